This design comes from an exercise in tuning for small area, a short achievable clock period and few clock cycles per item on the open sky130 flow, not from production work.
In this exercise RTL edits were held to simulation tests only and were not proved equivalent to the original.
Runs are listed by start time; runs that overlapped did not see each other's results, and the first one shown may already differ from the original design.
The series may have gaps, and a smaller design here may also do less where the tests do not look.

--- flow/design.v ---
`timescale 1ns / 1ps
module carry_sel_adder #(parameter ADDER_W = 124)
                      (input wire clk,
                       input wire [ADDER_W-1:0] A,
                       input wire [ADDER_W-1:0] B,
                       input wire cin,
                       output wire [ADDER_W-1:0] S,
                       output wire cout);
    reg [ADDER_W-1:0] S0, S1;
    reg C0, C1;
    always @(posedge clk)
    begin
        {C0, S0} <= A + B;
        {C1, S1} <= A + B + {{(ADDER_W-1){1'b0}}, 1'b1};
    end
    assign cout = (cin == 1'b1) ? C1 : C0;
    assign S    = (cin == 1'b1) ? S1 : S0;
endmodule
module mpadder #(parameter N = 512, parameter ADDER_W = 124, parameter ADDER_NUM = 4)
       (
        input  wire          clk,
        input  wire          resetn,
        input  wire          start,
        input  wire          subtract,
        input  wire [N+2:0]  in_a,
        input  wire [N+2:0]  in_b,
        output wire [N+3:0]  result,
        output wire          done
        );
        localparam LOW_W = ADDER_W * ADDER_NUM;
        wire cin;
        assign cin = subtract;
        wire [N+2:0] in_b_xor;
        wire [ADDER_NUM+1:0] carries;
        assign in_b_xor = in_b ^ {(N+3){subtract}};
        carry_sel_adder #(ADDER_W) adder_0(clk, in_a[ADDER_W-1:0], in_b_xor[ADDER_W-1:0], cin, result[ADDER_W-1:0], carries[0]);
        for (genvar i = 1; i < ADDER_NUM; i = i + 1) begin : g_adder
            carry_sel_adder #(ADDER_W) adder_i(clk, in_a[ADDER_W*i + ADDER_W-1 : ADDER_W*i], in_b_xor[ADDER_W*i + ADDER_W-1 : ADDER_W*i], carries[i-1], result[ADDER_W*i + ADDER_W-1 : ADDER_W*i], carries[i]);
        end
        assign {carries[ADDER_NUM], result[N+2:LOW_W]} = in_a[N+2:LOW_W] + in_b_xor[N+2:LOW_W] + {{(N+2-LOW_W){1'b0}}, carries[ADDER_NUM-1]};
        assign result[N+3]  = carries[ADDER_NUM] ^ subtract;
        reg regDone;
        always @(posedge clk)
        begin
            if (~resetn)
                regDone <= 1'b0;
            else
                regDone <= start;
        end
        assign done = regDone;
    endmodule
`timescale 1ns / 1ps
module montgomery #(parameter N = 512, parameter LOGN = 9) (
    input clk,
    input resetn,
    input start,
    input wire [N-1:0] in_a,
    input wire [N-1:0] in_b,
    input wire [N-1:0] in_m,
    output wire [N+3:0] result,
    output wire done);
    reg [LOGN:0] shift_counter;
    wire ai;
    wire c0;
    wire adder_b_done;
    wire [N+3:0] muxOutAdder_B;
    wire adder_b_done_mux;
    wire adder_m_done;
    reg adder_m_done_reg;
    assign c0 = (start) ? 1'b0 : muxOutAdder_B[0];
    wire mux1;
    assign mux1 = (c0) ? adder_m_done : adder_b_done_mux;
    always @(posedge clk)
    begin
        if (~resetn)
            adder_m_done_reg <= 1'b0;
        else if (shift_counter[LOGN] == 1'b0)
            adder_m_done_reg <= mux1;
        else
            adder_m_done_reg <= 1'b0;
    end
    reg [N-1:0] in_a_reg;
    always @(posedge clk)
    begin
        if (~resetn || start)
        begin
            shift_counter <= 0;
            in_a_reg      <= in_a;
        end
        else if (mux1 && shift_counter[LOGN] == 1'b0)
        begin
            in_a_reg      <= in_a_reg >> 1;
            shift_counter <= shift_counter + 1;
        end
    end
    reg stage;
    always @(posedge clk) begin
        if (~resetn || start)
            stage <= 1'b0;
        else if (shift_counter[LOGN] == 1'b1)
            stage <= 1'b1;
    end
    reg [N+3:0] regC_Q;
    wire start_b_;
    assign start_b_ = start || adder_m_done_reg;
    wire start_b;
    assign start_b = ai && start_b_;
    assign ai = (start) ? in_a[0] : in_a_reg[0];
    wire [N+3:0] adder_b_result;
    mpadder #(.N(N)) adder_B (
    .clk      (clk),
    .resetn   (resetn),
    .start    (start_b),
    .subtract (1'b0),
    .in_a     (regC_Q),
    .in_b     ({3'b0, in_b}),
    .result   (adder_b_result),
    .done     (adder_b_done));
    assign muxOutAdder_B = (in_a_reg[0] == 1) ? adder_b_result : regC_Q;
    assign adder_b_done_mux = (ai == 1) ? adder_b_done : start_b_;
    reg start_m_sub;
    always @(posedge clk) begin
        if (~resetn || start)
            start_m_sub <= 1'b0;
        else if (shift_counter[LOGN] == 1'b1)
            start_m_sub <= adder_m_done;
    end
    reg regLoopDone;
    reg start_m_sub_d;
    always @(posedge clk) begin
        if (~resetn || start)
            start_m_sub_d <= 1'b0;
        else if (shift_counter[LOGN] == 1'b1)
            start_m_sub_d <= start_m_sub || regLoopDone;
    end
    reg [N+3:0] regC_sub;
    wire [N+3:0] adder_m_input;
    assign adder_m_input = (stage) ? regC_sub : muxOutAdder_B;
    wire [N+3:0] adder_m_result;
    wire start_m;
    assign start_m = (shift_counter[LOGN]) ? start_m_sub_d : (adder_b_done_mux && c0);
    mpadder #(.N(N)) adder_M (
    .clk      (clk),
    .resetn   (resetn),
    .start    (start_m),
    .subtract (stage),
    .in_a     (adder_m_input),
    .in_b     ({3'b0, in_m}),
    .result   (adder_m_result),
    .done     (adder_m_done));
    wire [N+3:0] muxOutAdder_M;
    assign muxOutAdder_M = (c0 == 1) ? adder_m_result : muxOutAdder_B;
    always @(posedge clk)
    begin
        if (~resetn || start)
            regC_Q <= {(N+4){1'b0}};
        else if (mux1 && shift_counter[LOGN] == 1'b0)
            regC_Q <= (muxOutAdder_M >> (~shift_counter[LOGN]));
    end
    always @(posedge clk) begin
        if (~resetn || start) begin
            regLoopDone <= 1'b0;
        end else if(shift_counter[LOGN] == 1'b1) begin
            regLoopDone <= adder_m_done_reg;
        end
    end
    reg subDone;
    always @(posedge clk) begin
        if (~resetn || start)
            regC_sub <= {(N+4){1'b0}};
        else if (regLoopDone)
            regC_sub <= regC_Q;
        else if (stage == 1'b1 && start_m_sub == 1'b1 && subDone == 1'b0)
            regC_sub <= adder_m_result;
    end
    always @(posedge clk) begin
        if (~resetn || start)
            subDone      <= 1'b0;
        else if (adder_m_result[N+3] == 1'b1 && adder_m_done)
            subDone      <= 1'b1;
    end
    assign result = regC_sub[N-1:0];
    assign done = subDone;
endmodule
module montgomery_exp #(parameter N = 512, parameter LOGN = 9) (
    input clk,
    input resetn,
    input start,
    input encryp_mode,
    input [N-1:0] msg,
    input [N-1:0] exp,
    input [N-1:0] n,
    input [N-1:0] rmodn,
    input [N-1:0] r2modn,
    output [N-1:0] result,
    output done);
    wire [N-1:0] m0_in_a;
    wire [N-1:0] m0_in_b;
    wire [N-1:0] m0_res;
    wire [N-1:0] m1_in_a;
    wire [N-1:0] m1_in_b;
    wire [N-1:0] m1_res;
    wire m0_resetn;
    wire m1_resetn;
    wire m0_start;
    wire m1_start;
    wire m0_done;
    wire m1_done;
    wire m0m1_done;
    assign m0m1_done = m0_done && m1_done;
    reg regStart;
    always @(posedge clk) begin
        if (~resetn)
            regStart <= 1'b0;
        else if (m0_done || start)
            regStart <= start;
    end
    wire inLoop;
    assign inLoop = ~(regStart || start);
    reg [LOGN:0] shift_counter;
    always @(posedge clk) begin
        if (~resetn || start)
            shift_counter <= 0;
        else if (encryp_mode == 0 && inLoop && m0m1_done && shift_counter[4] == 1'b0)
            shift_counter <= shift_counter + 1;
        else if (encryp_mode != 0 && inLoop && m0m1_done && shift_counter[LOGN] == 1'b0)
            shift_counter <= shift_counter + 1;
    end
    wire outLoop;
    assign outLoop = inLoop && ((encryp_mode == 0) ? shift_counter[4] : shift_counter[LOGN]);
    reg [N-1:0] e_reg;
    always @(posedge clk) begin
        if (~resetn || start)
        begin
            if(encryp_mode == 0)
                e_reg <= exp << (N-16);
            else
                e_reg <= exp;
        end
        else if (inLoop && m0m1_done)
            e_reg <= e_reg << 1;
    end
    wire e_i;
    assign e_i = e_reg[N-1];
    reg start_d;
    always @(posedge clk) begin
        if (~resetn)
            start_d <= 1'b0;
        else
            start_d <= start;
    end
    reg m0_start_reg;
    always @(posedge clk) begin
        if (~resetn)
            m0_start_reg <= 1'b0;
        else if (start)
            m0_start_reg <= start;
        else if(~inLoop)
            m0_start_reg <= m0_done;
        else
            m0_start_reg <= m0m1_done;
    end
    assign m0_start = m0_start_reg && ((encryp_mode == 0) ? ~shift_counter[4] : ~shift_counter[LOGN]);
    assign m1_start = (outLoop) ? m0_start_reg : (m0_start && inLoop);
    wire [N-1:0] muxA_out;
    assign muxA_out = (e_i) ? m0_res : m1_res;
    reg muxX_sel;
    always @(posedge clk) begin
        if (~resetn || start)
            muxX_sel <= 1'b1;
        else if (inLoop)
            muxX_sel <= ~e_i;
    end
    wire [N-1:0] muxX_out;
    assign muxX_out = (muxX_sel) ? m0_res : m1_res;
    wire [N-1:0] muxRegA_D;
    assign muxRegA_D = (start) ? rmodn : muxA_out;
    reg [N-1:0] regA_Q;
    always @(posedge clk) begin
        if (~resetn)
            regA_Q <= {N{1'b0}};
        else if (start || m0m1_done)
            regA_Q <= muxRegA_D;
    end
    reg [N-1:0] regX_Q;
    always @(posedge clk) begin
        if (~resetn || start)
            regX_Q <= {N{1'b0}};
        else if (m0m1_done || (m0_done && regStart))
            regX_Q <= muxX_out;
    end
    assign m0_in_a = (~inLoop) ? msg : regA_Q;
    assign m0_in_b = (~inLoop) ? r2modn : regX_Q;
    montgomery #(.N(N), .LOGN(LOGN)) multi_0 (
    .clk      (clk),
    .resetn   (m0_resetn),
    .start    (m0_start),
    .in_a     (m0_in_a),
    .in_b     (m0_in_b),
    .in_m     (n),
    .result   (m0_res),
    .done     (m0_done));
    assign m1_in_a = (outLoop) ? regA_Q : ((e_i) ? regX_Q : regA_Q);
    assign m1_in_b = (outLoop) ? {{(N-1){1'b0}}, 1'b1} : m1_in_a;
    montgomery #(.N(N), .LOGN(LOGN)) multi_1 (
    .clk      (clk),
    .resetn   (m1_resetn),
    .start    (m1_start),
    .in_a     (m1_in_a),
    .in_b     (m1_in_b),
    .in_m     (n),
    .result   (m1_res),
    .done     (m1_done));
    reg regDone;
    always @(posedge clk) begin
        if (~resetn || start)
            regDone <= 1'b0;
        else if (m1_done && outLoop)
            regDone <= 1'b1;
        else
            regDone <= 1'b0;
    end
    assign result = m1_res;
    assign done = regDone;
    assign m0_resetn = (~inLoop) ? ((~m0_done) && resetn) : ((~m0m1_done) && resetn);
    assign m1_resetn = m0_resetn;
endmodule
`timescale 1ns / 1ps
module rsa_wrapper #(parameter N = 512, parameter LOGN = 9)
(
    input           clk,
    input           resetn,
    input  [  31:0] arm_to_fpga_cmd,
    input           arm_to_fpga_cmd_valid,
    output          fpga_to_arm_done,
    input           fpga_to_arm_done_read,
    input           arm_to_fpga_data_valid,
    output          arm_to_fpga_data_ready,
    input  [N-1:0] arm_to_fpga_data,
    output          fpga_to_arm_data_valid,
    input           fpga_to_arm_data_ready,
    output [N-1:0] fpga_to_arm_data);
    localparam STATE_BITS           = 3;    
    localparam STATE_WAIT_FOR_CMD   = 3'h0;  
    localparam STATE_READ_DATA      = 3'h1;
    localparam STATE_COMPUTE        = 3'h2;
    localparam STATE_ENCRYPT        = 3'h3;
    localparam STATE_DECRYPT        = 3'h4;
    localparam STATE_WRITE_DATA     = 3'h5;
    localparam STATE_ASSERT_DONE    = 3'h6;
    localparam STATE_WAIT_FOR_RESULT= 3'h7;
    reg [STATE_BITS-1:0] r_state;
    reg [STATE_BITS-1:0] next_state;
    localparam CMD_READ             = 32'h0;
    localparam CMD_ENCRYPT          = 32'h1;    
    localparam CMD_WRITE            = 32'h2;
    localparam CMD_DECRYPT          = 32'h3;
    wire calc_done;
    always @(*)
    begin
        if (resetn==1'b0)
        begin
            next_state <= STATE_WAIT_FOR_CMD;
        end
        else
        begin
            case (r_state)
                STATE_WAIT_FOR_CMD:
                    begin
                        if (arm_to_fpga_cmd_valid) begin
                            case (arm_to_fpga_cmd)
                                CMD_READ:
                                begin
                                    next_state <= STATE_READ_DATA;
                                end
                                CMD_ENCRYPT:
                                begin                      
                                    next_state <= STATE_ENCRYPT;
                                end
                                CMD_DECRYPT:
                                begin
                                    next_state <= STATE_DECRYPT;
                                end
                                CMD_WRITE:
                                begin
                                    next_state <= STATE_WRITE_DATA;
                                end
                                default:
                                    next_state <= r_state;
                            endcase
                        end else begin
                            next_state <= r_state;
                        end
                    end
                STATE_READ_DATA:
                    next_state <= (arm_to_fpga_data_valid) ? STATE_ASSERT_DONE : r_state;
                STATE_ENCRYPT:
                    next_state <= STATE_COMPUTE;
                STATE_DECRYPT:
                    next_state <= STATE_COMPUTE;
                STATE_COMPUTE:
                    next_state <= STATE_WAIT_FOR_RESULT;
                STATE_WAIT_FOR_RESULT:
                    next_state <= (calc_done) ? STATE_ASSERT_DONE : STATE_WAIT_FOR_RESULT;
                STATE_WRITE_DATA:
                begin
                    next_state <= (fpga_to_arm_data_ready) ? STATE_ASSERT_DONE : r_state;
                end
                STATE_ASSERT_DONE:
                begin
                    next_state <= (fpga_to_arm_done_read) ? STATE_WAIT_FOR_CMD : r_state;
                end
                default:
                    next_state <= STATE_WAIT_FOR_CMD;
            endcase
        end
    end
    always @(posedge(clk))
        if (resetn==1'b0)
            r_state <= STATE_WAIT_FOR_CMD;
        else
            r_state <= next_state;   
    reg [N-1:0] core_data;
    reg start;
    reg encrpyt_mode;
    reg exp_resetn;
    wire [N-1:0] result;
    reg  [N-1:0]   msg;
    reg  [N-1:0]   exp;
    reg  [N-1:0]   n;
    reg  [N-1:0]   rmodn;
    reg  [N-1:0]   r2modn;
    montgomery_exp #(.N(N), .LOGN(LOGN)) mont_exp(
        .clk(clk),
        .resetn(exp_resetn),
        .start(start),
        .encryp_mode(encrpyt_mode),
        .msg(msg),
        .exp(exp),
        .n(n),
        .rmodn(rmodn),
        .r2modn(r2modn),
        .result(result),
        .done(calc_done)
    );
    reg[2:0] param_cnt;
    always @(posedge(clk))
        if (resetn==1'b0)
        begin
            core_data <= {N{1'b0}};
            param_cnt <= 0;
            exp_resetn <= 1'b0;
        end
        else
        begin
            case (r_state)
                STATE_READ_DATA: begin
                    exp_resetn <= 1'b0;
                    if (arm_to_fpga_data_valid)
                    begin
                        case (param_cnt)
                            3'b000:
                            begin
                                msg <= arm_to_fpga_data;
                                param_cnt <= 3'b001;
                            end
                            3'b001:
                            begin
                                exp <= arm_to_fpga_data;
                                param_cnt <= 3'b010;
                            end
                            3'b010:
                            begin
                                n <= arm_to_fpga_data;
                                param_cnt <= 3'b011;
                            end
                            3'b011:
                            begin
                                rmodn <= arm_to_fpga_data;
                                param_cnt <= 3'b100;
                            end
                            3'b100:
                            begin
                                r2modn <= arm_to_fpga_data;
                                param_cnt <= 3'b000;
                            end
                            default: param_cnt <= 3'b000;
                        endcase
                    end
                    else
                    begin
                        msg <= msg;
                        exp <= exp;
                        n <= n;
                        rmodn <= rmodn;
                        r2modn <= r2modn;
                    end
                end
                STATE_ENCRYPT: begin
                    exp_resetn <= 1'b0;
                    encrpyt_mode <= 1'b0;
                end
                STATE_DECRYPT: begin
                    exp_resetn <= 1'b0;
                    encrpyt_mode <= 1'b1;
                end
                STATE_COMPUTE:
                begin
                    start <= 1'b1;
                    exp_resetn <= 1'b1;
                end
                default: begin
                    msg <= msg;
                    exp <= exp;
                    n <= n;
                    rmodn <= rmodn;
                    r2modn <= r2modn;
                    start <= 1'b0;
                end
            endcase
        end
    assign fpga_to_arm_data       = result;
    reg r_fpga_to_arm_data_valid;
    reg r_arm_to_fpga_data_ready;
    always @(posedge(clk)) begin
        r_fpga_to_arm_data_valid <= (r_state==STATE_WRITE_DATA);
        r_arm_to_fpga_data_ready <= (r_state==STATE_READ_DATA);
    end
    assign fpga_to_arm_data_valid = r_fpga_to_arm_data_valid;
    assign arm_to_fpga_data_ready = r_arm_to_fpga_data_ready;
    reg r_fpga_to_arm_done;
    always @(posedge(clk))
    begin
        r_fpga_to_arm_done <= (r_state==STATE_ASSERT_DONE);
    end
    assign fpga_to_arm_done = r_fpga_to_arm_done;
endmodule
--- flow/run.sh ---
#!/bin/bash
# synth_recipe.tcl (not shown) runs the flow's synth.tcl, then flattens the netlist and writes it again
# the make line also repeats each setting of config.mk as NAME=value (left out here)
make -C /OpenROAD-flow-scripts/flow DESIGN_CONFIG=/design/flow/config.mk WORK_HOME=/design/flow/orfs CLKGATE_MAP_FILE= SYNTH_SCRIPT=/design/flow/synth_recipe.tcl finish
--- flow/config.mk ---
export PLATFORM = sky130hd
export DESIGN_NAME = rsa_wrapper
export DESIGN_NICKNAME = rsa_wrapper
export VERILOG_FILES = /design/flow/design.v
export SDC_FILE = /design/flow/constraint.sdc
export NUM_CORES = 8
export LEC_CHECK = 0
export CAP_MARGIN = 30
export CORE_MARGIN = 2
export CORE_UTILIZATION = 35
export SETUP_SLACK_MARGIN = 0.3
export SLEW_MARGIN = 50
--- flow/constraint.sdc ---
create_clock -name core_clock -period 9.0 [get_ports {clk}]
set_input_delay 1.8000 -clock core_clock [delete_from_list [all_inputs] [get_ports {clk}]]
set_output_delay 1.8000 -clock core_clock [all_outputs]
set_load 0.01 [all_outputs]
==> results of run 1 <==
==> repair_timing <==
action / CTS / global route
gates resized for setup: 8 / 71
gates cloned: 0 / 2
buffers inserted: 6 / 17
endpoints found under the setup margin: 22 / 113
pin swaps: 2 / 11
==> final cells by class <==
class,instances,area share [%]
clock inverter,490,0.7161
tap,22701,4.121
sequential,10992,37.88
timing repair buffer,3427,4.798
multi-input combinational,52355,46.19
inverter,1255,0.6875
antenna,217,0.07878
clock buffer,1866,5.530
==> cell usage after synthesis (all sizes together) (75+ instances only) <==
cell type / count / share of area [%]
nand2: 13327 / 8.3
ha: 2061 / 4.3
nand3: 2223 / 1.9
xnor2: 2264 / 3.3
mux2: 549 / 1.0
and4: 177 / 0.26
nand4: 646 / 0.67
or3: 246 / 0.26
inv: 1255 / 0.78
o21a: 412 / 0.51
nand2b: 317 / 0.33
nor4: 294 / 0.34
edfxtp: 4098 / 20
o21bai: 430 / 0.54
and2: 947 / 0.99
buf: 999 / 0.95
nor3: 875 / 0.74
nor2: 5667 / 3.5
mux2i: 3639 / 6.1
a311oi: 104 / 0.16
nor2b: 310 / 0.32
o2111ai: 128 / 0.19
a21o: 1474 / 1.8
o211ai: 357 / 0.45
and3: 520 / 0.54
clkbuf: 3581 / 2.2
nor3b: 113 / 0.14
a221oi: 75 / 0.11
xor2: 2017 / 2.9
o21ai: 3836 / 3.2
a21oi: 4985 / 4.1
o31ai: 164 / 0.21
a211oi: 1110 / 1.4
or4: 104 / 0.13
dfxtp: 6894 / 23
a21boi: 114 / 0.14
a211o: 110 / 0.16
a2111oi: 134 / 0.22
or2: 190 / 0.20
a31oi: 1312 / 1.4
==> worst min-delay path, stage by stage, from the launching register on <==
cell      delay [ns]
edfxtp_1        0.32
nand2_1         0.04
nand2_1         0.05
==> stage by stage <==
| stage | TNS, ns | worst slack, ns | std cells | hold slack (ns) | utilization (%) |
|---|---|---|---|---|---|
| 2_1_floorplan | - | -9.461 | 69182 | 0.4161 | - |
| 3_3_place_gp | -2.214 | -0.2110 | 90611 | 0.4278 | 37.44 |
| 3_5_place_dp | 0 | 0.1060 | 90660 | 0.4312 | 37.53 |
| 4_1_cts | 0 | 0.3181 | 93022 | 0.4371 | 40.05 |
| 5_1_grt | 0 | 0.1797 | 93223 | 0.4515 | 40.19 |
| 6_report | 0 | 0.2740 | 93303 | 0.4392 | 40.20 |
==> metal layers <==
layer	share of wire, %	vias to the layer above
li1	-	243809
met1	44	251769
met2	42	20245
met3	8.3	3649
met4	5.3	96
met5	0.039	-
==> kinds of logic (layout without fill, tap and decap cells) <==
family	Yosys count	count (layout)	synth area share [%]
AND/OR/NAND/NOR	26249	26249	19.06
AO/OA/AOI/OAI	15551	15551	15.88
flip-flops	10992	10992	43.41
buffers and inverters	5835	7038	3.968
XOR/XNOR	4281	4281	6.235
multiplexers	4189	4189	7.088
adder cells (fa/ha/maj)	2085	2085	4.367
other	0	217	0
==> cell usage in the layout (no fill, tap or decap), types with 246 or more instances in the layout <==
master	count
a211oi_1	1079
a21o_1	1474
a21oi_1	4961
a31oi_1	1308
and2_1	929
and3_1	519
buf_12	287
buf_4	1930
clkbuf_1	302
clkbuf_16	1376
clkdlybuf4s50_1	989
dfxtp_1	6880
edfxtp_1	4098
ha_1	2060
inv_1	1251
mux2_2	549
mux2i_1	3621
nand2_1	13319
nand2b_1	313
nand3_1	2215
nand4_1	644
nor2_1	5648
nor2b_1	307
nor3_1	840
o211ai_1	352
o21a_1	409
o21ai_0	3760
o21bai_1	428
or3_1	246
xnor2_1	2258
xor2_1	2016
==> how the worst max path moves through the flow <==
stage | start | endpoint | cells past startpoint
5_1_grt | mont_exp.multi_0.adder_B.adder_0.C0 | mont_exp.multi_0.adder_M.g_adder[3].adder_i.S1[121] | 30
3_5_place_dp | encrpyt_mode | mont_exp.multi_1.adder_B.adder_0.C0 | 28
6_report | encrpyt_mode | mont_exp.multi_1.adder_B.adder_0.C0 | 29
3_3_place_gp | mont_exp.multi_0.adder_B.adder_0.C0 | mont_exp.multi_0.adder_M.g_adder[1].adder_i.S1[122] | 25
2_1_floorplan | arm_to_fpga_data_valid | r2modn[0] | 2
4_1_cts | mont_exp.multi_1.adder_B.adder_0.C0 | mont_exp.multi_1.adder_M.g_adder[3].adder_i.S1[118] | 32
==> results.txt, run 1 <==
* Layout cells sized above 1 at 8.057%
* Number of global-route vias before repair at between 400k and 500k
* Wirelength, routed at roughly 2,500,000 microns
* Worst R2R Path Depth at 29
* Mapped Nets at between 70,000 and 80,000
* Post-synth EDFFs at 4,098
* Slew HR at 37.07%
* Critical path class: reg2reg
* Post-synth ARST share at 0%
* Core footprint at 1,715,000 sq um
* Dpl hpwl at about 1,900,000 microns
* RSZ-0062 raised after global routing: true
* Die ar. at between 1,500,000 and 2,000,000 sq um
* Routed Antenna Nets at 0
* Setup Skew at ~0.13 ns
* Worst Hold Depth at 2
* #FFs+latches synth at between 10,000 and 15,000
* TritonCTS clock tree: built
* Worst Hold Launch: mont_exp.e_reg[111]
* Flop2flop setup slack at 0.27 ns
* Total CTS buffers at ~1,300
* Buf+Inv Stages, Crit Path at 10
* Outcome: finished clean
* Period minus WS final at approximately 8.7 ns
* Port bufs at roughly 1,100
* Largest net degree at the start of global routing at 167
* Syn Inst Count at slightly below 70,000
* Critical Path AT at slightly below 10 ns
* Sequential share of the synthesized area at a little over two fifths
* Initial antenna violation count at about 320
* Busiest grt layer: met2
* Final period utilization at 96.96%
* R2R Path Start: encrpyt_mode
* Nets at 72,000
* P&R area growth vs syn at 14.60%
* Top Registers: mont_exp.multi_0.regC_Q (516), mont_exp.multi_1.regC_Q (516)
* Top delay family on crit path: buffers and inverters
* Via count at a little over 500k
* Met2 usage at between 40% and 50%
* Starting density of the core at a little over a third
* FMAX at about 110 MHz
* Wire length per cell at roughly 26 microns
* IO Pins at ~1,100
* Least-Margin Pin Slew at 0.9440 ns
* CP max stage delay at around 0.55 ns
* Vias per inst at ~5.6
* Number of remaining DRC errors at 0
* Gr ovfl total at 0
* CP Launch Type: flip-flop
* First-pass GRT wire length at 3,491,000 microns
* Met1 Use GR at roughly 38%
* Layout fillers at roughly 170k
* H-tree levels at 7
* Root buffer cell: clkbuf_16
* Post-route cell area at 689,300 sq um
* Total Routing Usage GR at approximately 27%
* Mean post-synth cell area at approximately 8.7 sq um
* CP Max Fanout at 32
* Yosys warns at 9
* Row Count at between 400 and 500
* Register area at about 260,000 sq um
* Detailed Route Iter0 Violations at around 56,000
* # setup viols final at 0
* GP Congestion at between 1 and 1.5
* Clk Latency, worst-skew pair at between 1 and 1.5 ns
* Drt pass-1 iters at 10
* Met3 Use GR at about 5.4%
* Hold Path Class: reg2reg
* CP Capture Type: flip-flop
* Most Frequent Cell on Critical Path: buf_4
* Crit-path slowest cell: buf_4
* Multi-input gate area at roughly 320,000 sq um
* Hold EP: mont_exp.e_reg[112]
* Final Slew Violations at 0
* Reg clk slew, reported paths at around 0.060 ns
* Y dimension of the die at between 1000 and 1500 microns
* Chip Width at around 1300 microns
* Worst R2R End: mont_exp.multi_1.adder_B.adder_0.C0
* Main flop type after synthesis: dfxtp_1
* Area after DPL at between 600,000 and 700,000 sq um
* Synth cell types at roughly 130
* CP Data Required Time at around 10 ns
* MaxCap Viol Count at 0
* Bufs on Longest Clock Path at 6
* Clock Sinks at ~11,000
* Area of the mapped netlist at approximately 600,000 sq um
* Hold Buf Count CTS at 0
* Final Hold Vio Count at 0
Testbench counts, summed over its fixed seeds: cycles 2,281,739, ops 12.
Power of run 1 is not shown: the default activity estimate is doubtful for this run.
==> run 2: changes to the inputs <==
==> flow/design.v (replaced) <==
`timescale 1ns / 1ps
module mont_stage #(parameter W = 515) (
    input  wire [W-1:0] s_in,
    input  wire [W-1:0] c_in,
    input  wire         cl_in,
    input  wire [W:0]   pa,
    input  wire         neg,
    input  wire [W:0]   pq,
    output wire [W-1:0] s_out,
    output wire [W-1:0] c_out,
    output wire         cl_out);
    wire [W:0]   sx  = {1'b0, s_in};
    wire [W:0]   cx  = {1'b0, c_in};
    wire [W:0]   s1  = sx ^ cx ^ pa;
    wire [W:0]   c1  = (sx & cx) | (sx & pa) | (cx & pa);
    wire [W+1:0] c1s = {c1, neg};
    wire [W+1:0] s1x = {1'b0, s1};
    wire [W+1:0] pqx = {1'b0, pq};
    wire [W+1:0] s2  = s1x ^ c1s ^ pqx;
    wire [W+1:0] c2  = (s1x & c1s) | (s1x & pqx) | (c1s & pqx);
    assign s_out  = s2[W+1:2];
    assign c_out  = c2[W:1];
    assign cl_out = s2[0] | s2[1] | c2[0] | cl_in;
endmodule
`timescale 1ns / 1ps
module rsa_core (
    input  wire         clk,
    input  wire         rst,
    input  wire         start,
    input  wire         enc,
    input  wire [511:0] msg,
    input  wire [511:0] expo,
    input  wire [511:0] nmod,
    input  wire [511:0] r2,
    output reg          finish,
    output wire [511:0] result);
    localparam W  = 515;    
    localparam CW = 130;    
    localparam ST_IDLE  = 4'd0;
    localparam ST_LDA   = 4'd1;
    localparam ST_LDX   = 4'd2;
    localparam ST_PRIM1 = 4'd3;
    localparam ST_PRIM2 = 4'd4;
    localparam ST_ITER  = 4'd5;
    localparam ST_CNV   = 4'd6;
    localparam ST_WAIT  = 4'd7;
    localparam ST_ONE   = 4'd8;
    localparam ST_CORR  = 4'd9;
    localparam ST_DONE  = 4'd10;
    localparam OP_C1  = 3'd0;   
    localparam OP_C2  = 3'd1;   
    localparam OP_SQ  = 3'd2;   
    localparam OP_MU  = 3'd3;   
    localparam OP_FIN = 3'd4;   
    reg [3:0] st;
    reg [2:0] op;
    reg [1:0] k;
    reg [7:0] it;
    reg [7:0] fi;
    reg       first;
    reg [519:0] A;
    reg [519:0] X;
    reg [W-1:0] S;
    reg [W-1:0] C;
    reg         cl;
    reg         cy;
    assign result = A[511:0];
    reg [8:0] eidx, eidx1, eidx2;
    reg [7:0] e8;
    reg       ebit;
    reg       ev1, ev2, siss, scanning, found;
    reg [8:0] top;
    reg [8:0] cur;
    integer j;
    always @(posedge clk) begin
        for (j = 0; j < 8; j = j + 1)
            e8[j] <= expo[64*j + eidx[5:0]];
        eidx1 <= eidx;
        ebit  <= e8[eidx1[8:6]];
        eidx2 <= eidx1;
    end
    wire [515:0] Abits = {A[513], A[513], A[513:0]};
    wire [515:0] Xbits = {X[513], X[513], X[513:0]};
    wire         src_a   = (op == OP_SQ);
    wire         src_one = (op == OP_FIN);
    wire         fi_ok   = (fi <= 8'd128);
    wire [3:0]   ga = Abits[4*fi +: 4];
    wire [3:0]   gx = Xbits[4*fi +: 4];
    wire         gsign = src_a ? A[513] : X[513];
    wire [3:0]   gfetch = !fi_ok ? {4{gsign & ~src_one}} :
                          src_one ? ((fi == 8'd0) ? 4'b0001 : 4'b0000) :
                          src_a ? ga : gx;
    reg [3:0] gn;     
    reg       gnp;    
    reg d0s1, d0s2, d0n, d1s1, d1s2, d1n;
    reg q0s1, q0s2, q0n;
    wire n0s1 = gn[0] ^ gnp;
    wire n0s2 = (gn[1] & ~gn[0] & ~gnp) | (~gn[1] & gn[0] & gnp);
    wire n0n  = gn[1] & ~(gn[0] & gnp);
    wire n1s1 = gn[2] ^ gn[1];
    wire n1s2 = (gn[3] & ~gn[2] & ~gn[1]) | (~gn[3] & gn[2] & gn[1]);
    wire n1n  = gn[3] & ~(gn[2] & gn[1]);
    wire [515:0] B  = {A[513], A[513], A[513:0]};
    wire [513:0] Mx = {2'b00, nmod};
    wire [515:0] pa0r = (({516{d0s1}} & B) | ({516{d0s2}} & {B[514:0], 1'b0})) ^ {516{d0n}};
    wire [515:0] pa0  = {~pa0r[515], pa0r[514:0]};
    wire [515:0] pa1r = (({516{d1s1}} & B) | ({516{d1s2}} & {B[514:0], 1'b0})) ^ {516{d1n}};
    wire [515:0] pa1  = {~pa1r[515], pa1r[514:0]};
    wire [513:0] pq0l = ({514{q0s1}} & (Mx ^ {{513{q0n}}, 1'b0})) | ({514{q0s2}} & {Mx[512:0], 1'b0});
    wire [515:0] pq0  = first ? {~q0n, q0n, pq0l} : {1'b0, ~q0n, pq0l};
    wire [W-1:0] s1o, c1o;
    wire         cl1o;
    mont_stage #(.W(W)) stage0 (
        .s_in(S), .c_in(C), .cl_in(cl),
        .pa(pa0), .neg(d0n), .pq(pq0),
        .s_out(s1o), .c_out(c1o), .cl_out(cl1o));
    wire [1:0] L1 = s1o[1:0] + c1o[1:0] + pa1[1:0] + {1'b0, cl1o} + {1'b0, d1n};
    wire q1s1 = L1[0];
    wire q1s2 = L1[1] & ~L1[0];
    wire q1n  = L1[0] & (L1[1] == nmod[1]);
    wire [513:0] pq1l = ({514{q1s1}} & (Mx ^ {{513{q1n}}, 1'b0})) | ({514{q1s2}} & {Mx[512:0], 1'b0});
    wire [515:0] pq1  = {1'b0, ~q1n, pq1l};
    wire [W-1:0] s2o, c2o;
    wire         cl2o;
    mont_stage #(.W(W)) stage1 (
        .s_in(s1o), .c_in(c1o), .cl_in(cl1o),
        .pa(pa1), .neg(d1n), .pq(pq1),
        .s_out(s2o), .c_out(c2o), .cl_out(cl2o));
    wire [1:0] pa0n = (({2{n0s1}} & B[1:0]) | ({2{n0s2}} & {B[0], 1'b0})) ^ {2{n0n}};
    wire       iter = (st == ST_ITER);
    wire [1:0] Ln = (iter ? (s2o[1:0] + c2o[1:0] + {1'b0, cl2o}) : 2'b00) + pa0n + {1'b0, n0n};
    wire qns1 = Ln[0];
    wire qns2 = Ln[1] & ~Ln[0];
    wire qnn  = Ln[0] & (Ln[1] == nmod[1]);
    wire [519:0] r2e = {8'b0, r2};
    wire [519:0] mse = {8'b0, msg};
    wire [519:0] nme = {8'b0, nmod};
    wire [CW-1:0] op1 = (st == ST_CNV)  ? S[CW-1:0] :
                        (st == ST_CORR) ? A[CW-1:0] : {CW{1'b0}};
    wire [CW-1:0] op2 = (st == ST_CNV)  ? C[CW-1:0] :
                        (st == ST_LDA)  ? r2e[CW*k +: CW] :
                        (st == ST_LDX)  ? mse[CW*k +: CW] :
                        (st == ST_CORR) ? nme[CW*k +: CW] : {CW{1'b0}};
    wire          cin = (k == 2'd0) ? ((st == ST_CNV) ? cl : (st == ST_ONE)) : cy;
    wire [CW:0]   sum = {1'b0, op1} + {1'b0, op2} + {{CW{1'b0}}, cin};
    wire cnv_a = (op != OP_C1);
    wire cnv_x = (op == OP_C1) || (op == OP_C2);
    wire a_we = (st == ST_LDA) || (st == ST_ONE) || (st == ST_CORR) || ((st == ST_CNV) && cnv_a);
    wire x_we = (st == ST_LDX) || ((st == ST_CNV) && cnv_x);
    always @(posedge clk) begin
        if (a_we) A <= {sum[CW-1:0], A[519:CW]};
        if (x_we) X <= {sum[CW-1:0], X[519:CW]};
        cy <= sum[CW];
        if (iter) begin
            S  <= s2o;
            C  <= c2o;
            cl <= cl2o;
        end else begin
            S  <= {{CW{1'b0}}, S[W-1:CW]};
            C  <= {{CW{1'b0}}, C[W-1:CW]};
            cl <= 1'b0;
        end
    end
    always @(posedge clk) begin
        if (st == ST_PRIM1) begin
            gn  <= gfetch;
            gnp <= 1'b0;
            fi  <= fi + 8'd1;
        end else if (st == ST_PRIM2 || iter) begin
            d0s1 <= n0s1; d0s2 <= n0s2; d0n <= n0n;
            d1s1 <= n1s1; d1s2 <= n1s2; d1n <= n1n;
            q0s1 <= qns1; q0s2 <= qns2; q0n <= qnn;
            gnp <= gn[3];
            gn  <= gfetch;
            fi  <= fi + 8'd1;
        end else begin
            fi  <= 8'd0;
        end
        first <= (st == ST_PRIM2);
    end
    wire [7:0] it_last = (op == OP_C2) ? 8'd253 : 8'd128;
    wire       zsign   = sum[513 - 3*CW];    
    always @(posedge clk) begin
        finish <= 1'b0;
        if (rst) begin
            st       <= ST_IDLE;
            scanning <= 1'b0;
            siss     <= 1'b0;
            ev1      <= 1'b0;
            ev2      <= 1'b0;
        end else begin
            ev1 <= siss;
            ev2 <= ev1;
            if (siss) begin
                eidx <= eidx - 9'd1;
                if (eidx == 9'd0) siss <= 1'b0;
            end
            if (scanning && ev2) begin
                if (ebit) begin
                    scanning <= 1'b0;
                    siss     <= 1'b0;
                    ev1      <= 1'b0;
                    ev2      <= 1'b0;
                    found    <= 1'b1;
                    top      <= eidx2;
                end else if (eidx2 == 9'd0) begin
                    scanning <= 1'b0;
                    found    <= 1'b0;
                end
            end
            case (st)
            ST_IDLE: begin
                if (start) begin
                    st       <= ST_LDA;
                    k        <= 2'd0;
                    scanning <= 1'b1;
                    siss     <= 1'b1;
                    ev1      <= 1'b0;
                    ev2      <= 1'b0;
                    found    <= 1'b0;
                    eidx     <= enc ? 9'd15 : 9'd511;
                end
            end
            ST_LDA: begin
                k <= k + 2'd1;
                if (k == 2'd3) st <= ST_LDX;
            end
            ST_LDX: begin
                k <= k + 2'd1;
                if (k == 2'd3) begin
                    st <= ST_PRIM1;
                    op <= OP_C1;
                end
            end
            ST_PRIM1: st <= ST_PRIM2;
            ST_PRIM2: begin
                st <= ST_ITER;
                it <= 8'd0;
            end
            ST_ITER: begin
                it <= it + 8'd1;
                if (it == it_last) begin
                    st <= ST_CNV;
                    k  <= 2'd0;
                end
            end
            ST_CNV: begin
                k <= k + 2'd1;
                if (k == 2'd3) begin
                    case (op)
                    OP_C1: begin
                        op <= OP_C2;
                        st <= ST_PRIM1;
                    end
                    OP_C2: st <= ST_WAIT;
                    OP_SQ: begin
                        if (ebit) begin
                            op <= OP_MU;
                            st <= ST_PRIM1;
                        end else if (cur == 9'd0) begin
                            op <= OP_FIN;
                            st <= ST_PRIM1;
                        end else begin
                            cur  <= cur - 9'd1;
                            eidx <= cur - 9'd1;
                            op   <= OP_SQ;
                            st   <= ST_PRIM1;
                        end
                    end
                    OP_MU: begin
                        if (cur == 9'd0) begin
                            op <= OP_FIN;
                        end else begin
                            cur  <= cur - 9'd1;
                            eidx <= cur - 9'd1;
                            op   <= OP_SQ;
                        end
                        st <= ST_PRIM1;
                    end
                    default: begin   
                        if (zsign) begin
                            st <= ST_CORR;
                        end else begin
                            st     <= ST_IDLE;
                            finish <= 1'b1;
                        end
                    end
                    endcase
                end
            end
            ST_WAIT: begin
                if (!scanning) begin
                    if (!found) begin
                        st <= ST_ONE;
                        k  <= 2'd0;
                    end else if (top == 9'd0) begin
                        op <= OP_FIN;
                        st <= ST_PRIM1;
                    end else begin
                        cur  <= top - 9'd1;
                        eidx <= top - 9'd1;
                        op   <= OP_SQ;
                        st   <= ST_PRIM1;
                    end
                end
            end
            ST_ONE, ST_CORR: begin
                k <= k + 2'd1;
                if (k == 2'd3) begin
                    st     <= ST_IDLE;
                    finish <= 1'b1;
                end
            end
            default: st <= ST_IDLE;
            endcase
        end
    end
endmodule
`timescale 1ns / 1ps
module rsa_wrapper #(parameter N = 512, parameter LOGN = 9)
(
    input           clk,
    input           resetn,
    input  [  31:0] arm_to_fpga_cmd,
    input           arm_to_fpga_cmd_valid,
    output          fpga_to_arm_done,
    input           fpga_to_arm_done_read,
    input           arm_to_fpga_data_valid,
    output          arm_to_fpga_data_ready,
    input  [N-1:0] arm_to_fpga_data,
    output          fpga_to_arm_data_valid,
    input           fpga_to_arm_data_ready,
    output [N-1:0] fpga_to_arm_data);
    reg st_idle, st_rd, st_wr, st_comp, st_done;
    reg [2:0] slot;
    wire cmd_go   = st_idle & arm_to_fpga_cmd_valid;
    wire start    = cmd_go & arm_to_fpga_cmd[0];
    wire core_fin;
    always @(posedge clk) begin
        if (resetn == 1'b0) begin
            st_idle <= 1'b1;
            st_rd   <= 1'b0;
            st_wr   <= 1'b0;
            st_comp <= 1'b0;
            st_done <= 1'b0;
            slot    <= 3'd0;
        end else begin
            if (cmd_go) begin
                st_idle <= 1'b0;
                case (arm_to_fpga_cmd[1:0])
                    2'd0:    st_rd   <= 1'b1;
                    2'd2:    st_wr   <= 1'b1;
                    default: st_comp <= 1'b1;
                endcase
            end
            if (st_rd & arm_to_fpga_data_valid) begin
                st_rd   <= 1'b0;
                st_done <= 1'b1;
                slot    <= (slot == 3'd4) ? 3'd0 : slot + 3'd1;
            end
            if (st_wr & fpga_to_arm_data_ready) begin
                st_wr   <= 1'b0;
                st_done <= 1'b1;
            end
            if (st_comp & core_fin) begin
                st_comp <= 1'b0;
                st_done <= 1'b1;
            end
            if (st_done & fpga_to_arm_done_read) begin
                st_done <= 1'b0;
                st_idle <= 1'b1;
            end
        end
    end
    reg [N-1:0] msg, expo, nmod, r2;
    always @(posedge clk) begin
        if (st_rd && slot == 3'd0) msg  <= arm_to_fpga_data;
        if (st_rd && slot == 3'd1) expo <= arm_to_fpga_data;
        if (st_rd && slot == 3'd2) nmod <= arm_to_fpga_data;
        if (st_rd && slot == 3'd4) r2   <= arm_to_fpga_data;
    end
    rsa_core core (
        .clk    (clk),
        .rst    (~resetn),
        .start  (start),
        .enc    (~arm_to_fpga_cmd[1]),
        .msg    (msg),
        .expo   (expo),
        .nmod   (nmod),
        .r2     (r2),
        .finish (core_fin),
        .result (fpga_to_arm_data));
    assign fpga_to_arm_done       = st_done;
    assign arm_to_fpga_data_ready = st_rd;
    assign fpga_to_arm_data_valid = st_wr;
endmodule
==> run 2 against run 1 <==
Against the previous run: still clean; non-clock buffer count fell by 1955; clock-buffer cell count fell by 1325; design area fell by 58%; fmax rose by 16%; hold slack got worse by 0.12 ns; critical path type unchanged.
==> results.txt, run 2 <==
* Least-Margin Pin Slew at 0.8066 ns (-0.1373 ns)
* Mean post-synth cell area at 12.05 sq um (+39%)
* Crit-path slowest cell: edfxtp_1
* Gr ovfl total at 0 (unchanged)
* Post-CTS Setup Inserts at 0 (-6)
* Count leader, synth: nand2_1
* Top cells by area, synth: edfxtp_1, fa_1, dfxtp_1, mux4_2, xnor2_1
* Final Slew Violations at 0 (unchanged)
* Via count at 171,251 (-67%)
* FMAX at 132.7 MHz (+16%)
* Syn Inst Count at 20,977 (-70%)
* CP Max Fanout at 30 (-6.3%)
* Clock Sinks at 4,227 (-62%)
* Buf+Inv Stages, Crit Path at 2 (-8)
* Top delay family on crit path: compound AO/OA/AOI/OAI gates
* Critical Path AT at 8.38 ns (-1.50 ns)
* Synth top area share at 37.32% (+14 points)
* Critical path, cell by cell: buf_12, buf_4, mux4_2, o21ai_0, o21ai_0, ha_1, a21o_1, a21oi_1, o21bai_1, a211oi_1, o21ai_0, a21oi_1, a21oi_1, o211ai_1, a31oi_1, o21a_1, nor2_1, xnor2_1
* Detailed Route Iter0 Violations at 20,116 (-64%)
* Post-Place Cells at 30,201 (-67%)
* Post-synth EDFFs at 3,142 (-23%)
* Drt pass-1 iters at 9 (-1)
* Number of remaining DRC errors at 0 (unchanged)
* CP max stage delay at 0.71 ns (+0.16 ns)
* H-tree levels at 5 (-2)
* Top Registers: core.A (520), core.X (520), core.C (515)
* MaxCap Viol Count at 0 (unchanged)
* Reg clk slew, reported paths at 0.07 ns (about the same)
* Initial antenna violation count at 73 (-77%)
* First-pass GRT wire length at 1,340,000 microns (-62%)
* Y dimension of the die at 853.9 microns (-35%)
* Setup Skew at 0.09185 ns (-0.03333 ns)
* IO Pins at 1,065 (unchanged)
* Sequential share of the synthesized area at 45.91% (+2.5 points)
* CP Capture Type: flip-flop
* Synth cell types at 91 (-32%)
* Post-synth ARST share at 0% (unchanged)
* Routed Antenna Nets at 0 (unchanged)
* # setup viols final at 0 (unchanged)
* Layout cells sized above 1 at 9.367% (+1.3 points)
* Most common library cells after synthesis: nand2_1, edfxtp_1, inv_1
* RSZ-0062 raised after global routing: false
* Hold Buf Count CTS at 0 (unchanged)
* Wire length per cell at 30.93 microns (+17%)
* Area of the mapped netlist at 252,800 sq um (-58%)
* Yosys top cell by area: edfxtp_1
* Bufs on Longest Clock Path at 4 (-2)
* Chip Width at 853.9 microns (-35%)
* #FFs+latches synth at 4,227 (-62%)
* Total CTS buffers at 470 (-65%)
* Most common library cell in the layout ignoring fill and taps: nand2_1
* Period minus WS final at 7.538 ns (-1.188 ns)
* P&R area growth vs syn at 14.01%
* Yosys warns at 2 (-7)
* Vias per inst at 5.502 (-1.2%)
* Final non-filler cell total at 31,125 (-67%)
* Core footprint at 721,000 sq um (-58%)
* Row Count at 312 (-35%)
* Fin util at 39.98% (-0.22 points)
* Dpl hpwl at 721,500 microns (-63%)
* Setup TNS at 0 ns (unchanged)
* Final Hold Vio Count at 0 (unchanged)
* Largest net degree at the start of global routing at 133 (-20%)
* Hold Path Class: reg2reg
* Clk Latency, worst-skew pair at 1.15 ns (-0.23 ns)
* Layout fillers at 67,975 (-60%)
* Final setup margin at 1.462 ns (+1.188 ns)
* CP Launch Type: flip-flop
* Outcome: finished clean
* CP Data Required Time at 9.85 ns (-0.31 ns)
* TritonCTS clock tree: built
* Number of global-route vias before repair at 171,401 (-64%)
* Starting density of the core at 35.07% (about the same)
* Placement Setup Slack at 1.761 ns (+1.655 ns)
* Final period utilization at 83.75% (-13 points)
* Slew HR at 45.66% (+8.6 points)
* Commonest non-fill, non-tap cells in the layout: nand2_1, edfxtp_1, inv_1
* Mapped Nets at 23,737 (-67%)
* GP Congestion at 0.9720 (-3.8%)
* Root buffer cell: clkbuf_16
* Wirelength, routed at 962,800 microns (-61%)
* Die ar. at 729,200 sq um (-58%)
* Critical path class: reg2reg
* Port bufs at 1,034 (-2.8%)
* Nets at 23,873 (-67%)
* Main flop type after synthesis: edfxtp_1
* Total Routing Usage GR at 25.71% (-1.5 points)
* Resized Gates After CTS at 0 (-8)
run 2: cell type report:
cell class	count	area (sq um)	area share [%]
tap	9577	11980	4.157
inverter	2127	8016	2.781
antenna	26	65.06	0.02257
clock buffer	541	12200	4.231
timing repair buffer	1472	15840	5.495
clock inverter	340	3796	1.317
multi-input combinational	12815	120300	41.72
sequential	4227	116100	40.27
run 2: kinds of logic (layout without fill, tap and decap cells):
group,after synthesis,in the layout,synth area share [%]
muxes,858,858,6.853
adders and majority gates,2211,2211,17.06
DFF,4227,4227,45.91
xor gates and xnor gates,2213,2213,7.666
and+or+nand+nor,4182,4182,6.766
buffers and inverters,3935,4480,6.664
AOI/OAI and AO/OA,3351,3351,9.082
other,0,26,0
run 2: worst paths after layout:
kind / cells past startpoint / endpoint / slack, ns / from
setup reg to reg: 18 / core.X[517] / 1.46 / core.k[0]
hold reg to reg: 0 / core.eidx2[1] / 0.32 / core.eidx1[1]
setup / recovery: 18 / core.X[517] / 1.46 / core.k[0]
hold / removal: 0 / core.eidx2[1] / 0.32 / core.eidx1[1]
run 2: metal layers:
metal  wire length (microns)  part of all wire, %  vias up  GRT usage (%)
met5                     422                0.044        -              0
met4                   50350                  5.2       48          11.32
met3                  102800                   11     1458          7.065
met2                  426500                   44     8796          39.15
met1                  382700                   40    89208          34.43
li1                        -                    -    71741              -
run 2: metrics by stage:
stage	hold slack [ns]	cell area [sq um]
2_1_floorplan	0.3096	252900
3_3_place_gp	0.3119	270200
3_5_place_dp	0.3121	271700
4_1_cts	0.3194	287700
5_1_grt	0.3172	288200
6_report	0.3198	288300
Testbench counts for the RTL of run 2, summed over its fixed seeds: cycles 443,592, ops 12.
Power of run 2 is not shown: the default activity estimate is doubtful for this run.
==> run 3: changes to the inputs <==
--- a/flow/config.mk
+++ b/flow/config.mk
@@ -5,8 +5,9 @@
 export SDC_FILE = /design/flow/constraint.sdc
 export NUM_CORES = 8
 export LEC_CHECK = 0
+export ABC_CLOCK_PERIOD_IN_PS = 3500
 export CAP_MARGIN = 30
 export CORE_MARGIN = 2
 export CORE_UTILIZATION = 35
-export SETUP_SLACK_MARGIN = 0.3
+export SETUP_SLACK_MARGIN = 5
 export SLEW_MARGIN = 50
==> run 3 against run 2 <==
Against the previous run: routed wire length rose by 14%; non-clock buffer count rose by 1303; clock skew rose by 0.044 ns; sequential share of layout area fell by 4.2 points; clock-buffer cell count rose by 9; largest cell class unchanged; critical path type unchanged; design area rose by 12%; synthesized area did not move; final cell count rose by 4.3%.
==> results.txt, run 3 <==
* Outcome: finished clean
* P&R area growth vs syn at 27.31%
* CP max stage delay at 0.53 ns (-0.18 ns)
* Starting density of the core at 35.07% (unchanged)
* Hold Buf Count CTS at 0 (unchanged)
* Worst R2R End: core.q0n
* Crit-path slowest cell: fa_1
* Slew HR at 41.78% (-3.9 points)
* Root buffer cell: clkbuf_16
* Total CTS buffers at 473 (+0.64%)
* Mapped Nets at 23,737 (unchanged)
* Nets at 25,186 (+5.5%)
* Dpl hpwl at 710,800 microns (-1.5%)
* Multi-input gate area at 135,500 sq um (+13%)
* CP Max Fanout at 5 (-83%)
* Least-Margin Pin Slew at 0.8734 ns (+0.06672 ns)
* Vias per inst at 5.700 (+3.6%)
* Setup Skew at 0.1355 ns (+0.04368 ns)
* Setup crit end: core.q0n
* Hold Path Class: reg2reg
* Final period utilization at 72.49% (-11 points)
* CP Data Required Time at 9.91 ns (+0.06 ns)
* Most common library cells after synthesis: nand2_1, edfxtp_1, inv_1
* Gr ovfl total at 0 (unchanged)
* Commonest non-fill, non-tap cells in the layout: edfxtp_1, nand2_1, inv_1
* TritonCTS clock tree: built
* Port bufs at 1,034 (unchanged)
* Placement Setup Slack at 1.675 ns (-0.08641 ns)
* Worst Hold Depth at 0 (unchanged)
* Drt pass-1 iters at 6 (-3)
* Wirelength, routed at 1,099,000 microns (+14%)
* Sequential share of the synthesized area at 45.91% (unchanged)
* Setup TNS at 0 ns (unchanged)
* Mean post-synth cell area at 12.05 sq um (unchanged)
* Flop2flop setup slack at 2.48 ns (+1.01 ns)
* Main flop type after synthesis: edfxtp_1
* #FFs+latches synth at 4,227 (unchanged)
* CP Launch Type: flip-flop
* Post-synth ARST share at 0% (unchanged)
* Register area at 116,100 sq um (about the same)
* First-pass GRT wire length at 1,476,000 microns (+10%)
* Via count at 185,024 (+8.0%)
* MaxCap Viol Count at 0 (unchanged)
* Number of global-route vias before repair at 182,523 (+6.5%)
* Synth top area share at 37.32% (unchanged)
* Clock Sinks at 4,227 (unchanged)
* Total Routing Usage GR at 28.82% (+3.1 points)
* Final Hold Vio Count at 0 (unchanged)
* Largest net degree at the start of global routing at 165 (+24%)
* Final setup margin at 2.476 ns (+1.014 ns)
* Chip Width at 853.9 microns (unchanged)
* Layout fillers at 64,097 (-5.7%)
* Top cells by area, synth: edfxtp_1, fa_1, dfxtp_1, mux4_2, xnor2_1
* Bufs on Longest Clock Path at 4 (unchanged)
* Final Slew Violations at 0 (unchanged)
* RSZ-0062 raised after global routing: true
* Row Count at 312 (unchanged)
* Area of the mapped netlist at 252,800 sq um (unchanged)
* Count leader, synth: nand2_1
* Synth cell types at 91 (unchanged)
* Y dimension of the die at 853.9 microns (unchanged)
* Top Registers: core.A (520), core.X (520), core.C (515)
* Die ar. at 729,200 sq um (unchanged)
* Period minus WS final at 6.524 ns (-1.014 ns)
* H-tree levels at 5 (unchanged)
* Reg clk slew, reported paths at 0.07 ns (about the same)
* Critical Path AT at 7.44 ns (-0.94 ns)
* IO Pins at 1,065 (unchanged)
* Routed Antenna Nets at 0 (unchanged)
* # setup viols final at 0 (unchanged)
* Wire length per cell at 33.86 microns (+9.4%)
* Crit. Startpoint: core.d0s2
* Most Frequent Cell on Critical Path: fa_1
* Core footprint at 721,000 sq um (unchanged)
* CP Capture Type: flip-flop
* Critical path class: reg2reg
* R2R Path Start: core.d0s2
* GP Congestion at 0.9619 (-1.0%)
* Initial antenna violation count at 118 (+62%)
* Clk Latency, worst-skew pair at 1.18 ns (+0.03 ns)
* Syn Inst Count at 20,977 (unchanged)
* Most common library cell in the layout ignoring fill and taps: edfxtp_1
* Layout cells sized above 1 at 25.67% (+16 points)
* FMAX at 153.3 MHz (+16%)
* Post-synth EDFFs at 3,142 (unchanged)
* Number of remaining DRC errors at 0 (unchanged)
* Yosys top cell by area: edfxtp_1
* WHS at 0.3274 ns (+0.007621 ns)
* Detailed Route Iter0 Violations at 23,541 (+17%)
* Worst R2R Path Depth at 25 (+7)
* Yosys warns at 2 (unchanged)
## run 3: cell counts after synthesis
No cell type changed its count.
## run 3: how the worst min path moves through the flow
stage / start / to / slack, ns
final: core.eidx1[1] / core.eidx2[1] / 0.33
after global routing: core.eidx1[2] / core.eidx2[2] / 0.33
after CTS: core.eidx1[1] / core.eidx2[1] / 0.33
after detailed placement: core.eidx1[1] / core.eidx2[1] / 0.31
after global placement: core.eidx1[3] / core.eidx2[3] / 0.31
after floorplan: core.eidx1[0] / core.eidx2[0] / 0.31
## run 3: final cells by class
type	instances	share of cell area, %
Clock buffer	550	3.815
Timing Repair Buffer	2775	10.47
Timing Repair inverter	7	0.04587
Multi-Input combinational cell	12815	42.09
Inverter	2127	2.497
Antenna cell	40	0.03110
Sequential cell	4227	36.07
Tap cell	9577	3.723
Clock inverter	340	1.260
## run 3: cell families after synthesis
family,Yosys count,share of synthesized area [%]
and+or+nand+nor,4182,6.766
xor gates and xnor gates,2213,7.666
DFF,4227,45.91
AOI/OAI and AO/OA,3351,9.082
adders and majority gates,2211,17.06
muxes,858,6.853
buffers and inverters,3935,6.664
## run 3: critical path: cells and delay by family (launching register included)
kind / cells / cell delay, ns
compound gates: 5 / 0.85
xor+xnor: 8 / 1.40
fa+ha+maj: 6 / 2.87
buf+inv: 3 / 0.13
flops: 1 / 0.48
simple gates: 3 / 0.60
## run 3: stage by stage
stage	utilization, %	cells	area [sq um]
final	44.64	32458	321900
after global routing	44.63	32422	321800
after CTS	43.17	32122	311300
after detailed placement	37.67	30202	271600
after global placement	37.49	30148	270300
after floorplan	-	20977	252900
## run 3: layer usage
| metal | share of wire (%) | GRT usage, % | up-vias |
|---|---|---|---|
| met5 | 0.049 | 0 | - |
| met2 | 43 | 42.64 | 11831 |
| met4 | 7.3 | 16.41 | 72 |
| li1 | - | - | 74711 |
| met1 | 37 | 37.30 | 95956 |
| met3 | 13 | 9.227 | 2454 |
## run 3: what timing repair did
item	CTS	global route
gates cloned	161	43
buffers inserted	869	238
gates resized for setup	3777	1468
pin swaps	792	1070
setup endpoints to repair	1924	1352
Power of run 3 is not shown: the default activity estimate is doubtful for this run.
==> run 4: changes to the inputs <==
==> flow/design.v (replaced) <==
`timescale 1ns / 1ps
module csel_add #(parameter W = 130) (
    input  wire [W-1:0] a,
    input  wire [W-1:0] b,
    input  wire         cin,
    output wire [W-1:0] s,
    output wire         cout);
    localparam L = W / 2;
    localparam H = W - L;
    wire [L:0] lo  = {1'b0, a[L-1:0]} + {1'b0, b[L-1:0]} + {{L{1'b0}}, cin};
    wire [H:0] hi0 = {1'b0, a[W-1:L]} + {1'b0, b[W-1:L]};
    wire [H:0] hi1 = {1'b0, a[W-1:L]} + {1'b0, b[W-1:L]} + {{H{1'b0}}, 1'b1};
    wire [H:0] hi  = lo[L] ? hi1 : hi0;
    assign s    = {hi[H-1:0], lo[L-1:0]};
    assign cout = hi[H];
endmodule
`timescale 1ns / 1ps
module rsa_core (
    input  wire         clk,
    input  wire         rst,
    input  wire         start,
    input  wire         enc,
    input  wire [1:0]   ph,       
    input  wire [129:0] msg_t,    
    input  wire [129:0] exp_t,    
    input  wire [129:0] r2_t,     
    input  wire [511:0] nmod,
    output reg          finish,
    output wire [511:0] result);
    localparam W  = 515;    
    localparam CW = 130;    
    localparam ST_IDLE  = 4'd0;
    localparam ST_LDA   = 4'd1;
    localparam ST_LDX   = 4'd2;
    localparam ST_PRIM1 = 4'd3;
    localparam ST_PRIM2 = 4'd4;
    localparam ST_ITER  = 4'd5;
    localparam ST_CNV   = 4'd6;
    localparam ST_WAIT  = 4'd7;
    localparam ST_ONE   = 4'd8;
    localparam ST_CORR  = 4'd9;
    localparam ST_ALN   = 4'd10;
    localparam OP_C1  = 3'd0;   
    localparam OP_C2  = 3'd1;   
    localparam OP_SQ  = 3'd2;   
    localparam OP_MU  = 3'd3;   
    localparam OP_FIN = 3'd4;   
    reg [3:0] st;
    reg [2:0] op;
    reg [1:0] k;
    reg [7:0] it;
    reg [7:0] fi;
    reg       first;
    reg [519:0] A;
    reg [519:0] X;
    reg [W-1:0] S;
    reg [W-1:0] C;
    reg         cl;
    reg         cy;
    assign result = A[511:0];
    wire iter = (st == ST_ITER);
    reg [1:0] ecc;
    reg [7:0] eco;
    reg       ebit, ebv, scanning, found;
    wire      eb_now = exp_t[eco];
    wire      ehere  = (ph == ecc);
    wire      ezero  = (ecc == 2'd0) && (eco == 8'd0);
    wire [1:0] ecc_m = (eco == 8'd0) ? ecc - 2'd1 : ecc;
    wire [7:0] eco_m = (eco == 8'd0) ? 8'd129 : eco - 8'd1;
    wire [515:0] Abits = {A[513], A[513], A[513:0]};
    wire [515:0] Xbits = {X[513], X[513], X[513:0]};
    wire         src_a   = (op == OP_SQ);
    wire         src_one = (op == OP_FIN);
    wire         fi_ok   = (fi <= 8'd128);
    wire [3:0]   ga = Abits[4*fi +: 4];
    wire [3:0]   gx = Xbits[4*fi +: 4];
    wire         gsign = src_a ? A[513] : X[513];
    wire [3:0]   gfetch = !fi_ok ? {4{gsign & ~src_one}} :
                          src_one ? ((fi == 8'd0) ? 4'b0001 : 4'b0000) :
                          src_a ? ga : gx;
    reg [3:0] gn;     
    reg       gnp;    
    wire n0s1 = gn[0] ^ gnp;
    wire n0s2 = (gn[1] & ~gn[0] & ~gnp) | (~gn[1] & gn[0] & gnp);
    wire n0n  = gn[1] & ~(gn[0] & gnp);
    wire n1s1 = gn[2] ^ gn[1];
    wire n1s2 = (gn[3] & ~gn[2] & ~gn[1]) | (~gn[3] & gn[2] & gn[1]);
    wire n1n  = gn[3] & ~(gn[2] & gn[1]);
    reg a0s1, a0s2, a0n, a1s1, a1s2, a1n;
    reg q0p1, q0m1, q0p2, q1p1, q1m1, q1p2;    
    wire [515:0] B  = {A[513], A[513], A[513:0]};
    wire [513:0] Mx = {2'b00, nmod};
    wire [513:0] Mn = ~Mx;
    wire [515:0] pa0r = (({516{a0s1}} & B) | ({516{a0s2}} & {B[514:0], 1'b0})) ^ {516{a0n}};
    wire [515:0] pa0  = {~pa0r[515], pa0r[514:0]};
    wire [515:0] pa1r = (({516{a1s1}} & B) | ({516{a1s2}} & {B[514:0], 1'b0})) ^ {516{a1n}};
    wire [515:0] pa1  = {~pa1r[515], pa1r[514:0]};
    wire [513:0] pq0l = ({514{q0p1}} & Mx) | ({514{q0m1}} & {Mn[513:1], 1'b1}) | ({514{q0p2}} & {Mx[512:0], 1'b0});
    wire [515:0] pq0  = first ? {~q0m1, q0m1, pq0l} : {1'b0, ~q0m1, pq0l};
    wire [513:0] pq1l = ({514{q1p1}} & Mx) | ({514{q1m1}} & {Mn[513:1], 1'b1}) | ({514{q1p2}} & {Mx[512:0], 1'b0});
    wire [515:0] pq1  = {1'b0, ~q1m1, pq1l};
    wire [515:0] xs  = {1'b0, S};
    wire [515:0] xc  = {1'b0, C};
    wire [515:0] sa  = xs ^ xc ^ pa0;
    wire [515:0] ca  = (xs & xc) | (xs & pa0) | (xc & pa0);
    wire [517:0] pq0x = {2'b00, pq0};
    wire [517:0] pa1x = {pa1, a1n, 1'b0};
    wire [517:0] pq1x = {pq1, a1n, 1'b0};
    wire [517:0] sb  = pq0x ^ pa1x ^ pq1x;
    wire [517:0] cb  = (pq0x & pa1x) | (pq0x & pq1x) | (pa1x & pq1x);
    wire [517:0] sax = {2'b00, sa};
    wire [517:0] cax = {1'b0, ca, cl};
    wire [517:0] sc  = sax ^ cax ^ sb;
    wire [517:0] cc  = (sax & cax) | (sax & sb) | (cax & sb);
    wire [518:0] scx = {1'b0, sc};
    wire [518:0] ccx = {cc, 1'b0};
    wire [518:0] cbx = {cb, a0n};
    wire [518:0] sd  = scx ^ ccx ^ cbx;
    wire [518:0] cd  = (scx & ccx) | (scx & cbx) | (ccx & cbx);
    wire [W-1:0] s_nx  = sd[518:4];
    wire [W-1:0] c_nx  = cd[517:3];
    wire         cl_nx = (|sd[3:0]) | (|cd[2:0]);
    reg  [7:0] pa_r;     
    wire [7:0] m8   = nmod[7:0];
    wire [7:0] q0m8 = ({8{q0p1}} & m8) | ({8{q0m1}} & {~m8[7:1], 1'b1}) | ({8{q0p2}} & {m8[6:0], 1'b0});
    wire [5:0] q1m6 = ({6{q1p1}} & m8[5:0]) | ({6{q1m1}} & {~m8[5:1], 1'b1}) | ({6{q1p2}} & {m8[4:0], 1'b0});
    wire [7:0] T    = S[7:0] + C[7:0] + {7'd0, cl} + pa_r + q0m8 + {q1m6, 2'b00};
    wire [3:0] Z4   = iter ? T[7:4] : 4'd0;
    wire [7:0] pn0  = (({8{n0s1}} & B[7:0]) | ({8{n0s2}} & {B[6:0], 1'b0})) ^ {8{n0n}};
    wire [7:0] pn1  = (({8{n1s1}} & B[7:0]) | ({8{n1s2}} & {B[6:0], 1'b0})) ^ {8{n1n}};
    wire [7:0] pa_n = pn0 + {7'd0, n0n} + {pn1[5:0], 2'b00} + {5'd0, n1n, 2'b00};
    wire [3:0] K0   = pn0[3:0] + {3'd0, n0n};
    wire [1:0] L0   = Z4[1:0] + K0[1:0];
    wire       nq0p1 = L0[0] & (L0[1] != nmod[1]);
    wire       nq0m1 = L0[0] & (L0[1] == nmod[1]);
    wire       nq0p2 = (L0 == 2'd2);
    wire [3:0] q0m4 = ({4{nq0p1}} & m8[3:0]) | ({4{nq0m1}} & {~m8[3:1], 1'b1}) | ({4{nq0p2}} & {m8[2:0], 1'b0});
    wire [3:0] Wv   = Z4 + K0 + q0m4;
    wire [1:0] L1   = Wv[3:2] + pn1[1:0] + {1'b0, n1n};
    wire       nq1p1 = L1[0] & (L1[1] != nmod[1]);
    wire       nq1m1 = L1[0] & (L1[1] == nmod[1]);
    wire       nq1p2 = (L1 == 2'd2);
    reg  sel_cnv, sel_lda, sel_ldx, sel_corr;
    wire [519:0]  nme = {8'b0, nmod};
    wire [CW-1:0] nch = nme[CW*k +: CW];
    wire [CW-1:0] op1 = ({CW{sel_cnv}} & S[CW-1:0]) | ({CW{sel_corr}} & A[CW-1:0]);
    wire [CW-1:0] op2 = ({CW{sel_cnv}} & C[CW-1:0]) | ({CW{sel_lda}} & r2_t) |
                        ({CW{sel_ldx}} & msg_t) | ({CW{sel_corr}} & nch);
    wire          cin = (k == 2'd0) ? ((st == ST_CNV) ? cl : (st == ST_ONE)) : cy;
    wire [CW-1:0] sum;
    wire          cout;
    csel_add #(.W(CW)) cadd (.a(op1), .b(op2), .cin(cin), .s(sum), .cout(cout));
    wire cnv_a = (op != OP_C1);
    wire cnv_x = (op == OP_C1) || (op == OP_C2);
    wire a_we = (st == ST_LDA) || (st == ST_ONE) || (st == ST_CORR) || ((st == ST_CNV) && cnv_a);
    wire x_we = (st == ST_LDX) || ((st == ST_CNV) && cnv_x);
    always @(posedge clk) begin
        if (a_we) A <= {sum, A[519:CW]};
        if (x_we) X <= {sum, X[519:CW]};
        cy <= cout;
        if (iter) begin
            S  <= s_nx;
            C  <= c_nx;
            cl <= cl_nx;
        end else begin
            S  <= {{CW{1'b0}}, S[W-1:CW]};
            C  <= {{CW{1'b0}}, C[W-1:CW]};
            cl <= 1'b0;
        end
    end
    always @(posedge clk) begin
        if (st == ST_PRIM1) begin
            gn  <= gfetch;
            gnp <= 1'b0;
            fi  <= fi + 8'd1;
        end else if (st == ST_PRIM2 || iter) begin
            a0s1 <= n0s1; a0s2 <= n0s2; a0n <= n0n;
            a1s1 <= n1s1; a1s2 <= n1s2; a1n <= n1n;
            q0p1 <= nq0p1; q0m1 <= nq0m1; q0p2 <= nq0p2;
            q1p1 <= nq1p1; q1m1 <= nq1m1; q1p2 <= nq1p2;
            pa_r <= pa_n;
            gnp  <= gn[3];
            gn   <= gfetch;
            fi   <= fi + 8'd1;
        end else begin
            fi   <= 8'd0;
        end
        first <= (st == ST_PRIM2);
    end
    wire [7:0] it_last = (op == OP_C2) ? 8'd253 : 8'd128;
    wire       zsign   = sum[513 - 3*CW];    
    reg [3:0] st_n;
    reg [1:0] k_n;
    always @(*) begin
        st_n = st;
        k_n  = k;
        case (st)
        ST_IDLE:  if (start) st_n = ST_ALN;
        ST_ALN:   if (ph == 2'd3) begin st_n = ST_LDA; k_n = 2'd0; end
        ST_LDA:   begin k_n = k + 2'd1; if (k == 2'd3) st_n = ST_LDX; end
        ST_LDX:   begin k_n = k + 2'd1; if (k == 2'd3) st_n = ST_PRIM1; end
        ST_PRIM1: st_n = ST_PRIM2;
        ST_PRIM2: st_n = ST_ITER;
        ST_ITER:  if (it == it_last) begin st_n = ST_CNV; k_n = 2'd0; end
        ST_CNV: begin
            k_n = k + 2'd1;
            if (k == 2'd3) begin
                if (op == OP_C2)        st_n = ST_WAIT;
                else if (op == OP_FIN)  st_n = zsign ? ST_CORR : ST_IDLE;
                else                    st_n = ST_PRIM1;
            end
        end
        ST_WAIT: if (!scanning) begin
            if (!found) begin st_n = ST_ONE; k_n = 2'd0; end
            else st_n = ST_PRIM1;
        end
        ST_ONE, ST_CORR: begin k_n = k + 2'd1; if (k == 2'd3) st_n = ST_IDLE; end
        default: st_n = ST_IDLE;
        endcase
        if (rst) st_n = ST_IDLE;
    end
    always @(posedge clk) begin
        st <= st_n;
        k  <= k_n;
        sel_cnv  <= (st_n == ST_CNV);
        sel_lda  <= (st_n == ST_LDA);
        sel_ldx  <= (st_n == ST_LDX);
        sel_corr <= (st_n == ST_CORR);
    end
    always @(posedge clk) begin
        finish <= 1'b0;
        if (rst) begin
            scanning <= 1'b0;
        end else begin
            if (scanning && ehere) begin
                if (eb_now) begin
                    scanning <= 1'b0;
                    found    <= 1'b1;
                end else if (ezero) begin
                    scanning <= 1'b0;
                    found    <= 1'b0;
                end else begin
                    ecc <= ecc_m;
                    eco <= eco_m;
                end
            end
            if (!scanning && !ebv && ehere) begin
                ebit <= eb_now;
                ebv  <= 1'b1;
            end
            case (st)
            ST_IDLE: begin
                if (start) begin
                    scanning <= 1'b1;
                    found    <= 1'b0;
                    ebv      <= 1'b1;
                    ecc      <= enc ? 2'd0 : 2'd3;
                    eco      <= enc ? 8'd15 : 8'd121;
                end
            end
            ST_LDX: if (k == 2'd3) op <= OP_C1;
            ST_PRIM2: it <= 8'd0;
            ST_ITER: it <= it + 8'd1;
            ST_CNV: begin
                if (k == 2'd3) begin
                    case (op)
                    OP_C1: op <= OP_C2;
                    OP_C2: ;
                    OP_SQ, OP_MU: begin
                        if (op == OP_SQ && ebit) begin
                            op <= OP_MU;
                        end else if (ezero) begin
                            op <= OP_FIN;
                        end else begin
                            ecc <= ecc_m;
                            eco <= eco_m;
                            ebv <= 1'b0;
                            op  <= OP_SQ;
                        end
                    end
                    default: if (!zsign) finish <= 1'b1;   
                    endcase
                end
            end
            ST_WAIT: begin
                if (!scanning && found) begin
                    if (ezero) begin
                        op <= OP_FIN;
                    end else begin
                        ecc <= ecc_m;
                        eco <= eco_m;
                        ebv <= 1'b0;
                        op  <= OP_SQ;
                    end
                end
            end
            ST_ONE, ST_CORR: if (k == 2'd3) finish <= 1'b1;
            default: ;
            endcase
        end
    end
endmodule
`timescale 1ns / 1ps
module rsa_wrapper #(parameter N = 512, parameter LOGN = 9)
(
    input           clk,
    input           resetn,
    input  [  31:0] arm_to_fpga_cmd,
    input           arm_to_fpga_cmd_valid,
    output          fpga_to_arm_done,
    input           fpga_to_arm_done_read,
    input           arm_to_fpga_data_valid,
    output          arm_to_fpga_data_ready,
    input  [N-1:0] arm_to_fpga_data,
    output          fpga_to_arm_data_valid,
    input           fpga_to_arm_data_ready,
    output [N-1:0] fpga_to_arm_data);
    reg st_idle, st_rd, st_wr, st_comp, st_done;
    reg [2:0] slot;
    wire cmd_go   = st_idle & arm_to_fpga_cmd_valid;
    wire start    = cmd_go & arm_to_fpga_cmd[0];
    wire core_fin;
    always @(posedge clk) begin
        if (resetn == 1'b0) begin
            st_idle <= 1'b1;
            st_rd   <= 1'b0;
            st_wr   <= 1'b0;
            st_comp <= 1'b0;
            st_done <= 1'b0;
            slot    <= 3'd0;
        end else begin
            if (cmd_go) begin
                st_idle <= 1'b0;
                case (arm_to_fpga_cmd[1:0])
                    2'd0:    st_rd   <= 1'b1;
                    2'd2:    st_wr   <= 1'b1;
                    default: st_comp <= 1'b1;
                endcase
            end
            if (rd_ready & arm_to_fpga_data_valid) begin
                st_rd   <= 1'b0;
                st_done <= 1'b1;
                slot    <= (slot == 3'd4) ? 3'd0 : slot + 3'd1;
            end
            if (st_wr & fpga_to_arm_data_ready) begin
                st_wr   <= 1'b0;
                st_done <= 1'b1;
            end
            if (st_comp & core_fin) begin
                st_comp <= 1'b0;
                st_done <= 1'b1;
            end
            if (st_done & fpga_to_arm_done_read) begin
                st_done <= 1'b0;
                st_idle <= 1'b1;
            end
        end
    end
    reg  [1:0]   ph;
    reg  [1:0]   lc;
    reg  [519:0] msg_r, exp_r, r2_r;
    reg  [N-1:0] nmod;
    wire [519:0] din_e  = {8'b0, arm_to_fpga_data};
    wire [129:0] dchunk = din_e[130*ph +: 130];
    wire         ring_slot = (slot != 3'd2) && (slot != 3'd3);
    wire         rd_ready  = st_rd & (~ring_slot | (lc == 2'd3));
    always @(posedge clk) begin
        if (resetn == 1'b0) ph <= 2'd0;
        else                ph <= ph + 2'd1;
        if (st_rd && arm_to_fpga_data_valid) lc <= lc + 2'd1;
        else if (!st_rd)                     lc <= 2'd0;
        msg_r <= {(st_rd && slot == 3'd0) ? dchunk : msg_r[129:0], msg_r[519:130]};
        exp_r <= {(st_rd && slot == 3'd1) ? dchunk : exp_r[129:0], exp_r[519:130]};
        r2_r  <= {(st_rd && slot == 3'd4) ? dchunk : r2_r[129:0],  r2_r[519:130]};
        if (st_rd && slot == 3'd2) nmod <= arm_to_fpga_data;
    end
    rsa_core core (
        .clk    (clk),
        .rst    (~resetn),
        .start  (start),
        .enc    (~arm_to_fpga_cmd[1]),
        .ph     (ph),
        .msg_t  (msg_r[129:0]),
        .exp_t  (exp_r[129:0]),
        .r2_t   (r2_r[129:0]),
        .nmod   (nmod),
        .finish (core_fin),
        .result (fpga_to_arm_data));
    assign fpga_to_arm_done       = st_done;
    assign arm_to_fpga_data_ready = rd_ready;
    assign fpga_to_arm_data_valid = st_wr;
endmodule
--- a/flow/config.mk
+++ b/flow/config.mk
@@ -5,7 +5,6 @@
 export SDC_FILE = /design/flow/constraint.sdc
 export NUM_CORES = 8
 export LEC_CHECK = 0
-export ABC_CLOCK_PERIOD_IN_PS = 3500
 export CAP_MARGIN = 30
 export CORE_MARGIN = 2
 export CORE_UTILIZATION = 35
==> run 4 against run 3 <==
Against the previous run: still clean on timing, DRC and antenna; critical path depth rose by 7; clock-buffer cell count rose by 94; register-to-register slack got worse by 0.67 ns; via count fell by 2.3%; utilization fell by 0.74 points; final cell count fell by 2.9%; fmax fell by 9.3%; worst setup slack got worse by 0.67 ns; non-clock buffer count fell by 205; synthesized cell count fell by 0.68%; die area fell by 7.0%; largest cell class unchanged.
==> results.txt, run 4 <==
* Outcome: finished clean
* Clk Latency, worst-skew pair at 1.13 ns (-0.05 ns)
* Worst R2R Path Depth at 32 (+28%)
* Worst R2R End: core.q1p1
* Setup crit end: core.q1p1
* Reg clk slew, reported paths at 0.07 ns (about the same)
* Most common library cells after synthesis: nand2_1, inv_1, dfxtp_1
* P&R area growth vs syn at 25.21%
* WL met1 at 374,900 microns (-7.3%)
* Mapped Nets at 23,642 (-0.40%)
* RSZ-0062 raised after global routing: true
* Crit. Startpoint: core.q0m1
* Clock Sinks at 4,225 (-0.047%)
* Layout fillers at 61,298 (-4.4%)
* Wire length per cell at 33.27 microns (-1.7%)
* Layout cells sized above 1 at 21.73% (-3.9 points)
* Routed wl met2 at 443,000 microns (-6.1%)
* Yosys warns at 2 (unchanged)
* Synth top area share at 22.31% (-15 points)
* Hold Path Class: reg2reg
* Core footprint at 670,700 sq um (-7.0%)
* First-pass GRT wire length at 1,406,000 microns (-4.7%)
* Yosys top cell by area: dfxtp_1
* Least-Margin Pin Slew at 0.8962 ns (+0.02278 ns)
* Number of global-route vias before repair at 176,341 (-3.4%)
* Flop2flop setup slack at 1.81 ns (-0.67 ns)
* Period minus WS final at 7.194 ns (+0.6703 ns)
* Post-synth ARST share at 0% (unchanged)
* Die ar. at 678,500 sq um (-7.0%)
* Gr ovfl total at 0 (unchanged)
* Critical Path AT at 8.09 ns (+0.65 ns)
* Y dimension of the die at 823.7 microns (-3.5%)
* Bufs on Longest Clock Path at 4 (unchanged)
* MaxCap Viol Count at 0 (unchanged)
* Drt pass-1 iters at 9 (+3)
* CP Launch Type: flip-flop
* Mean post-synth cell area at 11.29 sq um (-6.3%)
* # setup viols final at 0 (unchanged)
* Critical path depth at 32 (+28%)
* FMAX at 139.0 MHz (-9.3%)
* Port bufs at 1,034 (unchanged)
* Top cells by area, synth: dfxtp_1, edfxtp_1, fa_1, mux4_2, nand2_1
* Post-synth EDFFs at 1,604 (-49%)
* CP Data Required Time at 9.89 ns (-0.02 ns)
* #FFs+latches synth at 4,225 (-0.047%)
* Top delay family on crit path: adder cells
* Final setup margin at 1.806 ns (-0.6703 ns)
* Crit-path slowest cell: fa_1
* Register area at 100,700 sq um (-13%)
* GP Congestion at 0.9592 (-0.28%)
* H-tree levels at 5 (unchanged)
* Main flop type after synthesis: dfxtp_1
* Via count at 180,767 (-2.3%)
* Initial antenna violation count at 104 (-12%)
* R2R Path Start: core.q0m1
* Setup Skew at 0.1416 ns (+0.006092 ns)
* Starting density of the core at 35.06% (about the same)
* Area of the mapped netlist at 235,200 sq um (-7.0%)
* Critical path class: reg2reg
* Wirelength, routed at 1,049,000 microns (-4.6%)
* Placement Setup Slack at 1.140 ns (-0.5341 ns)
* Number of remaining DRC errors at 0 (unchanged)
* Detailed Route Iter0 Violations at 23,776 (+1.0%)
* Vias per inst at 5.735 (+0.60%)
* Final Hold Vio Count at 0 (unchanged)
* Nets at 24,924 (-1.0%)
* IO Pins at 1,065 (unchanged)
* CP max stage delay at 0.51 ns (-0.02 ns)
* Total CTS buffers at 459 (-3.0%)
* Commonest non-fill, non-tap cells in the layout: nand2_1, inv_1, dfxtp_1
* Total Routing Usage GR at 29.18% (+0.36 points)
* Count leader, synth: nand2_1
* Root buffer cell: clkbuf_16
* Most Frequent Cell on Critical Path: xnor2_1
* Slew HR at 39.83% (-1.9 points)
* Syn Inst Count at 20,834 (-0.68%)
* Largest net degree at the start of global routing at 135 (-18%)
* Row Count at 301 (-3.5%)
* Multi-input gate area at 125,900 sq um (-7.1%)
* Final Slew Violations at 0 (unchanged)
* DR top layer: met5
* CP Capture Type: flip-flop
* Routed Antenna Nets at 0 (unchanged)
* TritonCTS clock tree: built
* CP Max Fanout at 5 (unchanged)
* Synth cell types at 105 (+15%)
* WL met3 at 139,700 microns (-1.2%)
* Dpl hpwl at 675,200 microns (-5.0%)
* Sequential share of the synthesized area at 42.79% (-3.1 points)
* Hold Buf Count CTS at 0 (unchanged)
* Buf+Inv Stages, Crit Path at 5 (+2)
* Final period utilization at 79.94% (+7.4 points)
* Chip Width at 823.7 microns (-3.5%)
* Most common library cell in the layout ignoring fill and taps: nand2_1
==> run 4: cell count changes after synthesis, sizes merged, moves of 756 or more <==
cell,before,now
a221oi,48,1013
a22oi,1800,1044
dfxtp,1085,2621
nor2,198,1183
xnor2,1630,664
edfxtp,3142,1604
==> run 4: area by class of cell <==
cell class                      count  area share (%)
Clock inverter                    227          0.8545
Multi-Input combinational cell  12187           42.76
Timing Repair Buffer             2570           10.25
Antenna cell                       58         0.04929
Inverter                         2670           3.426
Sequential cell                  4225           34.19
Timing Repair inverter              3        0.008923
Tap cell                         8938           3.798
Clock buffer                      644           4.658
==> run 4: how the worst min path moves through the flow <==
stage                     startpoint  cells after the start          to  slack [ns]
after floorplan           exp_r[130]                      0    exp_r[0]        0.31
after global placement    exp_r[420]                      0  exp_r[290]        0.31
after detailed placement   r2_r[236]                      0   r2_r[106]        0.31
after CTS                 exp_r[219]                      0   exp_r[89]        0.26
after global routing      exp_r[219]                      0   exp_r[89]        0.28
final                     exp_r[219]                      0   exp_r[89]        0.27
==> run 4: worst reg2reg max path: cells and delay by family (launching register included) <==
kind | cells | cell delay (ns)
buffers and inverters | 5 | 0.57
AOI/OAI and AO/OA | 6 | 1.21
DFF | 1 | 0.39
adders and majority gates | 7 | 2.68
xor gates and xnor gates | 11 | 1.80
and+or+nand+nor | 3 | 0.32
==> run 4: metrics by stage <==
| stage | util (%) | std cells | setup TNS [ns] | hold slack, ns | cell area (sq um) |
|---|---|---|---|---|---|
| 6_report | 43.90 | 31522 | 0 | 0.2661 | 294500 |
| 5_1_grt | 43.89 | 31487 | 0 | 0.2801 | 294400 |
| 2_1_floorplan | - | 20834 | -67.09 | 0.3096 | 235200 |
| 3_5_place_dp | 37.62 | 29375 | 0 | 0.3121 | 252400 |
| 4_1_cts | 42.58 | 31169 | 0 | 0.2625 | 285600 |
| 3_3_place_gp | 37.44 | 29329 | 0 | 0.3095 | 251100 |
==> run 4: kinds of logic after synthesis <==
group                      share of synthesized area [%]
buffers and inverters                              7.899
AOI/OAI and AO/OA                                  9.977
adders and majority gates                          18.66
and+or+nand+nor                                    8.115
xor gates and xnor gates                           4.734
muxes                                              7.823
DFF                                                42.79
==> run 4: routing by layer <==
metal	GRT usage (%)	up-vias
met1	36.47	91665
met5	0	-
li1	-	72977
met4	18.74	68
met3	9.683	2985
met2	43.32	13072
==> run 4: timing repair <==
action | 4_1_cts | 5_1_grt
gates resized for setup | 2050 | 996
pin swaps | 241 | 672
endpoints found under the setup margin | 1568 | 972
buffers inserted | 803 | 226
gates cloned | 120 | 60
Testbench counts for the RTL of run 4, summed over its fixed seeds: cycles 443,729, ops 12.
Power of run 4 is not shown: the default activity estimate is doubtful for this run.
==> run 5: changes to the inputs <==
==> flow/design.v (replaced) <==
`timescale 1ns / 1ps
`timescale 1ns / 1ps
module rsa_core (
    input  wire         clk,
    input  wire         rst,
    input  wire         start,
    input  wire         enc,
    input  wire [2:0]   ph,       
    input  wire [64:0]  exp_t,    
    input  wire [64:0]  msg_t1,   
    input  wire [64:0]  r2_t1,    
    input  wire [511:0] nmod,
    output reg          finish,
    output wire [511:0] result);
    localparam W  = 515;    
    localparam CW = 65;     
    localparam ST_IDLE  = 4'd0;
    localparam ST_LDA   = 4'd1;
    localparam ST_LDX   = 4'd2;
    localparam ST_PRIM1 = 4'd3;
    localparam ST_PRIM2 = 4'd4;
    localparam ST_ITER  = 4'd5;
    localparam ST_CNV   = 4'd6;
    localparam ST_WAIT  = 4'd7;
    localparam ST_ONE   = 4'd8;
    localparam ST_CORR  = 4'd9;
    localparam ST_ALN   = 4'd10;
    localparam ST_PRIM0 = 4'd11;
    localparam ST_WAIT2 = 4'd12;
    localparam OP_C1  = 3'd0;   
    localparam OP_C2  = 3'd1;   
    localparam OP_SQ  = 3'd2;   
    localparam OP_MU  = 3'd3;   
    localparam OP_FIN = 3'd4;   
    reg [3:0] st;
    reg [2:0] op;      
    reg [2:0] nop;     
    reg [2:0] k;
    reg [7:0] it;
    reg [7:0] fi;
    reg       first;
    reg [519:0] A;
    reg [519:0] X;
    reg [W-1:0] S;
    reg [W-1:0] C;
    reg         cl;
    reg         cy;
    reg [11:0]  lo12;  
    reg [7:0]   blo;   
    assign result = A[511:0];
    wire iter  = (st == ST_ITER);
    wire cnv   = (st == ST_CNV);
    wire chain = cnv && (op == OP_C1 || op == OP_SQ || op == OP_MU);
    wire prim0 = (st == ST_PRIM0) || (chain && k == 3'd5);
    wire prim1 = (st == ST_PRIM1) || (chain && k == 3'd6);
    wire prim2 = (st == ST_PRIM2) || (chain && k == 3'd7);
    wire cnv_a = (op != OP_C1);
    wire cnv_x = (op == OP_C1) || (op == OP_C2);
    reg [2:0] ecc;
    reg [6:0] eco;
    reg       ebit, ebv, scanning, found;
    wire      eb_now = exp_t[eco];
    wire      ehere  = (ph == ecc);
    wire      ezero  = (ecc == 3'd0) && (eco == 7'd0);
    wire [2:0] ecc_m = (eco == 7'd0) ? ecc - 3'd1 : ecc;
    wire [6:0] eco_m = (eco == 7'd0) ? 7'd64 : eco - 7'd1;
    reg          src_a, src_one, byp;
    wire [515:0] Abits = {A[513], A[513], A[513:0]};
    wire [515:0] Xbits = {X[513], X[513], X[513:0]};
    wire         fi_ok   = (fi <= 8'd128);
    wire [3:0]   ga = Abits[4*fi +: 4];
    wire [3:0]   gx = Xbits[4*fi +: 4];
    wire [3:0]   glo = (fi[1:0] == 2'd0) ? lo12[3:0] : (fi[1:0] == 2'd1) ? lo12[7:4] : lo12[11:8];
    reg  [3:0]   gfa, gfx, gfl;
    reg          fok_d, f0_d, flo_d;
    wire         gsign = src_a ? A[513] : X[513];
    wire [3:0]   gsel = !fok_d ? {4{gsign & ~src_one}} :
                        src_one ? {3'b000, f0_d} :
                        (byp && flo_d) ? gfl :
                        src_a ? gfa : gfx;
    reg       gn3;    
    wire       gp   = prim1 ? 1'b0 : gn3;
    wire       e0s1 = gsel[0] ^ gp;
    wire       e0s2 = (gsel[1] & ~gsel[0] & ~gp) | (~gsel[1] & gsel[0] & gp);
    wire       e0n  = gsel[1] & ~(gsel[0] & gp);
    wire       e1s1 = gsel[2] ^ gsel[1];
    wire       e1s2 = (gsel[3] & ~gsel[2] & ~gsel[1]) | (~gsel[3] & gsel[2] & gsel[1]);
    wire       e1n  = gsel[3] & ~(gsel[2] & gsel[1]);
    wire [7:0] ep0  = (({8{e0s1}} & blo) | ({8{e0s2}} & {blo[6:0], 1'b0})) ^ {8{e0n}};
    wire [7:0] ep1  = (({8{e1s1}} & blo) | ({8{e1s2}} & {blo[6:0], 1'b0})) ^ {8{e1n}};
    reg n0s1, n0s2, n0n, n1s1, n1s2, n1n;
    reg [3:0] K0;       
    reg [1:0] K1;       
    reg [7:0] pa_r;     
    reg a0s1, a0s2, a0n, a1s1, a1s2, a1n;
    reg q0p1, q0m1, q0p2, q1p1, q1m1, q1p2;    
    wire [515:0] B  = {A[513], A[513], A[513:0]};
    wire [513:0] Mx = {2'b00, nmod};
    wire [513:0] Mn = ~Mx;
    wire [515:0] pa0r = (({516{a0s1}} & B) | ({516{a0s2}} & {B[514:0], 1'b0})) ^ {516{a0n}};
    wire [515:0] pa0  = {~pa0r[515], pa0r[514:0]};
    wire [515:0] pa1r = (({516{a1s1}} & B) | ({516{a1s2}} & {B[514:0], 1'b0})) ^ {516{a1n}};
    wire [515:0] pa1  = {~pa1r[515], pa1r[514:0]};
    wire [513:0] pq0l = ({514{q0p1}} & Mx) | ({514{q0m1}} & {Mn[513:1], 1'b1}) | ({514{q0p2}} & {Mx[512:0], 1'b0});
    wire [515:0] pq0  = first ? {~q0m1, q0m1, pq0l} : {1'b0, ~q0m1, pq0l};
    wire [513:0] pq1l = ({514{q1p1}} & Mx) | ({514{q1m1}} & {Mn[513:1], 1'b1}) | ({514{q1p2}} & {Mx[512:0], 1'b0});
    wire [515:0] pq1  = {1'b0, ~q1m1, pq1l};
    wire [515:0] xs  = {1'b0, S};
    wire [515:0] xc  = {1'b0, C};
    wire [515:0] sa  = xs ^ xc ^ pa0;
    wire [515:0] ca  = (xs & xc) | (xs & pa0) | (xc & pa0);
    wire [517:0] pq0x = {2'b00, pq0};
    wire [517:0] pa1x = {pa1, a1n, 1'b0};
    wire [517:0] pq1x = {pq1, a1n, 1'b0};
    wire [517:0] sb  = pq0x ^ pa1x ^ pq1x;
    wire [517:0] cb  = (pq0x & pa1x) | (pq0x & pq1x) | (pa1x & pq1x);
    wire [517:0] sax = {2'b00, sa};
    wire [517:0] cax = {1'b0, ca, cl};
    wire [517:0] sc  = sax ^ cax ^ sb;
    wire [517:0] cc  = (sax & cax) | (sax & sb) | (cax & sb);
    wire [518:0] scx = {1'b0, sc};
    wire [518:0] ccx = {cc, 1'b0};
    wire [518:0] cbx = {cb, a0n};
    wire [518:0] sd  = scx ^ ccx ^ cbx;
    wire [518:0] cd  = (scx & ccx) | (scx & cbx) | (ccx & cbx);
    wire [W-1:0] s_nx  = sd[518:4];
    wire [W-1:0] c_nx  = cd[517:3];
    wire         cl_nx = (|sd[3:0]) | (|cd[2:0]);
    reg  [7:0] p1_r;
    wire [7:0] m8   = nmod[7:0];
    wire [7:0] q1m8 = {({6{q1p1}} & m8[5:0]) | ({6{q1m1}} & {~m8[5:1], 1'b1}) | ({6{q1p2}} & {m8[4:0], 1'b0}), 2'b00};
    wire [7:0] x1 = S[7:0] ^ C[7:0] ^ p1_r;
    wire [7:0] y1 = {(S[6:0] & C[6:0]) | (S[6:0] & p1_r[6:0]) | (C[6:0] & p1_r[6:0]), cl};
    wire [7:0] x2 = x1 ^ y1 ^ q1m8;
    wire [7:0] y2 = {(x1[6:0] & y1[6:0]) | (x1[6:0] & q1m8[6:0]) | (y1[6:0] & q1m8[6:0]), 1'b0};
    wire [7:0] g  = x2 & y2;
    wire [7:0] p  = x2 ^ y2;
    wire       g10 = g[1] | (p[1] & g[0]);
    wire       g32 = g[3] | (p[3] & g[2]);
    wire       p32 = p[3] & p[2];
    wire       c4  = g32 | (p32 & g10);
    wire       c5  = g[4] | (p[4] & c4);
    wire       g54 = g[5] | (p[5] & g[4]);
    wire       p54 = p[5] & p[4];
    wire       c6  = g54 | (p54 & c4);
    wire       c7  = g[6] | (p[6] & c6);
    wire [3:0] Zt  = {p[7] ^ c7, p[6] ^ c6, p[5] ^ c5, p[4] ^ c4};
    wire [3:0] Z4  = {4{iter}} & Zt;
    wire [3:0] mp1  = m8[3:0];
    wire [3:0] mm1  = {~m8[3:1], 1'b1};
    wire [3:0] mp2  = {m8[2:0], 1'b0};
    wire [7:0] M8m1 = {~m8[7:1], 1'b1};
    wire [7:0] M8p2 = {m8[6:0], 1'b0};
    wire [2:0] q1tab [0:15];
    wire [2:0] q0tab [0:3];
    wire [7:0] p1tab [0:3];
    genvar z;
    generate
        for (z = 0; z < 16; z = z + 1) begin : g_qt
            wire [3:0] e   = z + K0;
            wire       t0p1 = e[0] & (e[1] ^ nmod[1]);
            wire       t0m1 = e[0] & ~(e[1] ^ nmod[1]);
            wire       t0p2 = e[1] & ~e[0];
            wire [3:0] qm  = ({4{t0p1}} & mp1) | ({4{t0m1}} & mm1) | ({4{t0p2}} & mp2);
            wire [3:0] w   = e + qm;
            wire [1:0] l   = w[3:2] + K1;
            assign q1tab[z] = {l[0] & (l[1] ^ nmod[1]), l[0] & ~(l[1] ^ nmod[1]), l[1] & ~l[0]};
            if (z < 4) begin : g_q0
                assign q0tab[z] = {t0p1, t0m1, t0p2};
                assign p1tab[z] = pa_r + (({8{t0p1}} & m8) | ({8{t0m1}} & M8m1) | ({8{t0p2}} & M8p2));
            end
        end
    endgenerate
    wire [2:0] q0n = q0tab[Z4[1:0]];
    wire [2:0] q1n = q1tab[Z4];
    wire [7:0] p1n = ({8{Z4[1:0] == 2'd0}} & p1tab[0]) | ({8{Z4[1:0] == 2'd1}} & p1tab[1]) |
                     ({8{Z4[1:0] == 2'd2}} & p1tab[2]) | ({8{Z4[1:0] == 2'd3}} & p1tab[3]);
    wire [CW:0] sum = {1'b0, S[CW-1:0]} + {1'b0, C[CW-1:0]} + {{CW{1'b0}}, cy};
    reg  ld_r2, ld_msg, ld_a;
    reg  [7:0] nsel;     
    wire [519:0]  nme = {8'b0, nmod};
    reg  [CW-1:0] nch;
    integer j;
    always @(*) begin
        nch = {CW{1'b0}};
        for (j = 0; j < 8; j = j + 1)
            nch = nch | ({CW{nsel[j]}} & nme[CW*j +: CW]);
    end
    wire [CW-1:0] s_ld = ({CW{ld_a}} & A[2*CW-1:CW]);
    wire [CW-1:0] c_ld = ({CW{ld_r2}} & r2_t1) | ({CW{ld_msg}} & msg_t1) | nch;
    reg  zneg;           
    wire a_we = (st == ST_LDA) || (st == ST_ONE) || ((st == ST_CORR) && zneg) || (cnv && cnv_a);
    wire x_we = (st == ST_LDX) || (cnv && cnv_x);
    always @(posedge clk) begin
        if (a_we) A <= {sum[CW-1:0], A[519:CW]};
        if (x_we) X <= {sum[CW-1:0], X[519:CW]};
        if (iter && it == it_last)                     cy <= cl_nx;
        else if (st == ST_WAIT && !scanning && !found) cy <= 1'b1;
        else                                           cy <= sum[CW];
        if (cnv && k == 3'd0) lo12 <= sum[11:0];
        if (cnv && k == 3'd7) zneg <= sum[513 - 7*CW];
        if (cnv && k == 3'd0 && cnv_a) blo <= sum[7:0];
        else if (!(cnv && cnv_a))      blo <= A[7:0];
        if (iter) begin
            S  <= s_nx;
            C  <= c_nx;
            cl <= cl_nx;
        end else begin
            S  <= {{CW{1'b0}}, S[W-1:2*CW], S[2*CW-1:CW] | s_ld};
            C  <= {{CW{1'b0}}, C[W-1:2*CW], C[2*CW-1:CW] | c_ld};
            cl <= 1'b0;
        end
    end
    always @(posedge clk) begin
        a0s1 <= n0s1; a0s2 <= n0s2; a0n <= n0n;
        a1s1 <= n1s1; a1s2 <= n1s2; a1n <= n1n;
        {q0p1, q0m1, q0p2} <= q0n;
        {q1p1, q1m1, q1p2} <= q1n;
        p1_r <= p1n;
        gfa  <= ga;
        gfx  <= gx;
        gfl  <= glo;
        fok_d <= fi_ok;
        f0_d  <= (fi == 8'd0);
        flo_d <= (fi < 8'd3);
        gn3  <= gsel[3];
        n0s1 <= e0s1; n0s2 <= e0s2; n0n <= e0n;
        n1s1 <= e1s1; n1s2 <= e1s2; n1n <= e1n;
        K0   <= ep0[3:0] + {3'd0, e0n};
        K1   <= ep1[1:0] + {1'b0, e1n};
        pa_r <= ep0 + {7'd0, e0n} + {ep1[5:0], 2'b00} + {5'd0, e1n, 2'b00};
        fi   <= (prim0 || prim1 || prim2 || iter) ? fi + 8'd1 : 8'd0;
        src_a   <= (cnv ? nop : op) == OP_SQ;
        src_one <= (cnv ? nop : op) == OP_FIN;
        byp     <= cnv && (((cnv ? nop : op) == OP_SQ) ? cnv_a : cnv_x);
        first <= prim2;
    end
    wire [7:0] it_last = (op == OP_C2) ? 8'd253 : 8'd128;
    reg [3:0] st_n;
    reg [2:0] k_n;
    always @(*) begin
        st_n = st;
        k_n  = k;
        case (st)
        ST_IDLE:  if (start) st_n = ST_ALN;
        ST_ALN:   if (ph == 3'd7) begin st_n = ST_LDA; k_n = 3'd0; end
        ST_LDA:   begin k_n = k + 3'd1; if (k == 3'd7) st_n = ST_LDX; end
        ST_LDX:   begin k_n = k + 3'd1; if (k == 3'd7) st_n = ST_PRIM0; end
        ST_PRIM0: st_n = ST_PRIM1;
        ST_PRIM1: st_n = ST_PRIM2;
        ST_PRIM2: st_n = ST_ITER;
        ST_ITER:  if (it == it_last) begin st_n = ST_CNV; k_n = 3'd0; end
        ST_CNV: begin
            k_n = k + 3'd1;
            if (k == 3'd7) begin
                if (op == OP_C2)        st_n = ST_WAIT;
                else if (op == OP_FIN)  st_n = ST_CORR;
                else                    st_n = ST_ITER;
            end
        end
        ST_WAIT: if (!scanning) begin
            if (!found) begin st_n = ST_ONE; k_n = 3'd0; end
            else st_n = ST_WAIT2;
        end
        ST_WAIT2: st_n = ST_PRIM0;
        ST_ONE, ST_CORR: begin k_n = k + 3'd1; if (k == 3'd7) st_n = ST_IDLE; end
        default: st_n = ST_IDLE;
        endcase
        if (rst) st_n = ST_IDLE;
    end
    always @(posedge clk) begin
        st <= st_n;
        k  <= k_n;
        ld_r2  <= ((st == ST_IDLE) && start && (ph == 3'd6)) ||
                  ((st == ST_ALN) && (ph == 3'd6)) ||
                  ((st == ST_ALN) && (ph == 3'd7)) ||
                  ((st == ST_LDA) && (k <= 3'd5));
        ld_msg <= ((st == ST_LDA) && (k == 3'd6)) || ((st == ST_LDA) && (k == 3'd7)) ||
                  ((st == ST_LDX) && (k <= 3'd5));
        ld_a   <= (cnv && (op == OP_FIN) && (k >= 3'd6)) || ((st == ST_CORR) && (k <= 3'd5));
        nsel   <= ((cnv && (op == OP_FIN) && (k == 3'd6)) ? 8'b00000001 : 8'b0) |
                  ((cnv && (op == OP_FIN) && (k == 3'd7)) ? 8'b00000010 : 8'b0) |
                  (((st == ST_CORR) && (k <= 3'd5)) ? (8'b00000100 << k) : 8'b0);
    end
    always @(posedge clk) begin
        finish <= 1'b0;
        if (rst) begin
            scanning <= 1'b0;
        end else begin
            if (scanning && ehere) begin
                if (eb_now) begin
                    scanning <= 1'b0;
                    found    <= 1'b1;
                end else if (ezero) begin
                    scanning <= 1'b0;
                    found    <= 1'b0;
                end else begin
                    ecc <= ecc_m;
                    eco <= eco_m;
                end
            end
            if (!scanning && !ebv && ehere) begin
                ebit <= eb_now;
                ebv  <= 1'b1;
            end
            case (st)
            ST_IDLE: begin
                if (start) begin
                    scanning <= 1'b1;
                    found    <= 1'b0;
                    ebv      <= 1'b1;
                    ecc      <= enc ? 3'd0 : 3'd7;
                    eco      <= enc ? 7'd15 : 7'd56;
                end
            end
            ST_LDX: if (k == 3'd6) op <= OP_C1;
            ST_PRIM2: it <= 8'd0;
            ST_ITER: begin
                it <= it + 8'd1;
                if (it == it_last) begin
                    case (op)
                    OP_C1: nop <= OP_C2;
                    OP_SQ, OP_MU: begin
                        if (op == OP_SQ && ebit) begin
                            nop <= OP_MU;
                        end else if (ezero) begin
                            nop <= OP_FIN;
                        end else begin
                            ecc <= ecc_m;
                            eco <= eco_m;
                            ebv <= 1'b0;
                            nop <= OP_SQ;
                        end
                    end
                    default: nop <= op;
                    endcase
                end
            end
            ST_CNV: begin
                if (k == 3'd7) begin
                    it <= 8'd0;
                    if (op != OP_FIN && op != OP_C2) begin
                        op <= nop;
                    end
                end
            end
            ST_WAIT: begin
                if (!scanning && found) begin
                    if (ezero) begin
                        op <= OP_FIN;
                    end else begin
                        ecc <= ecc_m;
                        eco <= eco_m;
                        ebv <= 1'b0;
                        op  <= OP_SQ;
                    end
                end
            end
            ST_ONE, ST_CORR: if (k == 3'd7) finish <= 1'b1;
            default: ;
            endcase
        end
    end
endmodule
`timescale 1ns / 1ps
module rsa_wrapper #(parameter N = 512, parameter LOGN = 9)
(
    input           clk,
    input           resetn,
    input  [  31:0] arm_to_fpga_cmd,
    input           arm_to_fpga_cmd_valid,
    output          fpga_to_arm_done,
    input           fpga_to_arm_done_read,
    input           arm_to_fpga_data_valid,
    output          arm_to_fpga_data_ready,
    input  [N-1:0] arm_to_fpga_data,
    output          fpga_to_arm_data_valid,
    input           fpga_to_arm_data_ready,
    output [N-1:0] fpga_to_arm_data);
    reg st_idle, st_rd, st_wr, st_comp, st_done;
    reg [2:0] slot;
    wire cmd_go   = st_idle & arm_to_fpga_cmd_valid;
    wire start    = cmd_go & arm_to_fpga_cmd[0];
    wire core_fin;
    always @(posedge clk) begin
        if (resetn == 1'b0) begin
            st_idle <= 1'b1;
            st_rd   <= 1'b0;
            st_wr   <= 1'b0;
            st_comp <= 1'b0;
            st_done <= 1'b0;
            slot    <= 3'd0;
        end else begin
            if (cmd_go) begin
                st_idle <= 1'b0;
                case (arm_to_fpga_cmd[1:0])
                    2'd0:    st_rd   <= 1'b1;
                    2'd2:    st_wr   <= 1'b1;
                    default: st_comp <= 1'b1;
                endcase
            end
            if (rd_ready & arm_to_fpga_data_valid) begin
                st_rd   <= 1'b0;
                st_done <= 1'b1;
                slot    <= (slot == 3'd4) ? 3'd0 : slot + 3'd1;
            end
            if (st_wr & fpga_to_arm_data_ready) begin
                st_wr   <= 1'b0;
                st_done <= 1'b1;
            end
            if (st_comp & core_fin) begin
                st_comp <= 1'b0;
                st_done <= 1'b1;
            end
            if (st_done & fpga_to_arm_done_read) begin
                st_done <= 1'b0;
                st_idle <= 1'b1;
            end
        end
    end
    reg  [2:0]   ph;
    reg  [2:0]   lc;
    reg  [519:0] msg_r, exp_r, r2_r;
    reg  [N-1:0] nmod;
    wire [519:0] din_e  = {8'b0, arm_to_fpga_data};
    wire [64:0]  dchunk = din_e[65*ph +: 65];
    wire         ring_slot = (slot != 3'd2) && (slot != 3'd3);
    wire         rd_ready  = st_rd & (~ring_slot | (lc == 3'd7));
    always @(posedge clk) begin
        if (resetn == 1'b0) ph <= 3'd0;
        else                ph <= ph + 3'd1;
        if (st_rd && arm_to_fpga_data_valid) lc <= lc + 3'd1;
        else if (!st_rd)                     lc <= 3'd0;
        msg_r <= {(st_rd && slot == 3'd0) ? dchunk : msg_r[64:0], msg_r[519:65]};
        exp_r <= {(st_rd && slot == 3'd1) ? dchunk : exp_r[64:0], exp_r[519:65]};
        r2_r  <= {(st_rd && slot == 3'd4) ? dchunk : r2_r[64:0],  r2_r[519:65]};
        if (st_rd && slot == 3'd2) nmod <= arm_to_fpga_data;
    end
    rsa_core core (
        .clk    (clk),
        .rst    (~resetn),
        .start  (start),
        .enc    (~arm_to_fpga_cmd[1]),
        .ph     (ph),
        .exp_t  (exp_r[64:0]),
        .msg_t1 (msg_r[129:65]),
        .r2_t1  (r2_r[129:65]),
        .nmod   (nmod),
        .finish (core_fin),
        .result (fpga_to_arm_data));
    assign fpga_to_arm_done       = st_done;
    assign arm_to_fpga_data_ready = rd_ready;
    assign fpga_to_arm_data_valid = st_wr;
endmodule
==> run 5 against run 4 <==
Against the previous run: still clean; synthesized cell count is 1.8% lower; hold slack worse by 0.035 ns; die area is 2.5% lower; first-iteration DRC count is 17% higher; worst setup slack improved by 2.8 ns; largest cell class unchanged.
==> results.txt, run 5 <==
* Syn Inst Count at 20,449 (-1.8%)
* Commonest non-fill, non-tap cells in the layout: nand2_1, inv_1, dfxtp_1
* Setup crit end: core.q1p2
* Total CTS buffers at 463 (+0.87%)
* MaxCap Viol Count at 0 (unchanged)
* Main flop type after synthesis: dfxtp_1
* Final Hold Vio Count at 0 (unchanged)
* H-tree levels at 5 (unchanged)
* Root buffer cell: clkbuf_16
* Final period utilization at 48.59% (-31 points)
* Layout fillers at 61,525 (+0.37%)
* Flop2flop setup slack at 4.63 ns (+2.82 ns)
* Nets at 24,278 (-2.6%)
* Die ar. at 661,800 sq um (-2.5%)
* Mean post-synth cell area at 11.22 sq um (-0.64%)
* TritonCTS clock tree: built
* Chip Width at 813.5 microns (-1.2%)
* Setup Skew at 0.1310 ns (-0.01065 ns)
* CP Capture Type: flip-flop
* Via count at 177,932 (-1.6%)
* Hold Path Class: reg2reg
* RSZ-0062 raised after global routing: true
* Number of global-route vias before repair at 171,279 (-2.9%)
* Detailed Route Iter0 Violations at 27,743 (+17%)
* Count leader, synth: nand2_1
* Final Slew Violations at 0 (unchanged)
* Gr ovfl total at 0 (unchanged)
* Drt pass-1 iters at 10 (+1)
* #FFs+latches synth at 4,291 (+1.6%)
* CP Max Fanout at 5 (unchanged)
* Wire length per cell at 37.41 microns (+12%)
* CP Launch Type: flip-flop
* Core footprint at 653,700 sq um (-2.5%)
* Critical path class: reg2reg
* Least-Margin Pin Slew at 0.8566 ns (-0.03958 ns)
* Clock Sinks at 4,291 (+1.6%)
* FMAX at 228.7 MHz (+65%)
* Synth cell types at 102 (-2.9%)
* Mapped Nets at 23,251 (-1.7%)
* Initial antenna violation count at 274 (+160%)
* Most common library cells after synthesis: nand2_1, dfxtp_1, inv_1
* P&R area growth vs syn at 19.95%
* First-pass GRT wire length at 1,523,000 microns (+8.3%)
* IO Pins at 1,065 (unchanged)
* Yosys warns at 2 (unchanged)
* Y dimension of the die at 813.5 microns (-1.2%)
* Fin util at 42.09% (-1.8 points)
* Post-route cell area at 275,100 sq um (-6.6%)
* Outcome: finished clean
* Yosys top cell by area: dfxtp_1
* R2R Path Start: core.C[2]
* Layout cells sized above 1 at 13.27% (-8.5 points)
* Total Routing Usage GR at 33.73% (+4.6 points)
* # setup viols final at 0 (unchanged)
* Area after DPL at 250,800 sq um (-0.60%)
* Port bufs at 1,034 (unchanged)
* Top cells by area, synth: dfxtp_1, edfxtp_1, fa_1, mux4_2, nand2_1
* Reg clk slew, reported paths at 0.06 ns (about the same)
* Setup TNS at 0 ns (unchanged)
* Synth top area share at 23.44% (+1.1 points)
* Starting density of the core at 35.09% (about the same)
* Largest net degree at the start of global routing at 152 (+13%)
* Wirelength, routed at 1,150,000 microns (+9.7%)
* Area of the mapped netlist at 229,300 sq um (-2.5%)
* Row Count at 297 (-1.3%)
* GP Congestion at 0.9896 (+3.2%)
* Clk Latency, worst-skew pair at 1.17 ns (+0.04 ns)
* Bufs on Longest Clock Path at 4 (unchanged)
* CP Data Required Time at 9.97 ns (+0.08 ns)
* Post-synth ARST share at 0% (unchanged)
* Crit. Startpoint: core.C[2]
* Post-synth EDFFs at 1,606 (+0.12%)
* Sequential share of the synthesized area at 44.46% (+1.7 points)
* Routed Antenna Nets at 0 (unchanged)
* Most common library cell in the layout ignoring fill and taps: nand2_1
* Number of remaining DRC errors at 0 (unchanged)
* Dpl hpwl at 843,200 microns (+25%)
* Slew HR at 42.90% (+3.1 points)
* Period minus WS final at 4.373 ns (-2.821 ns)
* Worst R2R End: core.q1p2
* Critical Path AT at 5.35 ns (-2.74 ns)
* Vias per inst at 5.786 (+0.89%)
* Worst R2R Path Depth at 19 (-41%)
[run 5: layer usage]
layer / track usage, % / up-vias / share of wire (%)
li1: - / 70840 / -
met1: 39.83 / 89257 / 34
met2: 46.82 / 14456 / 40
met3: 11.80 / 3273 / 13
met4: 33.50 / 106 / 12
met5: 0.2535 / - / 0.092
[run 5: what timing repair did]
action | CTS | global route
gates resized for setup | 745 | 138
hold buffers | 0 | 0
setup endpoints to repair | 1463 | 330
gates cloned | 18 | 8
pin swaps | 53 | 52
hold endpoints to repair | 0 | 0
setup buffers | 524 | 42
[run 5: area by class of cell]
class	instances	area, sq um	area share, %
clock buffer	625	13390	4.868
sequential	4291	102100	37.12
clock inverter	251	2918	1.061
tap	8671	10850	3.944
inverter	2660	10040	3.649
multi-input combinational	11757	110800	40.27
antenna	196	490.5	0.1783
timing repair inverter	3	26.28	0.009551
timing repair buffer	2300	24480	8.899
[run 5: critical path: stages, from the launching register on]
cell,delay [ns]
dfxtp_4,0.35
fa_1,0.56
inv_1,0.06
fa_1,0.49
inv_2,0.05
ha_4,0.25
a41o_1,0.21
a21oi_2,0.08
o21bai_1,0.18
a21oi_2,0.09
fa_2,0.34
xnor3_2,0.28
xor2_4,0.17
buf_12,0.17
buf_4,0.14
buf_8,0.12
xor2_1,0.16
nor4_2,0.31
nor3_1,0.08
a31oi_1,0.15
[run 5: metrics by stage]
| stage | setup WS [ns] | hold slack [ns] | cells |
|---|---|---|---|
| final | 4.627 | 0.2315 | 30754 |
| after global routing | 4.459 | 0.2497 | 30623 |
| after CTS | 4.629 | 0.2323 | 30489 |
| after detailed placement | 3.737 | 0.3118 | 29071 |
| after global placement | 3.262 | 0.3091 | 28732 |
| after floorplan | 4.058 | 0.3096 | 20449 |
[run 5: logic make-up (layout without fill, tap and decap cells)]
logic type,count (synthesis),in the layout,share of synthesized area (%)
adder cells (fa/ha/maj),2252,2252,19.09
XOR/XNOR,1232,1232,4.745
multiplexers,576,576,5.132
AND/OR/NAND/NOR,4394,4394,7.670
flip-flops,4291,4291,44.46
buffers and inverters,4401,5839,8.072
other,0,196,0
AO/OA/AOI/OAI,3303,3303,10.83
[run 5: worst min path at each step]
stage                     end  slack, ns  startpoint  depth (start not counted)
finish              exp_r[60]       0.23  exp_r[125]                          0
global placement     core.a1n       0.31    core.n1n                          0
global route        exp_r[60]       0.25  exp_r[125]                          0
CTS                 exp_r[60]       0.23  exp_r[125]                          0
detailed placement   core.a0n       0.31    core.n0n                          0
floorplan            core.a0n       0.31    core.n0n                          0
Testbench counts for the RTL of run 5, summed over its fixed seeds: cycles 450,699, ops 12.
Power of run 5 is not shown: the default activity estimate is doubtful for this run.
==> run 6: changes to the inputs <==
--- a/flow/design.v
+++ b/flow/design.v
@@ -14,6 +14,7 @@
     output wire [511:0] result);
     localparam W  = 515;    
     localparam CW = 65;     
+    localparam NG = 86;     
     localparam ST_IDLE  = 4'd0;
     localparam ST_LDA   = 4'd1;
     localparam ST_LDX   = 4'd2;
@@ -27,17 +28,19 @@
     localparam ST_ALN   = 4'd10;
     localparam ST_PRIM0 = 4'd11;
     localparam ST_WAIT2 = 4'd12;
+    localparam ST_PRIM3 = 4'd13;
     localparam OP_C1  = 3'd0;   
     localparam OP_C2  = 3'd1;   
-    localparam OP_SQ  = 3'd2;   
-    localparam OP_MU  = 3'd3;   
-    localparam OP_FIN = 3'd4;   
+    localparam OP_C3  = 3'd2;   
+    localparam OP_SQ  = 3'd3;   
+    localparam OP_MU  = 3'd4;   
+    localparam OP_FIN = 3'd5;   
     reg [3:0] st;
     reg [2:0] op;      
     reg [2:0] nop;     
     reg [2:0] k;
     reg [7:0] it;
-    reg [7:0] fi;
+    reg [6:0] fi;
     reg       first;
     reg [519:0] A;
     reg [519:0] X;
@@ -45,17 +48,18 @@
     reg [W-1:0] C;
     reg         cl;
     reg         cy;
-    reg [11:0]  lo12;  
-    reg [7:0]   blo;   
+    reg [23:0]  lo24;  
+    reg [11:0]  blo;   
     assign result = A[511:0];
     wire iter  = (st == ST_ITER);
     wire cnv   = (st == ST_CNV);
-    wire chain = cnv && (op == OP_C1 || op == OP_SQ || op == OP_MU);
-    wire prim0 = (st == ST_PRIM0) || (chain && k == 3'd5);
-    wire prim1 = (st == ST_PRIM1) || (chain && k == 3'd6);
-    wire prim2 = (st == ST_PRIM2) || (chain && k == 3'd7);
-    wire cnv_a = (op != OP_C1);
-    wire cnv_x = (op == OP_C1) || (op == OP_C2);
+    wire chain = cnv && (op == OP_C1 || op == OP_C2 || op == OP_SQ || op == OP_MU);
+    wire prim0 = (st == ST_PRIM0) || (chain && k == 3'd4);
+    wire prim1 = (st == ST_PRIM1) || (chain && k == 3'd5);
+    wire prim2 = (st == ST_PRIM2) || (chain && k == 3'd6);
+    wire prim3 = (st == ST_PRIM3) || (chain && k == 3'd7);
+    wire cnv_a = (op == OP_C3) || (op == OP_SQ) || (op == OP_MU) || (op == OP_FIN);
+    wire cnv_x = (op == OP_C1) || (op == OP_C2) || (op == OP_C3);
     reg [2:0] ecc;
     reg [6:0] eco;
     reg       ebit, ebv, scanning, found;
@@ -67,140 +71,203 @@
     reg          src_a, src_one, byp;
     wire [515:0] Abits = {A[513], A[513], A[513:0]};
     wire [515:0] Xbits = {X[513], X[513], X[513:0]};
-    wire         fi_ok   = (fi <= 8'd128);
-    wire [3:0]   ga = Abits[4*fi +: 4];
-    wire [3:0]   gx = Xbits[4*fi +: 4];
-    wire [3:0]   glo = (fi[1:0] == 2'd0) ? lo12[3:0] : (fi[1:0] == 2'd1) ? lo12[7:4] : lo12[11:8];
-    reg  [3:0]   gfa, gfx, gfl;
+    wire         fi_ok = (fi < NG);
+    wire [5:0]   ga  = Abits[6*fi +: 6];
+    wire [5:0]   gx  = Xbits[6*fi +: 6];
+    wire [5:0]   glo = lo24[6*fi[1:0] +: 6];
+    reg  [5:0]   gfa, gfx, gfl;
     reg          fok_d, f0_d, flo_d;
     wire         gsign = src_a ? A[513] : X[513];
-    wire [3:0]   gsel = !fok_d ? {4{gsign & ~src_one}} :
-                        src_one ? {3'b000, f0_d} :
+    wire [5:0]   gsel = !fok_d ? {6{gsign & ~src_one}} :
+                        src_one ? {5'b00000, f0_d} :
                         (byp && flo_d) ? gfl :
                         src_a ? gfa : gfx;
-    reg       gn3;    
-    wire       gp   = prim1 ? 1'b0 : gn3;
-    wire       e0s1 = gsel[0] ^ gp;
-    wire       e0s2 = (gsel[1] & ~gsel[0] & ~gp) | (~gsel[1] & gsel[0] & gp);
-    wire       e0n  = gsel[1] & ~(gsel[0] & gp);
-    wire       e1s1 = gsel[2] ^ gsel[1];
-    wire       e1s2 = (gsel[3] & ~gsel[2] & ~gsel[1]) | (~gsel[3] & gsel[2] & gsel[1]);
-    wire       e1n  = gsel[3] & ~(gsel[2] & gsel[1]);
-    wire [7:0] ep0  = (({8{e0s1}} & blo) | ({8{e0s2}} & {blo[6:0], 1'b0})) ^ {8{e0n}};
-    wire [7:0] ep1  = (({8{e1s1}} & blo) | ({8{e1s2}} & {blo[6:0], 1'b0})) ^ {8{e1n}};
-    reg n0s1, n0s2, n0n, n1s1, n1s2, n1n;
-    reg [3:0] K0;       
-    reg [1:0] K1;       
-    reg [7:0] pa_r;     
-    reg a0s1, a0s2, a0n, a1s1, a1s2, a1n;
-    reg q0p1, q0m1, q0p2, q1p1, q1m1, q1p2;    
+    reg          gn5;   
+    wire       gp   = prim1 ? 1'b0 : gn5;
+    wire [2:0] eb1  = {gsel[5], gsel[3], gsel[1]};
+    wire [2:0] eb0  = {gsel[4], gsel[2], gsel[0]};
+    wire [2:0] ebm  = {gsel[3], gsel[1], gp};
+    wire [2:0] es1  = eb0 ^ ebm;
+    wire [2:0] es2  = (eb1 & ~eb0 & ~ebm) | (~eb1 & eb0 & ebm);
+    wire [2:0] en   = eb1 & ~(eb0 & ebm);
+    wire [11:0] ep0 = (({12{es1[0]}} & blo) | ({12{es2[0]}} & {blo[10:0], 1'b0})) ^ {12{en[0]}};
+    wire [11:0] ep1 = (({12{es1[1]}} & blo) | ({12{es2[1]}} & {blo[10:0], 1'b0})) ^ {12{en[1]}};
+    wire [11:0] ep2 = (({12{es1[2]}} & blo) | ({12{es2[2]}} & {blo[10:0], 1'b0})) ^ {12{en[2]}};
+    wire [5:0]  eK0 = ep0[5:0] + {5'd0, en[0]};
+    wire [3:0]  eK1 = ep1[3:0] + {3'd0, en[1]};
+    wire [1:0]  eK2 = ep2[1:0] + {1'b0, en[2]};
+    wire [11:0] ePa = ep0 + {11'd0, en[0]} + {ep1[9:0], 2'b00} + {9'd0, en[1], 2'b00} +
+                      {ep2[7:0], 4'b0000} + {7'd0, en[2], 4'b0000};
+    reg [2:0]  ns1, ns2, nn;
+    reg [5:0]  K0;       
+    reg [3:0]  K1;       
+    reg [1:0]  K2;       
+    reg [11:0] pa_r;     
+    reg [2:0] as1, as2, an;           
+    reg [2:0] qp1, qm1, qp2;          
     wire [515:0] B  = {A[513], A[513], A[513:0]};
     wire [513:0] Mx = {2'b00, nmod};
     wire [513:0] Mn = ~Mx;
-    wire [515:0] pa0r = (({516{a0s1}} & B) | ({516{a0s2}} & {B[514:0], 1'b0})) ^ {516{a0n}};
-    wire [515:0] pa0  = {~pa0r[515], pa0r[514:0]};
-    wire [515:0] pa1r = (({516{a1s1}} & B) | ({516{a1s2}} & {B[514:0], 1'b0})) ^ {516{a1n}};
-    wire [515:0] pa1  = {~pa1r[515], pa1r[514:0]};
-    wire [513:0] pq0l = ({514{q0p1}} & Mx) | ({514{q0m1}} & {Mn[513:1], 1'b1}) | ({514{q0p2}} & {Mx[512:0], 1'b0});
-    wire [515:0] pq0  = first ? {~q0m1, q0m1, pq0l} : {1'b0, ~q0m1, pq0l};
-    wire [513:0] pq1l = ({514{q1p1}} & Mx) | ({514{q1m1}} & {Mn[513:1], 1'b1}) | ({514{q1p2}} & {Mx[512:0], 1'b0});
-    wire [515:0] pq1  = {1'b0, ~q1m1, pq1l};
-    wire [515:0] xs  = {1'b0, S};
-    wire [515:0] xc  = {1'b0, C};
-    wire [515:0] sa  = xs ^ xc ^ pa0;
-    wire [515:0] ca  = (xs & xc) | (xs & pa0) | (xc & pa0);
-    wire [517:0] pq0x = {2'b00, pq0};
-    wire [517:0] pa1x = {pa1, a1n, 1'b0};
-    wire [517:0] pq1x = {pq1, a1n, 1'b0};
-    wire [517:0] sb  = pq0x ^ pa1x ^ pq1x;
-    wire [517:0] cb  = (pq0x & pa1x) | (pq0x & pq1x) | (pa1x & pq1x);
-    wire [517:0] sax = {2'b00, sa};
-    wire [517:0] cax = {1'b0, ca, cl};
-    wire [517:0] sc  = sax ^ cax ^ sb;
-    wire [517:0] cc  = (sax & cax) | (sax & sb) | (cax & sb);
-    wire [518:0] scx = {1'b0, sc};
-    wire [518:0] ccx = {cc, 1'b0};
-    wire [518:0] cbx = {cb, a0n};
-    wire [518:0] sd  = scx ^ ccx ^ cbx;
-    wire [518:0] cd  = (scx & ccx) | (scx & cbx) | (ccx & cbx);
-    wire [W-1:0] s_nx  = sd[518:4];
-    wire [W-1:0] c_nx  = cd[517:3];
-    wire         cl_nx = (|sd[3:0]) | (|cd[2:0]);
-    reg  [7:0] p1_r;
-    wire [7:0] m8   = nmod[7:0];
-    wire [7:0] q1m8 = {({6{q1p1}} & m8[5:0]) | ({6{q1m1}} & {~m8[5:1], 1'b1}) | ({6{q1p2}} & {m8[4:0], 1'b0}), 2'b00};
-    wire [7:0] x1 = S[7:0] ^ C[7:0] ^ p1_r;
-    wire [7:0] y1 = {(S[6:0] & C[6:0]) | (S[6:0] & p1_r[6:0]) | (C[6:0] & p1_r[6:0]), cl};
-    wire [7:0] x2 = x1 ^ y1 ^ q1m8;
-    wire [7:0] y2 = {(x1[6:0] & y1[6:0]) | (x1[6:0] & q1m8[6:0]) | (y1[6:0] & q1m8[6:0]), 1'b0};
-    wire [7:0] g  = x2 & y2;
-    wire [7:0] p  = x2 ^ y2;
-    wire       g10 = g[1] | (p[1] & g[0]);
-    wire       g32 = g[3] | (p[3] & g[2]);
-    wire       p32 = p[3] & p[2];
-    wire       c4  = g32 | (p32 & g10);
-    wire       c5  = g[4] | (p[4] & c4);
-    wire       g54 = g[5] | (p[5] & g[4]);
-    wire       p54 = p[5] & p[4];
-    wire       c6  = g54 | (p54 & c4);
-    wire       c7  = g[6] | (p[6] & c6);
-    wire [3:0] Zt  = {p[7] ^ c7, p[6] ^ c6, p[5] ^ c5, p[4] ^ c4};
-    wire [3:0] Z4  = {4{iter}} & Zt;
-    wire [3:0] mp1  = m8[3:0];
-    wire [3:0] mm1  = {~m8[3:1], 1'b1};
-    wire [3:0] mp2  = {m8[2:0], 1'b0};
-    wire [7:0] M8m1 = {~m8[7:1], 1'b1};
-    wire [7:0] M8p2 = {m8[6:0], 1'b0};
-    wire [2:0] q1tab [0:15];
-    wire [2:0] q0tab [0:3];
-    wire [7:0] p1tab [0:3];
+    wire [515:0] pa [0:2];
+    wire [515:0] pq [0:2];
+    genvar j;
+    generate
+        for (j = 0; j < 3; j = j + 1) begin : g_pp
+            wire [515:0] par = (({516{as1[j]}} & B) | ({516{as2[j]}} & {B[514:0], 1'b0})) ^ {516{an[j]}};
+            assign pa[j] = {~par[515], par[514:0]};
+            wire [513:0] pql = ({514{qp1[j]}} & Mx) | ({514{qm1[j]}} & {Mn[513:1], 1'b1}) |
+                               ({514{qp2[j]}} & {Mx[512:0], 1'b0});
+            if (j == 0) begin : g_first
+                assign pq[j] = first ? {~qm1[j], qm1[j], pql} : {1'b0, ~qm1[j], pql};
+            end else begin : g_rest
+                assign pq[j] = {1'b0, ~qm1[j], pql};
+            end
+        end
+    endgenerate
+    localparam UW = 521;
+    wire [UW-1:0] vS   = {6'd0, S};
+    wire [UW-1:0] vC   = {6'd0, C};
+    wire [UW-1:0] vPA0 = {5'd0, pa[0]};
+    wire [UW-1:0] vPQ0 = {5'd0, pq[0]};
+    wire [UW-1:0] vPA1 = {3'd0, pa[1], an[1], 1'b0};
+    wire [UW-1:0] vPQ1 = {3'd0, pq[1], an[1], 1'b0};
+    wire [UW-1:0] vPA2 = {1'b0, pa[2], an[2], 3'b000};
+    wire [UW-1:0] vPQ2 = {1'b0, pq[2], an[2], 3'b000};
+    wire [UW-1:0] s1 = vS ^ vC ^ vPA0;
+    wire [UW-1:0] c1 = {(vS[UW-2:0] & vC[UW-2:0]) | (vS[UW-2:0] & vPA0[UW-2:0]) | (vC[UW-2:0] & vPA0[UW-2:0]), cl};
+    wire [UW-1:0] s2 = vPQ0 ^ vPA1 ^ vPQ1;
+    wire [UW-1:0] c2 = {(vPQ0[UW-2:0] & vPA1[UW-2:0]) | (vPQ0[UW-2:0] & vPQ1[UW-2:0]) | (vPA1[UW-2:0] & vPQ1[UW-2:0]), an[0]};
+    wire [UW-1:0] s3 = s1 ^ c1 ^ s2;
+    wire [UW-1:0] c3 = {(s1[UW-2:0] & c1[UW-2:0]) | (s1[UW-2:0] & s2[UW-2:0]) | (c1[UW-2:0] & s2[UW-2:0]), 1'b0};
+    wire [UW-1:0] s4 = c2 ^ vPA2 ^ vPQ2;
+    wire [UW-1:0] c4 = {(c2[UW-2:0] & vPA2[UW-2:0]) | (c2[UW-2:0] & vPQ2[UW-2:0]) | (vPA2[UW-2:0] & vPQ2[UW-2:0]), 1'b0};
+    wire [UW-1:0] s5 = s3 ^ c3 ^ s4;
+    wire [UW-1:0] c5 = {(s3[UW-2:0] & c3[UW-2:0]) | (s3[UW-2:0] & s4[UW-2:0]) | (c3[UW-2:0] & s4[UW-2:0]), 1'b0};
+    wire [UW-1:0] s6 = s5 ^ c5 ^ c4;
+    wire [UW-1:0] c6 = {(s5[UW-2:0] & c5[UW-2:0]) | (s5[UW-2:0] & c4[UW-2:0]) | (c5[UW-2:0] & c4[UW-2:0]), 1'b0};
+    wire [W-1:0] s_nx  = s6[520:6];
+    wire [W-1:0] c_nx  = c6[520:6];
+    wire         cl_nx = (|s6[5:0]) | (|c6[5:0]);
+    reg  [11:0] p1_r;
+    reg  [11:0] m12;
+    wire [11:0] q1m  = {({10{qp1[1]}} & m12[9:0]) | ({10{qm1[1]}} & {~m12[9:1], 1'b1}) | ({10{qp2[1]}} & {m12[8:0], 1'b0}), 2'b00};
+    wire [11:0] q2m  = {({8{qp1[2]}} & m12[7:0]) | ({8{qm1[2]}} & {~m12[7:1], 1'b1}) | ({8{qp2[2]}} & {m12[6:0], 1'b0}), 4'b0000};
+    wire [11:0] x1 = S[11:0] ^ C[11:0] ^ p1_r;
+    wire [11:0] y1 = {(S[10:0] & C[10:0]) | (S[10:0] & p1_r[10:0]) | (C[10:0] & p1_r[10:0]), cl};
+    wire [11:0] x2 = x1 ^ y1 ^ q1m;
+    wire [11:0] y2 = {(x1[10:0] & y1[10:0]) | (x1[10:0] & q1m[10:0]) | (y1[10:0] & q1m[10:0]), 1'b0};
+    wire [11:0] x3 = x2 ^ y2 ^ q2m;
+    wire [11:0] y3 = {(x2[10:0] & y2[10:0]) | (x2[10:0] & q2m[10:0]) | (y2[10:0] & q2m[10:0]), 1'b0};
+    wire [11:0] g = x3 & y3;
+    wire [11:0] p = x3 ^ y3;
+    wire       G10 = g[1] | (p[1] & g[0]);
+    wire       G32 = g[3] | (p[3] & g[2]);   wire P32 = p[3] & p[2];
+    wire       G54 = g[5] | (p[5] & g[4]);   wire P54 = p[5] & p[4];
+    wire       G30 = G32 | (P32 & G10);
+    wire       c6_ = G54 | (P54 & G30);       
+    wire       c7_ = g[6] | (p[6] & c6_);
+    wire       G76 = g[7] | (p[7] & g[6]);   wire P76 = p[7] & p[6];
+    wire       c8_ = G76 | (P76 & c6_);
+    wire       c9_ = g[8] | (p[8] & c8_);
+    wire       G98 = g[9] | (p[9] & g[8]);   wire P98 = p[9] & p[8];
+    wire       G96 = G98 | (P98 & G76);      wire P96 = P98 & P76;
+    wire       c10_ = G96 | (P96 & c6_);
+    wire       c11_ = g[10] | (p[10] & c10_);
+    wire [5:0] Zt  = {p[11] ^ c11_, p[10] ^ c10_, p[9] ^ c9_, p[8] ^ c8_, p[7] ^ c7_, p[6] ^ c6_};
+    wire [5:0] Z   = {6{iter}} & Zt;
+    wire [5:0]  m6   = m12[5:0];
+    wire [5:0]  mm6  = {~m12[5:1], 1'b1};
+    wire [5:0]  mp6  = {m12[4:0], 1'b0};
+    wire [11:0] Mm12 = {~m12[11:1], 1'b1};
+    wire [11:0] Mp12 = {m12[10:0], 1'b0};
+    wire [11:0] sq0n;            
+    wire [47:0] sq1n;            
+    wire [31:0] shn;             
+    reg  [11:0] sq0;
+    reg  [47:0] sq1;
+    reg  [31:0] sh;
+    wire [5:0]  n6   = nmod[5:0];
+    wire [5:0]  nm6  = {~nmod[5:1], 1'b1};
+    wire [5:0]  np6  = {nmod[4:0], 1'b0};
     genvar z;
     generate
+        for (z = 0; z < 16; z = z + 1) begin : g_st
+            wire [1:0] f0   = z;
+            wire       t0p1 = f0[0] & (f0[1] ^ nmod[1]);
+            wire       t0m1 = f0[0] & ~(f0[1] ^ nmod[1]);
+            wire       t0p2 = f0[1] & ~f0[0];
+            wire [5:0] q0v  = ({6{t0p1}} & n6) | ({6{t0m1}} & nm6) | ({6{t0p2}} & np6);
+            wire [5:0] e1   = z + q0v;
+            wire [1:0] l1   = e1[3:2];
+            wire       t1p1 = l1[0] & (l1[1] ^ nmod[1]);
+            wire       t1m1 = l1[0] & ~(l1[1] ^ nmod[1]);
+            wire       t1p2 = l1[1] & ~l1[0];
+            wire [3:0] q1v  = ({4{t1p1}} & n6[3:0]) | ({4{t1m1}} & nm6[3:0]) | ({4{t1p2}} & np6[3:0]);
+            wire [3:0] e2   = e1[5:2] + q1v;
+            assign sq1n[3*z +: 3] = {t1p1, t1m1, t1p2};
+            assign shn[2*z +: 2]  = e2[3:2];
+            if (z < 4) begin : g_q0
+                assign sq0n[3*z +: 3] = {t0p1, t0m1, t0p2};
+            end
+        end
+    endgenerate
+    wire [5:0]  KK  = K0 + {K1, 2'b00};
+    wire [95:0] sq1d = {sq1, sq1};
+    wire [63:0] shd  = {sh, sh};
+    wire [23:0] sq0d = {sq0, sq0};
+    wire [47:0] q1tn = sq1d[3*KK[3:0] +: 48];
+    wire [31:0] hr   = shd[2*KK[3:0] +: 32];
+    wire [11:0] q0tn = sq0d[3*KK[1:0] +: 12];
+    wire [31:0] w2tn;
+    wire [47:0] p1tn;
+    generate
         for (z = 0; z < 16; z = z + 1) begin : g_qt
-            wire [3:0] e   = z + K0;
-            wire       t0p1 = e[0] & (e[1] ^ nmod[1]);
-            wire       t0m1 = e[0] & ~(e[1] ^ nmod[1]);
-            wire       t0p2 = e[1] & ~e[0];
-            wire [3:0] qm  = ({4{t0p1}} & mp1) | ({4{t0m1}} & mm1) | ({4{t0p2}} & mp2);
-            wire [3:0] w   = e + qm;
-            wire [1:0] l   = w[3:2] + K1;
-            assign q1tab[z] = {l[0] & (l[1] ^ nmod[1]), l[0] & ~(l[1] ^ nmod[1]), l[1] & ~l[0]};
+            wire wrap = (z + KK[3:0]) > 15;
+            assign w2tn[2*z +: 2] = KK[5:4] + {1'b0, wrap} + hr[2*z +: 2] + K2;
             if (z < 4) begin : g_q0
-                assign q0tab[z] = {t0p1, t0m1, t0p2};
-                assign p1tab[z] = pa_r + (({8{t0p1}} & m8) | ({8{t0m1}} & M8m1) | ({8{t0p2}} & M8p2));
+                wire [2:0] q0z = q0tn[3*z +: 3];
+                assign p1tn[12*z +: 12] = pa_r + (({12{q0z[2]}} & m12) | ({12{q0z[1]}} & Mm12) | ({12{q0z[0]}} & Mp12));
             end
         end
     endgenerate
-    wire [2:0] q0n = q0tab[Z4[1:0]];
-    wire [2:0] q1n = q1tab[Z4];
-    wire [7:0] p1n = ({8{Z4[1:0] == 2'd0}} & p1tab[0]) | ({8{Z4[1:0] == 2'd1}} & p1tab[1]) |
-                     ({8{Z4[1:0] == 2'd2}} & p1tab[2]) | ({8{Z4[1:0] == 2'd3}} & p1tab[3]);
+    reg [2:0]  ds1, ds2, dn;     
+    reg [11:0] q0t;
+    reg [47:0] q1t;
+    reg [31:0] w2t;
+    reg [47:0] p1t;
+    wire [2:0]  q0n = q0t[3*Z[1:0] +: 3];
+    wire [2:0]  q1n = q1t[3*Z[3:0] +: 3];
+    wire [1:0]  l2  = Z[5:4] + w2t[2*Z[3:0] +: 2];
+    wire [2:0]  q2n = {l2[0] & (l2[1] ^ m12[1]), l2[0] & ~(l2[1] ^ m12[1]), l2[1] & ~l2[0]};
+    wire [11:0] p1n = ({12{Z[1:0] == 2'd0}} & p1t[11:0])  | ({12{Z[1:0] == 2'd1}} & p1t[23:12]) |
+                      ({12{Z[1:0] == 2'd2}} & p1t[35:24]) | ({12{Z[1:0] == 2'd3}} & p1t[47:36]);
     wire [CW:0] sum = {1'b0, S[CW-1:0]} + {1'b0, C[CW-1:0]} + {{CW{1'b0}}, cy};
     reg  ld_r2, ld_msg, ld_a;
     reg  [7:0] nsel;     
     wire [519:0]  nme = {8'b0, nmod};
     reg  [CW-1:0] nch;
-    integer j;
+    integer i;
     always @(*) begin
         nch = {CW{1'b0}};
-        for (j = 0; j < 8; j = j + 1)
-            nch = nch | ({CW{nsel[j]}} & nme[CW*j +: CW]);
+        for (i = 0; i < 8; i = i + 1)
+            nch = nch | ({CW{nsel[i]}} & nme[CW*i +: CW]);
     end
     wire [CW-1:0] s_ld = ({CW{ld_a}} & A[2*CW-1:CW]);
     wire [CW-1:0] c_ld = ({CW{ld_r2}} & r2_t1) | ({CW{ld_msg}} & msg_t1) | nch;
     reg  zneg;           
     wire a_we = (st == ST_LDA) || (st == ST_ONE) || ((st == ST_CORR) && zneg) || (cnv && cnv_a);
     wire x_we = (st == ST_LDX) || (cnv && cnv_x);
+    wire [7:0] it_last = (op == OP_C3) ? 8'd253 : (NG - 1);
     always @(posedge clk) begin
         if (a_we) A <= {sum[CW-1:0], A[519:CW]};
         if (x_we) X <= {sum[CW-1:0], X[519:CW]};
         if (iter && it == it_last)                     cy <= cl_nx;
         else if (st == ST_WAIT && !scanning && !found) cy <= 1'b1;
         else                                           cy <= sum[CW];
-        if (cnv && k == 3'd0) lo12 <= sum[11:0];
+        if (cnv && k == 3'd0) lo24 <= sum[23:0];
         if (cnv && k == 3'd7) zneg <= sum[513 - 7*CW];
-        if (cnv && k == 3'd0 && cnv_a) blo <= sum[7:0];
-        else if (!(cnv && cnv_a))      blo <= A[7:0];
+        if (cnv && k == 3'd0 && cnv_a) blo <= sum[11:0];
+        else if (!(cnv && cnv_a))      blo <= A[11:0];
         if (iter) begin
             S  <= s_nx;
             C  <= c_nx;
@@ -212,30 +279,40 @@
         end
     end
     always @(posedge clk) begin
-        a0s1 <= n0s1; a0s2 <= n0s2; a0n <= n0n;
-        a1s1 <= n1s1; a1s2 <= n1s2; a1n <= n1n;
-        {q0p1, q0m1, q0p2} <= q0n;
-        {q1p1, q1m1, q1p2} <= q1n;
+        as1 <= ds1; as2 <= ds2; an <= dn;
+        if (st == ST_ALN) begin
+            m12 <= nmod[11:0];
+            sq0 <= sq0n;
+            sq1 <= sq1n;
+            sh  <= shn;
+        end
+        ds1 <= ns1; ds2 <= ns2; dn <= nn;
+        q0t <= q0tn;
+        q1t <= q1tn;
+        w2t <= w2tn;
+        p1t <= p1tn;
+        {qp1[0], qm1[0], qp2[0]} <= q0n;
+        {qp1[1], qm1[1], qp2[1]} <= q1n;
+        {qp1[2], qm1[2], qp2[2]} <= q2n;
         p1_r <= p1n;
         gfa  <= ga;
         gfx  <= gx;
         gfl  <= glo;
         fok_d <= fi_ok;
-        f0_d  <= (fi == 8'd0);
-        flo_d <= (fi < 8'd3);
-        gn3  <= gsel[3];
-        n0s1 <= e0s1; n0s2 <= e0s2; n0n <= e0n;
-        n1s1 <= e1s1; n1s2 <= e1s2; n1n <= e1n;
-        K0   <= ep0[3:0] + {3'd0, e0n};
-        K1   <= ep1[1:0] + {1'b0, e1n};
-        pa_r <= ep0 + {7'd0, e0n} + {ep1[5:0], 2'b00} + {5'd0, e1n, 2'b00};
-        fi   <= (prim0 || prim1 || prim2 || iter) ? fi + 8'd1 : 8'd0;
+        f0_d  <= (fi == 7'd0);
+        flo_d <= (fi < 7'd4);
+        gn5  <= gsel[5];
+        ns1  <= es1; ns2 <= es2; nn <= en;
+        K0   <= eK0;
+        K1   <= eK1;
+        K2   <= eK2;
+        pa_r <= ePa;
+        fi   <= (prim0 || prim1 || prim2 || prim3 || iter) ? (fi_ok ? fi + 7'd1 : fi) : 7'd0;
+        first <= prim3;
         src_a   <= (cnv ? nop : op) == OP_SQ;
         src_one <= (cnv ? nop : op) == OP_FIN;
         byp     <= cnv && (((cnv ? nop : op) == OP_SQ) ? cnv_a : cnv_x);
-        first <= prim2;
     end
-    wire [7:0] it_last = (op == OP_C2) ? 8'd253 : 8'd128;
     reg [3:0] st_n;
     reg [2:0] k_n;
     always @(*) begin
@@ -248,12 +325,13 @@
         ST_LDX:   begin k_n = k + 3'd1; if (k == 3'd7) st_n = ST_PRIM0; end
         ST_PRIM0: st_n = ST_PRIM1;
         ST_PRIM1: st_n = ST_PRIM2;
-        ST_PRIM2: st_n = ST_ITER;
+        ST_PRIM2: st_n = ST_PRIM3;
+        ST_PRIM3: st_n = ST_ITER;
         ST_ITER:  if (it == it_last) begin st_n = ST_CNV; k_n = 3'd0; end
         ST_CNV: begin
             k_n = k + 3'd1;
             if (k == 3'd7) begin
-                if (op == OP_C2)        st_n = ST_WAIT;
+                if (op == OP_C3)        st_n = ST_WAIT;
                 else if (op == OP_FIN)  st_n = ST_CORR;
                 else                    st_n = ST_ITER;
             end
@@ -314,12 +392,13 @@
                 end
             end
             ST_LDX: if (k == 3'd6) op <= OP_C1;
-            ST_PRIM2: it <= 8'd0;
+            ST_PRIM3: it <= 8'd0;
             ST_ITER: begin
                 it <= it + 8'd1;
                 if (it == it_last) begin
                     case (op)
                     OP_C1: nop <= OP_C2;
+                    OP_C2: nop <= OP_C3;
                     OP_SQ, OP_MU: begin
                         if (op == OP_SQ && ebit) begin
                             nop <= OP_MU;
@@ -339,7 +418,7 @@
             ST_CNV: begin
                 if (k == 3'd7) begin
                     it <= 8'd0;
-                    if (op != OP_FIN && op != OP_C2) begin
+                    if (op != OP_FIN && op != OP_C3) begin
                         op <= nop;
                     end
                 end
--- a/flow/config.mk
+++ b/flow/config.mk
@@ -8,5 +8,5 @@
 export CAP_MARGIN = 30
 export CORE_MARGIN = 2
 export CORE_UTILIZATION = 35
-export SETUP_SLACK_MARGIN = 5
+export SETUP_SLACK_MARGIN = 4.6
 export SLEW_MARGIN = 50
==> run 6 against run 5 <==
Against the previous run: fmax shrank 17%; utilization shrank 0.30 points; still clean; sequential share of layout area shrank 5.9 points; synthesized cell count grew 39%; clock skew shrank 0.011 ns; worst setup slack lost 0.88 ns; global-route usage grew 2.2 points; register-to-register slack lost 0.88 ns; critical endpoint is now core.qp1[2]; final cell count grew 32%; first-iteration DRC count grew 38%.
==> results.txt, run 6 <==
* Setup Skew at 0.1200 ns (-0.01095 ns)
* First-pass GRT wire length at 2,060,000 microns (+35%)
* Clock Sinks at 4,563 (+6.3%)
* Total Routing Usage GR at 35.91% (+2.2 points)
* Sequential share of the synthesized area at 37.16% (-7.3 points)
* Yosys top cell by area: fa_1
* GP Congestion at 1.015 (+2.5%)
* Final Slew Violations at 0 (unchanged)
* Number of global-route vias before repair at 229,280 (+34%)
* Mapped Nets at 32,428 (+39%)
* Chip Width at 916.8 microns (+13%)
* Top cells by area, synth: fa_1, dfxtp_1, edfxtp_1, nand2_1, inv_1
* Setup TNS at 0 ns (unchanged)
* CP Max Fanout at 5 (unchanged)
* Synth cell types at 85 (-17%)
* Reg clk slew, reported paths at 0.07 ns (about the same)
* Area after DPL at 318,300 sq um (+27%)
* Gr ovfl total at 0 (unchanged)
* Port bufs at 1,034 (unchanged)
* Crit. Startpoint: core.S[3]
* R2R Path Start: core.S[3]
* IO Pins at 1,065 (unchanged)
* Final Hold Vio Count at 0 (unchanged)
* Wire length per cell at 38.48 microns (+2.9%)
* Setup crit end: core.qp1[2]
* Least-Margin Pin Slew at 0.8794 ns (+0.02286 ns)
* Slew HR at 41.37% (-1.5 points)
* Post-synth EDFFs at 1,701 (+5.9%)
* Total CTS buffers at 538 (+16%)
* P&R area growth vs syn at 19.09%
* Die ar. at 840,500 sq um (+27%)
* CP Capture Type: flip-flop
* Area of the mapped netlist at 291,600 sq um (+27%)
* Most common library cells after synthesis: nand2_1, inv_1, fa_1
* Starting density of the core at 35.08% (about the same)
* Fin util at 41.78% (-0.30 points)
* Synth top area share at 21.61% (-1.8 points)
* Detailed Route Iter0 Violations at 38,223 (+38%)
* Placement Setup Slack at 2.956 ns (-0.7807 ns)
* Via count at 240,227 (+35%)
* Final setup margin at 3.744 ns (-0.8831 ns)
* Root buffer cell: clkbuf_16
* Final period utilization at 58.40% (+9.8 points)
* Nets at 32,928 (+36%)
* CP Launch Type: flip-flop
* Clk Latency, worst-skew pair at 1.24 ns (+0.07 ns)
* Hold Path Class: reg2reg
* RSZ-0062 raised after global routing: true
* Y dimension of the die at 916.8 microns (+13%)
* Main flop type after synthesis: dfxtp_1
* Drt pass-1 iters at 8 (-2)
* Layout cells sized above 1 at 12.10% (-1.2 points)
* Routed Antenna Nets at 0 (unchanged)
* Critical Path AT at 6.41 ns (+1.06 ns)
* Critical path class: reg2reg
* Count leader, synth: nand2_1
* Outcome: finished clean
* CP Data Required Time at 10.15 ns (+0.18 ns)
* Core footprint at 831,200 sq um (+27%)
* Vias per inst at 5.897 (+1.9%)
* TritonCTS clock tree: built
* Period minus WS final at 5.256 ns (+0.8831 ns)
* Number of remaining DRC errors at 0 (unchanged)
* Bufs on Longest Clock Path at 4 (unchanged)
* Wirelength, routed at 1,567,000 microns (+36%)
* Post-route cell area at 347,300 sq um (+26%)
* Flop2flop setup slack at 3.74 ns (-0.88 ns)
* Mean post-synth cell area at 10.24 sq um (-8.7%)
* Most common library cell in the layout ignoring fill and taps: nand2_1
* Worst R2R End: core.qp1[2]
* Post-synth ARST share at 0% (unchanged)
* Yosys warns at 2 (unchanged)
* H-tree levels at 6 (+1)
* Largest net degree at the start of global routing at 141 (-7.2%)
* Worst R2R Path Depth at 24 (+5)
* Worst Hold Depth at 0 (unchanged)
* MaxCap Viol Count at 0 (unchanged)
* Row Count at 335 (+13%)
* #FFs+latches synth at 4,563 (+6.3%)
* Commonest non-fill, non-tap cells in the layout: nand2_1, inv_1, fa_1
* Initial antenna violation count at 213 (-22%)
* Syn Inst Count at 28,475 (+39%)
* FMAX at 190.3 MHz (-17%)
* # setup viols final at 0 (unchanged)
* Dpl hpwl at 1,125,000 microns (+33%)
## run 6: cell count changes in the layout (fill, tap and decap cells not counted), sizes merged, moves of 587 or more
cell    previous run  this run
inv             2711      3841
o211ai            25      1055
fa              2078      3148
xnor2            649      1254
nand2           2743      4952
a22oi           1188      1775
## run 6: worst min-delay path by stage
stage                from          to  slack, ns
2_1_floorplan  core.dn[0]  core.an[0]       0.31
6_report       msg_r[379]  msg_r[314]       0.26
3_3_place_gp   exp_r[290]  exp_r[225]       0.31
4_1_cts        msg_r[379]  msg_r[314]       0.25
5_1_grt        msg_r[379]  msg_r[314]       0.24
3_5_place_dp   core.dn[0]  core.an[0]       0.31
## run 6: per-stage QoR
stage	hold WS, ns	std cells
4_1_cts	0.2483	40382
3_5_place_dp	0.3118	39035
2_1_floorplan	0.3096	28475
6_report	0.2586	40736
3_3_place_gp	0.3096	38504
5_1_grt	0.2369	40600
## run 6: timing repair
action	4_1_cts	5_1_grt
setup endpoints to repair	1337	652
resized for setup	511	161
hold buffers	0	0
pin swaps	87	57
buffers inserted	274	78
gates cloned	87	42
## run 6: per-layer routing
| layer | routed length (microns) | share of wire, % | GRT usage, % | vias up |
|---|---|---|---|---|
| li1 | - | - | - | 94572 |
| met1 | 527000 | 34 | 42.03 | 119639 |
| met2 | 621600 | 40 | 49.44 | 20891 |
| met3 | 219900 | 14 | 13.93 | 5047 |
| met4 | 198200 | 13 | 35.22 | 78 |
| met5 | 663 | 0.042 | 0.05089 | - |
## run 6: critical path: stages (launching register included)
cell	delay [ns]
dfxtp_4	0.38
inv_2	0.04
fa_1	0.52
inv_2	0.04
fa_1	0.45
ha_1	0.31
ha_1	0.29
and3_1	0.15
a31o_2	0.20
a21o_1	0.17
a21oi_2	0.17
fa_2	0.57
inv_4	0.14
o21ai_4	0.09
buf_6	0.17
a22oi_2	0.13
nand2_1	0.10
o211ai_1	0.16
o21ai_1	0.10
buf_4	0.18
ha_4	0.18
xnor2_4	0.13
xnor2_2	0.16
xnor2_1	0.22
and2_1	0.15
## run 6: area by class of cell
cell class,count,area [sq um]
well taps,11121,13910
clock buffers,742,15550
clock inverters,244,3013
fillers,79008,483900
repair inverters,3,26.28
inverters,3808,14370
diodes,194,485.5
flip-flops and latches,4563,108600
multi-input cells,17296,159000
repair buffers,2765,32360
## run 6: cells by family (layout without fill, tap and decap cells)
group	count (synthesis)	after routing	share of synthesized area, %
buf+inv	6616	7562	9.186
simple gates	6365	6365	8.590
compound gates	4918	4918	12.19
flops	4563	4563	37.16
fa+ha+maj	3404	3404	22.71
xor+xnor	1853	1853	5.565
mux	756	756	4.594
other cells	0	194	0
Testbench counts for the RTL of run 6, summed over its fixed seeds: cycles 311,686, ops 12.
Power of run 6 is left out: the tool's default activity adds up to more than one toggle a clock period on the data nets, which glitch-free logic cannot reach.
==> run 7: changes to the inputs <==
==> flow/design.v (replaced) <==
`timescale 1ns / 1ps
`timescale 1ns / 1ps
module rsa_core (
    input  wire         clk,
    input  wire         rst,
    input  wire         start,
    input  wire         enc,
    input  wire [2:0]   ph,       
    input  wire [64:0]  exp_t,    
    input  wire [64:0]  msg_t1,   
    input  wire [64:0]  r2_t1,    
    input  wire [511:0] nmod,
    output reg          finish,
    output wire [511:0] result);
    localparam W  = 515;    
    localparam CW = 65;     
    localparam ST_IDLE  = 4'd0;
    localparam ST_LDA   = 4'd1;
    localparam ST_LDX   = 4'd2;
    localparam ST_PRIM1 = 4'd3;
    localparam ST_PRIM2 = 4'd4;
    localparam ST_ITER  = 4'd5;
    localparam ST_CNV   = 4'd6;
    localparam ST_WAIT  = 4'd7;
    localparam ST_ONE   = 4'd8;
    localparam ST_CORR  = 4'd9;
    localparam ST_ALN   = 4'd10;
    localparam ST_PRIM0 = 4'd11;
    localparam ST_WAIT2 = 4'd12;
    localparam OP_C1  = 3'd0;   
    localparam OP_C2  = 3'd1;   
    localparam OP_SQ  = 3'd2;   
    localparam OP_MU  = 3'd3;   
    localparam OP_FIN = 3'd4;   
    reg [3:0] st;
    reg [2:0] op;      
    reg [2:0] nop;     
    reg [2:0] k;
    reg [7:0] it;
    reg [7:0] fi;
    reg       first;
    reg [519:0] A;
    reg [519:0] X;
    reg [W-1:0] S;
    reg [W-1:0] C;
    reg         cl;
    reg         cy;
    reg [11:0]  lo12;  
    reg [7:0]   blo;   
    assign result = A[511:0];
    wire iter  = (st == ST_ITER);
    wire cnv   = (st == ST_CNV);
    wire chain = cnv && (op == OP_C1 || op == OP_SQ || op == OP_MU);
    wire prim0 = (st == ST_PRIM0) || (chain && k == 3'd5);
    wire prim1 = (st == ST_PRIM1) || (chain && k == 3'd6);
    wire prim2 = (st == ST_PRIM2) || (chain && k == 3'd7);
    wire cnv_a = (op != OP_C1);
    wire cnv_x = (op == OP_C1) || (op == OP_C2);
    reg [2:0] ecc;
    reg [6:0] eco;
    reg       ebit, ebv, scanning, found;
    reg       eb_now, eh_r, pchg;
    wire      ehere = eh_r && !pchg;
    always @(posedge clk) begin
        eb_now <= exp_t[eco];
        eh_r   <= (ph == ecc);
    end
    wire      ezero  = (ecc == 3'd0) && (eco == 7'd0);
    wire [2:0] ecc_m = (eco == 7'd0) ? ecc - 3'd1 : ecc;
    wire [6:0] eco_m = (eco == 7'd0) ? 7'd64 : eco - 7'd1;
    reg          src_a, src_one, byp;
    wire [515:0] Abits = {A[513], A[513], A[513:0]};
    wire [515:0] Xbits = {X[513], X[513], X[513:0]};
    wire         fi_ok   = (fi <= 8'd128);
    wire [3:0]   ga = Abits[4*fi +: 4];
    wire [3:0]   gx = Xbits[4*fi +: 4];
    wire [3:0]   glo = (fi[1:0] == 2'd0) ? lo12[3:0] : (fi[1:0] == 2'd1) ? lo12[7:4] : lo12[11:8];
    reg  [3:0]   gfa, gfx, gfl;
    reg          fok_d, f0_d, flo_d;
    wire         gsign = src_a ? A[513] : X[513];
    wire [3:0]   gsel = !fok_d ? {4{gsign & ~src_one}} :
                        src_one ? {3'b000, f0_d} :
                        (byp && flo_d) ? gfl :
                        src_a ? gfa : gfx;
    reg       gn3;    
    wire       gp   = prim1 ? 1'b0 : gn3;
    wire       e0s1 = gsel[0] ^ gp;
    wire       e0s2 = (gsel[1] & ~gsel[0] & ~gp) | (~gsel[1] & gsel[0] & gp);
    wire       e0n  = gsel[1] & ~(gsel[0] & gp);
    wire       e1s1 = gsel[2] ^ gsel[1];
    wire       e1s2 = (gsel[3] & ~gsel[2] & ~gsel[1]) | (~gsel[3] & gsel[2] & gsel[1]);
    wire       e1n  = gsel[3] & ~(gsel[2] & gsel[1]);
    wire [7:0] ep0  = (({8{e0s1}} & blo) | ({8{e0s2}} & {blo[6:0], 1'b0})) ^ {8{e0n}};
    wire [7:0] ep1  = (({8{e1s1}} & blo) | ({8{e1s2}} & {blo[6:0], 1'b0})) ^ {8{e1n}};
    reg n0s1, n0s2, n0n, n1s1, n1s2, n1n;
    reg [3:0] K0;       
    reg [1:0] K1;       
    reg [7:0] pa_r;     
    reg a0s1, a0s2, a0n, a1s1, a1s2, a1n;
    reg q0p1, q0m1, q0p2, q1p1, q1m1, q1p2;    
    wire [515:0] B  = {A[513], A[513], A[513:0]};
    wire [513:0] Mx = {2'b00, nmod};
    wire [513:0] Mn = ~Mx;
    wire [515:0] pa0r = (({516{a0s1}} & B) | ({516{a0s2}} & {B[514:0], 1'b0})) ^ {516{a0n}};
    wire [515:0] pa0  = {~pa0r[515], pa0r[514:0]};
    wire [515:0] pa1r = (({516{a1s1}} & B) | ({516{a1s2}} & {B[514:0], 1'b0})) ^ {516{a1n}};
    wire [515:0] pa1  = {~pa1r[515], pa1r[514:0]};
    wire [513:0] pq0l = ({514{q0p1}} & Mx) | ({514{q0m1}} & {Mn[513:1], 1'b1}) | ({514{q0p2}} & {Mx[512:0], 1'b0});
    wire [515:0] pq0  = first ? {~q0m1, q0m1, pq0l} : {1'b0, ~q0m1, pq0l};
    wire [513:0] pq1l = ({514{q1p1}} & Mx) | ({514{q1m1}} & {Mn[513:1], 1'b1}) | ({514{q1p2}} & {Mx[512:0], 1'b0});
    wire [515:0] pq1  = {1'b0, ~q1m1, pq1l};
    wire [515:0] xs  = {1'b0, S};
    wire [515:0] xc  = {1'b0, C};
    wire [515:0] sa  = xs ^ xc ^ pa0;
    wire [515:0] ca  = (xs & xc) | (xs & pa0) | (xc & pa0);
    wire [517:0] pq0x = {2'b00, pq0};
    wire [517:0] pa1x = {pa1, a1n, 1'b0};
    wire [517:0] pq1x = {pq1, a1n, 1'b0};
    wire [517:0] sb  = pq0x ^ pa1x ^ pq1x;
    wire [517:0] cb  = (pq0x & pa1x) | (pq0x & pq1x) | (pa1x & pq1x);
    wire [517:0] sax = {2'b00, sa};
    wire [517:0] cax = {1'b0, ca, cl};
    wire [517:0] sc  = sax ^ cax ^ sb;
    wire [517:0] cc  = (sax & cax) | (sax & sb) | (cax & sb);
    wire [518:0] scx = {1'b0, sc};
    wire [518:0] ccx = {cc, 1'b0};
    wire [518:0] cbx = {cb, a0n};
    wire [518:0] sd  = scx ^ ccx ^ cbx;
    wire [518:0] cd  = (scx & ccx) | (scx & cbx) | (ccx & cbx);
    wire [W-1:0] s_nx  = sd[518:4];
    wire [W-1:0] c_nx  = cd[517:3];
    wire         cl_nx = (|sd[3:0]) | (|cd[2:0]);
    reg  [7:0] p1_r;
    wire [7:0] m8   = nmod[7:0];
    wire [7:0] q1m8 = {({6{q1p1}} & m8[5:0]) | ({6{q1m1}} & {~m8[5:1], 1'b1}) | ({6{q1p2}} & {m8[4:0], 1'b0}), 2'b00};
    wire [7:0] x1 = S[7:0] ^ C[7:0] ^ p1_r;
    wire [7:0] y1 = {(S[6:0] & C[6:0]) | (S[6:0] & p1_r[6:0]) | (C[6:0] & p1_r[6:0]), cl};
    wire [7:0] x2 = x1 ^ y1 ^ q1m8;
    wire [7:0] y2 = {(x1[6:0] & y1[6:0]) | (x1[6:0] & q1m8[6:0]) | (y1[6:0] & q1m8[6:0]), 1'b0};
    wire [3:0] g  = x2[3:0] & y2[3:0];
    wire [3:0] p  = x2[3:0] ^ y2[3:0];
    wire       g10 = g[1] | (p[1] & g[0]);
    wire       g32 = g[3] | (p[3] & g[2]);
    wire       p32 = p[3] & p[2];
    wire       c4  = g32 | (p32 & g10);
    wire [3:0] H0  = x2[7:4] + y2[7:4];
    wire [3:0] H1  = H0 + 4'd1;
    wire [3:0] mp1  = m8[3:0];
    wire [3:0] mm1  = {~m8[3:1], 1'b1};
    wire [3:0] mp2  = {m8[2:0], 1'b0};
    wire [7:0] M8m1 = {~m8[7:1], 1'b1};
    wire [7:0] M8p2 = {m8[6:0], 1'b0};
    wire [2:0] q1tab [0:15];
    wire [2:0] q0tab [0:3];
    wire [7:0] p1tab [0:3];
    genvar z;
    generate
        for (z = 0; z < 16; z = z + 1) begin : g_qt
            wire [3:0] e   = z + K0;
            wire       t0p1 = e[0] & (e[1] ^ nmod[1]);
            wire       t0m1 = e[0] & ~(e[1] ^ nmod[1]);
            wire       t0p2 = e[1] & ~e[0];
            wire [3:0] qm  = ({4{t0p1}} & mp1) | ({4{t0m1}} & mm1) | ({4{t0p2}} & mp2);
            wire [3:0] w   = e + qm;
            wire [1:0] l   = w[3:2] + K1;
            assign q1tab[z] = {l[0] & (l[1] ^ nmod[1]), l[0] & ~(l[1] ^ nmod[1]), l[1] & ~l[0]};
            if (z < 4) begin : g_q0
                assign q0tab[z] = {t0p1, t0m1, t0p2};
                assign p1tab[z] = pa_r + (({8{t0p1}} & m8) | ({8{t0m1}} & M8m1) | ({8{t0p2}} & M8p2));
            end
        end
    endgenerate
    wire [2:0] q0n = !iter ? q0tab[0] : c4 ? q0tab[H1[1:0]] : q0tab[H0[1:0]];
    wire [2:0] q1n = !iter ? q1tab[0] : c4 ? q1tab[H1] : q1tab[H0];
    wire [1:0] Z2  = {2{iter}} & (c4 ? H1[1:0] : H0[1:0]);
    wire [7:0] p1n = ({8{Z2 == 2'd0}} & p1tab[0]) | ({8{Z2 == 2'd1}} & p1tab[1]) |
                     ({8{Z2 == 2'd2}} & p1tab[2]) | ({8{Z2 == 2'd3}} & p1tab[3]);
    wire [CW:0] sum = {1'b0, S[CW-1:0]} + {1'b0, C[CW-1:0]} + {{CW{1'b0}}, cy};
    reg  ld_r2, ld_msg, ld_a;
    reg  [7:0] nsel;     
    wire [519:0]  nme = {8'b0, nmod};
    reg  [CW-1:0] nch;
    integer j;
    always @(*) begin
        nch = {CW{1'b0}};
        for (j = 0; j < 8; j = j + 1)
            nch = nch | ({CW{nsel[j]}} & nme[CW*j +: CW]);
    end
    wire [CW-1:0] s_ld = ({CW{ld_a}} & A[2*CW-1:CW]);
    wire [CW-1:0] c_ld = ({CW{ld_r2}} & r2_t1) | ({CW{ld_msg}} & msg_t1) | nch;
    reg  zneg;           
    wire a_we = (st == ST_LDA) || (st == ST_ONE) || ((st == ST_CORR) && zneg) || (cnv && cnv_a);
    wire x_we = (st == ST_LDX) || (cnv && cnv_x);
    always @(posedge clk) begin
        if (a_we) A <= {sum[CW-1:0], A[519:CW]};
        if (x_we) X <= {sum[CW-1:0], X[519:CW]};
        if (iter && it == it_last)                     cy <= cl_nx;
        else if (st == ST_WAIT && !scanning && !found) cy <= 1'b1;
        else                                           cy <= sum[CW];
        if (cnv && k == 3'd0) lo12 <= sum[11:0];
        if (cnv && k == 3'd7) zneg <= sum[513 - 7*CW];
        if (cnv && k == 3'd0 && cnv_a) blo <= sum[7:0];
        else if (!(cnv && cnv_a))      blo <= A[7:0];
        if (iter) begin
            S  <= s_nx;
            C  <= c_nx;
            cl <= cl_nx;
        end else begin
            S  <= {{CW{1'b0}}, S[W-1:2*CW], S[2*CW-1:CW] | s_ld};
            C  <= {{CW{1'b0}}, C[W-1:2*CW], C[2*CW-1:CW] | c_ld};
            cl <= 1'b0;
        end
    end
    always @(posedge clk) begin
        a0s1 <= n0s1; a0s2 <= n0s2; a0n <= n0n;
        a1s1 <= n1s1; a1s2 <= n1s2; a1n <= n1n;
        {q0p1, q0m1, q0p2} <= q0n;
        {q1p1, q1m1, q1p2} <= q1n;
        p1_r <= p1n;
        gfa  <= ga;
        gfx  <= gx;
        gfl  <= glo;
        fok_d <= fi_ok;
        f0_d  <= (fi == 8'd0);
        flo_d <= (fi < 8'd3);
        gn3  <= gsel[3];
        n0s1 <= e0s1; n0s2 <= e0s2; n0n <= e0n;
        n1s1 <= e1s1; n1s2 <= e1s2; n1n <= e1n;
        K0   <= ep0[3:0] + {3'd0, e0n};
        K1   <= ep1[1:0] + {1'b0, e1n};
        pa_r <= ep0 + {7'd0, e0n} + {ep1[5:0], 2'b00} + {5'd0, e1n, 2'b00};
        fi   <= (prim0 || prim1 || prim2 || iter) ? fi + 8'd1 : 8'd0;
        src_a   <= (cnv ? nop : op) == OP_SQ;
        src_one <= (cnv ? nop : op) == OP_FIN;
        byp     <= cnv && (((cnv ? nop : op) == OP_SQ) ? cnv_a : cnv_x);
        first <= prim2;
    end
    wire [7:0] it_last = (op == OP_C2) ? 8'd253 : 8'd128;
    reg [3:0] st_n;
    reg [2:0] k_n;
    always @(*) begin
        st_n = st;
        k_n  = k;
        case (st)
        ST_IDLE:  if (start) st_n = ST_ALN;
        ST_ALN:   if (ph == 3'd7) begin st_n = ST_LDA; k_n = 3'd0; end
        ST_LDA:   begin k_n = k + 3'd1; if (k == 3'd7) st_n = ST_LDX; end
        ST_LDX:   begin k_n = k + 3'd1; if (k == 3'd7) st_n = ST_PRIM0; end
        ST_PRIM0: st_n = ST_PRIM1;
        ST_PRIM1: st_n = ST_PRIM2;
        ST_PRIM2: st_n = ST_ITER;
        ST_ITER:  if (it == it_last) begin st_n = ST_CNV; k_n = 3'd0; end
        ST_CNV: begin
            k_n = k + 3'd1;
            if (k == 3'd7) begin
                if (op == OP_C2)        st_n = ST_WAIT;
                else if (op == OP_FIN)  st_n = ST_CORR;
                else                    st_n = ST_ITER;
            end
        end
        ST_WAIT: if (!scanning) begin
            if (!found) begin st_n = ST_ONE; k_n = 3'd0; end
            else st_n = ST_WAIT2;
        end
        ST_WAIT2: st_n = ST_PRIM0;
        ST_ONE, ST_CORR: begin k_n = k + 3'd1; if (k == 3'd7) st_n = ST_IDLE; end
        default: st_n = ST_IDLE;
        endcase
        if (rst) st_n = ST_IDLE;
    end
    always @(posedge clk) begin
        st <= st_n;
        k  <= k_n;
        ld_r2  <= ((st == ST_IDLE) && start && (ph == 3'd6)) ||
                  ((st == ST_ALN) && (ph == 3'd6)) ||
                  ((st == ST_ALN) && (ph == 3'd7)) ||
                  ((st == ST_LDA) && (k <= 3'd5));
        ld_msg <= ((st == ST_LDA) && (k == 3'd6)) || ((st == ST_LDA) && (k == 3'd7)) ||
                  ((st == ST_LDX) && (k <= 3'd5));
        ld_a   <= (cnv && (op == OP_FIN) && (k >= 3'd6)) || ((st == ST_CORR) && (k <= 3'd5));
        nsel   <= ((cnv && (op == OP_FIN) && (k == 3'd6)) ? 8'b00000001 : 8'b0) |
                  ((cnv && (op == OP_FIN) && (k == 3'd7)) ? 8'b00000010 : 8'b0) |
                  (((st == ST_CORR) && (k <= 3'd5)) ? (8'b00000100 << k) : 8'b0);
    end
    always @(posedge clk) begin
        finish <= 1'b0;
        pchg   <= 1'b0;
        if (rst) begin
            scanning <= 1'b0;
        end else begin
            if (scanning && ehere) begin
                if (eb_now) begin
                    scanning <= 1'b0;
                    found    <= 1'b1;
                end else if (ezero) begin
                    scanning <= 1'b0;
                    found    <= 1'b0;
                end else begin
                    ecc <= ecc_m;
                    eco <= eco_m;
                    pchg <= 1'b1;
                end
            end
            if (!scanning && !ebv && ehere) begin
                ebit <= eb_now;
                ebv  <= 1'b1;
            end
            case (st)
            ST_IDLE: begin
                if (start) begin
                    scanning <= 1'b1;
                    found    <= 1'b0;
                    ebv      <= 1'b1;
                    ecc      <= enc ? 3'd0 : 3'd7;
                    pchg     <= 1'b1;
                    eco      <= enc ? 7'd15 : 7'd56;
                end
            end
            ST_LDX: if (k == 3'd6) op <= OP_C1;
            ST_PRIM2: it <= 8'd0;
            ST_ITER: begin
                it <= it + 8'd1;
                if (it == it_last) begin
                    case (op)
                    OP_C1: nop <= OP_C2;
                    OP_SQ, OP_MU: begin
                        if (op == OP_SQ && ebit) begin
                            nop <= OP_MU;
                        end else if (ezero) begin
                            nop <= OP_FIN;
                        end else begin
                            ecc <= ecc_m;
                            eco <= eco_m;
                            pchg <= 1'b1;
                            ebv <= 1'b0;
                            nop <= OP_SQ;
                        end
                    end
                    default: nop <= op;
                    endcase
                end
            end
            ST_CNV: begin
                if (k == 3'd7) begin
                    it <= 8'd0;
                    if (op != OP_FIN && op != OP_C2) begin
                        op <= nop;
                    end
                end
            end
            ST_WAIT: begin
                if (!scanning && found) begin
                    if (ezero) begin
                        op <= OP_FIN;
                    end else begin
                        ecc <= ecc_m;
                        eco <= eco_m;
                        pchg <= 1'b1;
                        ebv <= 1'b0;
                        op  <= OP_SQ;
                    end
                end
            end
            ST_ONE, ST_CORR: if (k == 3'd7) finish <= 1'b1;
            default: ;
            endcase
        end
    end
endmodule
`timescale 1ns / 1ps
module rsa_wrapper #(parameter N = 512, parameter LOGN = 9)
(
    input           clk,
    input           resetn,
    input  [  31:0] arm_to_fpga_cmd,
    input           arm_to_fpga_cmd_valid,
    output          fpga_to_arm_done,
    input           fpga_to_arm_done_read,
    input           arm_to_fpga_data_valid,
    output          arm_to_fpga_data_ready,
    input  [N-1:0] arm_to_fpga_data,
    output          fpga_to_arm_data_valid,
    input           fpga_to_arm_data_ready,
    output [N-1:0] fpga_to_arm_data);
    reg st_idle, st_rd, st_wr, st_comp, st_done;
    reg [2:0] slot;
    wire cmd_go   = st_idle & arm_to_fpga_cmd_valid;
    wire start    = cmd_go & arm_to_fpga_cmd[0];
    wire core_fin;
    always @(posedge clk) begin
        if (resetn == 1'b0) begin
            st_idle <= 1'b1;
            st_rd   <= 1'b0;
            st_wr   <= 1'b0;
            st_comp <= 1'b0;
            st_done <= 1'b0;
            slot    <= 3'd0;
        end else begin
            if (cmd_go) begin
                st_idle <= 1'b0;
                case (arm_to_fpga_cmd[1:0])
                    2'd0:    st_rd   <= 1'b1;
                    2'd2:    st_wr   <= 1'b1;
                    default: st_comp <= 1'b1;
                endcase
            end
            if (rd_ready & arm_to_fpga_data_valid) begin
                st_rd   <= 1'b0;
                st_done <= 1'b1;
                slot    <= (slot == 3'd4) ? 3'd0 : slot + 3'd1;
            end
            if (st_wr & fpga_to_arm_data_ready) begin
                st_wr   <= 1'b0;
                st_done <= 1'b1;
            end
            if (st_comp & core_fin) begin
                st_comp <= 1'b0;
                st_done <= 1'b1;
            end
            if (st_done & fpga_to_arm_done_read) begin
                st_done <= 1'b0;
                st_idle <= 1'b1;
            end
        end
    end
    reg  [2:0]   ph;
    reg  [2:0]   lc;
    reg  [519:0] msg_r, exp_r, r2_r;
    reg  [N-1:0] nmod;
    wire [519:0] din_e  = {8'b0, arm_to_fpga_data};
    wire [64:0]  dchunk = din_e[65*ph +: 65];
    wire         ring_slot = (slot != 3'd2) && (slot != 3'd3);
    wire         rd_ready  = st_rd & (~ring_slot | (lc == 3'd7));
    always @(posedge clk) begin
        if (resetn == 1'b0) ph <= 3'd0;
        else                ph <= ph + 3'd1;
        if (st_rd && arm_to_fpga_data_valid) lc <= lc + 3'd1;
        else if (!st_rd)                     lc <= 3'd0;
        msg_r <= {(st_rd && slot == 3'd0) ? dchunk : msg_r[64:0], msg_r[519:65]};
        exp_r <= {(st_rd && slot == 3'd1) ? dchunk : exp_r[64:0], exp_r[519:65]};
        r2_r  <= {(st_rd && slot == 3'd4) ? dchunk : r2_r[64:0],  r2_r[519:65]};
        if (st_rd && slot == 3'd2) nmod <= arm_to_fpga_data;
    end
    rsa_core core (
        .clk    (clk),
        .rst    (~resetn),
        .start  (start),
        .enc    (~arm_to_fpga_cmd[1]),
        .ph     (ph),
        .exp_t  (exp_r[64:0]),
        .msg_t1 (msg_r[129:65]),
        .r2_t1  (r2_r[129:65]),
        .nmod   (nmod),
        .finish (core_fin),
        .result (fpga_to_arm_data));
    assign fpga_to_arm_done       = st_done;
    assign arm_to_fpga_data_ready = rd_ready;
    assign fpga_to_arm_data_valid = st_wr;
endmodule
--- a/flow/config.mk
+++ b/flow/config.mk
@@ -8,5 +8,5 @@
 export CAP_MARGIN = 30
 export CORE_MARGIN = 2
 export CORE_UTILIZATION = 35
-export SETUP_SLACK_MARGIN = 4.6
+export SETUP_SLACK_MARGIN = 5
 export SLEW_MARGIN = 50
==> run 7 against run 6 <==
Against the previous run: now fails the layout checks on antenna rules; routed wire length is 22% lower; clock skew increased by 0.046 ns; design area is 20% lower; fmax rose by 27%; via count shrank 23%; final cell count is 24% lower; register-to-register slack better by 1.1 ns; clock-buffer cell count shrank 132; first-iteration DRC count decreased by 19%; synthesized cell count decreased by 28%; die area is 21% lower; global-route usage is 0.33 points lower.
==> results.txt, run 7 <==
* Commonest non-fill, non-tap cells in the layout: nand2_1, inv_1, dfxtp_1
* Top delay family on crit path: multiplexers
* P&R area growth vs syn at 20.54%
* Number of global-route vias before repair at 175,104 (-24%)
* Largest family of logic cells by synthesized area: adder cells
* Wirelength, routed at 1,218,000 microns (-22%)
* Yosys top cell by area: dfxtp_1
* Period minus WS final at 4.146 ns (-1.111 ns)
* Worst R2R Path Depth at 6 (-75%)
* Synth top area share at 23.43% (+1.8 points)
* Violated checks: antenna rules
* Dpl hpwl at 890,900 microns (-21%)
* Largest net degree at the start of global routing at 141 (unchanged)
* Syn Inst Count at 20,479 (-28%)
* Critical path class: reg2reg
* Crit-path slowest cell: mux4_2
* Top cells by area, synth: dfxtp_1, edfxtp_1, fa_1, mux4_2, nand2_1
* Critical Path AT at 5.15 ns (-1.26 ns)
* Die ar. at 662,600 sq um (-21%)
* WHS at 0.2617 ns (+0.003073 ns)
* Post-synth ARST share at 0% (unchanged)
* Clk Latency, worst-skew pair at 1.17 ns (-0.07 ns)
* Core footprint at 654,000 sq um (-21%)
* Adder-cell share of the synthesized area at 19.09% (-3.6 points)
* Buf+Inv Stages, Crit Path at 1 (-4)
* Hold Path Class: reg2reg
* Via count at 185,376 (-23%)
* Worst R2R End: core.gfa[1]
* Least-Margin Pin Slew at 0.9722 ns (+0.09276 ns)
* Layout cells sized above 1 at 13.60% (+1.5 points)
* First-pass GRT wire length at 1,590,000 microns (-23%)
* Hold EP: exp_r[104]
* #FFs+latches synth at 4,294 (-5.9%)
* Most common library cells after synthesis: nand2_1, dfxtp_1, inv_1
* Total Routing Usage GR at 35.58% (-0.33 points)
* Post-synth EDFFs at 1,606 (-5.6%)
* IO Pins at 1,065 (unchanged)
* Routed Antenna Nets at 1 (+1)
* Initial antenna violation count at 325 (+53%)
* TritonCTS clock tree: built
* Area of the mapped netlist at 229,700 sq um (-21%)
* Mean post-synth cell area at 11.21 sq um (+9.5%)
* Drt pass-1 iters at 17 (+9)
* Bufs on Longest Clock Path at 4 (unchanged)
* RSZ-0062 raised after global routing: true
* Port bufs at 1,034 (unchanged)
* Wire length per cell at 39.27 microns (+2.1%)
* Post-Synth Simple-Gate Area at 7.640% (-0.95 points)
* FMAX at 241.2 MHz (+27%)
* Reg clk slew, reported paths at 0.06 ns (about the same)
* Outcome: finished with violations
* H-tree levels at 5 (-1)
* Root buffer cell: clkbuf_16
* Vias per inst at 5.978 (+1.4%)
* GP Congestion at 1.041 (+2.6%)
* Critical path, cell by cell: buf_12, mux4_2, mux4_2, mux4_2, mux2i_1, o21ai_0
* Final Slew Violations at 0 (unchanged)
* Worst Hold Depth at 0 (unchanged)
* Slew HR at 34.98% (-6.4 points)
* Nets at 24,409 (-26%)
* Synth Area in XOR/XNOR at 4.785% (-0.78 points)
* # setup viols final at 0 (unchanged)
* Flop2flop setup slack at 4.85 ns (+1.11 ns)
* Compound-Gate Fraction of Synth Area at 10.88% (-1.3 points)
* CP Max Fanout at 68 (+63)
* Yosys warns at 2 (unchanged)
* Gr ovfl total at 0 (unchanged)
* Mapped Nets at 23,287 (-28%)
* MaxCap Viol Count at 0 (unchanged)
* Most common library cell in the layout ignoring fill and taps: nand2_1
* Number of remaining DRC errors at 0 (unchanged)
* Final Hold Vio Count at 0 (unchanged)
* Setup Skew at 0.1656 ns (+0.04554 ns)
* Clock Sinks at 4,294 (-5.9%)
* Synth cell types at 94 (+11%)
* Worst Hold Launch: exp_r[169]
* Sequential share of the synthesized area at 44.43% (+7.3 points)
* Total CTS buffers at 463 (-14%)
* Main flop type after synthesis: dfxtp_1
* Most Frequent Cell on Critical Path: mux4_2
* CP Launch Type: flip-flop
* Final period utilization at 46.06% (-12 points)
* Multiplexer area fraction after synthesis at 5.152% (+0.56 points)
* CP Capture Type: flip-flop
* Final setup margin at 4.854 ns (+1.111 ns)
* Y dimension of the die at 814.0 microns (-11%)
* Chip Width at 814.0 microns (-11%)
* Count leader, synth: nand2_1
* Starting density of the core at 35.11% (about the same)
* Placement Setup Slack at 3.526 ns (+0.5698 ns)
* Setup TNS at 0 ns (unchanged)
* Detailed Route Iter0 Violations at 30,885 (-19%)
* R2R Path Start: core.fi[1]
* CP max stage delay at 0.74 ns (+0.17 ns)
* Row Count at 297 (-11%)
* CP Data Required Time at 10.00 ns (-0.15 ns)
-- run 7: changes by cell type after synthesis, moves of 156 or more --
cell and delta:
dfxtp_1 -174, fa_1 -1071, nand2_1 -2196, inv_1 -1129, buf_1 -455, a21oi_1 -156, a221oi_1 +489, o211ai_1 -1025
a22oi_1 -568, xnor2_1 -616, clkbuf_1 -641, nor2_1 +283
-- run 7: layer usage --
| layer | up-vias | track usage, % | wire (microns) |
|---|---|---|---|
| li1 | 71286 | - | - |
| met1 | 92847 | 41.13 | 401800 |
| met2 | 16607 | 48.60 | 482200 |
| met3 | 4510 | 15.69 | 187100 |
| met4 | 126 | 33.82 | 145700 |
| met5 | - | 0.7244 | 1094 |
-- run 7: how the worst max path moves through the flow --
stage,from,depth (start not counted),end,slack [ns]
floorplan,core.st[1],3,core.X[0],4.07
global placement,core.q1m1,16,core.q1m1,3.36
detailed placement,core.K0[0],21,core.q1p1,3.53
CTS,lc[0],5,arm_to_fpga_data_ready,4.86
global route,core.C[4],15,core.q1m1,4.78
finish,core.fi[1],6,core.gfa[1],4.85
-- run 7: cell type report --
cell class / count / area (sq um)
Inverter: 2669 / 10080
Tap cell: 8671 / 10850
Sequential cell: 4294 / 102200
Multi-Input combinational cell: 11797 / 111200
Timing Repair inverter: 4 / 35.03
Clock inverter: 262 / 2959
Antenna cell: 330 / 825.8
Clock buffer: 610 / 13120
Fill cell: 61569 / 377200
Timing Repair Buffer: 2372 / 25530
-- run 7: repair_timing --
action                                  4_1_cts  5_1_grt
pin swaps                                    53       45
cloned                                       29       13
hold buffers                                  0        0
gates resized for setup                     851      131
setup buffers                               536       31
endpoints found under the setup margin     1480      447
-- run 7: metrics by stage --
step	std cells	util, %	instance area (sq um)
final	31009	42.32	276800
after global routing	30744	42.22	276200
after CTS	30595	41.93	274200
after detailed placement	29158	38.37	251000
after global placement	28834	37.64	246200
after floorplan	20479	-	229700
-- run 7: cell families after synthesis --
family,count (synthesis)
muxes,583
buffers and inverters,4388
and+or+nand+nor,4387
adders and majority gates,2258
xor gates and xnor gates,1236
AOI/OAI and AO/OA,3333
DFF,4294
Testbench counts for the RTL of run 7, summed over its fixed seeds: cycles 450,699, ops 12.
Power of run 7 is not shown: the default activity estimate is doubtful for this run.
==> run 8: changes to the inputs <==
--- a/flow/config.mk
+++ b/flow/config.mk
@@ -7,6 +7,6 @@
 export LEC_CHECK = 0
 export CAP_MARGIN = 30
 export CORE_MARGIN = 2
-export CORE_UTILIZATION = 35
+export CORE_UTILIZATION = 40
 export SETUP_SLACK_MARGIN = 5
 export SLEW_MARGIN = 50
==> run 8 against run 7 <==
Against the previous run: the run now finishes clean; worst setup slack worse by 0.013 ns; first-iteration DRC count hardly changed; synthesized area stayed put; critical path depth is 10 higher; global-route usage is 4.3 points higher; die area is 12% lower; via count is 0.17% higher; hold slack better by 0.0041 ns; highest routed layer unchanged.
==> results.txt, run 8 <==
* Hold Path Class: reg2reg
* Worst R2R Path Depth at 16 (+10)
* Dpl hpwl at 871,000 microns (-2.2%)
* Layout cells sized above 1 at 13.84% (+0.25 points)
* Mean post-synth cell area at 11.21 sq um (unchanged)
* Vias per inst at 6.214 (+3.9%)
* Yosys warns at 2 (unchanged)
* Starting density of the core at 40.11% (+5.0 points)
* Final Hold Vio Count at 0 (unchanged)
* Critical Path AT at 5.16 ns (about the same)
* Row Count at 278 (-6.4%)
* Nets at 24,469 (+0.25%)
* Least-Margin Pin Slew at 0.8798 ns (-0.09237 ns)
* Largest net degree at the start of global routing at 139 (-1.4%)
* Y dimension of the die at 761.7 microns (-6.4%)
* IO Pins at 1,065 (unchanged)
* FMAX at 240.5 MHz (-0.31%)
* Final Slew Violations at 0 (unchanged)
* Initial antenna violation count at 298 (-8.3%)
* Number of global-route vias before repair at 175,348 (+0.14%)
* Reg clk slew, reported paths at 0.06 ns (about the same)
* CP max stage delay at 0.72 ns (-0.02 ns)
* Hold Buf Count CTS at 0 (unchanged)
* Drt pass-1 iters at 10 (-7)
* Top cells by area, synth: dfxtp_1, edfxtp_1, fa_1, mux4_2, nand2_1
* Worst Hold Launch: r2_r[240]
* TritonCTS clock tree: built
* Clock Sinks at 4,294 (unchanged)
* Main flop type after synthesis: dfxtp_1
* Most common library cell in the layout ignoring fill and taps: nand2_1
* Wirelength, routed at 1,194,000 microns (-2.0%)
* Total Routing Usage GR at 39.92% (+4.3 points)
* Setup TNS at 0 ns (unchanged)
* Chip Width at 761.7 microns (-6.4%)
* Bufs on Longest Clock Path at 4 (unchanged)
* Critical path, cell by cell: a21bo_2, a31o_4, nor2b_4, mux2_4, a22oi_2, xnor2_1, ha_1, ha_4, a21o_1, a21oi_2, o21bai_1, a21oi_2, xnor2_2, xnor2_2, xnor2_1, xnor2_1
* Mapped Nets at 23,287 (unchanged)
* Outcome: finished clean
* Synth cell types at 94 (unchanged)
* Core footprint at 572,500 sq um (-12%)
* MaxCap Viol Count at 0 (unchanged)
* Root buffer cell: clkbuf_16
* Count leader, synth: nand2_1
* Post-route cell area at 275,700 sq um (-0.40%)
* Clk Latency, worst-skew pair at 1.15 ns (-0.02 ns)
* Worst R2R End: core.pa_r[7]
* Area of the mapped netlist at 229,700 sq um (unchanged)
* Gr ovfl total at 0 (unchanged)
* Die ar. at 580,200 sq um (-12%)
* Port bufs at 1,034 (unchanged)
* Detailed Route Iter0 Violations at 30,891 (+0.019%)
* Post-synth ARST share at 0% (unchanged)
* Period minus WS final at 4.159 ns (+0.01301 ns)
* R2R Path Start: core.gn3
* Hold EP: r2_r[175]
* Via count at 185,690 (+0.17%)
* Most Frequent Cell on Critical Path: xnor2_1
* Final period utilization at 46.21% (+0.14 points)
* CP Launch Type: flip-flop
* Syn Inst Count at 20,479 (unchanged)
* P&R area growth vs syn at 20.06%
* Sequential share of the synthesized area at 44.43% (unchanged)
* Routed Antenna Nets at 0 (-1)
* Post-synth EDFFs at 1,606 (unchanged)
* Slew HR at 41.35% (+6.4 points)
* RSZ-0062 raised after global routing: true
* Most common library cells after synthesis: nand2_1, dfxtp_1, inv_1
* # setup viols final at 0 (unchanged)
* Yosys top cell by area: dfxtp_1
* Crit-path slowest cell: dfxtp_2
* CP Max Fanout at 12 (-82%)
* GP Congestion at 1.066 (+2.4%)
* #FFs+latches synth at 4,294 (unchanged)
* Synth top area share at 23.43% (unchanged)
* Flop2flop setup slack at 4.84 ns (about the same)
* H-tree levels at 5 (unchanged)
* Total CTS buffers at 462 (-0.22%)
* Area after DPL at 249,900 sq um (-0.43%)
* CP Data Required Time at 10.00 ns (about the same)
* Number of remaining DRC errors at 0 (unchanged)
* Setup Skew at 0.1068 ns (-0.05875 ns)
* Commonest non-fill, non-tap cells in the layout: nand2_1, inv_1, dfxtp_1
* Worst Hold Depth at 0 (unchanged)
* Fin util at 48.16% (+5.8 points)
* Critical path class: reg2reg
* First-pass GRT wire length at 1,568,000 microns (-1.4%)
* CP Capture Type: flip-flop
* Wire length per cell at 39.95 microns (+1.7%)
run 8: layout make-up:
type	count	area (sq um)
Clock buffer	631	13520
Sequential cell	4294	102200
Antenna cell	257	643.1
Tap cell	7560	9459
Clock inverter	238	2733
Inverter	2669	10070
Fill cell	51803	296800
Timing Repair inverter	4	35.03
Multi-Input combinational cell	11797	111200
Timing Repair Buffer	2433	25900
run 8: worst max-delay path by stage:
stage                     startpoint           end  slack [ns]  cells past startpoint
after floorplan           core.st[1]     core.X[0]        4.07                      3
after global placement     core.q1m1   core.S[167]        3.43                     13
after detailed placement   core.q1m1     core.q1m1        3.80                     17
after CTS                 core.K0[1]     core.q1m1        4.85                     16
after global routing      core.st[3]  core.pa_r[7]        4.79                     18
final                       core.gn3  core.pa_r[7]        4.84                     16
run 8: cell families (layout without fill, tap and decap cells):
logic type               Yosys count  count (layout)  share of synthesized area (%)
AO/OA/AOI/OAI                   3333            3333                          10.88
XOR/XNOR                        1236            1236                          4.785
adder cells (fa/ha/maj)         2258            2258                          19.09
buffers and inverters           4388            5975                          8.022
flip-flops                      4294            4294                          44.43
multiplexers                     583             583                          5.152
other                              0             257                              0
AND/OR/NAND/NOR                 4387            4387                          7.640
run 8: worst max-delay path, delay by kind of cell (launching register included):
kind                       cells  cell delay (ns)
AOI/OAI and AO/OA              7             1.48
adders and majority gates      2             0.58
DFF                            1             0.72
muxes                          1             0.32
and+or+nand+nor                1             0.18
xor gates and xnor gates       5             0.71
run 8: layer usage:
metal  vias up  GRT usage [%]  wire length, microns
met5         -              0                  1916
met4       160          33.84                130900
met3      4280          19.69                200300
met2     16924          53.82                466000
met1     93077          47.18                394700
li1      71249              -                     -
run 8: what timing repair did:
| item | in CTS | in global routing |
|---|---|---|
| hold endpoints to repair | 0 | 0 |
| cloned | 25 | 9 |
| pin swaps | 57 | 90 |
| setup buffers | 543 | 67 |
| setup endpoints to repair | 1520 | 381 |
| resized for setup | 725 | 210 |
run 8: metrics by stage:
stage / instances / hold slack [ns] / setup slack [ns]
after floorplan: 20479 / 0.3096 / 4.065
after global placement: 27734 / 0.3095 / 3.429
after detailed placement: 28073 / 0.3118 / 3.803
after CTS: 29510 / 0.2733 / 4.853
after global routing: 29676 / 0.2865 / 4.793
final: 29883 / 0.2658 / 4.841
Power of run 8 is not shown: the default activity estimate is doubtful for this run.
==> run 9: changes to the inputs <==
==> flow/design.v (replaced) <==
`timescale 1ns / 1ps
module csel_add #(parameter W = 130) (
    input  wire [W-1:0] a,
    input  wire [W-1:0] b,
    input  wire         cin,
    output wire [W-1:0] s,
    output wire         cout);
    localparam L = W / 2;
    localparam H = W - L;
    wire [L:0] lo  = {1'b0, a[L-1:0]} + {1'b0, b[L-1:0]} + {{L{1'b0}}, cin};
    wire [H:0] hi0 = {1'b0, a[W-1:L]} + {1'b0, b[W-1:L]};
    wire [H:0] hi1 = {1'b0, a[W-1:L]} + {1'b0, b[W-1:L]} + {{H{1'b0}}, 1'b1};
    wire [H:0] hi  = lo[L] ? hi1 : hi0;
    assign s    = {hi[H-1:0], lo[L-1:0]};
    assign cout = hi[H];
endmodule
`timescale 1ns / 1ps
module rsa_core (
    input  wire         clk,
    input  wire         rst,
    input  wire         start,
    input  wire         enc,
    input  wire [1:0]   ph,       
    input  wire [129:0] exp_t,    
    input  wire [129:0] msg_t1,   
    input  wire [129:0] r2_t1,    
    input  wire [511:0] nmod,
    output reg          finish,
    output wire [511:0] result);
    localparam W  = 515;    
    localparam CW = 130;    
    localparam NG = 86;     
    localparam ST_IDLE  = 4'd0;
    localparam ST_LDA   = 4'd1;
    localparam ST_LDX   = 4'd2;
    localparam ST_PRIM1 = 4'd3;
    localparam ST_PRIM2 = 4'd4;
    localparam ST_ITER  = 4'd5;
    localparam ST_CNV   = 4'd6;
    localparam ST_WAIT  = 4'd7;
    localparam ST_ONE   = 4'd8;
    localparam ST_CORR  = 4'd9;
    localparam ST_ALN   = 4'd10;
    localparam ST_PRIM0 = 4'd11;
    localparam ST_WAIT2 = 4'd12;
    localparam ST_PRIM3 = 4'd13;
    localparam OP_C1  = 3'd0;   
    localparam OP_C2  = 3'd1;   
    localparam OP_C3  = 3'd2;   
    localparam OP_SQ  = 3'd3;   
    localparam OP_MU  = 3'd4;   
    localparam OP_FIN = 3'd5;   
    localparam OP_P3  = 3'd6;   
    localparam OP_M3  = 3'd7;   
    reg [3:0] st;
    reg [2:0] op;      
    reg [2:0] nop;     
    reg       wf, nwf;     
    reg       pre, npre;   
    reg [1:0] k;
    reg [7:0] it;
    reg [6:0] fi;
    reg       first;
    reg [519:0] A;
    reg [519:0] X;
    reg [519:0] X3;
    reg [W-1:0] S;
    reg [W-1:0] C;
    reg         cl;
    reg         cy;
    reg [23:0]  lo24;  
    reg [11:0]  blo;   
    assign result = A[511:0];
    wire iter  = (st == ST_ITER);
    wire cnv   = (st == ST_CNV);
    wire chain = cnv && (op == OP_C1 || op == OP_C2 || op == OP_SQ || op == OP_MU ||
                         op == OP_P3 || op == OP_M3);
    wire prim0 = (st == ST_PRIM0) || (chain && k == 2'd0);
    wire prim1 = (st == ST_PRIM1) || (chain && k == 2'd1);
    wire prim2 = (st == ST_PRIM2) || (chain && k == 2'd2);
    wire prim3 = (st == ST_PRIM3) || (chain && k == 2'd3);
    wire cnv_a = (op == OP_C3) || (op == OP_SQ) || (op == OP_MU) || (op == OP_FIN) || (op == OP_M3);
    wire cnv_3 = (op == OP_P3);
    wire cnv_x = (op == OP_C1) || (op == OP_C2) || (op == OP_C3);
    reg [1:0] ecc;
    reg [7:0] eco;
    reg       ebit, ebv, scanning, found;
    reg       eb_now, eh_r, pchg;
    wire      ehere = eh_r && !pchg;
    always @(posedge clk) begin
        eb_now <= exp_t[eco];
        eh_r   <= (ph == ecc);
    end
    wire      ezero  = (ecc == 2'd0) && (eco == 8'd0);
    wire [1:0] ecc_m = (eco == 8'd0) ? ecc - 2'd1 : ecc;
    wire [7:0] eco_m = (eco == 8'd0) ? 8'd129 : eco - 8'd1;
    reg       ebit1, ebv1, eb1_now, eh1_r;
    wire      ehere1 = eh1_r && !pchg;
    always @(posedge clk) begin
        eb1_now <= exp_t[eco_m];
        eh1_r   <= (ph == ecc_m);
    end
    reg          src_a, src_one, src_3, byp;
    wire [515:0] Abits = {A[513], A[513], A[513:0]};
    wire [515:0] Xbits = {X[513], X[513], X[513:0]};
    wire         fi_ok = (fi < NG);
    wire [5:0]   ga  = Abits[6*fi +: 6];
    wire [5:0]   gx  = Xbits[6*fi +: 6];
    wire [5:0]   glo = (fi[1:0] == 2'd0) ? sum[5:0] : lo24[6*fi[1:0] +: 6];
    wire [515:0] X3bits = {X3[513], X3[513], X3[513:0]};
    wire [5:0]   g3  = X3bits[6*fi +: 6];
    wire         gsign = src_a ? A[513] : src_3 ? X3[513] : X[513];
    wire [5:0]   gfetch = !fi_ok ? {6{gsign & ~src_one}} :
                          src_one ? {5'b00000, fi == 7'd0} :
                          (byp && fi < 7'd4) ? glo :
                          src_a ? ga : src_3 ? g3 : gx;
    reg  [5:0]   gsel;   
    reg          gn5;   
    wire       gp   = prim1 ? 1'b0 : gn5;
    wire [2:0] eb1  = {gsel[5], gsel[3], gsel[1]};
    wire [2:0] eb0  = {gsel[4], gsel[2], gsel[0]};
    wire [2:0] ebm  = {gsel[3], gsel[1], gp};
    wire [2:0] es1  = eb0 ^ ebm;
    wire [2:0] es2  = (eb1 & ~eb0 & ~ebm) | (~eb1 & eb0 & ebm);
    wire [2:0] en   = eb1 & ~(eb0 & ebm);
    wire [11:0] ep0 = (({12{es1[0]}} & blo) | ({12{es2[0]}} & {blo[10:0], 1'b0})) ^ {12{en[0]}};
    wire [11:0] ep1 = (({12{es1[1]}} & blo) | ({12{es2[1]}} & {blo[10:0], 1'b0})) ^ {12{en[1]}};
    wire [11:0] ep2 = (({12{es1[2]}} & blo) | ({12{es2[2]}} & {blo[10:0], 1'b0})) ^ {12{en[2]}};
    wire [5:0]  eK0 = ep0[5:0] + {5'd0, en[0]};
    wire [3:0]  eK1 = ep1[3:0] + {3'd0, en[1]};
    wire [1:0]  eK2 = ep2[1:0] + {1'b0, en[2]};
    wire [11:0] ePa = ep0 + {11'd0, en[0]} + {ep1[9:0], 2'b00} + {9'd0, en[1], 2'b00} +
                      {ep2[7:0], 4'b0000} + {7'd0, en[2], 4'b0000};
    reg [2:0]  ns1, ns2, nn;
    reg [5:0]  K0;       
    reg [3:0]  K1;       
    reg [1:0]  K2;       
    reg [11:0] pa_r;     
    reg [2:0] as1, as2, an;           
    reg [2:0] qp1, qm1, qp2;          
    wire [515:0] B  = {A[513], A[513], A[513:0]};
    wire [513:0] Mx = {2'b00, nmod};
    wire [513:0] Mn = ~Mx;
    wire [515:0] pa [0:2];
    wire [515:0] pq [0:2];
    genvar j;
    generate
        for (j = 0; j < 3; j = j + 1) begin : g_pp
            wire [515:0] par = (({516{as1[j]}} & B) | ({516{as2[j]}} & {B[514:0], 1'b0})) ^ {516{an[j]}};
            assign pa[j] = {~par[515], par[514:0]};
            wire [513:0] pql = ({514{qp1[j]}} & Mx) | ({514{qm1[j]}} & {Mn[513:1], 1'b1}) |
                               ({514{qp2[j]}} & {Mx[512:0], 1'b0});
            if (j == 0) begin : g_first
                assign pq[j] = first ? {~qm1[j], qm1[j], pql} : {1'b0, ~qm1[j], pql};
            end else begin : g_rest
                assign pq[j] = {1'b0, ~qm1[j], pql};
            end
        end
    endgenerate
    localparam UW = 521;
    wire [UW-1:0] vS   = {6'd0, S};
    wire [UW-1:0] vC   = {6'd0, C};
    wire [UW-1:0] vPA0 = {5'd0, pa[0]};
    wire [UW-1:0] vPQ0 = {5'd0, pq[0]};
    wire [UW-1:0] vPA1 = {3'd0, pa[1], an[1], 1'b0};
    wire [UW-1:0] vPQ1 = {3'd0, pq[1], an[1], 1'b0};
    wire [UW-1:0] vPA2 = {1'b0, pa[2], an[2], 3'b000};
    wire [UW-1:0] vPQ2 = {1'b0, pq[2], an[2], 3'b000};
    wire [UW-1:0] s1 = vS ^ vC ^ vPA0;
    wire [UW-1:0] c1 = {(vS[UW-2:0] & vC[UW-2:0]) | (vS[UW-2:0] & vPA0[UW-2:0]) | (vC[UW-2:0] & vPA0[UW-2:0]), cl};
    wire [UW-1:0] s2 = vPQ0 ^ vPA1 ^ vPQ1;
    wire [UW-1:0] c2 = {(vPQ0[UW-2:0] & vPA1[UW-2:0]) | (vPQ0[UW-2:0] & vPQ1[UW-2:0]) | (vPA1[UW-2:0] & vPQ1[UW-2:0]), an[0]};
    wire [UW-1:0] s3 = s1 ^ c1 ^ s2;
    wire [UW-1:0] c3 = {(s1[UW-2:0] & c1[UW-2:0]) | (s1[UW-2:0] & s2[UW-2:0]) | (c1[UW-2:0] & s2[UW-2:0]), 1'b0};
    wire [UW-1:0] s4 = c2 ^ vPA2 ^ vPQ2;
    wire [UW-1:0] c4 = {(c2[UW-2:0] & vPA2[UW-2:0]) | (c2[UW-2:0] & vPQ2[UW-2:0]) | (vPA2[UW-2:0] & vPQ2[UW-2:0]), 1'b0};
    wire [UW-1:0] s5 = s3 ^ c3 ^ s4;
    wire [UW-1:0] c5 = {(s3[UW-2:0] & c3[UW-2:0]) | (s3[UW-2:0] & s4[UW-2:0]) | (c3[UW-2:0] & s4[UW-2:0]), 1'b0};
    wire [UW-1:0] s6 = s5 ^ c5 ^ c4;
    wire [UW-1:0] c6 = {(s5[UW-2:0] & c5[UW-2:0]) | (s5[UW-2:0] & c4[UW-2:0]) | (c5[UW-2:0] & c4[UW-2:0]), 1'b0};
    wire [W-1:0] s_nx  = s6[520:6];
    wire [W-1:0] c_nx  = c6[520:6];
    wire         cl_nx = (|s6[5:0]) | (|c6[5:0]);
    reg  [11:0] p1_r;
    reg  [11:0] m12;
    wire [11:0] q1m  = {({10{qp1[1]}} & m12[9:0]) | ({10{qm1[1]}} & {~m12[9:1], 1'b1}) | ({10{qp2[1]}} & {m12[8:0], 1'b0}), 2'b00};
    wire [11:0] q2m  = {({8{qp1[2]}} & m12[7:0]) | ({8{qm1[2]}} & {~m12[7:1], 1'b1}) | ({8{qp2[2]}} & {m12[6:0], 1'b0}), 4'b0000};
    wire [11:0] x1 = S[11:0] ^ C[11:0] ^ p1_r;
    wire [11:0] y1 = {(S[10:0] & C[10:0]) | (S[10:0] & p1_r[10:0]) | (C[10:0] & p1_r[10:0]), cl};
    wire [11:0] x2 = x1 ^ y1 ^ q1m;
    wire [11:0] y2 = {(x1[10:0] & y1[10:0]) | (x1[10:0] & q1m[10:0]) | (y1[10:0] & q1m[10:0]), 1'b0};
    wire [11:0] x3 = x2 ^ y2 ^ q2m;
    wire [11:0] y3 = {(x2[10:0] & y2[10:0]) | (x2[10:0] & q2m[10:0]) | (y2[10:0] & q2m[10:0]), 1'b0};
    wire [5:0] g  = x3[5:0] & y3[5:0];
    wire [5:0] p  = x3[5:0] ^ y3[5:0];
    wire       G10 = g[1] | (p[1] & g[0]);
    wire       G32 = g[3] | (p[3] & g[2]);   wire P32 = p[3] & p[2];
    wire       G54 = g[5] | (p[5] & g[4]);   wire P54 = p[5] & p[4];
    wire       G30 = G32 | (P32 & G10);
    wire       tc6 = G54 | (P54 & G30);       
    wire [5:0] H0  = x3[11:6] + y3[11:6];
    wire [5:0]  m6   = m12[5:0];
    wire [5:0]  mm6  = {~m12[5:1], 1'b1};
    wire [5:0]  mp6  = {m12[4:0], 1'b0};
    wire [11:0] Mm12 = {~m12[11:1], 1'b1};
    wire [11:0] Mp12 = {m12[10:0], 1'b0};
    wire [11:0] sq0n;            
    wire [47:0] sq1n;            
    wire [31:0] shn;             
    reg  [11:0] sq0;
    reg  [47:0] sq1;
    reg  [31:0] sh;
    wire [5:0]  n6   = nmod[5:0];
    wire [5:0]  nm6  = {~nmod[5:1], 1'b1};
    wire [5:0]  np6  = {nmod[4:0], 1'b0};
    genvar z;
    generate
        for (z = 0; z < 16; z = z + 1) begin : g_st
            wire [1:0] f0   = z;
            wire       t0p1 = f0[0] & (f0[1] ^ nmod[1]);
            wire       t0m1 = f0[0] & ~(f0[1] ^ nmod[1]);
            wire       t0p2 = f0[1] & ~f0[0];
            wire [5:0] q0v  = ({6{t0p1}} & n6) | ({6{t0m1}} & nm6) | ({6{t0p2}} & np6);
            wire [5:0] e1   = z + q0v;
            wire [1:0] l1   = e1[3:2];
            wire       t1p1 = l1[0] & (l1[1] ^ nmod[1]);
            wire       t1m1 = l1[0] & ~(l1[1] ^ nmod[1]);
            wire       t1p2 = l1[1] & ~l1[0];
            wire [3:0] q1v  = ({4{t1p1}} & n6[3:0]) | ({4{t1m1}} & nm6[3:0]) | ({4{t1p2}} & np6[3:0]);
            wire [3:0] e2   = e1[5:2] + q1v;
            assign sq1n[3*z +: 3] = {t1p1, t1m1, t1p2};
            assign shn[2*z +: 2]  = e2[3:2];
            if (z < 4) begin : g_q0
                assign sq0n[3*z +: 3] = {t0p1, t0m1, t0p2};
            end
        end
    endgenerate
    wire [5:0]  KK  = K0 + {K1, 2'b00};
    wire [95:0] sq1d = {sq1, sq1};
    wire [63:0] shd  = {sh, sh};
    wire [23:0] sq0d = {sq0, sq0};
    wire [47:0] q1tn = sq1d[3*KK[3:0] +: 48];
    wire [31:0] hr   = shd[2*KK[3:0] +: 32];
    wire [11:0] q0tn = sq0d[3*KK[1:0] +: 12];
    wire [31:0] w2tn;
    wire [63:0] w2on;            
    wire [63:0] w2pn;            
    wire [47:0] p1tn;
    generate
        for (z = 0; z < 16; z = z + 1) begin : g_qt
            wire wrap = (z + KK[3:0]) > 15;
            assign w2tn[2*z +: 2] = KK[5:4] + {1'b0, wrap} + hr[2*z +: 2] + K2;
            assign w2on[4*z +: 4] = 4'b0001 << w2tn[2*z +: 2];
            if (z < 4) begin : g_q0
                wire [2:0] q0z = q0tn[3*z +: 3];
                assign p1tn[12*z +: 12] = pa_r + (({12{q0z[2]}} & m12) | ({12{q0z[1]}} & Mm12) | ({12{q0z[0]}} & Mp12));
            end
        end
    endgenerate
    reg [2:0]  ds1, ds2, dn;     
    reg [11:0] q0t;
    reg [47:0] q1t;
    reg [63:0] w2o;              
    reg [63:0] w2p;              
    reg [47:0] p1t;
    assign w2pn = {w2on[2:0], w2on[3], w2on[63:4]};
    wire [47:0] q1t1 = {q1t[2:0], q1t[47:3]};
    wire [11:0] q0t1 = {q0t[2:0], q0t[11:3]};
    wire [47:0] p1t1 = {p1t[11:0], p1t[47:12]};
    wire [3:0]  oa  = w2o[4*H0[3:0] +: 4];
    wire [3:0]  ob  = w2p[4*H0[3:0] +: 4];
    wire [7:0]  oad = {oa, oa};
    wire [7:0]  obd = {ob, ob};
    wire [3:0]  ra  = oad[4 - H0[5:4] +: 4];
    wire [3:0]  rb  = obd[4 - H0[5:4] +: 4];
    wire [3:0]  lo2 = !iter ? w2o[3:0] : tc6 ? rb : ra;
    wire [2:0]  q2n = {m12[1] ? lo2[1] : lo2[3], m12[1] ? lo2[3] : lo2[1], lo2[2]};
    wire [2:0]  q0n = !iter ? q0t[2:0] : tc6 ? q0t1[3*H0[1:0] +: 3] : q0t[3*H0[1:0] +: 3];
    wire [2:0]  q1n = !iter ? q1t[2:0] : tc6 ? q1t1[3*H0[3:0] +: 3] : q1t[3*H0[3:0] +: 3];
    wire [1:0]  Z2  = H0[1:0];
    wire [11:0] p1a = ({12{Z2 == 2'd0}} & p1t[11:0])  | ({12{Z2 == 2'd1}} & p1t[23:12]) |
                      ({12{Z2 == 2'd2}} & p1t[35:24]) | ({12{Z2 == 2'd3}} & p1t[47:36]);
    wire [11:0] p1b = ({12{Z2 == 2'd0}} & p1t1[11:0])  | ({12{Z2 == 2'd1}} & p1t1[23:12]) |
                      ({12{Z2 == 2'd2}} & p1t1[35:24]) | ({12{Z2 == 2'd3}} & p1t1[47:36]);
    wire [11:0] p1n = !iter ? p1t[11:0] : tc6 ? p1b : p1a;
    wire [CW-1:0] sum;
    wire          sum_co;
    csel_add #(.W(CW)) cadd (.a(S[CW-1:0]), .b(C[CW-1:0]), .cin(cy), .s(sum), .cout(sum_co));
    reg  ld_r2, ld_msg, ld_a;
    reg  [3:0] nsel;     
    wire [519:0]  nme = {8'b0, nmod};
    reg  [CW-1:0] nch;
    integer i;
    always @(*) begin
        nch = {CW{1'b0}};
        for (i = 0; i < 4; i = i + 1)
            nch = nch | ({CW{nsel[i]}} & nme[CW*i +: CW]);
    end
    wire [CW-1:0] s_ld = ({CW{ld_a}} & A[2*CW-1:CW]);
    wire [CW-1:0] c_ld = ({CW{ld_r2}} & r2_t1) | ({CW{ld_msg}} & msg_t1) | nch;
    reg  zneg;           
    wire a_we = (st == ST_LDA) || (st == ST_ONE) || ((st == ST_CORR) && zneg) || (cnv && cnv_a);
    wire x_we = (st == ST_LDX) || (cnv && cnv_x);
    wire [7:0] it_last = (op == OP_C3) ? 8'd253 : (NG - 1);
    always @(posedge clk) begin
        if (a_we) A <= {sum[CW-1:0], A[519:CW]};
        if (x_we) X <= {sum[CW-1:0], X[519:CW]};
        if (cnv && cnv_3) X3 <= {sum[CW-1:0], X3[519:CW]};
        if (iter && it == it_last)                     cy <= cl_nx;
        else if (st == ST_WAIT && !scanning && !found) cy <= 1'b1;
        else                                           cy <= sum_co;
        if (cnv && k == 2'd0) lo24 <= sum[23:0];
        if (cnv && k == 2'd3) zneg <= sum[513 - 3*CW];
        if (cnv && k == 2'd0 && cnv_a) blo <= sum[11:0];
        else if (!(cnv && cnv_a))      blo <= A[11:0];
        if (iter) begin
            S  <= s_nx;
            C  <= c_nx;
            cl <= cl_nx;
        end else begin
            S  <= {{CW{1'b0}}, S[W-1:2*CW], S[2*CW-1:CW] | s_ld};
            C  <= {{CW{1'b0}}, C[W-1:2*CW], C[2*CW-1:CW] | c_ld};
            cl <= 1'b0;
        end
    end
    always @(posedge clk) begin
        as1 <= ds1; as2 <= ds2; an <= dn;
        if (st == ST_ALN) begin
            m12 <= nmod[11:0];
            sq0 <= sq0n;
            sq1 <= sq1n;
            sh  <= shn;
        end
        ds1 <= ns1; ds2 <= ns2; dn <= nn;
        q0t <= q0tn;
        q1t <= q1tn;
        w2o <= w2on;
        w2p <= w2pn;
        p1t <= p1tn;
        {qp1[0], qm1[0], qp2[0]} <= q0n;
        {qp1[1], qm1[1], qp2[1]} <= q1n;
        {qp1[2], qm1[2], qp2[2]} <= q2n;
        p1_r <= p1n;
        gsel <= gfetch;
        gn5  <= gsel[5];
        ns1  <= es1; ns2 <= es2; nn <= en;
        K0   <= eK0;
        K1   <= eK1;
        K2   <= eK2;
        pa_r <= ePa;
        fi   <= ((prim0 || prim1 || prim2 || prim3 || iter) && !(iter && it == it_last)) ? (fi_ok ? fi + 7'd1 : fi) : 7'd0;
        first <= prim3;
        src_a   <= (cnv || (iter && it == it_last) ? nop : op) == OP_SQ;
        src_one <= (cnv || (iter && it == it_last) ? nop : op) == OP_FIN;
        src_3   <= (cnv || (iter && it == it_last) ? nop : op) == OP_M3;
        byp     <= (cnv || (iter && it == it_last)) &&
                   ((nop == OP_SQ) ? cnv_a : (nop == OP_M3) ? cnv_3 : cnv_x);
    end
    reg [3:0] st_n;
    reg [1:0] k_n;
    always @(*) begin
        st_n = st;
        k_n  = k;
        case (st)
        ST_IDLE:  if (start) st_n = ST_ALN;
        ST_ALN:   if (ph == 2'd3) begin st_n = ST_LDA; k_n = 2'd0; end
        ST_LDA:   begin k_n = k + 2'd1; if (k == 2'd3) st_n = ST_LDX; end
        ST_LDX:   begin k_n = k + 2'd1; if (k == 2'd3) st_n = ST_PRIM0; end
        ST_PRIM0: st_n = ST_PRIM1;
        ST_PRIM1: st_n = ST_PRIM2;
        ST_PRIM2: st_n = ST_PRIM3;
        ST_PRIM3: st_n = ST_ITER;
        ST_ITER:  if (it == it_last) begin st_n = ST_CNV; k_n = 2'd0; end
        ST_CNV: begin
            k_n = k + 2'd1;
            if (k == 2'd3) begin
                if (op == OP_C3)        st_n = ST_WAIT;
                else if (op == OP_FIN)  st_n = ST_CORR;
                else                    st_n = ST_ITER;
            end
        end
        ST_WAIT: if (!scanning) begin
            if (!found) begin st_n = ST_ONE; k_n = 2'd0; end
            else st_n = ST_WAIT2;
        end
        ST_WAIT2: st_n = ST_PRIM0;
        ST_ONE, ST_CORR: begin k_n = k + 2'd1; if (k == 2'd3) st_n = ST_IDLE; end
        default: st_n = ST_IDLE;
        endcase
        if (rst) st_n = ST_IDLE;
    end
    always @(posedge clk) begin
        st <= st_n;
        k  <= k_n;
        ld_r2  <= ((st == ST_IDLE) && start && (ph == 2'd2)) ||
                  ((st == ST_ALN) && (ph == 2'd2)) ||
                  ((st == ST_ALN) && (ph == 2'd3)) ||
                  ((st == ST_LDA) && (k <= 2'd1));
        ld_msg <= ((st == ST_LDA) && (k == 2'd2)) || ((st == ST_LDA) && (k == 2'd3)) ||
                  ((st == ST_LDX) && (k <= 2'd1));
        ld_a   <= (cnv && (op == OP_FIN) && (k >= 2'd2)) || ((st == ST_CORR) && (k <= 2'd1));
        nsel   <= ((cnv && (op == OP_FIN) && (k == 2'd2)) ? 4'b0001 : 4'b0) |
                  ((cnv && (op == OP_FIN) && (k == 2'd3)) ? 4'b0010 : 4'b0) |
                  (((st == ST_CORR) && (k <= 2'd1)) ? (4'b0100 << k) : 4'b0);
    end
    always @(posedge clk) begin
        finish <= 1'b0;
        pchg   <= 1'b0;
        if (rst) begin
            scanning <= 1'b0;
        end else begin
            if (scanning && ehere) begin
                if (eb_now) begin
                    scanning <= 1'b0;
                    found    <= 1'b1;
                end else if (ezero) begin
                    scanning <= 1'b0;
                    found    <= 1'b0;
                end else begin
                    ecc <= ecc_m;
                    eco <= eco_m; pchg <= 1'b1;
                end
            end
            if (!scanning && !ebv && ehere) begin
                ebit <= eb_now;
                ebv  <= 1'b1;
            end
            if (!scanning && !ebv1 && ehere1) begin
                ebit1 <= eb1_now;
                ebv1  <= 1'b1;
            end
            case (st)
            ST_IDLE: begin
                if (start) begin
                    scanning <= 1'b1;
                    found    <= 1'b0;
                    ebv      <= 1'b1;
                    ebv1     <= 1'b1;
                    ecc      <= enc ? 2'd0 : 2'd3;
                    pchg     <= 1'b1;
                    eco      <= enc ? 8'd15 : 8'd121;
                end
            end
            ST_LDX: if (k == 2'd2) op <= OP_C1;
            ST_PRIM3: it <= 8'd0;
            ST_ITER: begin
                it <= it + 8'd1;
                if (it == it_last - 8'd1) begin
                    case (op)
                    OP_C1: nop <= OP_C2;
                    OP_C2: nop <= OP_C3;
                    OP_SQ, OP_P3, OP_MU, OP_M3: begin
                        nwf  <= 1'b0;
                        npre <= 1'b0;
                        if (op == OP_SQ && pre) begin
                            nop <= OP_P3;
                        end else if (op == OP_SQ && wf) begin
                            nop <= OP_M3;
                        end else if ((op == OP_SQ || op == OP_P3) && ebit) begin
                            if (!ezero && ebit1) begin
                                ecc <= ecc_m;
                                eco <= eco_m; pchg <= 1'b1;
                                ebv <= 1'b0; ebv1 <= 1'b0;
                                nop <= OP_SQ;
                                nwf <= 1'b1;
                            end else begin
                                nop <= OP_MU;
                            end
                        end else if (ezero) begin
                            nop <= OP_FIN;
                        end else begin
                            ecc <= ecc_m;
                            eco <= eco_m; pchg <= 1'b1;
                            ebv <= 1'b0; ebv1 <= 1'b0;
                            nop <= OP_SQ;
                        end
                    end
                    default: nop <= op;
                    endcase
                end
            end
            ST_CNV: begin
                if (k == 2'd3) begin
                    it <= 8'd0;
                    if (op != OP_FIN && op != OP_C3) begin
                        op  <= nop;
                        wf  <= nwf;
                        pre <= npre;
                    end
                end
            end
            ST_WAIT: begin
                if (!scanning && found) begin
                    if (ezero) begin
                        op <= OP_FIN;
                    end else begin
                        ecc <= ecc_m;
                        eco <= eco_m; pchg <= 1'b1;
                        ebv <= 1'b0; ebv1 <= 1'b0;
                        op  <= OP_SQ;
                        pre <= 1'b1;
                        wf  <= 1'b0;
                    end
                end
            end
            ST_ONE, ST_CORR: if (k == 2'd3) finish <= 1'b1;
            default: ;
            endcase
        end
    end
endmodule
`timescale 1ns / 1ps
module rsa_wrapper #(parameter N = 512, parameter LOGN = 9)
(
    input           clk,
    input           resetn,
    input  [  31:0] arm_to_fpga_cmd,
    input           arm_to_fpga_cmd_valid,
    output          fpga_to_arm_done,
    input           fpga_to_arm_done_read,
    input           arm_to_fpga_data_valid,
    output          arm_to_fpga_data_ready,
    input  [N-1:0] arm_to_fpga_data,
    output          fpga_to_arm_data_valid,
    input           fpga_to_arm_data_ready,
    output [N-1:0] fpga_to_arm_data);
    reg st_idle, st_rd, st_wr, st_comp, st_done;
    reg [2:0] slot;
    wire cmd_go   = st_idle & arm_to_fpga_cmd_valid;
    wire start    = cmd_go & arm_to_fpga_cmd[0];
    wire core_fin;
    always @(posedge clk) begin
        if (resetn == 1'b0) begin
            st_idle <= 1'b1;
            st_rd   <= 1'b0;
            st_wr   <= 1'b0;
            st_comp <= 1'b0;
            st_done <= 1'b0;
            slot    <= 3'd0;
        end else begin
            if (cmd_go) begin
                st_idle <= 1'b0;
                case (arm_to_fpga_cmd[1:0])
                    2'd0:    st_rd   <= 1'b1;
                    2'd2:    st_wr   <= 1'b1;
                    default: st_comp <= 1'b1;
                endcase
            end
            if (rd_ready & arm_to_fpga_data_valid) begin
                st_rd   <= 1'b0;
                st_done <= 1'b1;
                slot    <= (slot == 3'd4) ? 3'd0 : slot + 3'd1;
            end
            if (st_wr & fpga_to_arm_data_ready) begin
                st_wr   <= 1'b0;
                st_done <= 1'b1;
            end
            if (st_comp & core_fin) begin
                st_comp <= 1'b0;
                st_done <= 1'b1;
            end
            if (st_done & fpga_to_arm_done_read) begin
                st_done <= 1'b0;
                st_idle <= 1'b1;
            end
        end
    end
    reg  [1:0]   ph;
    reg  [1:0]   lc;
    reg  [519:0] msg_r, exp_r, r2_r;
    reg  [N-1:0] nmod;
    wire [519:0] din_e  = {8'b0, arm_to_fpga_data};
    wire [129:0] dchunk = din_e[130*ph +: 130];
    wire         ring_slot = (slot != 3'd2) && (slot != 3'd3);
    reg          rd_ready;    
    wire         st_rd_n   = (cmd_go & (arm_to_fpga_cmd[1:0] == 2'd0)) |
                             (st_rd & ~(rd_ready & arm_to_fpga_data_valid));
    wire [1:0]   lc_n      = !st_rd ? 2'd0 : arm_to_fpga_data_valid ? lc + 2'd1 : lc;
    always @(posedge clk) begin
        if (resetn == 1'b0) ph <= 2'd0;
        else                ph <= ph + 2'd1;
 rd_ready <= resetn & st_rd_n & (~ring_slot | (lc_n == 2'd3));
        if (st_rd && arm_to_fpga_data_valid) lc <= lc + 2'd1;
        else if (!st_rd)                     lc <= 2'd0;
        msg_r <= {(st_rd && slot == 3'd0) ? dchunk : msg_r[129:0], msg_r[519:130]};
        exp_r <= {(st_rd && slot == 3'd1) ? dchunk : exp_r[129:0], exp_r[519:130]};
        r2_r  <= {(st_rd && slot == 3'd4) ? dchunk : r2_r[129:0],  r2_r[519:130]};
        if (st_rd && slot == 3'd2) nmod <= arm_to_fpga_data;
    end
    rsa_core core (
        .clk    (clk),
        .rst    (~resetn),
        .start  (start),
        .enc    (~arm_to_fpga_cmd[1]),
        .ph     (ph),
        .exp_t  (exp_r[129:0]),
        .msg_t1 (msg_r[259:130]),
        .r2_t1  (r2_r[259:130]),
        .nmod   (nmod),
        .finish (core_fin),
        .result (fpga_to_arm_data));
    assign fpga_to_arm_done       = st_done;
    assign arm_to_fpga_data_ready = rd_ready;
    assign fpga_to_arm_data_valid = st_wr;
endmodule
--- a/flow/config.mk
+++ b/flow/config.mk
@@ -8,5 +8,5 @@
 export CAP_MARGIN = 30
 export CORE_MARGIN = 2
 export CORE_UTILIZATION = 40
-export SETUP_SLACK_MARGIN = 5
+export SETUP_SLACK_MARGIN = 4.7
 export SLEW_MARGIN = 50
==> run 9 against run 8 <==
Against the previous run: design area is 37% higher; global-route usage is 6.6 points lower; still clean; via count is 37% higher.
==> results.txt, run 9 <==
* Core footprint at 811,300 sq um (+42%)
* Final non-filler cell total at 42,333 (+42%)
* FMAX at 190.9 MHz (-21%)
* Final Hold Vio Count at 0 (unchanged)
* Clk Latency, worst-skew pair at 1.17 ns (+0.02 ns)
* Initial antenna violation count at 250 (-16%)
* Period minus WS final at 5.238 ns (+1.079 ns)
* Yosys top cell by area: edfxtp_1
* Multiplexer area fraction after synthesis at 6.902% (+1.7 points)
* Critical path class: reg2reg
* Number of global-route vias before repair at 250,291 (+43%)
* CP Max Fanout at 6 (-6)
* Critical Path AT at 6.31 ns (+1.15 ns)
* Dpl hpwl at 1,002,000 microns (+15%)
* Root buffer cell: clkbuf_16
* Wire length per cell at 33.65 microns (-16%)
* Area after DPL at 343,900 sq um (+38%)
* Layout cells sized above 1 at 13.70% (-0.14 points)
* Post-synth ARST share at 0% (unchanged)
* MaxCap Viol Count at 0 (unchanged)
* Vias per inst at 5.991 (-3.6%)
* Setup Skew at 0.09803 ns (-0.008777 ns)
* Wirelength, routed at 1,424,000 microns (+19%)
* Chip Width at 905.7 microns (+19%)
* Largest net degree at the start of global routing at 127 (-8.6%)
* Post-route cell area at 378,100 sq um (+37%)
* Synth cell types at 100 (+6.4%)
* GP Congestion at 0.9577 (-10%)
* Compound-Gate Fraction of Synth Area at 12.16% (+1.3 points)
* Bufs on Longest Clock Path at 4 (unchanged)
* Post-Synth Simple-Gate Area at 8.234% (+0.59 points)
* Largest family of logic cells by synthesized area: adder cells
* Least-Margin Pin Slew at 1.015 ns (+0.1351 ns)
* Total CTS buffers at 587 (+27%)
* Die ar. at 820,200 sq um (+41%)
* First-pass GRT wire length at 1,957,000 microns (+25%)
* TritonCTS clock tree: built
* Y dimension of the die at 905.7 microns (+19%)
* Drt pass-1 iters at 9 (-1)
* Syn Inst Count at 30,842 (+51%)
* Yosys warns at 2 (unchanged)
* Most common library cells after synthesis: nand2_1, inv_1, fa_1
* RSZ-0062 raised after global routing: true
* Port bufs at 1,034 (unchanged)
* Starting density of the core at 40.08% (about the same)
* Row Count at 331 (+19%)
* Post-synth EDFFs at 2,224 (+38%)
* Most common library cell in the layout ignoring fill and taps: nand2_1
* Gr ovfl total at 0 (unchanged)
* Sequential share of the synthesized area at 38.27% (-6.2 points)
* Final period utilization at 58.19% (+12 points)
* Detailed Route Iter0 Violations at 35,811 (+16%)
* Mean post-synth cell area at 10.54 sq um (-6.0%)
* Reg clk slew, reported paths at 0.07 ns (about the same)
* Synth Area in XOR/XNOR at 5.287% (+0.50 points)
* Slew HR at 32.34% (-9.0 points)
* CP Data Required Time at 10.07 ns (+0.07 ns)
* Final Slew Violations at 0 (unchanged)
* Number of remaining DRC errors at 0 (unchanged)
* Area of the mapped netlist at 325,200 sq um (+42%)
* Total Routing Usage GR at 33.34% (-6.6 points)
* Main flop type after synthesis: dfxtp_1
* Outcome: finished clean
* CP Capture Type: flip-flop
* Hold Buf Count CTS at 0 (unchanged)
* Adder-cell share of the synthesized area at 20.58% (+1.5 points)
* Clock Sinks at 5,105 (+19%)
* IO Pins at 1,065 (unchanged)
* Nets at 34,921 (+43%)
* Commonest non-fill, non-tap cells in the layout: nand2_1, inv_1, fa_1
* Count leader, synth: nand2_1
* P&R area growth vs syn at 16.27%
* # setup viols final at 0 (unchanged)
* Synth top area share at 20.54% (-2.9 points)
* Routed Antenna Nets at 0 (unchanged)
* CP Launch Type: flip-flop
* Post-Place Cells at 40,317 (+44%)
* Top cells by area, synth: edfxtp_1, fa_1, dfxtp_1, nand2_1, mux4_2
* #FFs+latches synth at 5,105 (+19%)
* Mapped Nets at 34,852 (+50%)
* Hold Path Class: reg2reg
* H-tree levels at 6 (+1)
* Via count at 253,601 (+37%)
==> run 9: changes by cell type after synthesis, moves of 239 or more <==
cell	previous run	this run
a21oi_1	284	818
a221oi_1	1032	537
a22oi_1	1207	1708
buf_1	156	604
clkbuf_1	1029	1797
edfxtp_1	1606	2224
fa_1	2077	3147
inv_1	2666	3809
mux2_2	12	426
mux2i_1	92	331
nand2_1	2755	4355
o211ai_1	30	1091
xnor2_1	638	1326
==> run 9: per-layer routing <==
layer | vias up | global-route usage, % | part of all wire, %
li1 | 103535 | - | -
met1 | 127308 | 42.56 | 36
met2 | 18316 | 48.89 | 42
met3 | 4380 | 9.339 | 12
met4 | 62 | 23.56 | 9.0
met5 | - | 0 | 0.038
==> run 9: worst paths after layout <==
path                            slack [ns]  cells past startpoint          end      start
worst max-delay path                  3.76                     21  core.qm1[2]  core.S[6]
worst min-delay path                  0.29                      0    r2_r[206]  r2_r[336]
worst max register to register        3.76                     21  core.qm1[2]  core.S[6]
worst min register to register        0.29                      0    r2_r[206]  r2_r[336]
==> run 9: cells by family (layout without fill, tap and decap cells) <==
group / count (synthesis) / in the layout
buffers and inverters: 6863 / 7424
flip-flops: 5105 / 5105
AND/OR/NAND/NOR: 6525 / 6526
AO/OA/AOI/OAI: 5532 / 5533
adder cells (fa/ha/maj): 3460 / 3460
XOR/XNOR: 1963 / 1964
multiplexers: 1394 / 1395
other: 0 / 104
==> run 9: worst max-delay path, cell delays in order, from the launching register on <==
cell and delay (ns):
dfxtp_4 0.38, inv_1 0.05, fa_1 0.48, inv_1 0.05, fa_1 0.48, inv_1 0.05, fa_1 0.50, inv_2 0.05
ha_4 0.15, fa_4 0.92, buf_6 0.18, buf_12 0.12, mux4_2 0.17, mux2i_1 0.07, mux4_2 0.53, o21a_1 0.22
a21oi_2 0.15, mux2i_1 0.09, nor2_1 0.12, a21oi_2 0.06, buf_6 0.16, mux2i_1 0.16
==> run 9: layout make-up <==
| cell class | instances | area (sq um) |
|---|---|---|
| Timing Repair Buffer | 2513 | 27700 |
| Antenna cell | 104 | 260.3 |
| Clock buffer | 790 | 16620 |
| Sequential cell | 5105 | 124600 |
| Multi-Input combinational cell | 18878 | 177300 |
| Tap cell | 10822 | 13540 |
| Inverter | 3820 | 14420 |
| Timing Repair inverter | 6 | 52.55 |
| Clock inverter | 295 | 3526 |
| Fill cell | 73741 | 433200 |
==> run 9: repair_timing <==
| item | 4_1_cts | 5_1_grt |
|---|---|---|
| cloned | 55 | 37 |
| resized for setup | 918 | 398 |
| endpoints found under the setup margin | 1720 | 649 |
| pin swaps | 143 | 245 |
| buffers inserted | 564 | 148 |
==> run 9: through the flow <==
step	hold slack [ns]	setup slack, ns	setup TNS (ns)	util (%)
finish	0.2913	3.762	0	46.60
global route	0.3037	3.641	0	46.59
global placement	0.3088	2.494	0	41.94
CTS	0.2912	3.847	0	46.04
detailed placement	0.3118	2.693	0	42.39
floorplan	0.3096	-0.6535	-339.81	-
Testbench counts for the RTL of run 9, summed over its fixed seeds: cycles 266,826, ops 12.
Power of run 9 is not shown: default switching activity piles up to over one toggle a cycle in this logic, so the estimate is an artifact.
==> run 10: changes to the inputs <==
==> flow/design.v (replaced) <==
`timescale 1ns / 1ps
`timescale 1ns / 1ps
module rsa_core (
    input  wire         clk,
    input  wire         rst,
    input  wire         start,
    input  wire         enc,
    input  wire [2:0]   ph,       
    input  wire [64:0]  exp_t,    
    input  wire [64:0]  msg_t1,   
    input  wire [64:0]  r2_t1,    
    input  wire [511:0] nmod,
    output reg          finish,
    output wire [511:0] result);
    localparam W  = 515;    
    localparam CW = 65;     
    localparam ST_IDLE  = 4'd0;
    localparam ST_LDA   = 4'd1;
    localparam ST_LDX   = 4'd2;
    localparam ST_PRIM1 = 4'd3;
    localparam ST_PRIM2 = 4'd4;
    localparam ST_ITER  = 4'd5;
    localparam ST_CNV   = 4'd6;
    localparam ST_WAIT  = 4'd7;
    localparam ST_ONE   = 4'd8;
    localparam ST_CORR  = 4'd9;
    localparam ST_ALN   = 4'd10;
    localparam ST_PRIM0 = 4'd11;
    localparam ST_WAIT2 = 4'd12;
    localparam OP_C1  = 3'd0;   
    localparam OP_C2  = 3'd1;   
    localparam OP_SQ  = 3'd2;   
    localparam OP_MU  = 3'd3;   
    localparam OP_FIN = 3'd4;   
    localparam OP_P3  = 3'd5;   
    localparam OP_M3  = 3'd6;   
    reg [3:0] st;
    reg [2:0] op;      
    reg [2:0] nop;     
    reg       wf, nwf;     
    reg       pre, npre;   
    reg [2:0] k;
    reg [7:0] it;
    reg [7:0] fi;
    reg       first;
    reg [519:0] A;
    reg [519:0] X;
    reg [519:0] X3;
    reg [W-1:0] S;
    reg [W-1:0] C;
    reg         cl;
    reg         cy;
    reg [11:0]  lo12;  
    reg [7:0]   blo;   
    assign result = A[511:0];
    wire iter  = (st == ST_ITER);
    wire cnv   = (st == ST_CNV);
    wire chain = cnv && (op == OP_C1 || op == OP_SQ || op == OP_MU || op == OP_P3 || op == OP_M3);
    wire prim0 = (st == ST_PRIM0) || (chain && k == 3'd5);
    wire prim1 = (st == ST_PRIM1) || (chain && k == 3'd6);
    wire prim2 = (st == ST_PRIM2) || (chain && k == 3'd7);
    wire cnv_a = (op != OP_C1) && (op != OP_P3);
    wire cnv_3 = (op == OP_P3);
    wire cnv_x = (op == OP_C1) || (op == OP_C2);
    reg [2:0] ecc;
    reg [6:0] eco;
    reg       ebit, ebv, scanning, found;
    reg       eb_now, eh_r, pchg;
    wire      ehere = eh_r && !pchg;
    always @(posedge clk) begin
        eb_now <= exp_t[eco];
        eh_r   <= (ph == ecc);
    end
    wire      ezero  = (ecc == 3'd0) && (eco == 7'd0);
    wire [2:0] ecc_m = (eco == 7'd0) ? ecc - 3'd1 : ecc;
    wire [6:0] eco_m = (eco == 7'd0) ? 7'd64 : eco - 7'd1;
    reg       ebit1, ebv1, eb1_now, eh1_r;
    wire      ehere1 = eh1_r && !pchg;
    always @(posedge clk) begin
        eb1_now <= exp_t[eco_m];
        eh1_r   <= (ph == ecc_m);
    end
    reg          src_a, src_one, src_3, byp;
    wire [515:0] Abits = {A[513], A[513], A[513:0]};
    wire [515:0] Xbits = {X[513], X[513], X[513:0]};
    wire         fi_ok   = (fi <= 8'd128);
    wire [3:0]   ga = Abits[4*fi +: 4];
    wire [3:0]   gx = Xbits[4*fi +: 4];
    wire [3:0]   glo = (fi[1:0] == 2'd0) ? lo12[3:0] : (fi[1:0] == 2'd1) ? lo12[7:4] : lo12[11:8];
    wire [515:0] X3bits = {X3[513], X3[513], X3[513:0]};
    wire [3:0]   g3 = X3bits[4*fi +: 4];
    reg  [3:0]   gfa, gfx, gfl, gf3;
    reg          fok_d, f0_d, flo_d;
    wire         gsign = src_a ? A[513] : src_3 ? X3[513] : X[513];
    wire [3:0]   gsel = !fok_d ? {4{gsign & ~src_one}} :
                        src_one ? {3'b000, f0_d} :
                        (byp && flo_d) ? gfl :
                        src_a ? gfa : src_3 ? gf3 : gfx;
    reg       gn3;    
    wire       gp   = prim1 ? 1'b0 : gn3;
    wire       e0s1 = gsel[0] ^ gp;
    wire       e0s2 = (gsel[1] & ~gsel[0] & ~gp) | (~gsel[1] & gsel[0] & gp);
    wire       e0n  = gsel[1] & ~(gsel[0] & gp);
    wire       e1s1 = gsel[2] ^ gsel[1];
    wire       e1s2 = (gsel[3] & ~gsel[2] & ~gsel[1]) | (~gsel[3] & gsel[2] & gsel[1]);
    wire       e1n  = gsel[3] & ~(gsel[2] & gsel[1]);
    wire [7:0] ep0  = (({8{e0s1}} & blo) | ({8{e0s2}} & {blo[6:0], 1'b0})) ^ {8{e0n}};
    wire [7:0] ep1  = (({8{e1s1}} & blo) | ({8{e1s2}} & {blo[6:0], 1'b0})) ^ {8{e1n}};
    reg n0s1, n0s2, n0n, n1s1, n1s2, n1n;
    reg [3:0] K0;       
    reg [1:0] K1;       
    reg [7:0] pa_r;     
    reg a0s1, a0s2, a0n, a1s1, a1s2, a1n;
    reg q0p1, q0m1, q0p2, q1p1, q1m1, q1p2;    
    wire [515:0] B  = {A[513], A[513], A[513:0]};
    wire [513:0] Mx = {2'b00, nmod};
    wire [513:0] Mn = ~Mx;
    wire [515:0] pa0r = (({516{a0s1}} & B) | ({516{a0s2}} & {B[514:0], 1'b0})) ^ {516{a0n}};
    wire [515:0] pa0  = {~pa0r[515], pa0r[514:0]};
    wire [515:0] pa1r = (({516{a1s1}} & B) | ({516{a1s2}} & {B[514:0], 1'b0})) ^ {516{a1n}};
    wire [515:0] pa1  = {~pa1r[515], pa1r[514:0]};
    wire [513:0] pq0l = ({514{q0p1}} & Mx) | ({514{q0m1}} & {Mn[513:1], 1'b1}) | ({514{q0p2}} & {Mx[512:0], 1'b0});
    wire [515:0] pq0  = first ? {~q0m1, q0m1, pq0l} : {1'b0, ~q0m1, pq0l};
    wire [513:0] pq1l = ({514{q1p1}} & Mx) | ({514{q1m1}} & {Mn[513:1], 1'b1}) | ({514{q1p2}} & {Mx[512:0], 1'b0});
    wire [515:0] pq1  = {1'b0, ~q1m1, pq1l};
    wire [515:0] xs  = {1'b0, S};
    wire [515:0] xc  = {1'b0, C};
    wire [515:0] sa  = xs ^ xc ^ pa0;
    wire [515:0] ca  = (xs & xc) | (xs & pa0) | (xc & pa0);
    wire [517:0] pq0x = {2'b00, pq0};
    wire [517:0] pa1x = {pa1, a1n, 1'b0};
    wire [517:0] pq1x = {pq1, a1n, 1'b0};
    wire [517:0] sb  = pq0x ^ pa1x ^ pq1x;
    wire [517:0] cb  = (pq0x & pa1x) | (pq0x & pq1x) | (pa1x & pq1x);
    wire [517:0] sax = {2'b00, sa};
    wire [517:0] cax = {1'b0, ca, cl};
    wire [517:0] sc  = sax ^ cax ^ sb;
    wire [517:0] cc  = (sax & cax) | (sax & sb) | (cax & sb);
    wire [518:0] scx = {1'b0, sc};
    wire [518:0] ccx = {cc, 1'b0};
    wire [518:0] cbx = {cb, a0n};
    wire [518:0] sd  = scx ^ ccx ^ cbx;
    wire [518:0] cd  = (scx & ccx) | (scx & cbx) | (ccx & cbx);
    wire [W-1:0] s_nx  = sd[518:4];
    wire [W-1:0] c_nx  = cd[517:3];
    wire         cl_nx = (|sd[3:0]) | (|cd[2:0]);
    reg  [7:0] p1_r;
    wire [7:0] m8   = nmod[7:0];
    wire [7:0] q1m8 = {({6{q1p1}} & m8[5:0]) | ({6{q1m1}} & {~m8[5:1], 1'b1}) | ({6{q1p2}} & {m8[4:0], 1'b0}), 2'b00};
    wire [7:0] x1 = S[7:0] ^ C[7:0] ^ p1_r;
    wire [7:0] y1 = {(S[6:0] & C[6:0]) | (S[6:0] & p1_r[6:0]) | (C[6:0] & p1_r[6:0]), cl};
    wire [7:0] x2 = x1 ^ y1 ^ q1m8;
    wire [7:0] y2 = {(x1[6:0] & y1[6:0]) | (x1[6:0] & q1m8[6:0]) | (y1[6:0] & q1m8[6:0]), 1'b0};
    wire [3:0] g  = x2[3:0] & y2[3:0];
    wire [3:0] p  = x2[3:0] ^ y2[3:0];
    wire       g10 = g[1] | (p[1] & g[0]);
    wire       g32 = g[3] | (p[3] & g[2]);
    wire       p32 = p[3] & p[2];
    wire       c4  = g32 | (p32 & g10);
    wire [3:0] H0  = x2[7:4] + y2[7:4];
    wire [3:0] H1  = H0 + 4'd1;
    wire [3:0] mp1  = m8[3:0];
    wire [3:0] mm1  = {~m8[3:1], 1'b1};
    wire [3:0] mp2  = {m8[2:0], 1'b0};
    wire [7:0] M8m1 = {~m8[7:1], 1'b1};
    wire [7:0] M8p2 = {m8[6:0], 1'b0};
    wire [2:0] q1tab [0:15];
    wire [2:0] q0tab [0:3];
    wire [7:0] p1tab [0:3];
    genvar z;
    generate
        for (z = 0; z < 16; z = z + 1) begin : g_qt
            wire [3:0] e   = z + K0;
            wire       t0p1 = e[0] & (e[1] ^ nmod[1]);
            wire       t0m1 = e[0] & ~(e[1] ^ nmod[1]);
            wire       t0p2 = e[1] & ~e[0];
            wire [3:0] qm  = ({4{t0p1}} & mp1) | ({4{t0m1}} & mm1) | ({4{t0p2}} & mp2);
            wire [3:0] w   = e + qm;
            wire [1:0] l   = w[3:2] + K1;
            assign q1tab[z] = {l[0] & (l[1] ^ nmod[1]), l[0] & ~(l[1] ^ nmod[1]), l[1] & ~l[0]};
            if (z < 4) begin : g_q0
                assign q0tab[z] = {t0p1, t0m1, t0p2};
                assign p1tab[z] = pa_r + (({8{t0p1}} & m8) | ({8{t0m1}} & M8m1) | ({8{t0p2}} & M8p2));
            end
        end
    endgenerate
    wire [2:0] q0n = !iter ? q0tab[0] : c4 ? q0tab[H1[1:0]] : q0tab[H0[1:0]];
    wire [2:0] q1n = !iter ? q1tab[0] : c4 ? q1tab[H1] : q1tab[H0];
    wire [1:0] Z2  = {2{iter}} & (c4 ? H1[1:0] : H0[1:0]);
    wire [7:0] p1n = ({8{Z2 == 2'd0}} & p1tab[0]) | ({8{Z2 == 2'd1}} & p1tab[1]) |
                     ({8{Z2 == 2'd2}} & p1tab[2]) | ({8{Z2 == 2'd3}} & p1tab[3]);
    wire [CW:0] sum = {1'b0, S[CW-1:0]} + {1'b0, C[CW-1:0]} + {{CW{1'b0}}, cy};
    reg  ld_r2, ld_msg, ld_a;
    reg  [7:0] nsel;     
    wire [519:0]  nme = {8'b0, nmod};
    reg  [CW-1:0] nch;
    integer j;
    always @(*) begin
        nch = {CW{1'b0}};
        for (j = 0; j < 8; j = j + 1)
            nch = nch | ({CW{nsel[j]}} & nme[CW*j +: CW]);
    end
    wire [CW-1:0] s_ld = ({CW{ld_a}} & A[2*CW-1:CW]);
    wire [CW-1:0] c_ld = ({CW{ld_r2}} & r2_t1) | ({CW{ld_msg}} & msg_t1) | nch;
    reg  zneg;           
    wire a_we = (st == ST_LDA) || (st == ST_ONE) || ((st == ST_CORR) && zneg) || (cnv && cnv_a);
    wire x_we = (st == ST_LDX) || (cnv && cnv_x);
    always @(posedge clk) begin
        if (a_we) A <= {sum[CW-1:0], A[519:CW]};
        if (x_we) X <= {sum[CW-1:0], X[519:CW]};
        if (cnv && cnv_3) X3 <= {sum[CW-1:0], X3[519:CW]};
        if (iter && it == it_last)                     cy <= cl_nx;
        else if (st == ST_WAIT && !scanning && !found) cy <= 1'b1;
        else                                           cy <= sum[CW];
        if (cnv && k == 3'd0) lo12 <= sum[11:0];
        if (cnv && k == 3'd7) zneg <= sum[513 - 7*CW];
        if (cnv && k == 3'd0 && cnv_a) blo <= sum[7:0];
        else if (!(cnv && cnv_a))      blo <= A[7:0];
        if (iter) begin
            S  <= s_nx;
            C  <= c_nx;
            cl <= cl_nx;
        end else begin
            S  <= {{CW{1'b0}}, S[W-1:2*CW], S[2*CW-1:CW] | s_ld};
            C  <= {{CW{1'b0}}, C[W-1:2*CW], C[2*CW-1:CW] | c_ld};
            cl <= 1'b0;
        end
    end
    always @(posedge clk) begin
        a0s1 <= n0s1; a0s2 <= n0s2; a0n <= n0n;
        a1s1 <= n1s1; a1s2 <= n1s2; a1n <= n1n;
        {q0p1, q0m1, q0p2} <= q0n;
        {q1p1, q1m1, q1p2} <= q1n;
        p1_r <= p1n;
        gfa  <= ga;
        gfx  <= gx;
        gf3  <= g3;
        gfl  <= glo;
        fok_d <= fi_ok;
        f0_d  <= (fi == 8'd0);
        flo_d <= (fi < 8'd3);
        gn3  <= gsel[3];
        n0s1 <= e0s1; n0s2 <= e0s2; n0n <= e0n;
        n1s1 <= e1s1; n1s2 <= e1s2; n1n <= e1n;
        K0   <= ep0[3:0] + {3'd0, e0n};
        K1   <= ep1[1:0] + {1'b0, e1n};
        pa_r <= ep0 + {7'd0, e0n} + {ep1[5:0], 2'b00} + {5'd0, e1n, 2'b00};
        fi   <= (prim0 || prim1 || prim2 || iter) ? fi + 8'd1 : 8'd0;
        src_a   <= (cnv ? nop : op) == OP_SQ;
        src_one <= (cnv ? nop : op) == OP_FIN;
        src_3   <= (cnv ? nop : op) == OP_M3;
        byp     <= cnv && (((cnv ? nop : op) == OP_SQ) ? cnv_a : ((cnv ? nop : op) == OP_M3) ? cnv_3 : cnv_x);
        first <= prim2;
    end
    wire [7:0] it_last = (op == OP_C2) ? 8'd253 : 8'd128;
    reg [3:0] st_n;
    reg [2:0] k_n;
    always @(*) begin
        st_n = st;
        k_n  = k;
        case (st)
        ST_IDLE:  if (start) st_n = ST_ALN;
        ST_ALN:   if (ph == 3'd7) begin st_n = ST_LDA; k_n = 3'd0; end
        ST_LDA:   begin k_n = k + 3'd1; if (k == 3'd7) st_n = ST_LDX; end
        ST_LDX:   begin k_n = k + 3'd1; if (k == 3'd7) st_n = ST_PRIM0; end
        ST_PRIM0: st_n = ST_PRIM1;
        ST_PRIM1: st_n = ST_PRIM2;
        ST_PRIM2: st_n = ST_ITER;
        ST_ITER:  if (it == it_last) begin st_n = ST_CNV; k_n = 3'd0; end
        ST_CNV: begin
            k_n = k + 3'd1;
            if (k == 3'd7) begin
                if (op == OP_C2)        st_n = ST_WAIT;
                else if (op == OP_FIN)  st_n = ST_CORR;
                else                    st_n = ST_ITER;
            end
        end
        ST_WAIT: if (!scanning) begin
            if (!found) begin st_n = ST_ONE; k_n = 3'd0; end
            else st_n = ST_WAIT2;
        end
        ST_WAIT2: st_n = ST_PRIM0;
        ST_ONE, ST_CORR: begin k_n = k + 3'd1; if (k == 3'd7) st_n = ST_IDLE; end
        default: st_n = ST_IDLE;
        endcase
        if (rst) st_n = ST_IDLE;
    end
    always @(posedge clk) begin
        st <= st_n;
        k  <= k_n;
        ld_r2  <= ((st == ST_IDLE) && start && (ph == 3'd6)) ||
                  ((st == ST_ALN) && (ph == 3'd6)) ||
                  ((st == ST_ALN) && (ph == 3'd7)) ||
                  ((st == ST_LDA) && (k <= 3'd5));
        ld_msg <= ((st == ST_LDA) && (k == 3'd6)) || ((st == ST_LDA) && (k == 3'd7)) ||
                  ((st == ST_LDX) && (k <= 3'd5));
        ld_a   <= (cnv && (op == OP_FIN) && (k >= 3'd6)) || ((st == ST_CORR) && (k <= 3'd5));
        nsel   <= ((cnv && (op == OP_FIN) && (k == 3'd6)) ? 8'b00000001 : 8'b0) |
                  ((cnv && (op == OP_FIN) && (k == 3'd7)) ? 8'b00000010 : 8'b0) |
                  (((st == ST_CORR) && (k <= 3'd5)) ? (8'b00000100 << k) : 8'b0);
    end
    always @(posedge clk) begin
        finish <= 1'b0;
        pchg   <= 1'b0;
        if (rst) begin
            scanning <= 1'b0;
        end else begin
            if (scanning && ehere) begin
                if (eb_now) begin
                    scanning <= 1'b0;
                    found    <= 1'b1;
                end else if (ezero) begin
                    scanning <= 1'b0;
                    found    <= 1'b0;
                end else begin
                    ecc <= ecc_m;
                    eco <= eco_m;
                    pchg <= 1'b1;
                end
            end
            if (!scanning && !ebv && ehere) begin
                ebit <= eb_now;
                ebv  <= 1'b1;
            end
            if (!scanning && !ebv1 && ehere1) begin
                ebit1 <= eb1_now;
                ebv1  <= 1'b1;
            end
            case (st)
            ST_IDLE: begin
                if (start) begin
                    scanning <= 1'b1;
                    found    <= 1'b0;
                    ebv      <= 1'b1;
                    ebv1     <= 1'b1;
                    ecc      <= enc ? 3'd0 : 3'd7;
                    pchg     <= 1'b1;
                    eco      <= enc ? 7'd15 : 7'd56;
                end
            end
            ST_LDX: if (k == 3'd6) op <= OP_C1;
            ST_PRIM2: it <= 8'd0;
            ST_ITER: begin
                it <= it + 8'd1;
                if (it == it_last) begin
                    case (op)
                    OP_C1: nop <= OP_C2;
                    OP_SQ, OP_P3, OP_MU, OP_M3: begin
                        nwf  <= 1'b0;
                        npre <= 1'b0;
                        if (op == OP_SQ && pre) begin
                            nop <= OP_P3;
                        end else if (op == OP_SQ && wf) begin
                            nop <= OP_M3;
                        end else if ((op == OP_SQ || op == OP_P3) && ebit) begin
                            if (!ezero && ebit1) begin
                                ecc <= ecc_m;
                                eco <= eco_m;
                                pchg <= 1'b1;
                                ebv <= 1'b0; ebv1 <= 1'b0;
                                nop <= OP_SQ;
                                nwf <= 1'b1;
                            end else begin
                                nop <= OP_MU;
                            end
                        end else if (ezero) begin
                            nop <= OP_FIN;
                        end else begin
                            ecc <= ecc_m;
                            eco <= eco_m;
                            pchg <= 1'b1;
                            ebv <= 1'b0; ebv1 <= 1'b0;
                            nop <= OP_SQ;
                        end
                    end
                    default: nop <= op;
                    endcase
                end
            end
            ST_CNV: begin
                if (k == 3'd7) begin
                    it <= 8'd0;
                    if (op != OP_FIN && op != OP_C2) begin
                        op  <= nop;
                        wf  <= nwf;
                        pre <= npre;
                    end
                end
            end
            ST_WAIT: begin
                if (!scanning && found) begin
                    if (ezero) begin
                        op <= OP_FIN;
                    end else begin
                        ecc <= ecc_m;
                        eco <= eco_m;
                        pchg <= 1'b1;
                        ebv <= 1'b0; ebv1 <= 1'b0;
                        op  <= OP_SQ;
                        pre <= 1'b1;
                        wf  <= 1'b0;
                    end
                end
            end
            ST_ONE, ST_CORR: if (k == 3'd7) finish <= 1'b1;
            default: ;
            endcase
        end
    end
endmodule
`timescale 1ns / 1ps
module rsa_wrapper #(parameter N = 512, parameter LOGN = 9)
(
    input           clk,
    input           resetn,
    input  [  31:0] arm_to_fpga_cmd,
    input           arm_to_fpga_cmd_valid,
    output          fpga_to_arm_done,
    input           fpga_to_arm_done_read,
    input           arm_to_fpga_data_valid,
    output          arm_to_fpga_data_ready,
    input  [N-1:0] arm_to_fpga_data,
    output          fpga_to_arm_data_valid,
    input           fpga_to_arm_data_ready,
    output [N-1:0] fpga_to_arm_data);
    reg st_idle, st_rd, st_wr, st_comp, st_done;
    reg [2:0] slot;
    wire cmd_go   = st_idle & arm_to_fpga_cmd_valid;
    wire start    = cmd_go & arm_to_fpga_cmd[0];
    wire core_fin;
    always @(posedge clk) begin
        if (resetn == 1'b0) begin
            st_idle <= 1'b1;
            st_rd   <= 1'b0;
            st_wr   <= 1'b0;
            st_comp <= 1'b0;
            st_done <= 1'b0;
            slot    <= 3'd0;
        end else begin
            if (cmd_go) begin
                st_idle <= 1'b0;
                case (arm_to_fpga_cmd[1:0])
                    2'd0:    st_rd   <= 1'b1;
                    2'd2:    st_wr   <= 1'b1;
                    default: st_comp <= 1'b1;
                endcase
            end
            if (rd_ready & arm_to_fpga_data_valid) begin
                st_rd   <= 1'b0;
                st_done <= 1'b1;
                slot    <= (slot == 3'd4) ? 3'd0 : slot + 3'd1;
            end
            if (st_wr & fpga_to_arm_data_ready) begin
                st_wr   <= 1'b0;
                st_done <= 1'b1;
            end
            if (st_comp & core_fin) begin
                st_comp <= 1'b0;
                st_done <= 1'b1;
            end
            if (st_done & fpga_to_arm_done_read) begin
                st_done <= 1'b0;
                st_idle <= 1'b1;
            end
        end
    end
    reg  [2:0]   ph;
    reg  [2:0]   lc;
    reg  [519:0] msg_r, exp_r, r2_r;
    reg  [N-1:0] nmod;
    wire [519:0] din_e  = {8'b0, arm_to_fpga_data};
    wire [64:0]  dchunk = din_e[65*ph +: 65];
    wire         ring_slot = (slot != 3'd2) && (slot != 3'd3);
    reg          rd_ready;    
    wire         st_rd_n   = (cmd_go & (arm_to_fpga_cmd[1:0] == 2'd0)) |
                             (st_rd & ~(rd_ready & arm_to_fpga_data_valid));
    wire [2:0]   lc_n      = !st_rd ? 3'd0 : arm_to_fpga_data_valid ? lc + 3'd1 : lc;
    always @(posedge clk) begin
        if (resetn == 1'b0) ph <= 3'd0;
        else                ph <= ph + 3'd1;
 rd_ready <= resetn & st_rd_n & (~ring_slot | (lc_n == 3'd7));
        if (st_rd && arm_to_fpga_data_valid) lc <= lc + 3'd1;
        else if (!st_rd)                     lc <= 3'd0;
        msg_r <= {(st_rd && slot == 3'd0) ? dchunk : msg_r[64:0], msg_r[519:65]};
        exp_r <= {(st_rd && slot == 3'd1) ? dchunk : exp_r[64:0], exp_r[519:65]};
        r2_r  <= {(st_rd && slot == 3'd4) ? dchunk : r2_r[64:0],  r2_r[519:65]};
        if (st_rd && slot == 3'd2) nmod <= arm_to_fpga_data;
    end
    rsa_core core (
        .clk    (clk),
        .rst    (~resetn),
        .start  (start),
        .enc    (~arm_to_fpga_cmd[1]),
        .ph     (ph),
        .exp_t  (exp_r[64:0]),
        .msg_t1 (msg_r[129:65]),
        .r2_t1  (r2_r[129:65]),
        .nmod   (nmod),
        .finish (core_fin),
        .result (fpga_to_arm_data));
    assign fpga_to_arm_done       = st_done;
    assign arm_to_fpga_data_ready = rd_ready;
    assign fpga_to_arm_data_valid = st_wr;
endmodule
--- a/flow/config.mk
+++ b/flow/config.mk
@@ -8,5 +8,5 @@
 export CAP_MARGIN = 30
 export CORE_MARGIN = 2
 export CORE_UTILIZATION = 40
-export SETUP_SLACK_MARGIN = 4.7
+export SETUP_SLACK_MARGIN = 5
 export SLEW_MARGIN = 50
==> run 10 against run 9 <==
Against the previous run: sequential share of layout area increased by 6.4 points; routed wire length is 13% lower; critical path type unchanged; first-iteration DRC count decreased by 17%; still clean on timing, DRC and antenna; non-clock buffer count down 172; global-route usage increased by 4.6 points; worst setup slack better by 1.1 ns; clock-buffer cell count down 84; fmax is 28% higher; utilization grew 1.4 points; die area decreased by 23%.
==> results.txt, run 10 <==
* MaxCap Viol Count at 0 (unchanged)
* Most common library cells after synthesis: nand2_1, dfxtp_1, inv_1
* Final setup margin at 4.900 ns (+1.137 ns)
* Main flop type after synthesis: dfxtp_1
* Starting density of the core at 40.16% (+0.075 points)
* Vias per inst at 6.068 (+1.3%)
* First-pass GRT wire length at 1,633,000 microns (-17%)
* Number of global-route vias before repair at 182,831 (-27%)
* CP Capture Type: flip-flop
* Crit-path slowest cell: dfxtp_1
* Mean post-synth cell area at 11.70 sq um (+11%)
* Initial antenna violation count at 275 (+10%)
* Drt pass-1 iters at 12 (+3)
* Die ar. at 632,900 sq um (-23%)
* Root buffer cell: clkbuf_16
* Dpl hpwl at 885,700 microns (-12%)
* Wire length per cell at 39.25 microns (+17%)
* Synth top area share at 25.53% (+5.0 points)
* Final Slew Violations at 0 (unchanged)
* Row Count at 290 (-12%)
* GP Congestion at 1.069 (+12%)
* Wirelength, routed at 1,238,000 microns (-13%)
* Most common library cell in the layout ignoring fill and taps: nand2_1
* FMAX at 243.9 MHz (+28%)
* H-tree levels at 6 (unchanged)
* Yosys top cell by area: edfxtp_1
* Post-synth ARST share at 0% (unchanged)
* RSZ-0062 raised after global routing: true
* Bufs on Longest Clock Path at 4 (unchanged)
* Critical path class: reg2reg
* TritonCTS clock tree: built
* Clock Sinks at 4,827 (-5.4%)
* Layout fillers at 56,050 (-24%)
* Largest net degree at the start of global routing at 121 (-4.7%)
* Port bufs at 1,034 (unchanged)
* Reg clk slew, reported paths at 0.06 ns (about the same)
* Least-Margin Pin Slew at 0.8843 ns (-0.1307 ns)
* # setup viols final at 0 (unchanged)
* CP max stage delay at 0.45 ns (-0.47 ns)
* Final period utilization at 45.56% (-13 points)
* Total Routing Usage GR at 37.91% (+4.6 points)
* Buf+Inv Stages, Crit Path at 2 (-5)
* Final Hold Vio Count at 0 (unchanged)
* IO Pins at 1,065 (unchanged)
* Hold Path Class: reg2reg
* Via count at 191,478 (-24%)
* Slew HR at 41.05% (+8.7 points)
* Multi-input gate area at 116,800 sq um (-34%)
* Hold Buf Count CTS at 0 (unchanged)
* Register area at 118,100 sq um (-5.2%)
* Most Frequent Cell on Critical Path: o21ai_2
* WHS at 0.2841 ns (-0.007150 ns)
* Outcome: finished clean
* Sequential share of the synthesized area at 47.07% (+8.8 points)
* Layout cells sized above 1 at 14.47% (+0.77 points)
* Routed Antenna Nets at 0 (unchanged)
* CP Max Fanout at 5 (-1)
* Yosys warns at 2 (unchanged)
* Critical path, cell by cell: ha_1, a211oi_1, nand3_4, a32o_2, buf_12, nor2_2, o21ai_2, a31oi_4, o21ai_2, o41ai_2, xnor2_2, buf_6
* Placement Setup Slack at 3.541 ns (+0.8475 ns)
* Commonest non-fill, non-tap cells in the layout: nand2_1, inv_1, dfxtp_1
* Y dimension of the die at 795.6 microns (-12%)
* Area of the mapped netlist at 250,600 sq um (-23%)
* CP Data Required Time at 9.89 ns (-0.18 ns)
* P&R area growth vs syn at 19.58%
* Flop2flop setup slack at 4.90 ns (+1.14 ns)
* Mapped Nets at 24,225 (-30%)
* Count leader, synth: nand2_1
* Nets at 25,329 (-27%)
* Clk Latency, worst-skew pair at 1.14 ns (-0.03 ns)
* Total CTS buffers at 543 (-7.5%)
* Gr ovfl total at 0 (unchanged)
* #FFs+latches synth at 4,827 (-5.4%)
* CP Launch Type: flip-flop
* Setup Skew at 0.08447 ns (-0.01356 ns)
* Number of remaining DRC errors at 0 (unchanged)
* Detailed Route Iter0 Violations at 29,725 (-17%)
* Synth cell types at 88 (-12%)
* Syn Inst Count at 21,417 (-31%)
* Core footprint at 624,100 sq um (-23%)
* Critical Path AT at 4.99 ns (-1.32 ns)
* Post-synth EDFFs at 2,131 (-4.2%)
* Period minus WS final at 4.100 ns (-1.137 ns)
* Top delay family on crit path: compound AO/OA/AOI/OAI gates
* Chip Width at 795.6 microns (-12%)
* Top cells by area, synth: edfxtp_1, dfxtp_1, fa_1, mux4_2, nand2_1
run 10: repair_timing:
action / 4_1_cts / 5_1_grt
pin swaps: 64 / 74
gates cloned: 27 / 14
setup endpoints to repair: 1618 / 373
resized for setup: 808 / 201
buffers inserted: 518 / 66
run 10: worst paths after layout:
| path | from | end | cells past startpoint |
|---|---|---|---|
| hold / removal | msg_r[189] | msg_r[124] | 0 |
| hold reg to reg | msg_r[189] | msg_r[124] | 0 |
| setup reg to reg | core.C[6] | core.X[506] | 12 |
| setup / recovery | core.C[6] | core.X[506] | 12 |
run 10: layer usage:
metal / share of wire (%) / wire, microns / track usage, % / up-vias
met5: 0.070 / 869 / 0.01512 / -
met4: 10 / 127600 / 31.71 / 124
met3: 15 / 180900 / 15.28 / 3569
met2: 40 / 499000 / 51.98 / 15891
met1: 35 / 430000 / 46.51 / 96588
li1: - / - / - / 75306
run 10: cells by family (layout without fill, tap and decap cells):
family / after synthesis / count (layout) / synth area share, %
adder cells (fa/ha/maj): 2258 / 2258 / 17.49
AO/OA/AOI/OAI: 3395 / 3395 / 10.11
other: 0 / 257 / 0
XOR/XNOR: 1246 / 1246 / 4.429
multiplexers: 756 / 756 / 6.266
AND/OR/NAND/NOR: 4477 / 4477 / 7.185
buffers and inverters: 4458 / 6015 / 7.451
flip-flops: 4827 / 4827 / 47.07
run 10: per-stage QoR:
| stage | std cells | TNS [ns] | utilization [%] | area, sq um |
|---|---|---|---|---|
| after floorplan | 21417 | -4521.61 | - | 250700 |
| after global placement | 29358 | 0 | 42.78 | 267000 |
| after detailed placement | 29639 | 0 | 43.52 | 271600 |
| after CTS | 31182 | 0 | 47.53 | 296600 |
| after global routing | 31375 | 0 | 47.95 | 299300 |
| final | 31553 | 0 | 48.02 | 299700 |
run 10: area by class of cell:
class / instances / area share [%]
Sequential cell: 4827 / 39.41
Multi-Input combinational cell: 12132 / 38.97
Timing Repair Buffer: 2341 / 8.364
Clock buffer: 706 / 5.035
Tap cell: 8322 / 3.474
Inverter: 2672 / 3.365
Clock inverter: 292 / 1.156
Antenna cell: 257 / 0.2146
Timing Repair inverter: 4 / 0.01169
Testbench counts for the RTL of run 10, summed over its fixed seeds: cycles 402,877, ops 12.
Power of run 10 is not shown: the default activity estimate is doubtful for this run.
==> run 11: changes to the inputs <==
--- a/flow/config.mk
+++ b/flow/config.mk
@@ -8,5 +8,7 @@
 export CAP_MARGIN = 30
 export CORE_MARGIN = 2
 export CORE_UTILIZATION = 40
+export CTS_CLUSTER_DIAMETER = 150
+export CTS_CLUSTER_SIZE = 20
 export SETUP_SLACK_MARGIN = 5
 export SLEW_MARGIN = 50
==> run 11 against run 10 <==
Against the previous run: the layout now fails its checks (antenna rules); hold slack improved by 0.0099 ns; final cell count decreased by 1.6%; worst setup slack improved by 0.0048 ns; flip-flop and latch count unchanged; design area decreased by 3.4%; synthesized cell count unchanged; first-iteration DRC count decreased by 0.62%; utilization decreased by 1.6 points; non-clock buffer count increased by 2; clock skew decreased by 0.011 ns; sequential share of layout area increased by 1.4 points; critical path type unchanged.
==> results.txt, run 11 <==
* Crit-path slowest cell: mux4_2
* Port bufs at 1,034 (unchanged)
* CP Data Required Time at 9.83 ns (-0.06 ns)
* Wirelength, routed at 1,229,000 microns (-0.78%)
* Register area at 118,100 sq um (about the same)
* Number of remaining DRC errors at 0 (unchanged)
* Y dimension of the die at 795.6 microns (unchanged)
* Gr ovfl total at 0 (unchanged)
* Total CTS buffers at 281 (-48%)
* Count leader, synth: nand2_1
* IO Pins at 1,065 (unchanged)
* Dpl hpwl at 885,700 microns (unchanged)
* Nets at 25,069 (-1.0%)
* Adder-cell share of the synthesized area at 17.49% (unchanged)
* #FFs+latches synth at 4,827 (unchanged)
* GP Congestion at 1.069 (unchanged)
* Multi-input gate area at 116,800 sq um (about the same)
* Critical path class: reg2reg
* Detailed Route Iter0 Violations at 29,541 (-0.62%)
* Most common library cells after synthesis: nand2_1, dfxtp_1, inv_1
* Setup TNS at 0 ns (unchanged)
* Reg clk slew, reported paths at 0.11 ns (+0.05 ns)
* Yosys warns at 2 (unchanged)
* Hold Path Class: reg2reg
* Hold Buf Count CTS at 0 (unchanged)
* Core footprint at 624,100 sq um (unchanged)
* Bufs on Longest Clock Path at 4 (unchanged)
* Number of global-route vias before repair at 179,698 (-1.7%)
* Mean post-synth cell area at 11.70 sq um (unchanged)
* Synth Area in XOR/XNOR at 4.429% (unchanged)
* Synth cell types at 88 (unchanged)
* Slew HR at 42.76% (+1.7 points)
* Routed Antenna Nets at 1 (+1)
* CP Max Fanout at 36 (+31)
* Top cells by area, synth: edfxtp_1, dfxtp_1, fa_1, mux4_2, nand2_1
* Final Slew Violations at 0 (unchanged)
* Period minus WS final at 4.096 ns (-0.004790 ns)
* Initial antenna violation count at 276 (+0.36%)
* CP max stage delay at 0.81 ns (+0.36 ns)
* CP Capture Type: flip-flop
* Sequential share of the synthesized area at 47.07% (unchanged)
* Least-Margin Pin Slew at 0.8586 ns (-0.02562 ns)
* TritonCTS clock tree: built
* Mapped Nets at 24,225 (unchanged)
* Syn Inst Count at 21,417 (unchanged)
* Critical path, cell by cell: buf_12, buf_16, mux4_2, mux4_2, mux4_2, mux2i_1, o21ai_0
* Drt pass-1 iters at 10 (-2)
* P&R area growth vs syn at 15.53%
* First-pass GRT wire length at 1,618,000 microns (-0.97%)
* Largest net degree at the start of global routing at 121 (unchanged)
* Most Frequent Cell on Critical Path: mux4_2
* Clock Sinks at 4,827 (unchanged)
* Final period utilization at 45.51% (-0.053 points)
* Root buffer cell: clkbuf_16
* Layout fillers at 57,039 (+1.8%)
* Vias per inst at 6.077 (+0.14%)
* Largest family of logic cells by synthesized area: adder cells
* Starting density of the core at 40.16% (unchanged)
* Wire length per cell at 39.55 microns (+0.78%)
* # setup viols final at 0 (unchanged)
* Final Hold Vio Count at 0 (unchanged)
* Critical Path AT at 4.93 ns (-0.06 ns)
* Multiplexer area fraction after synthesis at 6.266% (unchanged)
* Layout cells sized above 1 at 12.37% (-2.1 points)
* Post-synth ARST share at 0% (unchanged)
* FMAX at 244.2 MHz (+0.12%)
* RSZ-0062 raised after global routing: true
* Commonest non-fill, non-tap cells in the layout: nand2_1, inv_1, dfxtp_1
* Yosys top cell by area: edfxtp_1
* Violated checks: antenna rules
* H-tree levels at 5 (-1)
* Most common library cell in the layout ignoring fill and taps: nand2_1
* Post-Synth Simple-Gate Area at 7.185% (unchanged)
* Row Count at 290 (unchanged)
* Setup Skew at 0.07318 ns (-0.01129 ns)
* Chip Width at 795.6 microns (unchanged)
* CP Launch Type: flip-flop
* Outcome: finished with violations
* Die ar. at 632,900 sq um (unchanged)
* Area of the mapped netlist at 250,600 sq um (unchanged)
* Total Routing Usage GR at 37.61% (-0.30 points)
* Synth top area share at 25.53% (unchanged)
* Via count at 188,762 (-1.4%)
* Main flop type after synthesis: dfxtp_1
* Clk Latency, worst-skew pair at 1.06 ns (-0.08 ns)
* Compound-Gate Fraction of Synth Area at 10.11% (unchanged)
* MaxCap Viol Count at 0 (unchanged)
* Post-synth EDFFs at 2,131 (unchanged)
-- run 11: kinds of logic (layout without fill, tap and decap cells) --
logic type | count (synthesis) | in the layout
muxes | 756 | 756
adders and majority gates | 2258 | 2258
xor gates and xnor gates | 1246 | 1246
and+or+nand+nor | 4477 | 4477
buffers and inverters | 4458 | 5497
DFF | 4827 | 4827
AOI/OAI and AO/OA | 3395 | 3395
other | 0 | 285
-- run 11: per-layer routing --
metal  wire length (microns)  share of wire, %  track usage (%)
met1                  427900                35            46.33
met2                  497800                41            52.08
met3                  177800                14            14.69
met4                  124400                10            30.63
met5                     860             0.070                0
-- run 11: path summary, 6_finish.rpt --
| path | from | end | slack (ns) | cells past startpoint |
|---|---|---|---|---|
| worst max register to register | core.fi[0] | core.gfa[2] | 4.90 | 7 |
| worst min-delay path | exp_r[151] | exp_r[86] | 0.29 | 0 |
| worst max-delay path | core.fi[0] | core.gfa[2] | 4.90 | 7 |
| worst min register to register | exp_r[151] | exp_r[86] | 0.29 | 0 |
-- run 11: per-stage QoR --
stage	utilization [%]	std cells	cell area (sq um)	setup slack, ns	hold WS, ns
2_1_floorplan	-	21417	250700	-4.588	0.3096
3_3_place_gp	42.78	29358	267000	2.964	0.3095
3_5_place_dp	43.52	29639	271600	3.541	0.3118
4_1_cts	45.86	30660	286200	4.878	0.2876
5_1_grt	46.33	30900	289100	4.762	0.3081
6_report	46.39	31063	289500	4.904	0.2940
-- run 11: repair_timing --
item                                     CTS  global route
resized for setup                        675           221
pin swaps                                 69           102
endpoints found under the setup margin  1601           423
gates cloned                              27            15
setup buffers                            516            72
endpoints found under the hold margin      0             0
-- run 11: layout make-up --
cell class | instances | share of cell area, %
inverters | 2672 | 3.487
clock buffers | 452 | 2.680
diodes | 285 | 0.2463
multi-input cells | 12132 | 40.34
well taps | 8322 | 3.596
clock inverters | 26 | 0.1340
flip-flops and latches | 4827 | 40.80
repair inverters | 4 | 0.01210
repair buffers | 2343 | 8.705
-- run 11: critical path, delay by kind of cell, from the launching register on --
family	cells	cell delay (ns)
flip-flops	1	0.64
multiplexers	4	2.21
buffers and inverters	2	0.65
AO/OA/AOI/OAI	1	0.21
Power of run 11 is not shown: the default activity estimate is doubtful for this run.
==> run 12: changes to the inputs <==
--- a/flow/config.mk
+++ b/flow/config.mk
@@ -7,7 +7,7 @@
 export LEC_CHECK = 0
 export CAP_MARGIN = 30
 export CORE_MARGIN = 2
-export CORE_UTILIZATION = 40
+export CORE_UTILIZATION = 45
 export CTS_CLUSTER_DIAMETER = 150
 export CTS_CLUSTER_SIZE = 20
 export SETUP_SLACK_MARGIN = 5
==> run 12 against run 11 <==
Against the previous run: now clean on timing, DRC and antenna; fmax shrank 1.0%; non-clock buffer count is 65 lower; final cell count decreased by 3.0%.
==> results.txt, run 12 <==
* Final Slew Violations at 0 (unchanged)
* Hold Buf Count CTS at 0 (unchanged)
* Mean post-synth cell area at 11.70 sq um (unchanged)
* Detailed Route Iter0 Violations at 31,628 (+7.1%)
* Compound-Gate Fraction of Synth Area at 10.11% (unchanged)
* Outcome: finished clean
* Drt pass-1 iters at 10 (unchanged)
* Synth Area in XOR/XNOR at 4.429% (unchanged)
* Bufs on Longest Clock Path at 4 (unchanged)
* Number of remaining DRC errors at 0 (unchanged)
* Vias per inst at 6.300 (+3.7%)
* Area of the mapped netlist at 250,600 sq um (unchanged)
* Chip Width at 750.3 microns (-5.7%)
* Total Routing Usage GR at 41.69% (+4.1 points)
* Largest family of logic cells by synthesized area: adder cells
* TritonCTS clock tree: built
* Syn Inst Count at 21,417 (unchanged)
* Wirelength, routed at 1,203,000 microns (-2.1%)
* Flop2flop setup slack at 4.86 ns (-0.04 ns)
* Final Hold Vio Count at 0 (unchanged)
* Nets at 25,002 (-0.27%)
* First-pass GRT wire length at 1,590,000 microns (-1.7%)
* Dpl hpwl at 870,600 microns (-1.7%)
* RSZ-0062 raised after global routing: true
* Period minus WS final at 4.138 ns (+0.04253 ns)
* CP Launch Type: flip-flop
* Root buffer cell: clkbuf_16
* Number of global-route vias before repair at 178,984 (-0.40%)
* Commonest non-fill, non-tap cells in the layout: nand2_1, inv_1, dfxtp_1
* Die ar. at 562,900 sq um (-11%)
* Routed Antenna Nets at 0 (-1)
* Core footprint at 555,700 sq um (-11%)
* Starting density of the core at 45.10% (+4.9 points)
* Critical Path AT at 4.90 ns (-0.03 ns)
* H-tree levels at 5 (unchanged)
* Least-Margin Pin Slew at 0.8741 ns (+0.01542 ns)
* Setup Skew at 0.1116 ns (+0.03842 ns)
* #FFs+latches synth at 4,827 (unchanged)
* Layout cells sized above 1 at 11.83% (-0.54 points)
* Initial antenna violation count at 290 (+5.1%)
* GP Congestion at 1.098 (+2.7%)
* Port bufs at 1,034 (unchanged)
* Most common library cell in the layout ignoring fill and taps: nand2_1
* MaxCap Viol Count at 0 (unchanged)
* Hold Path Class: reg2reg
* # setup viols final at 0 (unchanged)
* IO Pins at 1,065 (unchanged)
* P&R area growth vs syn at 14.80%
* Worst Hold Depth at 0 (unchanged)
* Total CTS buffers at 280 (-0.36%)
* Multiplexer area fraction after synthesis at 6.266% (unchanged)
* Sequential share of the synthesized area at 47.07% (unchanged)
* Row Count at 274 (-5.5%)
* Clock Sinks at 4,827 (unchanged)
* Reg clk slew, reported paths at 0.10 ns (about the same)
* Wire length per cell at 39.89 microns (+0.86%)
* Final period utilization at 45.98% (+0.47 points)
* CP Max Fanout at 3 (-92%)
* Mapped Nets at 24,225 (unchanged)
* Top cells by area, synth: edfxtp_1, dfxtp_1, fa_1, mux4_2, nand2_1
* Yosys warns at 2 (unchanged)
* Layout fillers at 48,718 (-15%)
* Via count at 189,906 (+0.61%)
* Critical path class: reg2reg
* WHS at 0.2582 ns (-0.03584 ns)
* Post-synth EDFFs at 2,131 (unchanged)
* Main flop type after synthesis: dfxtp_1
* Adder-cell share of the synthesized area at 17.49% (unchanged)
* Largest net degree at the start of global routing at 133 (+9.9%)
* Count leader, synth: nand2_1
* Slew HR at 41.73% (-1.0 points)
* Most common library cells after synthesis: nand2_1, dfxtp_1, inv_1
* Synth cell types at 88 (unchanged)
* Gr ovfl total at 0 (unchanged)
* Post-Synth Simple-Gate Area at 7.185% (unchanged)
* Clk Latency, worst-skew pair at 1.12 ns (+0.06 ns)
* CP Capture Type: flip-flop
* FMAX at 241.7 MHz (-1.0%)
* Yosys top cell by area: edfxtp_1
* Worst R2R Path Depth at 13 (+6)
* Post-synth ARST share at 0% (unchanged)
* Y dimension of the die at 750.3 microns (-5.7%)
* CP Data Required Time at 9.76 ns (-0.07 ns)
* Synth top area share at 25.53% (unchanged)
## run 12: cell counts after synthesis
No cell type changed its count.
## run 12: repair_timing
item                        CTS  global route
setup endpoints to repair  1545           458
buffers inserted            529            65
resized for setup           623           171
pin swaps                    59            82
cloned                       25            14
## run 12: area by class of cell
class / instances / area, sq um / area share [%]
Sequential cell: 4827 / 118100 / 41.05
Multi-Input combinational cell: 12132 / 116500 / 40.50
Timing Repair Buffer: 2278 / 24730 / 8.596
Inverter: 2672 / 10080 / 3.502
Tap cell: 7452 / 9324 / 3.241
Clock buffer: 447 / 7697 / 2.675
Antenna cell: 304 / 760.7 / 0.2644
Clock inverter: 29 / 464.2 / 0.1613
Timing Repair inverter: 3 / 26.28 / 0.009132
## run 12: worst max-delay path: stages (launching register included)
cell       delay (ns)
dfxtp_1          0.35
inv_2            0.05
fa_2             0.41
buf_4            0.14
nor2b_1          0.14
o2111ai_1        0.24
nand3_4          0.31
a31oi_1          0.24
o21ai_1          0.57
nand4_1          0.17
and2_1           0.20
o21ai_0          0.25
a21oi_1          0.17
xnor2_2          0.58
## run 12: worst paths after layout
kind	startpoint	to
max	core.cy	core.X3[480]
max reg2reg	core.cy	core.X3[480]
min	r2_r[359]	r2_r[294]
min reg2reg	r2_r[359]	r2_r[294]
## run 12: kinds of logic (layout without fill, tap and decap cells)
group / after synthesis / after routing
AO/OA/AOI/OAI: 3395 / 3395
buffers and inverters: 4458 / 5429
AND/OR/NAND/NOR: 4477 / 4477
adder cells (fa/ha/maj): 2258 / 2258
other: 0 / 304
XOR/XNOR: 1246 / 1246
multiplexers: 756 / 756
flip-flops: 4827 / 4827
## run 12: routing by layer
layer | vias up | share of wire, % | global-route usage [%]
met1 | 95919 | 35 | 52.54
met2 | 16043 | 40 | 55.88
met3 | 3438 | 15 | 17.64
met5 | - | 0.082 | 0.4843
met4 | 150 | 9.8 | 32.90
li1 | 74356 | - | -
## run 12: through the flow
stage	cell area (sq um)	setup TNS [ns]	utilization, %	setup slack, ns	std cells
after floorplan	250700	-4521.61	-	-4.588	21417
after global placement	265700	0	47.81	3.180	28472
after detailed placement	270100	0	48.60	3.220	28714
after CTS	285000	0	51.28	4.706	29744
after global routing	287200	0	51.68	4.749	29936
final	287700	0	51.77	4.862	30144
Power of run 12 is not shown: the default activity estimate is doubtful for this run.
==> run 13: changes to the inputs <==
--- a/flow/config.mk
+++ b/flow/config.mk
@@ -7,8 +7,9 @@
 export LEC_CHECK = 0
 export CAP_MARGIN = 30
 export CORE_MARGIN = 2
-export CORE_UTILIZATION = 45
+export CORE_UTILIZATION = 40
 export CTS_CLUSTER_DIAMETER = 150
 export CTS_CLUSTER_SIZE = 20
+export PLACE_DENSITY = 0.65
 export SETUP_SLACK_MARGIN = 5
 export SLEW_MARGIN = 50
==> run 13 against run 12 <==
Against the previous run: still clean on timing, DRC and antenna; clock skew decreased by 0.020 ns; final cell count increased by 3.2%; utilization decreased by 5.3 points; hold slack improved by 0.031 ns; critical endpoint is now core.q1m1; highest routed layer unchanged.
==> results.txt, run 13 <==
* Top cells by area, synth: edfxtp_1, dfxtp_1, fa_1, mux4_2, nand2_1
* Slew HR at 37.01% (-4.7 points)
* Synth cell types at 88 (unchanged)
* Post-synth EDFFs at 2,131 (unchanged)
* Outcome: finished clean
* Critical path, cell by cell: inv_16, nor2_4, a221oi_4, fa_1, inv_1, ha_2, fa_2, ha_4, xnor2_4, buf_4, nand2_1, o22ai_1, a32o_1, a211o_1, a31oi_1, a211oi_1, a2111o_1
* Clk Latency, worst-skew pair at 1.09 ns (-0.03 ns)
* IO Pins at 1,065 (unchanged)
* Most common library cell in the layout ignoring fill and taps: nand2_1
* Detailed Route Iter0 Violations at 30,697 (-2.9%)
* Mapped Nets at 24,225 (unchanged)
* Synth top area share at 25.53% (unchanged)
* CP Capture Type: flip-flop
* RSZ-0062 raised after global routing: true
* First-pass GRT wire length at 1,615,000 microns (+1.6%)
* Period minus WS final at 4.143 ns (+0.004990 ns)
* CP Data Required Time at 9.98 ns (+0.22 ns)
* # setup viols final at 0 (unchanged)
* Bufs on Longest Clock Path at 4 (unchanged)
* Routed Antenna Nets at 0 (unchanged)
* Die ar. at 632,900 sq um (+12%)
* WHS at 0.2889 ns (+0.03074 ns)
* Setup Skew at 0.09163 ns (-0.01998 ns)
* Final Slew Violations at 0 (unchanged)
* Number of global-route vias before repair at 180,976 (+1.1%)
* Sequential share of the synthesized area at 47.07% (unchanged)
* Chip Width at 795.6 microns (+6.0%)
* Hold Path Class: reg2reg
* GP Congestion at 1.035 (-5.7%)
* Count leader, synth: nand2_1
* Setup TNS at 0 ns (unchanged)
* CP Max Fanout at 16 (+13)
* Yosys top cell by area: edfxtp_1
* Top delay family on crit path: compound AO/OA/AOI/OAI gates
* Yosys warns at 2 (unchanged)
* Dpl hpwl at 871,400 microns (about the same)
* CP Launch Type: flip-flop
* Via count at 191,996 (+1.1%)
* Fin util at 46.51% (-5.3 points)
* Reg clk slew, reported paths at 0.10 ns (about the same)
* Post-synth ARST share at 0% (unchanged)
* Final Hold Vio Count at 0 (unchanged)
* Largest net degree at the start of global routing at 124 (-6.8%)
* Hold Buf Count CTS at 0 (unchanged)
* TritonCTS clock tree: built
* Critical Path AT at 5.12 ns (+0.22 ns)
* Drt pass-1 iters at 8 (-2)
* Wirelength, routed at 1,230,000 microns (+2.3%)
* Least-Margin Pin Slew at 0.9449 ns (+0.07079 ns)
* Number of remaining DRC errors at 0 (unchanged)
* Syn Inst Count at 21,417 (unchanged)
* Most common library cells after synthesis: nand2_1, dfxtp_1, inv_1
* FMAX at 241.4 MHz (-0.12%)
* Wire length per cell at 39.54 microns (-0.89%)
* Buf+Inv Stages, Crit Path at 3 (+1)
* Y dimension of the die at 795.6 microns (+6.0%)
* Total Routing Usage GR at 37.39% (-4.3 points)
* Port bufs at 1,034 (unchanged)
* Starting density of the core at 40.16% (-4.9 points)
* Core footprint at 624,100 sq um (+12%)
* Mean post-synth cell area at 11.70 sq um (unchanged)
* Vias per inst at 6.171 (-2.0%)
* Total CTS buffers at 284 (+1.4%)
* Final period utilization at 46.03% (+0.055 points)
* Clock Sinks at 4,827 (unchanged)
* MaxCap Viol Count at 0 (unchanged)
* Flop2flop setup slack at 4.86 ns (about the same)
* Gr ovfl total at 0 (unchanged)
* Initial antenna violation count at 276 (-4.8%)
* H-tree levels at 5 (unchanged)
* Nets at 25,095 (+0.37%)
* Commonest non-fill, non-tap cells in the layout: nand2_1, inv_1, dfxtp_1
* Row Count at 290 (+5.8%)
* P&R area growth vs syn at 15.82%
* Layout cells sized above 1 at 12.30% (+0.46 points)
* Root buffer cell: clkbuf_16
* Main flop type after synthesis: dfxtp_1
* CP max stage delay at 0.50 ns (-0.08 ns)
* #FFs+latches synth at 4,827 (unchanged)
* Area of the mapped netlist at 250,600 sq um (unchanged)
* Critical path class: reg2reg
* Crit-path slowest cell: fa_2
-- run 13: cell families after synthesis --
logic type      synth area share, %
xor+xnor                      4.429
compound gates                10.11
fa+ha+maj                     17.49
mux                           6.266
buf+inv                       7.451
simple gates                  7.185
flops                         47.07
-- run 13: path summary, 6_finish.rpt --
check | startpoint | endpoint | depth (start not counted)
setup / recovery | core.q1m1 | core.q1m1 | 17
hold / removal | exp_r[492] | exp_r[427] | 0
setup reg to reg | core.q1m1 | core.q1m1 | 17
hold reg to reg | exp_r[492] | exp_r[427] | 0
-- run 13: metal layers --
layer / part of all wire, % / global-route usage (%) / vias to the layer above
li1: - / - / 74580
met1: 33 / 44.61 / 96580
met2: 40 / 51.71 / 16686
met3: 15 / 16.01 / 4006
met4: 11 / 31.85 / 144
met5: 0.081 / 0.3781 / -
-- run 13: layout make-up --
class                   count  area (sq um)
repair buffers           2365         25910
repair inverters            4         35.03
diodes                    296         740.7
fillers                 56743        333800
inverters                2672         10100
flip-flops and latches   4827        118100
clock buffers             461          7898
well taps                8322         10410
multi-input cells       12133        116500
clock inverters            33         534.3
-- run 13: timing repair --
item	in CTS	in global routing
setup buffers	558	27
resized for setup	728	173
cloned	33	28
pin swaps	62	59
endpoints found under the setup margin	1623	509
-- run 13: metrics by stage --
stage / worst slack, ns / area (sq um) / instances
2_1_floorplan: -4.588 / 250700 / 21417
3_3_place_gp: 3.050 / 267000 / 29376
3_5_place_dp: 3.278 / 271700 / 29646
4_1_cts: 4.906 / 287400 / 30731
5_1_grt: 4.779 / 289900 / 30955
6_report: 4.857 / 290300 / 31113
-- run 13: worst reg2reg max path: cells and delay by family (launching register included) --
family,cells,cell delay [ns]
compound gates,7,1.39
buf+inv,3,0.50
fa+ha+maj,4,1.38
simple gates,2,0.15
flops,1,0.43
xor+xnor,1,0.17
Power of run 13 is not shown: the default activity estimate is doubtful for this run.
==> run 14: changes to the inputs <==
--- a/flow/config.mk
+++ b/flow/config.mk
@@ -7,9 +7,8 @@
 export LEC_CHECK = 0
 export CAP_MARGIN = 30
 export CORE_MARGIN = 2
-export CORE_UTILIZATION = 40
+export CORE_UTILIZATION = 50
 export CTS_CLUSTER_DIAMETER = 150
 export CTS_CLUSTER_SIZE = 20
-export PLACE_DENSITY = 0.65
 export SETUP_SLACK_MARGIN = 5
 export SLEW_MARGIN = 50
==> run 14 against run 13 <==
Against the previous run: hold slack got worse by 0.057 ns; fmax rose by 1.3%; sequential share of layout area rose by 0.37 points; global-route usage rose by 9.0 points; synthesized area did not move; flip-flop and latch count did not move; via count fell by 1.0%; design area fell by 0.91%; clock-buffer cell count fell by 22; highest routed layer unchanged.
==> results.txt, run 14 <==
* Outcome: finished clean
* Met1 Use GR at 58.27% (+14 points)
* Post-synth ARST share at 0% (unchanged)
* Commonest non-fill, non-tap cells in the layout: nand2_1, inv_1, dfxtp_1
* RSZ-0062 raised after global routing: true
* CP max stage delay at 0.52 ns (+0.02 ns)
* Routed Antenna Nets at 0 (unchanged)
* #FFs+latches synth at 4,827 (unchanged)
* Setup Skew at 0.1134 ns (+0.02173 ns)
* Crit. Startpoint: core.q1p1
* FMAX at 244.6 MHz (+1.3%)
* Port bufs at 1,034 (unchanged)
* Number of remaining DRC errors at 0 (unchanged)
* Final period utilization at 45.42% (-0.61 points)
* Yosys warns at 2 (unchanged)
* Bufs on Longest Clock Path at 4 (unchanged)
* Slew HR at 41.81% (+4.8 points)
* Final non-filler cell total at 29,490 (-5.2%)
* Reg clk slew, reported paths at 0.10 ns (about the same)
* Area of the mapped netlist at 250,600 sq um (unchanged)
* Area after DPL at 269,500 sq um (-0.83%)
* GP Congestion at 1.110 (+7.2%)
* Total CTS buffers at 280 (-1.4%)
* Top cells by area, synth: edfxtp_1, dfxtp_1, fa_1, mux4_2, nand2_1
* H-tree levels at 5 (unchanged)
* Total Routing Usage GR at 46.42% (+9.0 points)
* Gr ovfl total at 0 (unchanged)
* Layout cells sized above 1 at 12.22% (-0.080 points)
* Most common library cells after synthesis: nand2_1, dfxtp_1, inv_1
* Flop2flop setup slack at 4.91 ns (+0.05 ns)
* Starting density of the core at 50.09% (+9.9 points)
* Hold Buf Count CTS at 0 (unchanged)
* Busiest grt layer: met2
* Worst R2R Path Depth at 14 (-3)
* Placement Setup Slack at 3.600 ns (+0.3222 ns)
* Least-Margin Pin Slew at 0.8728 ns (-0.07208 ns)
* Final setup margin at 4.912 ns (+0.05488 ns)
* Vias per inst at 6.444 (+4.4%)
* Via count at 190,044 (-1.0%)
* Critical Path AT at 5.00 ns (-0.12 ns)
* Synth top area share at 25.53% (unchanged)
* Worst R2R End: core.q1m1
* Mapped Nets at 24,225 (unchanged)
* Clock Sinks at 4,827 (unchanged)
* Chip Width at 712.0 microns (-11%)
* IO Pins at 1,065 (unchanged)
* Fin util at 57.49% (+11 points)
* Detailed Route Iter0 Violations at 30,085 (-2.0%)
* First-pass GRT wire length at 1,593,000 microns (-1.3%)
* Top delay family on crit path: compound AO/OA/AOI/OAI gates
* Most common library cell in the layout ignoring fill and taps: nand2_1
* Met3 Use GR at 17.87% (+1.9 points)
* Final Hold Vio Count at 0 (unchanged)
* Post-route cell area at 287,600 sq um (-0.91%)
* Hold Path Class: reg2reg
* Crit-path slowest cell: fa_2
* CP Max Fanout at 12 (-4)
* Largest net degree at the start of global routing at 147 (+19%)
* Clk Latency, worst-skew pair at 1.05 ns (-0.04 ns)
* Root buffer cell: clkbuf_16
* Initial antenna violation count at 309 (+12%)
* Synth cell types at 88 (unchanged)
* Main flop type after synthesis: dfxtp_1
* Sequential share of the synthesized area at 47.07% (unchanged)
* Critical path depth at 14 (-3)
* Number of global-route vias before repair at 179,380 (-0.88%)
* Setup crit end: core.q1m1
* Row Count at 260 (-10%)
* Nets at 25,097 (+0.0080%)
* Syn Inst Count at 21,417 (unchanged)
* Drt pass-1 iters at 10 (+2)
* Critical path class: reg2reg
* Post-synth EDFFs at 2,131 (unchanged)
* Wirelength, routed at 1,205,000 microns (-2.0%)
* Dpl hpwl at 877,700 microns (+0.72%)
* CP Launch Type: flip-flop
* CP Data Required Time at 9.91 ns (-0.07 ns)
* MaxCap Viol Count at 0 (unchanged)
* Yosys top cell by area: edfxtp_1
* Post-Place Cells at 27,989 (-5.6%)
* Critical path, cell by cell: buf_12, a221oi_4, fa_1, inv_1, ha_2, fa_2, ha_4, xnor2_4, nor3b_1, a31o_2, a211o_1, a31oi_1, a211oi_1, a2111o_1
* Wire length per cell at 40.87 microns (+3.4%)
* Period minus WS final at 4.088 ns (-0.05488 ns)
* Mean post-synth cell area at 11.70 sq um (unchanged)
* R2R Path Start: core.q1p1
* Count leader, synth: nand2_1
* Core footprint at 500,300 sq um (-20%)
* Die ar. at 506,900 sq um (-20%)
* TritonCTS clock tree: built
* P&R area growth vs syn at 14.76%
* Buf+Inv Stages, Crit Path at 2 (-1)
* Final Slew Violations at 0 (unchanged)
* CP Capture Type: flip-flop
* Met2 usage at 63.07% (+11 points)
* # setup viols final at 0 (unchanged)
* Y dimension of the die at 712.0 microns (-11%)
==> run 14: cell counts after synthesis <==
Identical to the previous run, type by type.
==> run 14: worst min path at each step <==
stage,start,end,slack [ns],depth (start not counted)
final,exp_r[90],exp_r[25],0.23,0
after floorplan,core.n0n,core.a0n,0.31,0
after global routing,exp_r[90],exp_r[25],0.24,0
after CTS,r2_r[422],r2_r[357],0.23,0
after detailed placement,core.n1s2,core.a1s2,0.31,0
after global placement,msg_r[360],msg_r[295],0.31,0
==> run 14: cell families after synthesis <==
kind of cell | after synthesis | share of synthesized area (%)
DFF | 4827 | 47.07
buffers and inverters | 4458 | 7.451
xor gates and xnor gates | 1246 | 4.429
adders and majority gates | 2258 | 17.49
and+or+nand+nor | 4477 | 7.185
AOI/OAI and AO/OA | 3395 | 10.11
muxes | 756 | 6.266
==> run 14: per-layer routing <==
layer / vias up / wire length, microns
met4: 154 / 125200
met2: 15747 / 483500
li1: 74586 / -
met5: - / 1305
met3: 3493 / 174900
met1: 96064 / 420200
==> run 14: area by class of cell <==
cell class	instances	area, sq um
Antenna cell	338	845.8
Clock buffer	439	7646
Clock inverter	25	573.1
Fill cell	42210	212700
Inverter	2672	10090
Multi-Input combinational cell	12132	116600
Sequential cell	4827	118100
Tap cell	6681	8359
Timing Repair Buffer	2372	25370
Timing Repair inverter	4	35.03
==> run 14: timing repair <==
item	CTS	global route
resized for setup	516	174
gates cloned	17	16
setup endpoints to repair	1560	580
pin swaps	66	70
setup buffers	578	49
==> run 14: metrics by stage <==
stage	hold WS, ns	setup TNS (ns)
after floorplan	0.3096	-4521.61
after global routing	0.2412	0
after CTS	0.2319	0
after global placement	0.3097	0
final	0.2323	0
after detailed placement	0.3118	0
Power of run 14 is not shown: the default activity estimate is doubtful for this run.
==> run 15: changes to the inputs <==
--- a/flow/design.v
+++ b/flow/design.v
@@ -89,13 +89,12 @@
     wire [3:0]   glo = (fi[1:0] == 2'd0) ? lo12[3:0] : (fi[1:0] == 2'd1) ? lo12[7:4] : lo12[11:8];
     wire [515:0] X3bits = {X3[513], X3[513], X3[513:0]};
     wire [3:0]   g3 = X3bits[4*fi +: 4];
-    reg  [3:0]   gfa, gfx, gfl, gf3;
-    reg          fok_d, f0_d, flo_d;
+    reg  [3:0]   gsel;   
     wire         gsign = src_a ? A[513] : src_3 ? X3[513] : X[513];
-    wire [3:0]   gsel = !fok_d ? {4{gsign & ~src_one}} :
-                        src_one ? {3'b000, f0_d} :
-                        (byp && flo_d) ? gfl :
-                        src_a ? gfa : src_3 ? gf3 : gfx;
+    wire [3:0]   gfetch = !fi_ok ? {4{gsign & ~src_one}} :
+                          src_one ? {3'b000, fi == 8'd0} :
+                          (byp && fi < 8'd3) ? glo :
+                          src_a ? ga : src_3 ? g3 : gx;
     reg       gn3;    
     wire       gp   = prim1 ? 1'b0 : gn3;
     wire       e0s1 = gsel[0] ^ gp;
@@ -157,8 +156,11 @@
     wire       g32 = g[3] | (p[3] & g[2]);
     wire       p32 = p[3] & p[2];
     wire       c4  = g32 | (p32 & g10);
-    wire [3:0] H0  = x2[7:4] + y2[7:4];
-    wire [3:0] H1  = H0 + 4'd1;
+    wire [3:0] hg  = x2[7:4] & y2[7:4];
+    wire [3:0] hp  = x2[7:4] ^ y2[7:4];
+    wire       hc2 = hg[1] | (hp[1] & hg[0]);
+    wire       hc3 = hg[2] | (hp[2] & hg[1]) | (hp[2] & hp[1] & hg[0]);
+    wire [3:0] H0  = hp ^ {hc3, hc2, hg[0], 1'b0};
     wire [3:0] mp1  = m8[3:0];
     wire [3:0] mm1  = {~m8[3:1], 1'b1};
     wire [3:0] mp2  = {m8[2:0], 1'b0};
@@ -184,11 +186,26 @@
             end
         end
     endgenerate
-    wire [2:0] q0n = !iter ? q0tab[0] : c4 ? q0tab[H1[1:0]] : q0tab[H0[1:0]];
-    wire [2:0] q1n = !iter ? q1tab[0] : c4 ? q1tab[H1] : q1tab[H0];
-    wire [1:0] Z2  = {2{iter}} & (c4 ? H1[1:0] : H0[1:0]);
-    wire [7:0] p1n = ({8{Z2 == 2'd0}} & p1tab[0]) | ({8{Z2 == 2'd1}} & p1tab[1]) |
+    wire [2:0] q0tab1 [0:3];
+    wire [2:0] q1tab1 [0:15];
+    wire [7:0] p1tab1 [0:3];
+    generate
+        for (z = 0; z < 16; z = z + 1) begin : g_rot
+            assign q1tab1[z] = q1tab[(z + 1) % 16];
+            if (z < 4) begin : g_rot4
+                assign q0tab1[z] = q0tab[(z + 1) % 4];
+                assign p1tab1[z] = p1tab[(z + 1) % 4];
+            end
+        end
+    endgenerate
+    wire [2:0] q0n = !iter ? q0tab[0] : c4 ? q0tab1[H0[1:0]] : q0tab[H0[1:0]];
+    wire [2:0] q1n = !iter ? q1tab[0] : c4 ? q1tab1[H0] : q1tab[H0];
+    wire [1:0] Z2  = H0[1:0];
+    wire [7:0] p1a = ({8{Z2 == 2'd0}} & p1tab[0]) | ({8{Z2 == 2'd1}} & p1tab[1]) |
                      ({8{Z2 == 2'd2}} & p1tab[2]) | ({8{Z2 == 2'd3}} & p1tab[3]);
+    wire [7:0] p1b = ({8{Z2 == 2'd0}} & p1tab1[0]) | ({8{Z2 == 2'd1}} & p1tab1[1]) |
+                     ({8{Z2 == 2'd2}} & p1tab1[2]) | ({8{Z2 == 2'd3}} & p1tab1[3]);
+    wire [7:0] p1n = !iter ? p1tab[0] : c4 ? p1b : p1a;
     wire [CW:0] sum = {1'b0, S[CW-1:0]} + {1'b0, C[CW-1:0]} + {{CW{1'b0}}, cy};
     reg  ld_r2, ld_msg, ld_a;
     reg  [7:0] nsel;     
@@ -232,13 +249,7 @@
         {q0p1, q0m1, q0p2} <= q0n;
         {q1p1, q1m1, q1p2} <= q1n;
         p1_r <= p1n;
-        gfa  <= ga;
-        gfx  <= gx;
-        gf3  <= g3;
-        gfl  <= glo;
-        fok_d <= fi_ok;
-        f0_d  <= (fi == 8'd0);
-        flo_d <= (fi < 8'd3);
+        gsel <= gfetch;
         gn3  <= gsel[3];
         n0s1 <= e0s1; n0s2 <= e0s2; n0n <= e0n;
         n1s1 <= e1s1; n1s2 <= e1s2; n1n <= e1n;
--- a/flow/config.mk
+++ b/flow/config.mk
@@ -7,7 +7,7 @@
 export LEC_CHECK = 0
 export CAP_MARGIN = 30
 export CORE_MARGIN = 2
-export CORE_UTILIZATION = 50
+export CORE_UTILIZATION = 45
 export CTS_CLUSTER_DIAMETER = 150
 export CTS_CLUSTER_SIZE = 20
 export SETUP_SLACK_MARGIN = 5
==> run 15 against run 14 <==
Against the previous run: still clean on timing, DRC and antenna; worst setup slack worse by 0.099 ns; synthesized cell count grew 3.7%; via count rose by 2.5%; clock skew decreased by 0.017 ns; routed wire length decreased by 0.30%; critical endpoint is now core.zneg.
==> results.txt, run 15 <==
* Outcome: finished clean
* FMAX at 238.8 MHz (-2.4%)
* TritonCTS clock tree: built
* Multi-input gate area at 117,300 sq um (+0.63%)
* Root buffer cell: clkbuf_16
* Die ar. at 565,900 sq um (+12%)
* Worst R2R Path Depth at 19 (+5)
* Clk Latency, worst-skew pair at 1.10 ns (+0.05 ns)
* Yosys top cell by area: edfxtp_1
* Synth top area share at 25.40% (-0.13 points)
* #FFs+latches synth at 4,812 (-0.31%)
* H-tree levels at 5 (unchanged)
* Final Slew Violations at 0 (unchanged)
* Most common library cell in the layout ignoring fill and taps: nand2_1
* Core footprint at 557,100 sq um (+11%)
* Critical path class: reg2reg
* # setup viols final at 0 (unchanged)
* Dpl hpwl at 877,400 microns (about the same)
* Bufs on Longest Clock Path at 4 (unchanged)
* Post-synth ARST share at 0% (unchanged)
* Wire length per cell at 39.08 microns (-4.4%)
* Period minus WS final at 4.187 ns (+0.09895 ns)
* Routed Antenna Nets at 0 (unchanged)
* Fin util at 51.60% (-5.9 points)
* Gr ovfl total at 0 (unchanged)
* Largest family of logic cells by synthesized area: adder cells
* Final period utilization at 46.52% (+1.1 points)
* Layout fillers at 49,346 (+17%)
* Synth cell types at 97 (+10%)
* Compound-Gate Fraction of Synth Area at 10.96% (+0.85 points)
* Flop2flop setup slack at 4.81 ns (-0.10 ns)
* CP Data Required Time at 9.78 ns (-0.13 ns)
* Setup TNS at 0 ns (unchanged)
* First-pass GRT wire length at 1,596,000 microns (+0.17%)
* GP Congestion at 0.9931 (-10%)
* Syn Inst Count at 22,207 (+3.7%)
* Largest net degree at the start of global routing at 143 (-2.7%)
* Worst Hold Launch: r2_r[219]
* Mapped Nets at 25,008 (+3.2%)
* CP Capture Type: flip-flop
* Number of remaining DRC errors at 0 (unchanged)
* Post-synth EDFFs at 2,131 (unchanged)
* Drt pass-1 iters at 10 (unchanged)
* Synth Area in XOR/XNOR at 4.401% (-0.027 points)
* Number of global-route vias before repair at 183,904 (+2.5%)
* MaxCap Viol Count at 0 (unchanged)
* Hold Path Class: reg2reg
* Critical Path AT at 4.97 ns (-0.03 ns)
* Multiplexer area fraction after synthesis at 5.308% (-0.96 points)
* Reg clk slew, reported paths at 0.11 ns (about the same)
* R2R Path Start: core.cy
* IO Pins at 1,065 (unchanged)
* Port bufs at 1,034 (unchanged)
* Initial antenna violation count at 238 (-23%)
* Worst Hold Depth at 0 (unchanged)
* Register area at 117,800 sq um (-0.25%)
* Commonest non-fill, non-tap cells in the layout: nand2_1, inv_1, dfxtp_1
* RSZ-0062 raised after global routing: true
* P&R area growth vs syn at 14.10%
* Clock Sinks at 4,812 (-0.31%)
* Mean post-synth cell area at 11.35 sq um (-3.0%)
* Setup Skew at 0.09638 ns (-0.01698 ns)
* Placement Setup Slack at 3.248 ns (-0.3515 ns)
* Post-Synth Simple-Gate Area at 7.667% (+0.48 points)
* Count leader, synth: nand2_1
* Nets at 25,732 (+2.5%)
* Main flop type after synthesis: dfxtp_1
* Slew HR at 37.41% (-4.4 points)
* Vias per inst at 6.335 (-1.7%)
* CP Max Fanout at 5 (-7)
* Final non-filler cell total at 30,747 (+4.3%)
* Detailed Route Iter0 Violations at 32,780 (+9.0%)
* Total CTS buffers at 278 (-0.71%)
* Worst R2R End: core.zneg
* Row Count at 274 (+5.4%)
* Via count at 194,767 (+2.5%)
* Top cells by area, synth: edfxtp_1, dfxtp_1, fa_1, nand2_1, mux4_2
* Adder-cell share of the synthesized area at 17.37% (-0.13 points)
* Starting density of the core at 45.23% (-4.9 points)
* Y dimension of the die at 752.3 microns (+5.7%)
* Post-Place Cells at 29,472 (+5.3%)
* Final Hold Vio Count at 0 (unchanged)
* Most common library cells after synthesis: nand2_1, dfxtp_1, inv_1
* Chip Width at 752.3 microns (+5.7%)
* Sequential share of the synthesized area at 46.70% (-0.37 points)
* Least-Margin Pin Slew at 0.9389 ns (+0.06613 ns)
* CP Launch Type: flip-flop
* Area of the mapped netlist at 251,900 sq um (+0.53%)
* Hold EP: r2_r[154]
* Final setup margin at 4.813 ns (-0.09895 ns)
* Layout cells sized above 1 at 11.09% (-1.1 points)
* Wirelength, routed at 1,202,000 microns (-0.30%)
* Yosys warns at 2 (unchanged)
* Total Routing Usage GR at 41.06% (-5.4 points)
run 15: logic make-up after synthesis:
group	Yosys count
simple gates	4813
flops	4812
buf+inv	4529
compound gates	3777
fa+ha+maj	2251
xor+xnor	1246
mux	779
run 15: stage by stage:
step | instance area [sq um] | hold slack [ns]
after floorplan | 252000 | 0.3096
after global placement | 266700 | 0.3096
after detailed placement | 270300 | 0.3118
after CTS | 285600 | 0.2767
after global routing | 287200 | 0.2819
final | 287500 | 0.2822
run 15: layout make-up:
type,instances,area share (%)
inverter,2669,3.507
antenna,149,0.1297
clock buffer,467,2.681
timing repair inverter,5,0.01523
timing repair buffer,2299,8.424
sequential,4812,40.98
clock inverter,28,0.2102
tap,7452,3.243
multi-input combinational,12866,40.81
run 15: worst max path at each step:
stage | depth (start not counted) | endpoint | from
after floorplan | 3 | core.X3[0] | core.op[1]
after global placement | 17 | core.q1m1 | core.q1m1
after detailed placement | 14 | core.zneg | core.C[0]
after CTS | 19 | core.q1m1 | core.K0[1]
after global routing | 19 | core.q1m1 | core.K0[0]
final | 19 | core.zneg | core.cy
run 15: repair_timing:
action                                  CTS  global route
endpoints found under the hold margin     0             0
hold buffers                              0             0
pin swaps                                72            49
gates cloned                             29            10
buffers inserted                        547            26
setup endpoints to repair              1535           340
gates resized for setup                 857           135
run 15: worst max-delay path, cell delays in order, from the launching register on:
cell,delay (ns)
dfxtp_2,0.34
inv_2,0.04
fa_2,0.40
inv_2,0.07
fa_2,0.20
a211oi_2,0.08
o211ai_1,0.17
buf_4,0.18
a21oi_4,0.07
buf_12,0.16
a2111oi_4,0.52
a2111oi_4,0.06
buf_6,0.18
or3_4,0.50
nand4_1,0.15
buf_6,0.16
a21oi_4,0.08
o21ai_4,0.23
xor2_4,0.10
buf_12,0.17
run 15: layer usage:
metal	vias to the layer above	share of wire, %	GRT usage, %
met2	16155	39	55.41
li1	76590	-	-
met3	3039	17	19.53
met5	-	0.094	0
met4	104	7.1	22.84
met1	98879	36	53.90
Testbench counts for the RTL of run 15, summed over its fixed seeds: cycles 402,877, ops 12.
Power of run 15 is not shown: the default activity estimate is doubtful for this run.
==> run 16: changes to the inputs <==
--- a/flow/config.mk
+++ b/flow/config.mk
@@ -7,7 +7,7 @@
 export LEC_CHECK = 0
 export CAP_MARGIN = 30
 export CORE_MARGIN = 2
-export CORE_UTILIZATION = 45
+export CORE_UTILIZATION = 50
 export CTS_CLUSTER_DIAMETER = 150
 export CTS_CLUSTER_SIZE = 20
 export SETUP_SLACK_MARGIN = 5
==> run 16 against run 15 <==
Against the previous run: via count decreased by 0.19%; worst setup slack about the same; first-iteration DRC count about the same; non-clock buffer count decreased by 87; synthesized cell count unchanged; hold slack improved by 0.024 ns; fmax about the same; synthesized area unchanged; critical path type unchanged.
==> results.txt, run 16 <==
* RSZ-0062 raised after global routing: true
* Final period utilization at 46.53% (about the same)
* Clock Sinks at 4,812 (unchanged)
* Initial antenna violation count at 213 (-11%)
* Slew HR at 35.49% (-1.9 points)
* IO Pins at 1,065 (unchanged)
* Reg clk slew, reported paths at 0.10 ns (about the same)
* Setup Skew at 0.06127 ns (-0.03511 ns)
* Number of global-route vias before repair at 181,004 (-1.6%)
* Final Hold Vio Count at 0 (unchanged)
* Critical Path AT at 4.97 ns (about the same)
* CP Max Fanout at 4 (-1)
* Post-synth EDFFs at 2,131 (unchanged)
* Number of remaining DRC errors at 0 (unchanged)
* Routed Antenna Nets at 0 (unchanged)
* Final setup margin at 4.812 ns (-0.0004400 ns)
* Mapped Nets at 25,008 (unchanged)
* Multiplexer area fraction after synthesis at 5.308% (unchanged)
* Synth cell types at 97 (unchanged)
* Outcome: finished clean
* CP Launch Type: flip-flop
* Critical path class: reg2reg
* Area of the mapped netlist at 251,900 sq um (unchanged)
* # setup viols final at 0 (unchanged)
* CP Data Required Time at 9.78 ns (about the same)
* Synth top area share at 25.40% (unchanged)
* Least-Margin Pin Slew at 0.9676 ns (+0.02872 ns)
* Clk Latency, worst-skew pair at 1.05 ns (-0.05 ns)
* First-pass GRT wire length at 1,572,000 microns (-1.5%)
* Placement Setup Slack at 3.557 ns (+0.3085 ns)
* Vias per inst at 6.498 (+2.6%)
* Post-Synth Simple-Gate Area at 7.667% (unchanged)
* Most common library cell in the layout ignoring fill and taps: nand2_1
* Syn Inst Count at 22,207 (unchanged)
* Sequential share of the synthesized area at 46.70% (unchanged)
* Port bufs at 1,034 (unchanged)
* Row Count at 260 (-5.1%)
* Top cells by area, synth: edfxtp_1, dfxtp_1, fa_1, nand2_1, mux4_2
* CP Capture Type: flip-flop
* Period minus WS final at 4.188 ns (+0.0004400 ns)
* Area after DPL at 268,900 sq um (-0.52%)
* Dpl hpwl at 864,200 microns (-1.5%)
* Layout cells sized above 1 at 10.85% (-0.24 points)
* Largest family of logic cells by synthesized area: adder cells
* Via count at 194,392 (-0.19%)
* Yosys top cell by area: edfxtp_1
* Gr ovfl total at 0 (unchanged)
* Main flop type after synthesis: dfxtp_1
* Final Slew Violations at 0 (unchanged)
* Layout fillers at 42,772 (-13%)
* Starting density of the core at 50.23% (+5.0 points)
* GP Congestion at 1.025 (+3.2%)
* Wire length per cell at 39.83 microns (+1.9%)
* H-tree levels at 5 (unchanged)
* #FFs+latches synth at 4,812 (unchanged)
* Root buffer cell: clkbuf_16
* Setup TNS at 0 ns (unchanged)
* TritonCTS clock tree: built
* Drt pass-1 iters at 10 (unchanged)
* Wirelength, routed at 1,192,000 microns (-0.83%)
* Total Routing Usage GR at 45.31% (+4.2 points)
* WHS at 0.3064 ns (+0.02419 ns)
* Post-route cell area at 285,800 sq um (-0.58%)
* MaxCap Viol Count at 0 (unchanged)
* Core footprint at 501,600 sq um (-10%)
* Flop2flop setup slack at 4.81 ns (about the same)
* Yosys warns at 2 (unchanged)
* Post-synth ARST share at 0% (unchanged)
* Adder-cell share of the synthesized area at 17.37% (unchanged)
* Nets at 25,644 (-0.34%)
* Die ar. at 509,600 sq um (-9.9%)
* Commonest non-fill, non-tap cells in the layout: nand2_1, inv_1, dfxtp_1
* Hold Buf Count CTS at 0 (unchanged)
* Mean post-synth cell area at 11.35 sq um (unchanged)
* Synth Area in XOR/XNOR at 4.401% (unchanged)
* Largest net degree at the start of global routing at 150 (+4.9%)
* Y dimension of the die at 713.9 microns (-5.1%)
* FMAX at 238.8 MHz (about the same)
* Chip Width at 713.9 microns (-5.1%)
* Compound-Gate Fraction of Synth Area at 10.96% (unchanged)
* Bufs on Longest Clock Path at 4 (unchanged)
* Total CTS buffers at 278 (unchanged)
* Detailed Route Iter0 Violations at 32,765 (-0.046%)
* Hold Path Class: reg2reg
* Count leader, synth: nand2_1
* P&R area growth vs syn at 13.44%
* Most common library cells after synthesis: nand2_1, dfxtp_1, inv_1
[run 16: final timing paths]
| check | start | to | cells past startpoint |
|---|---|---|---|
| min | r2_r[253] | r2_r[188] | 0 |
| max reg2reg | core.cy | core.X3[517] | 19 |
| max | core.cy | core.X3[517] | 19 |
| min reg2reg | r2_r[253] | r2_r[188] | 0 |
[run 16: routing by layer]
layer	share of wire (%)	vias to the layer above	global-route usage (%)
met5	0.13	-	0.4902
met4	6.9	100	24.30
met3	17	3073	21.67
met2	40	16191	61.68
met1	36	98587	59.37
li1	-	76441	-
[run 16: final cells by class]
class	count	area, sq um	share of cell area, %
repair inverters	4	37.54	0.01313
well taps	6681	8359	2.925
repair buffers	2212	23620	8.265
multi-input cells	12866	117300	41.05
clock buffers	462	7775	2.720
clock inverters	23	339.1	0.1186
diodes	185	462.9	0.1620
flip-flops and latches	4812	117800	41.22
inverters	2669	10100	3.535
[run 16: cell families (layout without fill, tap and decap cells)]
kind of cell / count (synthesis) / count (layout)
and+or+nand+nor: 4813 / 4813
DFF: 4812 / 4812
buffers and inverters: 4529 / 5370
AOI/OAI and AO/OA: 3777 / 3777
adders and majority gates: 2251 / 2251
xor gates and xnor gates: 1246 / 1246
muxes: 779 / 779
other: 0 / 185
[run 16: worst max-delay path, stage by stage, from the launching register on]
cell and delay, ns:
dfxtp_4 0.39, inv_4 0.06, fa_2 0.38, inv_2 0.07, fa_2 0.20, a211oi_2 0.08
o211ai_1 0.18, buf_4 0.19, a21oi_4 0.07, buf_12 0.16, a2111oi_4 0.53, a2111oi_4 0.07
buf_6 0.18, or3_4 0.49, nand4_1 0.15, buf_6 0.14, buf_4 0.10, a31oi_2 0.12
xnor2_2 0.19, buf_4 0.17
[run 16: through the flow]
step | utilization, % | instances
2_1_floorplan | - | 22207
3_5_place_dp | 53.60 | 28648
3_3_place_gp | 52.97 | 28453
5_1_grt | 56.89 | 29753
6_report | 56.97 | 29914
4_1_cts | 56.48 | 29630
[run 16: timing repair]
item / in CTS / in global routing
setup endpoints to repair: 1692 / 303
gates resized for setup: 832 / 158
cloned: 22 / 17
buffers inserted: 475 / 67
pin swaps: 51 / 77
Power of run 16 is not shown: the default activity estimate is doubtful for this run.
==> run 17: changes to the inputs <==
==> flow/design.v: back to that of run 10 <==
--- a/flow/config.mk
+++ b/flow/config.mk
@@ -7,8 +7,9 @@
 export LEC_CHECK = 0
 export CAP_MARGIN = 30
 export CORE_MARGIN = 2
-export CORE_UTILIZATION = 50
+export CORE_UTILIZATION = 60
 export CTS_CLUSTER_DIAMETER = 150
 export CTS_CLUSTER_SIZE = 20
+export PLACE_DENSITY = 0.7
 export SETUP_SLACK_MARGIN = 5
 export SLEW_MARGIN = 50
==> run 17 against run 16 <==
Against the previous run: largest cell class unchanged; clock skew is 0.027 ns higher; still clean on timing, DRC and antenna; die area is 17% lower; highest routed layer unchanged; global-route usage is 8.3 points higher.
==> results.txt, run 17 <==
* Outcome: finished clean
* Vias per inst at 6.902 (+6.2%)
* Root buffer cell: clkbuf_16
* Area of the mapped netlist at 250,600 sq um (-0.53%)
* Slew HR at 28.98% (-6.5 points)
* P&R area growth vs syn at 13.93%
* Mapped Nets at 24,225 (-3.1%)
* Synth cell types at 88 (-9.3%)
* Critical path class: reg2reg
* Adder-cell share of the synthesized area at 17.49% (+0.13 points)
* Setup crit end: core.q1m1
* CP Max Fanout at 6 (+2)
* Drt pass-1 iters at 13 (+3)
* Yosys top cell by area: edfxtp_1
* Critical Path AT at 5.11 ns (+0.14 ns)
* Worst Hold Depth at 0 (unchanged)
* Most common library cell in the layout ignoring fill and taps: nand2_1
* Starting density of the core at 60.20% (+10 points)
* Worst R2R End: core.q1m1
* Final Hold Vio Count at 0 (unchanged)
* Multiplexer area fraction after synthesis at 6.266% (+0.96 points)
* CP Capture Type: flip-flop
* Post-Place Cells at 26,738 (-6.7%)
* Row Count at 237 (-8.8%)
* Met3 Use GR at 23.84% (+2.2 points)
* Clk Latency, worst-skew pair at 1.05 ns (about the same)
* Crit. Startpoint: nmod[1]
* Least-Margin Pin Slew at 1.065 ns (+0.09774 ns)
* Total Routing Usage GR at 53.57% (+8.3 points)
* Most common library cells after synthesis: nand2_1, dfxtp_1, inv_1
* Setup TNS at 0 ns (unchanged)
* RSZ-0062 raised after global routing: true
* Met2 usage at 71.26% (+9.6 points)
* Reg clk slew, reported paths at 0.10 ns (about the same)
* IO Pins at 1,065 (unchanged)
* Main flop type after synthesis: dfxtp_1
* Post-synth ARST share at 0% (unchanged)
* Total CTS buffers at 279 (+0.36%)
* Y dimension of the die at 650.3 microns (-8.9%)
* #FFs+latches synth at 4,827 (+0.31%)
* Period minus WS final at 4.248 ns (+0.06037 ns)
* Commonest non-fill, non-tap cells in the layout: nand2_1, inv_1, dfxtp_1
* Yosys warns at 2 (unchanged)
* Post-Synth Simple-Gate Area at 7.185% (-0.48 points)
* TritonCTS clock tree: built
* Top cells by area, synth: edfxtp_1, dfxtp_1, fa_1, mux4_2, nand2_1
* Post-synth EDFFs at 2,131 (unchanged)
* Wirelength, routed at 1,161,000 microns (-2.6%)
* Layout cells sized above 1 at 11.68% (+0.83 points)
* Hold Path Class: reg2reg
* Number of remaining DRC errors at 0 (unchanged)
* Via count at 194,962 (+0.29%)
* Chip Width at 650.3 microns (-8.9%)
* Detailed Route Iter0 Violations at 34,934 (+6.6%)
* Largest net degree at the start of global routing at 149 (-0.67%)
* Synth Area in XOR/XNOR at 4.429% (+0.027 points)
* Flop2flop setup slack at 4.75 ns (-0.06 ns)
* Die ar. at 422,900 sq um (-17%)
* Count leader, synth: nand2_1
* Core footprint at 416,300 sq um (-17%)
* FMAX at 235.4 MHz (-1.4%)
* H-tree levels at 5 (unchanged)
* Final Slew Violations at 0 (unchanged)
* Compound-Gate Fraction of Synth Area at 10.11% (-0.85 points)
* CP Data Required Time at 9.86 ns (+0.08 ns)
* # setup viols final at 0 (unchanged)
* Initial antenna violation count at 315 (+48%)
* Busiest grt layer: met2
* First-pass GRT wire length at 1,542,000 microns (-1.9%)
* Final non-filler cell total at 28,249 (-5.6%)
* Nets at 25,008 (-2.5%)
* Mean post-synth cell area at 11.70 sq um (+3.1%)
* Routed Antenna Nets at 0 (unchanged)
* Final period utilization at 47.20% (+0.67 points)
* GP Congestion at 1.146 (+12%)
* Worst R2R Path Depth at 18 (-1)
* Largest family of logic cells by synthesized area: adder cells
* Number of global-route vias before repair at 184,562 (+2.0%)
* Gr ovfl total at 0 (unchanged)
* Clock Sinks at 4,827 (+0.31%)
* R2R Path Start: nmod[1]
* CP Launch Type: flip-flop
* Dpl hpwl at 815,400 microns (-5.7%)
* Layout fillers at 30,628 (-28%)
* Port bufs at 1,034 (unchanged)
* Wire length per cell at 41.09 microns (+3.1%)
* Synth top area share at 25.53% (+0.13 points)
* Bufs on Longest Clock Path at 4 (unchanged)
* Setup Skew at 0.08851 ns (+0.02724 ns)
* Syn Inst Count at 21,417 (-3.6%)
* Sequential share of the synthesized area at 47.07% (+0.37 points)
* MaxCap Viol Count at 0 (unchanged)
* Met1 Use GR at 63.78% (+4.4 points)
==> run 17: cell types whose count changed after synthesis, moves of 27 or more <==
| cell | before | now |
|---|---|---|
| a21oi_1 | 392 | 294 |
| nand2_1 | 2972 | 2768 |
| buf_1 | 134 | 192 |
| nor2_1 | 1336 | 1224 |
| o22ai_1 | 63 | 22 |
| buf_2 | 79 | 8 |
| o21ai_0 | 551 | 391 |
| mux2i_1 | 318 | 95 |
| buf_4 | 539 | 512 |
| clkbuf_1 | 1103 | 1073 |
| mux4_2 | 444 | 649 |
==> run 17: metal layers <==
layer	wire length, microns	share of wire (%)
met4	143100	12
met3	193900	17
met1	367000	32
met5	1230	0.11
met2	455500	39
==> run 17: layout make-up <==
class	instances	area [sq um]	share of cell area, %
Antenna cell	358	895.9	0.3137
Clock buffer	451	7712	2.701
Tap cell	5497	6878	2.409
Sequential cell	4827	118100	41.36
Clock inverter	24	464.2	0.1626
Timing Repair Buffer	2286	25030	8.766
Multi-Input combinational cell	12132	116300	40.74
Timing Repair inverter	2	17.52	0.006135
Inverter	2672	10090	3.535
==> run 17: worst max-delay path: stages (launching register included) <==
cell      delay, ns
edfxtp_1       0.45
buf_12         0.19
buf_12         0.16
buf_12         0.13
xnor2_4        0.24
xnor2_2        0.11
a22o_1         0.27
ha_1           0.32
xnor2_1        0.14
ha_1           0.21
xnor2_2        0.16
xnor2_2        0.24
xnor3_2        0.23
o22ai_1        0.10
a32o_1         0.21
a211o_1        0.31
a31oi_1        0.21
a211oi_2       0.10
a2111o_1       0.29
==> run 17: cells by family after synthesis <==
family,after synthesis
mux,756
fa+ha+maj,2258
compound gates,3395
xor+xnor,1246
buf+inv,4458
simple gates,4477
flops,4827
==> run 17: per-stage QoR <==
stage / hold WS (ns) / utilization (%) / cell area [sq um] / setup slack, ns
4_1_cts: 0.2646 / 67.69 / 281800 / 4.830
2_1_floorplan: 0.3096 / - / 250700 / -4.588
6_report: 0.2641 / 68.58 / 285500 / 4.752
5_1_grt: 0.2803 / 68.47 / 285100 / 4.649
3_5_place_dp: 0.3118 / 64.23 / 267400 / 3.355
3_3_place_gp: 0.3095 / 63.19 / 263100 / 3.251
==> run 17: worst min path at each step <==
stage / from / end / slack (ns)
2_1_floorplan: core.n0n / core.a0n / 0.31
3_3_place_gp: msg_r[481] / msg_r[416] / 0.31
3_5_place_dp: core.n1n / core.a1n / 0.31
4_1_cts: r2_r[422] / r2_r[357] / 0.26
5_1_grt: r2_r[422] / r2_r[357] / 0.28
6_report: r2_r[422] / r2_r[357] / 0.26
==> run 17: timing repair <==
action / in CTS / in global routing
gates cloned: 25 / 27
buffers inserted: 501 / 86
pin swaps: 72 / 62
hold buffers: 0 / 0
setup endpoints to repair: 1622 / 481
gates resized for setup: 402 / 151
Testbench counts for the RTL of run 17, summed over its fixed seeds: cycles 402,877, ops 12.
Power of run 17 is not shown: the default activity estimate is doubtful for this run.
==> run 18: changes to the inputs <==
==> flow/config.mk (replaced) <==
export PLATFORM = sky130hd
export DESIGN_NAME = rsa_wrapper
export DESIGN_NICKNAME = rsa_wrapper
export VERILOG_FILES = /design/flow/design.v
export SDC_FILE = /design/flow/constraint.sdc
export NUM_CORES = 8
export LEC_CHECK = 0
export CAP_MARGIN = 20
export CORE_MARGIN = 2
export CORE_UTILIZATION = 50
export CTS_CLUSTER_DIAMETER = 150
export CTS_CLUSTER_SIZE = 20
export SETUP_SLACK_MARGIN = 5
export SLEW_MARGIN = 20
==> run 18 against run 17 <==
Against the previous run: still clean; flip-flop and latch count unchanged; routed wire length increased by 4.7%; global-route usage down 6.5 points; synthesized area unchanged; die area rose by 20%.
==> results.txt, run 18 <==
* CP Max Fanout at 5 (-1)
* IO Pins at 1,065 (unchanged)
* Post-synth ARST share at 0% (unchanged)
* Root buffer cell: clkbuf_16
* CP Capture Type: flip-flop
* Yosys top cell by area: edfxtp_1
* Dpl hpwl at 856,600 microns (+5.1%)
* Row Count at 260 (+9.7%)
* Number of remaining DRC errors at 0 (unchanged)
* Post-synth EDFFs at 2,131 (unchanged)
* Period minus WS final at 4.199 ns (-0.04883 ns)
* CP Data Required Time at 9.91 ns (+0.05 ns)
* Layout fillers at 42,548 (+39%)
* Most common library cell in the layout ignoring fill and taps: nand2_1
* Critical Path AT at 5.10 ns (about the same)
* Worst Hold Depth at 0 (unchanged)
* CP max stage delay at 0.67 ns (+0.22 ns)
* Final Slew Violations at 0 (unchanged)
* Most common library cells after synthesis: nand2_1, dfxtp_1, inv_1
* Drt pass-1 iters at 13 (unchanged)
* Count leader, synth: nand2_1
* Synth cell types at 88 (unchanged)
* Detailed Route Iter0 Violations at 30,222 (-13%)
* Largest net degree at the start of global routing at 193 (+30%)
* Routed Antenna Nets at 0 (unchanged)
* CP Launch Type: flip-flop
* Crit-path slowest cell: fa_2
* Wirelength, routed at 1,215,000 microns (+4.7%)
* Wire length per cell at 41.45 microns (+0.88%)
* RSZ-0062 raised after global routing: true
* Fin util at 56.89% (-12 points)
* Bufs on Longest Clock Path at 4 (unchanged)
* Final period utilization at 46.66% (-0.54 points)
* Critical path class: reg2reg
* Worst Hold Launch: exp_r[166]
* Worst R2R Path Depth at 16 (-2)
* Yosys warns at 2 (unchanged)
* Mean post-synth cell area at 11.70 sq um (unchanged)
* FMAX at 238.1 MHz (+1.2%)
* Sequential share of the synthesized area at 47.07% (unchanged)
* Reg clk slew, reported paths at 0.11 ns (about the same)
* P&R area growth vs syn at 13.57%
* Y dimension of the die at 712.0 microns (+9.5%)
* Least-Margin Pin Slew at 1.327 ns (+0.2618 ns)
* Starting density of the core at 50.09% (-10 points)
* Slew HR at 11.52% (-17 points)
* TritonCTS clock tree: built
* Worst R2R End: core.q1m1
* Mapped Nets at 24,225 (unchanged)
* Via count at 189,880 (-2.6%)
* Area of the mapped netlist at 250,600 sq um (unchanged)
* Final Hold Vio Count at 0 (unchanged)
* Buf+Inv Stages, Crit Path at 3 (unchanged)
* Flop2flop setup slack at 4.80 ns (+0.05 ns)
* Number of global-route vias before repair at 179,193 (-2.9%)
* Nets at 24,946 (-0.25%)
* MaxCap Viol Count at 0 (unchanged)
* Critical path, cell by cell: fa_1, inv_2, fa_1, inv_2, ha_4, fa_2, ha_4, buf_12, xnor2_4, nand2_1, o22ai_1, a32o_1, a211o_1, a31oi_1, a211oi_1, a2111o_1
* Synth top area share at 25.53% (unchanged)
* Layout cells sized above 1 at 11.36% (-0.32 points)
* # setup viols final at 0 (unchanged)
* Gr ovfl total at 0 (unchanged)
* Main flop type after synthesis: dfxtp_1
* #FFs+latches synth at 4,827 (unchanged)
* Top cells by area, synth: edfxtp_1, dfxtp_1, fa_1, mux4_2, nand2_1
* Top delay family on crit path: adder cells
* Setup Skew at 0.1149 ns (+0.02642 ns)
* Total Routing Usage GR at 47.03% (-6.5 points)
* First-pass GRT wire length at 1,607,000 microns (+4.2%)
* Port bufs at 1,034 (unchanged)
* Total CTS buffers at 280 (+0.36%)
* Initial antenna violation count at 354 (+12%)
* Commonest non-fill, non-tap cells in the layout: nand2_1, inv_1, dfxtp_1
* Clock Sinks at 4,827 (unchanged)
* R2R Path Start: core.C[4]
* Hold Path Class: reg2reg
* Syn Inst Count at 21,417 (unchanged)
* Crit. Startpoint: core.C[4]
* Outcome: finished clean
* Vias per inst at 6.478 (-6.1%)
* Die ar. at 506,900 sq um (+20%)
* GP Congestion at 1.110 (-3.2%)
* Hold Buf Count CTS at 0 (unchanged)
* Hold EP: exp_r[101]
* Clk Latency, worst-skew pair at 1.07 ns (+0.02 ns)
* Chip Width at 712.0 microns (+9.5%)
* Core footprint at 500,300 sq um (+20%)
* H-tree levels at 5 (unchanged)
==> run 18: cell counts after synthesis <==
Identical to the previous run, type by type.
==> run 18: final cells by class <==
| class | instances | area (sq um) | area share, % |
|---|---|---|---|
| antenna | 300 | 750.7 | 0.2637 |
| timing repair buffer | 2219 | 22890 | 8.040 |
| timing repair inverter | 4 | 35.03 | 0.01231 |
| tap | 6681 | 8359 | 2.937 |
| inverter | 2672 | 10090 | 3.546 |
| clock inverter | 29 | 599.3 | 0.2106 |
| clock buffer | 446 | 7672 | 2.695 |
| multi-input combinational | 12134 | 116200 | 40.81 |
| sequential | 4827 | 118100 | 41.49 |
==> run 18: metrics by stage <==
| step | cells | hold WS, ns | setup WS [ns] | area, sq um | TNS, ns |
|---|---|---|---|---|---|
| final | 29312 | 0.2634 | 4.801 | 284600 | 0 |
| after global routing | 29134 | 0.2692 | 4.727 | 284200 | 0 |
| after CTS | 28944 | 0.2628 | 4.902 | 282400 | 0 |
| after detailed placement | 27733 | 0.3121 | 3.006 | 265100 | 0 |
| after global placement | 27728 | 0.3097 | 3.119 | 265000 | 0 |
| after floorplan | 21417 | 0.3096 | -4.588 | 250700 | -4521.61 |
==> run 18: worst max-delay path by stage <==
stage / endpoint / slack [ns] / cells past startpoint
global route: core.q1m1 / 4.73 / 15
floorplan: core.X3[0] / -4.59 / 5
CTS: core.q1m1 / 4.90 / 18
detailed placement: core.X[517] / 3.01 / 17
finish: core.q1m1 / 4.80 / 16
global placement: core.X[517] / 3.12 / 17
==> run 18: metal layers <==
layer	vias up	part of all wire [%]	global-route usage (%)
met5	-	0.11	0
met2	15667	40	63.53
met1	96344	35	58.38
met3	3492	15	19.32
met4	154	11	39.69
li1	74223	-	-
==> run 18: cell families (layout without fill, tap and decap cells) <==
family                   Yosys count  in the layout  synth area share (%)
AO/OA/AOI/OAI                   3395           3395                 10.11
multiplexers                     756            756                 6.266
XOR/XNOR                        1246           1246                 4.429
other                              0            300                     0
AND/OR/NAND/NOR                 4477           4479                 7.185
adder cells (fa/ha/maj)         2258           2258                 17.49
flip-flops                      4827           4827                 47.07
buffers and inverters           4458           5370                 7.451
==> run 18: what timing repair did <==
action                                   CTS  global route
resized for setup                        577           152
pin swaps                                 79            67
endpoints found under the hold margin      0             0
gates cloned                              27             7
setup buffers                            709            59
endpoints found under the setup margin  1810           448
Power of run 18 is not shown: the default activity estimate is doubtful for this run.
==> run 19: changes to the inputs <==
==> flow/config.mk (replaced) <==
export PLATFORM = sky130hd
export DESIGN_NAME = rsa_wrapper
export DESIGN_NICKNAME = rsa_wrapper
export VERILOG_FILES = /design/flow/design.v
export SDC_FILE = /design/flow/constraint.sdc
export NUM_CORES = 8
export LEC_CHECK = 0
export CAP_MARGIN = 30
export CORE_MARGIN = 2
export CORE_UTILIZATION = 50
export CTS_CLUSTER_DIAMETER = 120
export CTS_CLUSTER_SIZE = 24
export SETUP_SLACK_MARGIN = 5
export SLEW_MARGIN = 50
==> run 19 against run 18 <==
Against the previous run: final cell count grew 0.23%; routed wire length is 1.2% lower; still clean on timing, DRC and antenna; global-route usage shrank 0.74 points.
==> results.txt, run 19 <==
* Outcome: finished clean
* Wirelength, routed at 1,201,000 microns (-1.2%)
* Period minus WS final at 4.132 ns (-0.06676 ns)
* Chip Width at 712.0 microns (unchanged)
* #FFs+latches synth at 4,827 (unchanged)
* Syn Inst Count at 21,417 (unchanged)
* Synth top area share at 25.53% (unchanged)
* Final Slew Violations at 0 (unchanged)
* Critical path class: reg2reg
* Reg clk slew, reported paths at 0.12 ns (about the same)
* CP Capture Type: flip-flop
* P&R area growth vs syn at 13.99%
* Setup Skew at 0.1021 ns (-0.01279 ns)
* Core footprint at 500,300 sq um (unchanged)
* Port bufs at 1,034 (unchanged)
* IO Pins at 1,065 (unchanged)
* Yosys top cell by area: edfxtp_1
* FMAX at 242.0 MHz (+1.6%)
* Placement Setup Slack at 3.600 ns (+0.5937 ns)
* Hold Path Class: reg2reg
* Post-synth EDFFs at 2,131 (unchanged)
* # setup viols final at 0 (unchanged)
* Sequential share of the synthesized area at 47.07% (unchanged)
* MaxCap Viol Count at 0 (unchanged)
* Yosys warns at 2 (unchanged)
* Routed Antenna Nets at 0 (unchanged)
* Most common library cell in the layout ignoring fill and taps: nand2_1
* Gr ovfl total at 0 (unchanged)
* Count leader, synth: nand2_1
* Mapped Nets at 24,225 (unchanged)
* Main flop type after synthesis: dfxtp_1
* H-tree levels at 4 (-1)
* Y dimension of the die at 712.0 microns (unchanged)
* Post-Synth Simple-Gate Area at 7.185% (unchanged)
* Top cells by area, synth: edfxtp_1, dfxtp_1, fa_1, mux4_2, nand2_1
* CP Launch Type: flip-flop
* Flop2flop setup slack at 4.87 ns (+0.07 ns)
* Detailed Route Iter0 Violations at 30,694 (+1.6%)
* TritonCTS clock tree: built
* Starting density of the core at 50.09% (unchanged)
* Commonest non-fill, non-tap cells in the layout: nand2_1, inv_1, dfxtp_1
* Area of the mapped netlist at 250,600 sq um (unchanged)
* Initial antenna violation count at 327 (-7.6%)
* Wire length per cell at 40.88 microns (-1.4%)
* Critical Path AT at 5.04 ns (-0.06 ns)
* Clock Sinks at 4,827 (unchanged)
* Least-Margin Pin Slew at 0.8956 ns (-0.4317 ns)
* RSZ-0062 raised after global routing: true
* Mean post-synth cell area at 11.70 sq um (unchanged)
* CP Data Required Time at 9.91 ns (about the same)
* Number of global-route vias before repair at 178,472 (-0.40%)
* Nets at 25,046 (+0.40%)
* Largest family of logic cells by synthesized area: adder cells
* Root buffer cell: clkbuf_16
* Clk Latency, worst-skew pair at 1.07 ns (about the same)
* Number of remaining DRC errors at 0 (unchanged)
* CP Max Fanout at 5 (unchanged)
* Final period utilization at 45.91% (-0.74 points)
* Final Hold Vio Count at 0 (unchanged)
* Fin util at 57.10% (+0.21 points)
* Synth Area in XOR/XNOR at 4.429% (unchanged)
* Bufs on Longest Clock Path at 4 (unchanged)
* Via count at 189,555 (-0.17%)
* GP Congestion at 1.110 (unchanged)
* Layout cells sized above 1 at 11.97% (+0.61 points)
* Largest net degree at the start of global routing at 147 (-24%)
* First-pass GRT wire length at 1,588,000 microns (-1.2%)
* Synth cell types at 88 (unchanged)
* Adder-cell share of the synthesized area at 17.49% (unchanged)
* Post-synth ARST share at 0% (unchanged)
* Drt pass-1 iters at 9 (-4)
* Total CTS buffers at 229 (-18%)
* Die ar. at 506,900 sq um (unchanged)
* Final setup margin at 4.868 ns (+0.06676 ns)
* Row Count at 260 (unchanged)
* Compound-Gate Fraction of Synth Area at 10.11% (unchanged)
* Total Routing Usage GR at 46.28% (-0.74 points)
* Most common library cells after synthesis: nand2_1, dfxtp_1, inv_1
* Multiplexer area fraction after synthesis at 6.266% (unchanged)
* Slew HR at 40.30% (+29 points)
* Vias per inst at 6.452 (-0.40%)
* Dpl hpwl at 877,700 microns (+2.5%)
run 19: cell counts after synthesis:
No cell type changed its count.
run 19: layout make-up:
cell class	count	area, sq um
Clock buffer	375	6341
Timing Repair inverter	4	35.03
Tap cell	6681	8359
Clock inverter	28	481.7
Timing Repair Buffer	2372	25090
Sequential cell	4827	118100
Fill cell	42415	214700
Antenna cell	288	720.7
Multi-Input combinational cell	12132	116500
Inverter	2672	10090
run 19: critical path, stage by stage, from the launching register on:
cell	delay [ns]
dfxtp_4	0.38
fa_1	0.52
inv_1	0.06
fa_1	0.49
inv_1	0.05
ha_2	0.20
fa_2	0.65
ha_4	0.22
buf_12	0.12
xnor2_4	0.09
buf_4	0.16
a31o_2	0.22
a211o_1	0.30
a31oi_1	0.15
a211oi_1	0.09
a2111o_1	0.30
run 19: kinds of logic after synthesis:
| group | after synthesis |
|---|---|
| AND/OR/NAND/NOR | 4477 |
| multiplexers | 756 |
| XOR/XNOR | 1246 |
| AO/OA/AOI/OAI | 3395 |
| adder cells (fa/ha/maj) | 2258 |
| buffers and inverters | 4458 |
| flip-flops | 4827 |
run 19: metal layers:
layer | global-route usage (%) | vias to the layer above | wire (microns)
li1 | - | 74352 | -
met1 | 58.48 | 96261 | 422100
met2 | 63.05 | 15337 | 481200
met3 | 17.25 | 3433 | 170900
met4 | 38.26 | 172 | 125500
met5 | 0.2262 | - | 1263
run 19: worst paths after layout:
kind | endpoint | start | depth (start not counted)
max reg2reg | core.q1m1 | core.C[4] | 15
max | core.q1m1 | core.C[4] | 15
min | core.a1s1 | core.n1s1 | 0
min reg2reg | core.a1s1 | core.n1s1 | 0
run 19: per-stage QoR:
| step | std cells | hold slack [ns] | cell area [sq um] | TNS (ns) |
|---|---|---|---|---|
| global route | 29212 | 0.2649 | 285300 | 0 |
| finish | 29379 | 0.2617 | 285700 | 0 |
| floorplan | 21417 | 0.3096 | 250700 | -4521.61 |
| detailed placement | 27989 | 0.3118 | 269500 | 0 |
| CTS | 29009 | 0.2559 | 283000 | 0 |
| global placement | 27728 | 0.3097 | 265000 | 0 |
run 19: repair_timing:
action	in CTS	in global routing
gates resized for setup	560	128
setup buffers	603	32
setup endpoints to repair	1566	524
hold buffers	0	0
pin swaps	67	61
cloned	14	11
Power of run 19 is not shown: the default activity estimate is doubtful for this run.

static timing again, ports no longer ideal:
Ports are ideal in the flow. The routed layouts listed here were re-timed in OpenROAD. Step 1 sets driving cells, clkbuf_16 on the clock port and buf_2 on the other inputs (assumed; they add their load-dependent delay and slew). Step 2 times the ports against the registers' clock, not the clock port: input delays grow and output delays shrink by t, the midpoint of the rising clock arrivals with the driver on. Slacks: ideal ports / drivers / drivers and shift; pairs: ideal ports / drivers.
run	t (ns)	slack for setup (ns)	latest minus earliest clock arrival (ns)
run 1	1.524	0.274 / 0.274 / 0.274	0.132 / 0.132
run 2	1.246	1.462 / 1.462 / 1.462	0.094 / 0.094
run 3	1.261	2.476 / 2.476 / 2.476	0.138 / 0.138
run 4	1.206	1.806 / 1.806 / 1.806	0.149 / 0.149
run 5	1.242	4.627 / 4.627 / 4.484	0.138 / 0.137
run 6	1.318	3.744 / 3.744 / 3.744	0.128 / 0.127
run 7	1.227	4.854 / 4.770 / 4.387	0.171 / 0.170
run 8	1.242	4.841 / 4.764 / 4.406	0.137 / 0.137
run 9	1.294	3.762 / 3.762 / 3.762	0.109 / 0.109
run 10	1.243	4.900 / 4.780 / 4.460	0.087 / 0.087
run 11	1.173	4.904 / 4.776 / 4.511	0.086 / 0.087
run 12	1.192	4.862 / 4.792 / 4.257	0.117 / 0.117
run 13	1.194	4.857 / 4.768 / 4.157	0.108 / 0.108
run 14	1.143	4.912 / 4.806 / 4.303	0.127 / 0.127
run 15	1.187	4.813 / 4.787 / 4.457	0.112 / 0.112
run 16	1.144	4.812 / 4.786 / 4.621	0.066 / 0.066
run 17	1.139	4.752 / 4.752 / 4.464	0.098 / 0.099
run 18	1.150	4.801 / 4.801 / 4.263	0.115 / 0.115
run 19	1.153	4.868 / 4.792 / 4.386	0.109 / 0.109
The setup slack of run 13, which loses most, moves by -0.089 ns with the drivers and by -0.700 ns with both steps.
